This design comes from an exercise in tuning for small area, a short achievable clock period and few clock cycles on the open sky130 flow, not from production work. At most, simulation tests tie the RTL to the original design; equivalence was not proved. The runs stand in the order in which they began. Some may have run side by side, so a run need not build on the results above it, and the first need not be the original design. Some runs may be left out. An edit can pass the tests and still lose a function that they never use. For runs 3 to 5, 14, 16, 19, 20, 25, 26, 29, 30 and 32, only the layout was checked, not whether the RTL still works. No activity file was given, so power comes from the tool's default toggle rates.

[flow/run.sh]
#!/bin/bash
# synth_recipe.tcl (not shown) runs the flow's synth.tcl, then flattens the netlist and writes it again
# the make line also repeats each setting of config.mk as NAME=value (left out here)
make -C /OpenROAD-flow-scripts/flow DESIGN_CONFIG=/design/flow/config.mk WORK_HOME=/design/flow/orfs CLKGATE_MAP_FILE= SYNTH_SCRIPT=/design/flow/synth_recipe.tcl finish
[flow/config.mk]
export PLATFORM = sky130hd
export DESIGN_NAME = vendingMachine
export DESIGN_NICKNAME = vendingMachine
export VERILOG_FILES = /design/flow/design.v
export SDC_FILE = /design/flow/constraint.sdc
export NUM_CORES = 4
export LEC_CHECK = 0
export CAP_MARGIN = 20
export CORE_MARGIN = 2
export CORE_UTILIZATION = 40
export SLEW_MARGIN = 20
[flow/constraint.sdc]
create_clock -name core_clock -period 6.0 [get_ports {clk}]
set_input_delay 1.2000 -clock core_clock [delete_from_list [all_inputs] [get_ports {clk}]]
set_output_delay 1.2000 -clock core_clock [all_outputs]
set_load 0.01 [all_outputs]
[flow/design.v]
module vendingMachine(
   clk,
   reset,
   coinInA,
   coinInB,
   coinInC,
   coinInD,
   itemTypeIn,
   itemNumberIn,
   forceIn,
   coinOutA,
   coinOutB,
   coinOutC,
   coinOutD,
   itemTypeOut,
   itemNumberOut,
   serviceTypeOut
);
input          clk;
input          reset;
input  [5:0]   coinInA;           
input  [5:0]   coinInB;           
input  [5:0]   coinInC;           
input  [5:0]   coinInD;           
input  [1:0]   itemTypeIn;        
input  [2:0]   itemNumberIn;      
input          forceIn;           
output [5:0]   coinOutA;          
output [5:0]   coinOutB;          
output [5:0]   coinOutC;          
output [5:0]   coinOutD;          
output [1:0]   itemTypeOut;       
output [2:0]   itemNumberOut;     
output [1:0]   serviceTypeOut;    
reg    [5:0]   coinOutA;          
reg    [5:0]   coinOutB;          
reg    [5:0]   coinOutC;          
reg    [5:0]   coinOutD;          
reg    [1:0]   itemTypeOut;       
reg    [2:0]   itemNumberOut;     
reg    [1:0]   serviceTypeOut;    
reg            forceService;      
reg    [5:0]   countA;            
reg    [5:0]   countB;            
reg    [5:0]   countC;            
reg    [5:0]   countD;            
reg    [12:0]  inputValue;        
reg    [12:0]  serviceValue;      
reg    [1:0]   serviceCoinType;   
reg            changeReady;       
reg            initialized;       
always @ (posedge clk) begin
   if (!reset) begin
      coinOutA          <= 6'd0;
      coinOutB          <= 6'd0;
      coinOutC          <= 6'd0;
      coinOutD          <= 6'd0;
      itemTypeOut       <= 2'b00;
      itemNumberOut     <= 3'd0;
      serviceTypeOut    <= 2'b01;
      forceService      <= 1'b0;
      countA            <= 6'd5;
      countB            <= 6'd30;
      countC            <= 6'd10;
      countD            <= 6'd20;
      inputValue        <= 13'd0;
      serviceValue      <= 13'd0;
      serviceCoinType   <= 2'd0;
      changeReady       <= 1'b0;
      initialized       <= 1'b1;
   end
   else if (initialized) begin
      case (serviceTypeOut)
         2'b01   : begin
            if (itemNumberIn != 3'd0) begin   
               coinOutA          <= 6'd0;
               coinOutB          <= 6'd0;
               coinOutC          <= 6'd0;
               coinOutD          <= 6'd0;
               itemTypeOut       <= itemTypeIn;
               itemNumberOut     <= itemNumberIn;
               serviceTypeOut    <= 2'b10;
               forceService      <= forceIn;
               countA            <= (({1'b0, countA} + {1'b0, coinInA}) >= {1'b0, 6'b111111}) ? 6'b111111 : 
                                    (countA + coinInA);
               countB            <= (({1'b0, countB} + {1'b0, coinInB}) >= {1'b0, 6'b111111}) ? 6'b111111 : 
                                    (countB + coinInB);
               countC            <= (({1'b0, countC} + {1'b0, coinInC}) >= {1'b0, 6'b111111}) ? 6'b111111 : 
                                    (countC + coinInC);
               countD            <= (({1'b0, countD} + {1'b0, coinInD}) >= {1'b0, 6'b111111}) ? 6'b111111 : 
                                    (countD + coinInD);
               inputValue        <= (13'd50 * {7'd0, coinInA}) + 
                                    (13'd10 * {7'd0, coinInB}) + 
                                    (13'd5 * {7'd0, coinInC}) + 
                                    (13'd1 * {7'd0, coinInD});
               serviceValue      <= (itemTypeIn == 2'b00) ? ({10'd0, itemNumberIn} * 13'd15) : 
                                    (itemTypeIn == 2'b01) ? ({10'd0, itemNumberIn} * 13'd25) : 
                                    (itemTypeIn == 2'b10) ? ({10'd0, itemNumberIn} * 13'd75) : 
                                    (itemTypeIn == 2'b11) ? ({10'd0, itemNumberIn} * 13'd100) : 13'd0;
               serviceCoinType   <= 2'b00;
               changeReady       <= 1'b0;
            end
         end
         2'b00  : begin
            serviceTypeOut <= 2'b01;
         end
         default       : begin
            if (!changeReady) begin
               if (inputValue < serviceValue) begin
                  if (forceService) begin
                     itemNumberOut <= itemNumberOut - 3'd1;
                     serviceValue  <= (itemTypeOut == 2'b00) ? (serviceValue - 13'd15) : 
                                      (itemTypeOut == 2'b01) ? (serviceValue - 13'd25) : 
                                      (itemTypeOut == 2'b10) ? (serviceValue - 13'd75) : 
                                      (itemTypeOut == 2'b11) ? (serviceValue - 13'd100) : 13'd0;
                  end
                  else begin
                     changeReady   <= 1'b1;
                     serviceValue  <= inputValue;
                     itemNumberOut <= 3'd0;
                  end
               end
               else begin
                  changeReady   <= 1'b1;
                  serviceValue  <= inputValue - serviceValue;
               end
            end
            else begin
               case (serviceCoinType)
                  2'b00 : begin
                     if (serviceValue >= 13'd50) begin
                        if (countA == 6'd0) begin
                           serviceCoinType <= 2'b01;
                        end
                        else begin
                           coinOutA <= coinOutA + 6'd1;
                           countA <= countA - 6'd1;
                           serviceValue <= serviceValue - 13'd50;
                        end
                     end
                     else begin
                        serviceCoinType <= 2'b01;
                     end
                  end
                  2'b01 : begin
                     if (serviceValue >= 13'd10) begin
                        if (countB == 6'd0) begin
                           serviceCoinType <= 2'b10;
                        end
                        else begin
                           coinOutB <= coinOutB + 6'd1;
                           countB <= countB - 6'd1;
                           serviceValue <= serviceValue - 13'd10;
                        end
                     end
                     else begin
                        serviceCoinType <= 2'b10;
                     end
                  end
                  2'b10  : begin
                     if (serviceValue >= 13'd5) begin
                        if (countC == 6'd0) begin
                           serviceCoinType <= 2'b11;
                        end
                        else begin
                           coinOutC <= coinOutC + 6'd1;
                           countC <= countC - 6'd1;
                           serviceValue <= serviceValue - 13'd5;
                        end
                     end
                     else begin
                        serviceCoinType <= 2'b11;
                     end
                  end
                  2'b11  : begin
                     if (serviceValue >= 13'd1) begin
                        if (countD == 6'd0) begin
                           coinOutA          <= 6'd0;
                           coinOutB          <= 6'd0;
                           coinOutC          <= 6'd0;
                           coinOutD          <= 6'd0;
                           countA            <= (countA + coinOutA);
                           countB            <= (countB + coinOutB);
                           countC            <= (countC + coinOutC);
                           countD            <= (countD + coinOutD);
                           serviceCoinType   <= 2'b00;
                           if (forceService) begin
                              itemNumberOut     <= itemNumberOut - 3'd1;
                              serviceValue      <= (13'd50 * {7'd0, coinOutA}) + 
                                                   (13'd10 * {7'd0, coinOutB}) + 
                                                   (13'd5 * {7'd0, coinOutC}) + 
                                                   (13'd1 * {7'd0, coinOutD}) + 
                                                   serviceValue + (
                                                   (itemTypeOut == 2'b00) ? 13'd15 : 
                                                   (itemTypeOut == 2'b01) ? 13'd25 : 
                                                   (itemTypeOut == 2'b10) ? 13'd75 : 
                                                   (itemTypeOut == 2'b11) ? 13'd100 : 13'd0);
                           end
                           else begin
                              serviceValue   <= inputValue;
                              itemNumberOut  <= 3'd0;
                           end
                        end
                        else begin
                           coinOutD <= coinOutD + 6'd1;
                           countD <= countD - 6'd1;
                           serviceValue <= serviceValue - 13'd1;
                        end
                     end
                     else begin
                        serviceTypeOut <= 2'b00;
                     end
                  end
               endcase
            end
         end
      endcase
   end
end
endmodule
==> summary.txt, run 1 <==
vias in the first global route=12347; H-tree levels=3; Post-synth EDFFs=0; Critical Path Source Type=flop; vias post-DR=12758; Post-Layout Cell Count=2149; ranking of synthesized cells by area=ha_1 (20%), dfxtp_1 (13%), fa_1 (10%); Synth Cell Area=13100 um2; largest net degree at the start of global routing=42; peak supply drop=0.181 mV; share of cells above drive strength 1=5.21%; most instantiated library cell after synthesis=ha_1; Hold WS=467 ps; clock-pin slew on the worst setup and hold paths=80 ps; Die Width=185 um; DP HPWL=34.5 mm; Worst slew margin=30.7%; crit path time final=5740 ps; Skew-Pair Late Insertion Delay=380 ps; Die H=185 um; final WL=44.1 mm; Placed Cells=2133; Syn Area/Cell=7.92 um2; Max Root-Sink Buffers=2; root buffer cell=clkbuf_16; LEAKAGE=6.41 nW; Placeable Area=32500 um2; IO Pins=63; Final period util=95.6%; Slew @ Worst Pin=1040 ps; Register Area=1700 um2; Netlist cell types=81; Synth Flop Type=dfxtp_1; Area growth, synth to finish=11.9%; Post-synth top cells=ha_1 (209), inv_1 (154), nand2_1 (147); Final Max Slew Viols=0; Max-Cap Viols=0; grt total ovfl=0; full die area=34300 um2; setup bufs post-CTS=0; Yosys Warn Count=1; clk_skew=18.0 ps; Cells after Synth=1661; Row Count=66; final hold vios=0; Setup TNS Final=0 ps; Antenna diodes=0; GRT Resource Usage Total=26.4%; critical path data arrival time=5980 ps; outcome=no timing/DRC/antenna violations; area leader, netlist=ha_1; footprint of the multi-input gates=10600 um2; GPL Wtd Cong=0.967; CP endpoint kind=flop; fmax=174 MHz; Initial Util=40.5%; RSZ-0062 raised after global routing=no; first-pass GRT wire length=69.8 mm; Via density=5.94; Cell Pwr Density=388 nW/um2; Crit Path Class=flop to flop; fillcell total=3274; Avg WL per Cell=20.5 um; post-synth top area share=19.9%; post-synthesis sequential area ratio=12.9%; CTS tree=built; IO buf count=62; CTS buffer count=9; Crit Path Max Fanout=5; Nets=2011; initial antenna violation count=0; Worst Hold Class=flop to flop; Residual DRC=0; Async SR Flop Fraction=0%; Data required, critical path=6250 ps; Mapped Nets=1970; drt first pass iters=6; Yosys reg bits=85; Finish-stage setup viols=0; initial DRC count=1300; Final ANT Viol Nets=0; # clock sinks=85
==> sequential cells by signal (all words and copies together) (netlist names) <==
register	cells
coinOutB	6
countC	6
coinOutC	6
inputValue	13
countD	6
countB	6
changeReady	1
serviceTypeOut	2
coinOutA	6
itemNumberOut	3
countA	6
itemTypeOut	2
serviceValue	13
serviceCoinType	2
coinOutD	6
forceService	1
==> metal layers <==
metal / track usage, % / routed length [um]
met3: 4.52 / 3440
met2: 41.9 / 19500
met4: 10.8 / 1910
met1: 35.4 / 19200
met5: 0 / 0
==> cell type report <==
cell class              instances  share of cell area [%]
repair buffers                103                    6.31
clock buffers                  11                    1.72
flip-flops and latches         85                    11.6
inverters                     159                    4.06
clock inverters                 5                   0.289
well taps                     442                    3.76
multi-input cells            1344                    72.3
==> cell usage in the layout, fill, tap and decap left out, types with 6 or more instances in the layout <==
cell type,n
o22ai_1,13
inv_1,154
buf_4,41
fa_1,68
nor3_1,31
ha_1,208
dfxtp_1,84
nand3_1,49
nor4_1,9
and2_1,7
o21ai_0,78
o211ai_1,14
a311oi_1,8
a21o_1,29
a211o_1,6
a31oi_1,19
xnor2_1,92
o21bai_1,14
and3_1,13
mux2i_1,8
nand2b_1,26
a32oi_1,6
a221oi_1,8
clkbuf_16,9
o221ai_1,24
a2111oi_0,6
xor2_1,21
nor2_1,102
a221o_1,9
or3_1,18
nand2_1,147
nand4_1,6
o311ai_0,6
a211oi_1,13
a21oi_1,143
o21a_1,13
clkdlybuf4s50_1,62
nor2b_1,27
o31ai_1,9
==> what timing repair did <==
item	in CTS	in global routing
hold buffers	0	0
endpoints found under the setup margin	0	4
resized for setup	0	8
==> logic make-up (layout without fill, tap and decap cells) <==
group | after synthesis | in the layout | synth area share [%]
AO/OA/AOI/OAI | 482 | 482 | 24.7
AND/OR/NAND/NOR | 460 | 460 | 16.7
adder cells (fa/ha/maj) | 277 | 277 | 30.2
buffers and inverters | 232 | 278 | 6.64
XOR/XNOR | 113 | 113 | 7.53
flip-flops | 85 | 85 | 12.9
multiplexers | 12 | 12 | 1.21
==> final timing paths <==
kind / startpoint / endpoint / slack (ps) / depth (start not counted)
max: coinOutA[1] / serviceValue[12] / 260 / 20
min: inputValue[0] / inputValue[0] / 470 / 2
max reg2reg: coinOutA[1] / serviceValue[12] / 260 / 20
min reg2reg: inputValue[0] / inputValue[0] / 470 / 2
==> metrics by stage <==
step	util [%]	power, mW	area (um2)	worst slack (ps)
floorplan	-	3.84	13100	317
global placement	44.3	4.93	14400	51.5
detailed placement	44.3	4.98	14400	-44.5
CTS	45.2	5.62	14700	59.3
global route	45.3	6.19	14700	0.905
finish	45.3	5.71	14700	264
==> worst max-delay path, stage by stage, from the launching register on <==
cell and delay (ps):
dfxtp_1 330, ha_1 290, ha_1 270, ha_1 300
inv_1 60, fa_1 570, fa_1 450, fa_1 510
inv_1 60, fa_1 540, inv_1 60, fa_1 530
inv_1 60, ha_4 290, nand3_2 90, o2111ai_2 240
a21oi_1 120, o22ai_2 150, mux2_4 320, a311oi_2 260
a31oi_1 100
==> power breakdown <==
part           internal [mW]  switching [mW]  total (mW)
clock                  0.308           0.289       0.597
sequential             0.677           0.266       0.944
combinational           1.70            2.47        4.17
==> run 2: changes to the inputs <==
==> flow/design.v (replaced) <==
module vendingMachine(
   clk,
   reset,
   coinInA,
   coinInB,
   coinInC,
   coinInD,
   itemTypeIn,
   itemNumberIn,
   forceIn,
   coinOutA,
   coinOutB,
   coinOutC,
   coinOutD,
   itemTypeOut,
   itemNumberOut,
   serviceTypeOut
);
input          clk;
input          reset;
input  [5:0]   coinInA;
input  [5:0]   coinInB;
input  [5:0]   coinInC;
input  [5:0]   coinInD;
input  [1:0]   itemTypeIn;
input  [2:0]   itemNumberIn;
input          forceIn;
output [5:0]   coinOutA;
output [5:0]   coinOutB;
output [5:0]   coinOutC;
output [5:0]   coinOutD;
output [1:0]   itemTypeOut;
output [2:0]   itemNumberOut;
output [1:0]   serviceTypeOut;
reg            busy;              
reg            first;             
reg    [5:0]   countA, countB, countC, countD;   
reg    [9:0]   s5;                
reg    [2:0]   r;                 
reg    [2:0]   num;               
reg    [1:0]   typ;
reg            frc;
function [4:0] cost5;             
   input [1:0] t;
   case (t)
      2'd0: cost5 = 5'd3;
      2'd1: cost5 = 5'd5;
      2'd2: cost5 = 5'd15;
      default: cost5 = 5'd20;
   endcase
endfunction
function [5:0] satadd;
   input [5:0] x, y;
   reg   [6:0] t;
   begin
      t = {1'b0, x} + {1'b0, y};
      satadd = t[6] ? 6'd63 : t[5:0];
   end
endfunction
wire [3:0]  dq;                   
wire [2:0]  r0;                   
assign dq[0] = (~coinInD[4] & ~coinInD[3] & coinInD[2] & coinInD[0]) | (~coinInD[4] & ~coinInD[3] & coinInD[2] & coinInD[1]) | (~coinInD[5] & ~coinInD[4] & coinInD[3] & ~coinInD[2] & ~coinInD[1]) | (~coinInD[4] & coinInD[2] & coinInD[1] & coinInD[0]) | (~coinInD[5] & coinInD[4] & coinInD[3] & coinInD[2] & ~coinInD[1]) | (coinInD[5] & ~coinInD[4] & ~coinInD[3] & coinInD[1] & coinInD[0]) | (coinInD[5] & ~coinInD[4] & ~coinInD[3] & coinInD[2]) | (coinInD[5] & ~coinInD[4] & coinInD[2] & coinInD[0]) | (coinInD[5] & ~coinInD[4] & coinInD[2] & coinInD[1]) | (coinInD[5] & ~coinInD[3] & coinInD[2] & coinInD[1] & coinInD[0]) | (coinInD[4] & coinInD[3] & ~coinInD[2] & coinInD[1]) | (~coinInD[5] & coinInD[4] & ~coinInD[3] & ~coinInD[2]) | (coinInD[5] & coinInD[4] & ~coinInD[2] & ~coinInD[1]) | (~coinInD[5] & coinInD[4] & ~coinInD[2] & coinInD[0]);
assign dq[1] = (~coinInD[5] & ~coinInD[4] & coinInD[3] & coinInD[1]) | (~coinInD[5] & ~coinInD[4] & coinInD[3] & coinInD[2]) | (~coinInD[5] & coinInD[4] & ~coinInD[3] & ~coinInD[2]) | (~coinInD[5] & coinInD[3] & coinInD[2] & coinInD[1]) | (coinInD[5] & ~coinInD[4] & ~coinInD[3]) | (coinInD[5] & ~coinInD[3] & coinInD[2]) | (coinInD[5] & coinInD[4] & coinInD[3] & ~coinInD[2]) | (coinInD[5] & ~coinInD[3] & coinInD[1]);
assign dq[2] = (~coinInD[5] & coinInD[4] & coinInD[2]) | (~coinInD[5] & coinInD[4] & coinInD[3]) | (coinInD[5] & ~coinInD[4] & ~coinInD[3]) | (coinInD[4] & coinInD[3] & coinInD[2]);
assign dq[3] = (coinInD[5] & coinInD[3]) | (coinInD[5] & coinInD[4]);
assign r0[0] = (~coinInD[4] & ~coinInD[3] & coinInD[2] & coinInD[1] & ~coinInD[0]) | (~coinInD[5] & ~coinInD[4] & coinInD[3] & ~coinInD[2] & ~coinInD[1] & ~coinInD[0]) | (~coinInD[5] & ~coinInD[4] & coinInD[3] & coinInD[2] & ~coinInD[1] & coinInD[0]) | (~coinInD[5] & coinInD[4] & coinInD[3] & coinInD[2] & ~coinInD[1] & ~coinInD[0]) | (coinInD[5] & ~coinInD[4] & ~coinInD[3] & coinInD[2] & ~coinInD[0]) | (coinInD[5] & ~coinInD[4] & coinInD[2] & coinInD[1] & ~coinInD[0]) | (coinInD[5] & coinInD[4] & ~coinInD[3] & ~coinInD[2] & coinInD[1] & coinInD[0]) | (~coinInD[5] & ~coinInD[4] & ~coinInD[3] & ~coinInD[2] & coinInD[0]) | (coinInD[4] & ~coinInD[3] & ~coinInD[2] & ~coinInD[1] & ~coinInD[0]) | (coinInD[5] & ~coinInD[4] & coinInD[3] & ~coinInD[2] & coinInD[0]) | (coinInD[4] & coinInD[3] & coinInD[2] & coinInD[1] & coinInD[0]) | (~coinInD[5] & coinInD[4] & ~coinInD[3] & coinInD[2] & coinInD[0]) | (coinInD[5] & coinInD[4] & coinInD[3] & ~coinInD[2] & ~coinInD[0]) | (~coinInD[5] & coinInD[4] & ~coinInD[2] & coinInD[1] & ~coinInD[0]) | (coinInD[5] & coinInD[4] & coinInD[2] & ~coinInD[1] & coinInD[0]) | (~coinInD[4] & ~coinInD[3] & ~coinInD[2] & ~coinInD[1] & coinInD[0]) | (~coinInD[5] & ~coinInD[4] & ~coinInD[2] & coinInD[1] & coinInD[0]);
assign r0[1] = (~coinInD[5] & ~coinInD[4] & coinInD[3] & ~coinInD[1] & ~coinInD[0]) | (~coinInD[5] & ~coinInD[4] & coinInD[3] & coinInD[2] & ~coinInD[1]) | (~coinInD[5] & coinInD[4] & ~coinInD[3] & ~coinInD[2] & ~coinInD[1] & coinInD[0]) | (~coinInD[5] & coinInD[4] & coinInD[3] & ~coinInD[2] & coinInD[1] & coinInD[0]) | (~coinInD[5] & coinInD[3] & coinInD[2] & ~coinInD[1] & ~coinInD[0]) | (coinInD[5] & ~coinInD[4] & ~coinInD[3] & coinInD[2] & coinInD[1] & ~coinInD[0]) | (coinInD[5] & coinInD[4] & coinInD[3] & ~coinInD[2] & ~coinInD[1] & coinInD[0]) | (coinInD[5] & coinInD[3] & ~coinInD[2] & coinInD[1] & ~coinInD[0]) | (~coinInD[5] & ~coinInD[4] & ~coinInD[3] & coinInD[1] & coinInD[0]) | (coinInD[5] & coinInD[4] & ~coinInD[3] & ~coinInD[1] & ~coinInD[0]) | (~coinInD[5] & ~coinInD[3] & ~coinInD[2] & coinInD[1] & ~coinInD[0]) | (coinInD[5] & coinInD[3] & coinInD[2] & coinInD[1] & coinInD[0]) | (coinInD[5] & ~coinInD[3] & coinInD[2] & ~coinInD[1] & coinInD[0]) | (coinInD[5] & ~coinInD[4] & ~coinInD[3] & ~coinInD[2] & ~coinInD[1]) | (~coinInD[5] & coinInD[4] & ~coinInD[3] & coinInD[2] & coinInD[1]) | (coinInD[5] & coinInD[4] & coinInD[3] & coinInD[1] & ~coinInD[0]) | (coinInD[5] & ~coinInD[4] & coinInD[3] & coinInD[1] & coinInD[0]);
assign r0[2] = (coinInD[5] & ~coinInD[4] & ~coinInD[3] & ~coinInD[2] & coinInD[1] & ~coinInD[0]) | (~coinInD[5] & ~coinInD[4] & ~coinInD[3] & coinInD[2] & ~coinInD[1] & ~coinInD[0]) | (coinInD[5] & ~coinInD[4] & ~coinInD[3] & coinInD[2] & coinInD[1] & coinInD[0]) | (~coinInD[5] & ~coinInD[4] & coinInD[3] & ~coinInD[2] & ~coinInD[1] & coinInD[0]) | (coinInD[5] & ~coinInD[4] & coinInD[3] & coinInD[2] & ~coinInD[1] & ~coinInD[0]) | (~coinInD[5] & ~coinInD[4] & coinInD[3] & coinInD[2] & coinInD[1] & ~coinInD[0]) | (coinInD[5] & coinInD[4] & ~coinInD[3] & ~coinInD[2] & ~coinInD[1] & coinInD[0]) | (~coinInD[5] & coinInD[4] & ~coinInD[3] & ~coinInD[2] & coinInD[1] & coinInD[0]) | (coinInD[5] & coinInD[4] & ~coinInD[3] & coinInD[2] & coinInD[1] & ~coinInD[0]) | (~coinInD[5] & coinInD[4] & coinInD[3] & ~coinInD[2] & ~coinInD[1] & ~coinInD[0]) | (coinInD[5] & coinInD[4] & coinInD[3] & ~coinInD[2] & coinInD[1] & coinInD[0]) | (~coinInD[5] & coinInD[4] & coinInD[3] & coinInD[2] & ~coinInD[1] & coinInD[0]);
wire [7:0]  kn;                   
assign kn[0] = (~itemTypeIn[1] & itemNumberIn[0]) | (~itemTypeIn[0] & itemNumberIn[0]);
assign kn[1] = (~itemTypeIn[0] & ~itemNumberIn[1] & itemNumberIn[0]) | (~itemTypeIn[1] & itemTypeIn[0] & itemNumberIn[1]) | (~itemTypeIn[0] & itemNumberIn[1] & ~itemNumberIn[0]);
assign kn[2] = (~itemTypeIn[0] & ~itemNumberIn[2] & itemNumberIn[1] & ~itemNumberIn[0]) | (~itemTypeIn[1] & ~itemTypeIn[0] & itemNumberIn[2] & itemNumberIn[0]) | (itemTypeIn[0] & ~itemNumberIn[2] & itemNumberIn[0]) | (~itemTypeIn[1] & itemTypeIn[0] & itemNumberIn[2] & ~itemNumberIn[0]) | (itemTypeIn[1] & ~itemNumberIn[2] & itemNumberIn[0]) | (~itemTypeIn[0] & itemNumberIn[2] & ~itemNumberIn[1] & ~itemNumberIn[0]) | (itemTypeIn[1] & itemTypeIn[0] & itemNumberIn[0]);
assign kn[3] = (~itemNumberIn[2] & itemNumberIn[1] & itemNumberIn[0]) | (~itemTypeIn[0] & itemNumberIn[2] & ~itemNumberIn[1]) | (~itemTypeIn[1] & itemNumberIn[2] & ~itemNumberIn[1] & itemNumberIn[0]) | (itemTypeIn[0] & itemNumberIn[1] & ~itemNumberIn[0]) | (itemTypeIn[1] & ~itemTypeIn[0] & itemNumberIn[0]) | (itemTypeIn[1] & itemNumberIn[1]);
assign kn[4] = (~itemTypeIn[1] & ~itemTypeIn[0] & itemNumberIn[2] & itemNumberIn[1]) | (~itemTypeIn[1] & itemTypeIn[0] & itemNumberIn[2] & ~itemNumberIn[1]) | (itemTypeIn[1] & ~itemTypeIn[0] & itemNumberIn[1] & ~itemNumberIn[0]) | (itemTypeIn[1] & itemNumberIn[2] & ~itemNumberIn[0]) | (itemTypeIn[1] & itemTypeIn[0] & ~itemNumberIn[2] & itemNumberIn[0]) | (itemNumberIn[2] & itemNumberIn[1] & ~itemNumberIn[0]);
assign kn[5] = (~itemTypeIn[1] & itemTypeIn[0] & itemNumberIn[2] & itemNumberIn[1] & itemNumberIn[0]) | (itemTypeIn[1] & ~itemTypeIn[0] & itemNumberIn[2] & ~itemNumberIn[1] & ~itemNumberIn[0]) | (itemTypeIn[1] & ~itemTypeIn[0] & itemNumberIn[1] & itemNumberIn[0]) | (itemTypeIn[1] & itemTypeIn[0] & itemNumberIn[2] & ~itemNumberIn[1] & itemNumberIn[0]) | (itemTypeIn[1] & itemTypeIn[0] & itemNumberIn[1] & ~itemNumberIn[0]) | (itemTypeIn[1] & ~itemNumberIn[2] & itemNumberIn[1] & itemNumberIn[0]);
assign kn[6] = (itemTypeIn[1] & ~itemTypeIn[0] & itemNumberIn[2] & itemNumberIn[0]) | (itemTypeIn[1] & itemTypeIn[0] & itemNumberIn[2] & ~itemNumberIn[1]) | (itemTypeIn[1] & itemNumberIn[2] & itemNumberIn[1] & ~itemNumberIn[0]);
assign kn[7] = (itemTypeIn[1] & itemTypeIn[0] & itemNumberIn[2] & itemNumberIn[1] & itemNumberIn[0]);
wire [9:0]  v5   = {coinInA, 3'b0} + {3'b0, coinInA, 1'b0} + {3'b0, coinInB, 1'b0}
                 + {4'b0, coinInC} + {6'b0, dq};
wire [10:0] ev   = {1'b0, v5} - {3'b0, kn};
reg  [6:0]  ge;
reg  [7:0]  th [1:7];
integer j;
always @* begin
   for (j = 1; j < 8; j = j + 1) begin
      case (itemTypeIn)
         2'd0: th[j] = j * 3;
         2'd1: th[j] = j * 5;
         2'd2: th[j] = j * 15;
         default: th[j] = j * 20;
      endcase
      ge[j-1] = (v5[9:8] != 2'b0) | (v5[7:0] >= th[j]);
   end
end
wire        enough = ge[itemNumberIn - 3'd1];
wire [2:0]  nf   = ge[5] ? 3'd6 : ge[4] ? 3'd5 : ge[3] ? 3'd4 : ge[2] ? 3'd3 :
                   ge[1] ? 3'd2 : ge[0] ? 3'd1 : 3'd0;
reg  [4:0]  thf;
always @* begin
   case (nf)
      3'd1: thf = th[1][4:0];
      3'd2: thf = th[2][4:0];
      3'd3: thf = th[3][4:0];
      3'd4: thf = th[4][4:0];
      3'd5: thf = th[5][4:0];
      3'd6: thf = th[6][4:0];
      default: thf = 5'd0;
   endcase
end
wire [4:0]  sF   = v5[4:0] - thf;
wire [9:0]  s50  = enough ? ev[9:0] : forceIn ? {5'b0, sF} : v5;
wire [2:0]  num0 = enough ? itemNumberIn : forceIn ? nf : 3'd0;
wire [5:0]  fs   = {2'b0, s5[3:0]} + {2'b0, s5[7:4]} + {4'b0, s5[9:8]};
wire [2:0]  sm5;
assign sm5[0] = (~fs[4] & ~fs[3] & ~fs[2] & fs[0]) | (~fs[4] & ~fs[3] & fs[2] & fs[1] & ~fs[0]) | (~fs[4] & fs[3] & ~fs[2] & ~fs[1] & ~fs[0]) | (~fs[4] & ~fs[2] & fs[1] & fs[0]) | (~fs[4] & fs[3] & fs[2] & ~fs[1] & fs[0]) | (fs[4] & ~fs[3] & ~fs[2] & ~fs[0]) | (fs[4] & ~fs[3] & fs[2] & fs[0]) | (fs[4] & ~fs[2] & fs[1] & ~fs[0]) | (fs[4] & fs[3] & fs[2] & ~fs[1] & ~fs[0]) | (fs[4] & fs[2] & fs[1] & fs[0]);
assign sm5[1] = (fs[5]) | (~fs[4] & fs[3] & ~fs[1] & ~fs[0]) | (~fs[4] & fs[3] & fs[2] & ~fs[1]) | (fs[4] & ~fs[3] & ~fs[2] & ~fs[1] & fs[0]) | (fs[4] & fs[3] & ~fs[2] & fs[1] & fs[0]) | (fs[3] & fs[2] & ~fs[1] & ~fs[0]) | (~fs[4] & ~fs[3] & ~fs[2] & fs[1]) | (fs[4] & ~fs[3] & fs[1] & ~fs[0]) | (~fs[3] & fs[2] & fs[1] & fs[0]);
assign sm5[2] = (~fs[4] & ~fs[3] & fs[2] & ~fs[1] & ~fs[0]) | (~fs[4] & fs[3] & ~fs[2] & ~fs[1] & fs[0]) | (~fs[4] & fs[3] & fs[2] & fs[1] & ~fs[0]) | (fs[4] & ~fs[3] & ~fs[2] & fs[1] & fs[0]) | (fs[4] & fs[3] & ~fs[2] & ~fs[1] & ~fs[0]) | (fs[4] & fs[3] & fs[2] & ~fs[1] & fs[0]);
wire        b    = s5[0];
wire [3:0]  y    = {1'b0, sm5} + ((sm5[0] ^ b) ? 4'd5 : 4'd0);
wire [2:0]  m    = y[3:1];
wire [7:0]  p77  = s5[7:0] + {s5[5:0], 2'b0} + {s5[4:0], 3'b0} + {s5[1:0], 6'b0};
wire [7:0]  y77;
assign y77[0] = (y[0]);
assign y77[1] = (y[1]);
assign y77[2] = (~y[2] & y[0]) | (y[2] & ~y[0]);
assign y77[3] = (~y[3] & ~y[2] & ~y[1] & y[0]) | (y[1] & ~y[0]) | (y[2] & y[1]) | (y[3] & ~y[0]);
assign y77[4] = (y[3] & y[0]) | (~y[2] & y[1] & ~y[0]) | (y[2] & ~y[1] & ~y[0]) | (y[2] & y[1] & y[0]);
assign y77[5] = (y[3]) | (~y[2] & y[1] & y[0]) | (y[2] & ~y[1] & ~y[0]);
assign y77[6] = (y[3] & ~y[0]) | (~y[3] & ~y[2] & y[0]) | (y[2] & y[1] & ~y[0]);
assign y77[7] = (~y[2] & y[1]) | (y[2] & ~y[1] & y[0]) | (y[1] & ~y[0]) | (y[3] & y[0]);
wire [7:0]  a2   = p77 - y77;
wire [6:0]  a    = a2[7:1];
wire [10:0] r1x  = {1'b0, s5} - {2'b0, countA, 3'b0} - {4'b0, countA, 1'b0};
wire        exA  = ~r1x[10] & (r1x[9:0] >= 10'd10);
wire        rbig = r1x[9:8] != 2'b0;                          
wire [7:0]  rr   = exA ? r1x[7:0] : {4'b0, y};
wire [7:0]  u0   = {1'b0, countB, 1'b0} + {2'b0, countC};
wire [5:0]  dmr  = countD - {3'b0, r};
wire        rok  = countD >= {3'b0, r};
wire [3:0]  dq5;
assign dq5[0] = (~dmr[4] & ~dmr[3] & dmr[2] & dmr[0]) | (~dmr[4] & ~dmr[3] & dmr[2] & dmr[1]) | (~dmr[5] & ~dmr[4] & dmr[3] & ~dmr[2] & ~dmr[1]) | (~dmr[4] & dmr[2] & dmr[1] & dmr[0]) | (~dmr[5] & dmr[4] & dmr[3] & dmr[2] & ~dmr[1]) | (dmr[5] & ~dmr[4] & ~dmr[3] & dmr[1] & dmr[0]) | (dmr[5] & ~dmr[4] & ~dmr[3] & dmr[2]) | (dmr[5] & ~dmr[4] & dmr[2] & dmr[0]) | (dmr[5] & ~dmr[4] & dmr[2] & dmr[1]) | (dmr[5] & ~dmr[3] & dmr[2] & dmr[1] & dmr[0]) | (dmr[4] & dmr[3] & ~dmr[2] & dmr[1]) | (~dmr[5] & dmr[4] & ~dmr[3] & ~dmr[2]) | (dmr[5] & dmr[4] & ~dmr[2] & ~dmr[1]) | (~dmr[5] & dmr[4] & ~dmr[2] & dmr[0]);
assign dq5[1] = (~dmr[5] & ~dmr[4] & dmr[3] & dmr[1]) | (~dmr[5] & ~dmr[4] & dmr[3] & dmr[2]) | (~dmr[5] & dmr[4] & ~dmr[3] & ~dmr[2]) | (~dmr[5] & dmr[3] & dmr[2] & dmr[1]) | (dmr[5] & ~dmr[4] & ~dmr[3]) | (dmr[5] & ~dmr[3] & dmr[2]) | (dmr[5] & dmr[4] & dmr[3] & ~dmr[2]) | (dmr[5] & ~dmr[3] & dmr[1]);
assign dq5[2] = (~dmr[5] & dmr[4] & dmr[2]) | (~dmr[5] & dmr[4] & dmr[3]) | (dmr[5] & ~dmr[4] & ~dmr[3]) | (dmr[4] & dmr[3] & dmr[2]);
assign dq5[3] = (dmr[5] & dmr[3]) | (dmr[5] & dmr[4]);
wire [7:0]  uq   = u0 + {4'b0, dq5};
wire        bA   = r1x[7:0] >= {1'b0, countB, 1'b0} + 8'd2;
wire        bN   = {4'b0, y} >= {1'b0, countB, 1'b0} + 8'd2;
wire        cA_  = r1x[7:0] > u0;
wire        cN   = {4'b0, y} > u0;
wire        qA   = r1x[7:0] <= uq;
wire        qN   = {4'b0, y} <= uq;
wire        exB  = exA ? bA : bN;
wire        c0   = b & (countC == 6'd0);                      
wire        exC  = exB ? (exA ? cA_ : cN) : c0;
wire        okq  = exB ? (exA ? qA & ~rbig : qN) : ~(c0 & (dq5 == 4'd0));
wire        ok   = rok & okq & (first | frc | (num == 3'd0));
wire [7:0]  e2   = rr - {1'b0, countB, 1'b0};                 
wire [3:0]  qlo  = rr[3:0] - u0[3:0];                         
wire [5:0]  kq   = {qlo, 2'b0} + {2'b0, qlo} + {3'b0, r};
wire [5:0]  kD   = ~exC ? {3'b0, r} : exB ? kq : {3'b0, r} + 6'd5;
wire [5:0]  kA   = exA ? countA : a[5:0];
wire [5:0]  kB   = exB ? countB : rr[6:1];
wire [5:0]  kC   = exC ? countC : exB ? e2[5:0] : {5'b0, b};
always @(posedge clk) begin
   if (!reset) begin
      busy   <= 1'b0;
      countA <= 6'd5;
      countB <= 6'd30;
      countC <= 6'd10;
      countD <= 6'd20;
   end
   else if (!busy) begin
      if (itemNumberIn != 3'd0) begin
         busy   <= 1'b1;
         first  <= 1'b1;
         countA <= satadd(countA, coinInA);
         countB <= satadd(countB, coinInB);
         countC <= satadd(countC, coinInC);
         countD <= satadd(countD, coinInD);
         s5     <= s50;
         r      <= r0;
         num    <= num0;
         typ    <= itemTypeIn;
         frc    <= forceIn;
      end
   end
   else if (ok) begin
      busy   <= 1'b0;
      countA <= countA - kA;
      countB <= countB - kB;
      countC <= countC - kC;
      countD <= countD - kD;
   end
   else begin
      first  <= 1'b0;
      num    <= num - 3'd1;
      s5     <= s5 + {5'b0, cost5(typ)};
   end
end
assign coinOutA       = kA;
assign coinOutB       = kB;
assign coinOutC       = kC;
assign coinOutD       = kD;
assign itemTypeOut    = typ;
assign itemNumberOut  = num;
assign serviceTypeOut = !busy ? 2'b01 : ok ? 2'b00 : 2'b10;
endmodule
==> flow/flow/run.sh (new file) <==
#!/bin/bash
# The standard layout, except that synthesis leaves adders to ABC as plain
# gates instead of mapping them to the library's full/half-adder cells.
set -euo pipefail
bash standard.sh ADDER_MAP_FILE= finish > flow_make.log 2>&1
==> flow/standard.sh (new file) <==
#!/bin/bash
# synth_recipe.tcl (not shown) runs the flow's synth.tcl, then flattens the netlist and writes it again
# the make line also repeats each setting of config.mk as NAME=value (left out here)
make -C /OpenROAD-flow-scripts/flow DESIGN_CONFIG=/design/flow/config.mk WORK_HOME=/design/flow/orfs CLKGATE_MAP_FILE= SYNTH_SCRIPT=/design/flow/synth_recipe.tcl "${@:-finish}"
--- a/flow/config.mk
+++ b/flow/config.mk
@@ -5,6 +5,7 @@
 export SDC_FILE = /design/flow/constraint.sdc
 export NUM_CORES = 4
 export LEC_CHECK = 0
+export ABC_AREA = 1
 export CAP_MARGIN = 20
 export CORE_MARGIN = 2
 export CORE_UTILIZATION = 40
removed: flow/run.sh
==> summary.txt, run 2 <==
Via density=5.21; Syn Area/Cell=5.35 um2; Simple-Gate Fraction of Synth Area=51.3%; ranking of synthesized cells by area=nand2_1 (22%), inv_1 (8.6%), nand3_1 (7.9%); critical path data arrival time=4500 ps; IO Pins=63; Cells after Synth=1926; clock-pin slew on the worst setup and hold paths=60 ps; final worst setup slack=302 ps; Data required, critical path=4800 ps; first-pass GRT wire length=54.4 mm; hold_buf cts=0; Crit Path Class=flop to output pin; largest family of logic cells by synthesized area=simple AND/OR/NAND/NOR gates; final WL=33.4 mm; Post-Layout Cell Count=2353; most common cell after layout, fill and taps aside=nand2_1; share of cells above drive strength 1=15.7%; most instantiated library cell after synthesis=nand2_1; fillcell total=2705; mux contribution to synthesized area=0%; Yosys Warn Count=2; Nets=2053; Slew @ Worst Pin=837 ps; Max-Cap Viols=0; Setup TNS Final=0 ps; cell mode on critical path=nand2_1; Final period util=95.0%; Skew-Pair Late Insertion Delay=290 ps; CTS tree=built; GPL Wtd Cong=0.984; final hold vios=0; post-synth top area share=22.0%; Adder-Cell Fraction of Synth Area=0.777%; root buffer cell=clkbuf_16; grt total ovfl=0; Die Width=164 um; Finish-stage setup viols=0; Synth Cell Area=10300 um2; drt first pass iters=6; IO buf count=62; Residual DRC=0; CP endpoint kind=output pin; Placeable Area=25300 um2; H-tree levels=2; slowest stage delay, CP=570 ps; vias post-DR=12261; GRT Resource Usage Total=24.5%; # clock sinks=45; Mapped Nets=1958; initial DRC count=883; crit path time final=5700 ps; vias in the first global route=11019; Final Max Slew Viols=0; DP HPWL=27.7 mm; Final ANT Viol Nets=0; max FFs per register=10; Max Root-Sink Buffers=2; Setup WS pre-CTS=79.5 ps; post-synthesis xor/xnor area fraction=6.41%; Initial Util=40.8%; Post-synth top cells=nand2_1 (605), inv_1 (235), nor2_1 (194); area leader, netlist=nand2_1; Die H=164 um; Area growth, synth to finish=16.7%; post-synthesis sequential area ratio=10.7%; largest register by flop count=s5; initial antenna violation count=1; Row Count=58; most frequent cells in the layout=nand2_1 (591), inv_1 (233), nor2_1 (188), nand3_1 (160), o21ai_0 (101); full die area=27000 um2; fmax=175 MHz; Worst Hold Class=flop to flop; footprint of the multi-input gates=8070 um2; Avg WL per Cell=14.2 um; largest net degree at the start of global routing=41; Synth Flop Type=dfxtp_1; Post-synth EDFFs=20; Worst path slowest cell=clkdlybuf4s50_1; clk_skew=7.42 ps; Worst slew margin=44.0%; Register Area=1110 um2; Crit Path Max Fanout=6; Yosys reg bits=45; Critical Path Source Type=flop; Async SR Flop Fraction=0%; Netlist cell types=66; outcome=no timing/DRC/antenna violations; Synth Area in Compound Gates=18.1%; Placed Cells=2323; CTS buffer count=5
## run 2: cell types whose count changed after synthesis, moves of 30 or more
cell	change
a21oi_1	-67
fa_1	-68
xnor2_1	-76
clkbuf_1	-41
nor2_1	+92
nand3_2	+30
nand3_1	+113
nand2_1	+458
ha_1	-209
inv_2	+47
nand2_2	+54
inv_1	+81
dfxtp_1	-60
xor2_1	+31
## run 2: worst max-delay path: cells and delay by family, from the launching register on
kind	cells	cell delay (ps)
AOI/OAI and AO/OA	4	670
xor gates and xnor gates	1	140
buffers and inverters	6	1120
DFF	1	480
and+or+nand+nor	18	1770
## run 2: cell type report
type | instances | area share (%)
Inverter | 287 | 9.00
Multi-Input combinational cell | 1550 | 67.1
Sequential cell | 45 | 9.20
Antenna cell | 1 | 0.0208
Timing Repair Buffer | 132 | 9.80
Tap cell | 330 | 3.43
Clock inverter | 2 | 0.323
Clock buffer | 6 | 1.07
## run 2: timing repair
item | 4_1_cts | 5_1_grt
pin swaps | 0 | 12
setup buffers | 1 | 19
setup endpoints to repair | 2 | 23
gates resized for setup | 2 | 61
gates cloned | 0 | 1
## run 2: cells by family after synthesis
kind of cell	Yosys count
DFF	45
xor gates and xnor gates	72
AOI/OAI and AO/OA	312
buffers and inverters	332
and+or+nand+nor	1157
adders and majority gates	8
## run 2: stage by stage
| stage | instance area, um2 | hold slack [ps] | utilization [%] |
|---|---|---|---|
| 3_3_place_gp | 11500 | 549 | 45.5 |
| 5_1_grt | 12000 | 601 | 47.6 |
| 4_1_cts | 11700 | 568 | 46.2 |
| 6_report | 12000 | 568 | 47.6 |
| 3_5_place_dp | 11500 | 558 | 45.5 |
| 2_1_floorplan | 10300 | 497 | - |
## run 2: layer usage
| metal | track usage [%] | up-vias | share of wire, % |
|---|---|---|---|
| li1 | - | 6449 | - |
| met1 | 36.6 | 5451 | 51 |
| met2 | 38.5 | 322 | 43 |
| met3 | 0.653 | 39 | 4.3 |
| met4 | 6.96 | 0 | 1.9 |
| met5 | 0 | - | 0 |
## run 2: worst paths after layout
path	slack [ps]	start	endpoint	cells past startpoint
max	300	s5[2]	coinOutC[5]	29
max reg2reg	1320	r[1]	countA[3]	34
min	570	countD[2]	countD[2]	2
min reg2reg	570	countD[2]	countD[2]	2
Testbench counts for the RTL of run 2, summed over its fixed seeds: cycles 15,992.
Power of run 2 is left out: the tool's default activity adds up to more than one toggle a clock period on the data nets, which glitch-free logic cannot reach.
==> run 3: changes to the inputs <==
--- a/flow/design.v
+++ b/flow/design.v
@@ -49,14 +49,6 @@
       default: cost5 = 5'd20;
    endcase
 endfunction
-function [5:0] satadd;
-   input [5:0] x, y;
-   reg   [6:0] t;
-   begin
-      t = {1'b0, x} + {1'b0, y};
-      satadd = t[6] ? 6'd63 : t[5:0];
-   end
-endfunction
 wire [3:0]  dq;                   
 wire [2:0]  r0;                   
 assign dq[0] = (~coinInD[4] & ~coinInD[3] & coinInD[2] & coinInD[0]) | (~coinInD[4] & ~coinInD[3] & coinInD[2] & coinInD[1]) | (~coinInD[5] & ~coinInD[4] & coinInD[3] & ~coinInD[2] & ~coinInD[1]) | (~coinInD[4] & coinInD[2] & coinInD[1] & coinInD[0]) | (~coinInD[5] & coinInD[4] & coinInD[3] & coinInD[2] & ~coinInD[1]) | (coinInD[5] & ~coinInD[4] & ~coinInD[3] & coinInD[1] & coinInD[0]) | (coinInD[5] & ~coinInD[4] & ~coinInD[3] & coinInD[2]) | (coinInD[5] & ~coinInD[4] & coinInD[2] & coinInD[0]) | (coinInD[5] & ~coinInD[4] & coinInD[2] & coinInD[1]) | (coinInD[5] & ~coinInD[3] & coinInD[2] & coinInD[1] & coinInD[0]) | (coinInD[4] & coinInD[3] & ~coinInD[2] & coinInD[1]) | (~coinInD[5] & coinInD[4] & ~coinInD[3] & ~coinInD[2]) | (coinInD[5] & coinInD[4] & ~coinInD[2] & ~coinInD[1]) | (~coinInD[5] & coinInD[4] & ~coinInD[2] & coinInD[0]);
@@ -77,12 +69,14 @@
 assign kn[7] = (itemTypeIn[1] & itemTypeIn[0] & itemNumberIn[2] & itemNumberIn[1] & itemNumberIn[0]);
 wire [9:0]  v5   = {coinInA, 3'b0} + {3'b0, coinInA, 1'b0} + {3'b0, coinInB, 1'b0}
                  + {4'b0, coinInC} + {6'b0, dq};
-wire [10:0] ev   = {1'b0, v5} - {3'b0, kn};
-reg  [6:0]  ge;
-reg  [7:0]  th [1:7];
+wire [10:0] ev   = {1'b0, busy ? s5 : v5} + (busy ? {6'b0, cost5(typ)} : ~{3'b0, kn})
+                 + {10'b0, ~busy};
+wire        enough = ~ev[10];
+reg  [5:0]  ge;
+reg  [7:0]  th [1:6];
 integer j;
 always @* begin
-   for (j = 1; j < 8; j = j + 1) begin
+   for (j = 1; j < 7; j = j + 1) begin
       case (itemTypeIn)
          2'd0: th[j] = j * 3;
          2'd1: th[j] = j * 5;
@@ -92,7 +86,6 @@
       ge[j-1] = (v5[9:8] != 2'b0) | (v5[7:0] >= th[j]);
    end
 end
-wire        enough = ge[itemNumberIn - 3'd1];
 wire [2:0]  nf   = ge[5] ? 3'd6 : ge[4] ? 3'd5 : ge[3] ? 3'd4 : ge[2] ? 3'd3 :
                    ge[1] ? 3'd2 : ge[0] ? 3'd1 : 3'd0;
 reg  [4:0]  thf;
@@ -161,6 +154,14 @@
 wire [5:0]  kA   = exA ? countA : a[5:0];
 wire [5:0]  kB   = exB ? countB : rr[6:1];
 wire [5:0]  kC   = exC ? countC : exB ? e2[5:0] : {5'b0, b};
+wire [6:0]  tA   = {1'b0, countA} + (busy ? {1'b1, ~kA} : {1'b0, coinInA}) + {6'b0, busy};
+wire [6:0]  tB   = {1'b0, countB} + (busy ? {1'b1, ~kB} : {1'b0, coinInB}) + {6'b0, busy};
+wire [6:0]  tC   = {1'b0, countC} + (busy ? {1'b1, ~kC} : {1'b0, coinInC}) + {6'b0, busy};
+wire [6:0]  tD   = {1'b0, countD} + (busy ? {1'b1, ~kD} : {1'b0, coinInD}) + {6'b0, busy};
+wire [5:0]  nA   = (tA[6] & ~busy) ? 6'd63 : tA[5:0];
+wire [5:0]  nB   = (tB[6] & ~busy) ? 6'd63 : tB[5:0];
+wire [5:0]  nC   = (tC[6] & ~busy) ? 6'd63 : tC[5:0];
+wire [5:0]  nD   = (tD[6] & ~busy) ? 6'd63 : tD[5:0];
 always @(posedge clk) begin
    if (!reset) begin
       busy   <= 1'b0;
@@ -173,10 +174,10 @@
       if (itemNumberIn != 3'd0) begin
          busy   <= 1'b1;
          first  <= 1'b1;
-         countA <= satadd(countA, coinInA);
-         countB <= satadd(countB, coinInB);
-         countC <= satadd(countC, coinInC);
-         countD <= satadd(countD, coinInD);
+         countA <= nA;
+         countB <= nB;
+         countC <= nC;
+         countD <= nD;
          s5     <= s50;
          r      <= r0;
          num    <= num0;
@@ -186,15 +187,15 @@
    end
    else if (ok) begin
       busy   <= 1'b0;
-      countA <= countA - kA;
-      countB <= countB - kB;
-      countC <= countC - kC;
-      countD <= countD - kD;
+      countA <= nA;
+      countB <= nB;
+      countC <= nC;
+      countD <= nD;
    end
    else begin
       first  <= 1'b0;
       num    <= num - 3'd1;
-      s5     <= s5 + {5'b0, cost5(typ)};
+      s5     <= ev[9:0];
    end
 end
 assign coinOutA       = kA;
==> summary.txt, run 3 <==
fmax=174 MHz; Yosys Warn Count=2; initial DRC count=924; Skew-Pair Late Insertion Delay=300 ps; drt first pass iters=7; area leader, netlist=nand2_1; Post-synth EDFFs=20; GRT Resource Usage Total=24.9%; Placed Cells=2302; Worst Setup SP=s5[5]; Synth Cell Area=10000 um2; full die area=26400 um2; Mapped Nets=1922; hold_buf cts=0; Finish-stage setup viols=0; largest register by flop count=s5; Cells after Synth=1890; initial antenna violation count=0; final hold vios=0; H-tree levels=2; crit path time final=5760 ps; Async SR Flop Fraction=0%; Crit Path Max Fanout=15; DP HPWL=27.5 mm; Critical Path Sink=coinOutC[3]; clk_skew=7.81 ps; CTS tree=built; max FFs per register=10; Die Width=162 um; CTS buffer count=5; Worst slew margin=52.1%; reg-to-reg endpoint=countA[0]; Residual DRC=0; Data required, critical path=4800 ps; most frequent cells in the layout=nand2_1 (627), inv_1 (214), nor2_1 (163), nand3_1 (151), buf_4 (97); Critical Path Source Type=flop; post-synth top area share=24.1%; vias post-DR=12268; first-pass GRT wire length=53.6 mm; outcome=no timing/DRC/antenna violations; RSZ-0062 raised after global routing=yes; ranking of synthesized cells by area=nand2_1 (24%), inv_1 (8.2%), nand3_1 (8.2%); Worst Hold Class=flop to flop; Die H=162 um; Via density=5.24; Max-Cap Viols=0; design area=12100 um2; most common cell after layout, fill and taps aside=nand2_1; Avg WL per Cell=14.5 um; Initial Util=41.1%; IO buf count=62; GPL Wtd Cong=0.933; Post-synth top cells=nand2_1 (645), inv_1 (220), nor2_1 (178); Antenna diodes=0; Synth Flop Type=dfxtp_1; # clock sinks=45; IO Pins=63; Row Count=57; Final Max Slew Viols=0; Yosys reg bits=45; Crit Path Class=flop to output pin; critical path data arrival time=4560 ps; CP endpoint kind=output pin; Final ANT Viol Nets=0; grt total ovfl=0; Syn Area/Cell=5.31 um2; Netlist cell types=73; Worst path slowest cell=clkdlybuf4s50_1; Area growth, synth to finish=20.9%; most instantiated library cell after synthesis=nand2_1; Max Root-Sink Buffers=2; Slew @ Worst Pin=714 ps; worst r2r src=r[0]; Post-Layout Cell Count=2343; Nets=2050; slowest stage delay, CP=580 ps; final WL=34.0 mm; DP Area=11300 um2; root buffer cell=clkbuf_16; clock-pin slew on the worst setup and hold paths=70 ps; cell depth of the worst flop-to-flop path=36; post-synthesis sequential area ratio=11.0%; reg-to-reg setup timing slack=830 ps; vias in the first global route=10770; Placeable Area=24500 um2; Final period util=96.0%; share of cells above drive strength 1=18.6%; largest net degree at the start of global routing=38
## run 3: worst min path at each step
| stage | cells after the start | endpoint | slack [ps] | from |
|---|---|---|---|---|
| floorplan | 2 | countD[0] | 470 | countD[0] |
| global placement | 2 | countD[0] | 500 | countD[0] |
| detailed placement | 2 | countD[0] | 500 | countD[0] |
| CTS | 2 | countD[0] | 510 | countD[0] |
| global route | 2 | countD[0] | 550 | countD[0] |
| finish | 2 | countD[0] | 530 | countD[0] |
## run 3: stage by stage
step / util (%) / TNS, ps / setup WS, ps / hold slack [ps]
after detailed placement: 46.3 / -215 / -105 / 504
final: 49.6 / 0 / 243 / 526
after CTS: 47.1 / 0 / 4.31 / 514
after global routing: 49.6 / -274 / -107 / 554
after floorplan: - / 0 / 991 / 471
after global placement: 46.3 / -139 / -106 / 499
## run 3: per-layer routing
metal  wire, um  GRT usage (%)
met5          0              0
met4        811           6.36
met3       2260           2.22
met2      14900           39.9
met1      16000           35.9
## run 3: area by class of cell
class                      instances  area, um2
clock inverter                     3       17.5
multi-input combinational       1547       8070
tap                              324        405
inverter                         257        976
timing repair buffer             162       1440
fill                            2610      12300
clock buffer                       5        125
sequential                        45       1110
## run 3: timing repair
action | CTS | global route
resized for setup | 13 | 115
pin swaps | 5 | 32
endpoints found under the setup margin | 5 | 23
cloned | 0 | 0
setup buffers | 5 | 28
## run 3: kinds of logic after synthesis
group / Yosys count / synth area share, %
adder cells (fa/ha/maj): 4 / 0.399
buffers and inverters: 298 / 12.3
flip-flops: 45 / 11.0
XOR/XNOR: 61 / 5.39
AND/OR/NAND/NOR: 1196 / 54.2
AO/OA/AOI/OAI: 286 / 16.7
## run 3: critical path: cells and delay by family, from the launching register on
kind	cells	cell delay (ps)
buffers and inverters	6	1130
AND/OR/NAND/NOR	24	2290
flip-flops	1	540
AO/OA/AOI/OAI	2	280
Power of run 3 is left out for the same reason.
==> run 4: changes to the inputs <==
==> flow/flow/run.sh (replaced) <==
#!/bin/bash
# The standard layout, except in synthesis: adders are left to ABC as plain
# gates (not mapped to full/half-adder cells), and ABC maps for area with
# its area-oriented mapper (amap).  The ORFS scripts are used through links,
# with only abc_area.script replaced.
set -euo pipefail
here=$(pwd)
mkdir -p scripts
for f in "$FLOW_HOME"/scripts/*; do ln -sf "$f" scripts/; done
rm -f scripts/abc_area.script
cp flow/abc_area.script scripts/abc_area.script
bash standard.sh ADDER_MAP_FILE= SCRIPTS_DIR="$here/scripts" finish > flow_make.log 2>&1
==> flow/flow/abc_area.script (new file) <==
strash
dch
amap
topo
stime -c
buffer -c
upsize -c
dnsize -c
==> summary.txt, run 4 <==
final hold vios=0; initial antenna violation count=0; GRT Resource Usage Total=32.6%; crit path time final=6930 ps; Synth Cell Area=7970 um2; cell depth of the worst flop-to-flop path=49; Avg WL per Cell=18.4 um; Die H=145 um; final worst setup slack=-926 ps; critical path data arrival time=7160 ps; DP Area=12100 um2; hold_buf cts=0; max FFs per register=10; CTS tree=built; fmax=144 MHz; Worst Hold Class=flop to flop; CP bufs+invs=15; number of cells on the critical path=49; Post-synth EDFFs=20; first-pass GRT wire length=57.6 mm; # clock sinks=45; post-synth top area share=11.6%; GPL Wtd Cong=0.983; vias post-DR=13384; Antenna diodes=0; Row Count=51; most common cell after layout, fill and taps aside=buf_4; Crit Path Class=flop to flop; Slew @ Worst Pin=999 ps; IO buf count=62; DP HPWL=24.7 mm; Crit Path Max Fanout=5; H-tree levels=2; largest register by flop count=s5; Async SR Flop Fraction=0%; Cells after Synth=1346; design area=15500 um2; IO Pins=63; initial DRC count=1554; WHS Path Cells=3; Skew-Pair Late Insertion Delay=300 ps; fin util=79.3%; outcome=failed layout checks; RSZ-0062 raised after global routing=yes; Finish-stage setup viols=50; grt total ovfl=0; post-synthesis sequential area ratio=13.8%; Placeable Area=19500 um2; vias in the first global route=11768; clock-pin slew on the worst setup and hold paths=80 ps; Initial Util=40.8%; Max Root-Sink Buffers=2; full die area=21100 um2; CTS buffer count=5; Final Max Slew Viols=0; most frequent cells in the layout=buf_4 (535), nor2_1 (189), nand2_1 (137), inv_1 (104), o21ai_0 (98); Via density=5.97; Nets=2009; cell mode on critical path=buf_4; clk_skew=13.2 ps; Worst path slowest cell=a21oi_1; Die Width=145 um; Post-synth top cells=nor2_1 (247), nand2_1 (169), o21ai_0 (138); Final period util=115%; Netlist cell types=81; slowest stage delay, CP=510 ps; final WL=41.2 mm; Mapped Nets=1378; Top delay family on crit path=compound AO/OA/AOI/OAI gates; ranking of synthesized cells by area=nor2_1 (12%), o21ai_0 (8.7%), nand2_1 (8.0%); Residual DRC=0; most instantiated library cell after synthesis=nor2_1; Area growth, synth to finish=94.3%; area leader, netlist=nor2_1; root buffer cell=clkbuf_16; Max-Cap Viols=0; Worst slew margin=31.7%; Yosys Warn Count=2; drt first pass iters=6; Critical Path Source Type=flop; Syn Area/Cell=5.92 um2; largest net degree at the start of global routing=32; Final ANT Viol Nets=0; Yosys reg bits=45; Synth Flop Type=dfxtp_1; SO Viols=negative setup slack; share of cells above drive strength 1=53.6%; fillcell total=1325; Data required, critical path=6240 ps; CP endpoint kind=flop
==> run 4: changes by cell type after synthesis, sizes merged, moves of 16 or more <==
cell	previous run	this run
nand2	711	174
nand3	189	9
inv	252	149
o22ai	8	91
nor2	187	263
o21ai	133	200
a21oi	84	138
xor2	45	2
or2	32	3
nand4	25	1
o21a	5	24
o221ai	4	20
==> run 4: worst paths after layout <==
check,end,from,slack (ps)
max,countC[0],s5[5],-930
min,countA[3],countA[3],650
max reg2reg,countC[0],s5[5],-930
min reg2reg,countA[3],countA[3],650
==> run 4: metrics by stage <==
stage	TNS (ps)	setup slack, ps	hold WS, ps	std cells
2_1_floorplan	-905	-469	522	1346
3_3_place_gp	-22090	-1170	612	2062
3_5_place_dp	-26130	-1360	624	2062
4_1_cts	-18300	-749	638	2200
5_1_grt	-46590	-1240	691	2243
6_report	-28880	-926	650	2243
==> run 4: repair_timing <==
action / CTS / global route
gates resized for setup: 443 / 191
hold endpoints to repair: 0 / 0
cloned: 0 / 0
setup buffers: 146 / 59
setup endpoints to repair: 61 / 76
pin swaps: 174 / 129
==> run 4: cells by family (layout without fill, tap and decap cells) <==
group / Yosys count / in the layout / synth area share (%)
flops: 45 / 45 / 13.8
simple gates: 512 / 512 / 27.7
compound gates: 591 / 591 / 48.5
xor+xnor: 3 / 3 / 0.330
buf+inv: 195 / 827 / 9.61
==> run 4: worst reg2reg max path: cells and delay by family (launching register included) <==
family	cells	cell delay (ps)
flip-flops	1	460
AO/OA/AOI/OAI	20	3510
AND/OR/NAND/NOR	14	1260
buffers and inverters	15	1650
==> run 4: cell type report <==
class	count	area [um2]	area share, %
multi-input cells	1106	7860	50.8
repair buffers	664	5400	34.9
flip-flops and latches	45	1100	7.13
inverters	155	606	3.91
well taps	265	332	2.14
clock buffers	6	139	0.897
clock inverters	2	36.3	0.234
==> run 4: metal layers <==
| metal | track usage, % | vias up | wire, um |
|---|---|---|---|
| li1 | - | 6152 | - |
| met1 | 44.0 | 6163 | 15700 |
| met2 | 55.3 | 856 | 19000 |
| met3 | 2.92 | 213 | 4220 |
| met4 | 10.3 | 0 | 2260 |
| met5 | 0 | - | 0 |
Power of run 4 is left out for the same reason.
==> run 5: changes to the inputs <==
--- a/flow/design.v
+++ b/flow/design.v
@@ -34,6 +34,7 @@
 output [1:0]   serviceTypeOut;
 reg            busy;              
 reg            first;             
+reg            paid;              
 reg    [5:0]   countA, countB, countC, countD;   
 reg    [9:0]   s5;                
 reg    [2:0]   r;                 
@@ -86,21 +87,15 @@
       ge[j-1] = (v5[9:8] != 2'b0) | (v5[7:0] >= th[j]);
    end
 end
-wire [2:0]  nf   = ge[5] ? 3'd6 : ge[4] ? 3'd5 : ge[3] ? 3'd4 : ge[2] ? 3'd3 :
-                   ge[1] ? 3'd2 : ge[0] ? 3'd1 : 3'd0;
-reg  [4:0]  thf;
+wire [6:0]  e    = {ge[5], ge[5:1] ^ ge[4:0], ~ge[0]};
+wire [2:0]  nf   = {e[4] | e[5] | e[6], e[2] | e[3] | e[6], e[1] | e[3] | e[5]};
+reg  [4:0]  sF;
+integer k;
 always @* begin
-   case (nf)
-      3'd1: thf = th[1][4:0];
-      3'd2: thf = th[2][4:0];
-      3'd3: thf = th[3][4:0];
-      3'd4: thf = th[4][4:0];
-      3'd5: thf = th[5][4:0];
-      3'd6: thf = th[6][4:0];
-      default: thf = 5'd0;
-   endcase
+   sF = e[0] ? v5[4:0] : 5'd0;
+   for (k = 1; k < 7; k = k + 1)
+      sF = sF | ({5{e[k]}} & (v5[4:0] - th[k][4:0]));
 end
-wire [4:0]  sF   = v5[4:0] - thf;
 wire [9:0]  s50  = enough ? ev[9:0] : forceIn ? {5'b0, sF} : v5;
 wire [2:0]  num0 = enough ? itemNumberIn : forceIn ? nf : 3'd0;
 wire [5:0]  fs   = {2'b0, s5[3:0]} + {2'b0, s5[7:4]} + {4'b0, s5[9:8]};
@@ -154,17 +149,18 @@
 wire [5:0]  kA   = exA ? countA : a[5:0];
 wire [5:0]  kB   = exB ? countB : rr[6:1];
 wire [5:0]  kC   = exC ? countC : exB ? e2[5:0] : {5'b0, b};
-wire [6:0]  tA   = {1'b0, countA} + (busy ? {1'b1, ~kA} : {1'b0, coinInA}) + {6'b0, busy};
-wire [6:0]  tB   = {1'b0, countB} + (busy ? {1'b1, ~kB} : {1'b0, coinInB}) + {6'b0, busy};
-wire [6:0]  tC   = {1'b0, countC} + (busy ? {1'b1, ~kC} : {1'b0, coinInC}) + {6'b0, busy};
-wire [6:0]  tD   = {1'b0, countD} + (busy ? {1'b1, ~kD} : {1'b0, coinInD}) + {6'b0, busy};
-wire [5:0]  nA   = (tA[6] & ~busy) ? 6'd63 : tA[5:0];
-wire [5:0]  nB   = (tB[6] & ~busy) ? 6'd63 : tB[5:0];
-wire [5:0]  nC   = (tC[6] & ~busy) ? 6'd63 : tC[5:0];
-wire [5:0]  nD   = (tD[6] & ~busy) ? 6'd63 : tD[5:0];
+wire [5:0]  oA   = paid ? kA : 6'd0;
+wire [5:0]  oB   = paid ? kB : 6'd0;
+wire [5:0]  oC   = paid ? kC : 6'd0;
+wire [5:0]  oD   = paid ? kD : 6'd0;
+wire [6:0]  tA   = {1'b0, countA} - {1'b0, oA} + {1'b0, coinInA};
+wire [6:0]  tB   = {1'b0, countB} - {1'b0, oB} + {1'b0, coinInB};
+wire [6:0]  tC   = {1'b0, countC} - {1'b0, oC} + {1'b0, coinInC};
+wire [6:0]  tD   = {1'b0, countD} - {1'b0, oD} + {1'b0, coinInD};
 always @(posedge clk) begin
    if (!reset) begin
       busy   <= 1'b0;
+      paid   <= 1'b0;
       countA <= 6'd5;
       countB <= 6'd30;
       countC <= 6'd10;
@@ -173,11 +169,12 @@
    else if (!busy) begin
       if (itemNumberIn != 3'd0) begin
          busy   <= 1'b1;
+         paid   <= 1'b0;
          first  <= 1'b1;
-         countA <= nA;
-         countB <= nB;
-         countC <= nC;
-         countD <= nD;
+         countA <= tA[6] ? 6'd63 : tA[5:0];
+         countB <= tB[6] ? 6'd63 : tB[5:0];
+         countC <= tC[6] ? 6'd63 : tC[5:0];
+         countD <= tD[6] ? 6'd63 : tD[5:0];
          s5     <= s50;
          r      <= r0;
          num    <= num0;
@@ -187,10 +184,7 @@
    end
    else if (ok) begin
       busy   <= 1'b0;
-      countA <= nA;
-      countB <= nB;
-      countC <= nC;
-      countD <= nD;
+      paid   <= 1'b1;
    end
    else begin
       first  <= 1'b0;
==> flow/flow/run.sh (replaced) <==
#!/bin/bash
set -euo pipefail
here=$(pwd)
mkdir -p scripts
for f in "$FLOW_HOME"/scripts/*; do ln -sf "$f" scripts/; done
rm -f scripts/abc_area.script
cp flow/abc_area.script scripts/abc_area.script
bash standard.sh ADDER_MAP_FILE= SCRIPTS_DIR="$here/scripts" finish > flow_make.log 2>&1
==> flow/flow/abc_area.script (replaced) <==
strash
balance -l
resub -K 6 -l
rewrite -l
resub -K 6 -N 2 -l
refactor -l
resub -K 8 -l
balance -l
resub -K 8 -N 2 -l
rewrite -l
resub -K 10 -l
rewrite -z -l
resub -K 10 -N 2 -l
balance -l
resub -K 12 -l
refactor -z -l
resub -K 12 -N 2 -l
rewrite -z -l
balance -l
balance -l
resub -K 6 -l
rewrite -l
resub -K 6 -N 2 -l
refactor -l
resub -K 8 -l
balance -l
resub -K 8 -N 2 -l
rewrite -l
resub -K 10 -l
rewrite -z -l
resub -K 10 -N 2 -l
balance -l
resub -K 12 -l
refactor -z -l
resub -K 12 -N 2 -l
rewrite -z -l
balance -l
dch
map -B 0.9
topo
stime -c
buffer -c
upsize -c
dnsize -c
==> summary.txt, run 5 <==
final hold vios=0; post-synthesis xor/xnor area fraction=6.26%; initial antenna violation count=1; GPL Wtd Cong=0.982; Row Count=56; Yosys reg bits=46; Post-synth top cells=nand2_1 (652), inv_1 (243), nand3_1 (184); Final Max Slew Viols=0; drt first pass iters=6; IO Pins=63; cell depth of the worst flop-to-flop path=43; outcome=no timing/DRC/antenna violations; Critical Path Source Type=flop; largest register by flop count=s5; post-synth top area share=25.4%; fin util=52.0%; Data required, critical path=4800 ps; Worst path slowest cell=clkdlybuf4s50_1; Nets=2077; Via density=5.28; Syn Area/Cell=5.21 um2; grt total ovfl=0; cell mode on critical path=nand2_1; worst r2r src=s5[1]; RSZ-0062 raised after global routing=yes; max FFs per register=10; Async SR Flop Fraction=0%; ranking of synthesized cells by area=nand2_1 (25%), nand3_1 (9.6%), inv_1 (9.5%); hold endpoint=countA[2]; CP endpoint kind=output pin; design area=12300 um2; Initial Util=40.9%; WHS Path Cells=2; Yosys Warn Count=2; Setup WS pre-CTS=-175 ps; crit path time final=5750 ps; largest family of logic cells by synthesized area=simple AND/OR/NAND/NOR gates; Cells after Synth=1848; full die area=25300 um2; Max Root-Sink Buffers=2; # clock sinks=46; fmax=174 MHz; Netlist cell types=61; mux contribution to synthesized area=0%; Crit Path Max Fanout=7; share of cells above drive strength 1=18.0%; IO buf count=62; Adder-Cell Fraction of Synth Area=0.208%; Avg WL per Cell=15.3 um; hold_sp=countA[2]; Mapped Nets=1880; Slew @ Worst Pin=1120 ps; most instantiated library cell after synthesis=nand2_1; Post-Layout Cell Count=2366; clock-pin slew on the worst setup and hold paths=80 ps; CTS tree=built; Final period util=95.8%; first-pass GRT wire length=57.3 mm; Worst slew margin=25.2%; final WL=36.2 mm; DP Area=11600 um2; Simple-Gate Fraction of Synth Area=51.1%; Final ANT Viol Nets=0; Synth Area in Compound Gates=18.3%; Area growth, synth to finish=27.2%; largest net degree at the start of global routing=49; most frequent cells in the layout=nand2_1 (635), inv_1 (243), nand3_1 (174), buf_4 (163), nor2_1 (147); Placed Cells=2338; Skew-Pair Late Insertion Delay=310 ps; reg-to-reg setup timing slack=560 ps; critical path data arrival time=4550 ps; Finish-stage setup viols=0; Placeable Area=23500 um2; GRT Resource Usage Total=27.5%; initial DRC count=938; Synth Flop Type=dfxtp_1; Max-Cap Viols=0; most common cell after layout, fill and taps aside=nand2_1; Die Width=159 um; vias post-DR=12488; Post-synth EDFFs=20; area leader, netlist=nand2_1; post-synthesis sequential area ratio=11.6%; Die H=159 um; Crit Path Class=flop to output pin; clk_skew=9.92 ps; DP HPWL=29.5 mm; final worst setup slack=255 ps; slowest stage delay, CP=580 ps; Synth Cell Area=9630 um2; Worst Hold Class=flop to flop; root buffer cell=clkbuf_16; CTS buffer count=5; Residual DRC=0; H-tree levels=2; vias in the first global route=11287; reg-to-reg endpoint=countD[2]
## run 5: changes by cell type after synthesis, moves of 56 or more
cell     before  now
nand3_1       9  184
nand2_1     169  652
o22ai_1      82   12
inv_1       127  243
nor2_1      247  162
o21ai_0     138   82
## run 5: cell type report
class	instances	area, um2
repair buffers	226	1880
clock inverters	3	23.8
fillers	2578	11300
inverters	272	1020
clock buffers	5	125
well taps	319	399
multi-input cells	1494	7670
diodes	1	2.50
flip-flops and latches	46	1120
## run 5: routing by layer
metal / global-route usage (%) / wire (um) / vias up
met1: 37.6 / 16500 / 5661
li1: - / - / 6372
met5: 0 / 0 / -
met3: 2.71 / 2410 / 56
met4: 7.07 / 726 / 0
met2: 46.4 / 16600 / 399
## run 5: worst max-delay path, delay by kind of cell (launching register included)
| family | cells | cell delay [ps] |
|---|---|---|
| AOI/OAI and AO/OA | 3 | 530 |
| buffers and inverters | 8 | 1350 |
| DFF | 1 | 420 |
| and+or+nand+nor | 17 | 1940 |
## run 5: repair_timing
item / CTS / global route
hold buffers: 0 / 0
setup buffers: 5 / 14
pin swaps: 7 / 17
endpoints found under the setup margin: 8 / 53
resized for setup: 20 / 102
cloned: 0 / 0
## run 5: logic make-up after synthesis
group / count (synthesis)
AND/OR/NAND/NOR: 1133
buffers and inverters: 308
AO/OA/AOI/OAI: 291
XOR/XNOR: 68
flip-flops: 46
adder cells (fa/ha/maj): 2
## run 5: stage by stage
step / hold slack, ps / TNS [ps]
after floorplan: 539 / 0
after global placement: 585 / -154
after detailed placement: 586 / -522
after CTS: 607 / 0
after global routing: 663 / -203
final: 623 / 0
## run 5: how the worst max path moves through the flow
stage,start,end,slack (ps)
floorplan,coinInD[4],s5[3],790
detailed placement,coinInA[0],s5[2],-180
global route,r[1],serviceTypeOut[1],-170
global placement,coinInA[0],s5[2],-100
finish,s5[1],coinOutC[2],250
CTS,s5[1],coinOutA[5],0.4
Power of run 5 is left out for the same reason.
==> run 6: changes to the inputs <==
==> flow/design.v: back to that of run 2 <==
==> flow/flow/run.sh (replaced) <==
#!/bin/bash
# The standard layout, except that synthesis leaves adders to ABC as plain
# gates instead of mapping them to the library's full/half-adder cells.
set -euo pipefail
bash standard.sh ADDER_MAP_FILE= finish > flow_make.log 2>&1
--- a/flow/config.mk
+++ b/flow/config.mk
@@ -9,4 +9,5 @@
 export CAP_MARGIN = 20
 export CORE_MARGIN = 2
 export CORE_UTILIZATION = 40
+export SETUP_SLACK_MARGIN = 0.8
 export SLEW_MARGIN = 20
removed: flow/flow/abc_area.script
==> summary.txt, run 6 <==
Nets=2168; most frequent cells in the layout=nand2_1 (484), inv_1 (219), nor2_1 (166), buf_4 (154), nand2_2 (141); Data required, critical path=4800 ps; Async SR Flop Fraction=0%; GPL Wtd Cong=0.984; Setup TNS Final=0 ps; Setup WS pre-CTS=79.5 ps; grt total ovfl=0; Via density=5.35; drt first pass iters=5; root buffer cell=clkbuf_16; vias in the first global route=11520; clock-pin slew on the worst setup and hold paths=70 ps; Critical Path Source Type=flop; cell mode on critical path=nand2_2; RSZ-0062 raised after global routing=yes; Initial Util=40.8%; Simple-Gate Fraction of Synth Area=51.3%; CP endpoint kind=output pin; clk_skew=8.27 ps; post-synthesis xor/xnor area fraction=6.41%; CTS tree=built; CTS buffer count=5; largest net degree at the start of global routing=41; met2 usage=40.1%; crit path time final=5470 ps; DP HPWL=27.7 mm; GRT Resource Usage Total=25.4%; DP Area=11500 um2; Mapped Nets=1958; Yosys reg bits=45; Final ANT Viol Nets=0; outcome=no timing/DRC/antenna violations; share of cells above drive strength 1=31.9%; busiest grt layer=met2; Max Root-Sink Buffers=2; Final Max Slew Viols=0; largest register by flop count=s5; Worst path slowest cell=edfxtp_1; post-synth top area share=22.0%; Row Count=58; Die Width=164 um; Crit Path Max Fanout=5; Residual DRC=0; Avg WL per Cell=15.1 um; initial DRC count=974; final hold vios=0; slowest stage delay, CP=500 ps; Placeable Area=25300 um2; fillcell total=2495; max FFs per register=10; Skew-Pair Late Insertion Delay=290 ps; final worst setup slack=530 ps; IO buf count=62; initial antenna violation count=1; Area growth, synth to finish=37.1%; Post-synth top cells=nand2_1 (605), inv_1 (235), nor2_1 (194); most instantiated library cell after synthesis=nand2_1; Hold WS=561 ps; full die area=27000 um2; vias post-DR=13196; ranking of synthesized cells by area=nand2_1 (22%), inv_1 (8.6%), nand3_1 (7.9%); Netlist cell types=66; Syn Area/Cell=5.35 um2; Adder-Cell Fraction of Synth Area=0.777%; mux contribution to synthesized area=0%; CP bufs+invs=4; Die H=164 um; Yosys Warn Count=2; Top delay family on crit path=simple AND/OR/NAND/NOR gates; most common cell after layout, fill and taps aside=nand2_1; Max-Cap Viols=0; Post-synth EDFFs=20; # clock sinks=45; design area=14100 um2; Final period util=91.2%; Crit Path Class=flop to output pin; Slew @ Worst Pin=811 ps; met1 Use GR=36.8%; area leader, netlist=nand2_1; Synth Flop Type=dfxtp_1; first-pass GRT wire length=56.3 mm; critical path data arrival time=4270 ps; fmax=183 MHz; Finish-stage setup viols=0; Cells after Synth=1926; H-tree levels=2; Worst slew margin=45.7%; global routing usage on met3=1.16%; Worst Hold Class=flop to flop; IO Pins=63; Synth Cell Area=10300 um2; largest family of logic cells by synthesized area=simple AND/OR/NAND/NOR gates; post-synthesis sequential area ratio=10.7%; final WL=37.3 mm; Synth Area in Compound Gates=18.1%
==> run 6: worst paths after layout <==
path,start,end,slack (ps),depth (start not counted)
min,countD[1],countD[1],560,2
max,s5[1],coinOutA[5],530,36
min reg2reg,countD[1],countD[1],560,2
max reg2reg,s5[1],countD[5],700,46
==> run 6: cells by family after synthesis <==
logic type / Yosys count
compound gates: 312
xor+xnor: 72
fa+ha+maj: 8
buf+inv: 332
flops: 45
simple gates: 1157
==> run 6: repair_timing <==
action                                  4_1_cts  5_1_grt
setup buffers                                60       74
hold buffers                                  0        0
gates resized for setup                     176      370
endpoints found under the setup margin       36       40
pin swaps                                    50      154
gates cloned                                  0        2
==> run 6: area by class of cell <==
| cell class | count | area, um2 | area share (%) |
|---|---|---|---|
| timing repair buffer | 247 | 2060 | 14.6 |
| antenna | 1 | 2.50 | 0.0177 |
| tap | 330 | 413 | 2.92 |
| timing repair inverter | 1 | 8.76 | 0.0620 |
| sequential | 45 | 1110 | 7.87 |
| multi-input combinational | 1549 | 9240 | 65.4 |
| clock buffer | 6 | 129 | 0.913 |
| inverter | 287 | 1120 | 7.91 |
| clock inverter | 2 | 38.8 | 0.275 |
==> run 6: worst reg2reg max path: cells and delay by family, from the launching register on <==
kind,cells,cell delay (ps)
AO/OA/AOI/OAI,3,450
flip-flops,1,500
AND/OR/NAND/NOR,28,2910
buffers and inverters,15,1400
==> run 6: routing by layer <==
layer,share of wire (%),vias to the layer above
li1,-,6678
met1,47,6007
met2,45,437
met3,5.6,74
met4,2.8,0
met5,0,-
==> run 6: stage by stage <==
| step | utilization [%] | std cells |
|---|---|---|
| 2_1_floorplan | - | 1926 |
| 3_3_place_gp | 45.5 | 2323 |
| 3_5_place_dp | 45.5 | 2323 |
| 4_1_cts | 49.4 | 2391 |
| 5_1_grt | 55.9 | 2468 |
| 6_report | 55.9 | 2468 |
Testbench counts for the RTL of run 6, summed over its fixed seeds: cycles 15,992.
Power of run 6 is left out for the same reason.
==> run 7: changes to the inputs <==
--- a/flow/config.mk
+++ b/flow/config.mk
@@ -9,5 +9,5 @@
 export CAP_MARGIN = 20
 export CORE_MARGIN = 2
 export CORE_UTILIZATION = 40
-export SETUP_SLACK_MARGIN = 0.8
+export SETUP_SLACK_MARGIN = 0.4
 export SLEW_MARGIN = 20
==> summary.txt, run 7 <==
reg-to-reg setup timing slack=1380 ps; grt total ovfl=0; Netlist cell types=66; Cells after Synth=1926; post-synthesis sequential area ratio=10.7%; initial DRC count=966; IO Pins=63; Worst Hold Class=flop to flop; clk_skew=7.79 ps; Area growth, synth to finish=23.3%; # clock sinks=45; fmax=178 MHz; CP endpoint kind=output pin; critical path data arrival time=4410 ps; clock-pin slew on the worst setup and hold paths=70 ps; Post-Layout Cell Count=2394; first-pass GRT wire length=55.0 mm; Synth Flop Type=dfxtp_1; IO buf count=62; Placeable Area=25300 um2; post-synth top area share=22.0%; Placed Cells=2323; routed wl met3=1.56 mm; Avg WL per Cell=14.5 um; Crit Path Max Fanout=18; largest net degree at the start of global routing=41; slowest stage delay, CP=650 ps; GPL Wtd Cong=0.984; Initial Util=40.8%; CTS tree=built; Die Width=164 um; Mapped Nets=1958; Post-synth top cells=nand2_1 (605), inv_1 (235), nor2_1 (194); final worst setup slack=393 ps; Post-synth EDFFs=20; Yosys reg bits=45; Data required, critical path=4800 ps; Syn Area/Cell=5.35 um2; share of cells above drive strength 1=21.1%; Top Metal Used=met4; root buffer cell=clkbuf_16; Top delay family on crit path=buffers and inverters; DRT met1 WL=17.0 mm; full die area=27000 um2; Max-Cap Viols=0; Via density=5.23; initial antenna violation count=1; Die H=164 um; routed wl met2=15.4 mm; Synth Cell Area=10300 um2; Critical Path Source Type=flop; RSZ-0062 raised after global routing=yes; max FFs per register=10; final WL=34.6 mm; fin util=50.3%; most instantiated library cell after synthesis=nand2_1; Yosys Warn Count=2; Final ANT Viol Nets=0; GRT Resource Usage Total=24.8%; Max Root-Sink Buffers=2; Slew @ Worst Pin=841 ps; H-tree levels=2; Worst path slowest cell=clkdlybuf4s50_1; ranking of synthesized cells by area=nand2_1 (22%), inv_1 (8.6%), nand3_1 (7.9%); Skew-Pair Late Insertion Delay=290 ps; most common cell after layout, fill and taps aside=nand2_1; Setup WS pre-CTS=79.5 ps; final hold vios=0; Final period util=93.5%; CP bufs+invs=9; drt first pass iters=6; crit path time final=5610 ps; Worst slew margin=43.8%; most frequent cells in the layout=nand2_1 (568), inv_1 (225), nor2_1 (180), nand3_1 (148), buf_4 (102); Crit Path Class=flop to output pin; largest register by flop count=s5; DP HPWL=27.7 mm; area leader, netlist=nand2_1; Async SR Flop Fraction=0%; CTS buffer count=5; Nets=2094; Row Count=58; Final Max Slew Viols=0; vias post-DR=12514; Residual DRC=0; outcome=no timing/DRC/antenna violations; vias in the first global route=11192; Setup TNS Final=0 ps; Finish-stage setup viols=0
run 7: changes by cell type in the layout (fill, tap and decap cells not counted), moves of 15 or more:
cell	previous run	this run
buf_4	154	102
buf_6	28	7
nand2_1	484	568
nand2_2	141	85
nand2_4	47	22
nand3_1	121	148
nand3_4	22	7
run 7: final cells by class:
class                           instances  area (um2)
Multi-Input combinational cell       1550        8410
Clock inverter                          2        38.8
Sequential cell                        45        1110
Fill cell                            2630       12600
Antenna cell                            1        2.50
Clock buffer                            6         129
Inverter                              287        1100
Timing Repair Buffer                  173        1510
Tap cell                              330         413
run 7: worst paths after layout:
check / from / endpoint / depth (start not counted)
max: s5[2] / coinOutB[3] / 26
min: countD[1] / countD[1] / 2
max reg2reg: s5[2] / countD[4] / 35
min reg2reg: countD[1] / countD[1] / 2
run 7: timing repair:
item / CTS / global route
endpoints found under the setup margin: 19 / 35
hold buffers: 0 / 0
buffers inserted: 22 / 38
resized for setup: 38 / 173
gates cloned: 0 / 2
pin swaps: 11 / 52
run 7: routing by layer:
| layer | up-vias | track usage (%) |
|---|---|---|
| li1 | 6531 | - |
| met1 | 5612 | 36.7 |
| met2 | 328 | 39.0 |
| met3 | 43 | 0.779 |
| met4 | 0 | 7.11 |
| met5 | - | 0 |
run 7: worst reg2reg max path, delay by kind of cell (launching register included):
kind,cells,cell delay (ps)
flops,1,480
compound gates,3,500
simple gates,24,2310
buf+inv,8,1170
run 7: through the flow:
stage / cell area, um2 / hold slack (ps)
after floorplan: 10300 / 497
after global placement: 11500 / 549
after detailed placement: 11500 / 558
after CTS: 11900 / 568
after global routing: 12700 / 595
final: 12700 / 561
run 7: cells by family after synthesis:
| group | synth area share (%) |
|---|---|
| AOI/OAI and AO/OA | 18.1 |
| xor gates and xnor gates | 6.41 |
| and+or+nand+nor | 51.3 |
| DFF | 10.7 |
| adders and majority gates | 0.777 |
| buffers and inverters | 12.6 |
Power of run 7 is left out for the same reason.
==> run 8: changes to the inputs <==
==> flow/flow/run.sh (replaced) <==
#!/bin/bash
# The standard layout, with these changes:
# - synthesis leaves adders to ABC as plain gates instead of mapping them
#   to the full/half-adder cells;
# - each port gets a buf_2 as its buffer.
set -euo pipefail
bash standard.sh ADDER_MAP_FILE= "BUFFER_PORTS_ARGS=-buffer_cell sky130_fd_sc_hd__buf_2" finish > flow_make.log 2>&1
--- a/flow/config.mk
+++ b/flow/config.mk
@@ -9,5 +9,4 @@
 export CAP_MARGIN = 20
 export CORE_MARGIN = 2
 export CORE_UTILIZATION = 40
-export SETUP_SLACK_MARGIN = 0.4
 export SLEW_MARGIN = 20
==> summary.txt, run 8 <==
outcome=no timing/DRC/antenna violations; Crit Path Class=flop to output pin; cell mode on critical path=nand2_2; Yosys reg bits=45; final WL=32.7 mm; Cells after Synth=1926; slowest stage delay, CP=590 ps; IO Pins=63; Critical Path Source Type=flop; Final period util=94.0%; Max Root-Sink Buffers=2; Avg WL per Cell=14.2 um; Skew-Pair Late Insertion Delay=290 ps; grt total ovfl=0; footprint of the multi-input gates=7930 um2; fillcell total=2870; area leader, netlist=nand2_1; share of cells above drive strength 1=15.1%; Async SR Flop Fraction=0%; Die Width=164 um; post-synthesis sequential area ratio=10.7%; fin util=44.3%; H-tree levels=2; Crit Path Max Fanout=8; Worst path slowest cell=edfxtp_1; Area growth, synth to finish=8.50%; CTS buffer count=5; full die area=27000 um2; Adder-Cell Fraction of Synth Area=0.777%; IO buf count=62; Synth Cell Area=10300 um2; Residual DRC=0; RSZ-0062 raised after global routing=no; Mapped Nets=1958; # clock sinks=45; initial DRC count=814; critical path data arrival time=4440 ps; Finish-stage setup viols=0; clock-pin slew on the worst setup and hold paths=60 ps; CP bufs+invs=4; Initial Util=40.8%; fmax=177 MHz; largest register by flop count=s5; vias in the first global route=10833; design area=11200 um2; clk_skew=7.93 ps; Die H=164 um; final hold vios=0; CTS tree=built; vias post-DR=12120; first-pass GRT wire length=53.2 mm; largest family of logic cells by synthesized area=simple AND/OR/NAND/NOR gates; Synth Area in Compound Gates=18.1%; crit path time final=5640 ps; Netlist cell types=66; Post-synth EDFFs=20; post-synthesis xor/xnor area fraction=6.41%; GPL Wtd Cong=0.958; Max-Cap Viols=0; CP endpoint kind=output pin; drt first pass iters=5; DP Area=10900 um2; root buffer cell=clkbuf_16; Setup TNS Final=0 ps; Top delay family on crit path=simple AND/OR/NAND/NOR gates; post-synth top area share=22.0%; Via density=5.26; Nets=2005; most instantiated library cell after synthesis=nand2_1; Worst slew margin=50.6%; GRT Resource Usage Total=24.0%; max FFs per register=10; Final ANT Viol Nets=0; Simple-Gate Fraction of Synth Area=51.3%; Register Area=1110 um2; Syn Area/Cell=5.35 um2; ranking of synthesized cells by area=nand2_1 (22%), inv_1 (8.6%), nand3_1 (7.9%); Yosys Warn Count=2; Row Count=58; Worst Hold Class=flop to flop; Final Max Slew Viols=0; initial antenna violation count=2; Slew @ Worst Pin=738 ps; most common cell after layout, fill and taps aside=nand2_1; Placeable Area=25300 um2; most frequent cells in the layout=nand2_1 (605), inv_1 (234), nor2_1 (193), nand3_1 (162), o21ai_0 (102); Post-synth top cells=nand2_1 (605), inv_1 (235), nor2_1 (194); Synth Flop Type=dfxtp_1; Data required, critical path=4800 ps; mux contribution to synthesized area=0%; DP HPWL=26.9 mm; largest net degree at the start of global routing=41
run 8: cell count changes in the layout (fill, tap and decap cells not counted), moves of 13 or more:
cell	delta
buf_2	+59
nand2_2	-31
dlymetal6s2s_1	-22
clkdlybuf4s50_1	-29
nand3_1	+14
nand2_1	+37
nor2_1	+13
buf_4	-81
run 8: worst register-to-register path, delay by kind of cell (launching register included):
kind / cells / cell delay (ps)
AO/OA/AOI/OAI: 6 / 1130
flip-flops: 1 / 590
buffers and inverters: 6 / 950
AND/OR/NAND/NOR: 18 / 2050
run 8: timing repair:
action	in CTS	in global routing
setup buffers	0	13
endpoints found under the setup margin	0	8
hold buffers	0	0
hold endpoints to repair	0	0
gates resized for setup	0	16
run 8: stage by stage:
step	setup WS [ps]	cells	hold slack (ps)
finish	358	2306	568
detailed placement	421	2283	552
floorplan	1310	1926	497
CTS	97.8	2291	561
global placement	412	2283	553
global route	0.968	2305	625
run 8: cells by family (layout without fill, tap and decap cells):
group	after synthesis	count (layout)
other	0	2
buffers and inverters	332	380
AOI/OAI and AO/OA	312	312
xor gates and xnor gates	72	72
adders and majority gates	8	8
DFF	45	45
and+or+nand+nor	1157	1157
run 8: final cells by class:
class	instances	share of cell area (%)
multi-input combinational	1549	70.9
timing repair buffer	85	4.47
antenna	2	0.0448
clock inverter	1	0.0672
sequential	45	9.90
inverter	287	9.71
tap	330	3.69
clock buffer	7	1.19
run 8: layer usage:
layer  track usage, %  up-vias  wire, um
li1                 -     6347         -
met1             34.7     5377     16100
met2             38.7      351     14100
met3             1.46       45      1900
met4             6.36        0       629
met5                0        -         0
run 8: path summary, 6_finish.rpt:
kind	start	to	slack, ps	depth (start not counted)
max reg2reg	s5[4]	countA[1]	1220	30
min reg2reg	countD[2]	countD[2]	570	2
max	s5[4]	coinOutA[5]	360	29
min	countD[2]	countD[2]	570	2
Power of run 8 is left out for the same reason.
==> run 9: changes to the inputs <==
--- a/flow/design.v
+++ b/flow/design.v
@@ -49,14 +49,6 @@
       default: cost5 = 5'd20;
    endcase
 endfunction
-function [5:0] satadd;
-   input [5:0] x, y;
-   reg   [6:0] t;
-   begin
-      t = {1'b0, x} + {1'b0, y};
-      satadd = t[6] ? 6'd63 : t[5:0];
-   end
-endfunction
 wire [3:0]  dq;                   
 wire [2:0]  r0;                   
 assign dq[0] = (~coinInD[4] & ~coinInD[3] & coinInD[2] & coinInD[0]) | (~coinInD[4] & ~coinInD[3] & coinInD[2] & coinInD[1]) | (~coinInD[5] & ~coinInD[4] & coinInD[3] & ~coinInD[2] & ~coinInD[1]) | (~coinInD[4] & coinInD[2] & coinInD[1] & coinInD[0]) | (~coinInD[5] & coinInD[4] & coinInD[3] & coinInD[2] & ~coinInD[1]) | (coinInD[5] & ~coinInD[4] & ~coinInD[3] & coinInD[1] & coinInD[0]) | (coinInD[5] & ~coinInD[4] & ~coinInD[3] & coinInD[2]) | (coinInD[5] & ~coinInD[4] & coinInD[2] & coinInD[0]) | (coinInD[5] & ~coinInD[4] & coinInD[2] & coinInD[1]) | (coinInD[5] & ~coinInD[3] & coinInD[2] & coinInD[1] & coinInD[0]) | (coinInD[4] & coinInD[3] & ~coinInD[2] & coinInD[1]) | (~coinInD[5] & coinInD[4] & ~coinInD[3] & ~coinInD[2]) | (coinInD[5] & coinInD[4] & ~coinInD[2] & ~coinInD[1]) | (~coinInD[5] & coinInD[4] & ~coinInD[2] & coinInD[0]);
@@ -77,12 +69,14 @@
 assign kn[7] = (itemTypeIn[1] & itemTypeIn[0] & itemNumberIn[2] & itemNumberIn[1] & itemNumberIn[0]);
 wire [9:0]  v5   = {coinInA, 3'b0} + {3'b0, coinInA, 1'b0} + {3'b0, coinInB, 1'b0}
                  + {4'b0, coinInC} + {6'b0, dq};
-wire [10:0] ev   = {1'b0, v5} - {3'b0, kn};
-reg  [6:0]  ge;
-reg  [7:0]  th [1:7];
+wire [10:0] ev   = {1'b0, busy ? s5 : v5} + (busy ? {6'b0, cost5(typ)} : ~{3'b0, kn})
+                 + {10'b0, ~busy};
+wire        enough = ~ev[10];
+reg  [5:0]  ge;
+reg  [7:0]  th [1:6];
 integer j;
 always @* begin
-   for (j = 1; j < 8; j = j + 1) begin
+   for (j = 1; j < 7; j = j + 1) begin
       case (itemTypeIn)
          2'd0: th[j] = j * 3;
          2'd1: th[j] = j * 5;
@@ -92,22 +86,15 @@
       ge[j-1] = (v5[9:8] != 2'b0) | (v5[7:0] >= th[j]);
    end
 end
-wire        enough = ge[itemNumberIn - 3'd1];
-wire [2:0]  nf   = ge[5] ? 3'd6 : ge[4] ? 3'd5 : ge[3] ? 3'd4 : ge[2] ? 3'd3 :
-                   ge[1] ? 3'd2 : ge[0] ? 3'd1 : 3'd0;
-reg  [4:0]  thf;
+wire [6:0]  e    = {ge[5], ge[5:1] ^ ge[4:0], ~ge[0]};
+wire [2:0]  nf   = {e[4] | e[5] | e[6], e[2] | e[3] | e[6], e[1] | e[3] | e[5]};
+reg  [4:0]  sF;
+integer k;
 always @* begin
-   case (nf)
-      3'd1: thf = th[1][4:0];
-      3'd2: thf = th[2][4:0];
-      3'd3: thf = th[3][4:0];
-      3'd4: thf = th[4][4:0];
-      3'd5: thf = th[5][4:0];
-      3'd6: thf = th[6][4:0];
-      default: thf = 5'd0;
-   endcase
+   sF = e[0] ? v5[4:0] : 5'd0;
+   for (k = 1; k < 7; k = k + 1)
+      sF = sF | ({5{e[k]}} & (v5[4:0] - th[k][4:0]));
 end
-wire [4:0]  sF   = v5[4:0] - thf;
 wire [9:0]  s50  = enough ? ev[9:0] : forceIn ? {5'b0, sF} : v5;
 wire [2:0]  num0 = enough ? itemNumberIn : forceIn ? nf : 3'd0;
 wire [5:0]  fs   = {2'b0, s5[3:0]} + {2'b0, s5[7:4]} + {4'b0, s5[9:8]};
@@ -161,6 +148,18 @@
 wire [5:0]  kA   = exA ? countA : a[5:0];
 wire [5:0]  kB   = exB ? countB : rr[6:1];
 wire [5:0]  kC   = exC ? countC : exB ? e2[5:0] : {5'b0, b};
+wire [6:0]  tA   = {1'b0, countA} + {1'b0, coinInA};
+wire [6:0]  tB   = {1'b0, countB} + {1'b0, coinInB};
+wire [6:0]  tC   = {1'b0, countC} + {1'b0, coinInC};
+wire [6:0]  tD   = {1'b0, countD} + {1'b0, coinInD};
+wire [5:0]  pA   = exA ? 6'd0 : countA - a[5:0];
+wire [5:0]  pB   = exB ? 6'd0 : countB - rr[6:1];
+wire [5:0]  pC   = exC ? 6'd0 : countC - (exB ? e2[5:0] : {5'b0, b});
+wire [5:0]  pD   = countD - kD;
+wire [5:0]  nA   = busy ? pA : tA[6] ? 6'd63 : tA[5:0];
+wire [5:0]  nB   = busy ? pB : tB[6] ? 6'd63 : tB[5:0];
+wire [5:0]  nC   = busy ? pC : tC[6] ? 6'd63 : tC[5:0];
+wire [5:0]  nD   = busy ? pD : tD[6] ? 6'd63 : tD[5:0];
 always @(posedge clk) begin
    if (!reset) begin
       busy   <= 1'b0;
@@ -173,10 +172,10 @@
       if (itemNumberIn != 3'd0) begin
          busy   <= 1'b1;
          first  <= 1'b1;
-         countA <= satadd(countA, coinInA);
-         countB <= satadd(countB, coinInB);
-         countC <= satadd(countC, coinInC);
-         countD <= satadd(countD, coinInD);
+         countA <= nA;
+         countB <= nB;
+         countC <= nC;
+         countD <= nD;
          s5     <= s50;
          r      <= r0;
          num    <= num0;
@@ -186,15 +185,15 @@
    end
    else if (ok) begin
       busy   <= 1'b0;
-      countA <= countA - kA;
-      countB <= countB - kB;
-      countC <= countC - kC;
-      countD <= countD - kD;
+      countA <= nA;
+      countB <= nB;
+      countC <= nC;
+      countD <= nD;
    end
    else begin
       first  <= 1'b0;
       num    <= num - 3'd1;
-      s5     <= s5 + {5'b0, cost5(typ)};
+      s5     <= ev[9:0];
    end
 end
 assign coinOutA       = kA;
==> flow/flow/run.sh (replaced) <==
#!/bin/bash
# The standard layout, with these changes:
# - synthesis leaves adders to ABC as plain gates instead of mapping them
#   to the full/half-adder cells;
# - each port gets a buf_2 as its buffer.
set -euo pipefail
here=$(pwd)
mkdir -p scripts
for f in "$FLOW_HOME"/scripts/*; do ln -sf "$f" scripts/; done
rm -f scripts/abc_area.script
cp flow/abc_area.script scripts/abc_area.script
bash standard.sh ADDER_MAP_FILE= SCRIPTS_DIR="$here/scripts" "BUFFER_PORTS_ARGS=-buffer_cell sky130_fd_sc_hd__buf_2" finish > flow_make.log 2>&1
==> flow/flow/abc_area.script (new file) <==
strash
balance -l
resub -K 6 -l
rewrite -l
resub -K 6 -N 2 -l
refactor -l
resub -K 8 -l
balance -l
resub -K 8 -N 2 -l
rewrite -l
resub -K 10 -l
rewrite -z -l
resub -K 10 -N 2 -l
balance -l
resub -K 12 -l
refactor -z -l
resub -K 12 -N 2 -l
rewrite -z -l
balance -l
balance -l
resub -K 6 -l
rewrite -l
resub -K 6 -N 2 -l
refactor -l
resub -K 8 -l
balance -l
resub -K 8 -N 2 -l
rewrite -l
resub -K 10 -l
rewrite -z -l
resub -K 10 -N 2 -l
balance -l
resub -K 12 -l
refactor -z -l
resub -K 12 -N 2 -l
rewrite -z -l
balance -l
dch
map -B 0.9
topo
stime -c
buffer -c
upsize -c
dnsize -c
==> summary.txt, run 9 <==
slowest stage delay, CP=600 ps; drt first pass iters=5; Async SR Flop Fraction=0%; Syn Area/Cell=5.37 um2; GRT Resource Usage Total=25.1%; largest net degree at the start of global routing=32; Synth Flop Type=dfxtp_1; outcome=no timing/DRC/antenna violations; Crit Path Class=flop to output pin; Residual DRC=0; Yosys Warn Count=2; final WL=32.8 mm; Mapped Nets=1850; Worst path slowest cell=edfxtp_1; Crit Path Max Fanout=8; max FFs per register=10; Adder-Cell Fraction of Synth Area=0.102%; IO buf count=62; share of cells above drive strength 1=16.0%; Post-synth top cells=nand2_1 (596), inv_1 (209), nand3_1 (158); Max-Cap Viols=0; Post-synth EDFFs=20; footprint of the multi-input gates=7530 um2; initial DRC count=984; post-synth top area share=22.9%; area leader, netlist=nand2_1; critical path data arrival time=4390 ps; reg-to-reg setup timing slack=1210 ps; Nets=1902; Final period util=93.2%; CTS tree=built; Row Count=57; Worst Setup SP=s5[1]; first-pass GRT wire length=52.9 mm; Critical Path Source Type=flop; Die H=160 um; worst r2r src=r[1]; mux contribution to synthesized area=0.115%; crit path time final=5590 ps; grt total ovfl=0; Worst Hold Class=flop to flop; fmax=179 MHz; clk_skew=15.4 ps; CP endpoint kind=output pin; root buffer cell=clkbuf_16; largest register by flop count=s5; Synth Area in Compound Gates=19.7%; ranking of synthesized cells by area=nand2_1 (23%), nand3_1 (8.1%), inv_1 (8.0%); full die area=25700 um2; Register Area=1100 um2; Final ANT Viol Nets=0; Final Max Slew Viols=0; Setup TNS Final=0 ps; Worst slew margin=59.3%; IO Pins=63; Simple-Gate Fraction of Synth Area=48.7%; post-synthesis sequential area ratio=11.3%; # clock sinks=45; most instantiated library cell after synthesis=nand2_1; Finish-stage setup viols=0; Max Root-Sink Buffers=2; CTS buffer count=5; largest family of logic cells by synthesized area=simple AND/OR/NAND/NOR gates; Initial Util=40.4%; clock-pin slew on the worst setup and hold paths=70 ps; Cells after Synth=1818; Yosys reg bits=45; H-tree levels=2; Netlist cell types=67; Placeable Area=24200 um2; hold_sp=countA[1]; GPL Wtd Cong=0.970; vias post-DR=11743; Synth Cell Area=9770 um2; Skew-Pair Late Insertion Delay=300 ps; post-synthesis xor/xnor area fraction=7.29%; vias in the first global route=10563; most frequent cells in the layout=nand2_1 (588), inv_1 (208), nand3_1 (148), nor2_1 (144), o21ai_0 (114); DP HPWL=26.9 mm; Die Width=160 um; Via density=5.34; Area growth, synth to finish=9.70%; Slew @ Worst Pin=605 ps; initial antenna violation count=2; fillcell total=2669; cell mode on critical path=nand2_1; Avg WL per Cell=14.9 um; final hold vios=0; most common cell after layout, fill and taps aside=nand2_1; Data required, critical path=4800 ps
-- run 9: critical path, delay by kind of cell, from the launching register on --
family          cells  cell delay, ps
flops               1             600
simple gates       26            2440
buf+inv             5             530
compound gates      3             540
-- run 9: path summary, 6_finish.rpt --
path | cells after the start | to
worst max-delay path | 34 | coinOutD[5]
worst min-delay path | 2 | countA[1]
worst max register to register | 41 | countC[5]
worst min register to register | 2 | countA[1]
-- run 9: area by class of cell --
cell class | instances | share of cell area, %
Multi-Input combinational cell | 1468 | 70.3
Sequential cell | 45 | 10.3
Inverter | 258 | 9.13
Timing Repair Buffer | 92 | 5.00
Tap cell | 324 | 3.78
Clock buffer | 6 | 1.30
Clock inverter | 2 | 0.140
Antenna cell | 3 | 0.0701
-- run 9: logic make-up (layout without fill, tap and decap cells) --
logic type / after synthesis / in the layout
AND/OR/NAND/NOR: 1064 / 1064
AO/OA/AOI/OAI: 325 / 325
buffers and inverters: 305 / 358
XOR/XNOR: 77 / 77
flip-flops: 45 / 45
adder cells (fa/ha/maj): 1 / 1
multiplexers: 1 / 1
other: 0 / 3
-- run 9: through the flow --
stage,util [%],cells,area (um2),hold WS [ps],setup WS [ps]
4_1_cts,43.3,2179,10500,603,119
2_1_floorplan,-,1818,9770,529,1260
5_1_grt,44.3,2196,10700,608,-56.3
3_3_place_gp,42.6,2171,10300,585,422
3_5_place_dp,42.6,2171,10300,592,450
6_report,44.3,2198,10700,603,408
-- run 9: routing by layer --
layer / up-vias / track usage, % / routed length (um)
li1: 6016 / - / -
met1: 5320 / 34.1 / 15100
met2: 350 / 42.3 / 15000
met3: 57 / 1.77 / 1890
met4: 0 / 7.78 / 805
met5: - / 0 / 0
-- run 9: timing repair --
action,in CTS,in global routing
setup buffers,0,16
gates resized for setup,0,33
hold endpoints to repair,0,0
hold buffers,0,0
endpoints found under the setup margin,0,10
Testbench counts for the RTL of run 9, summed over its fixed seeds: cycles 15,992.
Power of run 9 is left out for the same reason.
==> run 10: changes to the inputs <==
--- a/flow/config.mk
+++ b/flow/config.mk
@@ -8,5 +8,5 @@
 export ABC_AREA = 1
 export CAP_MARGIN = 20
 export CORE_MARGIN = 2
-export CORE_UTILIZATION = 40
+export CORE_UTILIZATION = 55
 export SLEW_MARGIN = 20
==> summary.txt, run 10 <==
Die Width=137 um; Post-synth EDFFs=20; Setup TNS Final=0 ps; Netlist cell types=67; Worst Hold Class=flop to flop; Area growth, synth to finish=8.88%; Placeable Area=17400 um2; slowest stage delay, CP=460 ps; worst r2r src=r[0]; Skew-Pair Late Insertion Delay=300 ps; most frequent cells in the layout=nand2_1 (588), inv_1 (207), nand3_1 (153), nor2_1 (142), o21ai_0 (114); vias in the first global route=9952; ranking of synthesized cells by area=nand2_1 (23%), nand3_1 (8.1%), inv_1 (8.0%); post-synth top area share=22.9%; Finish-stage setup viols=0; root buffer cell=clkbuf_16; Max Root-Sink Buffers=2; Final Max Slew Viols=0; Final ANT Viol Nets=0; Die H=137 um; final WL=31.7 mm; Data required, critical path=4800 ps; Crit Path Class=flop to output pin; full die area=18800 um2; max FFs per register=10; most common cell after layout, fill and taps aside=nand2_1; initial antenna violation count=2; GPL Wtd Cong=1.01; outcome=no timing/DRC/antenna violations; Row Count=48; hold endpoint=countA[1]; Crit Path Max Fanout=11; Nets=1903; Register Area=1110 um2; initial DRC count=1055; critical path data arrival time=4470 ps; clk_skew=7.77 ps; first-pass GRT wire length=49.3 mm; footprint of the multi-input gates=7530 um2; Max-Cap Viols=0; cell mode on critical path=nand2_1; Avg WL per Cell=15.1 um; Residual DRC=0; Yosys Warn Count=2; Slew @ Worst Pin=785 ps; DP HPWL=25.6 mm; post-synthesis sequential area ratio=11.3%; fillcell total=1826; H-tree levels=2; design area=10600 um2; CP endpoint kind=output pin; Mapped Nets=1850; grt total ovfl=0; DP Area=10200 um2; Synth Cell Area=9770 um2; # clock sinks=45; Via density=5.64; most instantiated library cell after synthesis=nand2_1; reg-to-reg endpoint=countC[5]; Cells after Synth=1818; Post-synth top cells=nand2_1 (596), inv_1 (209), nand3_1 (158); largest net degree at the start of global routing=34; Final period util=94.5%; WHS Path Cells=2; cell depth of the worst flop-to-flop path=40; crit path time final=5670 ps; Worst path slowest cell=edfxtp_1; IO Pins=63; clock-pin slew on the worst setup and hold paths=70 ps; IO buf count=62; final hold vios=0; CTS tree=built; CTS buffer count=5; share of cells above drive strength 1=16.4%; vias post-DR=11835; drt first pass iters=6; Syn Area/Cell=5.37 um2; hold_sp=countA[1]; fin util=61.3%; Async SR Flop Fraction=0%; Yosys reg bits=45; RSZ-0062 raised after global routing=yes; GRT Resource Usage Total=32.7%; Worst slew margin=47.6%; reg-to-reg setup timing slack=1200 ps; Critical Path Source Type=flop; area leader, netlist=nand2_1; Synth Flop Type=dfxtp_1; largest register by flop count=s5; Initial Util=56.3%; fmax=176 MHz
[run 10: cell counts after synthesis]
No cell type changed its count.
[run 10: worst max-delay path: cells and delay by family (launching register included)]
kind            cells  cell delay (ps)
simple gates       25             2690
buf+inv             5              700
flops               1              460
xor+xnor            1              250
compound gates      1               60
[run 10: layer usage]
metal | wire (um) | global-route usage (%)
met1 | 14300 | 46.0
met2 | 14000 | 52.2
met3 | 2460 | 3.53
met4 | 977 | 10.2
met5 | 0 | 0
[run 10: timing repair]
action,4_1_cts,5_1_grt
hold buffers,0,0
endpoints found under the hold margin,0,0
resized for setup,0,39
buffers inserted,0,21
setup endpoints to repair,0,8
[run 10: logic make-up after synthesis]
kind of cell,Yosys count,synth area share (%)
AND/OR/NAND/NOR,1064,48.7
AO/OA/AOI/OAI,325,19.7
buffers and inverters,305,12.9
XOR/XNOR,77,7.29
flip-flops,45,11.3
multiplexers,1,0.115
adder cells (fa/ha/maj),1,0.102
[run 10: metrics by stage]
stage	hold WS, ps	setup slack, ps	std cells
floorplan	529	1260	1818
global placement	593	375	2068
detailed placement	598	339	2068
CTS	612	12.3	2076
global route	594	-44.1	2099
finish	563	332	2099
[run 10: area by class of cell]
cell class,instances,area share [%]
flip-flops and latches,45,10.4
clock inverters,1,0.0824
well taps,225,2.65
repair buffers,93,5.14
clock buffers,7,1.65
multi-input cells,1468,70.8
diodes,2,0.0471
inverters,258,9.21
[run 10: worst max path at each step]
stage                     startpoint     endpoint  slack, ps  depth (start not counted)
after floorplan           coinInD[4]        s5[1]       1260                         34
after global placement         s5[0]  coinOutA[5]        370                         31
after detailed placement       s5[0]  coinOutA[5]        340                         31
after CTS                      s5[0]  coinOutA[5]         10                         31
after global routing           s5[2]  coinOutA[5]        -40                         38
final                          s5[0]  coinOutA[5]        330                         32
Power of run 10 is left out for the same reason.
==> run 11: changes to the inputs <==
==> flow/flow/abc_area.script (replaced) <==
strash
&get -n
&deepsyn -T 20
&put
balance -l
resub -K 6 -l
rewrite -l
resub -K 6 -N 2 -l
refactor -l
resub -K 8 -l
balance -l
resub -K 8 -N 2 -l
rewrite -l
resub -K 10 -l
rewrite -z -l
resub -K 10 -N 2 -l
balance -l
resub -K 12 -l
refactor -z -l
resub -K 12 -N 2 -l
rewrite -z -l
balance -l
dch
map -B 0.9
topo
stime -c
buffer -c
upsize -c
dnsize -c
--- a/flow/config.mk
+++ b/flow/config.mk
@@ -8,5 +8,5 @@
 export ABC_AREA = 1
 export CAP_MARGIN = 20
 export CORE_MARGIN = 2
-export CORE_UTILIZATION = 55
+export CORE_UTILIZATION = 40
 export SLEW_MARGIN = 20
==> summary.txt, run 11 <==
Data required, critical path=4800 ps; Yosys Warn Count=2; GRT Resource Usage Total=27.7%; reg-to-reg endpoint=countA[5]; CP endpoint kind=output pin; cell mode on critical path=buf_4; Worst Hold Class=flop to flop; Worst path slowest cell=edfxtp_1; H-tree levels=2; Final ANT Viol Nets=0; outcome=failed layout checks; hold endpoint=countD[5]; initial DRC count=806; # clock sinks=45; Initial Util=41.1%; post-synth top area share=18.9%; Residual DRC=0; clock-pin slew on the worst setup and hold paths=80 ps; crit path time final=6250 ps; Post-synth EDFFs=20; reg-to-reg setup timing slack=150 ps; most common cell after layout, fill and taps aside=nand2_1; Placeable Area=21200 um2; Crit Path Max Fanout=5; cell depth of the worst flop-to-flop path=41; area leader, netlist=nand2_1; Synth Cell Area=8680 um2; Via density=5.40; largest register by flop count=s5; ranking of synthesized cells by area=nand2_1 (19%), inv_1 (9.6%), xor2_1 (8.0%); first-pass GRT wire length=49.7 mm; GPL Wtd Cong=0.940; most instantiated library cell after synthesis=nand2_1; Finish-stage setup viols=3; vias in the first global route=9735; Post-synth top cells=nand2_1 (438), inv_1 (221), nor2_1 (148); critical path data arrival time=5050 ps; Yosys reg bits=45; Placed Cells=1930; vias post-DR=10980; hold_sp=countD[5]; root buffer cell=clkbuf_16; Crit Path Class=flop to output pin; grt total ovfl=0; Netlist cell types=66; final WL=32.5 mm; Final period util=104%; fmax=160 MHz; initial antenna violation count=3; CTS buffer count=5; DP Area=9640 um2; post-synthesis sequential area ratio=12.7%; Skew-Pair Late Insertion Delay=310 ps; IO Pins=63; Syn Area/Cell=5.56 um2; drt first pass iters=6; Die H=151 um; worst r2r src=s5[4]; Max-Cap Viols=0; SO Viols=negative setup slack; Final Max Slew Viols=0; Hold WS=584 ps; Slew @ Worst Pin=881 ps; DP HPWL=24.9 mm; Cells after Synth=1561; slowest stage delay, CP=530 ps; full die area=22900 um2; Critical Path Source Type=flop; Async SR Flop Fraction=0%; Setup WS pre-CTS=-44.4 ps; Post-Layout Cell Count=2032; Area growth, synth to finish=26.8%; design area=11000 um2; clk_skew=9.91 ps; Worst slew margin=41.2%; share of cells above drive strength 1=23.2%; max FFs per register=10; largest net degree at the start of global routing=19; RSZ-0062 raised after global routing=yes; Max Root-Sink Buffers=2; Die Width=151 um; most frequent cells in the layout=nand2_1 (393), inv_1 (213), buf_4 (150), nor2_1 (142), o21ai_0 (115); Mapped Nets=1593; CTS tree=built; Row Count=53; Nets=1787; Synth Flop Type=dfxtp_1; final hold vios=0; Avg WL per Cell=16.0 um; WHS Path Cells=2; IO buf count=62; final worst setup slack=-246 ps
## run 11: changes by cell type after synthesis, sizes merged, moves of 6 or more
cell	before	now
a21boi	7	0
a21oi	89	82
a31oi	8	17
buf	33	12
clkbuf	14	20
inv	254	238
maj3	1	9
nand2	651	474
nand3	180	115
o21ai	153	139
or2	26	19
xor2	54	79
## run 11: critical path: cells and delay by family, from the launching register on
family | cells | cell delay (ps)
flops | 1 | 530
simple gates | 7 | 860
buf+inv | 22 | 2700
xor+xnor | 4 | 640
## run 11: final cells by class
| type | instances | area [um2] |
|---|---|---|
| Fill cell | 2211 | 10100 |
| Clock inverter | 1 | 7.51 |
| Tap cell | 275 | 344 |
| Multi-Input combinational cell | 1242 | 6930 |
| Antenna cell | 1 | 2.50 |
| Inverter | 243 | 932 |
| Clock buffer | 7 | 164 |
| Sequential cell | 45 | 1110 |
| Timing Repair Buffer | 218 | 1520 |
## run 11: worst max path at each step
stage / startpoint / end / slack [ps]
floorplan: s5[4] / coinOutA[5] / 710
detailed placement: s5[4] / coinOutD[5] / -40
CTS: s5[4] / coinOutD[5] / -20
global placement: s5[4] / coinOutD[5] / 40
global route: s5[0] / coinOutA[5] / -490
finish: s5[4] / coinOutA[5] / -250
## run 11: through the flow
stage	utilization [%]	setup TNS, ps
after floorplan	-	0
after global placement	45.6	0
after detailed placement	45.6	-44.4
after CTS	49.1	-17.0
after global routing	52.0	-2530
final	52.0	-396
## run 11: cells by family after synthesis
family                     count (synthesis)  synth area share, %
DFF                                       45                 12.7
buffers and inverters                    275                 12.7
and+or+nand+nor                          809                 41.4
adders and majority gates                  9                 1.04
xor gates and xnor gates                 102                 10.5
AOI/OAI and AO/OA                        321                 21.6
## run 11: what timing repair did
action                     4_1_cts  5_1_grt
hold endpoints to repair         0        0
buffers inserted                59       37
pin swaps                       26       57
hold buffers                     0        0
cloned                           0        1
resized for setup               45       88
setup endpoints to repair       11       37
## run 11: per-layer routing
| layer | vias up | track usage (%) | share of wire, % |
|---|---|---|---|
| li1 | 5494 | - | - |
| met1 | 4966 | 36.8 | 43 |
| met2 | 424 | 46.5 | 46 |
| met3 | 92 | 4.19 | 7.8 |
| met4 | 4 | 7.94 | 3.3 |
| met5 | - | 0 | 0.065 |
Power of run 11 is left out for the same reason.
==> run 12: changes to the inputs <==
--- a/flow/flow/abc_area.script
+++ b/flow/flow/abc_area.script
@@ -1,6 +1,6 @@
 strash
 &get -n
-&deepsyn -T 20
+&deepsyn -T 60
 &put
 balance -l
 resub -K 6 -l
==> summary.txt, run 12 <==
Cells after Synth=1629; Crit Path Class=flop to output pin; Slew @ Worst Pin=1100 ps; fillcell total=2441; Via density=5.29; Setup WS pre-CTS=224 ps; Worst Hold Class=flop to flop; Row Count=54; largest register by flop count=s5; GPL Wtd Cong=1.01; hold_buf cts=0; DP Area=9590 um2; Post-synth top cells=nand2_1 (470), inv_1 (241), nor2_1 (154); clock-pin slew on the worst setup and hold paths=70 ps; Residual DRC=0; Syn Area/Cell=5.48 um2; most instantiated library cell after synthesis=nand2_1; Avg WL per Cell=15.3 um; Final ANT Viol Nets=0; Die H=153 um; initial antenna violation count=0; Placeable Area=21900 um2; Finish-stage setup viols=0; Area growth, synth to finish=12.4%; Max-Cap Viols=0; GRT Resource Usage Total=24.9%; final WL=30.5 mm; root buffer cell=clkbuf_16; most frequent cells in the layout=nand2_1 (461), inv_1 (240), nor2_1 (152), nand3_1 (118), o21ai_0 (110); crit path time final=5700 ps; vias post-DR=10513; post-synth top area share=19.7%; drt first pass iters=5; Final period util=95.0%; Synth Flop Type=dfxtp_1; share of cells above drive strength 1=16.3%; Post-synth EDFFs=20; Max Root-Sink Buffers=2; design area=10000 um2; # clock sinks=45; most common cell after layout, fill and taps aside=nand2_1; Worst slew margin=26.3%; Die Width=153 um; final hold vios=0; clk_skew=9.07 ps; max FFs per register=10; Antenna diodes=0; Initial Util=40.8%; area leader, netlist=nand2_1; grt total ovfl=0; post-synthesis sequential area ratio=12.3%; full die area=23500 um2; slowest stage delay, CP=490 ps; CTS buffer count=5; Async SR Flop Fraction=0%; Netlist cell types=61; IO Pins=63; H-tree levels=2; CTS tree=built; DP HPWL=24.9 mm; Data required, critical path=4800 ps; critical path data arrival time=4500 ps; Worst path slowest cell=edfxtp_1; CP endpoint kind=output pin; outcome=no timing/DRC/antenna violations; cell mode on critical path=nand2_1; Yosys Warn Count=2; Yosys reg bits=45; first-pass GRT wire length=48.0 mm; Skew-Pair Late Insertion Delay=300 ps; Final Max Slew Viols=0; IO buf count=62; Nets=1740; vias in the first global route=9362; ranking of synthesized cells by area=nand2_1 (20%), inv_1 (10%), nand3_1 (6.9%); largest net degree at the start of global routing=28; Crit Path Max Fanout=13; Critical Path Source Type=flop; fmax=175 MHz; initial DRC count=843; Synth Cell Area=8930 um2; RSZ-0062 raised after global routing=yes; final worst setup slack=301 ps; Mapped Nets=1661
-- run 12: cell count changes in the layout (fill, tap and decap cells not counted), moves of 8 or more --
| cell | change |
|---|---|
| nand3_2 | +12 |
| nand3_1 | +22 |
| buf_4 | -106 |
| a21oi_1 | -14 |
| nand2_1 | +68 |
| xor2_1 | -14 |
| nor2_1 | +10 |
| inv_1 | +27 |
| a31oi_1 | -8 |
-- run 12: kinds of logic (layout without fill, tap and decap cells) --
kind of cell | Yosys count | count (layout) | synth area share (%)
AOI/OAI and AO/OA | 296 | 296 | 19.4
and+or+nand+nor | 900 | 900 | 45.8
adders and majority gates | 5 | 5 | 0.560
buffers and inverters | 295 | 375 | 13.3
DFF | 45 | 45 | 12.3
xor gates and xnor gates | 88 | 88 | 8.63
-- run 12: final cells by class --
type / instances / area, um2 / share of cell area, %
inverter: 261 / 985 / 9.80
tap: 280 / 350 / 3.49
clock buffer: 7 / 154 / 1.53
multi-input combinational: 1289 / 6810 / 67.8
timing repair buffer: 106 / 641 / 6.38
sequential: 45 / 1100 / 11.0
clock inverter: 1 / 3.75 / 0.0374
-- run 12: final timing paths --
path              cells after the start  slack [ps]           to      start
hold reg to reg                       2         580    countA[0]  countA[0]
setup / recovery                     33         300  coinOutC[4]      s5[3]
hold / removal                        2         580    countA[0]  countA[0]
setup reg to reg                     47        1150    countD[4]      s5[3]
-- run 12: through the flow --
stage / hold WS (ps) / instances / setup TNS [ps] / utilization (%)
2_1_floorplan: 526 / 1629 / 0 / -
3_3_place_gp: 601 / 1964 / 0 / 43.8
3_5_place_dp: 606 / 1964 / 0 / 43.8
4_1_cts: 616 / 1972 / 0 / 44.5
5_1_grt: 616 / 1989 / -82.7 / 45.9
6_report: 583 / 1989 / 0 / 45.9
-- run 12: metal layers --
| metal | GRT usage [%] | share of wire [%] | vias to the layer above |
|---|---|---|---|
| li1 | - | - | 5430 |
| met1 | 35.8 | 47 | 4693 |
| met2 | 39.7 | 44 | 356 |
| met3 | 2.58 | 6.6 | 34 |
| met4 | 6.90 | 2.1 | 0 |
| met5 | 0 | 0 | - |
-- run 12: what timing repair did --
| action | CTS | global route |
|---|---|---|
| setup buffers | 0 | 17 |
| resized for setup | 0 | 38 |
| setup endpoints to repair | 0 | 13 |
-- run 12: critical path: cells and delay by family, from the launching register on --
family | cells | cell delay (ps)
AOI/OAI and AO/OA | 2 | 450
buffers and inverters | 4 | 510
DFF | 1 | 490
and+or+nand+nor | 27 | 2730
Power of run 12 is left out for the same reason.
==> run 13: changes to the inputs <==
--- a/flow/flow/abc_area.script
+++ b/flow/flow/abc_area.script
@@ -1,7 +1,8 @@
 strash
 &get -n
-&deepsyn -T 60
+&deepsyn -J 5 -S 1
 &put
+balance
 balance -l
 resub -K 6 -l
 rewrite -l
==> summary.txt, run 13 <==
outcome=no timing/DRC/antenna violations; max FFs per register=10; vias in the first global route=9235; Residual DRC=0; area leader, netlist=nand2_1; initial antenna violation count=2; IO Pins=63; Crit Path Class=flop to output pin; Max Root-Sink Buffers=2; Finish-stage setup viols=0; Critical Path Source Type=flop; root buffer cell=clkbuf_16; final hold vios=0; share of cells above drive strength 1=14.9%; Synth Flop Type=dfxtp_1; Via density=5.34; Crit Path Max Fanout=16; post-synthesis sequential area ratio=12.3%; final WL=30.1 mm; Slew @ Worst Pin=964 ps; fmax=179 MHz; fillcell total=2458; cell mode on critical path=nand2_1; Area growth, synth to finish=8.32%; post-synth top area share=21.6%; CTS tree=built; Skew-Pair Late Insertion Delay=300 ps; met2 usage=41.1%; Nets=1703; # clock sinks=45; Worst slew margin=35.5%; Data required, critical path=4800 ps; largest register by flop count=s5; CP bufs+invs=4; Post-synth EDFFs=20; DP HPWL=24.6 mm; IO buf count=62; grt total ovfl=0; Setup TNS Final=0 ps; Max-Cap Viols=0; most instantiated library cell after synthesis=nand2_1; largest net degree at the start of global routing=46; first-pass GRT wire length=47.9 mm; busiest grt layer=met2; Yosys reg bits=45; Worst Hold Class=flop to flop; Async SR Flop Fraction=0%; Antenna diodes=0; initial DRC count=937; global routing usage on met3=2.68%; ranking of synthesized cells by area=nand2_1 (22%), inv_1 (8.2%), edfxtp_1 (6.7%); met1 Use GR=33.8%; CTS buffer count=5; Syn Area/Cell=5.51 um2; Yosys Warn Count=2; CP endpoint kind=output pin; DP Area=9460 um2; Final Max Slew Viols=0; Avg WL per Cell=15.4 um; drt first pass iters=5; Top delay family on crit path=simple AND/OR/NAND/NOR gates; vias post-DR=10427; Placeable Area=21900 um2; Worst path slowest cell=edfxtp_1; most frequent cells in the layout=nand2_1 (514), inv_1 (195), nor2_1 (135), nand3_1 (119), o21ai_0 (103); GRT Resource Usage Total=24.8%; RSZ-0062 raised after global routing=yes; most common cell after layout, fill and taps aside=nand2_1; Final period util=93.1%; slowest stage delay, CP=540 ps; critical path data arrival time=4380 ps; full die area=23600 um2; fin util=44.4%; GPL Wtd Cong=0.965; Synth Cell Area=8960 um2; clock-pin slew on the worst setup and hold paths=70 ps; Initial Util=41.0%; clk_skew=10.3 ps; Cells after Synth=1627; Netlist cell types=69; Post-synth top cells=nand2_1 (516), inv_1 (196), nor2_1 (136); Die Width=154 um; hold_buf cts=0; H-tree levels=2; crit path time final=5580 ps; Die H=154 um; Final ANT Viol Nets=0; design area=9710 um2; Mapped Nets=1659; Row Count=54
## run 13: final timing paths
| path | startpoint | endpoint | slack (ps) | cells after the start |
|---|---|---|---|---|
| max reg2reg | r[1] | countB[4] | 960 | 37 |
| min | countD[2] | countD[2] | 600 | 2 |
| min reg2reg | countD[2] | countD[2] | 600 | 2 |
| max | s5[2] | coinOutC[5] | 420 | 29 |
## run 13: kinds of logic (layout without fill, tap and decap cells)
family	Yosys count	count (layout)	synth area share, %
buf+inv	275	320	12.3
compound gates	285	285	18.9
fa+ha+maj	3	3	0.335
xor+xnor	92	92	9.66
simple gates	927	927	46.5
flops	45	45	12.3
## run 13: area by class of cell
| cell class | count | area, um2 | share of cell area (%) |
|---|---|---|---|
| clock buffers | 5 | 125 | 1.29 |
| clock inverters | 3 | 17.5 | 0.180 |
| inverters | 231 | 875 | 9.01 |
| multi-input cells | 1307 | 6790 | 69.9 |
| flip-flops and latches | 45 | 1100 | 11.4 |
| well taps | 280 | 350 | 3.61 |
| repair buffers | 81 | 453 | 4.66 |
## run 13: through the flow
| step | cells | hold slack, ps | worst slack, ps |
|---|---|---|---|
| floorplan | 1627 | 524 | 1240 |
| global placement | 1933 | 576 | 434 |
| detailed placement | 1933 | 588 | 398 |
| CTS | 1941 | 597 | 207 |
| global route | 1952 | 629 | -62.3 |
| finish | 1952 | 598 | 416 |
## run 13: worst min-delay path, stage by stage, from the launching register on
cell	delay, ps
dfxtp_1	390
nor2_1	130
a21oi_1	40
## run 13: routing by layer
layer / vias up / part of all wire (%)
met5: - / 0.090
met4: 4 / 2.6
met3: 60 / 6.1
met2: 356 / 46
met1: 4656 / 46
li1: 5351 / -
## run 13: what timing repair did
| item | in CTS | in global routing |
|---|---|---|
| gates resized for setup | 0 | 7 |
| endpoints found under the setup margin | 0 | 10 |
| setup buffers | 0 | 11 |
Power of run 13 is left out for the same reason.
==> run 14: changes to the inputs <==
--- a/flow/design.v
+++ b/flow/design.v
@@ -34,6 +34,7 @@
 output [1:0]   serviceTypeOut;
 reg            busy;              
 reg            first;             
+reg            paid;              
 reg    [5:0]   countA, countB, countC, countD;   
 reg    [9:0]   s5;                
 reg    [2:0]   r;                 
@@ -148,21 +149,18 @@
 wire [5:0]  kA   = exA ? countA : a[5:0];
 wire [5:0]  kB   = exB ? countB : rr[6:1];
 wire [5:0]  kC   = exC ? countC : exB ? e2[5:0] : {5'b0, b};
-wire [6:0]  tA   = {1'b0, countA} + {1'b0, coinInA};
-wire [6:0]  tB   = {1'b0, countB} + {1'b0, coinInB};
-wire [6:0]  tC   = {1'b0, countC} + {1'b0, coinInC};
-wire [6:0]  tD   = {1'b0, countD} + {1'b0, coinInD};
-wire [5:0]  pA   = exA ? 6'd0 : countA - a[5:0];
-wire [5:0]  pB   = exB ? 6'd0 : countB - rr[6:1];
-wire [5:0]  pC   = exC ? 6'd0 : countC - (exB ? e2[5:0] : {5'b0, b});
-wire [5:0]  pD   = countD - kD;
-wire [5:0]  nA   = busy ? pA : tA[6] ? 6'd63 : tA[5:0];
-wire [5:0]  nB   = busy ? pB : tB[6] ? 6'd63 : tB[5:0];
-wire [5:0]  nC   = busy ? pC : tC[6] ? 6'd63 : tC[5:0];
-wire [5:0]  nD   = busy ? pD : tD[6] ? 6'd63 : tD[5:0];
+wire [5:0]  oA   = paid ? kA : 6'd0;
+wire [5:0]  oB   = paid ? kB : 6'd0;
+wire [5:0]  oC   = paid ? kC : 6'd0;
+wire [5:0]  oD   = paid ? kD : 6'd0;
+wire [6:0]  tA   = {1'b0, countA} - {1'b0, oA} + {1'b0, coinInA};
+wire [6:0]  tB   = {1'b0, countB} - {1'b0, oB} + {1'b0, coinInB};
+wire [6:0]  tC   = {1'b0, countC} - {1'b0, oC} + {1'b0, coinInC};
+wire [6:0]  tD   = {1'b0, countD} - {1'b0, oD} + {1'b0, coinInD};
 always @(posedge clk) begin
    if (!reset) begin
       busy   <= 1'b0;
+      paid   <= 1'b0;
       countA <= 6'd5;
       countB <= 6'd30;
       countC <= 6'd10;
@@ -171,11 +169,12 @@
    else if (!busy) begin
       if (itemNumberIn != 3'd0) begin
          busy   <= 1'b1;
+         paid   <= 1'b0;
          first  <= 1'b1;
-         countA <= nA;
-         countB <= nB;
-         countC <= nC;
-         countD <= nD;
+         countA <= tA[6] ? 6'd63 : tA[5:0];
+         countB <= tB[6] ? 6'd63 : tB[5:0];
+         countC <= tC[6] ? 6'd63 : tC[5:0];
+         countD <= tD[6] ? 6'd63 : tD[5:0];
          s5     <= s50;
          r      <= r0;
          num    <= num0;
@@ -185,10 +184,7 @@
    end
    else if (ok) begin
       busy   <= 1'b0;
-      countA <= nA;
-      countB <= nB;
-      countC <= nC;
-      countD <= nD;
+      paid   <= 1'b1;
    end
    else begin
       first  <= 1'b0;
==> summary.txt, run 14 <==
Skew-Pair Late Insertion Delay=300 ps; initial antenna violation count=0; fillcell total=2389; cell depth of the worst flop-to-flop path=50; Crit Path Class=flop to output pin; crit path time final=5790 ps; Worst Hold Class=flop to flop; Die H=153 um; initial DRC count=812; reg-to-reg endpoint=countD[1]; Avg WL per Cell=15.2 um; Synth Flop Type=dfxtp_1; CTS buffer count=5; Row Count=54; Area growth, synth to finish=18.7%; Setup TNS Final=0 ps; critical path data arrival time=4590 ps; Worst path slowest cell=edfxtp_1; Slew @ Worst Pin=699 ps; Placeable Area=21900 um2; Setup WS pre-CTS=45.6 ps; Die Width=153 um; share of cells above drive strength 1=20.1%; Mapped Nets=1661; Data required, critical path=4800 ps; GPL Wtd Cong=1.01; vias post-DR=10683; Synth Cell Area=8930 um2; fin util=48.4%; Critical Path Source Type=flop; Async SR Flop Fraction=0%; final worst setup slack=214 ps; final WL=30.7 mm; Post-synth top cells=nand2_1 (474), inv_1 (242), nor2_1 (176); fmax=173 MHz; largest net degree at the start of global routing=24; # clock sinks=46; cell mode on critical path=nand2_4; Worst slew margin=53.2%; Nets=1766; vias in the first global route=9411; first-pass GRT wire length=48.5 mm; GRT Resource Usage Total=25.1%; max FFs per register=10; hold_sp=countB[4]; CP endpoint kind=output pin; ranking of synthesized cells by area=nand2_1 (20%), inv_1 (10%), nor2_1 (7.4%); clock-pin slew on the worst setup and hold paths=70 ps; WHS Path Cells=2; Final period util=96.4%; clk_skew=8.84 ps; DP HPWL=25.0 mm; hold endpoint=countB[4]; CTS tree=built; Antenna diodes=0; drt first pass iters=6; Finish-stage setup viols=0; Post-Layout Cell Count=2015; Final ANT Viol Nets=0; Final Max Slew Viols=0; Max-Cap Viols=0; outcome=no timing/DRC/antenna violations; most instantiated library cell after synthesis=nand2_1; hold_buf cts=0; IO Pins=63; Placed Cells=1964; Cells after Synth=1629; Initial Util=40.8%; IO buf count=62; Yosys Warn Count=2; worst r2r src=s5[1]; grt total ovfl=0; slowest stage delay, CP=520 ps; Syn Area/Cell=5.48 um2; area leader, netlist=nand2_1; most common cell after layout, fill and taps aside=nand2_1; most frequent cells in the layout=nand2_1 (447), inv_1 (236), nor2_1 (169), nand3_1 (97), o21ai_0 (73); full die area=23500 um2; Residual DRC=0; Max Root-Sink Buffers=2; reg-to-reg setup timing slack=510 ps; Netlist cell types=61; post-synthesis sequential area ratio=12.6%; H-tree levels=2; root buffer cell=clkbuf_16; RSZ-0062 raised after global routing=yes; Yosys reg bits=46; largest register by flop count=s5; Post-synth EDFFs=20; final hold vios=0; Via density=5.30; post-synth top area share=19.9%; Crit Path Max Fanout=8
run 14: cell types whose count changed in the layout (fill, tap and decap cells not counted), moves of 18 or more:
cell	before	now
inv_1	195	236
buf_4	19	58
nand2_1	514	447
nor2_1	135	169
o21ai_1	46	19
a21oi_1	51	69
nand3_1	119	97
nand2_4	4	24
o21ai_0	103	73
run 14: layout make-up:
type / instances / area (um2) / share of cell area (%)
multi-input cells: 1292 / 7180 / 67.8
flip-flops and latches: 46 / 1120 / 10.6
inverters: 267 / 1000 / 9.48
repair buffers: 122 / 777 / 7.33
well taps: 280 / 350 / 3.31
clock buffers: 6 / 150 / 1.42
clock inverters: 2 / 13.8 / 0.130
run 14: worst max-delay path by stage:
stage	cells after the start	start	end	slack [ps]
finish	38	s5[1]	coinOutA[4]	210
global route	40	s5[5]	coinOutA[4]	-110
CTS	43	s5[5]	coinOutD[5]	20
detailed placement	35	coinInD[5]	s5[5]	50
global placement	35	coinInD[5]	s5[6]	200
floorplan	35	coinInD[3]	s5[6]	790
run 14: worst max-delay path, delay by kind of cell (launching register included):
kind	cells	cell delay, ps
AND/OR/NAND/NOR	29	2880
flip-flops	1	520
buffers and inverters	7	680
AO/OA/AOI/OAI	2	220
run 14: kinds of logic after synthesis:
logic type                 Yosys count  share of synthesized area, %
adders and majority gates            5                         0.589
AOI/OAI and AO/OA                  265                          18.2
and+or+nand+nor                    921                          46.0
buffers and inverters              291                          12.4
DFF                                 46                          12.6
xor gates and xnor gates           101                          10.2
run 14: what timing repair did:
item | 4_1_cts | 5_1_grt
gates resized for setup | 7 | 115
endpoints found under the setup margin | 1 | 33
hold endpoints to repair | 0 | 0
pin swaps | 2 | 40
setup buffers | 1 | 42
run 14: through the flow:
step	hold slack [ps]	cell area (um2)
floorplan	551	8930
global placement	582	9610
detailed placement	596	9610
CTS	606	9810
global route	655	10600
finish	604	10600
run 14: per-layer routing:
metal / share of wire, % / GRT usage (%) / wire (um) / vias to the layer above
li1: - / - / - / 5466
met1: 45 / 35.0 / 13800 / 4871
met2: 47 / 42.3 / 14400 / 309
met3: 6.2 / 1.67 / 1910 / 37
met4: 1.7 / 5.81 / 527 / 0
met5: 0 / 0 / 0 / -
Power of run 14 is left out for the same reason.
==> run 15: changes to the inputs <==
--- a/flow/design.v
+++ b/flow/design.v
@@ -34,7 +34,6 @@
 output [1:0]   serviceTypeOut;
 reg            busy;              
 reg            first;             
-reg            paid;              
 reg    [5:0]   countA, countB, countC, countD;   
 reg    [9:0]   s5;                
 reg    [2:0]   r;                 
@@ -149,18 +148,21 @@
 wire [5:0]  kA   = exA ? countA : a[5:0];
 wire [5:0]  kB   = exB ? countB : rr[6:1];
 wire [5:0]  kC   = exC ? countC : exB ? e2[5:0] : {5'b0, b};
-wire [5:0]  oA   = paid ? kA : 6'd0;
-wire [5:0]  oB   = paid ? kB : 6'd0;
-wire [5:0]  oC   = paid ? kC : 6'd0;
-wire [5:0]  oD   = paid ? kD : 6'd0;
-wire [6:0]  tA   = {1'b0, countA} - {1'b0, oA} + {1'b0, coinInA};
-wire [6:0]  tB   = {1'b0, countB} - {1'b0, oB} + {1'b0, coinInB};
-wire [6:0]  tC   = {1'b0, countC} - {1'b0, oC} + {1'b0, coinInC};
-wire [6:0]  tD   = {1'b0, countD} - {1'b0, oD} + {1'b0, coinInD};
+wire [6:0]  tA   = {1'b0, countA} + {1'b0, coinInA};
+wire [6:0]  tB   = {1'b0, countB} + {1'b0, coinInB};
+wire [6:0]  tC   = {1'b0, countC} + {1'b0, coinInC};
+wire [6:0]  tD   = {1'b0, countD} + {1'b0, coinInD};
+wire [5:0]  pA   = exA ? 6'd0 : countA - a[5:0];
+wire [5:0]  pB   = exB ? 6'd0 : countB - rr[6:1];
+wire [5:0]  pC   = exC ? 6'd0 : countC - (exB ? e2[5:0] : {5'b0, b});
+wire [5:0]  pD   = countD - kD;
+wire [5:0]  nA   = busy ? pA : tA[6] ? 6'd63 : tA[5:0];
+wire [5:0]  nB   = busy ? pB : tB[6] ? 6'd63 : tB[5:0];
+wire [5:0]  nC   = busy ? pC : tC[6] ? 6'd63 : tC[5:0];
+wire [5:0]  nD   = busy ? pD : tD[6] ? 6'd63 : tD[5:0];
 always @(posedge clk) begin
    if (!reset) begin
       busy   <= 1'b0;
-      paid   <= 1'b0;
       countA <= 6'd5;
       countB <= 6'd30;
       countC <= 6'd10;
@@ -169,12 +171,11 @@
    else if (!busy) begin
       if (itemNumberIn != 3'd0) begin
          busy   <= 1'b1;
-         paid   <= 1'b0;
          first  <= 1'b1;
-         countA <= tA[6] ? 6'd63 : tA[5:0];
-         countB <= tB[6] ? 6'd63 : tB[5:0];
-         countC <= tC[6] ? 6'd63 : tC[5:0];
-         countD <= tD[6] ? 6'd63 : tD[5:0];
+         countA <= nA;
+         countB <= nB;
+         countC <= nC;
+         countD <= nD;
          s5     <= s50;
          r      <= r0;
          num    <= num0;
@@ -184,7 +185,10 @@
    end
    else if (ok) begin
       busy   <= 1'b0;
-      paid   <= 1'b1;
+      countA <= nA;
+      countB <= nB;
+      countC <= nC;
+      countD <= nD;
    end
    else begin
       first  <= 1'b0;
==> summary.txt, run 15 <==
Antenna diodes=0; slowest stage delay, CP=540 ps; share of cells above drive strength 1=14.9%; Via density=5.34; vias post-DR=10427; Placed Cells=1933; Async SR Flop Fraction=0%; GPL Wtd Cong=0.965; final hold vios=0; Nets=1703; H-tree levels=2; clk_skew=10.3 ps; hold_buf cts=0; CTS tree=built; Residual DRC=0; Worst Hold Class=flop to flop; Crit Path Class=flop to output pin; max FFs per register=10; Post-Layout Cell Count=1952; Finish-stage setup viols=0; Initial Util=41.0%; Area growth, synth to finish=8.32%; Netlist cell types=69; Post-synth top cells=nand2_1 (516), inv_1 (196), nor2_1 (136); Final Max Slew Viols=0; critical path data arrival time=4380 ps; Skew-Pair Late Insertion Delay=300 ps; DP HPWL=24.6 mm; most instantiated library cell after synthesis=nand2_1; largest register by flop count=s5; met2 usage=41.1%; Data required, critical path=4800 ps; Yosys Warn Count=2; post-synthesis sequential area ratio=12.3%; busiest grt layer=met2; post-synth top area share=21.6%; Slew @ Worst Pin=964 ps; Mapped Nets=1659; most common cell after layout, fill and taps aside=nand2_1; first-pass GRT wire length=47.9 mm; full die area=23600 um2; ranking of synthesized cells by area=nand2_1 (22%), inv_1 (8.2%), edfxtp_1 (6.7%); initial antenna violation count=2; Final ANT Viol Nets=0; initial DRC count=937; DP Area=9460 um2; grt total ovfl=0; met1 Use GR=33.8%; CTS buffer count=5; Avg WL per Cell=15.4 um; largest net degree at the start of global routing=46; Synth Cell Area=8960 um2; fmax=179 MHz; area leader, netlist=nand2_1; Worst slew margin=35.5%; vias in the first global route=9235; clock-pin slew on the worst setup and hold paths=70 ps; drt first pass iters=5; IO buf count=62; cell mode on critical path=nand2_1; Syn Area/Cell=5.51 um2; Crit Path Max Fanout=16; Final period util=93.1%; Die Width=154 um; Critical Path Source Type=flop; global routing usage on met3=2.68%; GRT Resource Usage Total=24.8%; design area=9710 um2; CP endpoint kind=output pin; most frequent cells in the layout=nand2_1 (514), inv_1 (195), nor2_1 (135), nand3_1 (119), o21ai_0 (103); Max-Cap Viols=0; Cells after Synth=1627; outcome=no timing/DRC/antenna violations; Placeable Area=21900 um2; # clock sinks=45; Post-synth EDFFs=20; Die H=154 um; IO Pins=63; root buffer cell=clkbuf_16; Max Root-Sink Buffers=2; Row Count=54; Worst path slowest cell=edfxtp_1; Synth Flop Type=dfxtp_1; crit path time final=5580 ps; Yosys reg bits=45; RSZ-0062 raised after global routing=yes; final WL=30.1 mm
## run 15: changes by cell type after synthesis, sizes merged, moves of 12 or more
cell	before	now
o21ai	108	162
nand2	518	561
nor2	183	145
a21oi	80	54
xor2	69	57
buf	11	24
inv	261	228
## run 15: what timing repair did
action / CTS / global route
setup buffers: 0 / 11
setup endpoints to repair: 0 / 10
resized for setup: 0 / 7
## run 15: cells by family after synthesis
logic type,after synthesis,synth area share [%]
xor gates and xnor gates,92,9.66
AOI/OAI and AO/OA,285,18.9
buffers and inverters,275,12.3
adders and majority gates,3,0.335
DFF,45,12.3
and+or+nand+nor,927,46.5
## run 15: through the flow
stage | utilization [%] | hold WS [ps] | setup slack, ps | setup TNS (ps)
2_1_floorplan | - | 524 | 1240 | 0
3_3_place_gp | 43.2 | 576 | 434 | 0
3_5_place_dp | 43.2 | 588 | 398 | 0
4_1_cts | 43.9 | 597 | 207 | 0
5_1_grt | 44.4 | 629 | -62.3 | -66.9
6_report | 44.4 | 598 | 416 | 0
## run 15: worst max-delay path, delay by kind of cell, from the launching register on
kind                   cells  cell delay (ps)
flip-flops                 1              540
AND/OR/NAND/NOR           19             1960
buffers and inverters      4              640
AO/OA/AOI/OAI              6              910
## run 15: worst paths after layout
check / cells after the start / startpoint / slack [ps] / to
worst max register to register: 37 / r[1] / 960 / countB[4]
worst min register to register: 2 / countD[2] / 600 / countD[2]
worst max-delay path: 29 / s5[2] / 420 / coinOutC[5]
worst min-delay path: 2 / countD[2] / 600 / countD[2]
## run 15: routing by layer
metal,up-vias,share of wire (%)
met5,-,0.090
met1,4656,46
met2,356,46
met4,4,2.6
met3,60,6.1
li1,5351,-
## run 15: final cells by class
| class | instances | area (um2) |
|---|---|---|
| clock inverters | 3 | 17.5 |
| inverters | 231 | 875 |
| clock buffers | 5 | 125 |
| fillers | 2458 | 12200 |
| well taps | 280 | 350 |
| flip-flops and latches | 45 | 1100 |
| multi-input cells | 1307 | 6790 |
| repair buffers | 81 | 453 |
Testbench counts for the RTL of run 15, summed over its fixed seeds: cycles 15,992.
Power of run 15 is left out for the same reason.
==> run 16: changes to the inputs <==
--- a/flow/design.v
+++ b/flow/design.v
@@ -161,6 +161,11 @@
 wire [5:0]  nC   = busy ? pC : tC[6] ? 6'd63 : tC[5:0];
 wire [5:0]  nD   = busy ? pD : tD[6] ? 6'd63 : tD[5:0];
 always @(posedge clk) begin
+   s5     <= busy ? ev[9:0] : s50;
+   num    <= busy ? num - 3'd1 : num0;
+   first  <= ~busy;
+end
+always @(posedge clk) begin
    if (!reset) begin
       busy   <= 1'b0;
       countA <= 6'd5;
@@ -171,14 +176,11 @@
    else if (!busy) begin
       if (itemNumberIn != 3'd0) begin
          busy   <= 1'b1;
-         first  <= 1'b1;
          countA <= nA;
          countB <= nB;
          countC <= nC;
          countD <= nD;
-         s5     <= s50;
          r      <= r0;
-         num    <= num0;
          typ    <= itemTypeIn;
          frc    <= forceIn;
       end
@@ -189,11 +191,6 @@
       countB <= nB;
       countC <= nC;
       countD <= nD;
-   end
-   else begin
-      first  <= 1'b0;
-      num    <= num - 3'd1;
-      s5     <= ev[9:0];
    end
 end
 assign coinOutA       = kA;
==> summary.txt, run 16 <==
outcome=no timing/DRC/antenna violations; worst r2r src=countA[2]; hold endpoint=s5[9]; cell mode on critical path=nand2_2; Initial Util=40.6%; Cells after Synth=1637; Synth Flop Type=dfxtp_1; Die Width=155 um; Skew-Pair Late Insertion Delay=310 ps; hold_buf cts=0; most instantiated library cell after synthesis=nand2_1; Netlist cell types=74; Yosys Warn Count=2; Final ANT Viol Nets=0; IO buf count=62; # clock sinks=45; Post-synth EDFFs=6; largest net degree at the start of global routing=34; DP Area=9620 um2; Max-Cap Viols=0; Residual DRC=0; final worst setup slack=455 ps; Yosys reg bits=45; first-pass GRT wire length=48.6 mm; Final Max Slew Viols=0; Slew @ Worst Pin=723 ps; final WL=29.9 mm; Worst slew margin=51.6%; CTS buffer count=5; Final period util=92.4%; Setup TNS Final=0 ps; design area=9820 um2; most frequent cells in the layout=nand2_1 (457), inv_1 (201), nor2_1 (143), nand3_1 (120), o21ai_0 (116); vias post-DR=10521; critical path data arrival time=4350 ps; hold_sp=s5[9]; Crit Path Class=flop to output pin; H-tree levels=2; max FFs per register=10; Nets=1708; most common cell after layout, fill and taps aside=nand2_1; largest register by flop count=s5; Antenna diodes=0; CTS tree=built; crit path time final=5550 ps; Die H=155 um; reg-to-reg endpoint=countD[5]; cell depth of the worst flop-to-flop path=43; post-synth top area share=18.9%; clk_skew=13.2 ps; full die area=24100 um2; Area growth, synth to finish=7.31%; Row Count=55; Worst Hold Class=flop to flop; Critical Path Source Type=flop; DP HPWL=24.4 mm; GPL Wtd Cong=0.982; drt first pass iters=5; Avg WL per Cell=15.3 um; vias in the first global route=9628; Setup WS pre-CTS=632 ps; IO Pins=63; Synth Cell Area=9160 um2; fmax=180 MHz; grt total ovfl=0; Data required, critical path=4800 ps; Crit Path Max Fanout=19; CP endpoint kind=output pin; GRT Resource Usage Total=24.7%; initial antenna violation count=1; Syn Area/Cell=5.59 um2; post-synthesis sequential area ratio=10.5%; Placeable Area=22600 um2; ranking of synthesized cells by area=nand2_1 (19%), dfxtp_1 (8.5%), inv_1 (8.3%); clock-pin slew on the worst setup and hold paths=70 ps; Worst path slowest cell=dfxtp_1; slowest stage delay, CP=530 ps; root buffer cell=clkbuf_16; Finish-stage setup viols=0; initial DRC count=838; reg-to-reg setup timing slack=1180 ps; Post-synth top cells=nand2_1 (462), inv_1 (202), nor2_1 (145); Async SR Flop Fraction=0%; WHS Path Cells=2; share of cells above drive strength 1=16.8%; final hold vios=0; Mapped Nets=1669; area leader, netlist=nand2_1; Max Root-Sink Buffers=2; Via density=5.37
## run 16: how the worst max path moves through the flow
| stage | from | to | slack (ps) | depth (start not counted) |
|---|---|---|---|---|
| 2_1_floorplan | s5[1] | coinOutA[5] | 1380 | 28 |
| 3_3_place_gp | r[1] | serviceTypeOut[1] | 650 | 31 |
| 3_5_place_dp | s5[1] | coinOutA[5] | 630 | 28 |
| 4_1_cts | s5[1] | coinOutA[5] | 290 | 30 |
| 5_1_grt | r[1] | serviceTypeOut[1] | -10 | 35 |
| 6_report | countA[2] | coinOutD[2] | 450 | 34 |
## run 16: through the flow
stage                     hold slack [ps]  utilization, %  cells
after floorplan                       484               -   1637
after CTS                             530            43.2   1959
final                                 548            43.5   1961
after global placement                510            42.6   1952
after global routing                  570            43.5   1961
after detailed placement              520            42.6   1952
## run 16: area by class of cell
class                   count  area (um2)
fillers                  2517       12700
multi-input cells        1311        7080
flip-flops and latches     45         970
inverters                 244         921
repair buffers             69         363
well taps                 285         357
clock buffers               5         125
clock inverters             2        11.3
## run 16: cells by family (layout without fill, tap and decap cells)
kind of cell | count (synthesis) | count (layout) | synth area share (%)
AND/OR/NAND/NOR | 904 | 904 | 46.8
adder cells (fa/ha/maj) | 4 | 4 | 0.451
XOR/XNOR | 91 | 91 | 9.23
flip-flops | 45 | 45 | 10.5
buffers and inverters | 281 | 320 | 12.7
AO/OA/AOI/OAI | 312 | 312 | 20.3
## run 16: repair_timing
action,CTS,global route
endpoints found under the setup margin,0,8
gates resized for setup,0,19
buffers inserted,0,2
## run 16: critical path: cells and delay by family, from the launching register on
family          cells  cell delay [ps]
simple gates       27             2550
compound gates      2              270
flops               1              530
buf+inv             5              670
## run 16: metal layers
layer	up-vias	share of wire [%]	GRT usage, %
met2	333	45	41.6
met5	-	0.043	0
met3	36	6.0	2.34
met1	4749	47	34.2
li1	5401	-	-
met4	2	1.8	5.59
Power of run 16 is left out for the same reason.
==> run 17: changes to the inputs <==
--- a/flow/design.v
+++ b/flow/design.v
@@ -161,11 +161,6 @@
 wire [5:0]  nC   = busy ? pC : tC[6] ? 6'd63 : tC[5:0];
 wire [5:0]  nD   = busy ? pD : tD[6] ? 6'd63 : tD[5:0];
 always @(posedge clk) begin
-   s5     <= busy ? ev[9:0] : s50;
-   num    <= busy ? num - 3'd1 : num0;
-   first  <= ~busy;
-end
-always @(posedge clk) begin
    if (!reset) begin
       busy   <= 1'b0;
       countA <= 6'd5;
@@ -176,11 +171,14 @@
    else if (!busy) begin
       if (itemNumberIn != 3'd0) begin
          busy   <= 1'b1;
+         first  <= 1'b1;
          countA <= nA;
          countB <= nB;
          countC <= nC;
          countD <= nD;
+         s5     <= s50;
          r      <= r0;
+         num    <= num0;
          typ    <= itemTypeIn;
          frc    <= forceIn;
       end
@@ -191,6 +189,11 @@
       countB <= nB;
       countC <= nC;
       countD <= nD;
+   end
+   else begin
+      first  <= 1'b0;
+      num    <= num - 3'd1;
+      s5     <= ev[9:0];
    end
 end
 assign coinOutA       = kA;
--- a/flow/config.mk
+++ b/flow/config.mk
@@ -9,4 +9,5 @@
 export CAP_MARGIN = 20
 export CORE_MARGIN = 2
 export CORE_UTILIZATION = 40
+export PLACE_DENSITY = 0.8
 export SLEW_MARGIN = 20
==> summary.txt, run 17 <==
design area=9720 um2; Synth Cell Area=8960 um2; largest register by flop count=s5; Syn Area/Cell=5.51 um2; clk_skew=2.93 ps; Finish-stage setup viols=0; Die Width=154 um; cell depth of the worst flop-to-flop path=40; Placeable Area=21900 um2; CTS tree=built; share of cells above drive strength 1=14.8%; post-synth top area share=21.6%; initial DRC count=878; Crit Path Class=flop to output pin; vias post-DR=10604; CP endpoint kind=output pin; H-tree levels=2; Yosys reg bits=45; Antenna diodes=0; largest net degree at the start of global routing=28; CTS buffer count=5; post-synthesis xor/xnor area fraction=9.66%; Worst Hold Class=flop to flop; Max-Cap Viols=0; Die H=154 um; final hold vios=0; Post-Layout Cell Count=1954; initial antenna violation count=0; WHS Path Cells=2; Final Max Slew Viols=0; Synth Area in Compound Gates=18.9%; Via density=5.43; GPL Wtd Cong=1.02; fmax=177 MHz; Netlist cell types=69; Skew-Pair Late Insertion Delay=290 ps; full die area=23600 um2; Post-synth EDFFs=20; Mapped Nets=1659; clock-pin slew on the worst setup and hold paths=60 ps; crit path time final=5630 ps; Final ANT Viol Nets=0; Nets=1705; first-pass GRT wire length=47.0 mm; final WL=29.4 mm; vias in the first global route=9621; Yosys Warn Count=2; Setup WS pre-CTS=396 ps; Critical Path Source Type=flop; most common cell after layout, fill and taps aside=nand2_1; ranking of synthesized cells by area=nand2_1 (22%), inv_1 (8.2%), edfxtp_1 (6.7%); drt first pass iters=7; most frequent cells in the layout=nand2_1 (516), inv_1 (196), nor2_1 (136), nand3_1 (119), o21ai_0 (103); IO buf count=62; Cells after Synth=1627; Hold WS=587 ps; grt total ovfl=0; Post-synth top cells=nand2_1 (516), inv_1 (196), nor2_1 (136); Max Root-Sink Buffers=2; max FFs per register=10; Worst slew margin=50.4%; post-synthesis sequential area ratio=12.3%; outcome=no timing/DRC/antenna violations; mux contribution to synthesized area=0%; largest family of logic cells by synthesized area=simple AND/OR/NAND/NOR gates; Initial Util=41.0%; Async SR Flop Fraction=0%; most instantiated library cell after synthesis=nand2_1; Area growth, synth to finish=8.40%; GRT Resource Usage Total=24.0%; Data required, critical path=4800 ps; IO Pins=63; Simple-Gate Fraction of Synth Area=46.5%; Adder-Cell Fraction of Synth Area=0.335%; DP HPWL=24.1 mm; Synth Flop Type=dfxtp_1; Residual DRC=0; critical path data arrival time=4430 ps; final worst setup slack=366 ps; Avg WL per Cell=15.0 um; Placed Cells=1937; Crit Path Max Fanout=16; DP Area=9490 um2; Row Count=54; # clock sinks=45; root buffer cell=clkbuf_16; area leader, netlist=nand2_1; Final period util=93.9%; Slew @ Worst Pin=742 ps
-- run 17: cell types whose count changed after synthesis, moves of 8 or more --
cell,before,now
inv_2,39,29
nand2_1,462,516
a21oi_1,68,51
nor2_1,145,136
dfxtp_1,39,25
o21ai_0,116,104
xor2_1,65,56
nand2_4,13,4
clkbuf_1,12,20
o21ai_1,33,46
edfxtp_1,6,20
xnor2_1,22,31
-- run 17: cell type report --
| class | count | area [um2] |
|---|---|---|
| Timing Repair Buffer | 83 | 472 |
| Sequential cell | 45 | 1100 |
| Inverter | 231 | 875 |
| Fill cell | 2409 | 12200 |
| Multi-Input combinational cell | 1307 | 6770 |
| Clock inverter | 3 | 21.3 |
| Clock buffer | 5 | 125 |
| Tap cell | 280 | 350 |
-- run 17: worst max-delay path, stage by stage (launching register included) --
cell      delay, ps
edfxtp_1        520
inv_2           160
nand2_1         130
o211ai_1        260
inv_1           110
o211ai_2        280
nand3_2         150
nand2_1          80
nand2_1          70
nand3_2          90
nand3_2         110
inv_1            70
nand3_1         110
nand2_2         160
inv_1            80
buf_4           190
nand2_1          70
o21ai_0          80
nand2_1          80
o21ai_0          80
nand2_1         210
nand2_4         200
inv_4           160
nand3_1         180
o21ai_0         300
buf_2           190
-- run 17: per-layer routing --
metal / vias up / part of all wire [%] / GRT usage (%)
met1: 4726 / 44 / 32.6
met5: - / 0 / 0
met4: 0 / 3.4 / 9.17
met2: 455 / 45 / 39.5
li1: 5353 / - / -
met3: 70 / 7.5 / 1.92
-- run 17: stage by stage --
stage                     util, %  TNS, ps
after global routing         44.4    -69.9
final                        44.4        0
after detailed placement     43.3        0
after global placement       43.3        0
after CTS                    44.0        0
after floorplan                 -        0
-- run 17: final timing paths --
kind	start	endpoint	slack, ps
worst max-delay path	s5[2]	coinOutC[2]	370
worst min-delay path	countD[2]	countD[2]	590
worst max register to register	r[1]	countC[1]	1030
worst min register to register	countD[2]	countD[2]	590
-- run 17: what timing repair did --
action,CTS,global route
gates resized for setup,0,4
endpoints found under the setup margin,0,9
setup buffers,0,9
hold buffers,0,0
-- run 17: cell families after synthesis --
logic type | Yosys count
AND/OR/NAND/NOR | 927
AO/OA/AOI/OAI | 285
buffers and inverters | 275
XOR/XNOR | 92
flip-flops | 45
adder cells (fa/ha/maj) | 3
Testbench counts for the RTL of run 17, summed over its fixed seeds: cycles 15,992.
Power of run 17 is left out for the same reason.
==> run 18: changes to the inputs <==
--- a/flow/config.mk
+++ b/flow/config.mk
@@ -9,5 +9,5 @@
 export CAP_MARGIN = 20
 export CORE_MARGIN = 2
 export CORE_UTILIZATION = 40
-export PLACE_DENSITY = 0.8
+export GPL_TIMING_DRIVEN = 0
 export SLEW_MARGIN = 20
==> summary.txt, run 18 <==
final hold vios=0; Final period util=93.3%; post-synthesis sequential area ratio=12.3%; worst r2r src=countB[1]; Async SR Flop Fraction=0%; Finish-stage setup viols=0; most instantiated library cell after synthesis=nand2_1; cell depth of the worst flop-to-flop path=32; hold endpoint=countD[2]; Initial Util=41.0%; Synth Cell Area=8960 um2; root buffer cell=clkbuf_16; Mapped Nets=1659; critical path data arrival time=4400 ps; Die Width=154 um; DP HPWL=24.7 mm; vias post-DR=10579; Hold WS=596 ps; Register Area=1100 um2; Critical Path Source Type=flop; ranking of synthesized cells by area=nand2_1 (22%), inv_1 (8.2%), edfxtp_1 (6.7%); Placeable Area=21900 um2; Final ANT Viol Nets=0; Nets=1733; Worst Hold Class=flop to flop; Adder-Cell Fraction of Synth Area=0.335%; Simple-Gate Fraction of Synth Area=46.5%; Syn Area/Cell=5.51 um2; initial DRC count=713; clock-pin slew on the worst setup and hold paths=70 ps; Area growth, synth to finish=11.0%; grt total ovfl=0; Yosys reg bits=45; outcome=no timing/DRC/antenna violations; initial antenna violation count=1; largest family of logic cells by synthesized area=simple AND/OR/NAND/NOR gates; IO buf count=59; WHS Path Cells=2; GPL Wtd Cong=0.935; clk_skew=8.22 ps; Final Max Slew Viols=0; reg-to-reg endpoint=countD[5]; CTS tree=built; H-tree levels=2; max FFs per register=10; fmax=179 MHz; Yosys Warn Count=2; Worst slew margin=38.4%; Max-Cap Viols=0; Crit Path Class=flop to output pin; IO Pins=63; hold_buf cts=0; Die H=154 um; Slew @ Worst Pin=924 ps; Crit Path Max Fanout=6; Skew-Pair Late Insertion Delay=290 ps; Row Count=54; share of cells above drive strength 1=15.7%; drt first pass iters=8; largest net degree at the start of global routing=14; # clock sinks=45; CTS buffer count=5; fillcell total=2438; post-synthesis xor/xnor area fraction=9.66%; Netlist cell types=69; Cells after Synth=1627; CP endpoint kind=output pin; reg-to-reg setup timing slack=1280 ps; CP bufs+invs=8; Synth Area in Compound Gates=18.9%; full die area=23600 um2; Max Root-Sink Buffers=2; Setup TNS Final=0 ps; Via density=5.33; slowest stage delay, CP=570 ps; hold_sp=countD[2]; Top delay family on crit path=simple AND/OR/NAND/NOR gates; mux contribution to synthesized area=0%; footprint of the multi-input gates=6850 um2; Post-synth top cells=nand2_1 (516), inv_1 (196), nor2_1 (136); GRT Resource Usage Total=25.0%; largest register by flop count=s5; crit path time final=5600 ps; Residual DRC=0; Data required, critical path=4800 ps; most common cell after layout, fill and taps aside=nand2_1; RSZ-0062 raised after global routing=yes; first-pass GRT wire length=48.1 mm; Synth Flop Type=dfxtp_1; vias in the first global route=9429; most frequent cells in the layout=nand2_1 (512), inv_1 (195), nor2_1 (135), nand3_1 (116), o21ai_0 (99); Post-synth EDFFs=20; Worst path slowest cell=edfxtp_1; Avg WL per Cell=15.2 um; post-synth top area share=21.6%; final WL=30.1 mm; area leader, netlist=nand2_1; cell mode on critical path=nand3_2
-- run 18: cell count changes in the layout (fill, tap and decap cells not counted), moves of 3 or more --
cell      change
o21ai_0       -4
nand3_1       -3
buf_2         +6
nand2_1       -4
nand2_2       +3
nand3_2       +3
clkbuf_1     +21
-- run 18: cell families after synthesis --
group,Yosys count
xor gates and xnor gates,92
buffers and inverters,275
DFF,45
and+or+nand+nor,927
AOI/OAI and AO/OA,285
adders and majority gates,3
-- run 18: worst max path at each step --
stage	cells after the start	start	slack, ps	end
floorplan	34	coinInD[1]	1240	s5[1]
global placement	35	r[1]	30	num[2]
detailed placement	28	coinInA[2]	270	s5[0]
CTS	36	s5[1]	230	coinOutA[5]
global route	35	s5[2]	-30	coinOutD[5]
finish	33	s5[3]	400	coinOutD[5]
-- run 18: timing repair --
action | CTS | global route
setup endpoints to repair | 0 | 8
buffers inserted | 0 | 7
resized for setup | 0 | 24
-- run 18: per-layer routing --
layer	share of wire, %	vias up	wire length (um)	global-route usage (%)
li1	-	5412	-	-
met1	45	4765	13600	34.3
met2	45	346	13600	41.8
met3	6.7	54	2030	2.76
met4	2.6	2	769	6.38
met5	0.023	-	7	0
-- run 18: stage by stage --
step	cell area (um2)	worst slack [ps]	std cells	util, %
floorplan	8960	1240	1627	-
global placement	9610	27.8	1966	43.9
detailed placement	9630	270	1967	44.0
CTS	9800	232	1975	44.8
global route	9940	-33.1	1982	45.4
finish	9950	403	1983	45.4
-- run 18: area by class of cell --
cell class	instances	area share (%)
clock buffer	7	1.43
multi-input combinational	1307	68.9
clock inverter	1	0.302
tap	280	3.52
antenna	1	0.0252
inverter	231	8.79
timing repair buffer	67	3.61
sequential	45	11.1
buffer	44	2.34
-- run 18: worst reg2reg max path, delay by kind of cell (launching register included) --
family	cells	cell delay (ps)
compound gates	9	1480
xor+xnor	1	410
buf+inv	3	630
flops	1	310
simple gates	19	1780
Power of run 18 is left out for the same reason.
==> run 19: changes to the inputs <==
--- a/flow/design.v
+++ b/flow/design.v
@@ -51,13 +51,9 @@
 endfunction
 wire [3:0]  dq;                   
 wire [2:0]  r0;                   
-assign dq[0] = (~coinInD[4] & ~coinInD[3] & coinInD[2] & coinInD[0]) | (~coinInD[4] & ~coinInD[3] & coinInD[2] & coinInD[1]) | (~coinInD[5] & ~coinInD[4] & coinInD[3] & ~coinInD[2] & ~coinInD[1]) | (~coinInD[4] & coinInD[2] & coinInD[1] & coinInD[0]) | (~coinInD[5] & coinInD[4] & coinInD[3] & coinInD[2] & ~coinInD[1]) | (coinInD[5] & ~coinInD[4] & ~coinInD[3] & coinInD[1] & coinInD[0]) | (coinInD[5] & ~coinInD[4] & ~coinInD[3] & coinInD[2]) | (coinInD[5] & ~coinInD[4] & coinInD[2] & coinInD[0]) | (coinInD[5] & ~coinInD[4] & coinInD[2] & coinInD[1]) | (coinInD[5] & ~coinInD[3] & coinInD[2] & coinInD[1] & coinInD[0]) | (coinInD[4] & coinInD[3] & ~coinInD[2] & coinInD[1]) | (~coinInD[5] & coinInD[4] & ~coinInD[3] & ~coinInD[2]) | (coinInD[5] & coinInD[4] & ~coinInD[2] & ~coinInD[1]) | (~coinInD[5] & coinInD[4] & ~coinInD[2] & coinInD[0]);
-assign dq[1] = (~coinInD[5] & ~coinInD[4] & coinInD[3] & coinInD[1]) | (~coinInD[5] & ~coinInD[4] & coinInD[3] & coinInD[2]) | (~coinInD[5] & coinInD[4] & ~coinInD[3] & ~coinInD[2]) | (~coinInD[5] & coinInD[3] & coinInD[2] & coinInD[1]) | (coinInD[5] & ~coinInD[4] & ~coinInD[3]) | (coinInD[5] & ~coinInD[3] & coinInD[2]) | (coinInD[5] & coinInD[4] & coinInD[3] & ~coinInD[2]) | (coinInD[5] & ~coinInD[3] & coinInD[1]);
-assign dq[2] = (~coinInD[5] & coinInD[4] & coinInD[2]) | (~coinInD[5] & coinInD[4] & coinInD[3]) | (coinInD[5] & ~coinInD[4] & ~coinInD[3]) | (coinInD[4] & coinInD[3] & coinInD[2]);
-assign dq[3] = (coinInD[5] & coinInD[3]) | (coinInD[5] & coinInD[4]);
-assign r0[0] = (~coinInD[4] & ~coinInD[3] & coinInD[2] & coinInD[1] & ~coinInD[0]) | (~coinInD[5] & ~coinInD[4] & coinInD[3] & ~coinInD[2] & ~coinInD[1] & ~coinInD[0]) | (~coinInD[5] & ~coinInD[4] & coinInD[3] & coinInD[2] & ~coinInD[1] & coinInD[0]) | (~coinInD[5] & coinInD[4] & coinInD[3] & coinInD[2] & ~coinInD[1] & ~coinInD[0]) | (coinInD[5] & ~coinInD[4] & ~coinInD[3] & coinInD[2] & ~coinInD[0]) | (coinInD[5] & ~coinInD[4] & coinInD[2] & coinInD[1] & ~coinInD[0]) | (coinInD[5] & coinInD[4] & ~coinInD[3] & ~coinInD[2] & coinInD[1] & coinInD[0]) | (~coinInD[5] & ~coinInD[4] & ~coinInD[3] & ~coinInD[2] & coinInD[0]) | (coinInD[4] & ~coinInD[3] & ~coinInD[2] & ~coinInD[1] & ~coinInD[0]) | (coinInD[5] & ~coinInD[4] & coinInD[3] & ~coinInD[2] & coinInD[0]) | (coinInD[4] & coinInD[3] & coinInD[2] & coinInD[1] & coinInD[0]) | (~coinInD[5] & coinInD[4] & ~coinInD[3] & coinInD[2] & coinInD[0]) | (coinInD[5] & coinInD[4] & coinInD[3] & ~coinInD[2] & ~coinInD[0]) | (~coinInD[5] & coinInD[4] & ~coinInD[2] & coinInD[1] & ~coinInD[0]) | (coinInD[5] & coinInD[4] & coinInD[2] & ~coinInD[1] & coinInD[0]) | (~coinInD[4] & ~coinInD[3] & ~coinInD[2] & ~coinInD[1] & coinInD[0]) | (~coinInD[5] & ~coinInD[4] & ~coinInD[2] & coinInD[1] & coinInD[0]);
-assign r0[1] = (~coinInD[5] & ~coinInD[4] & coinInD[3] & ~coinInD[1] & ~coinInD[0]) | (~coinInD[5] & ~coinInD[4] & coinInD[3] & coinInD[2] & ~coinInD[1]) | (~coinInD[5] & coinInD[4] & ~coinInD[3] & ~coinInD[2] & ~coinInD[1] & coinInD[0]) | (~coinInD[5] & coinInD[4] & coinInD[3] & ~coinInD[2] & coinInD[1] & coinInD[0]) | (~coinInD[5] & coinInD[3] & coinInD[2] & ~coinInD[1] & ~coinInD[0]) | (coinInD[5] & ~coinInD[4] & ~coinInD[3] & coinInD[2] & coinInD[1] & ~coinInD[0]) | (coinInD[5] & coinInD[4] & coinInD[3] & ~coinInD[2] & ~coinInD[1] & coinInD[0]) | (coinInD[5] & coinInD[3] & ~coinInD[2] & coinInD[1] & ~coinInD[0]) | (~coinInD[5] & ~coinInD[4] & ~coinInD[3] & coinInD[1] & coinInD[0]) | (coinInD[5] & coinInD[4] & ~coinInD[3] & ~coinInD[1] & ~coinInD[0]) | (~coinInD[5] & ~coinInD[3] & ~coinInD[2] & coinInD[1] & ~coinInD[0]) | (coinInD[5] & coinInD[3] & coinInD[2] & coinInD[1] & coinInD[0]) | (coinInD[5] & ~coinInD[3] & coinInD[2] & ~coinInD[1] & coinInD[0]) | (coinInD[5] & ~coinInD[4] & ~coinInD[3] & ~coinInD[2] & ~coinInD[1]) | (~coinInD[5] & coinInD[4] & ~coinInD[3] & coinInD[2] & coinInD[1]) | (coinInD[5] & coinInD[4] & coinInD[3] & coinInD[1] & ~coinInD[0]) | (coinInD[5] & ~coinInD[4] & coinInD[3] & coinInD[1] & coinInD[0]);
-assign r0[2] = (coinInD[5] & ~coinInD[4] & ~coinInD[3] & ~coinInD[2] & coinInD[1] & ~coinInD[0]) | (~coinInD[5] & ~coinInD[4] & ~coinInD[3] & coinInD[2] & ~coinInD[1] & ~coinInD[0]) | (coinInD[5] & ~coinInD[4] & ~coinInD[3] & coinInD[2] & coinInD[1] & coinInD[0]) | (~coinInD[5] & ~coinInD[4] & coinInD[3] & ~coinInD[2] & ~coinInD[1] & coinInD[0]) | (coinInD[5] & ~coinInD[4] & coinInD[3] & coinInD[2] & ~coinInD[1] & ~coinInD[0]) | (~coinInD[5] & ~coinInD[4] & coinInD[3] & coinInD[2] & coinInD[1] & ~coinInD[0]) | (coinInD[5] & coinInD[4] & ~coinInD[3] & ~coinInD[2] & ~coinInD[1] & coinInD[0]) | (~coinInD[5] & coinInD[4] & ~coinInD[3] & ~coinInD[2] & coinInD[1] & coinInD[0]) | (coinInD[5] & coinInD[4] & ~coinInD[3] & coinInD[2] & coinInD[1] & ~coinInD[0]) | (~coinInD[5] & coinInD[4] & coinInD[3] & ~coinInD[2] & ~coinInD[1] & ~coinInD[0]) | (coinInD[5] & coinInD[4] & coinInD[3] & ~coinInD[2] & coinInD[1] & coinInD[0]) | (~coinInD[5] & coinInD[4] & coinInD[3] & coinInD[2] & ~coinInD[1] & coinInD[0]);
+wire [9:0]  d13  = {coinInD, 3'b0} + {1'b0, coinInD, 2'b0} + {4'b0, coinInD};
+assign dq = d13[9:6];
+assign r0 = coinInD[2:0] - ({dq[0], 2'b0} + {2'b0, dq[0]} + {dq[1], 1'b0}) - {dq[2], 2'b0};
 wire [7:0]  kn;                   
 assign kn[0] = (~itemTypeIn[1] & itemNumberIn[0]) | (~itemTypeIn[0] & itemNumberIn[0]);
 assign kn[1] = (~itemTypeIn[0] & ~itemNumberIn[1] & itemNumberIn[0]) | (~itemTypeIn[1] & itemTypeIn[0] & itemNumberIn[1]) | (~itemTypeIn[0] & itemNumberIn[1] & ~itemNumberIn[0]);
--- a/flow/config.mk
+++ b/flow/config.mk
@@ -9,5 +9,4 @@
 export CAP_MARGIN = 20
 export CORE_MARGIN = 2
 export CORE_UTILIZATION = 40
-export GPL_TIMING_DRIVEN = 0
 export SLEW_MARGIN = 20
==> summary.txt, run 19 <==
most frequent cells in the layout=nand2_1 (410), inv_1 (203), nor2_1 (165), o21ai_0 (102), buf_4 (87); critical path data arrival time=4650 ps; Final period util=97.6%; RSZ-0062 raised after global routing=yes; GRT Resource Usage Total=24.1%; Row Count=54; Worst path slowest cell=edfxtp_1; CP endpoint kind=output pin; IO Pins=63; Critical Path Sink=coinOutD[3]; max FFs per register=10; crit path time final=5850 ps; Slew @ Worst Pin=791 ps; grt total ovfl=0; reg-to-reg endpoint=countD[5]; cell mode on critical path=nand2_2; area leader, netlist=nand2_1; Crit Path Max Fanout=6; # clock sinks=45; Worst Hold Class=flop to flop; Synth Cell Area=8810 um2; vias post-DR=10675; Post-synth EDFFs=20; Placed Cells=1943; post-synthesis sequential area ratio=12.5%; initial antenna violation count=0; reg-to-reg setup timing slack=710 ps; Yosys reg bits=45; Data required, critical path=4800 ps; cell depth of the worst flop-to-flop path=46; fin util=49.5%; Max Root-Sink Buffers=2; Post-synth top cells=nand2_1 (463), inv_1 (219), nor2_1 (174); Finish-stage setup viols=0; Crit Path Class=flop to output pin; Antenna diodes=0; Nets=1772; DP HPWL=23.4 mm; Die Width=152 um; vias in the first global route=9290; worst r2r src=s5[1]; ranking of synthesized cells by area=nand2_1 (20%), inv_1 (9.3%), nor2_1 (7.4%); Mapped Nets=1649; root buffer cell=clkbuf_16; Worst Setup SP=s5[1]; first-pass GRT wire length=46.5 mm; most common cell after layout, fill and taps aside=nand2_1; Area growth, synth to finish=21.8%; Placeable Area=21700 um2; Cells after Synth=1617; fillcell total=2278; H-tree levels=2; Residual DRC=0; Final Max Slew Viols=0; Post-Layout Cell Count=2021; Via density=5.28; IO buf count=62; largest register by flop count=s5; drt first pass iters=6; Async SR Flop Fraction=0%; largest net degree at the start of global routing=29; Avg WL per Cell=14.8 um; Initial Util=40.6%; slowest stage delay, CP=490 ps; clk_skew=14.0 ps; CTS tree=built; Worst slew margin=47.2%; Critical Path Source Type=flop; Yosys Warn Count=2; fmax=171 MHz; Final ANT Viol Nets=0; Max-Cap Viols=0; most instantiated library cell after synthesis=nand2_1; initial DRC count=770; Netlist cell types=64; full die area=23200 um2; final hold vios=0; Die H=152 um; Setup TNS Final=0 ps; clock-pin slew on the worst setup and hold paths=80 ps; CTS buffer count=5; hold_buf cts=0; Skew-Pair Late Insertion Delay=310 ps; share of cells above drive strength 1=24.1%; GPL Wtd Cong=0.918; final WL=30.0 mm; post-synth top area share=19.7%; outcome=no timing/DRC/antenna violations; Synth Flop Type=dfxtp_1; Syn Area/Cell=5.45 um2
## run 19: stage by stage
stage | instance area (um2) | worst slack, ps | hold WS [ps]
2_1_floorplan | 8810 | 788 | 465
3_3_place_gp | 9450 | 51.0 | 484
3_5_place_dp | 9450 | 28.1 | 488
4_1_cts | 9720 | 15.0 | 500
5_1_grt | 10700 | -185 | 564
6_report | 10700 | 146 | 516
## run 19: final cells by class
class | count | area [um2] | area share (%)
Timing Repair Buffer | 152 | 1000 | 9.35
Tap cell | 280 | 350 | 3.26
Multi-Input combinational cell | 1285 | 7160 | 66.7
Clock inverter | 2 | 16.3 | 0.152
Sequential cell | 45 | 1100 | 10.3
Clock buffer | 6 | 139 | 1.29
Inverter | 251 | 962 | 8.96
## run 19: worst min path at each step
stage                endpoint  slack [ps]  depth (start not counted)       from
floorplan           countD[5]         460                          2  countD[5]
global placement    countD[5]         480                          2  countD[5]
detailed placement  countD[5]         490                          2  countD[5]
CTS                 countD[5]         500                          2  countD[5]
global route        countD[5]         560                          2  countD[5]
finish              countD[5]         520                          2  countD[5]
## run 19: kinds of logic after synthesis
family,share of synthesized area (%)
flip-flops,12.5
AND/OR/NAND/NOR,44.4
AO/OA/AOI/OAI,20.3
buffers and inverters,13.0
XOR/XNOR,9.13
adder cells (fa/ha/maj),0.682
## run 19: critical path: cells and delay by family (launching register included)
family / cells / cell delay [ps]
AO/OA/AOI/OAI: 3 / 500
buffers and inverters: 4 / 540
flip-flops: 1 / 490
AND/OR/NAND/NOR: 28 / 2790
## run 19: metal layers
| layer | vias to the layer above | wire length [um] | GRT usage (%) |
|---|---|---|---|
| li1 | 5470 | - | - |
| met1 | 4827 | 13700 | 33.6 |
| met2 | 322 | 13900 | 39.9 |
| met3 | 56 | 1840 | 3.04 |
| met4 | 0 | 552 | 5.29 |
| met5 | - | 0 | 0 |
## run 19: what timing repair did
item	in CTS	in global routing
resized for setup	7	165
buffers inserted	10	58
pin swaps	2	73
endpoints found under the setup margin	5	24
cloned	0	2
Power of run 19 is left out for the same reason.
==> run 20: changes to the inputs <==
--- a/flow/design.v
+++ b/flow/design.v
@@ -51,9 +51,13 @@
 endfunction
 wire [3:0]  dq;                   
 wire [2:0]  r0;                   
-wire [9:0]  d13  = {coinInD, 3'b0} + {1'b0, coinInD, 2'b0} + {4'b0, coinInD};
-assign dq = d13[9:6];
-assign r0 = coinInD[2:0] - ({dq[0], 2'b0} + {2'b0, dq[0]} + {dq[1], 1'b0}) - {dq[2], 2'b0};
+assign dq[0] = (~coinInD[4] & ~coinInD[3] & coinInD[2] & coinInD[0]) | (~coinInD[4] & ~coinInD[3] & coinInD[2] & coinInD[1]) | (~coinInD[5] & ~coinInD[4] & coinInD[3] & ~coinInD[2] & ~coinInD[1]) | (~coinInD[4] & coinInD[2] & coinInD[1] & coinInD[0]) | (~coinInD[5] & coinInD[4] & coinInD[3] & coinInD[2] & ~coinInD[1]) | (coinInD[5] & ~coinInD[4] & ~coinInD[3] & coinInD[1] & coinInD[0]) | (coinInD[5] & ~coinInD[4] & ~coinInD[3] & coinInD[2]) | (coinInD[5] & ~coinInD[4] & coinInD[2] & coinInD[0]) | (coinInD[5] & ~coinInD[4] & coinInD[2] & coinInD[1]) | (coinInD[5] & ~coinInD[3] & coinInD[2] & coinInD[1] & coinInD[0]) | (coinInD[4] & coinInD[3] & ~coinInD[2] & coinInD[1]) | (~coinInD[5] & coinInD[4] & ~coinInD[3] & ~coinInD[2]) | (coinInD[5] & coinInD[4] & ~coinInD[2] & ~coinInD[1]) | (~coinInD[5] & coinInD[4] & ~coinInD[2] & coinInD[0]);
+assign dq[1] = (~coinInD[5] & ~coinInD[4] & coinInD[3] & coinInD[1]) | (~coinInD[5] & ~coinInD[4] & coinInD[3] & coinInD[2]) | (~coinInD[5] & coinInD[4] & ~coinInD[3] & ~coinInD[2]) | (~coinInD[5] & coinInD[3] & coinInD[2] & coinInD[1]) | (coinInD[5] & ~coinInD[4] & ~coinInD[3]) | (coinInD[5] & ~coinInD[3] & coinInD[2]) | (coinInD[5] & coinInD[4] & coinInD[3] & ~coinInD[2]) | (coinInD[5] & ~coinInD[3] & coinInD[1]);
+assign dq[2] = (~coinInD[5] & coinInD[4] & coinInD[2]) | (~coinInD[5] & coinInD[4] & coinInD[3]) | (coinInD[5] & ~coinInD[4] & ~coinInD[3]) | (coinInD[4] & coinInD[3] & coinInD[2]);
+assign dq[3] = (coinInD[5] & coinInD[3]) | (coinInD[5] & coinInD[4]);
+assign r0[0] = (~coinInD[4] & ~coinInD[3] & coinInD[2] & coinInD[1] & ~coinInD[0]) | (~coinInD[5] & ~coinInD[4] & coinInD[3] & ~coinInD[2] & ~coinInD[1] & ~coinInD[0]) | (~coinInD[5] & ~coinInD[4] & coinInD[3] & coinInD[2] & ~coinInD[1] & coinInD[0]) | (~coinInD[5] & coinInD[4] & coinInD[3] & coinInD[2] & ~coinInD[1] & ~coinInD[0]) | (coinInD[5] & ~coinInD[4] & ~coinInD[3] & coinInD[2] & ~coinInD[0]) | (coinInD[5] & ~coinInD[4] & coinInD[2] & coinInD[1] & ~coinInD[0]) | (coinInD[5] & coinInD[4] & ~coinInD[3] & ~coinInD[2] & coinInD[1] & coinInD[0]) | (~coinInD[5] & ~coinInD[4] & ~coinInD[3] & ~coinInD[2] & coinInD[0]) | (coinInD[4] & ~coinInD[3] & ~coinInD[2] & ~coinInD[1] & ~coinInD[0]) | (coinInD[5] & ~coinInD[4] & coinInD[3] & ~coinInD[2] & coinInD[0]) | (coinInD[4] & coinInD[3] & coinInD[2] & coinInD[1] & coinInD[0]) | (~coinInD[5] & coinInD[4] & ~coinInD[3] & coinInD[2] & coinInD[0]) | (coinInD[5] & coinInD[4] & coinInD[3] & ~coinInD[2] & ~coinInD[0]) | (~coinInD[5] & coinInD[4] & ~coinInD[2] & coinInD[1] & ~coinInD[0]) | (coinInD[5] & coinInD[4] & coinInD[2] & ~coinInD[1] & coinInD[0]) | (~coinInD[4] & ~coinInD[3] & ~coinInD[2] & ~coinInD[1] & coinInD[0]) | (~coinInD[5] & ~coinInD[4] & ~coinInD[2] & coinInD[1] & coinInD[0]);
+assign r0[1] = (~coinInD[5] & ~coinInD[4] & coinInD[3] & ~coinInD[1] & ~coinInD[0]) | (~coinInD[5] & ~coinInD[4] & coinInD[3] & coinInD[2] & ~coinInD[1]) | (~coinInD[5] & coinInD[4] & ~coinInD[3] & ~coinInD[2] & ~coinInD[1] & coinInD[0]) | (~coinInD[5] & coinInD[4] & coinInD[3] & ~coinInD[2] & coinInD[1] & coinInD[0]) | (~coinInD[5] & coinInD[3] & coinInD[2] & ~coinInD[1] & ~coinInD[0]) | (coinInD[5] & ~coinInD[4] & ~coinInD[3] & coinInD[2] & coinInD[1] & ~coinInD[0]) | (coinInD[5] & coinInD[4] & coinInD[3] & ~coinInD[2] & ~coinInD[1] & coinInD[0]) | (coinInD[5] & coinInD[3] & ~coinInD[2] & coinInD[1] & ~coinInD[0]) | (~coinInD[5] & ~coinInD[4] & ~coinInD[3] & coinInD[1] & coinInD[0]) | (coinInD[5] & coinInD[4] & ~coinInD[3] & ~coinInD[1] & ~coinInD[0]) | (~coinInD[5] & ~coinInD[3] & ~coinInD[2] & coinInD[1] & ~coinInD[0]) | (coinInD[5] & coinInD[3] & coinInD[2] & coinInD[1] & coinInD[0]) | (coinInD[5] & ~coinInD[3] & coinInD[2] & ~coinInD[1] & coinInD[0]) | (coinInD[5] & ~coinInD[4] & ~coinInD[3] & ~coinInD[2] & ~coinInD[1]) | (~coinInD[5] & coinInD[4] & ~coinInD[3] & coinInD[2] & coinInD[1]) | (coinInD[5] & coinInD[4] & coinInD[3] & coinInD[1] & ~coinInD[0]) | (coinInD[5] & ~coinInD[4] & coinInD[3] & coinInD[1] & coinInD[0]);
+assign r0[2] = (coinInD[5] & ~coinInD[4] & ~coinInD[3] & ~coinInD[2] & coinInD[1] & ~coinInD[0]) | (~coinInD[5] & ~coinInD[4] & ~coinInD[3] & coinInD[2] & ~coinInD[1] & ~coinInD[0]) | (coinInD[5] & ~coinInD[4] & ~coinInD[3] & coinInD[2] & coinInD[1] & coinInD[0]) | (~coinInD[5] & ~coinInD[4] & coinInD[3] & ~coinInD[2] & ~coinInD[1] & coinInD[0]) | (coinInD[5] & ~coinInD[4] & coinInD[3] & coinInD[2] & ~coinInD[1] & ~coinInD[0]) | (~coinInD[5] & ~coinInD[4] & coinInD[3] & coinInD[2] & coinInD[1] & ~coinInD[0]) | (coinInD[5] & coinInD[4] & ~coinInD[3] & ~coinInD[2] & ~coinInD[1] & coinInD[0]) | (~coinInD[5] & coinInD[4] & ~coinInD[3] & ~coinInD[2] & coinInD[1] & coinInD[0]) | (coinInD[5] & coinInD[4] & ~coinInD[3] & coinInD[2] & coinInD[1] & ~coinInD[0]) | (~coinInD[5] & coinInD[4] & coinInD[3] & ~coinInD[2] & ~coinInD[1] & ~coinInD[0]) | (coinInD[5] & coinInD[4] & coinInD[3] & ~coinInD[2] & coinInD[1] & coinInD[0]) | (~coinInD[5] & coinInD[4] & coinInD[3] & coinInD[2] & ~coinInD[1] & coinInD[0]);
 wire [7:0]  kn;                   
 assign kn[0] = (~itemTypeIn[1] & itemNumberIn[0]) | (~itemTypeIn[0] & itemNumberIn[0]);
 assign kn[1] = (~itemTypeIn[0] & ~itemNumberIn[1] & itemNumberIn[0]) | (~itemTypeIn[1] & itemTypeIn[0] & itemNumberIn[1]) | (~itemTypeIn[0] & itemNumberIn[1] & ~itemNumberIn[0]);
@@ -65,8 +69,7 @@
 assign kn[7] = (itemTypeIn[1] & itemTypeIn[0] & itemNumberIn[2] & itemNumberIn[1] & itemNumberIn[0]);
 wire [9:0]  v5   = {coinInA, 3'b0} + {3'b0, coinInA, 1'b0} + {3'b0, coinInB, 1'b0}
                  + {4'b0, coinInC} + {6'b0, dq};
-wire [10:0] ev   = {1'b0, busy ? s5 : v5} + (busy ? {6'b0, cost5(typ)} : ~{3'b0, kn})
-                 + {10'b0, ~busy};
+wire [10:0] ev   = {1'b0, v5} - {3'b0, kn};
 wire        enough = ~ev[10];
 reg  [5:0]  ge;
 reg  [7:0]  th [1:6];
@@ -189,7 +192,7 @@
    else begin
       first  <= 1'b0;
       num    <= num - 3'd1;
-      s5     <= ev[9:0];
+      s5     <= s5 + {5'b0, cost5(typ)};
    end
 end
 assign coinOutA       = kA;
==> summary.txt, run 20 <==
most common cell after layout, fill and taps aside=nand2_1; IO buf count=62; hold_buf cts=0; Via density=5.32; initial DRC count=816; Skew-Pair Late Insertion Delay=310 ps; Netlist cell types=56; Simple-Gate Fraction of Synth Area=42.1%; Crit Path Max Fanout=6; Max-Cap Viols=0; IO Pins=63; CP endpoint kind=output pin; cell depth of the worst flop-to-flop path=52; Die H=151 um; CTS buffer count=5; final WL=30.9 mm; slowest stage delay, CP=500 ps; reg-to-reg setup timing slack=460 ps; Yosys reg bits=45; H-tree levels=2; largest family of logic cells by synthesized area=simple AND/OR/NAND/NOR gates; Initial Util=40.8%; Register Area=1110 um2; largest net degree at the start of global routing=25; Residual DRC=0; Final ANT Viol Nets=0; hold endpoint=countD[5]; Mapped Nets=1593; max FFs per register=10; Area growth, synth to finish=23.7%; Post-synth EDFFs=20; full die area=22700 um2; hold_sp=countD[5]; footprint of the multi-input gates=6960 um2; final hold vios=0; post-synth top area share=19.1%; CP bufs+invs=4; GRT Resource Usage Total=26.6%; mux contribution to synthesized area=0%; Hold WS=563 ps; Top delay family on crit path=simple AND/OR/NAND/NOR gates; Synth Flop Type=dfxtp_1; Worst slew margin=52.9%; Finish-stage setup viols=7; fmax=164 MHz; grt total ovfl=0; Avg WL per Cell=15.7 um; Max Root-Sink Buffers=2; Adder-Cell Fraction of Synth Area=0.698%; Worst path slowest cell=edfxtp_1; number of cells on the critical path=36; crit path time final=6090 ps; area leader, netlist=nand2_1; ranking of synthesized cells by area=nand2_1 (19%), inv_1 (10%), xor2_1 (8.2%); share of cells above drive strength 1=22.7%; Critical Path Source Type=flop; Async SR Flop Fraction=0%; critical path data arrival time=4890 ps; first-pass GRT wire length=47.4 mm; Synth Area in Compound Gates=21.2%; SO Viols=negative setup slack; fillcell total=2219; Synth Cell Area=8600 um2; Post-Layout Cell Count=1972; # clock sinks=45; vias in the first global route=9226; root buffer cell=clkbuf_16; cell mode on critical path=nand2_2; Setup TNS Final=-351 ps; Row Count=53; Final period util=102%; fin util=50.4%; Slew @ Worst Pin=701 ps; WHS Path Cells=2; GPL Wtd Cong=0.931; Data required, critical path=4800 ps; Placed Cells=1910; Nets=1728; Worst Hold Class=flop to flop; Crit Path Class=flop to output pin; initial antenna violation count=0; Antenna diodes=0; Placeable Area=21100 um2; DP HPWL=23.9 mm; clock-pin slew on the worst setup and hold paths=80 ps; Die Width=151 um; RSZ-0062 raised after global routing=yes; post-synthesis sequential area ratio=12.8%; vias post-DR=10489; post-synthesis xor/xnor area fraction=10.2%; reg-to-reg endpoint=countD[5]; Post-synth top cells=nand2_1 (437), inv_1 (231), nor2_1 (165); largest register by flop count=s5; clk_skew=5.65 ps; Syn Area/Cell=5.51 um2; Yosys Warn Count=2; worst r2r src=s5[0]; most frequent cells in the layout=nand2_1 (394), inv_1 (216), nor2_1 (150), o21ai_0 (116), buf_4 (96); most instantiated library cell after synthesis=nand2_1; outcome=failed layout checks; final worst setup slack=-94.3 ps; Cells after Synth=1561; drt first pass iters=6; Final Max Slew Viols=0; CTS tree=built
-- run 20: cell types whose count changed in the layout (fill, tap and decap cells not counted), moves of 14 or more --
cell	previous run	this run
inv_2	41	24
o21ai_0	102	116
o21ai_1	31	8
nand2_1	410	394
nor2_1	165	150
nand2_2	77	58
-- run 20: kinds of logic after synthesis --
family	after synthesis
DFF	45
AOI/OAI and AO/OA	311
buffers and inverters	282
and+or+nand+nor	817
adders and majority gates	6
xor gates and xnor gates	100
-- run 20: area by class of cell --
| type | instances | area share (%) |
|---|---|---|
| multi-input combinational | 1234 | 65.5 |
| timing repair buffer | 165 | 10.7 |
| sequential | 45 | 10.4 |
| inverter | 245 | 8.73 |
| tap | 275 | 3.24 |
| clock buffer | 7 | 1.44 |
| clock inverter | 1 | 0.0471 |
-- run 20: layer usage --
metal	global-route usage (%)	vias to the layer above	wire, um	share of wire, %
li1	-	5336	-	-
met1	36.3	4696	13900	45
met2	44.2	408	14400	46
met3	2.64	49	1920	6.2
met4	8.04	0	768	2.5
met5	0	-	0	0
-- run 20: how the worst max path moves through the flow --
stage | end | startpoint | slack, ps
floorplan | s5[0] | coinInD[3] | 550
global placement | coinOutA[5] | s5[0] | -190
finish | coinOutD[5] | s5[0] | -90
CTS | coinOutC[2] | s5[0] | -8
global route | coinOutD[5] | s5[0] | -450
detailed placement | coinOutA[5] | s5[0] | -200
-- run 20: worst min-delay path, delay by kind of cell (launching register included) --
kind	cells	cell delay, ps
flip-flops	1	380
AND/OR/NAND/NOR	2	150
-- run 20: what timing repair did --
item | in CTS | in global routing
setup buffers | 21 | 34
setup endpoints to repair | 14 | 35
gates resized for setup | 49 | 129
pin swaps | 26 | 59
-- run 20: per-stage QoR --
step                      cell area (um2)  setup WS, ps
after global routing                10600          -446
after detailed placement             9420          -202
after floorplan                      8600           550
after global placement               9420          -189
after CTS                            9930         -7.71
final                               10600         -94.3
Power of run 20 is left out for the same reason.
==> run 21: changes to the inputs <==
--- a/flow/design.v
+++ b/flow/design.v
@@ -69,7 +69,8 @@
 assign kn[7] = (itemTypeIn[1] & itemTypeIn[0] & itemNumberIn[2] & itemNumberIn[1] & itemNumberIn[0]);
 wire [9:0]  v5   = {coinInA, 3'b0} + {3'b0, coinInA, 1'b0} + {3'b0, coinInB, 1'b0}
                  + {4'b0, coinInC} + {6'b0, dq};
-wire [10:0] ev   = {1'b0, v5} - {3'b0, kn};
+wire [10:0] ev   = {1'b0, busy ? s5 : v5} + (busy ? {6'b0, cost5(typ)} : ~{3'b0, kn})
+                 + {10'b0, ~busy};
 wire        enough = ~ev[10];
 reg  [5:0]  ge;
 reg  [7:0]  th [1:6];
@@ -192,7 +193,7 @@
    else begin
       first  <= 1'b0;
       num    <= num - 3'd1;
-      s5     <= s5 + {5'b0, cost5(typ)};
+      s5     <= ev[9:0];
    end
 end
 assign coinOutA       = kA;
==> flow/flow/run.sh (replaced) <==
#!/bin/bash
# The standard layout, with these changes:
# - synthesis leaves adders to ABC as plain gates instead of mapping them
#   to the full/half-adder cells;
# - each port gets a buf_1 as its buffer.
set -euo pipefail
here=$(pwd)
mkdir -p scripts
for f in "$FLOW_HOME"/scripts/*; do ln -sf "$f" scripts/; done
rm -f scripts/abc_area.script
cp flow/abc_area.script scripts/abc_area.script
bash standard.sh ADDER_MAP_FILE= SCRIPTS_DIR="$here/scripts" "BUFFER_PORTS_ARGS=-buffer_cell sky130_fd_sc_hd__buf_1" finish > flow_make.log 2>&1
==> summary.txt, run 21 <==
Post-synth top cells=nand2_1 (516), inv_1 (196), nor2_1 (136); largest net degree at the start of global routing=46; CTS buffer count=5; IO buf count=62; CP endpoint kind=output pin; Register Area=1100 um2; cell depth of the worst flop-to-flop path=37; Cells after Synth=1627; most common cell after layout, fill and taps aside=nand2_1; H-tree levels=2; cell mode on critical path=nand2_1; initial antenna violation count=1; grt total ovfl=0; Max-Cap Viols=0; IO Pins=63; outcome=no timing/DRC/antenna violations; Row Count=54; Worst slew margin=35.7%; crit path time final=5670 ps; vias in the first global route=9474; max FFs per register=10; Residual DRC=0; drt first pass iters=6; # clock sinks=45; Worst Hold Class=flop to flop; critical path data arrival time=4470 ps; footprint of the multi-input gates=6850 um2; Final ANT Viol Nets=0; Via density=5.35; ranking of synthesized cells by area=nand2_1 (22%), inv_1 (8.2%), edfxtp_1 (6.7%); Avg WL per Cell=15.6 um; Crit Path Max Fanout=5; DP HPWL=24.8 mm; fin util=45.1%; slowest stage delay, CP=510 ps; post-synthesis sequential area ratio=12.3%; number of cells on the critical path=32; Post-synth EDFFs=20; Die Width=154 um; Mapped Nets=1659; area leader, netlist=nand2_1; Simple-Gate Fraction of Synth Area=46.5%; Data required, critical path=4800 ps; vias post-DR=10538; most frequent cells in the layout=nand2_1 (512), inv_1 (196), nor2_1 (136), nand3_1 (115), o21ai_0 (101); CP bufs+invs=6; Max Root-Sink Buffers=2; clk_skew=12.0 ps; CTS tree=built; Crit Path Class=flop to output pin; post-synthesis xor/xnor area fraction=9.66%; most instantiated library cell after synthesis=nand2_1; Yosys Warn Count=2; initial DRC count=831; RSZ-0062 raised after global routing=yes; Finish-stage setup viols=0; Critical Path Source Type=flop; full die area=23600 um2; Antenna diodes=0; Die H=154 um; WHS Path Cells=2; largest family of logic cells by synthesized area=simple AND/OR/NAND/NOR gates; Area growth, synth to finish=10.2%; Skew-Pair Late Insertion Delay=300 ps; Adder-Cell Fraction of Synth Area=0.335%; Final Max Slew Viols=0; final WL=30.7 mm; first-pass GRT wire length=48.9 mm; post-synth top area share=21.6%; Yosys reg bits=45; Top delay family on crit path=simple AND/OR/NAND/NOR gates; GRT Resource Usage Total=25.2%; Async SR Flop Fraction=0%; GPL Wtd Cong=0.952; mux contribution to synthesized area=0%; fmax=176 MHz; clock-pin slew on the worst setup and hold paths=80 ps; Netlist cell types=69; Nets=1722; Syn Area/Cell=5.51 um2; Synth Cell Area=8960 um2; fillcell total=2424; Slew @ Worst Pin=962 ps; Worst path slowest cell=edfxtp_1; final hold vios=0; Synth Flop Type=dfxtp_1; largest register by flop count=s5; Placeable Area=21900 um2; share of cells above drive strength 1=12.8%; Synth Area in Compound Gates=18.9%; Final period util=94.6%; root buffer cell=clkbuf_16; Initial Util=41.0%
==> run 21: changes by cell type after synthesis, sizes merged, moves of 23 or more <==
cell,delta
a21oi,-23
nand3,+26
nand2,+89
xor2,-24
o21ai,+23
nor2,-23
==> run 21: worst min-delay path, stage by stage, from the launching register on <==
cell     delay, ps
dfxtp_1        360
inv_1          120
o21ai_1         80
==> run 21: per-layer routing <==
layer	track usage [%]	share of wire [%]	up-vias
met5	0	0.042	-
met4	5.37	1.7	2
met3	2.59	6.3	40
met2	42.4	46	357
met1	34.9	46	4749
li1	-	-	5390
==> run 21: cells by family after synthesis <==
family	Yosys count
buffers and inverters	275
AO/OA/AOI/OAI	285
XOR/XNOR	92
flip-flops	45
adder cells (fa/ha/maj)	3
AND/OR/NAND/NOR	927
==> run 21: layout make-up <==
| type | count | area share [%] |
|---|---|---|
| Multi-Input combinational cell | 1308 | 69.3 |
| Inverter | 231 | 8.85 |
| Sequential cell | 45 | 11.2 |
| Clock inverter | 3 | 0.696 |
| Clock buffer | 5 | 1.27 |
| Timing Repair Buffer | 99 | 5.20 |
| Tap cell | 280 | 3.54 |
==> run 21: final timing paths <==
kind                            slack [ps]      start          end
worst min register to register         600  countC[0]    countC[0]
worst min-delay path                   600  countC[0]    countC[0]
worst max register to register        1000       r[1]    countA[0]
worst max-delay path                   330      s5[1]  coinOutD[3]
==> run 21: stage by stage <==
step	worst slack, ps	TNS, ps	cell area (um2)	cells	hold slack, ps
2_1_floorplan	1240	0	8960	1627	524
3_3_place_gp	403	0	9450	1942	577
3_5_place_dp	350	0	9450	1942	584
4_1_cts	192	0	9640	1950	595
5_1_grt	-42.3	-97.1	9880	1971	621
6_report	327	0	9880	1971	599
==> run 21: repair_timing <==
action                     CTS  global route
setup endpoints to repair    0            12
hold buffers                 0             0
buffers inserted             0            20
resized for setup            0            22
Testbench counts for the RTL of run 21, summed over its fixed seeds: cycles 15,992.
Power of run 21 is left out for the same reason.
==> run 22: changes to the inputs <==
==> flow/flow/run.sh (replaced) <==
#!/bin/bash
# The standard layout, with these changes:
# - synthesis leaves adders to ABC as plain gates instead of mapping them
#   to the full/half-adder cells;
# - each port gets a buf_2 as its buffer.
set -euo pipefail
here=$(pwd)
mkdir -p scripts
for f in "$FLOW_HOME"/scripts/*; do ln -sf "$f" scripts/; done
rm -f scripts/abc_area.script
cp flow/abc_area.script scripts/abc_area.script
bash standard.sh ADDER_MAP_FILE= SCRIPTS_DIR="$here/scripts" "BUFFER_PORTS_ARGS=-buffer_cell sky130_fd_sc_hd__buf_2" finish > flow_make.log 2>&1
--- a/flow/config.mk
+++ b/flow/config.mk
@@ -9,4 +9,6 @@
 export CAP_MARGIN = 20
 export CORE_MARGIN = 2
 export CORE_UTILIZATION = 40
+export CTS_CLUSTER_DIAMETER = 300
+export CTS_CLUSTER_SIZE = 64
 export SLEW_MARGIN = 20
==> summary.txt, run 22 <==
CP endpoint kind=output pin; Final ANT Viol Nets=0; Hold WS=598 ps; cell depth of the worst flop-to-flop path=37; clk_skew=10.3 ps; Synth Area in Compound Gates=18.9%; Initial Util=41.0%; DP Area=9460 um2; Synth Cell Area=8960 um2; drt first pass iters=5; largest family of logic cells by synthesized area=simple AND/OR/NAND/NOR gates; Final Max Slew Viols=0; outcome=no timing/DRC/antenna violations; first-pass GRT wire length=47.9 mm; most instantiated library cell after synthesis=nand2_1; reg-to-reg endpoint=countB[4]; Nets=1703; largest net degree at the start of global routing=46; CTS buffer count=5; Avg WL per Cell=15.4 um; crit path time final=5580 ps; routed wl met3=1.83 mm; full die area=23600 um2; Final period util=93.1%; final WL=30.1 mm; Row Count=54; Setup WS pre-CTS=398 ps; Cells after Synth=1627; Post-synth EDFFs=20; most common cell after layout, fill and taps aside=nand2_1; Slew @ Worst Pin=964 ps; Placeable Area=21900 um2; Worst slew margin=35.5%; Netlist cell types=69; vias in the first global route=9235; max FFs per register=10; Finish-stage setup viols=0; vias post-DR=10427; hold endpoint=countD[2]; reg-to-reg setup timing slack=960 ps; largest register by flop count=s5; grt total ovfl=0; CTS tree=built; routed wl met2=13.8 mm; final worst setup slack=416 ps; area leader, netlist=nand2_1; hold_sp=countD[2]; RSZ-0062 raised after global routing=yes; Die H=154 um; post-synth top area share=21.6%; GPL Wtd Cong=0.965; Synth Flop Type=dfxtp_1; final hold vios=0; mux contribution to synthesized area=0%; fin util=44.4%; root buffer cell=clkbuf_16; DP HPWL=24.6 mm; hold_buf cts=0; GRT Resource Usage Total=24.8%; cell mode on critical path=nand2_1; share of cells above drive strength 1=14.9%; DRT met1 WL=13.7 mm; initial antenna violation count=2; Crit Path Max Fanout=16; Post-synth top cells=nand2_1 (516), inv_1 (196), nor2_1 (136); clock-pin slew on the worst setup and hold paths=70 ps; Crit Path Class=flop to output pin; Yosys Warn Count=2; Adder-Cell Fraction of Synth Area=0.335%; # clock sinks=45; Top Metal Used=met5; H-tree levels=2; slowest stage delay, CP=540 ps; Simple-Gate Fraction of Synth Area=46.5%; Worst path slowest cell=edfxtp_1; fmax=179 MHz; WHS Path Cells=2; Max-Cap Viols=0; Via density=5.34; IO buf count=62; Mapped Nets=1659; Skew-Pair Late Insertion Delay=300 ps; ranking of synthesized cells by area=nand2_1 (22%), inv_1 (8.2%), edfxtp_1 (6.7%); Max Root-Sink Buffers=2; initial DRC count=937; Worst Setup SP=s5[2]; Area growth, synth to finish=8.32%; Antenna diodes=0; Data required, critical path=4800 ps; IO Pins=63; post-synthesis sequential area ratio=12.3%; Critical Path Source Type=flop; Async SR Flop Fraction=0%; Die Width=154 um; fillcell total=2458; Residual DRC=0; post-synthesis xor/xnor area fraction=9.66%; Worst Hold Class=flop to flop; design area=9710 um2; critical path data arrival time=4380 ps; Syn Area/Cell=5.51 um2; Yosys reg bits=45; most frequent cells in the layout=nand2_1 (514), inv_1 (195), nor2_1 (135), nand3_1 (119), o21ai_0 (103); worst r2r src=r[1]
[run 22: timing repair]
| item | CTS | global route |
|---|---|---|
| endpoints found under the hold margin | 0 | 0 |
| gates resized for setup | 0 | 7 |
| endpoints found under the setup margin | 0 | 10 |
| buffers inserted | 0 | 11 |
[run 22: critical path: cells and delay by family (launching register included)]
family	cells	cell delay, ps
and+or+nand+nor	19	1960
buffers and inverters	4	640
AOI/OAI and AO/OA	6	910
DFF	1	540
[run 22: cell type report]
cell class / count / area (um2) / area share (%)
inverters: 231 / 875 / 9.01
multi-input cells: 1307 / 6790 / 69.9
flip-flops and latches: 45 / 1100 / 11.4
well taps: 280 / 350 / 3.61
repair buffers: 81 / 453 / 4.66
clock buffers: 5 / 125 / 1.29
clock inverters: 3 / 17.5 / 0.180
[run 22: cells by family after synthesis]
logic type | count (synthesis)
AO/OA/AOI/OAI | 285
adder cells (fa/ha/maj) | 3
buffers and inverters | 275
AND/OR/NAND/NOR | 927
flip-flops | 45
XOR/XNOR | 92
[run 22: routing by layer]
metal / vias up / track usage, %
met5: - / 0
met1: 4656 / 33.8
li1: 5351 / -
met3: 60 / 2.68
met2: 356 / 41.1
met4: 4 / 7.99
[run 22: worst max path at each step]
stage | to | cells after the start
after floorplan | s5[1] | 34
after global placement | s5[7] | 35
after detailed placement | s5[7] | 35
after CTS | coinOutD[3] | 32
after global routing | serviceTypeOut[1] | 38
final | coinOutC[5] | 29
[run 22: through the flow]
step / setup TNS (ps) / std cells
2_1_floorplan: 0 / 1627
3_3_place_gp: 0 / 1933
3_5_place_dp: 0 / 1933
4_1_cts: 0 / 1941
5_1_grt: -66.9 / 1952
6_report: 0 / 1952
Power of run 22 is left out for the same reason.
==> run 23: changes to the inputs <==
--- a/flow/flow/abc_area.script
+++ b/flow/flow/abc_area.script
@@ -1,4 +1,26 @@
 strash
+&get -n
+&deepsyn -J 5 -S 1
+&put
+balance
+balance -l
+resub -K 6 -l
+rewrite -l
+resub -K 6 -N 2 -l
+refactor -l
+resub -K 8 -l
+balance -l
+resub -K 8 -N 2 -l
+rewrite -l
+resub -K 10 -l
+rewrite -z -l
+resub -K 10 -N 2 -l
+balance -l
+resub -K 12 -l
+refactor -z -l
+resub -K 12 -N 2 -l
+rewrite -z -l
+balance -l
 &get -n
 &deepsyn -J 5 -S 1
 &put
--- a/flow/config.mk
+++ b/flow/config.mk
@@ -9,6 +9,4 @@
 export CAP_MARGIN = 20
 export CORE_MARGIN = 2
 export CORE_UTILIZATION = 40
-export CTS_CLUSTER_DIAMETER = 300
-export CTS_CLUSTER_SIZE = 64
 export SLEW_MARGIN = 20
==> summary.txt, run 23 <==
IO buf count=62; Cells after Synth=1547; Final Max Slew Viols=0; drt first pass iters=7; initial DRC count=765; hold_sp=countA[2]; Worst slew margin=59.4%; Skew-Pair Late Insertion Delay=290 ps; RSZ-0062 raised after global routing=yes; Crit Path Class=flop to output pin; CP endpoint kind=output pin; share of cells above drive strength 1=20.8%; fmax=171 MHz; Syn Area/Cell=5.65 um2; IO Pins=63; Yosys Warn Count=2; most instantiated library cell after synthesis=nand2_1; DP HPWL=24.4 mm; Area growth, synth to finish=17.0%; Final ANT Viol Nets=0; post-synthesis sequential area ratio=12.6%; ranking of synthesized cells by area=nand2_1 (20%), inv_1 (7.8%), o21ai_0 (7.3%); full die area=23100 um2; Post-synth top cells=nand2_1 (455), inv_1 (182), nor2_1 (139); Async SR Flop Fraction=0%; Yosys reg bits=45; Worst Hold Class=flop to flop; post-synth top area share=19.5%; Worst path slowest cell=edfxtp_1; GPL Wtd Cong=0.966; first-pass GRT wire length=46.4 mm; Post-synth EDFFs=20; cell mode on critical path=nand2_2; largest register by flop count=s5; CTS buffer count=5; Slew @ Worst Pin=602 ps; design area=10200 um2; clock-pin slew on the worst setup and hold paths=70 ps; # clock sinks=45; largest net degree at the start of global routing=27; Residual DRC=0; grt total ovfl=0; Antenna diodes=0; Placeable Area=21600 um2; Finish-stage setup viols=0; final hold vios=0; outcome=no timing/DRC/antenna violations; fillcell total=2354; Synth Flop Type=dfxtp_1; final WL=29.9 mm; Crit Path Max Fanout=5; critical path data arrival time=4660 ps; slowest stage delay, CP=510 ps; vias post-DR=10196; Netlist cell types=67; Critical Path Source Type=flop; Mapped Nets=1579; Worst Setup SP=s5[0]; initial antenna violation count=0; most frequent cells in the layout=nand2_1 (422), inv_1 (179), nor2_1 (137), o21ai_0 (122), nand3_1 (91); max FFs per register=10; worst r2r src=s5[0]; Avg WL per Cell=15.6 um; H-tree levels=2; Max-Cap Viols=0; Row Count=54; hold_buf cts=0; Initial Util=40.5%; DP Area=9390 um2; Data required, critical path=4800 ps; most common cell after layout, fill and taps aside=nand2_1; vias in the first global route=8767; Max Root-Sink Buffers=2; Via density=5.32; Die H=152 um; GRT Resource Usage Total=24.4%; crit path time final=5860 ps; Synth Cell Area=8750 um2; CTS tree=built; Final period util=97.7%; Nets=1669; clk_skew=7.92 ps; area leader, netlist=nand2_1; Die Width=152 um; root buffer cell=clkbuf_16
==> run 23: cell count changes after synthesis, sizes merged, moves of 6 or more <==
cell,delta
nand3,-21
nand2,-54
buf,-9
a21oi,+17
nor2,+6
xor2,+7
xnor2,-7
inv,-22
==> run 23: final cells by class <==
class / instances / area [um2] / area share, %
clock inverter: 3 / 68.8 / 0.672
sequential: 45 / 1100 / 10.8
clock buffer: 5 / 125 / 1.22
inverter: 211 / 807 / 7.89
multi-input combinational: 1256 / 7050 / 68.9
tap: 280 / 350 / 3.42
timing repair buffer: 118 / 734 / 7.18
==> run 23: per-layer routing <==
layer / wire length [um] / track usage [%] / vias to the layer above
met5: 0 / 0 / -
li1: - / - / 5205
met4: 543 / 6.19 / 0
met2: 13300 / 38.6 / 319
met3: 1800 / 1.28 / 37
met1: 14200 / 36.2 / 4635
==> run 23: logic make-up after synthesis <==
logic type | Yosys count | share of synthesized area [%]
xor+xnor | 92 | 10.0
simple gates | 850 | 45.4
compound gates | 310 | 20.5
buf+inv | 247 | 11.1
fa+ha+maj | 3 | 0.343
flops | 45 | 12.6
==> run 23: timing repair <==
action | 4_1_cts | 5_1_grt
cloned | 0 | 1
setup endpoints to repair | 1 | 10
setup buffers | 2 | 34
pin swaps | 0 | 41
gates resized for setup | 1 | 95
==> run 23: per-stage QoR <==
| step | hold WS [ps] | std cells | worst slack (ps) | utilization, % | TNS, ps |
|---|---|---|---|---|---|
| after floorplan | 494 | 1547 | 1040 | - | 0 |
| after global placement | 569 | 1873 | 250 | 43.4 | 0 |
| after detailed placement | 562 | 1873 | 231 | 43.4 | 0 |
| after CTS | 572 | 1883 | 30.3 | 44.4 | 0 |
| after global routing | 606 | 1918 | -134 | 47.3 | -732 |
| final | 579 | 1918 | 138 | 47.3 | 0 |
==> run 23: worst paths after layout <==
| kind | slack (ps) | depth (start not counted) | endpoint |
|---|---|---|---|
| hold / removal | 580 | 2 | countA[2] |
| hold reg to reg | 580 | 2 | countA[2] |
| setup / recovery | 140 | 36 | coinOutA[5] |
| setup reg to reg | 910 | 44 | countD[4] |
==> run 23: worst max-delay path: cells and delay by family (launching register included) <==
family                 cells  cell delay, ps
AO/OA/AOI/OAI              3             320
XOR/XNOR                   1             160
buffers and inverters      2             290
flip-flops                 1             510
AND/OR/NAND/NOR           30            3080
Power of run 23 is left out for the same reason.
==> run 24: changes to the inputs <==
==> flow/flow/abc_area.script (replaced) <==
strash
&get -n
&deepsyn -J 5 -S 1
&put
balance
balance -l
resub -K 6 -l
rewrite -l
resub -K 6 -N 2 -l
refactor -l
resub -K 8 -l
balance -l
resub -K 8 -N 2 -l
rewrite -l
resub -K 10 -l
rewrite -z -l
resub -K 10 -N 2 -l
balance -l
resub -K 12 -l
refactor -z -l
resub -K 12 -N 2 -l
rewrite -z -l
balance -l
dch
map -B 0.9
map -B 0.9
topo
stime -c
buffer -c
upsize -c
dnsize -c
==> summary.txt, run 24 <==
outcome=no timing/DRC/antenna violations; post-synth top area share=23.1%; Yosys reg bits=45; Initial Util=40.7%; CP endpoint kind=output pin; Crit Path Max Fanout=16; Placeable Area=21800 um2; final hold vios=0; vias in the first global route=9535; Avg WL per Cell=15.4 um; CTS tree=built; share of cells above drive strength 1=12.9%; most instantiated library cell after synthesis=nand2_1; post-synthesis sequential area ratio=12.4%; ranking of synthesized cells by area=nand2_1 (23%), inv_1 (9.0%), edfxtp_1 (6.8%); Antenna diodes=0; Worst slew margin=54.3%; Max-Cap Viols=0; Residual DRC=0; Via density=5.40; Syn Area/Cell=5.46 um2; Data required, critical path=4800 ps; largest net degree at the start of global routing=39; WHS Path Cells=2; final WL=30.3 mm; Area growth, synth to finish=9.86%; Worst Hold Class=flop to flop; Synth Cell Area=8880 um2; max FFs per register=10; initial DRC count=865; clock-pin slew on the worst setup and hold paths=70 ps; most frequent cells in the layout=nand2_1 (544), inv_1 (213), nand3_1 (117), nor2_1 (115), o21ai_0 (115); critical path data arrival time=4410 ps; Post-Layout Cell Count=1963; Nets=1714; drt first pass iters=5; grt total ovfl=0; CTS buffer count=5; Placed Cells=1943; IO buf count=62; fillcell total=2386; most common cell after layout, fill and taps aside=nand2_1; Post-synth EDFFs=20; Critical Path Source Type=flop; Die Width=153 um; Cells after Synth=1628; Setup TNS Final=0 ps; Max Root-Sink Buffers=2; H-tree levels=2; Synth Flop Type=dfxtp_1; IO Pins=63; initial antenna violation count=0; fin util=44.7%; Mapped Nets=1660; DP HPWL=24.4 mm; crit path time final=5610 ps; largest register by flop count=s5; vias post-DR=10610; GPL Wtd Cong=0.935; fmax=178 MHz; Die H=153 um; cell depth of the worst flop-to-flop path=38; Yosys Warn Count=2; area leader, netlist=nand2_1; hold_buf cts=0; Async SR Flop Fraction=0%; Netlist cell types=65; GRT Resource Usage Total=25.1%; root buffer cell=clkbuf_16; DP Area=9440 um2; Finish-stage setup viols=0; Post-synth top cells=nand2_1 (547), inv_1 (213), nand3_1 (118); RSZ-0062 raised after global routing=no; Row Count=54; Skew-Pair Late Insertion Delay=310 ps; # clock sinks=45; full die area=23400 um2; Final ANT Viol Nets=0; Final Max Slew Viols=0; clk_skew=12.2 ps; Final period util=93.5%; Crit Path Class=flop to output pin; design area=9760 um2; Slew @ Worst Pin=685 ps; first-pass GRT wire length=48.3 mm
-- run 24: cell types whose count changed in the layout (fill, tap and decap cells not counted), moves of 18 or more --
| cell | before | now |
|---|---|---|
| nand2_1 | 422 | 544 |
| buf_4 | 55 | 20 |
| inv_1 | 179 | 213 |
| nand2_2 | 59 | 31 |
| nand3_1 | 91 | 117 |
| nor2_1 | 137 | 115 |
| nand2_4 | 25 | 7 |
-- run 24: timing repair --
action	CTS	global route
gates resized for setup	0	16
endpoints found under the setup margin	0	8
setup buffers	0	11
-- run 24: layout make-up --
cell class	count	area [um2]	share of cell area (%)
repair buffers	82	460	4.72
well taps	280	350	3.59
flip-flops and latches	45	1110	11.3
clock inverters	2	12.5	0.128
multi-input cells	1314	6800	69.7
clock buffers	6	139	1.42
inverters	234	886	9.08
-- run 24: stage by stage --
stage	hold slack, ps	worst slack [ps]
final	535	387
after global routing	550	13.7
after CTS	527	87.8
after detailed placement	517	290
after global placement	508	364
after floorplan	478	1230
-- run 24: metal layers --
metal / GRT usage (%) / vias to the layer above / wire length [um]
met5: 0 / - / 0
met4: 6.79 / 0 / 703
met3: 2.84 / 61 / 2310
met2: 41.4 / 398 / 13600
met1: 34.8 / 4767 / 13600
li1: - / 5384 / -
-- run 24: critical path, stage by stage, from the launching register on --
cell	delay, ps
edfxtp_1	490
buf_4	210
nand2_1	110
nand3_1	110
nand3b_1	110
nand2_2	110
o21ai_2	180
nand3_2	130
nand3_2	120
nand2_1	50
nand2_1	130
nand3_1	90
nand3_1	120
nand2_1	80
nand2_2	180
nand2_8	90
inv_2	170
nand2_2	110
nand2_4	150
nand2_2	90
nand2_4	100
nand2_4	70
nand2_4	120
nand2_4	170
a21oi_1	150
o21ai_0	200
o21ai_0	290
buf_2	180
-- run 24: worst paths after layout --
check | startpoint | end | slack (ps)
worst max register to register | r[1] | countB[1] | 1090
worst max-delay path | s5[2] | coinOutC[5] | 390
worst min-delay path | countA[5] | countA[5] | 530
worst min register to register | countA[5] | countA[5] | 530
-- run 24: cells by family after synthesis --
family	share of synthesized area, %
and+or+nand+nor	45.9
muxes	0.127
buffers and inverters	11.9
AOI/OAI and AO/OA	19.2
DFF	12.4
adders and majority gates	0.676
xor gates and xnor gates	9.76
Power of run 24 is left out for the same reason.
==> run 25: changes to the inputs <==
--- a/flow/design.v
+++ b/flow/design.v
@@ -37,6 +37,8 @@
 reg    [5:0]   countA, countB, countC, countD;   
 reg    [9:0]   s5;                
 reg    [2:0]   r;                 
+reg    [3:0]   dq5;               
+reg            rok;               
 reg    [2:0]   num;               
 reg    [1:0]   typ;
 reg            frc;
@@ -122,13 +124,6 @@
 wire        rbig = r1x[9:8] != 2'b0;                          
 wire [7:0]  rr   = exA ? r1x[7:0] : {4'b0, y};
 wire [7:0]  u0   = {1'b0, countB, 1'b0} + {2'b0, countC};
-wire [5:0]  dmr  = countD - {3'b0, r};
-wire        rok  = countD >= {3'b0, r};
-wire [3:0]  dq5;
-assign dq5[0] = (~dmr[4] & ~dmr[3] & dmr[2] & dmr[0]) | (~dmr[4] & ~dmr[3] & dmr[2] & dmr[1]) | (~dmr[5] & ~dmr[4] & dmr[3] & ~dmr[2] & ~dmr[1]) | (~dmr[4] & dmr[2] & dmr[1] & dmr[0]) | (~dmr[5] & dmr[4] & dmr[3] & dmr[2] & ~dmr[1]) | (dmr[5] & ~dmr[4] & ~dmr[3] & dmr[1] & dmr[0]) | (dmr[5] & ~dmr[4] & ~dmr[3] & dmr[2]) | (dmr[5] & ~dmr[4] & dmr[2] & dmr[0]) | (dmr[5] & ~dmr[4] & dmr[2] & dmr[1]) | (dmr[5] & ~dmr[3] & dmr[2] & dmr[1] & dmr[0]) | (dmr[4] & dmr[3] & ~dmr[2] & dmr[1]) | (~dmr[5] & dmr[4] & ~dmr[3] & ~dmr[2]) | (dmr[5] & dmr[4] & ~dmr[2] & ~dmr[1]) | (~dmr[5] & dmr[4] & ~dmr[2] & dmr[0]);
-assign dq5[1] = (~dmr[5] & ~dmr[4] & dmr[3] & dmr[1]) | (~dmr[5] & ~dmr[4] & dmr[3] & dmr[2]) | (~dmr[5] & dmr[4] & ~dmr[3] & ~dmr[2]) | (~dmr[5] & dmr[3] & dmr[2] & dmr[1]) | (dmr[5] & ~dmr[4] & ~dmr[3]) | (dmr[5] & ~dmr[3] & dmr[2]) | (dmr[5] & dmr[4] & dmr[3] & ~dmr[2]) | (dmr[5] & ~dmr[3] & dmr[1]);
-assign dq5[2] = (~dmr[5] & dmr[4] & dmr[2]) | (~dmr[5] & dmr[4] & dmr[3]) | (dmr[5] & ~dmr[4] & ~dmr[3]) | (dmr[4] & dmr[3] & dmr[2]);
-assign dq5[3] = (dmr[5] & dmr[3]) | (dmr[5] & dmr[4]);
 wire [7:0]  uq   = u0 + {4'b0, dq5};
 wire        bA   = r1x[7:0] >= {1'b0, countB, 1'b0} + 8'd2;
 wire        bN   = {4'b0, y} >= {1'b0, countB, 1'b0} + 8'd2;
@@ -160,6 +155,13 @@
 wire [5:0]  nB   = busy ? pB : tB[6] ? 6'd63 : tB[5:0];
 wire [5:0]  nC   = busy ? pC : tC[6] ? 6'd63 : tC[5:0];
 wire [5:0]  nD   = busy ? pD : tD[6] ? 6'd63 : tD[5:0];
+wire [5:0]  cD1  = tD[6] ? 6'd63 : tD[5:0];
+wire [5:0]  dmr  = cD1 - {3'b0, r0};
+wire [3:0]  dq50;
+assign dq50[0] = (~dmr[4] & ~dmr[3] & dmr[2] & dmr[0]) | (~dmr[4] & ~dmr[3] & dmr[2] & dmr[1]) | (~dmr[5] & ~dmr[4] & dmr[3] & ~dmr[2] & ~dmr[1]) | (~dmr[4] & dmr[2] & dmr[1] & dmr[0]) | (~dmr[5] & dmr[4] & dmr[3] & dmr[2] & ~dmr[1]) | (dmr[5] & ~dmr[4] & ~dmr[3] & dmr[1] & dmr[0]) | (dmr[5] & ~dmr[4] & ~dmr[3] & dmr[2]) | (dmr[5] & ~dmr[4] & dmr[2] & dmr[0]) | (dmr[5] & ~dmr[4] & dmr[2] & dmr[1]) | (dmr[5] & ~dmr[3] & dmr[2] & dmr[1] & dmr[0]) | (dmr[4] & dmr[3] & ~dmr[2] & dmr[1]) | (~dmr[5] & dmr[4] & ~dmr[3] & ~dmr[2]) | (dmr[5] & dmr[4] & ~dmr[2] & ~dmr[1]) | (~dmr[5] & dmr[4] & ~dmr[2] & dmr[0]);
+assign dq50[1] = (~dmr[5] & ~dmr[4] & dmr[3] & dmr[1]) | (~dmr[5] & ~dmr[4] & dmr[3] & dmr[2]) | (~dmr[5] & dmr[4] & ~dmr[3] & ~dmr[2]) | (~dmr[5] & dmr[3] & dmr[2] & dmr[1]) | (dmr[5] & ~dmr[4] & ~dmr[3]) | (dmr[5] & ~dmr[3] & dmr[2]) | (dmr[5] & dmr[4] & dmr[3] & ~dmr[2]) | (dmr[5] & ~dmr[3] & dmr[1]);
+assign dq50[2] = (~dmr[5] & dmr[4] & dmr[2]) | (~dmr[5] & dmr[4] & dmr[3]) | (dmr[5] & ~dmr[4] & ~dmr[3]) | (dmr[4] & dmr[3] & dmr[2]);
+assign dq50[3] = (dmr[5] & dmr[3]) | (dmr[5] & dmr[4]);
 always @(posedge clk) begin
    if (!reset) begin
       busy   <= 1'b0;
@@ -178,6 +180,8 @@
          countD <= nD;
          s5     <= s50;
          r      <= r0;
+         dq5    <= dq50;
+         rok    <= cD1 >= {3'b0, r0};
          num    <= num0;
          typ    <= itemTypeIn;
          frc    <= forceIn;
==> summary.txt, run 25 <==
Max Root-Sink Buffers=2; Critical Path Source Type=flop; vias in the first global route=9511; Post-synth top cells=nand2_1 (467), inv_1 (215), nor2_1 (143); DP HPWL=23.8 mm; Nets=1703; Max-Cap Viols=0; Setup TNS Final=0 ps; final worst setup slack=188 ps; H-tree levels=2; post-synthesis xor/xnor area fraction=8.36%; met2 usage=41.1%; CP endpoint kind=output pin; final hold vios=0; Worst slew margin=50.4%; most frequent cells in the layout=nand2_1 (436), inv_1 (213), nor2_1 (137), o21ai_0 (106), nand3_1 (102); first-pass GRT wire length=47.7 mm; critical path data arrival time=4610 ps; WHS Path Cells=2; post-synth top area share=19.9%; cell depth of the worst flop-to-flop path=43; drt first pass iters=5; Synth Cell Area=8790 um2; Synth Flop Type=edfxtp_1; number of cells on the critical path=39; Final period util=96.9%; clk_skew=7.18 ps; GRT Resource Usage Total=24.7%; outcome=no timing/DRC/antenna violations; IO Pins=63; final WL=30.0 mm; fmax=172 MHz; Data required, critical path=4800 ps; Skew-Pair Late Insertion Delay=300 ps; Setup WS pre-CTS=7.07 ps; crit path time final=5810 ps; GPL Wtd Cong=0.955; max FFs per register=10; largest net degree at the start of global routing=33; Avg WL per Cell=15.4 um; Synth Area in Compound Gates=20.4%; hold_buf cts=0; Netlist cell types=66; Yosys reg bits=50; global routing usage on met3=1.56%; clock-pin slew on the worst setup and hold paths=80 ps; root buffer cell=clkbuf_16; Antenna diodes=0; Crit Path Max Fanout=8; Adder-Cell Fraction of Synth Area=1.74%; grt total ovfl=0; Async SR Flop Fraction=0%; Simple-Gate Fraction of Synth Area=43.2%; Initial Util=40.5%; Residual DRC=0; full die area=23200 um2; busiest grt layer=met2; Die Width=152 um; Die H=152 um; Worst path slowest cell=or4_4; largest register by flop count=s5; most instantiated library cell after synthesis=nand2_1; Hold WS=557 ps; share of cells above drive strength 1=19.0%; Worst Hold Class=flop to flop; # clock sinks=50; CTS buffer count=5; met1 Use GR=34.9%; Crit Path Class=flop to output pin; Finish-stage setup viols=0; Via density=5.37; Area growth, synth to finish=17.1%; CP bufs+invs=5; initial antenna violation count=1; Top delay family on crit path=simple AND/OR/NAND/NOR gates; largest family of logic cells by synthesized area=simple AND/OR/NAND/NOR gates; vias post-DR=10485; CTS tree=built; post-synthesis sequential area ratio=14.2%; Slew @ Worst Pin=743 ps; Post-synth EDFFs=25; Final ANT Viol Nets=0; IO buf count=62; ranking of synthesized cells by area=nand2_1 (20%), inv_1 (9.2%), edfxtp_1 (8.5%); Final Max Slew Viols=0; slowest stage delay, CP=460 ps; Yosys Warn Count=2; mux contribution to synthesized area=0%; Placeable Area=21700 um2; cell mode on critical path=nand2_2; area leader, netlist=nand2_1; Mapped Nets=1606; Cells after Synth=1574; most common cell after layout, fill and taps aside=nand2_1; initial DRC count=680; Syn Area/Cell=5.58 um2; Row Count=54
==> run 25: cell count changes in the layout (fill, tap and decap cells not counted), moves of 14 or more <==
cell | previous run | this run
nand3_1 | 117 | 102
xor2_1 | 66 | 49
nand2_4 | 7 | 23
buf_4 | 20 | 56
nor2_1 | 115 | 137
o21ai_1 | 28 | 14
nand2_2 | 31 | 57
nand2_1 | 544 | 436
==> run 25: cell families after synthesis <==
family                     Yosys count
other                                1
DFF                                 50
adders and majority gates           15
xor gates and xnor gates            83
and+or+nand+nor                    858
AOI/OAI and AO/OA                  297
buffers and inverters              270
==> run 25: worst register-to-register path, delay by kind of cell, from the launching register on <==
family	cells	cell delay [ps]
flops	1	420
compound gates	2	220
simple gates	36	3730
buf+inv	5	460
==> run 25: routing by layer <==
| metal | vias to the layer above | routed length, um |
|---|---|---|
| met5 | - | 16 |
| met4 | 2 | 630 |
| met3 | 44 | 1600 |
| met2 | 329 | 13800 |
| met1 | 4791 | 14000 |
| li1 | 5319 | - |
==> run 25: final cells by class <==
| class | count | area (um2) |
|---|---|---|
| fillers | 2350 | 11400 |
| multi-input cells | 1256 | 6820 |
| flip-flops and latches | 50 | 1250 |
| inverters | 239 | 925 |
| repair buffers | 119 | 757 |
| well taps | 280 | 350 |
| clock buffers | 5 | 125 |
| clock inverters | 3 | 68.8 |
==> run 25: what timing repair did <==
| action | 4_1_cts | 5_1_grt |
|---|---|---|
| gates resized for setup | 8 | 84 |
| pin swaps | 1 | 26 |
| setup buffers | 13 | 29 |
| gates cloned | 0 | 2 |
| endpoints found under the setup margin | 7 | 14 |
==> run 25: through the flow <==
step                      cell area [um2]  std cells  utilization (%)
after CTS                            9750       1921             45.0
after global routing                10300       1952             47.5
final                               10300       1952             47.5
after detailed placement             9410       1900             43.4
after floorplan                      8790       1574                -
after global placement               9410       1900             43.4
==> run 25: final timing paths <==
kind              slack [ps]  startpoint           endpoint
setup / recovery         190       s5[2]  serviceTypeOut[1]
hold / removal           560   countD[1]          countD[1]
setup reg to reg        1050       s5[2]          countC[3]
hold reg to reg          560   countD[1]          countD[1]
Power of run 25 is left out for the same reason.
==> run 26: changes to the inputs <==
--- a/flow/flow/abc_area.script
+++ b/flow/flow/abc_area.script
@@ -23,7 +23,6 @@
 balance -l
 dch
 map -B 0.9
-map -B 0.9
 topo
 stime -c
 buffer -c
==> summary.txt, run 26 <==
drt first pass iters=6; clock-pin slew on the worst setup and hold paths=80 ps; Post-synth EDFFs=25; Die H=151 um; Crit Path Class=flop to output pin; GPL Wtd Cong=0.949; Final period util=95.7%; Worst path slowest cell=edfxtp_1; Syn Area/Cell=5.49 um2; IO Pins=63; most instantiated library cell after synthesis=nand2_1; final WL=29.9 mm; Crit Path Max Fanout=8; final hold vios=0; Die Width=151 um; Final ANT Viol Nets=0; Max Root-Sink Buffers=2; vias in the first global route=9388; IO buf count=62; Synth Cell Area=8620 um2; crit path time final=5740 ps; initial DRC count=698; initial antenna violation count=1; grt total ovfl=0; most common cell after layout, fill and taps aside=nand2_1; Final Max Slew Viols=0; largest register by flop count=s5; Synth Flop Type=edfxtp_1; Post-synth top cells=nand2_1 (454), inv_1 (216), nor2_1 (170); DP HPWL=24.0 mm; share of cells above drive strength 1=16.9%; clk_skew=10.1 ps; Max-Cap Viols=0; Async SR Flop Fraction=0%; RSZ-0062 raised after global routing=yes; first-pass GRT wire length=47.2 mm; CP endpoint kind=output pin; vias post-DR=10327; Worst slew margin=38.6%; most frequent cells in the layout=nand2_1 (434), inv_1 (214), nor2_1 (165), o21ai_0 (103), nand3_1 (94); cell mode on critical path=nand2_2; slowest stage delay, CP=510 ps; fillcell total=2336; Top delay family on crit path=simple AND/OR/NAND/NOR gates; Setup WS pre-CTS=-4.11 ps; number of cells on the critical path=36; Data required, critical path=4800 ps; post-synthesis sequential area ratio=14.5%; final worst setup slack=256 ps; Area growth, synth to finish=14.8%; Netlist cell types=64; area leader, netlist=nand2_1; Skew-Pair Late Insertion Delay=320 ps; WHS Path Cells=2; CTS buffer count=5; Via density=5.36; Critical Path Source Type=flop; cell depth of the worst flop-to-flop path=38; full die area=22700 um2; hold_buf cts=0; Yosys reg bits=50; CP bufs+invs=5; Row Count=53; Yosys Warn Count=2; Slew @ Worst Pin=915 ps; ranking of synthesized cells by area=nand2_1 (20%), inv_1 (9.4%), edfxtp_1 (8.7%); Avg WL per Cell=15.5 um; GRT Resource Usage Total=26.2%; critical path data arrival time=4540 ps; Finish-stage setup viols=0; Worst Hold Class=flop to flop; Nets=1680; root buffer cell=clkbuf_16; # clock sinks=50; CTS tree=built; Initial Util=40.9%; Cells after Synth=1568; fin util=46.9%; Residual DRC=0; largest net degree at the start of global routing=43; Mapped Nets=1600; outcome=no timing/DRC/antenna violations; Placeable Area=21100 um2; fmax=174 MHz; post-synth top area share=19.8%; H-tree levels=2; max FFs per register=10
[run 26: changes by cell type after synthesis, moves of 6 or more]
cell | before | now
nand2_2 | 41 | 29
maj3_1 | 13 | 3
xor2_1 | 50 | 44
o221ai_1 | 4 | 10
nor3_1 | 13 | 22
nand2_1 | 467 | 454
a21oi_1 | 74 | 80
nor2_1 | 143 | 170
nand3_1 | 110 | 103
o21ai_1 | 12 | 25
[run 26: layout make-up]
type	instances	area, um2	share of cell area, %
Antenna cell	1	2.50	0.0253
Clock buffer	6	150	1.52
Clock inverter	2	17.5	0.177
Inverter	241	905	9.15
Multi-Input combinational cell	1244	6560	66.4
Sequential cell	50	1260	12.7
Tap cell	275	344	3.48
Timing Repair Buffer	106	651	6.58
[run 26: path summary, 6_finish.rpt]
path              from                 to  slack (ps)
max              s5[2]  serviceTypeOut[1]         260
min          countA[2]          countA[2]         570
max reg2reg      s5[2]          countB[1]         540
min reg2reg  countA[2]          countA[2]         570
[run 26: stage by stage]
stage                     hold WS, ps  instance area, um2  setup TNS (ps)  cells
after floorplan                   506                8620               0   1568
after global placement            567                9270           -46.9   1892
after detailed placement          565                9270           -4.11   1892
after CTS                         581                9470               0   1904
after global routing              616                9890            -409   1924
final                             571                9890               0   1925
[run 26: repair_timing]
item	in CTS	in global routing
setup endpoints to repair	1	17
resized for setup	1	65
pin swaps	0	16
buffers inserted	4	21
[run 26: cell families after synthesis]
| family | count (synthesis) | synth area share (%) |
|---|---|---|
| and+or+nand+nor | 857 | 43.7 |
| AOI/OAI and AO/OA | 305 | 20.9 |
| buffers and inverters | 274 | 12.3 |
| xor gates and xnor gates | 78 | 8.19 |
| DFF | 50 | 14.5 |
| adders and majority gates | 3 | 0.349 |
| other | 1 | 0.0435 |
[run 26: worst reg2reg max path, delay by kind of cell, from the launching register on]
family | cells | cell delay (ps)
flops | 1 | 510
buf+inv | 8 | 1080
compound gates | 6 | 920
simple gates | 24 | 2850
[run 26: per-layer routing]
metal / part of all wire, % / up-vias / routed length, um / GRT usage [%]
met2: 45 / 347 / 13300 / 41.8
met3: 6.8 / 47 / 2040 / 4.30
met5: 0 / - / 0 / 0
li1: - / 5272 / - / -
met4: 2.7 / 0 / 811 / 8.79
met1: 46 / 4661 / 13700 / 35.9
Power of run 26 is left out for the same reason.
==> run 27: changes to the inputs <==
==> flow/design.v: back to that of run 9 <==
--- a/flow/flow/abc_area.script
+++ b/flow/flow/abc_area.script
@@ -21,7 +21,7 @@
 resub -K 12 -N 2 -l
 rewrite -z -l
 balance -l
-dch
+dch -f
 map -B 0.9
 topo
 stime -c
==> summary.txt, run 27 <==
full die area=23800 um2; Worst path slowest cell=edfxtp_1; final hold vios=0; DP Area=9550 um2; IO buf count=62; GPL Wtd Cong=0.962; share of cells above drive strength 1=16.4%; Worst slew margin=54.7%; post-synth top area share=21.2%; GRT Resource Usage Total=25.0%; Critical Path Source Type=flop; final WL=30.2 mm; Max Root-Sink Buffers=2; CTS buffer count=5; hold_buf cts=0; design area=9900 um2; Cells after Synth=1626; Data required, critical path=4800 ps; largest register by flop count=s5; post-synthesis sequential area ratio=12.2%; vias in the first global route=9328; Slew @ Worst Pin=676 ps; Placeable Area=22000 um2; Setup WS pre-CTS=483 ps; critical path data arrival time=4520 ps; Crit Path Class=flop to output pin; Finish-stage setup viols=0; DP HPWL=24.3 mm; root buffer cell=clkbuf_16; hold_sp=countA[5]; Max-Cap Viols=0; Residual DRC=0; Nets=1715; grt total ovfl=0; IO Pins=63; Syn Area/Cell=5.54 um2; Async SR Flop Fraction=0%; vias post-DR=10521; Synth Cell Area=9020 um2; drt first pass iters=6; Synth Flop Type=dfxtp_1; outcome=no timing/DRC/antenna violations; Die H=154 um; # clock sinks=45; most common cell after layout, fill and taps aside=nand2_1; first-pass GRT wire length=47.8 mm; Initial Util=41.1%; initial DRC count=909; Worst Setup SP=s5[1]; Final Max Slew Viols=0; Yosys Warn Count=2; H-tree levels=2; Yosys reg bits=45; Avg WL per Cell=15.4 um; clock-pin slew on the worst setup and hold paths=70 ps; Final ANT Viol Nets=0; worst r2r src=s5[1]; Netlist cell types=70; ranking of synthesized cells by area=nand2_1 (21%), inv_1 (8.1%), nand3_1 (6.7%); most instantiated library cell after synthesis=nand2_1; crit path time final=5720 ps; area leader, netlist=nand2_1; fmax=175 MHz; Final period util=95.3%; Mapped Nets=1658; CTS tree=built; Post-synth top cells=nand2_1 (510), inv_1 (195), nor2_1 (130); max FFs per register=10; Area growth, synth to finish=9.78%; Worst Hold Class=flop to flop; Row Count=54; Die Width=154 um; CP endpoint kind=output pin; Via density=5.35; largest net degree at the start of global routing=44; most frequent cells in the layout=nand2_1 (510), inv_1 (195), nor2_1 (130), nand3_1 (121), o21ai_0 (118); initial antenna violation count=2; clk_skew=13.4 ps; Post-synth EDFFs=20; Skew-Pair Late Insertion Delay=310 ps; final worst setup slack=279 ps; Crit Path Max Fanout=6; slowest stage delay, CP=540 ps
==> run 27: cell types whose count changed in the layout (fill, tap and decap cells not counted), sizes merged, moves of 8 or more <==
cell | before | now
nor3 | 22 | 13
o21ai | 134 | 163
nand2 | 488 | 567
a21oi | 83 | 58
buf | 106 | 93
nand4 | 14 | 25
o221ai | 10 | 2
xor2 | 47 | 57
nor2 | 177 | 140
nand3 | 117 | 142
inv | 242 | 229
==> run 27: critical path: cells and delay by family (launching register included) <==
family,cells,cell delay (ps)
xor+xnor,1,210
compound gates,2,410
simple gates,23,2480
buf+inv,4,570
flops,1,540
==> run 27: metrics by stage <==
step                hold slack [ps]  setup TNS [ps]  cells  util, %
finish                          509               0   1965     45.1
global route                    534           -60.7   1964     45.1
CTS                             511               0   1945     44.2
detailed placement              491               0   1937     43.5
global placement                491               0   1937     43.5
floorplan                       476               0   1626        -
==> run 27: cells by family after synthesis <==
family / Yosys count / share of synthesized area [%]
flops: 45 / 12.2
xor+xnor: 86 / 9.23
fa+ha+maj: 3 / 0.333
compound gates: 291 / 19.0
buf+inv: 271 / 12.0
simple gates: 930 / 47.3
==> run 27: layer usage <==
layer  vias up  GRT usage, %  part of all wire (%)
li1       5382             -                     -
met1      4722          34.7                    47
met2       354          40.2                    44
met3        61          3.55                   6.8
met4         2          7.21                   2.6
met5         -             0                 0.046
==> run 27: repair_timing <==
action,in CTS,in global routing
buffers inserted,0,19
setup endpoints to repair,0,10
gates resized for setup,0,9
==> run 27: area by class of cell <==
type	count	area, um2
diodes	1	2.50
clock buffers	5	125
clock inverters	3	28.8
fillers	2393	12100
inverters	228	863
multi-input cells	1310	6880
flip-flops and latches	45	1100
well taps	280	350
repair buffers	93	543
==> run 27: final timing paths <==
check             slack, ps  cells after the start          end
setup / recovery        280                     30  coinOutC[5]
hold / removal          510                      2    countA[5]
setup reg to reg       1060                     31    countC[3]
hold reg to reg         510                      2    countA[5]
Testbench counts for the RTL of run 27, summed over its fixed seeds: cycles 15,992.
Power of run 27 is left out for the same reason.
==> run 28: changes to the inputs <==
--- a/flow/flow/abc_area.script
+++ b/flow/flow/abc_area.script
@@ -21,8 +21,8 @@
 resub -K 12 -N 2 -l
 rewrite -z -l
 balance -l
-dch -f
-map -B 0.9
+dch
+map
 topo
 stime -c
 buffer -c
==> summary.txt, run 28 <==
Critical Path Source Type=flop; Row Count=54; IO buf count=62; Max-Cap Viols=0; clk_skew=16.4 ps; crit path time final=5870 ps; Simple-Gate Fraction of Synth Area=38.5%; Syn Area/Cell=5.62 um2; Skew-Pair Late Insertion Delay=320 ps; vias post-DR=11287; Post-synth top cells=nand2_1 (381), nor2_1 (243), inv_1 (200); Worst slew margin=35.6%; Finish-stage setup viols=0; full die area=23700 um2; post-synthesis xor/xnor area fraction=6.86%; Synth Area in Compound Gates=31.7%; mux contribution to synthesized area=0%; area leader, netlist=nand2_1; Via density=5.70; ranking of synthesized cells by area=nand2_1 (16%), nor2_1 (10%), inv_1 (8.3%); cell depth of the worst flop-to-flop path=22; Slew @ Worst Pin=953 ps; Die H=154 um; Final Max Slew Viols=0; Netlist cell types=85; DP HPWL=27.8 mm; drt first pass iters=6; Worst Hold Class=flop to flop; Async SR Flop Fraction=0%; max FFs per register=10; Max Root-Sink Buffers=2; design area=10600 um2; root buffer cell=clkbuf_16; Area growth, synth to finish=18.0%; Die Width=154 um; final hold vios=0; Final period util=97.9%; # clock sinks=45; hold endpoint=countD[2]; most instantiated library cell after synthesis=nand2_1; RSZ-0062 raised after global routing=yes; post-synthesis sequential area ratio=12.2%; Crit Path Class=flop to output pin; clock-pin slew on the worst setup and hold paths=80 ps; largest register by flop count=s5; first-pass GRT wire length=52.7 mm; reg-to-reg setup timing slack=640 ps; IO Pins=63; Setup TNS Final=0 ps; hold_sp=countD[2]; GPL Wtd Cong=0.989; Cells after Synth=1604; share of cells above drive strength 1=16.2%; vias in the first global route=10035; fmax=170 MHz; H-tree levels=2; CP endpoint kind=output pin; reg-to-reg endpoint=countD[4]; Synth Cell Area=9010 um2; Yosys Warn Count=2; GRT Resource Usage Total=27.5%; most frequent cells in the layout=nand2_1 (365), nor2_1 (237), inv_1 (197), a21oi_1 (108), o21ai_0 (94); worst r2r src=s5[9]; Initial Util=41.0%; initial antenna violation count=0; largest net degree at the start of global routing=39; grt total ovfl=0; hold_buf cts=0; CTS buffer count=5; Adder-Cell Fraction of Synth Area=0.111%; final WL=34.6 mm; outcome=no timing/DRC/antenna violations; Nets=1731; Data required, critical path=4800 ps; Avg WL per Cell=17.5 um; Post-synth EDFFs=20; Residual DRC=0; critical path data arrival time=4670 ps; Yosys reg bits=45; Antenna diodes=0; DP Area=9730 um2; post-synth top area share=15.9%; Mapped Nets=1636; Final ANT Viol Nets=0; WHS Path Cells=1; Placeable Area=22000 um2; most common cell after layout, fill and taps aside=nand2_1; Synth Flop Type=dfxtp_1; largest family of logic cells by synthesized area=simple AND/OR/NAND/NOR gates; initial DRC count=1008; CTS tree=built; Crit Path Max Fanout=7
[run 28: cell types whose count changed after synthesis, sizes merged, moves of 20 or more]
cell,change
nand2,-182
a21oi,+65
nor2,+111
o21ai,-44
nand3,-51
inv,-20
[run 28: critical path, cell delays in order (launching register included)]
cell and delay, ps:
edfxtp_1 480, nor2_4 200, nand3b_1 220, a21oi_4 110, o311ai_4 390, nand3_4 240
a21oi_4 230, nand3b_1 200, buf_4 220, a31oi_4 200, o211ai_4 170, a31oi_4 340
buf_4 190, nand2_2 70, nand3_2 110, nand2_2 90, o21ai_4 90, nand3_2 100
and3_1 210, a21oi_1 170, nor2_1 90, nor2_1 110, buf_2 130
[run 28: final cells by class]
cell class	instances	area, um2
Timing Repair Buffer	122	771
Sequential cell	45	1100
Fill cell	2394	11300
Multi-Input combinational cell	1316	7450
Clock buffer	5	125
Tap cell	280	350
Inverter	209	785
Clock inverter	3	47.5
[run 28: logic make-up (layout without fill, tap and decap cells)]
| group | Yosys count | count (layout) |
|---|---|---|
| fa+ha+maj | 1 | 1 |
| compound gates | 428 | 428 |
| simple gates | 818 | 818 |
| flops | 45 | 45 |
| buf+inv | 243 | 339 |
| xor+xnor | 69 | 69 |
[run 28: repair_timing]
| item | in CTS | in global routing |
|---|---|---|
| setup endpoints to repair | 3 | 15 |
| setup buffers | 3 | 27 |
| gates resized for setup | 1 | 103 |
| pin swaps | 0 | 37 |
[run 28: worst max path at each step]
stage	startpoint	to	slack, ps	cells after the start
detailed placement	s5[0]	coinOutA[5]	220	23
CTS	s5[9]	coinOutA[5]	6	22
floorplan	s5[1]	coinOutA[5]	910	22
global placement	coinInD[5]	s5[1]	340	30
finish	s5[9]	coinOutD[5]	130	22
global route	s5[9]	coinOutD[5]	-120	24
[run 28: routing by layer]
metal / global-route usage (%) / up-vias / share of wire, %
met5: 0 / - / 0
li1: - / 5623 / -
met4: 6.50 / 0 / 2.1
met3: 2.14 / 51 / 7.3
met1: 38.0 / 5174 / 45
met2: 46.7 / 439 / 46
[run 28: metrics by stage]
stage / worst slack, ps / util [%] / hold slack (ps) / instances
after global placement: 335 / 44.3 / 536 / 1942
after detailed placement: 221 / 44.3 / 537 / 1942
after CTS: 6.47 / 45.2 / 549 / 1953
after floorplan: 908 / - / 514 / 1604
final: 126 / 48.4 / 557 / 1980
after global routing: -118 / 48.4 / 572 / 1980
Power of run 28 is left out for the same reason.
==> run 29: changes to the inputs <==
--- a/flow/design.v
+++ b/flow/design.v
@@ -161,6 +161,11 @@
 wire [5:0]  nC   = busy ? pC : tC[6] ? 6'd63 : tC[5:0];
 wire [5:0]  nD   = busy ? pD : tD[6] ? 6'd63 : tD[5:0];
 always @(posedge clk) begin
+   s5     <= busy ? ev[9:0] : s50;
+   num    <= busy ? num - 3'd1 : num0;
+   first  <= ~busy;
+end
+always @(posedge clk) begin
    if (!reset) begin
       busy   <= 1'b0;
       countA <= 6'd5;
@@ -171,14 +176,11 @@
    else if (!busy) begin
       if (itemNumberIn != 3'd0) begin
          busy   <= 1'b1;
-         first  <= 1'b1;
          countA <= nA;
          countB <= nB;
          countC <= nC;
          countD <= nD;
-         s5     <= s50;
          r      <= r0;
-         num    <= num0;
          typ    <= itemTypeIn;
          frc    <= forceIn;
       end
@@ -189,11 +191,6 @@
       countB <= nB;
       countC <= nC;
       countD <= nD;
-   end
-   else begin
-      first  <= 1'b0;
-      num    <= num - 3'd1;
-      s5     <= ev[9:0];
    end
 end
 assign coinOutA       = kA;
--- a/flow/flow/abc_area.script
+++ b/flow/flow/abc_area.script
@@ -22,7 +22,8 @@
 rewrite -z -l
 balance -l
 dch
-map
+map -B 0.9
+map -B 0.9
 topo
 stime -c
 buffer -c
==> summary.txt, run 29 <==
max FFs per register=10; DP HPWL=25.6 mm; Synth Cell Area=9310 um2; Crit Path Max Fanout=6; vias post-DR=10664; Skew-Pair Late Insertion Delay=310 ps; Critical Path Source Type=flop; Max Root-Sink Buffers=2; IO buf count=62; DP Area=9800 um2; CTS tree=built; Netlist cell types=76; IO Pins=63; Worst Setup SP=r[1]; Worst path slowest cell=edfxtp_1; Finish-stage setup viols=0; Antenna diodes=0; Setup WS pre-CTS=447 ps; Nets=1725; Hold WS=518 ps; most frequent cells in the layout=nand2_1 (470), inv_1 (194), nand3_1 (135), o21ai_0 (122), nor2_1 (116); GRT Resource Usage Total=25.5%; full die area=24500 um2; share of cells above drive strength 1=18.1%; Final period util=93.3%; Die Width=157 um; worst r2r src=s5[3]; H-tree levels=2; Slew @ Worst Pin=664 ps; GPL Wtd Cong=0.937; Area growth, synth to finish=7.54%; Post-synth EDFFs=6; initial DRC count=746; Initial Util=41.0%; # clock sinks=45; ranking of synthesized cells by area=nand2_1 (19%), dfxtp_1 (8.4%), inv_1 (7.9%); clk_skew=4.99 ps; cell mode on critical path=nand2_1; Top delay family on crit path=simple AND/OR/NAND/NOR gates; design area=10000 um2; outcome=no timing/DRC/antenna violations; Via density=5.39; hold_buf cts=0; Crit Path Class=flop to output pin; CP bufs+invs=5; fmax=179 MHz; drt first pass iters=5; first-pass GRT wire length=50.0 mm; most instantiated library cell after synthesis=nand2_1; Syn Area/Cell=5.65 um2; grt total ovfl=0; Async SR Flop Fraction=0%; Synth Flop Type=dfxtp_1; fillcell total=2535; critical path data arrival time=4400 ps; hold_sp=countD[3]; Placeable Area=22700 um2; Cells after Synth=1647; final worst setup slack=405 ps; Max-Cap Viols=0; Worst Hold Class=flop to flop; final WL=31.2 mm; Final ANT Viol Nets=0; CTS buffer count=5; clock-pin slew on the worst setup and hold paths=70 ps; Die H=157 um; Residual DRC=0; Worst slew margin=55.2%; largest register by flop count=s5; Final Max Slew Viols=0; most common cell after layout, fill and taps aside=nand2_1; final hold vios=0; Mapped Nets=1679; vias in the first global route=9700; crit path time final=5600 ps; Yosys reg bits=45; post-synth top area share=19.1%; Row Count=55; Data required, critical path=4800 ps; Post-synth top cells=nand2_1 (474), inv_1 (195), nand3_1 (136); CP endpoint kind=output pin; post-synthesis sequential area ratio=10.3%; slowest stage delay, CP=490 ps; initial antenna violation count=0; largest net degree at the start of global routing=42; Avg WL per Cell=15.8 um; area leader, netlist=nand2_1; root buffer cell=clkbuf_16; Yosys Warn Count=2
[run 29: cell types whose count changed in the layout (fill, tap and decap cells not counted), sizes merged, moves of 14 or more]
cell / previous run / this run
dfxtp: 25 / 39
nor2: 251 / 132
edfxtp: 20 / 6
o22ai: 26 / 9
buf: 122 / 80
xor2: 51 / 71
a21oi: 123 / 64
nand2: 385 / 560
inv: 208 / 230
a31oi: 28 / 12
nand3: 91 / 164
o21ai: 119 / 153
[run 29: repair_timing]
| item | CTS | global route |
|---|---|---|
| resized for setup | 0 | 14 |
| setup buffers | 0 | 5 |
| setup endpoints to repair | 0 | 11 |
[run 29: kinds of logic after synthesis]
kind of cell | count (synthesis) | synth area share (%)
and+or+nand+nor | 914 | 46.7
muxes | 1 | 0.108
xor gates and xnor gates | 96 | 9.03
AOI/OAI and AO/OA | 310 | 20.5
adders and majority gates | 7 | 0.766
DFF | 45 | 10.3
buffers and inverters | 274 | 12.6
[run 29: metal layers]
metal / vias to the layer above / routed length, um / global-route usage (%)
met1: 4823 / 14200 / 33.6
met2: 316 / 14200 / 43.0
met3: 57 / 1810 / 3.41
met5: - / 0 / 0
li1: 5468 / - / -
met4: 0 / 968 / 8.04
[run 29: area by class of cell]
| cell class | count | area (um2) | area share, % |
|---|---|---|---|
| multi-input cells | 1328 | 7200 | 71.9 |
| flip-flops and latches | 45 | 970 | 9.69 |
| inverters | 233 | 898 | 8.97 |
| repair buffers | 80 | 445 | 4.45 |
| well taps | 285 | 357 | 3.56 |
| clock buffers | 6 | 129 | 1.29 |
| clock inverters | 2 | 15.0 | 0.150 |
[run 29: path summary, 6_finish.rpt]
| kind | to | slack, ps | cells after the start |
|---|---|---|---|
| max reg2reg | countD[5] | 1180 | 43 |
| max | serviceTypeOut[1] | 400 | 35 |
| min | countD[3] | 520 | 2 |
| min reg2reg | countD[3] | 520 | 2 |
[run 29: worst register-to-register path: cells and delay by family, from the launching register on]
kind,cells,cell delay [ps]
buf+inv,1,90
simple gates,41,3840
flops,1,510
compound gates,1,260
[run 29: per-stage QoR]
stage               setup TNS [ps]  std cells  util [%]
finish                           0       1979      44.1
CTS                              0       1974      43.8
detailed placement               0       1966      43.2
floorplan                        0       1647         -
global route                 -9.04       1979      44.1
global placement                 0       1966      43.2
Power of run 29 is left out for the same reason.
==> run 30: changes to the inputs <==
--- a/flow/design.v
+++ b/flow/design.v
@@ -72,28 +72,47 @@
 wire [10:0] ev   = {1'b0, busy ? s5 : v5} + (busy ? {6'b0, cost5(typ)} : ~{3'b0, kn})
                  + {10'b0, ~busy};
 wire        enough = ~ev[10];
-reg  [5:0]  ge;
-reg  [7:0]  th [1:6];
-integer j;
+wire [2:0]  n0, n1, n2, n3;
+wire [1:0]  f0;
+wire [2:0]  f1, f3;
+wire [3:0]  f2;
+wire [4:0]  v5a = v5[4:0];
+wire [5:0]  v5b = v5[5:0];
+wire [6:0]  v5c = v5[6:0];
+wire [5:0]  v5d = v5[7:2];
+assign n0[0] = (~v5a[4] & ~v5a[2] & v5a[1] & v5a[0]) | (~v5a[4] & ~v5a[3] & v5a[2] & ~v5a[1]) | (v5a[3] & ~v5a[2] & v5a[0]) | (v5a[3] & ~v5a[2] & v5a[1]) | (v5a[3] & v5a[1] & v5a[0]) | (v5a[4] & ~v5a[2] & ~v5a[1]);
+assign n0[1] = (~v5a[3] & v5a[2] & v5a[1]) | (v5a[3] & ~v5a[2]) | (v5a[4] & v5a[1]) | (v5a[4] & v5a[2]);
+assign n0[2] = (v5a[3] & v5a[2]) | (v5a[4]);
+assign f0[0] = (~v5a[4] & ~v5a[3] & ~v5a[2] & ~v5a[1] & v5a[0]) | (~v5a[4] & ~v5a[3] & v5a[2] & ~v5a[1] & ~v5a[0]) | (~v5a[3] & v5a[2] & v5a[1] & v5a[0]) | (v5a[3] & ~v5a[2] & v5a[1] & ~v5a[0]) | (v5a[3] & v5a[2] & ~v5a[1] & v5a[0]) | (v5a[4] & ~v5a[2] & ~v5a[1] & ~v5a[0]) | (v5a[4] & v5a[1] & v5a[0]);
+assign f0[1] = (~v5a[4] & ~v5a[3] & ~v5a[2] & v5a[1] & ~v5a[0]) | (~v5a[3] & v5a[2] & ~v5a[1] & v5a[0]) | (v5a[3] & ~v5a[2] & ~v5a[1] & ~v5a[0]) | (v5a[3] & ~v5a[2] & v5a[1] & v5a[0]) | (v5a[3] & v5a[2] & v5a[1] & ~v5a[0]) | (v5a[4] & ~v5a[1] & v5a[0]) | (v5a[4] & v5a[2]);
+assign n1[0] = (~v5b[4] & ~v5b[3] & v5b[2] & v5b[0]) | (~v5b[4] & ~v5b[3] & v5b[2] & v5b[1]) | (~v5b[4] & v5b[3] & ~v5b[2] & ~v5b[1]) | (~v5b[4] & v5b[2] & v5b[1] & v5b[0]) | (v5b[4] & ~v5b[3] & ~v5b[2]) | (v5b[4] & ~v5b[2] & v5b[1]) | (v5b[4] & v5b[3] & v5b[2] & ~v5b[1]) | (v5b[4] & ~v5b[2] & v5b[0]);
+assign n1[1] = (v5b[5]) | (~v5b[4] & v5b[3] & v5b[1]) | (~v5b[4] & v5b[3] & v5b[2]) | (v5b[4] & ~v5b[3] & ~v5b[2]) | (v5b[3] & v5b[2] & v5b[1]);
+assign n1[2] = (v5b[5]) | (v5b[4] & v5b[2]) | (v5b[4] & v5b[3]);
+assign f1[0] = (~v5b[4] & ~v5b[3] & ~v5b[2] & v5b[0]) | (~v5b[4] & ~v5b[3] & v5b[2] & v5b[1] & ~v5b[0]) | (~v5b[4] & v5b[3] & ~v5b[2] & ~v5b[1] & ~v5b[0]) | (~v5b[4] & ~v5b[2] & v5b[1] & v5b[0]) | (~v5b[4] & v5b[3] & v5b[2] & ~v5b[1] & v5b[0]) | (v5b[4] & ~v5b[3] & ~v5b[2] & ~v5b[0]) | (v5b[4] & ~v5b[3] & v5b[2] & v5b[0]) | (v5b[4] & ~v5b[2] & v5b[1] & ~v5b[0]) | (v5b[4] & v5b[3] & v5b[2] & ~v5b[1] & ~v5b[0]) | (v5b[4] & v5b[2] & v5b[1] & v5b[0]);
+assign f1[1] = (v5b[5] & ~v5b[1]) | (~v5b[4] & v5b[3] & ~v5b[1] & ~v5b[0]) | (~v5b[4] & v5b[3] & v5b[2] & ~v5b[1]) | (v5b[4] & ~v5b[3] & ~v5b[2] & ~v5b[1] & v5b[0]) | (v5b[4] & v5b[3] & ~v5b[2] & v5b[1] & v5b[0]) | (v5b[3] & v5b[2] & ~v5b[1] & ~v5b[0]) | (v5b[4] & ~v5b[3] & v5b[1] & ~v5b[0]) | (~v5b[4] & ~v5b[3] & v5b[1] & v5b[0]) | (v5b[4] & ~v5b[3] & v5b[2] & v5b[1]) | (~v5b[5] & ~v5b[4] & ~v5b[3] & ~v5b[2] & v5b[1]);
+assign f1[2] = (v5b[5] & v5b[1]) | (~v5b[4] & ~v5b[3] & v5b[2] & ~v5b[1] & ~v5b[0]) | (~v5b[4] & v5b[3] & ~v5b[2] & ~v5b[1] & v5b[0]) | (~v5b[4] & v5b[3] & v5b[2] & v5b[1] & ~v5b[0]) | (v5b[4] & ~v5b[3] & ~v5b[2] & v5b[1] & v5b[0]) | (v5b[4] & v5b[3] & ~v5b[2] & ~v5b[1] & ~v5b[0]) | (v5b[4] & v5b[3] & v5b[2] & ~v5b[1] & v5b[0]);
+assign n2[0] = (~v5c[4] & v5c[3] & v5c[2] & v5c[1] & v5c[0]) | (v5c[4] & ~v5c[3]) | (~v5c[6] & v5c[4] & ~v5c[2]) | (~v5c[6] & ~v5c[5] & v5c[4] & ~v5c[1]) | (v5c[5] & ~v5c[4] & v5c[3] & v5c[2] & v5c[0]) | (v5c[5] & ~v5c[4] & v5c[3] & v5c[2] & v5c[1]) | (v5c[6] & ~v5c[4] & v5c[3] & v5c[1] & v5c[0]) | (v5c[6] & ~v5c[4] & v5c[3] & v5c[2]) | (v5c[4] & ~v5c[2] & ~v5c[1]);
+assign n2[1] = (~v5c[5] & v5c[4] & v5c[3] & v5c[2] & v5c[1]) | (v5c[5] & ~v5c[4]) | (v5c[5] & ~v5c[3]) | (v5c[5] & ~v5c[2]) | (v5c[6] & v5c[4] & v5c[3] & v5c[1]) | (v5c[6] & v5c[4] & v5c[3] & v5c[2]);
+assign n2[2] = (v5c[5] & v5c[4] & v5c[3] & v5c[2]) | (v5c[6]);
+assign f2[0] = (~v5c[4] & ~v5c[3] & v5c[0]) | (~v5c[6] & ~v5c[4] & ~v5c[2] & v5c[0]) | (~v5c[6] & ~v5c[5] & ~v5c[4] & ~v5c[1] & v5c[0]) | (v5c[4] & ~v5c[3] & ~v5c[0]) | (~v5c[6] & v5c[4] & ~v5c[2] & ~v5c[0]) | (~v5c[6] & ~v5c[5] & v5c[4] & ~v5c[1] & ~v5c[0]) | (v5c[4] & v5c[3] & v5c[2] & v5c[1] & v5c[0]) | (v5c[5] & ~v5c[4] & v5c[3] & v5c[2] & v5c[1] & ~v5c[0]) | (v5c[5] & v5c[4] & v5c[3] & v5c[2] & v5c[0]) | (~v5c[4] & ~v5c[2] & ~v5c[1] & v5c[0]) | (v5c[6] & ~v5c[4] & v5c[3] & v5c[2] & ~v5c[0]) | (v5c[4] & ~v5c[2] & ~v5c[1] & ~v5c[0]) | (v5c[6] & v5c[4] & v5c[3] & v5c[1] & v5c[0]) | (v5c[6] & v5c[4] & v5c[3] & v5c[2] & v5c[0]);
+assign f2[1] = (~v5c[5] & ~v5c[4] & ~v5c[3] & v5c[1]) | (~v5c[6] & ~v5c[5] & ~v5c[4] & ~v5c[2] & v5c[1]) | (~v5c[5] & ~v5c[4] & v5c[1] & ~v5c[0]) | (~v5c[5] & v5c[4] & ~v5c[1] & v5c[0]) | (~v5c[5] & ~v5c[3] & v5c[1] & ~v5c[0]) | (~v5c[6] & ~v5c[5] & ~v5c[2] & v5c[1] & ~v5c[0]) | (v5c[5] & ~v5c[4] & ~v5c[3] & ~v5c[1]) | (v5c[5] & ~v5c[4] & ~v5c[2] & ~v5c[1]) | (v5c[5] & ~v5c[4] & ~v5c[1] & ~v5c[0]) | (v5c[5] & v5c[3] & v5c[2] & v5c[1] & v5c[0]) | (v5c[5] & v5c[4] & v5c[1] & v5c[0]) | (v5c[5] & ~v5c[3] & ~v5c[1] & ~v5c[0]) | (v5c[5] & ~v5c[2] & ~v5c[1] & ~v5c[0]) | (v5c[5] & v5c[4] & v5c[3] & v5c[2] & v5c[1]) | (v5c[6] & v5c[3] & v5c[2] & ~v5c[1] & v5c[0]) | (v5c[6] & v5c[4] & v5c[3] & v5c[2] & ~v5c[1]);
+assign f2[2] = (~v5c[6] & ~v5c[5] & ~v5c[4] & ~v5c[3] & v5c[2]) | (~v5c[6] & ~v5c[5] & v5c[2] & ~v5c[1]) | (~v5c[6] & ~v5c[5] & ~v5c[4] & v5c[2] & ~v5c[0]) | (~v5c[6] & v5c[4] & ~v5c[2] & v5c[1] & v5c[0]) | (~v5c[6] & ~v5c[5] & ~v5c[3] & v5c[2] & ~v5c[0]) | (~v5c[6] & v5c[5] & ~v5c[2] & v5c[1]) | (~v5c[6] & ~v5c[4] & ~v5c[3] & v5c[2] & ~v5c[1]) | (v5c[5] & v5c[4] & ~v5c[2] & v5c[0]) | (v5c[6] & ~v5c[5] & ~v5c[4] & ~v5c[3] & ~v5c[2]) | (v5c[6] & ~v5c[2] & ~v5c[1]) | (v5c[6] & v5c[3] & v5c[2] & v5c[1] & v5c[0]) | (v5c[6] & v5c[4] & v5c[2] & v5c[1] & v5c[0]) | (v5c[6] & v5c[4] & v5c[3] & v5c[2] & v5c[1]) | (v5c[6] & v5c[5] & v5c[2] & v5c[1]) | (v5c[6] & v5c[4] & ~v5c[3] & ~v5c[2] & ~v5c[0]) | (v5c[6] & ~v5c[4] & v5c[3] & ~v5c[2] & ~v5c[0]) | (~v5c[6] & ~v5c[3] & v5c[2] & ~v5c[1] & ~v5c[0]) | (~v5c[6] & ~v5c[4] & v5c[2] & ~v5c[1] & ~v5c[0]);
+assign f2[3] = (~v5c[6] & v5c[3] & ~v5c[2]) | (~v5c[6] & ~v5c[5] & v5c[3] & ~v5c[1]) | (~v5c[6] & ~v5c[5] & ~v5c[4] & v5c[3] & ~v5c[0]) | (v5c[4] & ~v5c[3] & v5c[2] & v5c[1] & v5c[0]) | (v5c[5] & ~v5c[3] & v5c[2] & v5c[1]) | (v5c[5] & v5c[4] & ~v5c[3] & v5c[2] & v5c[0]) | (v5c[6] & ~v5c[3] & v5c[2]) | (v5c[3] & ~v5c[2] & ~v5c[1]) | (~v5c[4] & v5c[3] & ~v5c[2] & ~v5c[0]) | (v5c[6] & v5c[4] & ~v5c[3] & v5c[1] & v5c[0]) | (v5c[6] & v5c[5] & v5c[1]) | (v5c[5] & ~v5c[4] & v5c[3] & ~v5c[1] & ~v5c[0]);
+assign n3[0] = (~v5d[4] & ~v5d[3] & v5d[2] & v5d[0]) | (~v5d[4] & ~v5d[3] & v5d[2] & v5d[1]) | (~v5d[4] & v5d[3] & ~v5d[2] & ~v5d[1]) | (~v5d[4] & v5d[2] & v5d[1] & v5d[0]) | (v5d[4] & ~v5d[3] & ~v5d[2]) | (v5d[4] & ~v5d[2] & v5d[1]) | (v5d[4] & v5d[3] & v5d[2] & ~v5d[1]) | (v5d[4] & ~v5d[2] & v5d[0]);
+assign n3[1] = (v5d[5]) | (~v5d[4] & v5d[3] & v5d[1]) | (~v5d[4] & v5d[3] & v5d[2]) | (v5d[4] & ~v5d[3] & ~v5d[2]) | (v5d[3] & v5d[2] & v5d[1]);
+assign n3[2] = (v5d[5]) | (v5d[4] & v5d[2]) | (v5d[4] & v5d[3]);
+assign f3[0] = (~v5d[4] & ~v5d[3] & ~v5d[2] & v5d[0]) | (~v5d[4] & ~v5d[3] & v5d[2] & v5d[1] & ~v5d[0]) | (~v5d[4] & v5d[3] & ~v5d[2] & ~v5d[1] & ~v5d[0]) | (~v5d[4] & ~v5d[2] & v5d[1] & v5d[0]) | (~v5d[4] & v5d[3] & v5d[2] & ~v5d[1] & v5d[0]) | (v5d[4] & ~v5d[3] & ~v5d[2] & ~v5d[0]) | (v5d[4] & ~v5d[3] & v5d[2] & v5d[0]) | (v5d[4] & ~v5d[2] & v5d[1] & ~v5d[0]) | (v5d[4] & v5d[3] & v5d[2] & ~v5d[1] & ~v5d[0]) | (v5d[4] & v5d[2] & v5d[1] & v5d[0]);
+assign f3[1] = (v5d[5] & ~v5d[1]) | (~v5d[4] & v5d[3] & ~v5d[1] & ~v5d[0]) | (~v5d[4] & v5d[3] & v5d[2] & ~v5d[1]) | (v5d[4] & ~v5d[3] & ~v5d[2] & ~v5d[1] & v5d[0]) | (v5d[4] & v5d[3] & ~v5d[2] & v5d[1] & v5d[0]) | (v5d[3] & v5d[2] & ~v5d[1] & ~v5d[0]) | (v5d[4] & ~v5d[3] & v5d[1] & ~v5d[0]) | (~v5d[4] & ~v5d[3] & v5d[1] & v5d[0]) | (v5d[4] & ~v5d[3] & v5d[2] & v5d[1]) | (~v5d[5] & ~v5d[4] & ~v5d[3] & ~v5d[2] & v5d[1]);
+assign f3[2] = (v5d[5] & v5d[1]) | (~v5d[4] & ~v5d[3] & v5d[2] & ~v5d[1] & ~v5d[0]) | (~v5d[4] & v5d[3] & ~v5d[2] & ~v5d[1] & v5d[0]) | (~v5d[4] & v5d[3] & v5d[2] & v5d[1] & ~v5d[0]) | (v5d[4] & ~v5d[3] & ~v5d[2] & v5d[1] & v5d[0]) | (v5d[4] & v5d[3] & ~v5d[2] & ~v5d[1] & ~v5d[0]) | (v5d[4] & v5d[3] & v5d[2] & ~v5d[1] & v5d[0]);
+reg  [2:0]  nf;
+reg  [4:0]  sF;
 always @* begin
-   for (j = 1; j < 7; j = j + 1) begin
-      case (itemTypeIn)
-         2'd0: th[j] = j * 3;
-         2'd1: th[j] = j * 5;
-         2'd2: th[j] = j * 15;
-         default: th[j] = j * 20;
-      endcase
-      ge[j-1] = (v5[9:8] != 2'b0) | (v5[7:0] >= th[j]);
-   end
-end
-wire [6:0]  e    = {ge[5], ge[5:1] ^ ge[4:0], ~ge[0]};
-wire [2:0]  nf   = {e[4] | e[5] | e[6], e[2] | e[3] | e[6], e[1] | e[3] | e[5]};
-reg  [4:0]  sF;
-integer k;
-always @* begin
-   sF = e[0] ? v5[4:0] : 5'd0;
-   for (k = 1; k < 7; k = k + 1)
-      sF = sF | ({5{e[k]}} & (v5[4:0] - th[k][4:0]));
+   case (itemTypeIn)
+      2'd0: begin nf = n0; sF = {3'b0, f0}; end
+      2'd1: begin nf = n1; sF = {2'b0, f1}; end
+      2'd2: begin nf = n2; sF = {1'b0, f2}; end
+      default: begin nf = n3; sF = {f3, v5[1:0]}; end
+   endcase
 end
 wire [9:0]  s50  = enough ? ev[9:0] : forceIn ? {5'b0, sF} : v5;
 wire [2:0]  num0 = enough ? itemNumberIn : forceIn ? nf : 3'd0;
@@ -161,11 +180,6 @@
 wire [5:0]  nC   = busy ? pC : tC[6] ? 6'd63 : tC[5:0];
 wire [5:0]  nD   = busy ? pD : tD[6] ? 6'd63 : tD[5:0];
 always @(posedge clk) begin
-   s5     <= busy ? ev[9:0] : s50;
-   num    <= busy ? num - 3'd1 : num0;
-   first  <= ~busy;
-end
-always @(posedge clk) begin
    if (!reset) begin
       busy   <= 1'b0;
       countA <= 6'd5;
@@ -176,11 +190,14 @@
    else if (!busy) begin
       if (itemNumberIn != 3'd0) begin
          busy   <= 1'b1;
+         first  <= 1'b1;
          countA <= nA;
          countB <= nB;
          countC <= nC;
          countD <= nD;
+         s5     <= s50;
          r      <= r0;
+         num    <= num0;
          typ    <= itemTypeIn;
          frc    <= forceIn;
       end
@@ -191,6 +208,11 @@
       countB <= nB;
       countC <= nC;
       countD <= nD;
+   end
+   else begin
+      first  <= 1'b0;
+      num    <= num - 3'd1;
+      s5     <= ev[9:0];
    end
 end
 assign coinOutA       = kA;
--- a/flow/flow/abc_area.script
+++ b/flow/flow/abc_area.script
@@ -23,7 +23,6 @@
 balance -l
 dch
 map -B 0.9
-map -B 0.9
 topo
 stime -c
 buffer -c
==> summary.txt, run 30 <==
outcome=failed layout checks; SO Viols=negative setup slack; Placed Cells=2061; Initial Util=40.4%; Skew-Pair Late Insertion Delay=310 ps; IO buf count=62; grt total ovfl=0; post-synthesis sequential area ratio=12.6%; Nets=1878; Max Root-Sink Buffers=2; first-pass GRT wire length=52.2 mm; Data required, critical path=4800 ps; Synth Flop Type=dfxtp_1; Die Width=152 um; cell mode on critical path=nand2_2; Max-Cap Viols=0; Avg WL per Cell=16.0 um; Yosys Warn Count=1; slowest stage delay, CP=450 ps; initial DRC count=986; post-synth top area share=20.7%; Row Count=54; final worst setup slack=-506 ps; Critical Path Source Type=flop; most common cell after layout, fill and taps aside=nand2_1; Final Max Slew Viols=0; most instantiated library cell after synthesis=nand2_1; IO Pins=63; vias post-DR=11487; critical path data arrival time=5310 ps; Final period util=108%; fillcell total=2213; most frequent cells in the layout=nand2_1 (431), buf_4 (203), inv_1 (192), nor2_1 (138), o21ai_0 (127); fmax=154 MHz; Final ANT Viol Nets=0; CTS tree=built; drt first pass iters=6; vias in the first global route=10519; area leader, netlist=nand2_1; DP HPWL=26.1 mm; Finish-stage setup viols=4; largest net degree at the start of global routing=40; Syn Area/Cell=5.46 um2; Cells after Synth=1600; RSZ-0062 raised after global routing=yes; Die H=152 um; CTS buffer count=5; root buffer cell=clkbuf_16; Post-Layout Cell Count=2127; Residual DRC=0; initial antenna violation count=2; Worst Hold Class=flop to flop; Via density=5.40; Worst path slowest cell=edfxtp_1; share of cells above drive strength 1=27.1%; crit path time final=6510 ps; Crit Path Class=flop to output pin; Placeable Area=21600 um2; final WL=34.0 mm; Worst slew margin=48.9%; CP endpoint kind=output pin; full die area=23000 um2; GRT Resource Usage Total=28.7%; final hold vios=0; Synth Cell Area=8730 um2; clk_skew=8.44 ps; Post-synth top cells=nand2_1 (481), inv_1 (197), nor2_1 (147); Antenna diodes=0; clock-pin slew on the worst setup and hold paths=70 ps; Slew @ Worst Pin=758 ps; # clock sinks=45; Area growth, synth to finish=33.8%; Async SR Flop Fraction=0%; max FFs per register=10; Netlist cell types=63; GPL Wtd Cong=1.01; Crit Path Max Fanout=6; ranking of synthesized cells by area=nand2_1 (21%), inv_1 (8.5%), o21ai_0 (7.9%); Mapped Nets=1632; Yosys reg bits=45; largest register by flop count=s5; Post-synth EDFFs=20; H-tree levels=2
## run 30: cell count changes after synthesis, moves of 15 or more
cell | previous run | this run
nand2_2 | 66 | 35
o21ai_1 | 22 | 7
o21ai_0 | 122 | 138
nor2_1 | 118 | 147
## run 30: routing by layer
metal / global-route usage, % / vias up / wire length [um]
met2: 48.4 / 431 / 15700
li1: - / 5713 / -
met1: 38.0 / 5259 / 14800
met5: 0 / - / 33
met4: 9.12 / 4 / 973
met3: 3.71 / 80 / 2440
## run 30: worst max-delay path: cells and delay by family (launching register included)
family                 cells  cell delay [ps]
buffers and inverters      5              450
AO/OA/AOI/OAI              3              460
AND/OR/NAND/NOR           45             3620
flip-flops                 1              450
## run 30: worst paths after layout
check	startpoint	end	slack (ps)	depth (start not counted)
worst max-delay path	s5[8]	serviceTypeOut[1]	-510	53
worst min-delay path	countB[5]	countB[5]	500	2
worst min register to register	countB[5]	countB[5]	500	2
worst max register to register	s5[1]	countD[4]	-440	55
## run 30: layout make-up
class	instances	area, um2	share of cell area, %
inverter	229	865	7.40
clock buffer	6	129	1.10
multi-input combinational	1283	7170	61.4
sequential	45	1100	9.43
tap	280	350	3.00
timing repair buffer	282	2060	17.6
clock inverter	2	10.0	0.0857
## run 30: logic make-up after synthesis
kind of cell / after synthesis / share of synthesized area [%]
and+or+nand+nor: 892 / 45.1
DFF: 45 / 12.6
AOI/OAI and AO/OA: 296 / 20.1
adders and majority gates: 7 / 0.802
buffers and inverters: 272 / 12.4
xor gates and xnor gates: 88 / 8.91
## run 30: per-stage QoR
stage / util (%) / worst slack (ps) / hold WS [ps] / area, um2 / TNS (ps)
2_1_floorplan: - / 192 / 455 / 8730 / 0
3_3_place_gp: 48.1 / -110 / 471 / 10400 / -339
4_1_cts: 50.9 / -355 / 501 / 11000 / -567
3_5_place_dp: 48.1 / -188 / 488 / 10400 / -527
6_report: 54.0 / -506 / 499 / 11700 / -1600
5_1_grt: 54.0 / -886 / 517 / 11700 / -7100
## run 30: timing repair
action,in CTS,in global routing
pin swaps,22,54
buffers inserted,33,32
cloned,0,0
endpoints found under the setup margin,4,64
hold buffers,0,0
endpoints found under the hold margin,0,0
resized for setup,54,131
Power of run 30 is left out for the same reason.
==> run 31: changes to the inputs <==
==> flow/design.v: back to that of run 9 <==
--- a/flow/flow/abc_area.script
+++ b/flow/flow/abc_area.script
@@ -22,7 +22,7 @@
 rewrite -z -l
 balance -l
 dch
-map -B 0.9
+map -B 2
 topo
 stime -c
 buffer -c
==> summary.txt, run 31 <==
fmax=167 MHz; initial antenna violation count=3; design area=10700 um2; Crit Path Max Fanout=6; IO Pins=63; RSZ-0062 raised after global routing=yes; root buffer cell=clkbuf_16; hold endpoint=countD[3]; Yosys reg bits=45; ranking of synthesized cells by area=nand2_1 (28%), inv_1 (10%), o21ai_0 (8.9%); clock-pin slew on the worst setup and hold paths=80 ps; GRT Resource Usage Total=24.8%; Netlist cell types=51; Hold WS=551 ps; max FFs per register=10; hold_sp=countD[3]; final worst setup slack=-5.05 ps; hold_buf cts=0; Finish-stage setup viols=1; most common cell after layout, fill and taps aside=nand2_1; critical path data arrival time=4810 ps; DP HPWL=24.3 mm; reg-to-reg endpoint=countD[5]; grt total ovfl=0; Via density=5.12; Worst Hold Class=flop to flop; largest register by flop count=s5; H-tree levels=2; CP endpoint kind=output pin; Crit Path Class=flop to output pin; Slew @ Worst Pin=740 ps; post-synth top area share=27.6%; DP Area=9600 um2; Worst slew margin=49.4%; final WL=30.9 mm; WHS Path Cells=2; Nets=1897; Placeable Area=21800 um2; share of cells above drive strength 1=19.3%; Async SR Flop Fraction=0%; Final ANT Viol Nets=0; Residual DRC=0; Row Count=54; most instantiated library cell after synthesis=nand2_1; initial DRC count=789; worst r2r src=s5[1]; Setup TNS Final=-5.05 ps; Die Width=153 um; IO buf count=62; slowest stage delay, CP=530 ps; # clock sinks=45; Mapped Nets=1771; drt first pass iters=6; Final period util=100%; Max-Cap Viols=0; Worst Setup SP=s5[1]; Syn Area/Cell=5.12 um2; CTS buffer count=5; Synth Cell Area=8910 um2; cell depth of the worst flop-to-flop path=64; fin util=49.2%; clk_skew=12.5 ps; crit path time final=6010 ps; area leader, netlist=nand2_1; full die area=23500 um2; Data required, critical path=4800 ps; cell mode on critical path=nand2_4; most frequent cells in the layout=nand2_1 (617), inv_1 (232), nor2_1 (151), o21ai_0 (136), nand3_1 (108); largest net degree at the start of global routing=32; Skew-Pair Late Insertion Delay=320 ps; Cells after Synth=1739; SO Viols=negative setup slack; Area growth, synth to finish=20.6%; Post-synth top cells=nand2_1 (655), inv_1 (239), nor2_1 (164); reg-to-reg setup timing slack=330 ps; first-pass GRT wire length=47.5 mm; post-synthesis sequential area ratio=12.4%; final hold vios=0; vias post-DR=10985; Initial Util=40.8%; vias in the first global route=9462; Synth Flop Type=dfxtp_1; Post-synth EDFFs=20; Avg WL per Cell=14.4 um; Max Root-Sink Buffers=2; Critical Path Source Type=flop; CTS tree=built; GPL Wtd Cong=0.931; Worst path slowest cell=edfxtp_1; Final Max Slew Viols=0; Die H=153 um; outcome=failed layout checks; Yosys Warn Count=2
[run 31: cell count changes after synthesis, moves of 10 or more]
cell / previous run / this run
nand4_1: 23 / 3
a31oi_1: 12 / 2
nand3_1: 126 / 114
nand3_2: 11 / 0
inv_1: 197 / 239
xor2_1: 63 / 51
o21ai_0: 138 / 159
nor2_1: 147 / 164
nand2_1: 481 / 655
o211ai_1: 16 / 5
[run 31: kinds of logic after synthesis]
| logic type | Yosys count | share of synthesized area (%) |
|---|---|---|
| muxes | 1 | 0.126 |
| buffers and inverters | 309 | 13.8 |
| adders and majority gates | 3 | 0.337 |
| AOI/OAI and AO/OA | 260 | 15.8 |
| DFF | 45 | 12.4 |
| xor gates and xnor gates | 85 | 8.61 |
| and+or+nand+nor | 1036 | 49.0 |
[run 31: worst max path at each step]
stage / to / slack (ps)
final: coinOutD[2] / -5
after global routing: coinOutA[5] / -390
after CTS: coinOutA[5] / -20
after detailed placement: coinOutA[5] / -30
after floorplan: s5[1] / 700
after global placement: coinOutA[5] / 10
[run 31: area by class of cell]
type	instances	area, um2
Antenna cell	1	2.50
Clock buffer	6	150
Clock inverter	2	20.0
Fill cell	2382	11100
Inverter	277	1060
Multi-Input combinational cell	1387	7060
Sequential cell	45	1100
Tap cell	280	350
Timing Repair Buffer	149	1010
[run 31: worst max-delay path, delay by kind of cell, from the launching register on]
kind            cells  cell delay, ps
simple gates       28            2630
compound gates      2             140
buf+inv            10             840
flops               1             530
xor+xnor            2             320
[run 31: through the flow]
stage,setup WS [ps],cells
floorplan,703,1739
global placement,10.2,2077
detailed placement,-34.8,2077
CTS,-21.5,2093
global route,-390,2146
finish,-5.05,2147
[run 31: timing repair]
| action | CTS | global route |
|---|---|---|
| pin swaps | 2 | 55 |
| gates resized for setup | 14 | 137 |
| setup buffers | 8 | 51 |
| endpoints found under the setup margin | 9 | 40 |
| cloned | 0 | 2 |
[run 31: metal layers]
| layer | wire [um] | GRT usage [%] | part of all wire, % | vias to the layer above |
|---|---|---|---|---|
| li1 | - | - | - | 5667 |
| met1 | 13900 | 33.4 | 45 | 4899 |
| met2 | 13900 | 40.5 | 45 | 356 |
| met3 | 2090 | 3.97 | 6.8 | 61 |
| met4 | 925 | 7.94 | 3.0 | 2 |
| met5 | 13 | 0 | 0.042 | - |
Testbench counts for the RTL of run 31, summed over its fixed seeds: cycles 15,992.
Power of run 31 is left out for the same reason.
==> run 32: changes to the inputs <==
--- a/flow/design.v
+++ b/flow/design.v
@@ -33,7 +33,6 @@
 output [2:0]   itemNumberOut;
 output [1:0]   serviceTypeOut;
 reg            busy;              
-reg            first;             
 reg    [5:0]   countA, countB, countC, countD;   
 reg    [9:0]   s5;                
 reg    [2:0]   r;                 
@@ -69,7 +68,16 @@
 assign kn[7] = (itemTypeIn[1] & itemTypeIn[0] & itemNumberIn[2] & itemNumberIn[1] & itemNumberIn[0]);
 wire [9:0]  v5   = {coinInA, 3'b0} + {3'b0, coinInA, 1'b0} + {3'b0, coinInB, 1'b0}
                  + {4'b0, coinInC} + {6'b0, dq};
-wire [10:0] ev   = {1'b0, busy ? s5 : v5} + (busy ? {6'b0, cost5(typ)} : ~{3'b0, kn})
+wire [7:0]  knr;                  
+assign knr[0] = (~typ[1] & num[0]) | (~typ[0] & num[0]);
+assign knr[1] = (~typ[0] & ~num[1] & num[0]) | (~typ[1] & typ[0] & num[1]) | (~typ[0] & num[1] & ~num[0]);
+assign knr[2] = (~typ[0] & ~num[2] & num[1] & ~num[0]) | (~typ[1] & ~typ[0] & num[2] & num[0]) | (typ[0] & ~num[2] & num[0]) | (~typ[1] & typ[0] & num[2] & ~num[0]) | (typ[1] & ~num[2] & num[0]) | (~typ[0] & num[2] & ~num[1] & ~num[0]) | (typ[1] & typ[0] & num[0]);
+assign knr[3] = (~num[2] & num[1] & num[0]) | (~typ[0] & num[2] & ~num[1]) | (~typ[1] & num[2] & ~num[1] & num[0]) | (typ[0] & num[1] & ~num[0]) | (typ[1] & ~typ[0] & num[0]) | (typ[1] & num[1]);
+assign knr[4] = (~typ[1] & ~typ[0] & num[2] & num[1]) | (~typ[1] & typ[0] & num[2] & ~num[1]) | (typ[1] & ~typ[0] & num[1] & ~num[0]) | (typ[1] & num[2] & ~num[0]) | (typ[1] & typ[0] & ~num[2] & num[0]) | (num[2] & num[1] & ~num[0]);
+assign knr[5] = (~typ[1] & typ[0] & num[2] & num[1] & num[0]) | (typ[1] & ~typ[0] & num[2] & ~num[1] & ~num[0]) | (typ[1] & ~typ[0] & num[1] & num[0]) | (typ[1] & typ[0] & num[2] & ~num[1] & num[0]) | (typ[1] & typ[0] & num[1] & ~num[0]) | (typ[1] & ~num[2] & num[1] & num[0]);
+assign knr[6] = (typ[1] & ~typ[0] & num[2] & num[0]) | (typ[1] & typ[0] & num[2] & ~num[1]) | (typ[1] & num[2] & num[1] & ~num[0]);
+assign knr[7] = (typ[1] & typ[0] & num[2] & num[1] & num[0]);
+wire [10:0] ev   = {1'b0, busy ? s5 : v5} + (busy ? {3'b0, frc ? {3'b0, cost5(typ)} : knr} : ~{3'b0, kn})
                  + {10'b0, ~busy};
 wire        enough = ~ev[10];
 reg  [5:0]  ge;
@@ -140,7 +148,7 @@
 wire        c0   = b & (countC == 6'd0);                      
 wire        exC  = exB ? (exA ? cA_ : cN) : c0;
 wire        okq  = exB ? (exA ? qA & ~rbig : qN) : ~(c0 & (dq5 == 4'd0));
-wire        ok   = rok & okq & (first | frc | (num == 3'd0));
+wire        ok   = rok & okq;
 wire [7:0]  e2   = rr - {1'b0, countB, 1'b0};                 
 wire [3:0]  qlo  = rr[3:0] - u0[3:0];                         
 wire [5:0]  kq   = {qlo, 2'b0} + {2'b0, qlo} + {3'b0, r};
@@ -171,7 +179,6 @@
    else if (!busy) begin
       if (itemNumberIn != 3'd0) begin
          busy   <= 1'b1;
-         first  <= 1'b1;
          countA <= nA;
          countB <= nB;
          countC <= nC;
@@ -191,8 +198,7 @@
       countD <= nD;
    end
    else begin
-      first  <= 1'b0;
-      num    <= num - 3'd1;
+      num    <= frc ? num - 3'd1 : 3'd0;
       s5     <= ev[9:0];
    end
 end
--- a/flow/flow/abc_area.script
+++ b/flow/flow/abc_area.script
@@ -22,7 +22,7 @@
 rewrite -z -l
 balance -l
 dch
-map -B 2
+map -B 0.9
 topo
 stime -c
 buffer -c
==> summary.txt, run 32 <==
largest register by flop count=s5; final hold vios=0; Slew @ Worst Pin=847 ps; largest net degree at the start of global routing=35; final WL=32.3 mm; DP HPWL=25.8 mm; initial DRC count=693; vias post-DR=11186; Async SR Flop Fraction=0%; GRT Resource Usage Total=25.6%; most frequent cells in the layout=nand2_1 (459), inv_1 (228), nor2_1 (174), o21ai_0 (119), nand3_1 (89); cell depth of the worst flop-to-flop path=45; Final Max Slew Viols=0; Finish-stage setup viols=0; RSZ-0062 raised after global routing=yes; Residual DRC=0; Max Root-Sink Buffers=2; slowest stage delay, CP=520 ps; Via density=5.42; IO buf count=62; Die Width=155 um; Cells after Synth=1683; Final period util=98.4%; Mapped Nets=1715; Placeable Area=22600 um2; Row Count=55; Data required, critical path=4800 ps; Worst Hold Class=flop to flop; share of cells above drive strength 1=19.7%; drt first pass iters=5; hold_sp=countD[3]; post-synthesis sequential area ratio=11.7%; Crit Path Class=flop to output pin; Critical Path Source Type=flop; cell mode on critical path=nand2_2; fillcell total=2414; post-synth top area share=20.4%; first-pass GRT wire length=49.8 mm; grt total ovfl=0; Worst slew margin=42.9%; area leader, netlist=nand2_1; Yosys Warn Count=2; root buffer cell=clkbuf_16; Nets=1811; H-tree levels=2; Syn Area/Cell=5.44 um2; Synth Cell Area=9160 um2; outcome=no timing/DRC/antenna violations; Antenna diodes=0; Yosys reg bits=44; most instantiated library cell after synthesis=nand2_1; most common cell after layout, fill and taps aside=nand2_1; IO Pins=63; design area=10800 um2; GPL Wtd Cong=0.938; Avg WL per Cell=15.7 um; Crit Path Max Fanout=8; CTS tree=built; max FFs per register=10; Post-synth top cells=nand2_1 (499), inv_1 (236), nor2_1 (176); worst r2r src=s5[1]; Post-synth EDFFs=19; WHS Path Cells=2; fmax=169 MHz; # clock sinks=44; Max-Cap Viols=0; critical path data arrival time=4710 ps; Area growth, synth to finish=17.7%; Synth Flop Type=dfxtp_1; vias in the first global route=9971; Final ANT Viol Nets=0; full die area=24100 um2; initial antenna violation count=0; Initial Util=40.6%; CP endpoint kind=output pin; CTS buffer count=5; clk_skew=6.31 ps; Die H=155 um; Worst path slowest cell=edfxtp_1; clock-pin slew on the worst setup and hold paths=70 ps; DP Area=9770 um2; Skew-Pair Late Insertion Delay=300 ps; Netlist cell types=73; ranking of synthesized cells by area=nand2_1 (20%), inv_1 (9.7%), nor2_1 (7.2%); Worst Setup SP=s5[1]; crit path time final=5910 ps
-- run 32: cell count changes after synthesis, moves of 11 or more --
cell	delta
a21oi_1	+11
nor2_1	+12
o22ai_1	+17
nand4_1	+11
o21ai_0	-35
nand2_1	-156
xor2_1	+21
o21ai_1	+16
nand3_2	+18
-- run 32: worst max-delay path, delay by kind of cell, from the launching register on --
| kind | cells | cell delay (ps) |
|---|---|---|
| XOR/XNOR | 1 | 260 |
| AND/OR/NAND/NOR | 28 | 2760 |
| buffers and inverters | 2 | 240 |
| AO/OA/AOI/OAI | 2 | 290 |
| adder cells (fa/ha/maj) | 1 | 340 |
| flip-flops | 1 | 520 |
-- run 32: path summary, 6_finish.rpt --
kind / slack [ps] / end
setup reg to reg: 830 / countD[5]
hold reg to reg: 540 / countD[3]
setup / recovery: 90 / coinOutA[5]
hold / removal: 540 / countD[3]
-- run 32: logic make-up after synthesis --
kind of cell               count (synthesis)  share of synthesized area (%)
AOI/OAI and AO/OA                        308                           19.7
DFF                                       44                           11.7
adders and majority gates                  6                          0.696
and+or+nand+nor                          916                           44.6
buffers and inverters                    308                           13.3
xor gates and xnor gates                 101                           9.90
-- run 32: cell type report --
cell class | count | area, um2 | area share, %
multi-input cells | 1331 | 7340 | 68.1
flip-flops and latches | 44 | 1070 | 9.93
inverters | 265 | 1000 | 9.27
repair buffers | 132 | 850 | 7.88
well taps | 285 | 357 | 3.31
clock buffers | 5 | 125 | 1.16
clock inverters | 3 | 42.5 | 0.394
-- run 32: per-stage QoR --
stage | hold slack, ps | setup WS, ps | cells | TNS, ps | util [%]
2_1_floorplan | 476 | 834 | 1683 | 0 | -
4_1_cts | 537 | 24.1 | 2022 | 0 | 44.2
5_1_grt | 546 | -182 | 2065 | -1000 | 47.8
3_5_place_dp | 526 | 225 | 2009 | 0 | 43.3
3_3_place_gp | 532 | 305 | 2009 | 0 | 43.3
6_report | 538 | 93.0 | 2065 | 0 | 47.8
-- run 32: layer usage --
| layer | part of all wire [%] | vias to the layer above | global-route usage, % |
|---|---|---|---|
| met2 | 46 | 402 | 42.7 |
| met1 | 45 | 5111 | 34.5 |
| met4 | 2.9 | 0 | 8.26 |
| met3 | 5.8 | 53 | 2.87 |
| met5 | 0 | - | 0 |
| li1 | - | 5620 | - |
-- run 32: what timing repair did --
action                     in CTS  in global routing
hold buffers                    0                  0
setup endpoints to repair       1                 13
hold endpoints to repair        0                  0
setup buffers                   5                 43
pin swaps                       0                 48
gates resized for setup         0                125
Power of run 32 is left out for the same reason.
==> run 33: changes to the inputs <==
==> flow/design.v: back to that of run 9 <==
--- a/flow/config.mk
+++ b/flow/config.mk
@@ -8,5 +8,5 @@
 export ABC_AREA = 1
 export CAP_MARGIN = 20
 export CORE_MARGIN = 2
-export CORE_UTILIZATION = 40
+export CORE_UTILIZATION = 45
 export SLEW_MARGIN = 20
==> summary.txt, run 33 <==
outcome=no timing/DRC/antenna violations; Yosys Warn Count=2; final hold vios=0; hold_buf cts=0; most instantiated library cell after synthesis=nand2_1; Post-synth EDFFs=20; Max-Cap Viols=0; most frequent cells in the layout=nand2_1 (514), inv_1 (196), nor2_1 (135), nand3_1 (116), o21ai_0 (102); Avg WL per Cell=15.4 um; full die area=21100 um2; largest net degree at the start of global routing=30; Synth Flop Type=dfxtp_1; Die Width=145 um; clock-pin slew on the worst setup and hold paths=80 ps; Residual DRC=0; Async SR Flop Fraction=0%; cell mode on critical path=nand3_2; Worst slew margin=48.1%; DP HPWL=24.4 mm; post-synthesis sequential area ratio=12.3%; Skew-Pair Late Insertion Delay=310 ps; max FFs per register=10; Setup TNS Final=0 ps; critical path data arrival time=4470 ps; share of cells above drive strength 1=15.4%; IO buf count=62; Die H=145 um; Nets=1709; Via density=5.37; grt total ovfl=0; Placed Cells=1924; Critical Path Source Type=flop; final WL=29.9 mm; IO Pins=63; Mapped Nets=1659; Netlist cell types=69; root buffer cell=clkbuf_16; ranking of synthesized cells by area=nand2_1 (22%), inv_1 (8.2%), edfxtp_1 (6.7%); final worst setup slack=328 ps; design area=9800 um2; initial antenna violation count=2; Post-Layout Cell Count=1944; Placeable Area=19500 um2; Final period util=94.5%; Worst Hold Class=flop to flop; DP Area=9480 um2; CP endpoint kind=output pin; initial DRC count=895; Post-synth top cells=nand2_1 (516), inv_1 (196), nor2_1 (136); Row Count=51; Worst path slowest cell=edfxtp_1; post-synth top area share=21.6%; Slew @ Worst Pin=779 ps; fillcell total=2146; Final Max Slew Viols=0; first-pass GRT wire length=48.4 mm; Final ANT Viol Nets=0; H-tree levels=2; Initial Util=45.9%; Synth Cell Area=8960 um2; fmax=176 MHz; Setup WS pre-CTS=478 ps; vias in the first global route=9502; slowest stage delay, CP=510 ps; vias post-DR=10445; Finish-stage setup viols=0; Crit Path Class=flop to output pin; Area growth, synth to finish=9.34%; Yosys reg bits=45; Crit Path Max Fanout=12; most common cell after layout, fill and taps aside=nand2_1; CTS tree=built; GPL Wtd Cong=0.974; Max Root-Sink Buffers=2; area leader, netlist=nand2_1; clk_skew=12.2 ps; drt first pass iters=6; CTS buffer count=5; Data required, critical path=4800 ps; largest register by flop count=s5; Cells after Synth=1627; # clock sinks=45; Syn Area/Cell=5.51 um2; GRT Resource Usage Total=27.8%; crit path time final=5670 ps
## run 33: layer usage
layer  GRT usage (%)  vias to the layer above  routed length [um]
li1                -                     5356                   -
met1            38.5                     4672               13600
met2            46.0                      360               13400
met3            2.99                       55                2190
met4            7.21                        2                 672
met5               0                        -                  11
## run 33: cell type report
class                      count  area (um2)  share of cell area [%]
antenna                        1        2.50                  0.0255
clock buffer                   5         125                    1.28
clock inverter                 3        43.8                   0.447
inverter                     231         875                    8.92
multi-input combinational   1307        6820                    69.6
sequential                    45        1100                    11.2
tap                          265         332                    3.38
timing repair buffer          87         498                    5.08
## run 33: path summary, 6_finish.rpt
check	cells after the start	endpoint	startpoint	slack, ps
max	30	coinOutD[3]	s5[3]	330
max reg2reg	32	countD[5]	countA[1]	1210
min reg2reg	2	countC[0]	countC[0]	610
min	2	countC[0]	countC[0]	610
## run 33: worst max-delay path, delay by kind of cell (launching register included)
kind                      cells  cell delay [ps]
and+or+nand+nor              20             2270
buffers and inverters         6              630
DFF                           1              510
AOI/OAI and AO/OA             3              450
xor gates and xnor gates      1              300
## run 33: cells by family after synthesis
logic type	synth area share [%]
AND/OR/NAND/NOR	46.5
AO/OA/AOI/OAI	18.9
flip-flops	12.3
XOR/XNOR	9.66
buffers and inverters	12.3
adder cells (fa/ha/maj)	0.335
## run 33: repair_timing
| item | 4_1_cts | 5_1_grt |
|---|---|---|
| endpoints found under the setup margin | 0 | 6 |
| resized for setup | 0 | 14 |
| setup buffers | 0 | 11 |
## run 33: through the flow
step | util, % | hold WS [ps]
3_5_place_dp | 48.6 | 573
4_1_cts | 49.4 | 584
3_3_place_gp | 48.6 | 576
6_report | 50.2 | 606
5_1_grt | 50.2 | 643
2_1_floorplan | - | 524
Testbench counts for the RTL of run 33, summed over its fixed seeds: cycles 15,992.
Power of run 33 is left out for the same reason.
==> run 34: changes to the inputs <==
--- a/flow/config.mk
+++ b/flow/config.mk
@@ -8,5 +8,5 @@
 export ABC_AREA = 1
 export CAP_MARGIN = 20
 export CORE_MARGIN = 2
-export CORE_UTILIZATION = 45
+export CORE_UTILIZATION = 35
 export SLEW_MARGIN = 20
==> summary.txt, run 34 <==
Skew-Pair Late Insertion Delay=310 ps; Residual DRC=0; hold_sp=countD[2]; Cells after Synth=1627; Die Width=164 um; CP endpoint kind=output pin; largest register by flop count=s5; CTS buffer count=5; reg-to-reg endpoint=countD[5]; DP HPWL=25.1 mm; Finish-stage setup viols=0; Mapped Nets=1659; first-pass GRT wire length=48.9 mm; Placeable Area=25200 um2; post-synthesis sequential area ratio=12.3%; Initial Util=35.6%; Via density=5.18; vias in the first global route=9520; # clock sinks=45; final WL=30.4 mm; Crit Path Max Fanout=7; cell mode on critical path=nand2_1; Die H=164 um; clk_skew=12.6 ps; Post-synth top cells=nand2_1 (516), inv_1 (196), nor2_1 (136); Final Max Slew Viols=0; Row Count=58; critical path data arrival time=4390 ps; Yosys Warn Count=2; hold endpoint=countD[2]; post-synth top area share=21.6%; vias post-DR=10419; crit path time final=5590 ps; Worst Hold Class=flop to flop; Synth Cell Area=8960 um2; Worst slew margin=49.5%; Setup WS pre-CTS=400 ps; CTS tree=built; Nets=1713; Yosys reg bits=45; clock-pin slew on the worst setup and hold paths=80 ps; Area growth, synth to finish=10.7%; GRT Resource Usage Total=22.8%; most instantiated library cell after synthesis=nand2_1; Synth Flop Type=dfxtp_1; Post-Layout Cell Count=2012; grt total ovfl=0; final hold vios=0; initial antenna violation count=0; reg-to-reg setup timing slack=1060 ps; Placed Cells=1988; Async SR Flop Fraction=0%; Final period util=93.2%; Data required, critical path=4800 ps; Avg WL per Cell=15.1 um; drt first pass iters=6; Final ANT Viol Nets=0; Post-synth EDFFs=20; outcome=no timing/DRC/antenna violations; final worst setup slack=410 ps; IO Pins=63; IO buf count=62; initial DRC count=836; Max Root-Sink Buffers=2; area leader, netlist=nand2_1; ranking of synthesized cells by area=nand2_1 (22%), inv_1 (8.2%), edfxtp_1 (6.7%); RSZ-0062 raised after global routing=yes; Critical Path Source Type=flop; Worst path slowest cell=edfxtp_1; fmax=179 MHz; largest net degree at the start of global routing=27; most common cell after layout, fill and taps aside=nand2_1; most frequent cells in the layout=nand2_1 (514), inv_1 (194), nor2_1 (136), nand3_1 (116), o21ai_0 (102); Crit Path Class=flop to output pin; root buffer cell=clkbuf_16; Slew @ Worst Pin=756 ps; Antenna diodes=0; worst r2r src=s5[2]; full die area=26900 um2; H-tree levels=2; share of cells above drive strength 1=15.8%; Max-Cap Viols=0; Worst Setup SP=s5[2]; Netlist cell types=69; cell depth of the worst flop-to-flop path=32; slowest stage delay, CP=570 ps; max FFs per register=10; GPL Wtd Cong=1.02; Syn Area/Cell=5.51 um2; WHS Path Cells=2
[run 34: cells by family (layout without fill, tap and decap cells)]
kind of cell	Yosys count	count (layout)	share of synthesized area (%)
adders and majority gates	3	3	0.335
xor gates and xnor gates	92	92	9.66
buffers and inverters	275	330	12.3
AOI/OAI and AO/OA	285	285	18.9
and+or+nand+nor	927	927	46.5
DFF	45	45	12.3
[run 34: final cells by class]
cell class                      count  area, um2
Fill cell                        2774      15300
Multi-Input combinational cell   1307       6810
Sequential cell                    45       1100
Inverter                          231        878
Timing Repair Buffer               91        528
Tap cell                          330        413
Clock buffer                        5        125
Clock inverter                      3       68.8
[run 34: stage by stage]
stage | TNS [ps] | util, % | hold slack [ps] | area, um2
floorplan | 0 | - | 524 | 8960
global placement | 0 | 38.0 | 575 | 9560
detailed placement | 0 | 38.0 | 578 | 9560
CTS | 0 | 38.7 | 588 | 9750
global route | -54.3 | 39.4 | 632 | 9920
finish | 0 | 39.4 | 603 | 9920
[run 34: layer usage]
metal / track usage, % / up-vias / wire, um
li1: - / 5365 / -
met1: 30.7 / 4661 / 13800
met2: 39.5 / 356 / 14200
met3: 1.74 / 37 / 1720
met4: 5.62 / 0 / 670
met5: 0 / - / 0
[run 34: what timing repair did]
item                       4_1_cts  5_1_grt
hold endpoints to repair         0        0
buffers inserted                 0       16
resized for setup                0       14
hold buffers                     0        0
setup endpoints to repair        0       11
[run 34: worst max-delay path: cells and delay by family (launching register included)]
family / cells / cell delay, ps
simple gates: 18 / 1730
flops: 1 / 570
xor+xnor: 1 / 230
compound gates: 6 / 870
buf+inv: 5 / 660
[run 34: how the worst max path moves through the flow]
stage	to	cells past startpoint
2_1_floorplan	s5[1]	34
3_3_place_gp	s5[2]	28
3_5_place_dp	coinOutD[3]	28
4_1_cts	coinOutD[3]	32
5_1_grt	coinOutD[3]	32
6_report	coinOutD[3]	30
Power of run 34 is left out for the same reason.
==> run 35: changes to the inputs <==
--- a/flow/design.v
+++ b/flow/design.v
@@ -37,6 +37,8 @@
 reg    [5:0]   countA, countB, countC, countD;   
 reg    [9:0]   s5;                
 reg    [2:0]   r;                 
+reg    [3:0]   dq5;               
+reg            rok;               
 reg    [2:0]   num;               
 reg    [1:0]   typ;
 reg            frc;
@@ -122,13 +124,6 @@
 wire        rbig = r1x[9:8] != 2'b0;                          
 wire [7:0]  rr   = exA ? r1x[7:0] : {4'b0, y};
 wire [7:0]  u0   = {1'b0, countB, 1'b0} + {2'b0, countC};
-wire [5:0]  dmr  = countD - {3'b0, r};
-wire        rok  = countD >= {3'b0, r};
-wire [3:0]  dq5;
-assign dq5[0] = (~dmr[4] & ~dmr[3] & dmr[2] & dmr[0]) | (~dmr[4] & ~dmr[3] & dmr[2] & dmr[1]) | (~dmr[5] & ~dmr[4] & dmr[3] & ~dmr[2] & ~dmr[1]) | (~dmr[4] & dmr[2] & dmr[1] & dmr[0]) | (~dmr[5] & dmr[4] & dmr[3] & dmr[2] & ~dmr[1]) | (dmr[5] & ~dmr[4] & ~dmr[3] & dmr[1] & dmr[0]) | (dmr[5] & ~dmr[4] & ~dmr[3] & dmr[2]) | (dmr[5] & ~dmr[4] & dmr[2] & dmr[0]) | (dmr[5] & ~dmr[4] & dmr[2] & dmr[1]) | (dmr[5] & ~dmr[3] & dmr[2] & dmr[1] & dmr[0]) | (dmr[4] & dmr[3] & ~dmr[2] & dmr[1]) | (~dmr[5] & dmr[4] & ~dmr[3] & ~dmr[2]) | (dmr[5] & dmr[4] & ~dmr[2] & ~dmr[1]) | (~dmr[5] & dmr[4] & ~dmr[2] & dmr[0]);
-assign dq5[1] = (~dmr[5] & ~dmr[4] & dmr[3] & dmr[1]) | (~dmr[5] & ~dmr[4] & dmr[3] & dmr[2]) | (~dmr[5] & dmr[4] & ~dmr[3] & ~dmr[2]) | (~dmr[5] & dmr[3] & dmr[2] & dmr[1]) | (dmr[5] & ~dmr[4] & ~dmr[3]) | (dmr[5] & ~dmr[3] & dmr[2]) | (dmr[5] & dmr[4] & dmr[3] & ~dmr[2]) | (dmr[5] & ~dmr[3] & dmr[1]);
-assign dq5[2] = (~dmr[5] & dmr[4] & dmr[2]) | (~dmr[5] & dmr[4] & dmr[3]) | (dmr[5] & ~dmr[4] & ~dmr[3]) | (dmr[4] & dmr[3] & dmr[2]);
-assign dq5[3] = (dmr[5] & dmr[3]) | (dmr[5] & dmr[4]);
 wire [7:0]  uq   = u0 + {4'b0, dq5};
 wire        bA   = r1x[7:0] >= {1'b0, countB, 1'b0} + 8'd2;
 wire        bN   = {4'b0, y} >= {1'b0, countB, 1'b0} + 8'd2;
@@ -160,6 +155,18 @@
 wire [5:0]  nB   = busy ? pB : tB[6] ? 6'd63 : tB[5:0];
 wire [5:0]  nC   = busy ? pC : tC[6] ? 6'd63 : tC[5:0];
 wire [5:0]  nD   = busy ? pD : tD[6] ? 6'd63 : tD[5:0];
+wire [5:0]  cD1  = tD[6] ? 6'd63 : tD[5:0];
+wire [5:0]  dmr  = cD1 - {3'b0, r0};
+wire [3:0]  dq50;
+assign dq50[0] = (~dmr[4] & ~dmr[3] & dmr[2] & dmr[0]) | (~dmr[4] & ~dmr[3] & dmr[2] & dmr[1]) | (~dmr[5] & ~dmr[4] & dmr[3] & ~dmr[2] & ~dmr[1]) | (~dmr[4] & dmr[2] & dmr[1] & dmr[0]) | (~dmr[5] & dmr[4] & dmr[3] & dmr[2] & ~dmr[1]) | (dmr[5] & ~dmr[4] & ~dmr[3] & dmr[1] & dmr[0]) | (dmr[5] & ~dmr[4] & ~dmr[3] & dmr[2]) | (dmr[5] & ~dmr[4] & dmr[2] & dmr[0]) | (dmr[5] & ~dmr[4] & dmr[2] & dmr[1]) | (dmr[5] & ~dmr[3] & dmr[2] & dmr[1] & dmr[0]) | (dmr[4] & dmr[3] & ~dmr[2] & dmr[1]) | (~dmr[5] & dmr[4] & ~dmr[3] & ~dmr[2]) | (dmr[5] & dmr[4] & ~dmr[2] & ~dmr[1]) | (~dmr[5] & dmr[4] & ~dmr[2] & dmr[0]);
+assign dq50[1] = (~dmr[5] & ~dmr[4] & dmr[3] & dmr[1]) | (~dmr[5] & ~dmr[4] & dmr[3] & dmr[2]) | (~dmr[5] & dmr[4] & ~dmr[3] & ~dmr[2]) | (~dmr[5] & dmr[3] & dmr[2] & dmr[1]) | (dmr[5] & ~dmr[4] & ~dmr[3]) | (dmr[5] & ~dmr[3] & dmr[2]) | (dmr[5] & dmr[4] & dmr[3] & ~dmr[2]) | (dmr[5] & ~dmr[3] & dmr[1]);
+assign dq50[2] = (~dmr[5] & dmr[4] & dmr[2]) | (~dmr[5] & dmr[4] & dmr[3]) | (dmr[5] & ~dmr[4] & ~dmr[3]) | (dmr[4] & dmr[3] & dmr[2]);
+assign dq50[3] = (dmr[5] & dmr[3]) | (dmr[5] & dmr[4]);
+always @(posedge clk) begin
+   s5     <= busy ? ev[9:0] : s50;
+   num    <= busy ? num - 3'd1 : num0;
+   first  <= ~busy;
+end
 always @(posedge clk) begin
    if (!reset) begin
       busy   <= 1'b0;
@@ -171,14 +178,13 @@
    else if (!busy) begin
       if (itemNumberIn != 3'd0) begin
          busy   <= 1'b1;
-         first  <= 1'b1;
          countA <= nA;
          countB <= nB;
          countC <= nC;
          countD <= nD;
-         s5     <= s50;
          r      <= r0;
-         num    <= num0;
+         dq5    <= dq50;
+         rok    <= cD1 >= {3'b0, r0};
          typ    <= itemTypeIn;
          frc    <= forceIn;
       end
@@ -189,11 +195,6 @@
       countB <= nB;
       countC <= nC;
       countD <= nD;
-   end
-   else begin
-      first  <= 1'b0;
-      num    <= num - 3'd1;
-      s5     <= ev[9:0];
    end
 end
 assign coinOutA       = kA;
--- a/flow/config.mk
+++ b/flow/config.mk
@@ -8,5 +8,5 @@
 export ABC_AREA = 1
 export CAP_MARGIN = 20
 export CORE_MARGIN = 2
-export CORE_UTILIZATION = 35
+export CORE_UTILIZATION = 40
 export SLEW_MARGIN = 20
==> summary.txt, run 35 <==
outcome=no timing/DRC/antenna violations; grt total ovfl=0; hold endpoint=countD[0]; DP HPWL=23.6 mm; fillcell total=2378; Mapped Nets=1607; Area growth, synth to finish=10.4%; cell depth of the worst flop-to-flop path=36; Simple-Gate Fraction of Synth Area=43.0%; Netlist cell types=60; worst r2r src=s5[1]; Final ANT Viol Nets=0; Yosys Warn Count=2; WHS Path Cells=2; vias in the first global route=9097; largest family of logic cells by synthesized area=simple AND/OR/NAND/NOR gates; Synth Area in Compound Gates=20.7%; post-synthesis xor/xnor area fraction=9.76%; Max-Cap Viols=0; most instantiated library cell after synthesis=nand2_1; final WL=29.2 mm; Slew @ Worst Pin=923 ps; Finish-stage setup viols=0; Initial Util=41.0%; Cells after Synth=1575; Nets=1667; post-synthesis sequential area ratio=12.8%; Skew-Pair Late Insertion Delay=310 ps; largest register by flop count=s5; hold_buf cts=0; Max Root-Sink Buffers=2; cell mode on critical path=nand2_1; slowest stage delay, CP=370 ps; Placeable Area=21200 um2; Antenna diodes=0; initial antenna violation count=0; largest net degree at the start of global routing=38; post-synth top area share=19.8%; Critical Path Source Type=flop; critical path data arrival time=4420 ps; crit path time final=5620 ps; CP bufs+invs=5; clock-pin slew on the worst setup and hold paths=80 ps; mux contribution to synthesized area=0%; initial DRC count=772; clk_skew=11.5 ps; Data required, critical path=4800 ps; GPL Wtd Cong=1.05; Synth Cell Area=8670 um2; Top delay family on crit path=simple AND/OR/NAND/NOR gates; CTS tree=built; IO buf count=62; Die Width=151 um; first-pass GRT wire length=46.3 mm; H-tree levels=2; Syn Area/Cell=5.51 um2; vias post-DR=10245; Hold WS=553 ps; Via density=5.36; reg-to-reg setup timing slack=790 ps; Avg WL per Cell=15.3 um; area leader, netlist=nand2_1; CP endpoint kind=output pin; Synth Flop Type=dfxtp_1; Async SR Flop Fraction=0%; # clock sinks=50; reg-to-reg endpoint=countB[4]; most common cell after layout, fill and taps aside=nand2_1; final hold vios=0; max FFs per register=10; Worst Hold Class=flop to flop; CTS buffer count=5; drt first pass iters=6; Adder-Cell Fraction of Synth Area=0.923%; root buffer cell=clkbuf_16; fmax=178 MHz; Final period util=93.7%; IO Pins=63; Final Max Slew Viols=0; hold_sp=countD[0]; Crit Path Max Fanout=9; Row Count=53; share of cells above drive strength 1=13.7%; GRT Resource Usage Total=25.5%; Worst slew margin=38.3%; Die H=151 um; ranking of synthesized cells by area=nand2_1 (20%), inv_1 (9.6%), dfxtp_1 (9.0%); Residual DRC=0; most frequent cells in the layout=nand2_1 (454), inv_1 (221), nor2_1 (149), o21ai_0 (110), nand3_1 (107); Post-synth EDFFs=11; Yosys reg bits=50; Worst path slowest cell=dfxtp_2; full die area=22900 um2; Post-synth top cells=nand2_1 (458), inv_1 (222), nor2_1 (151); Crit Path Class=flop to output pin
[run 35: tightest hold or removal path, cell delays in order (launching register included)]
cell and delay [ps]:
dfxtp_1 340, inv_1 90, a311oi_1 80
[run 35: logic make-up after synthesis]
logic type,count (synthesis)
compound gates,304
xor+xnor,95
fa+ha+maj,8
buf+inv,275
flops,50
other cells,1
simple gates,842
[run 35: timing repair]
item | 4_1_cts | 5_1_grt
endpoints found under the setup margin | 0 | 15
gates resized for setup | 0 | 33
buffers inserted | 0 | 9
endpoints found under the hold margin | 0 | 0
[run 35: cell type report]
type                    count  area (um2)  area share (%)
clock buffers               6         129            1.35
repair buffers             88         513            5.36
well taps                 275         344            3.59
multi-input cells        1250        6520            68.1
flip-flops and latches     50        1130            11.8
inverters                 240         901            9.41
clock inverters             2        37.5           0.392
[run 35: stage by stage]
step                      cell area [um2]  setup WS (ps)  std cells  setup TNS, ps  util [%]
after CTS                            9420            138       1902              0      44.5
after global placement               9250            393       1894              0      43.7
after floorplan                      8670           1230       1575              0         -
after detailed placement             9250            272       1894              0      43.7
final                                9580            380       1911              0      45.3
after global routing                 9580          -28.7       1911          -28.7      45.3
[run 35: per-layer routing]
layer | part of all wire (%) | wire [um] | GRT usage (%) | vias up
li1 | - | - | - | 5250
met1 | 48 | 13900 | 36.2 | 4628
met5 | 0 | 0 | 0 | -
met2 | 44 | 13000 | 41.1 | 317
met4 | 2.2 | 657 | 6.87 | 0
met3 | 5.7 | 1680 | 2.56 | 50
[run 35: worst max path at each step]
stage          startpoint     endpoint  slack (ps)  depth (start not counted)
2_1_floorplan  coinInD[3]       num[0]        1230                         33
3_3_place_gp   coinInD[3]       num[1]         390                         32
3_5_place_dp   coinInD[3]       num[1]         270                         33
4_1_cts             s5[4]  coinOutD[5]         140                         31
5_1_grt             s5[1]  coinOutD[5]         -30                         39
6_report            s5[1]  coinOutD[5]         380                         34
Testbench counts for the RTL of run 35, summed over its fixed seeds: cycles 15,992.
Power of run 35 is left out for the same reason.
==> run 36: changes to the inputs <==
--- a/flow/flow/abc_area.script
+++ b/flow/flow/abc_area.script
@@ -23,6 +23,7 @@
 balance -l
 dch
 map -B 0.9
+map -B 0.9
 topo
 stime -c
 buffer -c
==> summary.txt, run 36 <==
Setup WS pre-CTS=238 ps; Netlist cell types=66; post-synth top area share=21.5%; Synth Flop Type=dfxtp_1; final worst setup slack=531 ps; Area growth, synth to finish=9.91%; hold_sp=countD[4]; GRT Resource Usage Total=24.9%; Final period util=91.2%; Worst Hold Class=flop to flop; Yosys Warn Count=2; initial antenna violation count=0; reg-to-reg setup timing slack=970 ps; Worst path slowest cell=dfxtp_2; Worst slew margin=52.2%; Placed Cells=1919; Post-synth top cells=nand2_1 (510), inv_1 (204), nor2_1 (121), o21ai_0 (121), nand3_1 (108); Nets=1686; Post-Layout Cell Count=1935; Final Max Slew Viols=0; share of cells above drive strength 1=14.4%; critical path data arrival time=4270 ps; outcome=no timing/DRC/antenna violations; Slew @ Worst Pin=716 ps; CP endpoint kind=output pin; Max-Cap Viols=0; hold_buf cts=0; DP HPWL=24.4 mm; crit path time final=5470 ps; full die area=23400 um2; Placeable Area=21800 um2; cell mode on critical path=nand2_1; CTS tree=built; ranking of synthesized cells by area=nand2_1 (22%), dfxtp_1 (8.8%), inv_1 (8.6%); worst r2r src=s5[2]; clk_skew=19.9 ps; IO buf count=62; Residual DRC=0; drt first pass iters=6; # clock sinks=50; max FFs per register=10; Skew-Pair Late Insertion Delay=320 ps; Crit Path Class=flop to output pin; Final ANT Viol Nets=0; final WL=29.9 mm; Crit Path Max Fanout=8; first-pass GRT wire length=47.5 mm; slowest stage delay, CP=440 ps; Antenna diodes=0; GPL Wtd Cong=0.981; vias in the first global route=9188; Cells after Synth=1602; WHS Path Cells=2; root buffer cell=clkbuf_16; vias post-DR=10270; H-tree levels=2; largest net degree at the start of global routing=36; IO Pins=63; Critical Path Source Type=flop; Mapped Nets=1634; post-synthesis sequential area ratio=12.5%; Avg WL per Cell=15.5 um; Finish-stage setup viols=0; Die H=153 um; fmax=183 MHz; CTS buffer count=5; most frequent cells in the layout=nand2_1 (505), inv_1 (202), o21ai_0 (120), nor2_1 (119), nand3_1 (105); Yosys reg bits=50; largest register by flop count=s5; Initial Util=40.7%; Syn Area/Cell=5.55 um2; initial DRC count=983; area leader, netlist=nand2_1; Row Count=54; Synth Cell Area=8890 um2; grt total ovfl=0; final hold vios=0; Async SR Flop Fraction=0%; Max Root-Sink Buffers=2; Die Width=153 um; cell depth of the worst flop-to-flop path=39; clock-pin slew on the worst setup and hold paths=80 ps; most common cell after layout, fill and taps aside=nand2_1; reg-to-reg endpoint=countB[3]; most instantiated library cell after synthesis=nand2_1; Post-synth EDFFs=11; hold endpoint=countD[4]; Data required, critical path=4800 ps; Via density=5.31
-- run 36: cell count changes after synthesis, moves of 8 or more --
cell,previous run,this run
inv_2,17,26
o21ai_0,112,121
o22ai_1,22,11
a21oi_1,76,56
nand2_1,458,510
nand3_2,17,9
inv_1,222,204
nor2_1,151,121
-- run 36: repair_timing --
item                                    CTS  global route
cloned                                    0             0
hold endpoints to repair                  0             0
endpoints found under the setup margin    2            17
setup buffers                             0             8
pin swaps                                 0             4
resized for setup                         1            39
-- run 36: logic make-up after synthesis --
logic type               count (synthesis)  share of synthesized area (%)
XOR/XNOR                               101                           10.0
AND/OR/NAND/NOR                        871                           43.7
adder cells (fa/ha/maj)                 10                           1.14
buffers and inverters                  273                           12.6
other                                    1                         0.0422
flip-flops                              50                           12.5
AO/OA/AOI/OAI                          296                           20.0
-- run 36: routing by layer --
| layer | wire [um] | global-route usage (%) |
|---|---|---|
| met5 | 0 | 0 |
| met1 | 14100 | 34.8 |
| met2 | 13700 | 42.0 |
| met4 | 446 | 5.16 |
| met3 | 1690 | 1.84 |
-- run 36: worst max-delay path, delay by kind of cell (launching register included) --
kind	cells	cell delay, ps
xor+xnor	2	430
flops	1	440
compound gates	1	150
simple gates	28	2530
buf+inv	5	410
-- run 36: cell type report --
| class | instances | area [um2] |
|---|---|---|
| fillers | 2394 | 12100 |
| well taps | 280 | 350 |
| multi-input cells | 1279 | 6750 |
| clock buffers | 5 | 125 |
| flip-flops and latches | 50 | 1130 |
| clock inverters | 3 | 43.8 |
| inverters | 236 | 891 |
| repair buffers | 82 | 477 |
-- run 36: metrics by stage --
step | area (um2) | hold WS [ps] | util [%] | setup TNS (ps)
floorplan | 8890 | 474 | - | 0
global placement | 9410 | 521 | 43.1 | 0
detailed placement | 9410 | 528 | 43.1 | 0
CTS | 9580 | 542 | 43.9 | 0
global route | 9770 | 563 | 44.8 | -4.73
finish | 9770 | 541 | 44.8 | 0
-- run 36: worst max path at each step --
stage                from          end  slack (ps)  cells past startpoint
2_1_floorplan  coinInD[1]       dq5[0]        1320                     27
3_3_place_gp        s5[2]  coinOutD[5]         290                     34
3_5_place_dp        s5[2]  coinOutD[5]         240                     34
4_1_cts         countA[0]  coinOutD[5]          30                     34
5_1_grt         countA[2]  coinOutD[5]          -5                     37
6_report            s5[5]  coinOutD[5]         530                     36
Power of run 36 is left out for the same reason.
==> run 37: changes to the inputs <==
--- a/flow/flow/abc_area.script
+++ b/flow/flow/abc_area.script
@@ -21,7 +21,7 @@
 resub -K 12 -N 2 -l
 rewrite -z -l
 balance -l
-dch
+dch -f
 map -B 0.9
 map -B 0.9
 topo
==> summary.txt, run 37 <==
CP endpoint kind=output pin; Max-Cap Viols=0; Placeable Area=22400 um2; fillcell total=2507; Worst slew margin=37.5%; area leader, netlist=nand2_1; RSZ-0062 raised after global routing=no; max FFs per register=10; first-pass GRT wire length=49.1 mm; Post-synth top cells=nand2_1 (468), inv_1 (201), nor2_1 (114); # clock sinks=50; Final period util=91.7%; IO buf count=62; largest net degree at the start of global routing=36; clock-pin slew on the worst setup and hold paths=80 ps; Data required, critical path=4800 ps; Post-synth EDFFs=11; Mapped Nets=1615; Synth Flop Type=dfxtp_1; Post-Layout Cell Count=1919; Final Max Slew Viols=0; Register Area=1120 um2; Hold WS=538 ps; Slew @ Worst Pin=933 ps; initial antenna violation count=1; Crit Path Max Fanout=26; outcome=no timing/DRC/antenna violations; Finish-stage setup viols=0; H-tree levels=2; Via density=5.40; crit path time final=5500 ps; critical path data arrival time=4300 ps; IO Pins=63; largest register by flop count=s5; Worst Hold Class=flop to flop; post-synthesis sequential area ratio=12.3%; most frequent cells in the layout=nand2_1 (467), inv_1 (201), nor2_1 (114), o21ai_0 (113), nand3_1 (106); DP HPWL=25.1 mm; Initial Util=40.4%; vias in the first global route=9649; Setup TNS Final=0 ps; Avg WL per Cell=15.8 um; footprint of the multi-input gates=6920 um2; ranking of synthesized cells by area=nand2_1 (19%), dfxtp_1 (8.6%), inv_1 (8.3%); Die H=154 um; fmax=182 MHz; Worst path slowest cell=dfxtp_1; Yosys Warn Count=2; Cells after Synth=1583; reg-to-reg setup timing slack=970 ps; slowest stage delay, CP=440 ps; Critical Path Source Type=flop; drt first pass iters=7; Final ANT Viol Nets=0; Nets=1664; vias post-DR=10360; most instantiated library cell after synthesis=nand2_1; Syn Area/Cell=5.72 um2; cell mode on critical path=nand2_1; Residual DRC=0; Async SR Flop Fraction=0%; full die area=23900 um2; clk_skew=19.4 ps; final WL=30.3 mm; Synth Cell Area=9060 um2; final hold vios=0; GPL Wtd Cong=0.978; Placed Cells=1909; root buffer cell=clkbuf_16; grt total ovfl=0; Crit Path Class=flop to output pin; post-synth top area share=19.4%; CTS buffer count=5; initial DRC count=719; Area growth, synth to finish=8.58%; Skew-Pair Late Insertion Delay=320 ps; GRT Resource Usage Total=25.5%; Netlist cell types=73; Max Root-Sink Buffers=2; Yosys reg bits=50; Row Count=55; most common cell after layout, fill and taps aside=nand2_1; Die Width=154 um; share of cells above drive strength 1=15.2%; CTS tree=built
run 37: area by class of cell:
| cell class | instances | area share, % |
|---|---|---|
| Tap cell | 285 | 3.63 |
| Sequential cell | 50 | 11.4 |
| Timing Repair Buffer | 71 | 3.84 |
| Clock buffer | 5 | 1.27 |
| Multi-Input combinational cell | 1272 | 70.4 |
| Antenna cell | 1 | 0.0254 |
| Clock inverter | 3 | 0.496 |
| Inverter | 232 | 8.96 |
run 37: logic make-up after synthesis:
| group | after synthesis | synth area share, % |
|---|---|---|
| flip-flops | 50 | 12.3 |
| AO/OA/AOI/OAI | 313 | 21.2 |
| other | 1 | 0.0414 |
| XOR/XNOR | 103 | 10.4 |
| adder cells (fa/ha/maj) | 11 | 1.23 |
| buffers and inverters | 261 | 11.5 |
| AND/OR/NAND/NOR | 844 | 43.4 |
run 37: worst max-delay path: cells and delay by family (launching register included):
family                 cells  cell delay, ps
flip-flops                 1             440
buffers and inverters      4             550
AO/OA/AOI/OAI              1             260
AND/OR/NAND/NOR           28            2730
run 37: through the flow:
step                setup slack [ps]  cell area [um2]  utilization (%)
floorplan                       1270             9060                -
global placement                 627             9630             42.9
detailed placement               629             9630             42.9
CTS                              304             9800             43.7
global route                    13.9             9830             43.8
finish                           497             9830             43.8
run 37: worst paths after layout:
kind | end | cells after the start | from
worst max-delay path | coinOutD[0] | 33 | countA[0]
worst min-delay path | num[2] | 2 | num[2]
worst max register to register | countA[3] | 24 | countB[0]
worst min register to register | num[2] | 2 | num[2]
run 37: per-layer routing:
metal  up-vias  GRT usage, %  part of all wire [%]
li1       5288             -                     -
met3        57          2.33                   5.9
met1      4681          34.8                    47
met5         -             0                     0
met4         0          7.19                   3.1
met2       334          42.9                    44
run 37: timing repair:
action / in CTS / in global routing
endpoints found under the hold margin: 0 / 0
hold buffers: 0 / 0
setup endpoints to repair: 0 / 9
buffers inserted: 0 / 1
resized for setup: 0 / 10
Power of run 37 is left out for the same reason.

==> static timing again, ports no longer ideal <==
In the flow no input, the clock included, has a driving cell. The finished layouts below were timed again as built, in two steps. Step 1 sets driving cells, clkbuf_16 on the clock port and buf_2 on the other inputs (assumed; they add their load-dependent delay and slew). Step 2, shift: input delay + t, output delay - t, t = (earliest + latest rising clock arrival at the registers) / 2. This alone moves slack from input paths to output paths. Slacks: no drivers / after step 1 / after step 2; pairs: no drivers / after step 1.
run | shift t [ns] | slack for setup (ns) | hold WS [ns] | worst setup path at the end | clock arrival spread, ns
run 1 | 0.414 | 0.264 / 0.264 / -0.050 | 0.467 / 0.467 / 0.467 | input to register | 0.018 / 0.018
run 2 | 0.326 | 0.302 / 0.263 / 0.180 | 0.568 / 0.568 / 0.568 | input to register | 0.007 / 0.007
run 3 | 0.332 | 0.243 / 0.204 / 0.116 | 0.526 / 0.526 / 0.526 | input to register | 0.009 / 0.008
run 4 | 0.341 | -0.926 / -0.926 / -0.926 | 0.650 / 0.650 / 0.650 | register to register | 0.014 / 0.013
run 5 | 0.341 | 0.255 / 0.215 / 0.053 | 0.623 / 0.623 / 0.623 | input to register | 0.010 / 0.010
run 6 | 0.326 | 0.530 / 0.491 / 0.668 | 0.561 / 0.561 / 0.561 | input to register | 0.009 / 0.008
run 7 | 0.327 | 0.393 / 0.353 / 0.599 | 0.561 / 0.561 / 0.561 | input to register | 0.008 / 0.008
run 8 | 0.329 | 0.358 / 0.319 / 0.411 | 0.568 / 0.568 / 0.568 | input to register | 0.007 / 0.008
run 9 | 0.340 | 0.408 / 0.364 / 0.361 | 0.603 / 0.603 / 0.603 | input to register | 0.015 / 0.015
run 10 | 0.336 | 0.332 / 0.288 / 0.468 | 0.563 / 0.563 / 0.563 | input to register | 0.007 / 0.008
run 11 | 0.350 | -0.246 / -0.292 / 0.058 | 0.584 / 0.584 / 0.584 | register to output | 0.010 / 0.010
run 12 | 0.333 | 0.301 / 0.261 / 0.224 | 0.583 / 0.583 / 0.583 | input to register | 0.009 / 0.009
run 13 | 0.335 | 0.416 / 0.376 / 0.345 | 0.598 / 0.598 / 0.598 | input to register | 0.011 / 0.011
run 14 | 0.339 | 0.214 / 0.172 / 0.113 | 0.604 / 0.604 / 0.604 | input to register | 0.009 / 0.009
run 15 | 0.335 | 0.416 / 0.376 / 0.345 | 0.598 / 0.598 / 0.598 | input to register | 0.011 / 0.011
run 16 | 0.340 | 0.455 / 0.416 / 0.739 | 0.548 / 0.548 / 0.548 | input to register | 0.013 / 0.013
run 17 | 0.330 | 0.366 / 0.327 / 0.266 | 0.587 / 0.587 / 0.587 | input to register | 0.003 / 0.003
run 18 | 0.331 | 0.403 / 0.362 / 0.208 | 0.596 / 0.596 / 0.596 | input to register | 0.008 / 0.008
run 19 | 0.351 | 0.146 / 0.102 / 0.133 | 0.516 / 0.516 / 0.516 | input to register | 0.014 / 0.014
run 20 | 0.353 | -0.094 / -0.136 / 0.172 | 0.563 / 0.563 / 0.563 | input to register | 0.006 / 0.006
run 21 | 0.346 | 0.327 / 0.280 / 0.247 | 0.599 / 0.599 / 0.599 | input to register | 0.012 / 0.012
run 22 | 0.335 | 0.416 / 0.376 / 0.345 | 0.598 / 0.598 / 0.598 | input to register | 0.011 / 0.011
run 23 | 0.331 | 0.138 / 0.096 / 0.270 | 0.579 / 0.579 / 0.579 | input to register | 0.007 / 0.008
run 24 | 0.351 | 0.387 / 0.339 / 0.186 | 0.535 / 0.535 / 0.535 | input to register | 0.012 / 0.012
run 25 | 0.337 | 0.188 / 0.150 / 0.252 | 0.557 / 0.557 / 0.557 | input to register | 0.007 / 0.007
run 26 | 0.351 | 0.256 / 0.215 / 0.140 | 0.571 / 0.571 / 0.571 | input to register | 0.010 / 0.011
run 27 | 0.350 | 0.279 / 0.236 / 0.458 | 0.509 / 0.509 / 0.509 | input to register | 0.014 / 0.014
run 28 | 0.344 | 0.126 / 0.090 / 0.146 | 0.557 / 0.557 / 0.557 | input to register | 0.016 / 0.016
run 29 | 0.343 | 0.405 / 0.364 / 0.399 | 0.518 / 0.518 / 0.518 | input to register | 0.005 / 0.004
run 30 | 0.353 | -0.506 / -0.548 / -0.438 | 0.499 / 0.499 / 0.499 | register to register | 0.009 / 0.008
run 31 | 0.354 | -0.005 / -0.048 / 0.255 | 0.551 / 0.551 / 0.551 | input to register | 0.013 / 0.012
run 32 | 0.335 | 0.093 / 0.055 / 0.228 | 0.538 / 0.538 / 0.538 | input to register | 0.007 / 0.006
run 33 | 0.346 | 0.328 / 0.286 / 0.468 | 0.606 / 0.606 / 0.606 | input to register | 0.012 / 0.012
run 34 | 0.345 | 0.410 / 0.369 / 0.427 | 0.603 / 0.603 / 0.603 | input to register | 0.013 / 0.012
run 35 | 0.346 | 0.380 / 0.339 / 0.269 | 0.553 / 0.553 / 0.553 | input to register | 0.011 / 0.012
run 36 | 0.353 | 0.531 / 0.487 / 0.534 | 0.541 / 0.541 / 0.541 | input to register | 0.020 / 0.020
run 37 | 0.355 | 0.497 / 0.452 / 0.504 | 0.538 / 0.538 / 0.538 | input to register | 0.020 / 0.019
Met with ideal ports but missed after step 2: setup timing in run 1. For run 1, which loses most, drivers alone change the setup slack by 0.000 ns; drivers and shift together by -0.314 ns.
